Context: an optimization exercise on an open-source flow, tuned for small area and a short achievable clock period. The choices shown serve that exercise and are no tape-out recipe. Where RTL was checked, it was by simulation tests only, not by an equivalence proof against the original. Runs are listed by start time; runs that overlapped did not see each other's results, and the first one shown may already differ from the original design. Some runs may be left out. An edit can pass the tests and still lose a function that they never use. The RTL of runs 3 to 9, 12 to 15 and 17 was laid out without a check of its function.

==> flow/design.v <==
module memory #(parameter inWidth = 121,
    parameter weightWidth = 16,
    parameter memoryDepth = 7)
(
   output reg signed [weightWidth-1:0] data_out,
   input [memoryDepth-1:0] address,
   input signed [weightWidth-1:0] data_in,
   input write_enable,
   input clk,
   input reset
);
   reg [weightWidth-1:0] mem [inWidth-1:0];
    integer i;
   always @(posedge clk or posedge reset) begin
        if (reset) begin
                for (i=0; i<inWidth; i=i+1) mem[i] <= 16'd0;
				data_out <= 0;
        end
        else if (write_enable) begin
                mem[address] <= data_in;
		end
        else begin
			data_out <= mem[address];
		end
   end
endmodule
module mac #(    parameter weightWidth = 16,
	parameter featureWidth = 16,
    parameter memoryDepth = 7
    )
(
    input signed [weightWidth-1:0] a,
    input signed [featureWidth-1:0] b,
    input clk, reset, sload,
    output reg signed [featureWidth+weightWidth:0] f
);
    reg signed [weightWidth-1:0] l1;
    reg signed [featureWidth-1:0] l2;
    reg signed [featureWidth+weightWidth:0] add;
    reg sloadreg;
    wire signed [featureWidth+weightWidth-1:0] mul;
    assign mul = l1 * l2;
    always @ (*)
    begin
		if (reset) begin
			add <= 0;
		end
		else begin
			if (sloadreg) begin
				add <= 0;
			end
			else begin
				add <= f;
			end
		end
    end
    always @ (posedge clk or posedge reset)
    begin
        if (reset) begin
            l1 <= 0;
            l2 <= 0;
            f <= 0;
            sloadreg <= 0;
        end
        else begin
            l1 <= a;
            l2 <= b;
            f <= add + mul;
            sloadreg <= sload;
        end
    end
endmodule
module outDown #(
		parameter weightWidth = 16,
		parameter featureWidth = 16,
		parameter div = 7
    )
	 (
	 input reset,
	 input clk,
	 input enable,
	 input signed [featureWidth+weightWidth:0] in,
	 output signed [featureWidth-1:0] out
	 );
	 reg [featureWidth+weightWidth:0] tmp;
	 always @(posedge clk or posedge reset) begin
	 if (reset) begin
		tmp <= 0;
	 end
	 else begin
		 if (enable) begin
				tmp <= in >> div;
		 end
		 else begin
				tmp <= 0;
		 end
	 end
	 end
	 assign out = tmp[featureWidth-1:0];
endmodule
module relu #(parameter weightWidth = 16,
		parameter featureWidth = 16)
(    
    input signed [featureWidth-1:0] x,
    input enable,
    input clk,
    output reg [featureWidth-1:0] finalout
);
    always @(posedge clk) begin
        if (enable) begin
            if (!x[featureWidth-1])  
                finalout <= x;
            else
                finalout <= 0;
        end
        else begin
            finalout <= 0;    
        end
    end
endmodule
module neuron #(    parameter inWidth = 120,
    parameter weightWidth = 16,
	parameter featureWidth = 16,
    parameter memoryDepth = 7,  
	parameter div = 4,  
    parameter layerselect = 1
	 )
(
    input startup,
    input reset,
    input enable,
    input signed [(inWidth*featureWidth)-1:0] in,
    input signed [weightWidth-1:0] weight,
    input clk,
    output wire signed [featureWidth-1:0] out,  
    output reg outvalid, tmp3
);    
    reg we;
    reg tmp, tmp2, newIn, macreset;  
    reg [memoryDepth-1:0] raddr;
    reg [memoryDepth-1:0] waddr;
    wire signed [weightWidth-1:0] ramOut;
    wire signed [weightWidth+featureWidth:0] macOut;
	 wire signed [featureWidth-1:0] truncateOut;
    reg [memoryDepth-1:0] addr;
    reg signed [featureWidth-1:0] qIn;
    reg signed [weightWidth-1:0] macIna;
    reg signed [featureWidth-1:0] macInb;
    always @(*) begin  
    if (reset) begin
        addr <= 0;
        we <= 0;
    end
    else if (enable) begin
        case (startup)
        1: begin
            addr <= waddr;
            we <= 1;
        end
        0: begin
            addr <= raddr;
            we <= 0;
        end
		default: begin
            we <= 0;
            addr <= 0;
        end			  
        endcase
    end  
    else begin
        addr <= 0;
        we <= 0;
    end  
    end
    always @(*) begin  
    if (reset) begin
        macIna <= 0;
        macInb <= 0;
    end
    else if (enable) begin
        case (startup)
        1: begin
            macIna <= 0;
            macInb <= 0;
        end
        0: begin
            macIna <= ramOut;
            macInb <= qIn;
        end
		default: begin
            macIna <= 0;
            macInb <= 0;
        end							
        endcase
    end  
    else begin
        macIna <= 0;
        macInb <= 0;
    end  
    end
    always @(posedge clk or posedge reset) begin  
    if (reset) begin
        raddr <= 0;
        waddr <= 0;
		newIn <= 0;
    end
    else if (enable) begin
        if (startup) begin
			newIn <= 0;
            raddr <= 0;
			if (waddr < inWidth-1) begin
				waddr <= waddr + 7'd1;
			end 
			else begin
				waddr <=0;
			end
        end
        else begin
            waddr <= 0;
			if (raddr < inWidth-1) begin
				raddr <= raddr + 7'd1;
				newIn <= 0;
			end 
			else begin
				raddr <=0;
				newIn <= 1;
			end
        end
    end  
	else if (!enable) begin
		raddr <=0;
		waddr <= 0;
		newIn <= 0;
	end
    end
    always @(posedge clk or posedge reset) begin  
    if (reset) begin
        tmp <= 0;
		tmp2 <= 0;
		tmp3 <= 0;
		outvalid <= 0;
		macreset <= 1;
    end
    else if (enable) begin
        tmp <= newIn;
		tmp2 <= tmp;
		tmp3 <= tmp2;
		outvalid <= tmp3;
		macreset <= 0;
	end
	else if (!enable) begin
		macreset <= 1;
	end
    end
    always @(posedge clk or posedge reset) begin
    if (reset) begin
        qIn <= 0;
    end
    else if (enable) begin
		if (!startup) begin
			qIn <= in >> (raddr * featureWidth);
		end 
		else begin
			qIn <= 0;
		end
	end
	else if (!enable) begin 
		qIn <= 0;
	end
    end
    memory #(inWidth, weightWidth, memoryDepth) xMEM( .data_out(ramOut), .address(addr), .data_in(weight), .write_enable(we), .clk(clk), .reset(reset) );
    mac #(weightWidth,featureWidth,memoryDepth) xMAC(.clk(clk), .reset(macreset), .a(macIna), .b(macInb), .sload(macreset), .f(macOut));
	generate
		if ( layerselect < 4 ) begin
			outDown #(weightWidth,featureWidth,div) xDown(.clk(clk), .reset(reset), .enable(enable), .in(macOut), .out(truncateOut));
			relu #(weightWidth, featureWidth)  xRELU(.enable(enable), .clk(clk), .x(truncateOut), .finalout(out));
		end
		else begin
			outDown #(weightWidth,featureWidth,div) xDown(.clk(clk), .reset(reset), .enable(enable), .in(macOut), .out(out));
		end
    endgenerate
endmodule
module neuron_l2 (
    input clk,
    input reset,
    input enable,
    input startup,
    input signed [17*16-1:0] in,
    input signed [15:0] weight,
    output wire signed [15:0] out,
    output wire outvalid,
    output wire tmp3
);
    neuron #(17, 16, 16, 5, 12, 2) n2 (.clk(clk), .in(in), .weight(weight), .enable(enable), .reset(reset),
        .startup(startup), .out(out), .outvalid(outvalid), .tmp3(tmp3));
endmodule
==> flow/run.sh <==
#!/bin/bash
# synth_recipe.tcl (not shown) runs the flow's synth.tcl, then flattens the netlist and writes it again
# the make line also repeats each setting of config.mk as NAME=value (left out here)
make -C /OpenROAD-flow-scripts/flow DESIGN_CONFIG=/design/flow/config.mk WORK_HOME=/design/flow/orfs CLKGATE_MAP_FILE= SYNTH_SCRIPT=/design/flow/synth_recipe.tcl finish
==> flow/config.mk <==
export PLATFORM = sky130hd
export DESIGN_NAME = neuron_l2
export DESIGN_NICKNAME = neuron_l2
export VERILOG_FILES = /design/flow/design.v
export SDC_FILE = /design/flow/constraint.sdc
export NUM_CORES = 4
export LEC_CHECK = 0
export CAP_MARGIN = 20
export CORE_MARGIN = 2
export CORE_UTILIZATION = 40
export SLEW_MARGIN = 20
==> flow/constraint.sdc <==
create_clock -name core_clock -period 7.0 [get_ports {clk}]
set_input_delay 1.4000 -clock core_clock [delete_from_list [all_inputs] [get_ports {clk}]]
set_output_delay 1.4000 -clock core_clock [all_outputs]
set_load 0.01 [all_outputs]
==> run_results.csv, run 1 <==
group,metric,value,unit
outcome,status,"no timing/DRC/antenna violations",
logic_synthesis,synth_cell_types,88,
layout,drive_gt1_share,19.0,%
clocking,clkTransAtPathRegs,60,ps
routing,topRoutingLayerUsed,"met5",
routing,drc,0,
min_path,hold_class,"reg2async",
routing,dr_wl_met3,4450,um
placement,finalWeightedCongestion,0.894,
grt,antenna_found_initial,8,
worst_setup_path,critPathMaxFanout,16,
worst_setup_path,critPathArrivalTime,6860,ps
logic_synthesis,synth_seq_cells,412,
clocking,cts_tree,"yes",
floorplanning,ioPinCount,310,
clocking,clk_latency,600,ps
sta,setup_viol,0,
sta,finalClockSkew,26.0,ps
layout,fillers,6593,
grt,grt_max_degree,200,
clocking,postCtsSetupRepairBufs,0,
worst_setup_path,end_kind,"register",
layout,layout.nets,3445,
logic_synthesis,async_flop_share,96.4,%
sta,maxSlewViolCount,0,
logic_synthesis,syn_nets,3181,
routing,via_per_inst,5.46,
clocking,cts-buffers-inserted,44,
clocking,cts_root_buffer,"clkbuf_16",
flow_run,cap_violations,0,
clocking,cts_htree_levels,2,
routing,wl_met2,47300,um
floorplanning,rows,99,
routing,dr.pass1.iters,5,
floorplanning,die-area,0.0756,mm^2
sta,period_needed,6410,ps
floorplanning,die-width,275,um
routing,ant_nets,0,
sta,tightest_slew,1090,ps
grt,grtUsageTotal,27.4,%
routing,wirelength,101000,um
logic_synthesis,synth_flop_cell,"dfrtp_1",
clocking,ctsHoldBuffers,0,
sta,finalWorstSetupSlack,594,ps
placement,hpwlAfterDp,76400,um
routing,route.detailed.wl_per_inst,26.5,um
clocking,ctsResizeCount,0,
sta,hold_viol,0,
sta,rsz0062_at_grt,"false",
layout,multi_input_area,0.0172,mm^2
logic_synthesis,synth_seq_area_share,34.9,%
logic_synthesis,synth_cells,2543,
layout,synthToLayoutAreaGrowth,19.1,%
sta,timing.fmax,156,MHz
floorplanning,core-area,0.0728,mm^2
routing,vias,20757,
grt,grt_pass1_wl,151000,um
placement,placedInstanceArea,0.0335,mm^2
logic_synthesis,ys_warn_count,6,
floorplanning,die_y,275,um
placement,portBuffers,308,
clocking,cts.sinks,412,
placement,place_ws,618,ps
floorplanning,initial_core_util,40.3,%
sta,relSlewSlack,26.8,%
worst_setup_path,critPathRequiredTime,7450,ps
sta,fin_crit_sh,91.5,%
grt,grt_pass1_vias,22100,
layout,regArea,0.0102,mm^2
grt,grt-ovfl-total,0,
worst_setup_path,critPathLaunchType,"register",
logic_synthesis,synth_edf_count,0,
routing,drt-met1-wl,46800,um
layout,final_cell_area,0.0350,mm^2
routing,drt_iter0_drc,1527,
worst_setup_path,critPathKind,"reg2reg",
clocking,cts_buffer_depth,3,
logic_synthesis,avgSynthCellArea,11.5,um^2
logic_synthesis,synth.cell_area,0.0294,mm^2
## path summary, 6_finish.rpt
check	start	to	slack, ps	cells after the start
worst max-delay path	n2.xMAC.l2[1]	n2.xMAC.f[27]	590	20
worst min-delay path	n2.macreset	n2.xMAC.sloadreg	130	1
worst max register to register	n2.xMAC.l2[1]	n2.xMAC.f[27]	590	20
worst min register to register	n2.macreset	n2.xMAC.sloadreg	130	1
max in group asynchronous	reset	n2.xMEM.mem[15][6]	3690	5
min in group core_clock	n2.macreset	n2.xMAC.sloadreg	440	0
## layout make-up
type	instances	share of cell area, %
diodes	3	0.0215
clock buffers	62	3.49
clock inverters	18	0.694
inverters	352	3.79
multi-input cells	1639	49.2
flip-flops and latches	412	29.3
well taps	959	3.43
repair buffers	358	10.0
## layout by cell type (no fill, tap or decap), types with 7 or more instances in the layout
cell             count
a21o_1              10
a21oi_1             44
a221o_1              7
a221oi_1            11
a22o_1              10
a22oi_1             56
a31oi_1             18
and2_1             224
and3_1              11
and4_1               7
buf_4               47
clkbuf_1            13
clkbuf_16           44
clkdlybuf4s50_1    308
dfrtp_1            394
dfxtp_1             15
fa_1               255
ha_1                91
inv_1              349
mux2_2             249
mux2_4              33
mux4_2              80
nand2_1            186
nand2_2              8
nand3_1             27
nand4_1             11
nor2_1              41
nor3_1              14
nor4_1              10
nor4_4               7
o21ai_0             50
o21ai_1             12
xnor2_1             35
xor2_1              10
## routing by layer
layer / vias to the layer above / GRT usage, %
met4: 4 / 5.76
met2: 602 / 44.3
li1: 9039 / -
met5: - / 0
met1: 10977 / 39.7
met3: 135 / 3.35
## through the flow
stage / utilization (%) / cells / TNS [ps] / hold WS [ps]
2_1_floorplan: - / 2543 / -107620 / 396
3_3_place_gp: 45.9 / 3719 / 0 / 104
3_5_place_dp: 45.9 / 3719 / 0 / 110
4_1_cts: 47.9 / 3799 / 0 / 125
5_1_grt: 48.0 / 3800 / 0 / 145
6_report: 48.0 / 3803 / 0 / 132
## logic make-up after synthesis
family,Yosys count,share of synthesized area [%]
compound gates,282,6.68
xor+xnor,46,1.37
buf+inv,492,6.85
mux,372,17.6
other cells,1,0.0128
simple gates,592,11.4
flops,412,34.9
fa+ha+maj,346,21.3
## synth_stat cells, drive strengths merged (4+ instances only)
cell type    n  area (um^2)
a221oi      12          111
a21oi       48          270
a22oi       56          420
xor2        10         87.6
o31ai        4         30.0
nand2b       7         46.3
a22o        11         97.6
a31oi       18          113
clkbuf      73          274
dfxtp       15          300
a2111oi      5         50.0
o21ai       63          319
a211oi       6         45.0
and4         7         61.3
nor3        25          200
and3        11         68.8
mux2i       10          133
buf         67          414
and2       224         1400
mux4        80         1800
a2bb2oi      4         35.0
a222oi       4         40.0
or3          5         31.3
a221o        7         70.1
o21a         4         30.0
nor2        49          220
nand3       30          173
ha          91         1140
xnor2       36          315
mux2       282         3220
nand2      196          771
fa         255         5100
a21o        10         75.1
o2bb2ai      5         43.8
o211ai       4         30.0
nor4        17          211
nand4       12         90.1
dfrtp      396         9910
inv        352         1320
## state kept, by name, summed over array words and instances, names as in the netlist
signal / cells
n2.genblk1.xDown.tmp: 16
n2.xMAC.l1: 16
n2.macreset: 1
n2.newIn: 1
n2.xMAC.l2: 16
n2.genblk1.xRELU.finalout: 15
n2.waddr: 5
n2.tmp2: 1
n2.tmp3: 1
n2.xMAC.sloadreg: 1
n2.xMAC.f: 28
n2.xMEM.mem: 272
n2.qIn: 16
n2.outvalid: 1
n2.tmp: 1
n2.xMEM.data_out: 16
n2.raddr: 5
## critical path, cell delays in order (launching register included)
cell and delay (ps):
dfrtp_1 670, nand2_1 190, inv_1 160, fa_1 440, inv_1 100, fa_1 410, fa_1 540, inv_1 60
fa_1 450, fa_1 520, inv_1 50, fa_1 470, inv_1 40, ha_1 370, nand2_1 150, or4_1 510
a211oi_1 490, nor4_1 150, o21bai_1 260, o31ai_1 120, xnor2_1 130
Power of run 1 is not shown: the default activity estimate is doubtful for this run.
==> run 2: changes to the inputs <==
==> flow/design.v (replaced) <==
module neuron_l2 (
    input clk,
    input reset,
    input enable,
    input startup,
    input signed [17*16-1:0] in,
    input signed [15:0] weight,
    output reg signed [15:0] out,
    output reg outvalid,
    output reg tmp3
);
    wire load = enable & startup;
    wire comp = enable & ~startup;
    reg [15:0] C [0:16];
    reg [16:0] V;        
    reg [16:0] z;        
    reg [16:0] wz;       
    integer j;
    always @(posedge clk) begin
        for (j = 0; j < 17; j = j + 1)
            C[j] <= (load & wz[j]) ? weight : C[(j + 16) % 17];
    end
    always @(posedge clk or posedge reset) begin
        if (reset) begin
            V <= 17'd0;
            z <= 17'd1;
            wz <= 17'd2;
        end else begin
            V <= ({17{load}} & wz) | {V[15:0], V[16]};
            z <= {z[15:0], z[16]};
            if (!load) wz <= {z[14:0], z[16:15]};
        end
    end
    reg [4:0] raddr;
    reg newIn, s1, s2;
    always @(posedge clk or posedge reset) begin
        if (reset) begin
            raddr <= 0; newIn <= 0; s1 <= 0; s2 <= 0; tmp3 <= 0; outvalid <= 0;
        end else if (enable) begin
            if (startup) begin
                raddr <= 0; newIn <= 0;
            end else if (raddr == 5'd16) begin
                raddr <= 0; newIn <= 1;
            end else begin
                raddr <= raddr + 5'd1; newIn <= 0;
            end
            s1 <= newIn; s2 <= s1; tmp3 <= s2; outvalid <= tmp3;
        end else begin
            raddr <= 0; newIn <= 0;
        end
    end
    wire xon = V[0];
    reg [15:0] xsel;
    integer i;
    always @(*) begin
        xsel = 16'd0;
        for (i = 0; i < 17; i = i + 1)
            xsel = xsel | (in[16*i +: 16] & {16{z[i] & xon}});
    end
    reg signed [15:0] xr;
    always @(posedge clk) xr <= xsel;
    reg [27:0] prod;
    wire signed [15:0] w1 = C[1];
    wire signed [31:0] p = xr * w1;
    always @(posedge clk) prod <= p[27:0];
    reg [27:0] acc;
    wire clr = comp & ~s2 & (raddr == 5'd2);
    always @(posedge clk) acc <= (clr ? 28'd0 : acc) + prod;
    wire g19 = s2 & comp & (raddr == 5'd2);
    wire g20 = tmp3 & comp & (raddr == 5'd3);
    always @(posedge clk) out <= g19 ? (acc[27] ? 16'd0 : acc[27:12]) : (g20 ? out : 16'd0);
endmodule
==> run_results.csv, run 2 <==
group,metric,value,unit
worst_setup_path,critPathArrivalTime,6790,ps
logic_synthesis,synth_top_area_cell,"dfxtp_1",
logic_synthesis,synth_cell_types,65,
worst_setup_path,cp-endpoint,"prod[27]",
layout,layout.nets,3188,
clocking,clkTransAtPathRegs,60,ps
worst_setup_path,cp_common_cell,"fa_1",
routing,route.detailed.wl_per_inst,20.8,um
grt,grt_pass1_wl,111000,um
routing,drt_iter0_drc,1340,
clocking,cts_tree,"yes",
worst_setup_path,cp_slowest_cell,"dfxtp_1",
clocking,postCtsSetupRepairBufs,0,
sta,maxSlewViolCount,0,
worst_setup_path,critPathMaxFanout,16,
clocking,cts_buffer_depth,3,
worst_setup_path,cp-startpoint,"xr[11]",
layout,final_cell_area,0.0299,mm^2
logic_synthesis,synth.cell_area,0.0246,mm^2
sta,setup_viol,0,
floorplanning,initial_core_util,40.6,%
sta,period_needed,6290,ps
clocking,cts-buffers-inserted,45,
routing,vias,17370,
placement,finalWeightedCongestion,0.936,
floorplanning,core-area,0.0606,mm^2
sta,timing.fmax,159,MHz
logic_synthesis,yosys.cell_count.top_type,"dfxtp_1",
grt,antenna_found_initial,3,
min_path,holdPathStages,0,
layout,mostFrequentLayoutCell,"dfxtp_1",
outcome,status,"no timing/DRC/antenna violations",
logic_synthesis,synth_seq_area_share,36.0,%
clocking,ctsHoldBuffers,0,
placement,hpwlAfterDp,54800,um
routing,drc,0,
clocking,cts_htree_levels,2,
layout,top_regs,"C x272, acc x28, prod x28",
sta,rsz0062_at_grt,"false",
sta,hold_viol,0,
placement,portBuffers,308,
grt,grt-ovfl-total,0,
logic_synthesis,synth_seq_cells,420,
grt,grt_pass1_vias,18637,
sta,relSlewSlack,21.2,%
logic_synthesis,synth_top_area_share,28.0,%
worst_setup_path,r2r_end,"prod[27]",
worst_setup_path,worstPathCellList,"nand2_1, fa_1, fa_1, fa_1, inv_1, fa_1, fa_1, inv_1, fa_1, inv_1, ha_1, a211oi_1, o211ai_1, a32oi_1, o311ai_1, o211a_1, a211o_1, a21oi_1, xnor2_1",
worst_setup_path,ff2ff_path_depth,19,
logic_synthesis,syn_nets,2930,
logic_synthesis,synth_flop_cell,"dfxtp_1",
clocking,cts_root_buffer,"clkbuf_16",
routing,via_per_inst,5.14,
logic_synthesis,synth_edf_count,15,
clocking,cts.sinks,420,
worst_setup_path,end_kind,"register",
sta,tightest_slew,1180,ps
worst_setup_path,cpPeakStageDelay,750,ps
routing,wirelength,70400,um
routing,dr.pass1.iters,6,
flow_run,cap_violations,0,
worst_setup_path,r2r-start,"xr[11]",
logic_synthesis,synthTopCellsByCount,"344 x dfxtp_1, 282 x inv_1, 276 x mux2_2, 230 x fa_1, 228 x nand2_1",
logic_synthesis,synth_top_cells_by_area,"dfxtp_1 28%, fa_1 19%, mux2_2 13%",
logic_synthesis,ys_warn_count,2,
logic_synthesis,synth_cells,2301,
logic_synthesis,async_flop_share,14.5,%
grt,grt_max_degree,62,
clocking,ctsResizeCount,0,
worst_setup_path,critPathLaunchType,"register",
layout,utilization,49.4,%
sta,finalClockSkew,29.7,ps
worst_setup_path,critPathKind,"reg2reg",
layout,largest_reg_flops,272,
min_path,hold_class,"reg2reg",
placement,placedInstanceArea,0.0283,mm^2
floorplanning,ioPinCount,310,
sta,tns,0,ps
logic_synthesis,avgSynthCellArea,10.7,um^2
clocking,clk_latency,590,ps
worst_setup_path,critPathRequiredTime,7510,ps
floorplanning,die_y,252,um
routing,ant_nets,0,
layout,final_cell_mix,"344 x dfxtp_1, 308 x clkdlybuf4s50_1, 281 x inv_1",
layout,synthToLayoutAreaGrowth,21.6,%
floorplanning,die-width,252,um
floorplanning,die-area,0.0635,mm^2
sta,fin_crit_sh,89.8,%
worst_setup_path,reg2reg_slack,710,ps
grt,grtUsageTotal,22.6,%
layout,drive_gt1_share,14.6,%
floorplanning,rows,90,
layout,top_register,"C",
-- run 2: how the worst min path moves through the flow --
stage | endpoint | slack (ps) | start
6_report | z[10] | 390 | z[9]
5_1_grt | z[14] | 400 | z[13]
4_1_cts | z[10] | 390 | z[9]
3_5_place_dp | z[4] | 380 | z[3]
3_3_place_gp | z[15] | 370 | z[14]
2_1_floorplan | z[10] | 370 | z[9]
-- run 2: stage by stage --
stage               hold WS, ps  instances  worst slack, ps
finish                      389       3379              715
global route                404       3377              372
CTS                         390       3377              798
detailed placement          378       3294              813
global placement            375       3294              886
floorplan                   366       2301             1300
-- run 2: area by class of cell --
cell class	count	area [um^2]
multi-input cells	1487	14200
clock inverters	23	293
diodes	2	5.00
inverters	282	1060
clock buffers	60	1260
well taps	782	978
repair buffers	323	3200
fillers	5527	30700
flip-flops and latches	420	8870
-- run 2: metal layers --
metal,track usage [%],routed length (um)
met5,0,13
met4,4.07,1160
met3,4.10,3870
met2,36.8,32400
met1,31.8,32900
-- run 2: worst max-delay path, delay by kind of cell (launching register included) --
family | cells | cell delay, ps
simple gates | 1 | 180
buf+inv | 3 | 150
compound gates | 7 | 1620
fa+ha+maj | 7 | 3350
xor+xnor | 1 | 150
flops | 1 | 750
-- run 2: cells by family (layout without fill, tap and decap cells) --
family / count (synthesis) / in the layout / synth area share (%)
AOI/OAI and AO/OA: 255 / 255 / 7.67
xor gates and xnor gates: 67 / 67 / 2.39
adders and majority gates: 337 / 337 / 24.2
buffers and inverters: 394 / 688 / 6.05
DFF: 420 / 420 / 36.0
muxes: 277 / 277 / 12.7
other: 1 / 3 / 0.0152
and+or+nand+nor: 550 / 550 / 11.0
Power of run 2 is not shown: the default activity estimate is doubtful for this run.
==> run 3: changes to the inputs <==
==> flow/design.v (replaced) <==
module neuron_l2 (
    input clk,
    input reset,
    input enable,
    input startup,
    input signed [17*16-1:0] in,
    input signed [15:0] weight,
    output reg signed [15:0] out,
    output reg outvalid,
    output reg tmp3
);
    wire load = enable & startup;
    wire comp = enable & ~startup;
    reg [15:0] C [0:16];
    reg [16:0] V;        
    reg [16:0] z;        
    reg [16:0] wz;       
    reg [15:0] wr;
    reg ld1;
    integer j;
    always @(posedge clk) begin
        wr <= weight;
        ld1 <= load;
        if (!ld1) wz <= {z[14:0], z[16:15]};
        for (j = 0; j < 17; j = j + 1)
            C[j] <= (ld1 & wz[j]) ? wr : C[(j + 16) % 17];
    end
    always @(posedge clk or posedge reset) begin
        if (reset) begin
            V <= 17'd0;
            z <= 17'd1;
        end else begin
            V <= ({17{ld1}} & wz) | {V[15:0], V[16]};
            z <= {z[15:0], z[16]};
        end
    end
    reg [4:0] raddr;
    reg newIn, s1, s2;
    always @(posedge clk or posedge reset) begin
        if (reset) begin
            raddr <= 0; newIn <= 0; s1 <= 0; s2 <= 0; tmp3 <= 0; outvalid <= 0;
        end else if (enable) begin
            if (startup) begin
                raddr <= 0; newIn <= 0;
            end else if (raddr == 5'd16) begin
                raddr <= 0; newIn <= 1;
            end else begin
                raddr <= raddr + 5'd1; newIn <= 0;
            end
            s1 <= newIn; s2 <= s1; tmp3 <= s2; outvalid <= tmp3;
        end else begin
            raddr <= 0; newIn <= 0;
        end
    end
    reg [15:0] xsel;
    integer i;
    always @(*) begin
        xsel = 16'd0;
        for (i = 0; i < 17; i = i + 1)
            xsel = xsel | (in[16*i +: 16] & {16{z[i] & V[0]}});
    end
    reg [15:0] xr;
    reg [7:0] bp1, bn1, bp2, bn2;
    wire [16:0] we = {C[0], 1'b0};
    integer d;
    always @(posedge clk) begin
        xr <= xsel;
        for (d = 0; d < 8; d = d + 1) begin
            bp1[d] <= ~we[2*d+2] & (we[2*d+1] ^ we[2*d]);
            bn1[d] <=  we[2*d+2] & (we[2*d+1] ^ we[2*d]);
            bp2[d] <= ~we[2*d+2] &  we[2*d+1] &  we[2*d];
            bn2[d] <=  we[2*d+2] & ~we[2*d+1] & ~we[2*d];
        end
    end
    wire [7:0] bneg = bn1 | bn2;
    wire [16:0] x1 = {xr[15], xr};
    wire [16:0] x2 = {xr, 1'b0};
    wire [16:0] pp0 = ({17{bp1[0]}} & x1) | ({17{bn1[0]}} & ~x1) | ({17{bp2[0]}} & x2) | ({17{bn2[0]}} & ~x2);
    wire [16:0] pp1 = ({17{bp1[1]}} & x1) | ({17{bn1[1]}} & ~x1) | ({17{bp2[1]}} & x2) | ({17{bn2[1]}} & ~x2);
    wire [16:0] pp2 = ({17{bp1[2]}} & x1) | ({17{bn1[2]}} & ~x1) | ({17{bp2[2]}} & x2) | ({17{bn2[2]}} & ~x2);
    wire [16:0] pp3 = ({17{bp1[3]}} & x1) | ({17{bn1[3]}} & ~x1) | ({17{bp2[3]}} & x2) | ({17{bn2[3]}} & ~x2);
    wire [16:0] pp4 = ({17{bp1[4]}} & x1) | ({17{bn1[4]}} & ~x1) | ({17{bp2[4]}} & x2) | ({17{bn2[4]}} & ~x2);
    wire [16:0] pp5 = ({17{bp1[5]}} & x1) | ({17{bn1[5]}} & ~x1) | ({17{bp2[5]}} & x2) | ({17{bn2[5]}} & ~x2);
    wire [16:0] pp6 = ({17{bp1[6]}} & x1) | ({17{bn1[6]}} & ~x1) | ({17{bp2[6]}} & x2) | ({17{bn2[6]}} & ~x2);
    wire [16:0] pp7 = ({17{bp1[7]}} & x1) | ({17{bn1[7]}} & ~x1) | ({17{bp2[7]}} & x2) | ({17{bn2[7]}} & ~x2);
    wire a1 = pp0[10] ^ pp1[8];
    wire a2 = pp0[10] & pp1[8];
    wire a3 = pp0[11] ^ pp1[9];
    wire a4 = pp0[11] & pp1[9];
    wire a5 = pp0[12] ^ pp1[10] ^ pp2[8];
    wire a6 = (pp0[12] & pp1[10]) | (pp0[12] & pp2[8]) | (pp1[10] & pp2[8]);
    wire a7 = pp3[6] ^ pp4[4];
    wire a8 = pp3[6] & pp4[4];
    wire a9 = pp0[13] ^ pp1[11] ^ pp2[9];
    wire a10 = (pp0[13] & pp1[11]) | (pp0[13] & pp2[9]) | (pp1[11] & pp2[9]);
    wire a11 = pp3[7] ^ pp4[5];
    wire a12 = pp3[7] & pp4[5];
    wire a13 = pp0[14] ^ pp1[12] ^ pp2[10];
    wire a14 = (pp0[14] & pp1[12]) | (pp0[14] & pp2[10]) | (pp1[12] & pp2[10]);
    wire a15 = pp3[8] ^ pp4[6] ^ pp5[4];
    wire a16 = (pp3[8] & pp4[6]) | (pp3[8] & pp5[4]) | (pp4[6] & pp5[4]);
    wire a17 = pp6[2] ^ pp7[0];
    wire a18 = pp6[2] & pp7[0];
    wire a19 = pp0[15] ^ pp1[13] ^ pp2[11];
    wire a20 = (pp0[15] & pp1[13]) | (pp0[15] & pp2[11]) | (pp1[13] & pp2[11]);
    wire a21 = pp3[9] ^ pp4[7] ^ pp5[5];
    wire a22 = (pp3[9] & pp4[7]) | (pp3[9] & pp5[5]) | (pp4[7] & pp5[5]);
    wire a23 = pp6[3] ^ pp7[1];
    wire a24 = pp6[3] & pp7[1];
    wire a25 = ~pp0[16] ^ pp1[14] ^ pp2[12];
    wire a26 = (~pp0[16] & pp1[14]) | (~pp0[16] & pp2[12]) | (pp1[14] & pp2[12]);
    wire a27 = pp3[10] ^ pp4[8] ^ pp5[6];
    wire a28 = (pp3[10] & pp4[8]) | (pp3[10] & pp5[6]) | (pp4[8] & pp5[6]);
    wire a29 = pp6[4] ^ pp7[2];
    wire a30 = pp6[4] & pp7[2];
    wire a31 = pp1[15] ^ pp2[13] ^ pp3[11];
    wire a32 = (pp1[15] & pp2[13]) | (pp1[15] & pp3[11]) | (pp2[13] & pp3[11]);
    wire a33 = pp4[9] ^ pp5[7] ^ pp6[5];
    wire a34 = (pp4[9] & pp5[7]) | (pp4[9] & pp6[5]) | (pp5[7] & pp6[5]);
    wire a35 = ~pp1[16] ^ pp2[14] ^ pp3[12];
    wire a36 = (~pp1[16] & pp2[14]) | (~pp1[16] & pp3[12]) | (pp2[14] & pp3[12]);
    wire a37 = pp4[10] ^ pp5[8];
    wire a38 = pp4[10] & pp5[8];
    wire a39 = pp2[15] ^ pp3[13] ^ pp4[11];
    wire a40 = (pp2[15] & pp3[13]) | (pp2[15] & pp4[11]) | (pp3[13] & pp4[11]);
    wire a41 = ~pp2[16] ^ pp3[14];
    wire a42 = ~pp2[16] & pp3[14];
    wire a43 = pp0[6] ^ pp1[4];
    wire a44 = pp0[6] & pp1[4];
    wire a45 = pp0[7] ^ pp1[5];
    wire a46 = pp0[7] & pp1[5];
    wire a47 = pp0[8] ^ pp1[6] ^ pp2[4];
    wire a48 = (pp0[8] & pp1[6]) | (pp0[8] & pp2[4]) | (pp1[6] & pp2[4]);
    wire a49 = pp3[2] ^ pp4[0];
    wire a50 = pp3[2] & pp4[0];
    wire a51 = pp0[9] ^ pp1[7] ^ pp2[5];
    wire a52 = (pp0[9] & pp1[7]) | (pp0[9] & pp2[5]) | (pp1[7] & pp2[5]);
    wire a53 = pp3[3] ^ pp4[1];
    wire a54 = pp3[3] & pp4[1];
    wire a55 = a1 ^ pp2[6] ^ pp3[4];
    wire a56 = (a1 & pp2[6]) | (a1 & pp3[4]) | (pp2[6] & pp3[4]);
    wire a57 = pp4[2] ^ pp5[0] ^ bneg[5];
    wire a58 = (pp4[2] & pp5[0]) | (pp4[2] & bneg[5]) | (pp5[0] & bneg[5]);
    wire a59 = a3 ^ pp2[7] ^ pp3[5];
    wire a60 = (a3 & pp2[7]) | (a3 & pp3[5]) | (pp2[7] & pp3[5]);
    wire a61 = pp4[3] ^ pp5[1] ^ a2;
    wire a62 = (pp4[3] & pp5[1]) | (pp4[3] & a2) | (pp5[1] & a2);
    wire a63 = a5 ^ a7 ^ pp5[2];
    wire a64 = (a5 & a7) | (a5 & pp5[2]) | (a7 & pp5[2]);
    wire a65 = pp6[0] ^ bneg[6] ^ a4;
    wire a66 = (pp6[0] & bneg[6]) | (pp6[0] & a4) | (bneg[6] & a4);
    wire a67 = a9 ^ a11 ^ pp5[3];
    wire a68 = (a9 & a11) | (a9 & pp5[3]) | (a11 & pp5[3]);
    wire a69 = pp6[1] ^ a6 ^ a8;
    wire a70 = (pp6[1] & a6) | (pp6[1] & a8) | (a6 & a8);
    wire a71 = a13 ^ a15 ^ a17;
    wire a72 = (a13 & a15) | (a13 & a17) | (a15 & a17);
    wire a73 = bneg[7] ^ a10 ^ a12;
    wire a74 = (bneg[7] & a10) | (bneg[7] & a12) | (a10 & a12);
    wire a75 = a19 ^ a21 ^ a23;
    wire a76 = (a19 & a21) | (a19 & a23) | (a21 & a23);
    wire a77 = a14 ^ a16 ^ a18;
    wire a78 = (a14 & a16) | (a14 & a18) | (a16 & a18);
    wire a79 = a25 ^ a27 ^ a29;
    wire a80 = (a25 & a27) | (a25 & a29) | (a27 & a29);
    wire a81 = a20 ^ a22 ^ a24;
    wire a82 = (a20 & a22) | (a20 & a24) | (a22 & a24);
    wire a83 = a31 ^ a33 ^ pp7[3];
    wire a84 = (a31 & a33) | (a31 & pp7[3]) | (a33 & pp7[3]);
    wire a85 = a26 ^ a28 ^ a30;
    wire a86 = (a26 & a28) | (a26 & a30) | (a28 & a30);
    wire a87 = a35 ^ a37 ^ pp6[6];
    wire a88 = (a35 & a37) | (a35 & pp6[6]) | (a37 & pp6[6]);
    wire a89 = pp7[4] ^ a32 ^ a34;
    wire a90 = (pp7[4] & a32) | (pp7[4] & a34) | (a32 & a34);
    wire a91 = a39 ^ pp5[9] ^ pp6[7];
    wire a92 = (a39 & pp5[9]) | (a39 & pp6[7]) | (pp5[9] & pp6[7]);
    wire a93 = pp7[5] ^ a36 ^ a38;
    wire a94 = (pp7[5] & a36) | (pp7[5] & a38) | (a36 & a38);
    wire a95 = a41 ^ pp4[12] ^ pp5[10];
    wire a96 = (a41 & pp4[12]) | (a41 & pp5[10]) | (pp4[12] & pp5[10]);
    wire a97 = pp6[8] ^ pp7[6] ^ a40;
    wire a98 = (pp6[8] & pp7[6]) | (pp6[8] & a40) | (pp7[6] & a40);
    wire a99 = pp3[15] ^ pp4[13] ^ pp5[11];
    wire a100 = (pp3[15] & pp4[13]) | (pp3[15] & pp5[11]) | (pp4[13] & pp5[11]);
    wire a101 = pp6[9] ^ pp7[7] ^ a42;
    wire a102 = (pp6[9] & pp7[7]) | (pp6[9] & a42) | (pp7[7] & a42);
    wire a103 = ~pp3[16] ^ pp4[14] ^ pp5[12];
    wire a104 = (~pp3[16] & pp4[14]) | (~pp3[16] & pp5[12]) | (pp4[14] & pp5[12]);
    wire a105 = pp6[10] ^ pp7[8];
    wire a106 = pp6[10] & pp7[8];
    wire a107 = pp4[15] ^ pp5[13] ^ pp6[11];
    wire a108 = (pp4[15] & pp5[13]) | (pp4[15] & pp6[11]) | (pp5[13] & pp6[11]);
    wire a109 = ~pp4[16] ^ pp5[14];
    wire a110 = ~pp4[16] & pp5[14];
    wire a111 = pp0[4] ^ pp1[2];
    wire a112 = pp0[4] & pp1[2];
    wire a113 = pp0[5] ^ pp1[3];
    wire a114 = pp0[5] & pp1[3];
    wire a115 = a43 ^ pp2[2] ^ pp3[0];
    wire a116 = (a43 & pp2[2]) | (a43 & pp3[0]) | (pp2[2] & pp3[0]);
    wire a117 = a45 ^ pp2[3] ^ pp3[1];
    wire a118 = (a45 & pp2[3]) | (a45 & pp3[1]) | (pp2[3] & pp3[1]);
    wire a119 = a47 ^ a49 ^ bneg[4];
    wire a120 = (a47 & a49) | (a47 & bneg[4]) | (a49 & bneg[4]);
    wire a121 = a51 ^ a53 ^ a48;
    wire a122 = (a51 & a53) | (a51 & a48) | (a53 & a48);
    wire a123 = a55 ^ a57 ^ a52;
    wire a124 = (a55 & a57) | (a55 & a52) | (a57 & a52);
    wire a125 = a59 ^ a61 ^ a56;
    wire a126 = (a59 & a61) | (a59 & a56) | (a61 & a56);
    wire a127 = a63 ^ a65 ^ a60;
    wire a128 = (a63 & a65) | (a63 & a60) | (a65 & a60);
    wire a129 = a67 ^ a69 ^ a64;
    wire a130 = (a67 & a69) | (a67 & a64) | (a69 & a64);
    wire a131 = a71 ^ a73 ^ a68;
    wire a132 = (a71 & a73) | (a71 & a68) | (a73 & a68);
    wire a133 = a75 ^ a77 ^ a72;
    wire a134 = (a75 & a77) | (a75 & a72) | (a77 & a72);
    wire a135 = a79 ^ a81 ^ a76;
    wire a136 = (a79 & a81) | (a79 & a76) | (a81 & a76);
    wire a137 = a83 ^ a85 ^ a80;
    wire a138 = (a83 & a85) | (a83 & a80) | (a85 & a80);
    wire a139 = a87 ^ a89 ^ a84;
    wire a140 = (a87 & a89) | (a87 & a84) | (a89 & a84);
    wire a141 = a91 ^ a93 ^ a88;
    wire a142 = (a91 & a93) | (a91 & a88) | (a93 & a88);
    wire a143 = a95 ^ a97 ^ a92;
    wire a144 = (a95 & a97) | (a95 & a92) | (a97 & a92);
    wire a145 = a99 ^ a101 ^ a96;
    wire a146 = (a99 & a101) | (a99 & a96) | (a101 & a96);
    wire a147 = a103 ^ a105 ^ a100;
    wire a148 = (a103 & a105) | (a103 & a100) | (a105 & a100);
    wire a149 = a107 ^ pp7[9] ^ a104;
    wire a150 = (a107 & pp7[9]) | (a107 & a104) | (pp7[9] & a104);
    wire a151 = a109 ^ pp6[12] ^ pp7[10];
    wire a152 = (a109 & pp6[12]) | (a109 & pp7[10]) | (pp6[12] & pp7[10]);
    wire a153 = pp5[15] ^ pp6[13] ^ pp7[11];
    wire a154 = (pp5[15] & pp6[13]) | (pp5[15] & pp7[11]) | (pp6[13] & pp7[11]);
    wire a155 = ~pp5[16] ^ pp6[14];
    wire a156 = ~pp5[16] & pp6[14];
    reg [27:0] r1 [0:2];
    always @(posedge clk) begin
        r1[0] <= {pp6[15], a155, a153, a151, a149, a147, a145, a143, a141, a139, a137, a135, a133, a131, a129, a127, a125, a123, a121, a119, a117, a115, a113, a111, pp0[3], pp0[2], pp0[1], pp0[0]};
        r1[1] <= {pp7[13], pp7[12], a110, a108, a106, a102, a98, a94, a90, a86, a82, a78, a74, a70, a66, a62, a58, a54, a50, a46, a44, bneg[3], pp2[1], pp2[0], pp1[1], pp1[0], 1'b0, bneg[0]};
        r1[2] <= {a156, a154, a152, a150, a148, a146, a144, a142, a140, a138, a136, a134, a132, a130, a128, a126, a124, a122, a120, a118, a116, a114, a112, bneg[2], 1'b0, bneg[1], 1'b0, 1'b0};
    end
    reg [27:0] as, ac;
    reg clr;
    always @(posedge clk) clr <= comp & (raddr == 5'd1);
    wire [27:0] fs = clr ? 28'd89849856 : as;
    wire [27:0] fc = clr ? 28'd0 : ac;
    wire b1 = r1[0][2] ^ r1[1][2];
    wire b2 = r1[0][2] & r1[1][2];
    wire b3 = r1[0][3] ^ r1[1][3];
    wire b4 = r1[0][3] & r1[1][3];
    wire b5 = r1[0][4] ^ r1[1][4] ^ r1[2][4];
    wire b6 = (r1[0][4] & r1[1][4]) | (r1[0][4] & r1[2][4]) | (r1[1][4] & r1[2][4]);
    wire b7 = r1[0][5] ^ r1[1][5] ^ r1[2][5];
    wire b8 = (r1[0][5] & r1[1][5]) | (r1[0][5] & r1[2][5]) | (r1[1][5] & r1[2][5]);
    wire b9 = r1[0][6] ^ r1[1][6] ^ r1[2][6];
    wire b10 = (r1[0][6] & r1[1][6]) | (r1[0][6] & r1[2][6]) | (r1[1][6] & r1[2][6]);
    wire b11 = r1[0][7] ^ r1[1][7] ^ r1[2][7];
    wire b12 = (r1[0][7] & r1[1][7]) | (r1[0][7] & r1[2][7]) | (r1[1][7] & r1[2][7]);
    wire b13 = r1[0][8] ^ r1[1][8] ^ r1[2][8];
    wire b14 = (r1[0][8] & r1[1][8]) | (r1[0][8] & r1[2][8]) | (r1[1][8] & r1[2][8]);
    wire b15 = r1[0][9] ^ r1[1][9] ^ r1[2][9];
    wire b16 = (r1[0][9] & r1[1][9]) | (r1[0][9] & r1[2][9]) | (r1[1][9] & r1[2][9]);
    wire b17 = r1[0][10] ^ r1[1][10] ^ r1[2][10];
    wire b18 = (r1[0][10] & r1[1][10]) | (r1[0][10] & r1[2][10]) | (r1[1][10] & r1[2][10]);
    wire b19 = r1[0][11] ^ r1[1][11] ^ r1[2][11];
    wire b20 = (r1[0][11] & r1[1][11]) | (r1[0][11] & r1[2][11]) | (r1[1][11] & r1[2][11]);
    wire b21 = r1[0][12] ^ r1[1][12] ^ r1[2][12];
    wire b22 = (r1[0][12] & r1[1][12]) | (r1[0][12] & r1[2][12]) | (r1[1][12] & r1[2][12]);
    wire b23 = r1[0][13] ^ r1[1][13] ^ r1[2][13];
    wire b24 = (r1[0][13] & r1[1][13]) | (r1[0][13] & r1[2][13]) | (r1[1][13] & r1[2][13]);
    wire b25 = r1[0][14] ^ r1[1][14] ^ r1[2][14];
    wire b26 = (r1[0][14] & r1[1][14]) | (r1[0][14] & r1[2][14]) | (r1[1][14] & r1[2][14]);
    wire b27 = r1[0][15] ^ r1[1][15] ^ r1[2][15];
    wire b28 = (r1[0][15] & r1[1][15]) | (r1[0][15] & r1[2][15]) | (r1[1][15] & r1[2][15]);
    wire b29 = r1[0][16] ^ r1[1][16] ^ r1[2][16];
    wire b30 = (r1[0][16] & r1[1][16]) | (r1[0][16] & r1[2][16]) | (r1[1][16] & r1[2][16]);
    wire b31 = r1[0][17] ^ r1[1][17] ^ r1[2][17];
    wire b32 = (r1[0][17] & r1[1][17]) | (r1[0][17] & r1[2][17]) | (r1[1][17] & r1[2][17]);
    wire b33 = r1[0][18] ^ r1[1][18] ^ r1[2][18];
    wire b34 = (r1[0][18] & r1[1][18]) | (r1[0][18] & r1[2][18]) | (r1[1][18] & r1[2][18]);
    wire b35 = r1[0][19] ^ r1[1][19] ^ r1[2][19];
    wire b36 = (r1[0][19] & r1[1][19]) | (r1[0][19] & r1[2][19]) | (r1[1][19] & r1[2][19]);
    wire b37 = r1[0][20] ^ r1[1][20] ^ r1[2][20];
    wire b38 = (r1[0][20] & r1[1][20]) | (r1[0][20] & r1[2][20]) | (r1[1][20] & r1[2][20]);
    wire b39 = r1[0][21] ^ r1[1][21] ^ r1[2][21];
    wire b40 = (r1[0][21] & r1[1][21]) | (r1[0][21] & r1[2][21]) | (r1[1][21] & r1[2][21]);
    wire b41 = r1[0][22] ^ r1[1][22] ^ r1[2][22];
    wire b42 = (r1[0][22] & r1[1][22]) | (r1[0][22] & r1[2][22]) | (r1[1][22] & r1[2][22]);
    wire b43 = r1[0][23] ^ r1[1][23] ^ r1[2][23];
    wire b44 = (r1[0][23] & r1[1][23]) | (r1[0][23] & r1[2][23]) | (r1[1][23] & r1[2][23]);
    wire b45 = r1[0][24] ^ r1[1][24] ^ r1[2][24];
    wire b46 = (r1[0][24] & r1[1][24]) | (r1[0][24] & r1[2][24]) | (r1[1][24] & r1[2][24]);
    wire b47 = r1[0][25] ^ r1[1][25] ^ r1[2][25];
    wire b48 = (r1[0][25] & r1[1][25]) | (r1[0][25] & r1[2][25]) | (r1[1][25] & r1[2][25]);
    wire b49 = r1[0][26] ^ r1[1][26] ^ r1[2][26];
    wire b50 = (r1[0][26] & r1[1][26]) | (r1[0][26] & r1[2][26]) | (r1[1][26] & r1[2][26]);
    wire b51 = r1[0][27] ^ r1[1][27] ^ r1[2][27];
    wire b52 = (r1[0][27] & r1[1][27]) | (r1[0][27] & r1[2][27]) | (r1[1][27] & r1[2][27]);
    wire b53 = r1[0][0] ^ r1[1][0];
    wire b54 = r1[0][0] & r1[1][0];
    wire b55 = r1[0][1] ^ fs[1];
    wire b56 = r1[0][1] & fs[1];
    wire b57 = b1 ^ r1[2][2] ^ fs[2];
    wire b58 = (b1 & r1[2][2]) | (b1 & fs[2]) | (r1[2][2] & fs[2]);
    wire b59 = b3 ^ fs[3] ^ fc[3];
    wire b60 = (b3 & fs[3]) | (b3 & fc[3]) | (fs[3] & fc[3]);
    wire b61 = b5 ^ fs[4] ^ fc[4];
    wire b62 = (b5 & fs[4]) | (b5 & fc[4]) | (fs[4] & fc[4]);
    wire b63 = b7 ^ fs[5] ^ fc[5];
    wire b64 = (b7 & fs[5]) | (b7 & fc[5]) | (fs[5] & fc[5]);
    wire b65 = b9 ^ fs[6] ^ fc[6];
    wire b66 = (b9 & fs[6]) | (b9 & fc[6]) | (fs[6] & fc[6]);
    wire b67 = b11 ^ fs[7] ^ fc[7];
    wire b68 = (b11 & fs[7]) | (b11 & fc[7]) | (fs[7] & fc[7]);
    wire b69 = b13 ^ fs[8] ^ fc[8];
    wire b70 = (b13 & fs[8]) | (b13 & fc[8]) | (fs[8] & fc[8]);
    wire b71 = b15 ^ fs[9] ^ fc[9];
    wire b72 = (b15 & fs[9]) | (b15 & fc[9]) | (fs[9] & fc[9]);
    wire b73 = b17 ^ fs[10] ^ fc[10];
    wire b74 = (b17 & fs[10]) | (b17 & fc[10]) | (fs[10] & fc[10]);
    wire b75 = b19 ^ fs[11] ^ fc[11];
    wire b76 = (b19 & fs[11]) | (b19 & fc[11]) | (fs[11] & fc[11]);
    wire b77 = b21 ^ fs[12] ^ fc[12];
    wire b78 = (b21 & fs[12]) | (b21 & fc[12]) | (fs[12] & fc[12]);
    wire b79 = b23 ^ fs[13] ^ fc[13];
    wire b80 = (b23 & fs[13]) | (b23 & fc[13]) | (fs[13] & fc[13]);
    wire b81 = b25 ^ fs[14] ^ fc[14];
    wire b82 = (b25 & fs[14]) | (b25 & fc[14]) | (fs[14] & fc[14]);
    wire b83 = b27 ^ fs[15] ^ fc[15];
    wire b84 = (b27 & fs[15]) | (b27 & fc[15]) | (fs[15] & fc[15]);
    wire b85 = b29 ^ fs[16] ^ fc[16];
    wire b86 = (b29 & fs[16]) | (b29 & fc[16]) | (fs[16] & fc[16]);
    wire b87 = b31 ^ fs[17] ^ fc[17];
    wire b88 = (b31 & fs[17]) | (b31 & fc[17]) | (fs[17] & fc[17]);
    wire b89 = b33 ^ fs[18] ^ fc[18];
    wire b90 = (b33 & fs[18]) | (b33 & fc[18]) | (fs[18] & fc[18]);
    wire b91 = b35 ^ fs[19] ^ fc[19];
    wire b92 = (b35 & fs[19]) | (b35 & fc[19]) | (fs[19] & fc[19]);
    wire b93 = b37 ^ fs[20] ^ fc[20];
    wire b94 = (b37 & fs[20]) | (b37 & fc[20]) | (fs[20] & fc[20]);
    wire b95 = b39 ^ fs[21] ^ fc[21];
    wire b96 = (b39 & fs[21]) | (b39 & fc[21]) | (fs[21] & fc[21]);
    wire b97 = b41 ^ fs[22] ^ fc[22];
    wire b98 = (b41 & fs[22]) | (b41 & fc[22]) | (fs[22] & fc[22]);
    wire b99 = b43 ^ fs[23] ^ fc[23];
    wire b100 = (b43 & fs[23]) | (b43 & fc[23]) | (fs[23] & fc[23]);
    wire b101 = b45 ^ fs[24] ^ fc[24];
    wire b102 = (b45 & fs[24]) | (b45 & fc[24]) | (fs[24] & fc[24]);
    wire b103 = b47 ^ fs[25] ^ fc[25];
    wire b104 = (b47 & fs[25]) | (b47 & fc[25]) | (fs[25] & fc[25]);
    wire b105 = b49 ^ fs[26] ^ fc[26];
    wire b106 = (b49 & fs[26]) | (b49 & fc[26]) | (fs[26] & fc[26]);
    wire b107 = b51 ^ fs[27] ^ fc[27];
    wire b108 = (b51 & fs[27]) | (b51 & fc[27]) | (fs[27] & fc[27]);
    wire b109 = b53 ^ fs[0];
    wire b110 = b53 & fs[0];
    wire b111 = b55 ^ fc[1] ^ b54;
    wire b112 = (b55 & fc[1]) | (b55 & b54) | (fc[1] & b54);
    wire b113 = b57 ^ fc[2] ^ b56;
    wire b114 = (b57 & fc[2]) | (b57 & b56) | (fc[2] & b56);
    wire b115 = b59 ^ b2 ^ b58;
    wire b116 = (b59 & b2) | (b59 & b58) | (b2 & b58);
    wire b117 = b61 ^ b4 ^ b60;
    wire b118 = (b61 & b4) | (b61 & b60) | (b4 & b60);
    wire b119 = b63 ^ b6 ^ b62;
    wire b120 = (b63 & b6) | (b63 & b62) | (b6 & b62);
    wire b121 = b65 ^ b8 ^ b64;
    wire b122 = (b65 & b8) | (b65 & b64) | (b8 & b64);
    wire b123 = b67 ^ b10 ^ b66;
    wire b124 = (b67 & b10) | (b67 & b66) | (b10 & b66);
    wire b125 = b69 ^ b12 ^ b68;
    wire b126 = (b69 & b12) | (b69 & b68) | (b12 & b68);
    wire b127 = b71 ^ b14 ^ b70;
    wire b128 = (b71 & b14) | (b71 & b70) | (b14 & b70);
    wire b129 = b73 ^ b16 ^ b72;
    wire b130 = (b73 & b16) | (b73 & b72) | (b16 & b72);
    wire b131 = b75 ^ b18 ^ b74;
    wire b132 = (b75 & b18) | (b75 & b74) | (b18 & b74);
    wire b133 = b77 ^ b20 ^ b76;
    wire b134 = (b77 & b20) | (b77 & b76) | (b20 & b76);
    wire b135 = b79 ^ b22 ^ b78;
    wire b136 = (b79 & b22) | (b79 & b78) | (b22 & b78);
    wire b137 = b81 ^ b24 ^ b80;
    wire b138 = (b81 & b24) | (b81 & b80) | (b24 & b80);
    wire b139 = b83 ^ b26 ^ b82;
    wire b140 = (b83 & b26) | (b83 & b82) | (b26 & b82);
    wire b141 = b85 ^ b28 ^ b84;
    wire b142 = (b85 & b28) | (b85 & b84) | (b28 & b84);
    wire b143 = b87 ^ b30 ^ b86;
    wire b144 = (b87 & b30) | (b87 & b86) | (b30 & b86);
    wire b145 = b89 ^ b32 ^ b88;
    wire b146 = (b89 & b32) | (b89 & b88) | (b32 & b88);
    wire b147 = b91 ^ b34 ^ b90;
    wire b148 = (b91 & b34) | (b91 & b90) | (b34 & b90);
    wire b149 = b93 ^ b36 ^ b92;
    wire b150 = (b93 & b36) | (b93 & b92) | (b36 & b92);
    wire b151 = b95 ^ b38 ^ b94;
    wire b152 = (b95 & b38) | (b95 & b94) | (b38 & b94);
    wire b153 = b97 ^ b40 ^ b96;
    wire b154 = (b97 & b40) | (b97 & b96) | (b40 & b96);
    wire b155 = b99 ^ b42 ^ b98;
    wire b156 = (b99 & b42) | (b99 & b98) | (b42 & b98);
    wire b157 = b101 ^ b44 ^ b100;
    wire b158 = (b101 & b44) | (b101 & b100) | (b44 & b100);
    wire b159 = b103 ^ b46 ^ b102;
    wire b160 = (b103 & b46) | (b103 & b102) | (b46 & b102);
    wire b161 = b105 ^ b48 ^ b104;
    wire b162 = (b105 & b48) | (b105 & b104) | (b48 & b104);
    wire b163 = b107 ^ b50 ^ b106;
    wire b164 = (b107 & b50) | (b107 & b106) | (b50 & b106);
    always @(posedge clk) begin
        as <= {b163, b161, b159, b157, b155, b153, b151, b149, b147, b145, b143, b141, b139, b137, b135, b133, b131, b129, b127, b125, b123, b121, b119, b117, b115, b113, b111, b109};
        ac <= {b162, b160, b158, b156, b154, b152, b150, b148, b146, b144, b142, b140, b138, b136, b134, b132, b130, b128, b126, b124, b122, b120, b118, b116, b114, b112, b110, fc[0]};
    end
    wire [27:0] acc = as + ac;
    wire g19 = s2 & (raddr == 5'd2);
    wire g20 = tmp3 & (raddr == 5'd3);
    always @(posedge clk) out <= g19 ? (acc[27] ? 16'd0 : acc[27:12]) : (g20 ? out : 16'd0);
endmodule
==> run_results.csv, run 3 <==
group,metric,value,unit
layout,fillers,5426,
sta,fin_crit_sh,46.7,%
logic_synthesis,ys_warn_count,3,
placement,finalWeightedCongestion,1.03,
logic_synthesis,avgSynthCellArea,11.8,um^2
worst_setup_path,critPathRequiredTime,7480,ps
logic_synthesis,yosys.cell_count.top_type,"dfxtp_1",
layout,final_cell_mix,"471 x dfxtp_1, 308 x clkdlybuf4s50_1, 289 x mux2_2",
logic_synthesis,synth_seq_cells,548,
logic_synthesis,synth_top_cells_by_area,"dfxtp_1 38%, mux2_2 13%, fa_1 11%",
grt,grtUsageTotal,23.2,%
floorplanning,die-width,253,um
layout,layout.nets,2786,
grt,grt_pass1_wl,111000,um
logic_synthesis,synth_seq_area_share,46.5,%
clocking,cts_buffer_depth,3,
flow_run,cap_violations,0,
logic_synthesis,synth_top_area_cell,"dfxtp_1",
floorplanning,die_y,253,um
sta,setup_viol,0,
clocking,clkTransAtPathRegs,60,ps
sta,rsz0062_at_grt,"false",
placement,dp.cells,3041,
sta,tightest_slew,1190,ps
placement,hpwlAfterDp,54700,um
outcome,status,"no timing/DRC/antenna violations",
grt,grt_max_degree,55,
min_path,hold_class,"reg2reg",
logic_synthesis,synth_flop_cell,"dfxtp_1",
worst_setup_path,critPathArrivalTime,3750,ps
logic_synthesis,synth_cells,2092,
logic_synthesis,synth_edf_count,32,
clocking,clk_latency,630,ps
sta,maxSlewViolCount,0,
floorplanning,rows,91,
clocking,cts_tree,"yes",
layout,finalNonFillerCells,3147,
routing,ant_nets,0,
logic_synthesis,synth_top_area_share,38.1,%
logic_synthesis,synth.cell_area,0.0248,mm^2
layout,drive_gt1_share,17.6,%
routing,wirelength,73300,um
sta,timing.fmax,306,MHz
floorplanning,initial_core_util,40.3,%
layout,top_register,"C",
routing,route.detailed.wl_per_inst,23.3,um
floorplanning,ioPinCount,310,
worst_setup_path,end_kind,"register",
worst_setup_path,critPathKind,"reg2reg",
sta,period_needed,3270,ps
worst_setup_path,critPathLaunchType,"register",
placement,portBuffers,308,
routing,drt_iter0_drc,1170,
routing,via_per_inst,5.23,
worst_setup_path,critPathMaxFanout,17,
logic_synthesis,synthTopCellsByCount,"472 x dfxtp_1, 289 x mux2_2, 185 x mux2i_1, 155 x nand2_1, 149 x clkbuf_1",
routing,dr.pass1.iters,7,
clocking,cts_root_buffer,"clkbuf_16",
logic_synthesis,async_flop_share,8.03,%
grt,grt-ovfl-total,0,
layout,final_cell_area,0.0302,mm^2
clocking,ctsResizeCount,0,
placement,placedInstanceArea,0.0283,mm^2
floorplanning,core-area,0.0615,mm^2
clocking,cts_htree_levels,2,
clocking,ctsHoldBuffers,0,
sta,hold_viol,0,
clocking,cts.sinks,548,
clocking,cts-buffers-inserted,55,
logic_synthesis,synth_cell_types,63,
clocking,postCtsSetupRepairBufs,0,
grt,antenna_found_initial,1,
routing,drc,0,
routing,vias,16461,
sta,finalClockSkew,28.7,ps
floorplanning,die-area,0.0639,mm^2
layout,mostFrequentLayoutCell,"dfxtp_1",
layout,largest_reg_flops,272,
sta,relSlewSlack,20.9,%
layout,top_regs,"C x272, r1 x80, as x28",
sta,tns,0,ps
logic_synthesis,syn_nets,2570,
layout,synthToLayoutAreaGrowth,22.1,%
grt,grt_pass1_vias,17132,
run 3: layer usage:
layer  global-route usage (%)  up-vias  share of wire [%]
met3                     3.25       89                4.5
li1                         -     7725                  -
met2                     36.5      423                 46
met5                        0        -                  0
met1                     33.5     8224                 48
met4                     5.61        0                2.1
run 3: cell families after synthesis:
logic type               count (synthesis)  synth area share [%]
flip-flops                             548                  46.5
adder cells (fa/ha/maj)                186                  13.5
multiplexers                           474                  20.6
XOR/XNOR                                25                 0.884
other                                    1                0.0151
AO/OA/AOI/OAI                          225                  7.08
buffers and inverters                  220                  3.41
AND/OR/NAND/NOR                        413                  8.08
run 3: layout make-up:
type                       count  area (um^2)  area share [%]
antenna                        3         7.51          0.0248
clock buffer                  80         1630            5.39
clock inverter                23          293           0.968
inverter                      59          223           0.736
multi-input combinational   1324        12400            41.1
sequential                   548        11500            38.1
tap                          790          988            3.27
timing repair buffer         320         3170            10.5
run 3: stage by stage:
step	hold slack (ps)	worst slack, ps	utilization (%)
after floorplan	363	4080	-
after global placement	372	3820	46.0
after detailed placement	377	3760	46.1
after CTS	390	3760	49.2
after global routing	397	3610	49.2
final	391	3730	49.2
run 3: worst max-delay path, cell delays in order, from the launching register on:
cell      delay, ps
dfxtp_1         990
mux2_2          420
a211oi_1        310
fa_1            470
inv_1            90
fa_1            430
fa_1            430
run 3: worst paths after layout:
kind                       slack (ps)  cells past startpoint   from        end
setup / recovery                 3730                      6  xr[9]  r1[0][14]
hold / removal                    390                      0   z[9]      z[10]
setup reg to reg                 3730                      6  xr[9]  r1[0][14]
hold reg to reg                   390                      0   z[9]      z[10]
max in group asynchronous        5230                      2  reset   raddr[4]
min in group asynchronous        1220                      2  reset       z[4]
Power of run 3 is not shown: the default activity estimate is doubtful for this run.
==> run 4: changes to the inputs <==
--- a/flow/config.mk
+++ b/flow/config.mk
@@ -9,3 +9,4 @@
 export CORE_MARGIN = 2
 export CORE_UTILIZATION = 40
+export SETUP_SLACK_MARGIN = 4.5
 export SLEW_MARGIN = 20
==> run_results.csv, run 4 <==
group,metric,value,unit
floorplanning,die_y,253,um
sta,maxSlewViolCount,0,
routing,drt_iter0_drc,1293,
flow_run,cap_violations,0,
logic_synthesis,syn_nets,2570,
clocking,cts-buffers-inserted,55,
floorplanning,initial_core_util,40.3,%
logic_synthesis,synth_cell_types,63,
worst_setup_path,cp_slowest_cell,"or4b_4",
logic_synthesis,yosys.cell_count.top_type,"dfxtp_1",
sta,hold_viol,0,
layout,layout.nets,2858,
floorplanning,die-width,253,um
logic_synthesis,synth_top_area_cell,"dfxtp_1",
floorplanning,core-area,0.0615,mm^2
clocking,ctsHoldBuffers,0,
worst_setup_path,worstPathCellList,"ha_4, o21a_1, o21a_1, nand4_1, buf_4, nand3b_4, a21oi_4, o21bai_4, or4b_4, a31oi_4",
clocking,clk_latency,620,ps
clocking,cts_buffer_depth,3,
logic_synthesis,synth_seq_area_share,46.5,%
floorplanning,ioPinCount,310,
sta,tightest_slew,1120,ps
routing,dr.pass1.iters,6,
layout,top_regs,"C x272, r1 x80, as x28",
routing,vias,16732,
min_path,holdPathStages,0,
logic_synthesis,avgSynthCellArea,11.8,um^2
logic_synthesis,synth.cell_area,0.0248,mm^2
sta,fin_crit_sh,36.9,%
logic_synthesis,synthTopCellsByCount,"472 x dfxtp_1, 289 x mux2_2, 185 x mux2i_1, 155 x nand2_1, 149 x clkbuf_1",
worst_setup_path,cp_common_cell,"o21a_1",
outcome,status,"no timing/DRC/antenna violations",
logic_synthesis,synth_flop_cell,"dfxtp_1",
sta,rsz0062_at_grt,"true",
grt,grt_pass1_vias,17624,
layout,fillers,5473,
routing,drc,0,
min_path,hold_class,"reg2reg",
worst_setup_path,critPathMaxFanout,3,
sta,setup_viol,0,
sta,relSlewSlack,25.0,%
logic_synthesis,synth_cells,2092,
floorplanning,die-area,0.0639,mm^2
grt,grt-ovfl-total,0,
grt,grtUsageTotal,23.8,%
routing,ant_nets,0,
placement,hpwlAfterDp,54700,um
worst_setup_path,critPathRequiredTime,7460,ps
worst_setup_path,cpPeakStageDelay,550,ps
worst_setup_path,end_kind,"register",
placement,portBuffers,308,
routing,via_per_inst,5.19,
floorplanning,rows,91,
layout,final_cell_mix,"425 x dfxtp_1, 291 x clkdlybuf4s50_1, 286 x mux2_2",
sta,tns,0,ps
logic_synthesis,ys_warn_count,3,
sta,timing.fmax,387,MHz
grt,grt_pass1_wl,115000,um
placement,finalWeightedCongestion,1.03,
clocking,cts.sinks,548,
worst_setup_path,cp_num_cells,10,
logic_synthesis,synth_top_cells_by_area,"dfxtp_1 38%, mux2_2 13%, fa_1 11%",
routing,wirelength,75200,um
clocking,cts_tree,"yes",
worst_setup_path,crit_buf_inv,1,
logic_synthesis,synth_edf_count,32,
worst_setup_path,critPathArrivalTime,3050,ps
worst_setup_path,ff2ff_path_depth,10,
logic_synthesis,async_flop_share,8.03,%
clocking,clkTransAtPathRegs,60,ps
worst_setup_path,critPathLaunchType,"register",
layout,largest_reg_flops,272,
logic_synthesis,synth_top_area_share,38.1,%
layout,synthToLayoutAreaGrowth,26.4,%
worst_setup_path,crit_family,"simple AND/OR/NAND/NOR gates",
clocking,cts_root_buffer,"clkbuf_16",
sta,period_needed,2590,ps
sta,finalClockSkew,25.4,ps
routing,route.detailed.wl_per_inst,23.3,um
worst_setup_path,critPathKind,"reg2reg",
clocking,cts_htree_levels,2,
sta,fin_hold_ws,386,ps
grt,grt_max_degree,55,
logic_synthesis,synth_seq_cells,548,
layout,mostFrequentLayoutCell,"dfxtp_1",
grt,antenna_found_initial,4,
layout,top_register,"C",
layout,drive_gt1_share,24.7,%
-- run 4: cell families (layout without fill, tap and decap cells) --
kind of cell	count (synthesis)	count (layout)	share of synthesized area, %
buf+inv	220	555	3.41
other cells	1	5	0.0151
xor+xnor	25	25	0.884
mux	474	474	20.6
compound gates	225	225	7.08
simple gates	413	413	8.08
fa+ha+maj	186	186	13.5
flops	548	548	46.5
-- run 4: worst paths after layout --
path                       start  endpoint  slack [ps]
setup / recovery           ac[9]    out[8]        4410
min in group asynchronous  reset      z[6]        1240
hold reg to reg            z[13]     z[14]         390
setup reg to reg           ac[9]    out[8]        4410
max in group asynchronous  reset  raddr[0]        5220
hold / removal             z[13]     z[14]         390
-- run 4: area by class of cell --
cell class                      instances  area (um^2)  share of cell area [%]
Multi-Input combinational cell       1324        12800                    40.8
Sequential cell                       548        11600                    37.1
Timing Repair Buffer                  392         3750                    12.0
Clock buffer                           79         1600                    5.10
Tap cell                              790          988                    3.16
Clock inverter                         25          329                    1.05
Inverter                               59          231                   0.739
Antenna cell                            4         10.0                  0.0320
-- run 4: per-layer routing --
metal	wire length, um	GRT usage, %
met1	35300	34.3
met2	34600	37.6
met3	3460	2.70
met4	1870	6.76
met5	0	0
-- run 4: timing repair --
item	in CTS	in global routing
cloned	1	0
endpoints found under the setup margin	61	53
pin swaps	25	30
buffers inserted	33	32
gates resized for setup	181	44
-- run 4: metrics by stage --
step                      instances  util (%)  setup slack, ps  area [um^2]
after floorplan                2092         -             4480        24900
after global placement         3047      46.2             3860        28400
after detailed placement       3047      46.2             3810        28400
after CTS                      3185      50.3             4430        30900
after global routing           3221      50.9             4310        31300
final                          3221      50.9             4410        31300
Power of run 4 is not shown: the default activity estimate is doubtful for this run.
==> run 5: changes to the inputs <==
--- a/flow/config.mk
+++ b/flow/config.mk
@@ -6,4 +6,5 @@
 export NUM_CORES = 4
 export LEC_CHECK = 0
+export ABC_CLOCK_PERIOD_IN_PS = 2000
 export CAP_MARGIN = 20
 export CORE_MARGIN = 2
==> run_results.csv, run 5 <==
group,metric,value,unit
outcome,status,"no timing/DRC/antenna violations",
floorplanning,ioPinCount,310,
sta,fin_crit_sh,36.9,%
layout,mostFrequentLayoutCell,"dfxtp_1",
grt,grt_pass1_vias,17624,
layout,final_cell_mix,"425 x dfxtp_1, 291 x clkdlybuf4s50_1, 286 x mux2_2",
grt,grt-ovfl-total,0,
routing,wirelength,75200,um
logic_synthesis,synth_cell_types,63,
sta,tns,0,ps
clocking,clk_latency,620,ps
logic_synthesis,synthTopCellsByCount,"472 x dfxtp_1, 289 x mux2_2, 185 x mux2i_1, 155 x nand2_1, 149 x clkbuf_1",
layout,top_regs,"C x272, r1 x80, as x28",
grt,grt_max_degree,55,
worst_setup_path,r2r-start,"ac[9]",
layout,finalNonFillerCells,3221,
layout,regArea,0.0116,mm^2
flow_run,cap_violations,0,
routing,vias,16732,
worst_setup_path,worstPathCellList,"ha_4, o21a_1, o21a_1, nand4_1, buf_4, nand3b_4, a21oi_4, o21bai_4, or4b_4, a31oi_4",
worst_setup_path,cp-startpoint,"ac[9]",
placement,dp.cells,3047,
placement,finalWeightedCongestion,1.03,
floorplanning,die-width,253,um
floorplanning,die-area,0.0639,mm^2
logic_synthesis,synth_top_area_share,38.1,%
routing,ant_nets,0,
sta,timing.fmax,387,MHz
placement,portBuffers,308,
worst_setup_path,critPathRequiredTime,7460,ps
logic_synthesis,synth_seq_cells,548,
layout,drive_gt1_share,24.7,%
min_path,hold_class,"reg2reg",
logic_synthesis,avgSynthCellArea,11.8,um^2
logic_synthesis,syn_nets,2570,
clocking,cts-buffers-inserted,55,
routing,route.detailed.wl_per_inst,23.3,um
worst_setup_path,cp_slowest_cell,"or4b_4",
logic_synthesis,synth_edf_count,32,
logic_synthesis,synth_cells,2092,
worst_setup_path,critPathArrivalTime,3050,ps
clocking,cts.sinks,548,
clocking,clkTransAtPathRegs,60,ps
sta,setup_viol,0,
clocking,cts_buffer_depth,3,
worst_setup_path,cpPeakStageDelay,550,ps
sta,finalClockSkew,25.4,ps
sta,period_needed,2590,ps
worst_setup_path,critPathKind,"reg2reg",
clocking,cts_root_buffer,"clkbuf_16",
placement,hpwlAfterDp,54700,um
layout,layout.nets,2858,
logic_synthesis,yosys.cell_count.top_type,"dfxtp_1",
sta,maxSlewViolCount,0,
min_path,worstHoldStart,"z[13]",
floorplanning,initial_core_util,40.3,%
floorplanning,die_y,253,um
grt,grt_pass1_wl,115000,um
sta,tightest_slew,1120,ps
grt,antenna_found_initial,4,
layout,multi_input_area,0.0128,mm^2
floorplanning,core-area,0.0615,mm^2
logic_synthesis,synth_top_cells_by_area,"dfxtp_1 38%, mux2_2 13%, fa_1 11%",
routing,dr.pass1.iters,6,
layout,largest_reg_flops,272,
logic_synthesis,synth_seq_area_share,46.5,%
logic_synthesis,synth_flop_cell,"dfxtp_1",
clocking,cts_htree_levels,2,
grt,grtUsageTotal,23.8,%
routing,drc,0,
routing,via_per_inst,5.19,
logic_synthesis,ys_warn_count,3,
layout,synthToLayoutAreaGrowth,26.4,%
worst_setup_path,critPathLaunchType,"register",
logic_synthesis,synth_top_area_cell,"dfxtp_1",
worst_setup_path,critPathMaxFanout,3,
logic_synthesis,async_flop_share,8.03,%
worst_setup_path,end_kind,"register",
sta,rsz0062_at_grt,"true",
sta,hold_viol,0,
logic_synthesis,synth.cell_area,0.0248,mm^2
layout,fillers,5473,
clocking,cts_tree,"yes",
sta,relSlewSlack,25.0,%
routing,drt_iter0_drc,1293,
layout,top_register,"C",
worst_setup_path,cp_common_cell,"o21a_1",
floorplanning,rows,91,
-- run 5: cell families (layout without fill, tap and decap cells) --
group	Yosys count	count (layout)	share of synthesized area [%]
buf+inv	220	555	3.41
other cells	1	5	0.0151
xor+xnor	25	25	0.884
mux	474	474	20.6
flops	548	548	46.5
compound gates	225	225	7.08
fa+ha+maj	186	186	13.5
simple gates	413	413	8.08
-- run 5: path summary, 6_finish.rpt --
check / end / slack [ps] / cells after the start
max: out[8] / 4410 / 10
min: z[14] / 390 / 0
max reg2reg: out[8] / 4410 / 10
min reg2reg: z[14] / 390 / 0
max in group asynchronous: raddr[0] / 5220 / 2
min in group asynchronous: z[6] / 1240 / 2
-- run 5: final cells by class --
class	count	area share (%)
multi-input combinational	1324	40.8
sequential	548	37.1
timing repair buffer	392	12.0
clock buffer	79	5.10
tap	790	3.16
clock inverter	25	1.05
inverter	59	0.739
antenna	4	0.0320
-- run 5: metal layers --
metal	track usage, %	wire [um]	vias to the layer above
met5	0	0	-
met4	6.76	1870	0
met3	2.70	3460	97
met2	37.6	34600	436
met1	34.3	35300	8337
li1	-	-	7862
-- run 5: metrics by stage --
step	hold WS [ps]	setup slack [ps]	instance area, um^2	utilization [%]
final	386	4410	31300	50.9
after global routing	406	4310	31300	50.9
after CTS	387	4430	30900	50.3
after detailed placement	378	3810	28400	46.2
after global placement	371	3860	28400	46.2
after floorplan	363	4480	24900	-
-- run 5: worst max-delay path, delay by kind of cell (launching register included) --
| kind | cells | cell delay [ps] |
|---|---|---|
| compound gates | 5 | 840 |
| fa+ha+maj | 1 | 220 |
| flops | 1 | 380 |
| simple gates | 3 | 840 |
| buf+inv | 1 | 160 |
-- run 5: timing repair --
action                                  in CTS  in global routing
hold buffers                                 0                  0
setup buffers                               33                 32
pin swaps                                   25                 30
resized for setup                          181                 44
endpoints found under the setup margin      61                 53
cloned                                       1                  0
Power of run 5 is not shown: the default activity estimate is doubtful for this run.
==> run 6: changes to the inputs <==
==> flow/flow/run.sh (new file) <==
#!/bin/bash
# Standard layout, with plain buffers (not delay cells) on the ports.
set -euo pipefail
export BUFFER_PORTS_ARGS="-buffer_cell sky130_fd_sc_hd__buf_2"
bash standard.sh synth > make_synth.log 2>&1
bash standard.sh finish > make_finish.log 2>&1
==> flow/standard.sh (new file) <==
#!/bin/bash
# synth_recipe.tcl (not shown) runs the flow's synth.tcl, then flattens the netlist and writes it again
# the make line also repeats each setting of config.mk as NAME=value (left out here)
make -C /OpenROAD-flow-scripts/flow DESIGN_CONFIG=/design/flow/config.mk WORK_HOME=/design/flow/orfs CLKGATE_MAP_FILE= SYNTH_SCRIPT=/design/flow/synth_recipe.tcl "${@:-finish}"
--- a/flow/config.mk
+++ b/flow/config.mk
@@ -6,5 +6,4 @@
 export NUM_CORES = 4
 export LEC_CHECK = 0
-export ABC_CLOCK_PERIOD_IN_PS = 2000
 export CAP_MARGIN = 20
 export CORE_MARGIN = 2
removed: flow/run.sh
==> run_results.csv, run 6 <==
group,metric,value,unit
logic_synthesis,synth_cells,2092,
sta,tightest_slew,1130,ps
placement,portBuffers,308,
layout,final_cell_mix,"425 x dfxtp_1, 306 x buf_2, 285 x mux2_2",
logic_synthesis,synth_edf_count,32,
worst_setup_path,cp-startpoint,"ac[8]",
clocking,cts-buffers-inserted,54,
routing,wirelength,73900,um
sta,maxSlewViolCount,0,
layout,synthToLayoutAreaGrowth,21.1,%
clocking,clkTransAtPathRegs,70,ps
worst_setup_path,critPathRequiredTime,7430,ps
placement,hpwlAfterDp,54100,um
worst_setup_path,cp_num_cells,9,
grt,grt_pass1_vias,17666,
logic_synthesis,avgSynthCellArea,11.8,um^2
routing,route.detailed.wl_per_inst,23.0,um
sta,period_needed,2630,ps
clocking,cts_tree,"yes",
flow_run,cap_violations,0,
clocking,cts_buffer_depth,3,
routing,drc,0,
routing,vias,16889,
routing,ant_nets,0,
sta,setup_viol,0,
logic_synthesis,synth_cell_types,63,
worst_setup_path,cpPeakStageDelay,510,ps
grt,grtUsageTotal,23.2,%
min_path,hold_class,"reg2reg",
routing,drt_iter0_drc,1175,
floorplanning,core-area,0.0615,mm^2
worst_setup_path,worstPathCellList,"ha_4, a211o_1, a31oi_4, a2bb2oi_4, nand3b_4, a21oi_4, o21bai_4, or4b_4, a31oi_2",
layout,top_register,"C",
floorplanning,die-area,0.0639,mm^2
logic_synthesis,yosys.cell_count.top_type,"dfxtp_1",
worst_setup_path,crit_family,"compound AO/OA/AOI/OAI gates",
layout,largest_reg_flops,272,
sta,rsz0062_at_grt,"true",
placement,finalWeightedCongestion,1.02,
sta,timing.fmax,380,MHz
logic_synthesis,ys_warn_count,3,
clocking,cts_root_buffer,"clkbuf_16",
sta,tns,0,ps
logic_synthesis,synth_top_cells_by_area,"dfxtp_1 38%, mux2_2 13%, fa_1 11%",
worst_setup_path,cp-endpoint,"out[8]",
worst_setup_path,critPathLaunchType,"register",
logic_synthesis,synth.cell_area,0.0248,mm^2
logic_synthesis,synth_seq_cells,548,
grt,grt-ovfl-total,0,
floorplanning,rows,91,
logic_synthesis,synth_seq_area_share,46.5,%
logic_synthesis,synth_top_area_cell,"dfxtp_1",
clocking,cts.sinks,548,
clocking,cts_htree_levels,2,
routing,via_per_inst,5.25,
routing,dr.pass1.iters,6,
worst_setup_path,reg2reg_slack,4370,ps
layout,mostFrequentLayoutCell,"dfxtp_1",
layout,fillers,5529,
logic_synthesis,synthTopCellsByCount,"472 x dfxtp_1, 289 x mux2_2, 185 x mux2i_1, 155 x nand2_1, 149 x clkbuf_1",
logic_synthesis,synth_top_area_share,38.1,%
clocking,ctsHoldBuffers,0,
worst_setup_path,r2r-start,"ac[8]",
logic_synthesis,syn_nets,2570,
worst_setup_path,crit_buf_inv,0,
floorplanning,die_y,253,um
grt,antenna_found_initial,5,
layout,drive_gt1_share,37.4,%
floorplanning,ioPinCount,310,
outcome,status,"no timing/DRC/antenna violations",
logic_synthesis,async_flop_share,8.03,%
worst_setup_path,critPathArrivalTime,3060,ps
worst_setup_path,critPathMaxFanout,4,
worst_setup_path,r2r_end,"out[8]",
floorplanning,initial_core_util,40.3,%
sta,finalClockSkew,43.0,ps
layout,top_regs,"C x272, r1 x80, as x28",
layout,layout.nets,2855,
clocking,clk_latency,620,ps
worst_setup_path,end_kind,"register",
worst_setup_path,cp_slowest_cell,"or4b_4",
floorplanning,die-width,253,um
sta,hold_viol,0,
worst_setup_path,ff2ff_path_depth,9,
worst_setup_path,critPathKind,"reg2reg",
logic_synthesis,synth_flop_cell,"dfxtp_1",
sta,relSlewSlack,24.6,%
grt,grt_pass1_wl,113000,um
sta,fin_crit_sh,37.6,%
grt,grt_max_degree,55,
run 6: cell counts after synthesis:
Identical to the previous run, type by type.
run 6: through the flow:
stage	area, um^2	hold slack, ps	util, %	instances	setup slack [ps]
6_report	30000	393	48.8	3214	4370
5_1_grt	30000	403	48.8	3213	4320
4_1_cts	29400	393	47.9	3172	4380
3_5_place_dp	26800	377	43.6	3039	3870
3_3_place_gp	26800	369	43.6	3039	3940
2_1_floorplan	24900	363	-	2092	4480
run 6: cell families after synthesis:
logic type / share of synthesized area, %
xor+xnor: 0.884
compound gates: 7.08
flops: 46.5
fa+ha+maj: 13.5
mux: 20.6
simple gates: 8.08
buf+inv: 3.41
other cells: 0.0151
run 6: timing repair:
action,in CTS,in global routing
gates resized for setup,123,60
setup endpoints to repair,70,67
setup buffers,33,38
cloned,1,0
pin swaps,40,33
run 6: layer usage:
| layer | GRT usage, % | vias to the layer above | part of all wire [%] | routed length (um) |
|---|---|---|---|---|
| met1 | 32.2 | 8438 | 46 | 33900 |
| met2 | 37.5 | 489 | 46 | 34300 |
| li1 | - | 7867 | - | - |
| met3 | 4.49 | 93 | 5.6 | 4150 |
| met5 | 0 | - | 0.012 | 9 |
| met4 | 5.11 | 2 | 2.0 | 1490 |
run 6: worst reg2reg max path, delay by kind of cell (launching register included):
kind | cells | cell delay, ps
AND/OR/NAND/NOR | 2 | 630
flip-flops | 1 | 330
AO/OA/AOI/OAI | 6 | 1220
adder cells (fa/ha/maj) | 1 | 260
run 6: how the worst min path moves through the flow:
stage | startpoint | slack, ps | depth (start not counted) | to
after detailed placement | z[13] | 380 | 0 | z[14]
final | z[6] | 390 | 0 | z[7]
after floorplan | z[9] | 360 | 0 | z[10]
after global placement | z[13] | 370 | 0 | z[14]
after global routing | z[6] | 400 | 0 | z[7]
after CTS | z[13] | 390 | 0 | z[14]
run 6: final cells by class:
cell class	count	area, um^2	share of cell area, %
Multi-Input combinational cell	1325	13000	43.2
Sequential cell	548	11600	38.7
Timing Repair Buffer	389	2270	7.56
Clock buffer	76	1610	5.36
Tap cell	790	988	3.30
Clock inverter	23	318	1.06
Inverter	59	231	0.772
Antenna cell	4	10.0	0.0334
Power of run 6 is not shown: the default activity estimate is doubtful for this run.
==> run 7: changes to the inputs <==
--- a/flow/design.v
+++ b/flow/design.v
@@ -16,13 +16,9 @@
     reg [16:0] z;        
     reg [16:0] wz;       
-    reg [15:0] wr;
-    reg ld1;
     integer j;
     always @(posedge clk) begin
-        wr <= weight;
-        ld1 <= load;
-        if (!ld1) wz <= {z[14:0], z[16:15]};
+        if (!load) wz <= {z[14:0], z[16:15]};
         for (j = 0; j < 17; j = j + 1)
-            C[j] <= (ld1 & wz[j]) ? wr : C[(j + 16) % 17];
+            C[j] <= (load & wz[j]) ? weight : C[(j + 16) % 17];
     end
     always @(posedge clk or posedge reset) begin
@@ -31,5 +27,5 @@
             z <= 17'd1;
         end else begin
-            V <= ({17{ld1}} & wz) | {V[15:0], V[16]};
+            V <= ({17{load}} & wz) | {V[15:0], V[16]};
             z <= {z[15:0], z[16]};
         end
@@ -53,4 +49,5 @@
         end
     end
+    wire xon = V[0] & ~newIn;
     reg [15:0] xsel;
     integer i;
@@ -58,5 +55,5 @@
         xsel = 16'd0;
         for (i = 0; i < 17; i = i + 1)
-            xsel = xsel | (in[16*i +: 16] & {16{z[i] & V[0]}});
+            xsel = xsel | (in[16*i +: 16] & {16{z[i] & xon}});
     end
     reg [15:0] xr;
@@ -248,6 +245,6 @@
     reg [27:0] as, ac;
     reg clr;
-    always @(posedge clk) clr <= comp & (raddr == 5'd1);
-    wire [27:0] fs = clr ? 28'd89849856 : as;
+    always @(posedge clk) clr <= comp & ~s1 & (raddr == 5'd1);
+    wire [27:0] fs = clr ? 28'd393216 : as;
     wire [27:0] fc = clr ? 28'd0 : ac;
     wire b1 = r1[0][2] ^ r1[1][2];
@@ -420,6 +417,5 @@
     end
     wire [27:0] acc = as + ac;
-    wire g19 = s2 & (raddr == 5'd2);
     wire g20 = tmp3 & (raddr == 5'd3);
-    always @(posedge clk) out <= g19 ? (acc[27] ? 16'd0 : acc[27:12]) : (g20 ? out : 16'd0);
+    always @(posedge clk) out <= (g20 & ~acc[27]) ? acc[27:12] : 16'd0;
 endmodule
==> run_results.csv, run 7 <==
group,metric,value,unit
outcome,status,"no timing/DRC/antenna violations",
sta,relSlewSlack,39.3,%
floorplanning,ioPinCount,310,
floorplanning,core-area,0.0600,mm^2
worst_setup_path,cp_common_cell,"fa_1",
routing,drt_iter0_drc,1104,
placement,finalWeightedCongestion,0.987,
routing,via_per_inst,5.24,
placement,hpwlAfterDp,58800,um
logic_synthesis,ys_warn_count,3,
logic_synthesis,synth_flop_cell,"dfxtp_1",
routing,ant_nets,0,
sta,hold_viol,0,
logic_synthesis,synth_top_cells_by_area,"dfxtp_1 39%, mux2_2 13%, fa_1 11%",
min_path,hold_class,"reg2reg",
logic_synthesis,avgSynthCellArea,11.7,um^2
logic_synthesis,synth_seq_cells,532,
clocking,cts-buffers-inserted,54,
clocking,clk_latency,630,ps
clocking,cts_buffer_depth,3,
clocking,cts_root_buffer,"clkbuf_16",
grt,grtUsageTotal,25.6,%
sta,timing.fmax,385,MHz
logic_synthesis,synth_seq_area_share,45.6,%
floorplanning,die_y,250,um
grt,grt-ovfl-total,0,
placement,portBuffers,309,
sta,setup_viol,0,
logic_synthesis,yosys.cell_count.top_type,"dfxtp_1",
flow_run,cap_violations,0,
clocking,cts_tree,"yes",
layout,mostFrequentLayoutCell,"dfxtp_1",
sta,fin_crit_sh,37.1,%
routing,vias,16640,
clocking,ctsHoldBuffers,0,
layout,top_register,"C",
worst_setup_path,critPathKind,"reg2reg",
logic_synthesis,synth_top_area_cell,"dfxtp_1",
floorplanning,initial_core_util,40.3,%
logic_synthesis,synth_cells,2059,
clocking,cts_htree_levels,2,
layout,largest_reg_flops,272,
logic_synthesis,synthTopCellsByCount,"471 x dfxtp_1, 289 x mux2_2, 184 x mux2i_1, 151 x nand2_1, 149 x clkbuf_1",
logic_synthesis,synth_top_area_share,39.0,%
worst_setup_path,crit_family,"adder cells",
routing,drc,0,
sta,maxSlewViolCount,0,
grt,grt_max_degree,55,
worst_setup_path,cpPeakStageDelay,470,ps
grt,grt_pass1_vias,17014,
sta,tightest_slew,911,ps
layout,utilization,49.4,%
worst_setup_path,end_kind,"register",
floorplanning,die-area,0.0625,mm^2
floorplanning,die-width,250,um
routing,dr.pass1.iters,6,
logic_synthesis,async_flop_share,8.27,%
sta,rsz0062_at_grt,"true",
logic_synthesis,synth_edf_count,17,
logic_synthesis,syn_nets,2536,
floorplanning,rows,90,
worst_setup_path,crit_buf_inv,1,
layout,final_cell_mix,"432 x dfxtp_1, 309 x buf_2, 213 x mux2_2",
sta,period_needed,2600,ps
logic_synthesis,synth.cell_area,0.0242,mm^2
layout,drive_gt1_share,37.7,%
layout,synthToLayoutAreaGrowth,22.6,%
logic_synthesis,synth_cell_types,58,
worst_setup_path,critPathRequiredTime,7480,ps
worst_setup_path,worstPathCellList,"mux2_2, a211oi_4, fa_1, inv_1, fa_1, fa_1",
routing,wirelength,80900,um
clocking,clkTransAtPathRegs,80,ps
routing,route.detailed.wl_per_inst,25.5,um
sta,tns,0,ps
worst_setup_path,cp_slowest_cell,"dfxtp_4",
layout,layout.nets,2825,
grt,antenna_found_initial,12,
worst_setup_path,critPathLaunchType,"register",
worst_setup_path,critPathMaxFanout,6,
clocking,cts.sinks,532,
grt,grt_pass1_wl,118000,um
layout,top_regs,"C x272, r1 x80, as x28",
worst_setup_path,critPathArrivalTime,3080,ps
sta,finalClockSkew,37.7,ps
==> run 7: changes by cell type after synthesis, moves of 3 or more <==
cell | previous run | this run
and3_1 | 3 | 6
edfxtp_1 | 32 | 17
o21ai_1 | 3 | 0
nand2_1 | 155 | 151
nand2b_1 | 32 | 28
o21ai_0 | 12 | 15
a22o_1 | 8 | 5
nor2b_1 | 64 | 76
inv_1 | 58 | 45
a22oi_1 | 96 | 102
a31oi_1 | 3 | 0
nand3_1 | 31 | 28
==> run 7: kinds of logic (layout without fill, tap and decap cells) <==
group | count (synthesis) | in the layout | share of synthesized area, %
buffers and inverters | 204 | 536 | 3.20
XOR/XNOR | 24 | 24 | 0.869
flip-flops | 532 | 532 | 45.6
adder cells (fa/ha/maj) | 185 | 185 | 13.7
AO/OA/AOI/OAI | 219 | 219 | 6.86
AND/OR/NAND/NOR | 420 | 420 | 8.53
other | 1 | 3 | 0.0155
multiplexers | 474 | 474 | 21.2
==> run 7: per-stage QoR <==
step           instance area (um^2)  cells  worst slack (ps)  hold WS [ps]
5_1_grt                       29700   3175              4350           403
6_report                      29700   3175              4400           390
4_1_cts                       28900   3132              4280           395
3_3_place_gp                  26700   3012              3590           371
3_5_place_dp                  26700   3012              3570           380
2_1_floorplan                 25000   2059              4440           362
==> run 7: worst paths after layout <==
path | start | endpoint | slack (ps) | depth (start not counted)
setup / recovery | xr[12] | r1[0][15] | 4400 | 6
hold / removal | z[9] | z[10] | 390 | 0
setup reg to reg | xr[12] | r1[0][15] | 4400 | 6
hold reg to reg | z[9] | z[10] | 390 | 0
max in group asynchronous | reset | z[14] | 5500 | 2
min in group asynchronous | reset | V[10] | 930 | 2
==> run 7: per-layer routing <==
layer  global-route usage (%)  vias up  part of all wire [%]
li1                         -     7730                     -
met1                     37.1     8369                    47
met2                     40.5      435                    46
met3                     4.18      104                   5.3
met4                     4.91        2                   1.8
met5                        0        -                 0.016
==> run 7: worst reg2reg max path, cell delays in order (launching register included) <==
cell	delay, ps
dfxtp_4	470
mux2_2	400
a211oi_4	200
fa_1	420
inv_1	80
fa_1	450
fa_1	440
==> run 7: cell type report <==
type                            count  area [um^2]
Clock inverter                     16          179
Clock buffer                       83         1580
Tap cell                          782          978
Inverter                           46          186
Fill cell                        5350        30400
Sequential cell                   532        11100
Antenna cell                        2         5.00
Timing Repair Buffer              391         2320
Multi-Input combinational cell   1323        13300
==> run 7: timing repair <==
action / CTS / global route
endpoints found under the setup margin: 211 / 171
pin swaps: 22 / 32
buffers inserted: 20 / 41
gates cloned: 1 / 0
gates resized for setup: 88 / 90
Power of run 7 is not shown: the default activity estimate is doubtful for this run.
==> run 8: changes to the inputs <==
==> flow/design.v (replaced) <==
module neuron_l2 (
    input clk,
    input reset,
    input enable,
    input startup,
    input signed [17*16-1:0] in,
    input signed [15:0] weight,
    output reg signed [15:0] out,
    output reg outvalid,
    output reg tmp3
);
    wire load = enable & startup;
    wire comp = enable & ~startup;
    reg [15:0] C [0:16];
    reg [16:0] V;        
    reg [16:0] z;        
    reg [16:0] wz;       
    integer j;
    always @(posedge clk) begin
        if (!load) wz <= {z[14:0], z[16:15]};
        for (j = 0; j < 17; j = j + 1)
            C[j] <= (load & wz[j]) ? weight : C[(j + 16) % 17];
    end
    always @(posedge clk or posedge reset) begin
        if (reset) begin
            V <= 17'd0;
            z <= 17'd1;
        end else begin
            V <= ({17{load}} & wz) | {V[15:0], V[16]};
            z <= {z[15:0], z[16]};
        end
    end
    reg [4:0] raddr;
    reg newIn, s1, s2;
    always @(posedge clk or posedge reset) begin
        if (reset) begin
            raddr <= 0; newIn <= 0; s1 <= 0; s2 <= 0; tmp3 <= 0; outvalid <= 0;
        end else if (enable) begin
            if (startup) begin
                raddr <= 0; newIn <= 0;
            end else if (raddr == 5'd16) begin
                raddr <= 0; newIn <= 1;
            end else begin
                raddr <= raddr + 5'd1; newIn <= 0;
            end
            s1 <= newIn; s2 <= s1; tmp3 <= s2; outvalid <= tmp3;
        end else begin
            raddr <= 0; newIn <= 0;
        end
    end
    wire xon = V[0] & ~newIn;
    reg [15:0] xsel;
    integer i;
    always @(*) begin
        xsel = 16'd0;
        for (i = 0; i < 17; i = i + 1)
            xsel = xsel | (in[16*i +: 16] & {16{z[i] & xon}});
    end
    reg [15:0] xr;
    reg [7:0] bp1, bn1, bp2, bn2;
    wire [16:0] we = {C[0], 1'b0};
    integer d;
    always @(posedge clk) begin
        xr <= xsel;
        for (d = 0; d < 8; d = d + 1) begin
            bp1[d] <= ~we[2*d+2] & (we[2*d+1] ^ we[2*d]);
            bn1[d] <=  we[2*d+2] & (we[2*d+1] ^ we[2*d]);
            bp2[d] <= ~we[2*d+2] &  we[2*d+1] &  we[2*d];
            bn2[d] <=  we[2*d+2] & ~we[2*d+1] & ~we[2*d];
        end
    end
    wire [7:0] bneg = bn1 | bn2;
    wire [16:0] x1 = {xr[15], xr};
    wire [16:0] x2 = {xr, 1'b0};
    wire [16:0] pp0 = ({17{bp1[0]}} & x1) | ({17{bn1[0]}} & ~x1) | ({17{bp2[0]}} & x2) | ({17{bn2[0]}} & ~x2);
    wire [16:0] pp1 = ({17{bp1[1]}} & x1) | ({17{bn1[1]}} & ~x1) | ({17{bp2[1]}} & x2) | ({17{bn2[1]}} & ~x2);
    wire [16:0] pp2 = ({17{bp1[2]}} & x1) | ({17{bn1[2]}} & ~x1) | ({17{bp2[2]}} & x2) | ({17{bn2[2]}} & ~x2);
    wire [16:0] pp3 = ({17{bp1[3]}} & x1) | ({17{bn1[3]}} & ~x1) | ({17{bp2[3]}} & x2) | ({17{bn2[3]}} & ~x2);
    wire [16:0] pp4 = ({17{bp1[4]}} & x1) | ({17{bn1[4]}} & ~x1) | ({17{bp2[4]}} & x2) | ({17{bn2[4]}} & ~x2);
    wire [16:0] pp5 = ({17{bp1[5]}} & x1) | ({17{bn1[5]}} & ~x1) | ({17{bp2[5]}} & x2) | ({17{bn2[5]}} & ~x2);
    wire [16:0] pp6 = ({17{bp1[6]}} & x1) | ({17{bn1[6]}} & ~x1) | ({17{bp2[6]}} & x2) | ({17{bn2[6]}} & ~x2);
    wire [16:0] pp7 = ({17{bp1[7]}} & x1) | ({17{bn1[7]}} & ~x1) | ({17{bp2[7]}} & x2) | ({17{bn2[7]}} & ~x2);
    wire a1 = pp0[10] ^ pp1[8];
    wire a2 = pp0[10] & pp1[8];
    wire a3 = pp0[11] ^ pp1[9];
    wire a4 = pp0[11] & pp1[9];
    wire a5 = pp0[12] ^ pp1[10] ^ pp2[8];
    wire a6 = (pp0[12] & pp1[10]) | (pp0[12] & pp2[8]) | (pp1[10] & pp2[8]);
    wire a7 = pp3[6] ^ pp4[4];
    wire a8 = pp3[6] & pp4[4];
    wire a9 = pp0[13] ^ pp1[11] ^ pp2[9];
    wire a10 = (pp0[13] & pp1[11]) | (pp0[13] & pp2[9]) | (pp1[11] & pp2[9]);
    wire a11 = pp3[7] ^ pp4[5];
    wire a12 = pp3[7] & pp4[5];
    wire a13 = pp0[14] ^ pp1[12] ^ pp2[10];
    wire a14 = (pp0[14] & pp1[12]) | (pp0[14] & pp2[10]) | (pp1[12] & pp2[10]);
    wire a15 = pp3[8] ^ pp4[6] ^ pp5[4];
    wire a16 = (pp3[8] & pp4[6]) | (pp3[8] & pp5[4]) | (pp4[6] & pp5[4]);
    wire a17 = pp6[2] ^ pp7[0];
    wire a18 = pp6[2] & pp7[0];
    wire a19 = pp0[15] ^ pp1[13] ^ pp2[11];
    wire a20 = (pp0[15] & pp1[13]) | (pp0[15] & pp2[11]) | (pp1[13] & pp2[11]);
    wire a21 = pp3[9] ^ pp4[7] ^ pp5[5];
    wire a22 = (pp3[9] & pp4[7]) | (pp3[9] & pp5[5]) | (pp4[7] & pp5[5]);
    wire a23 = pp6[3] ^ pp7[1];
    wire a24 = pp6[3] & pp7[1];
    wire a25 = ~pp0[16] ^ pp1[14] ^ pp2[12];
    wire a26 = (~pp0[16] & pp1[14]) | (~pp0[16] & pp2[12]) | (pp1[14] & pp2[12]);
    wire a27 = pp3[10] ^ pp4[8] ^ pp5[6];
    wire a28 = (pp3[10] & pp4[8]) | (pp3[10] & pp5[6]) | (pp4[8] & pp5[6]);
    wire a29 = pp6[4] ^ pp7[2];
    wire a30 = pp6[4] & pp7[2];
    wire a31 = pp1[15] ^ pp2[13] ^ pp3[11];
    wire a32 = (pp1[15] & pp2[13]) | (pp1[15] & pp3[11]) | (pp2[13] & pp3[11]);
    wire a33 = pp4[9] ^ pp5[7] ^ pp6[5];
    wire a34 = (pp4[9] & pp5[7]) | (pp4[9] & pp6[5]) | (pp5[7] & pp6[5]);
    wire a35 = ~pp1[16] ^ pp2[14] ^ pp3[12];
    wire a36 = (~pp1[16] & pp2[14]) | (~pp1[16] & pp3[12]) | (pp2[14] & pp3[12]);
    wire a37 = pp4[10] ^ pp5[8];
    wire a38 = pp4[10] & pp5[8];
    wire a39 = pp2[15] ^ pp3[13] ^ pp4[11];
    wire a40 = (pp2[15] & pp3[13]) | (pp2[15] & pp4[11]) | (pp3[13] & pp4[11]);
    wire a41 = ~pp2[16] ^ pp3[14];
    wire a42 = ~pp2[16] & pp3[14];
    wire a43 = pp0[6] ^ pp1[4];
    wire a44 = pp0[6] & pp1[4];
    wire a45 = pp0[7] ^ pp1[5];
    wire a46 = pp0[7] & pp1[5];
    wire a47 = pp0[8] ^ pp1[6] ^ pp2[4];
    wire a48 = (pp0[8] & pp1[6]) | (pp0[8] & pp2[4]) | (pp1[6] & pp2[4]);
    wire a49 = pp3[2] ^ pp4[0];
    wire a50 = pp3[2] & pp4[0];
    wire a51 = pp0[9] ^ pp1[7] ^ pp2[5];
    wire a52 = (pp0[9] & pp1[7]) | (pp0[9] & pp2[5]) | (pp1[7] & pp2[5]);
    wire a53 = pp3[3] ^ pp4[1];
    wire a54 = pp3[3] & pp4[1];
    wire a55 = a1 ^ pp2[6] ^ pp3[4];
    wire a56 = (a1 & pp2[6]) | (a1 & pp3[4]) | (pp2[6] & pp3[4]);
    wire a57 = pp4[2] ^ pp5[0] ^ bneg[5];
    wire a58 = (pp4[2] & pp5[0]) | (pp4[2] & bneg[5]) | (pp5[0] & bneg[5]);
    wire a59 = a3 ^ pp2[7] ^ pp3[5];
    wire a60 = (a3 & pp2[7]) | (a3 & pp3[5]) | (pp2[7] & pp3[5]);
    wire a61 = pp4[3] ^ pp5[1] ^ a2;
    wire a62 = (pp4[3] & pp5[1]) | (pp4[3] & a2) | (pp5[1] & a2);
    wire a63 = a5 ^ a7 ^ pp5[2];
    wire a64 = (a5 & a7) | (a5 & pp5[2]) | (a7 & pp5[2]);
    wire a65 = pp6[0] ^ bneg[6] ^ a4;
    wire a66 = (pp6[0] & bneg[6]) | (pp6[0] & a4) | (bneg[6] & a4);
    wire a67 = a9 ^ a11 ^ pp5[3];
    wire a68 = (a9 & a11) | (a9 & pp5[3]) | (a11 & pp5[3]);
    wire a69 = pp6[1] ^ a6 ^ a8;
    wire a70 = (pp6[1] & a6) | (pp6[1] & a8) | (a6 & a8);
    wire a71 = a13 ^ a15 ^ a17;
    wire a72 = (a13 & a15) | (a13 & a17) | (a15 & a17);
    wire a73 = bneg[7] ^ a10 ^ a12;
    wire a74 = (bneg[7] & a10) | (bneg[7] & a12) | (a10 & a12);
    wire a75 = a19 ^ a21 ^ a23;
    wire a76 = (a19 & a21) | (a19 & a23) | (a21 & a23);
    wire a77 = a14 ^ a16 ^ a18;
    wire a78 = (a14 & a16) | (a14 & a18) | (a16 & a18);
    wire a79 = a25 ^ a27 ^ a29;
    wire a80 = (a25 & a27) | (a25 & a29) | (a27 & a29);
    wire a81 = a20 ^ a22 ^ a24;
    wire a82 = (a20 & a22) | (a20 & a24) | (a22 & a24);
    wire a83 = a31 ^ a33 ^ pp7[3];
    wire a84 = (a31 & a33) | (a31 & pp7[3]) | (a33 & pp7[3]);
    wire a85 = a26 ^ a28 ^ a30;
    wire a86 = (a26 & a28) | (a26 & a30) | (a28 & a30);
    wire a87 = a35 ^ a37 ^ pp6[6];
    wire a88 = (a35 & a37) | (a35 & pp6[6]) | (a37 & pp6[6]);
    wire a89 = pp7[4] ^ a32 ^ a34;
    wire a90 = (pp7[4] & a32) | (pp7[4] & a34) | (a32 & a34);
    wire a91 = a39 ^ pp5[9] ^ pp6[7];
    wire a92 = (a39 & pp5[9]) | (a39 & pp6[7]) | (pp5[9] & pp6[7]);
    wire a93 = pp7[5] ^ a36 ^ a38;
    wire a94 = (pp7[5] & a36) | (pp7[5] & a38) | (a36 & a38);
    wire a95 = a41 ^ pp4[12] ^ pp5[10];
    wire a96 = (a41 & pp4[12]) | (a41 & pp5[10]) | (pp4[12] & pp5[10]);
    wire a97 = pp6[8] ^ pp7[6] ^ a40;
    wire a98 = (pp6[8] & pp7[6]) | (pp6[8] & a40) | (pp7[6] & a40);
    wire a99 = pp3[15] ^ pp4[13] ^ pp5[11];
    wire a100 = (pp3[15] & pp4[13]) | (pp3[15] & pp5[11]) | (pp4[13] & pp5[11]);
    wire a101 = pp6[9] ^ pp7[7] ^ a42;
    wire a102 = (pp6[9] & pp7[7]) | (pp6[9] & a42) | (pp7[7] & a42);
    wire a103 = ~pp3[16] ^ pp4[14] ^ pp5[12];
    wire a104 = (~pp3[16] & pp4[14]) | (~pp3[16] & pp5[12]) | (pp4[14] & pp5[12]);
    wire a105 = pp6[10] ^ pp7[8];
    wire a106 = pp6[10] & pp7[8];
    wire a107 = pp4[15] ^ pp5[13] ^ pp6[11];
    wire a108 = (pp4[15] & pp5[13]) | (pp4[15] & pp6[11]) | (pp5[13] & pp6[11]);
    wire a109 = ~pp4[16] ^ pp5[14];
    wire a110 = ~pp4[16] & pp5[14];
    reg [27:0] r1 [0:3];
    always @(posedge clk) begin
        r1[0] <= {pp6[15], ~pp5[16], pp5[15], a109, a107, a103, a99, a95, a91, a87, a83, a79, a75, a71, a67, a63, a59, a55, a51, a47, a45, a43, pp0[5], pp0[4], pp0[3], pp0[2], pp0[1], pp0[0]};
        r1[1] <= {pp7[13], pp6[14], pp6[13], pp6[12], pp7[9], a105, a101, a97, a93, a89, a85, a81, a77, a73, a69, a65, a61, a57, a53, a49, pp2[3], pp2[2], pp1[3], pp1[2], pp1[1], pp1[0], 1'b0, bneg[0]};
        r1[2] <= {1'b0, pp7[12], pp7[11], pp7[10], a104, a100, a96, a92, a88, a84, a80, a76, a72, a68, a64, a60, a56, a52, a48, bneg[4], pp3[1], pp3[0], pp2[1], pp2[0], 1'b0, bneg[1], 1'b0, 1'b0};
        r1[3] <= {1'b0, 1'b0, a110, a108, a106, a102, a98, a94, a90, a86, a82, a78, a74, a70, a66, a62, a58, a54, a50, a46, a44, bneg[3], 1'b0, bneg[2], 1'b0, 1'b0, 1'b0, 1'b0};
    end
    reg [27:0] as, ac;
    reg clr;
    always @(posedge clk) clr <= comp & ~s1 & (raddr == 5'd1);
    wire [27:0] fs = clr ? 28'd393216 : as;
    wire [27:0] fc = clr ? 28'd0 : ac;
    wire b1 = r1[0][2] ^ r1[1][2];
    wire b2 = r1[0][2] & r1[1][2];
    wire b3 = r1[0][3] ^ r1[1][3];
    wire b4 = r1[0][3] & r1[1][3];
    wire b5 = r1[0][4] ^ r1[1][4] ^ r1[2][4];
    wire b6 = (r1[0][4] & r1[1][4]) | (r1[0][4] & r1[2][4]) | (r1[1][4] & r1[2][4]);
    wire b7 = r1[3][4] ^ fs[4];
    wire b8 = r1[3][4] & fs[4];
    wire b9 = r1[0][5] ^ r1[1][5] ^ r1[2][5];
    wire b10 = (r1[0][5] & r1[1][5]) | (r1[0][5] & r1[2][5]) | (r1[1][5] & r1[2][5]);
    wire b11 = fs[5] ^ fc[5];
    wire b12 = fs[5] & fc[5];
    wire b13 = r1[0][6] ^ r1[1][6] ^ r1[2][6];
    wire b14 = (r1[0][6] & r1[1][6]) | (r1[0][6] & r1[2][6]) | (r1[1][6] & r1[2][6]);
    wire b15 = r1[3][6] ^ fs[6] ^ fc[6];
    wire b16 = (r1[3][6] & fs[6]) | (r1[3][6] & fc[6]) | (fs[6] & fc[6]);
    wire b17 = r1[0][7] ^ r1[1][7] ^ r1[2][7];
    wire b18 = (r1[0][7] & r1[1][7]) | (r1[0][7] & r1[2][7]) | (r1[1][7] & r1[2][7]);
    wire b19 = r1[3][7] ^ fs[7] ^ fc[7];
    wire b20 = (r1[3][7] & fs[7]) | (r1[3][7] & fc[7]) | (fs[7] & fc[7]);
    wire b21 = r1[0][8] ^ r1[1][8] ^ r1[2][8];
    wire b22 = (r1[0][8] & r1[1][8]) | (r1[0][8] & r1[2][8]) | (r1[1][8] & r1[2][8]);
    wire b23 = r1[3][8] ^ fs[8] ^ fc[8];
    wire b24 = (r1[3][8] & fs[8]) | (r1[3][8] & fc[8]) | (fs[8] & fc[8]);
    wire b25 = r1[0][9] ^ r1[1][9] ^ r1[2][9];
    wire b26 = (r1[0][9] & r1[1][9]) | (r1[0][9] & r1[2][9]) | (r1[1][9] & r1[2][9]);
    wire b27 = r1[3][9] ^ fs[9] ^ fc[9];
    wire b28 = (r1[3][9] & fs[9]) | (r1[3][9] & fc[9]) | (fs[9] & fc[9]);
    wire b29 = r1[0][10] ^ r1[1][10] ^ r1[2][10];
    wire b30 = (r1[0][10] & r1[1][10]) | (r1[0][10] & r1[2][10]) | (r1[1][10] & r1[2][10]);
    wire b31 = r1[3][10] ^ fs[10] ^ fc[10];
    wire b32 = (r1[3][10] & fs[10]) | (r1[3][10] & fc[10]) | (fs[10] & fc[10]);
    wire b33 = r1[0][11] ^ r1[1][11] ^ r1[2][11];
    wire b34 = (r1[0][11] & r1[1][11]) | (r1[0][11] & r1[2][11]) | (r1[1][11] & r1[2][11]);
    wire b35 = r1[3][11] ^ fs[11] ^ fc[11];
    wire b36 = (r1[3][11] & fs[11]) | (r1[3][11] & fc[11]) | (fs[11] & fc[11]);
    wire b37 = r1[0][12] ^ r1[1][12] ^ r1[2][12];
    wire b38 = (r1[0][12] & r1[1][12]) | (r1[0][12] & r1[2][12]) | (r1[1][12] & r1[2][12]);
    wire b39 = r1[3][12] ^ fs[12] ^ fc[12];
    wire b40 = (r1[3][12] & fs[12]) | (r1[3][12] & fc[12]) | (fs[12] & fc[12]);
    wire b41 = r1[0][13] ^ r1[1][13] ^ r1[2][13];
    wire b42 = (r1[0][13] & r1[1][13]) | (r1[0][13] & r1[2][13]) | (r1[1][13] & r1[2][13]);
    wire b43 = r1[3][13] ^ fs[13] ^ fc[13];
    wire b44 = (r1[3][13] & fs[13]) | (r1[3][13] & fc[13]) | (fs[13] & fc[13]);
    wire b45 = r1[0][14] ^ r1[1][14] ^ r1[2][14];
    wire b46 = (r1[0][14] & r1[1][14]) | (r1[0][14] & r1[2][14]) | (r1[1][14] & r1[2][14]);
    wire b47 = r1[3][14] ^ fs[14] ^ fc[14];
    wire b48 = (r1[3][14] & fs[14]) | (r1[3][14] & fc[14]) | (fs[14] & fc[14]);
    wire b49 = r1[0][15] ^ r1[1][15] ^ r1[2][15];
    wire b50 = (r1[0][15] & r1[1][15]) | (r1[0][15] & r1[2][15]) | (r1[1][15] & r1[2][15]);
    wire b51 = r1[3][15] ^ fs[15] ^ fc[15];
    wire b52 = (r1[3][15] & fs[15]) | (r1[3][15] & fc[15]) | (fs[15] & fc[15]);
    wire b53 = r1[0][16] ^ r1[1][16] ^ r1[2][16];
    wire b54 = (r1[0][16] & r1[1][16]) | (r1[0][16] & r1[2][16]) | (r1[1][16] & r1[2][16]);
    wire b55 = r1[3][16] ^ fs[16] ^ fc[16];
    wire b56 = (r1[3][16] & fs[16]) | (r1[3][16] & fc[16]) | (fs[16] & fc[16]);
    wire b57 = r1[0][17] ^ r1[1][17] ^ r1[2][17];
    wire b58 = (r1[0][17] & r1[1][17]) | (r1[0][17] & r1[2][17]) | (r1[1][17] & r1[2][17]);
    wire b59 = r1[3][17] ^ fs[17] ^ fc[17];
    wire b60 = (r1[3][17] & fs[17]) | (r1[3][17] & fc[17]) | (fs[17] & fc[17]);
    wire b61 = r1[0][18] ^ r1[1][18] ^ r1[2][18];
    wire b62 = (r1[0][18] & r1[1][18]) | (r1[0][18] & r1[2][18]) | (r1[1][18] & r1[2][18]);
    wire b63 = r1[3][18] ^ fs[18] ^ fc[18];
    wire b64 = (r1[3][18] & fs[18]) | (r1[3][18] & fc[18]) | (fs[18] & fc[18]);
    wire b65 = r1[0][19] ^ r1[1][19] ^ r1[2][19];
    wire b66 = (r1[0][19] & r1[1][19]) | (r1[0][19] & r1[2][19]) | (r1[1][19] & r1[2][19]);
    wire b67 = r1[3][19] ^ fs[19] ^ fc[19];
    wire b68 = (r1[3][19] & fs[19]) | (r1[3][19] & fc[19]) | (fs[19] & fc[19]);
    wire b69 = r1[0][20] ^ r1[1][20] ^ r1[2][20];
    wire b70 = (r1[0][20] & r1[1][20]) | (r1[0][20] & r1[2][20]) | (r1[1][20] & r1[2][20]);
    wire b71 = r1[3][20] ^ fs[20] ^ fc[20];
    wire b72 = (r1[3][20] & fs[20]) | (r1[3][20] & fc[20]) | (fs[20] & fc[20]);
    wire b73 = r1[0][21] ^ r1[1][21] ^ r1[2][21];
    wire b74 = (r1[0][21] & r1[1][21]) | (r1[0][21] & r1[2][21]) | (r1[1][21] & r1[2][21]);
    wire b75 = r1[3][21] ^ fs[21] ^ fc[21];
    wire b76 = (r1[3][21] & fs[21]) | (r1[3][21] & fc[21]) | (fs[21] & fc[21]);
    wire b77 = r1[0][22] ^ r1[1][22] ^ r1[2][22];
    wire b78 = (r1[0][22] & r1[1][22]) | (r1[0][22] & r1[2][22]) | (r1[1][22] & r1[2][22]);
    wire b79 = r1[3][22] ^ fs[22] ^ fc[22];
    wire b80 = (r1[3][22] & fs[22]) | (r1[3][22] & fc[22]) | (fs[22] & fc[22]);
    wire b81 = r1[0][23] ^ r1[1][23] ^ r1[2][23];
    wire b82 = (r1[0][23] & r1[1][23]) | (r1[0][23] & r1[2][23]) | (r1[1][23] & r1[2][23]);
    wire b83 = r1[3][23] ^ fs[23] ^ fc[23];
    wire b84 = (r1[3][23] & fs[23]) | (r1[3][23] & fc[23]) | (fs[23] & fc[23]);
    wire b85 = r1[0][24] ^ r1[1][24] ^ r1[2][24];
    wire b86 = (r1[0][24] & r1[1][24]) | (r1[0][24] & r1[2][24]) | (r1[1][24] & r1[2][24]);
    wire b87 = r1[3][24] ^ fs[24] ^ fc[24];
    wire b88 = (r1[3][24] & fs[24]) | (r1[3][24] & fc[24]) | (fs[24] & fc[24]);
    wire b89 = r1[0][25] ^ r1[1][25] ^ r1[2][25];
    wire b90 = (r1[0][25] & r1[1][25]) | (r1[0][25] & r1[2][25]) | (r1[1][25] & r1[2][25]);
    wire b91 = r1[3][25] ^ fs[25] ^ fc[25];
    wire b92 = (r1[3][25] & fs[25]) | (r1[3][25] & fc[25]) | (fs[25] & fc[25]);
    wire b93 = r1[0][26] ^ r1[1][26] ^ r1[2][26];
    wire b94 = (r1[0][26] & r1[1][26]) | (r1[0][26] & r1[2][26]) | (r1[1][26] & r1[2][26]);
    wire b95 = fs[26] ^ fc[26];
    wire b96 = fs[26] & fc[26];
    wire b97 = r1[0][27] ^ r1[1][27] ^ fs[27];
    wire b98 = (r1[0][27] & r1[1][27]) | (r1[0][27] & fs[27]) | (r1[1][27] & fs[27]);
    wire b99 = r1[0][0] ^ r1[1][0];
    wire b100 = r1[0][0] & r1[1][0];
    wire b101 = r1[0][1] ^ fs[1];
    wire b102 = r1[0][1] & fs[1];
    wire b103 = b1 ^ r1[2][2] ^ fs[2];
    wire b104 = (b1 & r1[2][2]) | (b1 & fs[2]) | (r1[2][2] & fs[2]);
    wire b105 = b3 ^ fs[3] ^ fc[3];
    wire b106 = (b3 & fs[3]) | (b3 & fc[3]) | (fs[3] & fc[3]);
    wire b107 = b5 ^ b7 ^ fc[4];
    wire b108 = (b5 & b7) | (b5 & fc[4]) | (b7 & fc[4]);
    wire b109 = b9 ^ b11 ^ b6;
    wire b110 = (b9 & b11) | (b9 & b6) | (b11 & b6);
    wire b111 = b13 ^ b15 ^ b10;
    wire b112 = (b13 & b15) | (b13 & b10) | (b15 & b10);
    wire b113 = b17 ^ b19 ^ b14;
    wire b114 = (b17 & b19) | (b17 & b14) | (b19 & b14);
    wire b115 = b21 ^ b23 ^ b18;
    wire b116 = (b21 & b23) | (b21 & b18) | (b23 & b18);
    wire b117 = b25 ^ b27 ^ b22;
    wire b118 = (b25 & b27) | (b25 & b22) | (b27 & b22);
    wire b119 = b29 ^ b31 ^ b26;
    wire b120 = (b29 & b31) | (b29 & b26) | (b31 & b26);
    wire b121 = b33 ^ b35 ^ b30;
    wire b122 = (b33 & b35) | (b33 & b30) | (b35 & b30);
    wire b123 = b37 ^ b39 ^ b34;
    wire b124 = (b37 & b39) | (b37 & b34) | (b39 & b34);
    wire b125 = b41 ^ b43 ^ b38;
    wire b126 = (b41 & b43) | (b41 & b38) | (b43 & b38);
    wire b127 = b45 ^ b47 ^ b42;
    wire b128 = (b45 & b47) | (b45 & b42) | (b47 & b42);
    wire b129 = b49 ^ b51 ^ b46;
    wire b130 = (b49 & b51) | (b49 & b46) | (b51 & b46);
    wire b131 = b53 ^ b55 ^ b50;
    wire b132 = (b53 & b55) | (b53 & b50) | (b55 & b50);
    wire b133 = b57 ^ b59 ^ b54;
    wire b134 = (b57 & b59) | (b57 & b54) | (b59 & b54);
    wire b135 = b61 ^ b63 ^ b58;
    wire b136 = (b61 & b63) | (b61 & b58) | (b63 & b58);
    wire b137 = b65 ^ b67 ^ b62;
    wire b138 = (b65 & b67) | (b65 & b62) | (b67 & b62);
    wire b139 = b69 ^ b71 ^ b66;
    wire b140 = (b69 & b71) | (b69 & b66) | (b71 & b66);
    wire b141 = b73 ^ b75 ^ b70;
    wire b142 = (b73 & b75) | (b73 & b70) | (b75 & b70);
    wire b143 = b77 ^ b79 ^ b74;
    wire b144 = (b77 & b79) | (b77 & b74) | (b79 & b74);
    wire b145 = b81 ^ b83 ^ b78;
    wire b146 = (b81 & b83) | (b81 & b78) | (b83 & b78);
    wire b147 = b85 ^ b87 ^ b82;
    wire b148 = (b85 & b87) | (b85 & b82) | (b87 & b82);
    wire b149 = b89 ^ b91 ^ b86;
    wire b150 = (b89 & b91) | (b89 & b86) | (b91 & b86);
    wire b151 = b93 ^ b95 ^ b90;
    wire b152 = (b93 & b95) | (b93 & b90) | (b95 & b90);
    wire b153 = b97 ^ fc[27] ^ b94;
    wire b154 = (b97 & fc[27]) | (b97 & b94) | (fc[27] & b94);
    wire b155 = b99 ^ fs[0];
    wire b156 = b99 & fs[0];
    wire b157 = b101 ^ fc[1] ^ b100;
    wire b158 = (b101 & fc[1]) | (b101 & b100) | (fc[1] & b100);
    wire b159 = b103 ^ fc[2] ^ b102;
    wire b160 = (b103 & fc[2]) | (b103 & b102) | (fc[2] & b102);
    wire b161 = b105 ^ b2 ^ b104;
    wire b162 = (b105 & b2) | (b105 & b104) | (b2 & b104);
    wire b163 = b107 ^ b4 ^ b106;
    wire b164 = (b107 & b4) | (b107 & b106) | (b4 & b106);
    wire b165 = b109 ^ b8 ^ b108;
    wire b166 = (b109 & b8) | (b109 & b108) | (b8 & b108);
    wire b167 = b111 ^ b12 ^ b110;
    wire b168 = (b111 & b12) | (b111 & b110) | (b12 & b110);
    wire b169 = b113 ^ b16 ^ b112;
    wire b170 = (b113 & b16) | (b113 & b112) | (b16 & b112);
    wire b171 = b115 ^ b20 ^ b114;
    wire b172 = (b115 & b20) | (b115 & b114) | (b20 & b114);
    wire b173 = b117 ^ b24 ^ b116;
    wire b174 = (b117 & b24) | (b117 & b116) | (b24 & b116);
    wire b175 = b119 ^ b28 ^ b118;
    wire b176 = (b119 & b28) | (b119 & b118) | (b28 & b118);
    wire b177 = b121 ^ b32 ^ b120;
    wire b178 = (b121 & b32) | (b121 & b120) | (b32 & b120);
    wire b179 = b123 ^ b36 ^ b122;
    wire b180 = (b123 & b36) | (b123 & b122) | (b36 & b122);
    wire b181 = b125 ^ b40 ^ b124;
    wire b182 = (b125 & b40) | (b125 & b124) | (b40 & b124);
    wire b183 = b127 ^ b44 ^ b126;
    wire b184 = (b127 & b44) | (b127 & b126) | (b44 & b126);
    wire b185 = b129 ^ b48 ^ b128;
    wire b186 = (b129 & b48) | (b129 & b128) | (b48 & b128);
    wire b187 = b131 ^ b52 ^ b130;
    wire b188 = (b131 & b52) | (b131 & b130) | (b52 & b130);
    wire b189 = b133 ^ b56 ^ b132;
    wire b190 = (b133 & b56) | (b133 & b132) | (b56 & b132);
    wire b191 = b135 ^ b60 ^ b134;
    wire b192 = (b135 & b60) | (b135 & b134) | (b60 & b134);
    wire b193 = b137 ^ b64 ^ b136;
    wire b194 = (b137 & b64) | (b137 & b136) | (b64 & b136);
    wire b195 = b139 ^ b68 ^ b138;
    wire b196 = (b139 & b68) | (b139 & b138) | (b68 & b138);
    wire b197 = b141 ^ b72 ^ b140;
    wire b198 = (b141 & b72) | (b141 & b140) | (b72 & b140);
    wire b199 = b143 ^ b76 ^ b142;
    wire b200 = (b143 & b76) | (b143 & b142) | (b76 & b142);
    wire b201 = b145 ^ b80 ^ b144;
    wire b202 = (b145 & b80) | (b145 & b144) | (b80 & b144);
    wire b203 = b147 ^ b84 ^ b146;
    wire b204 = (b147 & b84) | (b147 & b146) | (b84 & b146);
    wire b205 = b149 ^ b88 ^ b148;
    wire b206 = (b149 & b88) | (b149 & b148) | (b88 & b148);
    wire b207 = b151 ^ b92 ^ b150;
    wire b208 = (b151 & b92) | (b151 & b150) | (b92 & b150);
    wire b209 = b153 ^ b96 ^ b152;
    wire b210 = (b153 & b96) | (b153 & b152) | (b96 & b152);
    always @(posedge clk) begin
        as <= {b209, b207, b205, b203, b201, b199, b197, b195, b193, b191, b189, b187, b185, b183, b181, b179, b177, b175, b173, b171, b169, b167, b165, b163, b161, b159, b157, b155};
        ac <= {b208, b206, b204, b202, b200, b198, b196, b194, b192, b190, b188, b186, b184, b182, b180, b178, b176, b174, b172, b170, b168, b166, b164, b162, b160, b158, b156, fc[0]};
    end
    wire [27:0] acc = as + ac;
    wire g20 = tmp3 & (raddr == 5'd3);
    always @(posedge clk) out <= (g20 & ~acc[27]) ? acc[27:12] : 16'd0;
endmodule
==> run_results.csv, run 8 <==
group,metric,value,unit
logic_synthesis,syn_nets,2581,
placement,finalWeightedCongestion,0.987,
layout,fillers,5578,
worst_setup_path,cpPeakStageDelay,380,ps
sta,fin_crit_sh,36.3,%
routing,drt-met1-wl,37000,um
min_path,holdPathEnd,"z[13]",
floorplanning,die-area,0.0641,mm^2
min_path,holdPathStages,0,
worst_setup_path,end_kind,"output pin",
sta,timing.fmax,393,MHz
grt,grt-ovfl-total,0,
worst_setup_path,critPathRequiredTime,5600,ps
worst_setup_path,critPathMaxFanout,2,
worst_setup_path,critPathArrivalTime,1140,ps
logic_synthesis,synth_top_family_by_area,"multiplexers",
logic_synthesis,avgSynthCellArea,11.8,um^2
clocking,clkTransAtPathRegs,70,ps
routing,dr.pass1.iters,6,
logic_synthesis,synth_seq_cells,552,
logic_synthesis,synth_xor_area_share,0.987,%
layout,regArea,0.0115,mm^2
routing,wirelength,78500,um
placement,portBuffers,309,
logic_synthesis,yosys.cell_count.top_type,"dfxtp_1",
sta,tightest_slew,1050,ps
sta,hold_viol,0,
clocking,cts.sinks,552,
min_path,worstHoldStart,"z[12]",
logic_synthesis,synth_flop_cell,"dfxtp_1",
grt,grt_pass1_wl,116000,um
sta,period_needed,2540,ps
layout,multi_input_area,0.0129,mm^2
worst_setup_path,r2r-start,"xr[13]",
layout,final_cell_mix,"482 x dfxtp_1, 309 x buf_2, 262 x mux2_2",
clocking,cts-buffers-inserted,56,
outcome,status,"no timing/DRC/antenna violations",
routing,dr_wl_met3,4800,um
sta,finalClockSkew,42.6,ps
worst_setup_path,ff2ff_path_depth,5,
grt,grt_max_degree,55,
routing,route.detailed.wl_per_inst,24.3,um
worst_setup_path,critPathLaunchType,"register",
floorplanning,die-width,253,um
logic_synthesis,synth_compound_area_share,7.22,%
logic_synthesis,synth_top_area_cell,"dfxtp_1",
placement,hpwlAfterDp,57900,um
worst_setup_path,reg2reg_slack,4550,ps
clocking,cts_buffer_depth,3,
clocking,cts_root_buffer,"clkbuf_16",
routing,topRoutingLayerUsed,"met5",
layout,largest_reg_flops,272,
routing,wl_met2,35000,um
layout,top_regs,"C x272, r1 x100, as x28",
worst_setup_path,crit_family,"flip-flops",
sta,maxSlewViolCount,0,
routing,via_per_inst,5.14,
sta,relSlewSlack,30.1,%
clocking,cts_tree,"yes",
layout,mostFrequentLayoutCell,"dfxtp_1",
sta,tns,0,ps
floorplanning,core-area,0.0616,mm^2
routing,drt_iter0_drc,1140,
flow_run,cap_violations,0,
routing,vias,16634,
sta,rsz0062_at_grt,"true",
logic_synthesis,synth.area.mux_share,20.6,%
worst_setup_path,cp_slowest_cell,"dfrtp_1",
routing,ant_nets,0,
clocking,cts_htree_levels,2,
sta,setup_viol,0,
logic_synthesis,synthTopCellsByCount,"491 x dfxtp_1, 289 x mux2_2, 186 x mux2i_1, 160 x nand2_1, 134 x fa_1",
worst_setup_path,worstPathCellList,"buf_2",
min_path,hold_class,"reg2reg",
floorplanning,die_y,253,um
layout,synthToLayoutAreaGrowth,18.8,%
clocking,clk_latency,630,ps
grt,antenna_found_initial,10,
logic_synthesis,ys_warn_count,3,
logic_synthesis,async_flop_share,7.97,%
logic_synthesis,synth_edf_count,17,
logic_synthesis,synth.cell_area,0.0248,mm^2
worst_setup_path,r2r_end,"r1[0][18]",
logic_synthesis,synth_cell_types,64,
layout,layout.nets,2820,
clocking,ctsHoldBuffers,0,
floorplanning,ioPinCount,310,
logic_synthesis,synthAdderAreaFrac,13.4,%
floorplanning,initial_core_util,40.3,%
routing,drc,0,
worst_setup_path,crit_buf_inv,1,
floorplanning,rows,91,
logic_synthesis,synth_cells,2104,
worst_setup_path,critPathKind,"reg2out",
grt,grtUsageTotal,24.7,%
logic_synthesis,synth_seq_area_share,46.1,%
grt,grt_pass1_vias,17352,
layout,drive_gt1_share,33.3,%
logic_synthesis,synth_top_area_share,39.6,%
logic_synthesis,synth_simple_gate_area_share,8.42,%
layout,top_register,"C",
logic_synthesis,synth_top_cells_by_area,"dfxtp_1 40%, mux2_2 13%, fa_1 11%",
## run 8: timing repair
action / 4_1_cts / 5_1_grt
pin swaps: 1 / 8
buffers inserted: 8 / 6
endpoints found under the setup margin: 228 / 32
gates cloned: 0 / 1
resized for setup: 29 / 18
## run 8: worst register-to-register path, stage by stage (launching register included)
cell and delay [ps]:
dfxtp_4 560, mux2_2 410, a211oi_1 330, fa_1 520, inv_1 100, fa_1 410
## run 8: how the worst max path moves through the flow
stage | cells past startpoint | start | end | slack [ps]
after floorplan | 5 | enable | C[0][10] | 4440
after global placement | 4 | enable | C[16][15] | 3640
after detailed placement | 4 | enable | C[0][13] | 3550
after CTS | 5 | xr[13] | r1[0][18] | 4320
after global routing | 1 | tmp3 | tmp3 | 4410
final | 1 | tmp3 | tmp3 | 4460
## run 8: cell type report
cell class / instances / share of cell area [%]
Clock inverter: 29 / 1.37
Clock buffer: 75 / 5.47
Tap cell: 837 / 3.55
Timing Repair Buffer: 342 / 6.26
Inverter: 47 / 0.615
Sequential cell: 552 / 38.9
Multi-Input combinational cell: 1344 / 43.8
Antenna cell: 10 / 0.0848
## run 8: kinds of logic after synthesis
group / after synthesis
AO/OA/AOI/OAI: 227
XOR/XNOR: 28
adder cells (fa/ha/maj): 185
buffers and inverters: 208
flip-flops: 552
multiplexers: 475
other: 1
AND/OR/NAND/NOR: 428
## run 8: metal layers
layer	up-vias	track usage [%]
met3	99	6.14
met4	2	5.85
met5	-	0
met2	413	38.1
li1	7820	-
met1	8300	34.7
## run 8: per-stage QoR
stage / util, % / setup WS (ps) / area (um^2) / cells / hold WS [ps]
3_3_place_gp: 44.1 / 3640 / 27200 / 3107 / 372
2_1_floorplan: - / 4440 / 25200 / 2104 / 362
6_report: 47.9 / 4460 / 29500 / 3236 / 386
5_1_grt: 47.9 / 4410 / 29500 / 3234 / 396
4_1_cts: 47.6 / 4320 / 29300 / 3219 / 385
3_5_place_dp: 44.1 / 3550 / 27200 / 3107 / 381
Power of run 8 is not shown: the default activity estimate is doubtful for this run.
==> run 9: changes to the inputs <==
--- a/flow/config.mk
+++ b/flow/config.mk
@@ -9,4 +9,6 @@
 export CORE_MARGIN = 2
 export CORE_UTILIZATION = 40
-export SETUP_SLACK_MARGIN = 4.5
+export CTS_CLUSTER_DIAMETER = 100
+export CTS_CLUSTER_SIZE = 30
+export SETUP_SLACK_MARGIN = 5.0
 export SLEW_MARGIN = 20
==> run_results.csv, run 9 <==
group,metric,value,unit
sta,finalClockSkew,23.7,ps
logic_synthesis,synth.cell_area,0.0248,mm^2
sta,rsz0062_at_grt,"true",
floorplanning,rows,91,
logic_synthesis,synth_top_area_share,39.6,%
sta,relSlewSlack,43.7,%
worst_setup_path,cpPeakStageDelay,390,ps
sta,fin_crit_sh,36.1,%
worst_setup_path,crit_buf_inv,1,
flow_run,cap_violations,0,
sta,setup_viol,0,
placement,portBuffers,309,
logic_synthesis,ys_warn_count,3,
clocking,cts-buffers-inserted,22,
logic_synthesis,synth_edf_count,17,
layout,synthToLayoutAreaGrowth,29.1,%
logic_synthesis,yosys.cell_count.top_type,"dfxtp_1",
worst_setup_path,cp_num_cells,1,
logic_synthesis,avgSynthCellArea,11.8,um^2
worst_setup_path,critPathMaxFanout,2,
sta,hold_viol,0,
sta,maxSlewViolCount,0,
floorplanning,ioPinCount,310,
logic_synthesis,synth_flop_cell,"dfxtp_1",
routing,drc,0,
layout,finalNonFillerCells,3357,
routing,drt_iter0_drc,1139,
layout,multi_input_area,0.0146,mm^2
worst_setup_path,critPathArrivalTime,1130,ps
sta,tightest_slew,845,ps
routing,via_per_inst,5.20,
grt,antenna_found_initial,5,
logic_synthesis,synth_seq_area_share,46.1,%
placement,hpwlAfterDp,59500,um
grt,grt_pass1_wl,127000,um
sta,timing.fmax,395,MHz
min_path,holdPathStages,0,
clocking,cts.sinks,552,
clocking,clkTransAtPathRegs,110,ps
worst_setup_path,ff2ff_path_depth,7,
sta,period_needed,2530,ps
routing,wirelength,87500,um
placement,placedInstanceArea,0.0277,mm^2
worst_setup_path,critPathLaunchType,"register",
layout,final_cell_area,0.0321,mm^2
worst_setup_path,cp_slowest_cell,"dfrtp_1",
floorplanning,die-area,0.0641,mm^2
layout,fillers,5345,
placement,finalWeightedCongestion,1.00,
worst_setup_path,end_kind,"output pin",
layout,top_register,"C",
worst_setup_path,worstPathCellList,"buf_2",
layout,mostFrequentLayoutCell,"dfxtp_1",
layout,layout.nets,2983,
logic_synthesis,synth_cell_types,64,
outcome,status,"no timing/DRC/antenna violations",
clocking,ctsHoldBuffers,0,
clocking,cts_tree,"yes",
logic_synthesis,synth_top_area_cell,"dfxtp_1",
grt,grt_pass1_vias,18112,
clocking,cts_buffer_depth,3,
logic_synthesis,async_flop_share,7.97,%
floorplanning,initial_core_util,40.3,%
logic_synthesis,synth_top_cells_by_area,"dfxtp_1 40%, mux2_2 13%, fa_1 11%",
logic_synthesis,synthTopCellsByCount,"491 x dfxtp_1, 289 x mux2_2, 186 x mux2i_1, 160 x nand2_1, 134 x fa_1",
layout,drive_gt1_share,47.2,%
clocking,clk_latency,600,ps
routing,route.detailed.wl_per_inst,26.1,um
layout,largest_reg_flops,272,
clocking,cts_root_buffer,"clkbuf_16",
routing,vias,17471,
floorplanning,die_y,253,um
grt,grt_max_degree,45,
routing,dr.pass1.iters,7,
layout,top_regs,"C x272, r1 x100, as x28",
grt,grt-ovfl-total,0,
worst_setup_path,critPathRequiredTime,5600,ps
logic_synthesis,synth_seq_cells,552,
floorplanning,die-width,253,um
worst_setup_path,critPathKind,"reg2out",
logic_synthesis,syn_nets,2581,
layout,regArea,0.0116,mm^2
worst_setup_path,crit_family,"flip-flops",
clocking,cts_htree_levels,1,
layout,final_cell_mix,"438 x dfxtp_1, 298 x buf_2, 262 x mux2_2",
logic_synthesis,synth_cells,2104,
routing,ant_nets,0,
placement,dp.cells,3113,
min_path,hold_class,"reg2reg",
grt,grtUsageTotal,27.1,%
sta,tns,0,ps
floorplanning,core-area,0.0616,mm^2
[run 9: layout make-up]
class | count | share of cell area [%]
antenna | 5 | 0.0390
clock buffer | 31 | 1.83
clock inverter | 2 | 0.156
inverter | 47 | 0.601
multi-input combinational | 1367 | 45.5
sequential | 552 | 36.1
tap | 837 | 3.27
timing repair buffer | 516 | 12.6
[run 9: what timing repair did]
item                       4_1_cts  5_1_grt
gates cloned                    34        2
pin swaps                       96      106
buffers inserted               126       44
resized for setup              305      147
setup endpoints to repair      456      281
[run 9: cell families (layout without fill, tap and decap cells)]
| family | count (synthesis) | in the layout | synth area share, % |
|---|---|---|---|
| xor gates and xnor gates | 28 | 28 | 0.987 |
| muxes | 475 | 475 | 20.6 |
| adders and majority gates | 185 | 185 | 13.4 |
| buffers and inverters | 208 | 596 | 3.32 |
| DFF | 552 | 552 | 46.1 |
| AOI/OAI and AO/OA | 227 | 227 | 7.22 |
| other | 1 | 6 | 0.0151 |
| and+or+nand+nor | 428 | 451 | 8.42 |
[run 9: routing by layer]
layer	GRT usage (%)	share of wire, %	wire [um]
met1	37.8	47	40900
met4	3.60	1.4	1200
met3	3.50	3.6	3150
met5	0	0	0
met2	46.1	48	42300
[run 9: final timing paths]
check | from | to | slack, ps
worst max-delay path | outvalid | outvalid | 4470
worst min-delay path | z[12] | z[13] | 410
worst max register to register | clr | as[20] | 4510
worst min register to register | z[12] | z[13] | 410
max in group asynchronous | reset | z[4] | 5560
min in group asynchronous | reset | s1 | 970
[run 9: stage by stage]
step	util, %	hold slack, ps	setup WS, ps
CTS	50.3	413	4440
global route	52.0	426	4430
global placement	45.0	371	3790
detailed placement	45.0	381	3740
floorplan	-	362	4450
finish	52.1	411	4470
Power of run 9 is not shown: the default activity estimate is doubtful for this run.
==> run 10: changes to the inputs <==
--- a/flow/design.v
+++ b/flow/design.v
@@ -14,19 +14,26 @@
     reg [15:0] C [0:16];
     reg [16:0] V;        
-    reg [16:0] z;        
-    reg [16:0] wz;       
+    reg [4:0] zc;        
+    reg [4:0] wc;        
+    wire [15:0] wn = ~weight;
     integer j;
     always @(posedge clk) begin
-        if (!load) wz <= {z[14:0], z[16:15]};
+        if (!load) wc <= (zc >= 5'd15) ? zc - 5'd15 : zc + 5'd2;
+        C[0] <= (load & (wc == 5'd0)) ? weight : C[16];
+        for (j = 1; j < 17; j = j + 1)
+            C[j] <= ~((load & (wc == j)) ? ((j % 2) ? weight : wn) : C[j - 1]);
+    end
+    reg [16:0] wsel;
+    always @(*) begin
         for (j = 0; j < 17; j = j + 1)
-            C[j] <= (load & wz[j]) ? weight : C[(j + 16) % 17];
+            wsel[j] = load & (wc == j);
     end
     always @(posedge clk or posedge reset) begin
         if (reset) begin
             V <= 17'd0;
-            z <= 17'd1;
+            zc <= 5'd0;
         end else begin
-            V <= ({17{load}} & wz) | {V[15:0], V[16]};
-            z <= {z[15:0], z[16]};
+            V <= wsel | {V[15:0], V[16]};
+            zc <= (zc == 5'd16) ? 5'd0 : zc + 5'd1;
         end
     end
@@ -55,5 +62,5 @@
         xsel = 16'd0;
         for (i = 0; i < 17; i = i + 1)
-            xsel = xsel | (in[16*i +: 16] & {16{z[i] & xon}});
+            xsel = xsel | (in[16*i +: 16] & {16{zc == i}});
     end
     reg [15:0] xr;
@@ -62,5 +69,5 @@
     integer d;
     always @(posedge clk) begin
-        xr <= xsel;
+        xr <= xsel & {16{xon}};
         for (d = 0; d < 8; d = d + 1) begin
             bp1[d] <= ~we[2*d+2] & (we[2*d+1] ^ we[2*d]);
--- a/flow/config.mk
+++ b/flow/config.mk
@@ -9,6 +9,4 @@
 export CORE_MARGIN = 2
 export CORE_UTILIZATION = 40
-export CTS_CLUSTER_DIAMETER = 100
-export CTS_CLUSTER_SIZE = 30
-export SETUP_SLACK_MARGIN = 5.0
+export SETUP_SLACK_MARGIN = 4.5
 export SLEW_MARGIN = 20
==> run_results.csv, run 10 <==
group,metric,value,unit
clocking,clkTransAtPathRegs,60,ps
layout,top_register,"C",
sta,fin_crit_sh,37.2,%
worst_setup_path,end_kind,"register",
layout,drive_gt1_share,23.6,%
layout,final_cell_mix,"474 x dfxtp_1, 309 x buf_2, 308 x mux2i_1",
grt,antenna_found_initial,12,
grt,grt_max_degree,34,
clocking,clk_latency,620,ps
sta,rsz0062_at_grt,"true",
placement,portBuffers,309,
logic_synthesis,synth_top_area_cell,"dfxtp_1",
worst_setup_path,critPathMaxFanout,8,
sta,finalClockSkew,27.3,ps
layout,multi_input_area,0.0126,mm^2
grt,grtUsageTotal,22.7,%
grt,grtUsageMet3,5.05,%
routing,via_per_inst,5.19,
routing,vias,17115,
floorplanning,die_y,248,um
layout,fillers,5333,
worst_setup_path,ff2ff_path_depth,12,
floorplanning,initial_core_util,40.3,%
worst_setup_path,critPathLaunchType,"register",
sta,tns,0,ps
logic_synthesis,yosys.cell_count.top_type,"dfxtp_1",
sta,period_needed,2610,ps
min_path,hold_class,"reg2reg",
layout,largest_reg_flops,272,
clocking,cts-buffers-inserted,53,
clocking,cts.sinks,528,
sta,hold_viol,0,
floorplanning,ioPinCount,310,
sta,maxSlewViolCount,0,
logic_synthesis,synth_top_area_share,41.4,%
grt,grt_pass1_vias,17577,
flow_run,cap_violations,0,
layout,layout.nets,2956,
grt,grt_busiest_layer,"met2",
logic_synthesis,async_flop_share,6.06,%
floorplanning,die-area,0.0613,mm^2
clocking,cts_buffer_depth,3,
clocking,ctsHoldBuffers,0,
placement,finalWeightedCongestion,1.04,
clocking,cts_htree_levels,2,
logic_synthesis,synth.cell_area,0.0238,mm^2
worst_setup_path,critPathArrivalTime,3150,ps
logic_synthesis,synth_flop_cell,"dfxtp_1",
routing,drc,0,
floorplanning,rows,89,
logic_synthesis,synth_cell_types,61,
floorplanning,die-width,248,um
routing,route.detailed.wl_per_inst,20.9,um
logic_synthesis,synth_edf_count,5,
sta,timing.fmax,384,MHz
sta,tightest_slew,975,ps
logic_synthesis,ys_warn_count,3,
grt,grt_use_met2,34.6,%
logic_synthesis,syn_nets,2718,
layout,mostFrequentLayoutCell,"dfxtp_1",
logic_synthesis,synth_seq_area_share,45.4,%
logic_synthesis,synthTopCellsByCount,"491 x dfxtp_1, 308 x mux2i_1, 186 x nor2_1, 159 x nand2_1, 143 x a21oi_1",
sta,setup_viol,0,
layout,top_regs,"C x272, r1 x100, as x28",
outcome,status,"no timing/DRC/antenna violations",
logic_synthesis,synth_seq_cells,528,
routing,dr.pass1.iters,6,
clocking,cts_root_buffer,"clkbuf_16",
grt,grt-ovfl-total,0,
min_path,holdPathStages,1,
clocking,cts_tree,"yes",
layout,regArea,0.0108,mm^2
routing,ant_nets,0,
logic_synthesis,synth_top_cells_by_area,"dfxtp_1 41%, mux2i_1 13%, fa_1 11%",
routing,wirelength,68900,um
grt,use_met1,31.5,%
placement,hpwlAfterDp,49700,um
floorplanning,core-area,0.0589,mm^2
logic_synthesis,synth_cells,2235,
sta,relSlewSlack,35.0,%
routing,drt_iter0_drc,1372,
grt,grt_pass1_wl,106000,um
worst_setup_path,critPathKind,"reg2reg",
layout,synthToLayoutAreaGrowth,20.0,%
logic_synthesis,avgSynthCellArea,10.6,um^2
worst_setup_path,critPathRequiredTime,7540,ps
==> run 10: cells by family after synthesis <==
kind of cell	after synthesis	synth area share [%]
and+or+nand+nor	553	10.8
AOI/OAI and AO/OA	357	9.95
adders and majority gates	191	14.3
buffers and inverters	232	3.78
xor gates and xnor gates	33	1.22
DFF	528	45.4
muxes	340	14.5
other	1	0.0158
==> run 10: per-layer routing <==
| metal | part of all wire (%) | wire length (um) |
|---|---|---|
| met5 | 0.039 | 27 |
| met3 | 6.0 | 4110 |
| met4 | 2.7 | 1830 |
| met1 | 46 | 32000 |
| met2 | 45 | 30900 |
==> run 10: final cells by class <==
type                       instances  share of cell area, %
timing repair buffer             365                   7.50
sequential                       528                   38.0
clock inverter                    23                  0.865
multi-input combinational       1475                   44.2
clock buffer                      73                   5.38
inverter                          50                  0.658
tap                              773                   3.39
antenna                            9                 0.0790
==> run 10: timing repair <==
item | CTS | global route
hold endpoints to repair | 0 | 0
setup buffers | 17 | 14
setup endpoints to repair | 290 | 217
cloned | 1 | 0
gates resized for setup | 62 | 39
pin swaps | 29 | 16
==> run 10: worst max-delay path, cell delays in order (launching register included) <==
cell      delay [ps]
dfxtp_2          330
ha_4             280
nand4_1          180
a21o_4           280
a31oi_4          190
a311oi_4         130
buf_12           160
o211ai_4         200
a41oi_2          170
mux2i_2          180
buf_4            150
buf_12           140
nor3b_2          140
==> run 10: worst paths after layout <==
| path | from | endpoint | slack [ps] |
|---|---|---|---|
| hold / removal | C[11][11] | C[12][11] | 400 |
| setup / recovery | as[3] | out[3] | 4390 |
| hold reg to reg | C[11][11] | C[12][11] | 400 |
| setup reg to reg | as[3] | out[3] | 4390 |
| min in group asynchronous | reset | s1 | 880 |
| max in group asynchronous | reset | zc[0] | 5780 |
==> run 10: stage by stage <==
step	instances	cell area [um^2]	util (%)	worst slack [ps]	hold WS, ps
floorplan	2235	23900	-	4280	383
global placement	3158	25800	43.9	3540	385
detailed placement	3158	25800	43.9	3430	389
CTS	3272	28100	47.7	4240	392
global route	3296	28500	48.4	4300	402
finish	3296	28500	48.4	4390	395
Power of run 10 is not shown: the default activity estimate is doubtful for this run.
==> run 11: changes to the inputs <==
==> flow/flow/run.sh (replaced) <==
#!/bin/bash
# Standard layout, with plain buffers (not delay cells) on the ports.
set -euo pipefail
export BUFFER_PORTS_ARGS="-buffer_cell sky130_fd_sc_hd__buf_1"
bash standard.sh synth > make_synth.log 2>&1
bash standard.sh finish > make_finish.log 2>&1
--- a/flow/config.mk
+++ b/flow/config.mk
@@ -9,4 +9,6 @@
 export CORE_MARGIN = 2
 export CORE_UTILIZATION = 40
+export CTS_CLUSTER_DIAMETER = 100
+export CTS_CLUSTER_SIZE = 30
 export SETUP_SLACK_MARGIN = 4.5
 export SLEW_MARGIN = 20
==> run_results.csv, run 11 <==
group,metric,value,unit
routing,wirelength,68600,um
grt,use_met1,32.0,%
logic_synthesis,synth_flop_cell,"dfxtp_1",
logic_synthesis,synth_seq_area_share,45.4,%
sta,fin_crit_sh,37.0,%
layout,largest_reg_flops,272,
routing,route.detailed.wl_per_inst,21.2,um
grt,grt_pass1_wl,105000,um
logic_synthesis,syn_nets,2718,
sta,period_needed,2590,ps
routing,via_per_inst,5.24,
layout,drive_gt1_share,10.6,%
clocking,cts_tree,"yes",
grt,grt_busiest_layer,"met2",
floorplanning,rows,89,
sta,rsz0062_at_grt,"true",
grt,grt_use_met2,36.2,%
worst_setup_path,end_kind,"register",
grt,grt-ovfl-total,0,
floorplanning,die-area,0.0613,mm^2
routing,ant_nets,0,
logic_synthesis,yosys.cell_count.top_type,"dfxtp_1",
worst_setup_path,critPathKind,"reg2reg",
sta,timing.fmax,386,MHz
grt,grt_pass1_vias,17240,
logic_synthesis,synth_seq_cells,528,
floorplanning,initial_core_util,40.3,%
clocking,cts.sinks,528,
worst_setup_path,critPathRequiredTime,7480,ps
clocking,cts_htree_levels,1,
logic_synthesis,ys_warn_count,3,
sta,tns,0,ps
logic_synthesis,synth_top_cells_by_area,"dfxtp_1 41%, mux2i_1 13%, fa_1 11%",
clocking,cts_buffer_depth,3,
placement,portBuffers,309,
layout,top_register,"C",
worst_setup_path,critPathMaxFanout,8,
routing,drt_iter0_drc,1327,
logic_synthesis,synth_top_area_share,41.4,%
min_path,hold_class,"reg2reg",
logic_synthesis,synth_edf_count,5,
grt,antenna_found_initial,3,
worst_setup_path,critPathArrivalTime,3060,ps
grt,grtUsageTotal,22.2,%
outcome,status,"no timing/DRC/antenna violations",
grt,grtUsageMet3,2.84,%
logic_synthesis,async_flop_share,6.06,%
layout,mostFrequentLayoutCell,"dfxtp_1",
logic_synthesis,avgSynthCellArea,10.6,um^2
logic_synthesis,synth.cell_area,0.0238,mm^2
logic_synthesis,synth_top_area_cell,"dfxtp_1",
clocking,cts-buffers-inserted,23,
flow_run,cap_violations,0,
clocking,cts_root_buffer,"clkbuf_16",
layout,top_regs,"C x272, r1 x100, as x28",
floorplanning,die-width,248,um
placement,hpwlAfterDp,49700,um
sta,relSlewSlack,31.1,%
sta,maxSlewViolCount,0,
logic_synthesis,synthTopCellsByCount,"491 x dfxtp_1, 308 x mux2i_1, 186 x nor2_1, 159 x nand2_1, 143 x a21oi_1",
floorplanning,die_y,248,um
layout,layout.nets,2928,
clocking,clk_latency,590,ps
layout,final_cell_mix,"467 x dfxtp_1, 308 x mux2i_1, 294 x buf_1",
routing,dr.pass1.iters,8,
sta,hold_viol,0,
clocking,clkTransAtPathRegs,110,ps
sta,tightest_slew,1030,ps
layout,synthToLayoutAreaGrowth,14.3,%
floorplanning,ioPinCount,310,
floorplanning,core-area,0.0589,mm^2
logic_synthesis,synth_cell_types,61,
logic_synthesis,synth_cells,2235,
grt,grt_max_degree,34,
sta,finalClockSkew,21.0,ps
placement,finalWeightedCongestion,0.984,
worst_setup_path,critPathLaunchType,"register",
routing,vias,16919,
routing,drc,0,
sta,setup_viol,0,
==> run 11: changes by cell type in the layout (fill, tap and decap cells not counted), sizes merged <==
cell    delta
buf       -12
bufinv     -2
diode      -6
clkinv    -13
clkbuf    -32
inv        -2
nand3      +1
==> run 11: stage by stage <==
| step | hold WS, ps | instances | setup WS [ps] | util [%] | cell area, um^2 |
|---|---|---|---|---|---|
| 3_3_place_gp | 386 | 3158 | 3360 | 43.2 | 25500 |
| 6_report | 401 | 3230 | 4410 | 46.1 | 27200 |
| 5_1_grt | 410 | 3228 | 4300 | 46.1 | 27200 |
| 2_1_floorplan | 383 | 2235 | 4280 | - | 23900 |
| 3_5_place_dp | 391 | 3158 | 3270 | 43.2 | 25500 |
| 4_1_cts | 381 | 3207 | 4120 | 45.3 | 26700 |
==> run 11: final cells by class <==
class | instances | area, um^2
Antenna cell | 3 | 7.51
Timing Repair Buffer | 366 | 1740
Inverter | 50 | 188
Clock buffer | 28 | 604
Sequential cell | 528 | 10800
Multi-Input combinational cell | 1476 | 12700
Tap cell | 773 | 967
Fill cell | 5506 | 31800
Clock inverter | 6 | 110
==> run 11: path summary, 6_finish.rpt <==
| kind | slack [ps] | cells after the start | end | startpoint |
|---|---|---|---|---|
| worst max-delay path | 4410 | 12 | out[3] | as[14] |
| max in group asynchronous | 5790 | 3 | zc[2] | reset |
| worst min register to register | 400 | 1 | C[2][5] | C[1][5] |
| worst min-delay path | 400 | 1 | C[2][5] | C[1][5] |
| min in group asynchronous | 860 | 3 | tmp3 | reset |
| worst max register to register | 4410 | 12 | out[3] | as[14] |
==> run 11: logic make-up after synthesis <==
group	Yosys count	share of synthesized area (%)
simple gates	553	10.8
xor+xnor	33	1.22
compound gates	357	9.95
mux	340	14.5
buf+inv	232	3.78
other cells	1	0.0158
flops	528	45.4
fa+ha+maj	191	14.3
==> run 11: metal layers <==
layer	up-vias	share of wire, %
met1	8456	47
met5	-	0
met4	0	1.6
li1	8035	-
met3	66	4.8
met2	362	47
==> run 11: critical path, cell delays in order, from the launching register on <==
cell      delay, ps
dfxtp_2         350
ha_4            270
a21oi_2         150
nor2b_1          90
o31a_1          280
a311oi_4        250
buf_12          160
o211ai_4         90
a41oi_2         220
mux2i_2         260
buf_4           150
buf_12          140
nor3b_2          50
==> run 11: timing repair <==
action | 4_1_cts | 5_1_grt
hold buffers | 0 | 0
gates resized for setup | 71 | 69
endpoints found under the setup margin | 366 | 202
pin swaps | 26 | 24
gates cloned | 1 | 1
setup buffers | 14 | 19
Power of run 11 is not shown: the default activity estimate is doubtful for this run.
==> run 12: changes to the inputs <==
--- a/flow/design.v
+++ b/flow/design.v
@@ -15,17 +15,31 @@
     reg [16:0] V;        
     reg [4:0] zc;        
-    reg [4:0] wc;        
-    wire [15:0] wn = ~weight;
-    integer j;
-    always @(posedge clk) begin
-        if (!load) wc <= (zc >= 5'd15) ? zc - 5'd15 : zc + 5'd2;
-        C[0] <= (load & (wc == 5'd0)) ? weight : C[16];
-        for (j = 1; j < 17; j = j + 1)
-            C[j] <= ~((load & (wc == j)) ? ((j % 2) ? weight : wn) : C[j - 1]);
-    end
+    reg [4:0] pc;        
+    reg dly;             
+    reg ld1;
+    reg [15:0] wr1;
+    wire [4:0] tn = (zc >= 5'd15) ? zc - 5'd15 : zc + 5'd2;   
+    wire wen = dly ? ld1 : load;
+    wire [15:0] wd = dly ? wr1 : weight;
+    wire [15:0] wdn = ~wd;
     reg [16:0] wsel;
+    integer j;
     always @(*) begin
         for (j = 0; j < 17; j = j + 1)
-            wsel[j] = load & (wc == j);
+            wsel[j] = (j % 2 == 0) & wen & (pc == j);
+    end
+    always @(posedge clk) begin
+        ld1 <= load;
+        wr1 <= weight;
+        if (!load) begin
+            pc <= tn + {4'd0, tn[0]};
+            dly <= tn[0];
+        end
+        C[0] <= wsel[0] ? wd : C[16];
+        for (j = 1; j < 17; j = j + 1)
+            if (j % 2)
+                C[j] <= C[j - 1];
+            else
+                C[j] <= ~(wsel[j] ? ((j % 4 == 2) ? wd : wdn) : C[j - 1]);
     end
     always @(posedge clk or posedge reset) begin
@@ -66,13 +80,13 @@
     reg [15:0] xr;
     reg [7:0] bp1, bn1, bp2, bn2;
-    wire [16:0] we = {C[0], 1'b0};
+    wire [16:0] we = {C[0], 1'b0};   
     integer d;
     always @(posedge clk) begin
-        xr <= xsel & {16{xon}};
+        xr <= xsel;
         for (d = 0; d < 8; d = d + 1) begin
-            bp1[d] <= ~we[2*d+2] & (we[2*d+1] ^ we[2*d]);
-            bn1[d] <=  we[2*d+2] & (we[2*d+1] ^ we[2*d]);
-            bp2[d] <= ~we[2*d+2] &  we[2*d+1] &  we[2*d];
-            bn2[d] <=  we[2*d+2] & ~we[2*d+1] & ~we[2*d];
+            bp1[d] <= xon & ~we[2*d+2] & (we[2*d+1] ^ we[2*d]);
+            bn1[d] <= xon &  we[2*d+2] & (we[2*d+1] ^ we[2*d]);
+            bp2[d] <= xon & ~we[2*d+2] &  we[2*d+1] &  we[2*d];
+            bn2[d] <= xon &  we[2*d+2] & ~we[2*d+1] & ~we[2*d];
         end
     end
==> run_results.csv, run 12 <==
group,metric,value,unit
outcome,status,"no timing/DRC/antenna violations",
sta,fin_crit_sh,38.5,%
logic_synthesis,avgSynthCellArea,11.5,um^2
sta,tns,0,ps
clocking,clkTransAtPathRegs,110,ps
logic_synthesis,synth.cell_area,0.0234,mm^2
worst_setup_path,critPathArrivalTime,3110,ps
worst_setup_path,cp_common_cell,"ha_4",
worst_setup_path,ff2ff_path_depth,8,
logic_synthesis,synth_top_area_cell,"dfxtp_1",
logic_synthesis,synth_flop_cell,"dfxtp_1",
floorplanning,initial_core_util,40.5,%
floorplanning,rows,88,
worst_setup_path,r2r_end,"xr[9]",
worst_setup_path,critPathLaunchType,"register",
grt,grt_pass1_wl,102000,um
worst_setup_path,crit_family,"compound AO/OA/AOI/OAI gates",
logic_synthesis,synth_edf_count,5,
logic_synthesis,synth_cells,2031,
logic_synthesis,synth_seq_area_share,47.6,%
routing,wirelength,67300,um
sta,relSlewSlack,30.9,%
worst_setup_path,r2r-start,"zc[0]",
routing,dr_wl_met3,4120,um
clocking,cts-buffers-inserted,22,
sta,maxSlewViolCount,0,
placement,hpwlAfterDp,50600,um
worst_setup_path,cp_slowest_cell,"a222oi_1",
routing,wl_met2,29800,um
logic_synthesis,synthTopCellsByCount,"508 x dfxtp_1, 311 x mux2i_1, 149 x nand2_1, 134 x fa_1, 109 x clkbuf_1",
placement,portBuffers,309,
layout,drive_gt1_share,12.2,%
logic_synthesis,async_flop_share,5.87,%
logic_synthesis,synth_top_area_share,43.5,%
sta,finalWorstSetupSlack,4300,ps
worst_setup_path,end_kind,"register",
logic_synthesis,synth_top_cells_by_area,"dfxtp_1 43%, mux2i_1 13%, fa_1 11%",
worst_setup_path,reg2reg_slack,4300,ps
placement,finalWeightedCongestion,1.07,
worst_setup_path,cp_num_cells,8,
worst_setup_path,cp-startpoint,"zc[0]",
logic_synthesis,ys_warn_count,3,
clocking,cts.sinks,545,
grt,grt_max_degree,55,
clocking,cts_tree,"yes",
logic_synthesis,synth_seq_cells,545,
placement,place_ws,3110,ps
clocking,cts_htree_levels,1,
floorplanning,die_y,246,um
layout,finalNonFillerCells,3076,
routing,drc,0,
placement,dp.cells,3002,
layout,mostFrequentLayoutCell,"dfxtp_1",
routing,via_per_inst,5.27,
logic_synthesis,yosys.cell_count.top_type,"dfxtp_1",
clocking,ctsHoldBuffers,0,
logic_synthesis,syn_nets,2516,
sta,hold_viol,0,
clocking,clk_latency,590,ps
logic_synthesis,synth_cell_types,69,
floorplanning,die-width,246,um
layout,layout.nets,2788,
grt,grt_pass1_vias,16631,
flow_run,cap_violations,0,
floorplanning,ioPinCount,310,
floorplanning,core-area,0.0577,mm^2
worst_setup_path,worstPathCellList,"ha_4, and3_4, ha_4, buf_12, a222oi_1, nand2_1, nor2_1, nand3_2",
routing,topRoutingLayerUsed,"met5",
clocking,cts_buffer_depth,3,
floorplanning,die-area,0.0604,mm^2
sta,tightest_slew,1040,ps
grt,grt-ovfl-total,0,
layout,synthToLayoutAreaGrowth,15.2,%
grt,grtUsageTotal,22.2,%
layout,largest_reg_flops,272,
sta,period_needed,2700,ps
grt,antenna_found_initial,5,
layout,final_cell_mix,"488 x dfxtp_1, 311 x mux2i_1, 289 x buf_1",
worst_setup_path,crit_buf_inv,1,
routing,route.detailed.wl_per_inst,21.9,um
layout,top_register,"C",
worst_setup_path,critPathMaxFanout,4,
routing,drt-met1-wl,31700,um
min_path,hold_class,"reg2reg",
sta,rsz0062_at_grt,"true",
sta,finalClockSkew,23.2,ps
routing,dr.pass1.iters,6,
clocking,cts_root_buffer,"clkbuf_16",
worst_setup_path,cpPeakStageDelay,870,ps
sta,setup_viol,0,
worst_setup_path,critPathKind,"reg2reg",
worst_setup_path,critPathRequiredTime,7420,ps
layout,top_regs,"C x272, r1 x100, as x28",
routing,vias,16201,
routing,ant_nets,0,
worst_setup_path,cp-endpoint,"xr[9]",
routing,drt_iter0_drc,985,
sta,timing.fmax,371,MHz
-- run 12: cell type report --
class	instances	area (um^2)
Antenna cell	2	5.00
Clock buffer	25	562
Clock inverter	5	62.6
Fill cell	5378	30800
Inverter	51	195
Multi-Input combinational cell	1306	12100
Sequential cell	545	11200
Tap cell	765	957
Timing Repair Buffer	377	1850
-- run 12: routing by layer --
layer,track usage (%),up-vias
met4,4.97,4
met2,34.3,410
met3,4.93,94
met5,0,-
met1,31.7,8085
li1,-,7608
-- run 12: per-stage QoR --
step | area [um^2] | utilization (%) | hold slack [ps]
2_1_floorplan | 23500 | - | 310
3_3_place_gp | 25300 | 43.9 | 310
3_5_place_dp | 25300 | 43.9 | 312
4_1_cts | 26400 | 45.8 | 336
5_1_grt | 26900 | 46.7 | 341
6_report | 26900 | 46.7 | 332
-- run 12: repair_timing --
item,4_1_cts,5_1_grt
cloned,2,0
pin swaps,17,23
buffers inserted,31,9
endpoints found under the setup margin,219,114
endpoints found under the hold margin,0,0
gates resized for setup,36,97
-- run 12: logic make-up (layout without fill, tap and decap cells) --
kind of cell / count (synthesis) / after routing / synth area share, %
buffers and inverters: 182 / 458 / 3.09
adder cells (fa/ha/maj): 193 / 193 / 14.6
multiplexers: 343 / 343 / 14.9
XOR/XNOR: 36 / 36 / 1.35
AND/OR/NAND/NOR: 442 / 444 / 9.30
other: 1 / 3 / 0.0160
AO/OA/AOI/OAI: 289 / 289 / 9.19
flip-flops: 545 / 545 / 47.6
-- run 12: worst min-delay path by stage --
stage	start	depth (start not counted)	slack [ps]	endpoint
floorplan	C[10][0]	0	310	C[11][0]
global placement	C[8][6]	0	310	C[9][6]
detailed placement	C[12][7]	0	310	C[13][7]
CTS	C[8][3]	0	340	C[9][3]
global route	C[12][14]	0	340	C[13][14]
finish	C[8][3]	0	330	C[9][3]
Power of run 12 is not shown: the default activity estimate is doubtful for this run.
==> run 13: changes to the inputs <==
--- a/flow/design.v
+++ b/flow/design.v
@@ -14,10 +14,10 @@
     reg [15:0] C [0:16];
     reg [16:0] V;        
-    reg [4:0] zc;        
-    reg [4:0] pc;        
+    reg [16:0] z;        
+    reg [8:0] ps;        
     reg dly;             
     reg ld1;
     reg [15:0] wr1;
-    wire [4:0] tn = (zc >= 5'd15) ? zc - 5'd15 : zc + 5'd2;   
+    wire [16:0] tz = {z[14:0], z[16:15]};    
     wire wen = dly ? ld1 : load;
     wire [15:0] wd = dly ? wr1 : weight;
@@ -27,5 +27,5 @@
     always @(*) begin
         for (j = 0; j < 17; j = j + 1)
-            wsel[j] = (j % 2 == 0) & wen & (pc == j);
+            wsel[j] = (j % 2 == 0) ? (wen & ps[j / 2]) : 1'b0;
     end
     always @(posedge clk) begin
@@ -33,6 +33,8 @@
         wr1 <= weight;
         if (!load) begin
-            pc <= tn + {4'd0, tn[0]};
-            dly <= tn[0];
+            ps[0] <= tz[0];
+            for (j = 1; j < 9; j = j + 1)
+                ps[j] <= tz[2 * j] | tz[2 * j - 1];
+            dly <= tz[1] | tz[3] | tz[5] | tz[7] | tz[9] | tz[11] | tz[13] | tz[15];
         end
         C[0] <= wsel[0] ? wd : C[16];
@@ -46,8 +48,8 @@
         if (reset) begin
             V <= 17'd0;
-            zc <= 5'd0;
+            z <= 17'd1;
         end else begin
             V <= wsel | {V[15:0], V[16]};
-            zc <= (zc == 5'd16) ? 5'd0 : zc + 5'd1;
+            z <= {z[15:0], z[16]};
         end
     end
@@ -56,5 +58,5 @@
     always @(posedge clk or posedge reset) begin
         if (reset) begin
-            raddr <= 0; newIn <= 0; s1 <= 0; s2 <= 0; tmp3 <= 0; outvalid <= 0;
+            raddr <= 0; newIn <= 0; s1 <= 0; s2 <= 0;
         end else if (enable) begin
             if (startup) begin
@@ -65,9 +67,16 @@
                 raddr <= raddr + 5'd1; newIn <= 0;
             end
-            s1 <= newIn; s2 <= s1; tmp3 <= s2; outvalid <= tmp3;
+            s1 <= newIn; s2 <= s1;
         end else begin
             raddr <= 0; newIn <= 0;
         end
     end
+    always @(posedge clk) begin
+        if (reset) begin
+            tmp3 <= 0; outvalid <= 0;
+        end else if (enable) begin
+            tmp3 <= s2; outvalid <= tmp3;
+        end
+    end
     wire xon = V[0] & ~newIn;
     reg [15:0] xsel;
@@ -76,5 +85,5 @@
         xsel = 16'd0;
         for (i = 0; i < 17; i = i + 1)
-            xsel = xsel | (in[16*i +: 16] & {16{zc == i}});
+            xsel = xsel | (in[16*i +: 16] & {16{z[i]}});
     end
     reg [15:0] xr;
@@ -439,5 +448,7 @@
     end
     wire [27:0] acc = as + ac;
-    wire g20 = tmp3 & (raddr == 5'd3);
-    always @(posedge clk) out <= (g20 & ~acc[27]) ? acc[27:12] : 16'd0;
+    wire [27:0] acc19 = as + ac + 28'd89456640;
+    reg og;
+    always @(posedge clk) og <= comp & s2 & (raddr == 5'd2) & ~acc19[27];
+    always @(posedge clk) out <= og ? acc[27:12] : 16'd0;
 endmodule
==> run_results.csv, run 13 <==
group,metric,value,unit
sta,tns,0,ps
logic_synthesis,synth_edf_count,10,
logic_synthesis,synth_seq_area_share,49.6,%
worst_setup_path,end_kind,"register",
clocking,cts.sinks,563,
layout,mostFrequentLayoutCell,"dfxtp_1",
logic_synthesis,synth_cell_types,64,
floorplanning,initial_core_util,40.5,%
clocking,cts_buffer_depth,3,
routing,via_per_inst,5.27,
floorplanning,core-area,0.0577,mm^2
sta,rsz0062_at_grt,"true",
clocking,cts_tree,"yes",
logic_synthesis,synth_cells,2142,
logic_synthesis,async_flop_share,7.46,%
logic_synthesis,synth.area.mux_share,10.0,%
logic_synthesis,synth_simple_gate_area_share,11.3,%
flow_run,cap_violations,0,
clocking,clk_latency,600,ps
logic_synthesis,synth_top_cells_by_area,"dfxtp_1 44%, fa_1 11%, mux2i_1 8.6%",
logic_synthesis,synthTopCellsByCount,"511 x dfxtp_1, 200 x mux2i_1, 178 x nand2_1, 167 x nor2_1, 158 x a21oi_1",
clocking,cts_htree_levels,1,
worst_setup_path,worstPathCellList,"ha_4, nand4_1, a2111o_1, a21o_4, nand2_4, a211oi_4, nor3_4, o211ai_1, buf_4, a211o_1, nand2_1",
grt,grt-ovfl-total,0,
sta,maxSlewViolCount,0,
sta,hold_viol,0,
logic_synthesis,synth_flop_cell,"dfxtp_1",
worst_setup_path,r2r-start,"as[3]",
layout,top_register,"C",
routing,drc,0,
placement,portBuffers,309,
floorplanning,die-width,246,um
min_path,holdPathEnd,"C[3][12]",
worst_setup_path,critPathLaunchType,"register",
logic_synthesis,syn_nets,2620,
layout,utilization,46.0,%
worst_setup_path,reg2reg_slack,4290,ps
grt,grt_max_degree,55,
routing,route.detailed.wl_per_inst,24.0,um
sta,relSlewSlack,28.0,%
clocking,cts-buffers-inserted,23,
outcome,status,"no timing/DRC/antenna violations",
logic_synthesis,synth_seq_cells,563,
routing,ant_nets,0,
worst_setup_path,ff2ff_path_depth,11,
logic_synthesis,synth_top_area_share,43.8,%
routing,vias,16595,
logic_synthesis,ys_warn_count,3,
grt,grt_pass1_wl,112000,um
grt,grt_pass1_vias,16658,
min_path,hold_class,"reg2reg",
layout,synthToLayoutAreaGrowth,13.6,%
sta,setup_viol,0,
placement,hpwlAfterDp,57700,um
logic_synthesis,synthAdderAreaFrac,14.3,%
sta,tightest_slew,1080,ps
worst_setup_path,r2r_end,"og",
sta,finalClockSkew,25.5,ps
worst_setup_path,critPathKind,"reg2reg",
grt,grtUsageTotal,25.0,%
logic_synthesis,synth.cell_area,0.0234,mm^2
sta,fin_hold_ws,322,ps
logic_synthesis,synth_compound_area_share,10.8,%
clocking,clkTransAtPathRegs,120,ps
sta,timing.fmax,369,MHz
floorplanning,ioPinCount,310,
clocking,ctsHoldBuffers,0,
routing,dr.pass1.iters,8,
logic_synthesis,avgSynthCellArea,10.9,um^2
layout,fillers,5448,
logic_synthesis,yosys.cell_count.top_type,"dfxtp_1",
worst_setup_path,crit_buf_inv,1,
floorplanning,die-area,0.0603,mm^2
worst_setup_path,critPathArrivalTime,3250,ps
grt,antenna_found_initial,10,
worst_setup_path,cp-startpoint,"as[3]",
sta,period_needed,2710,ps
layout,layout.nets,2852,
floorplanning,die_y,246,um
layout,final_cell_mix,"478 x dfxtp_1, 291 x buf_1, 200 x mux2i_1",
worst_setup_path,critPathMaxFanout,4,
sta,fin_crit_sh,38.7,%
layout,largest_reg_flops,272,
logic_synthesis,synth_xor_area_share,0.938,%
logic_synthesis,synth_top_area_cell,"dfxtp_1",
worst_setup_path,cp_slowest_cell,"a2111o_1",
clocking,cts_root_buffer,"clkbuf_16",
worst_setup_path,critPathRequiredTime,7540,ps
min_path,holdPathStages,0,
layout,top_regs,"C x272, r1 x100, as x28",
logic_synthesis,synth_top_family_by_area,"adder cells",
routing,drt_iter0_drc,1213,
placement,finalWeightedCongestion,1.09,
min_path,worstHoldStart,"C[2][12]",
routing,wirelength,75600,um
worst_setup_path,crit_family,"compound AO/OA/AOI/OAI gates",
layout,drive_gt1_share,9.49,%
floorplanning,rows,88,
worst_setup_path,cpPeakStageDelay,500,ps
[run 13: routing by layer]
layer / GRT usage, % / wire, um / up-vias / share of wire [%]
li1: - / - / 7794 / -
met1: 37.4 / 36700 / 8261 / 49
met2: 38.7 / 33700 / 462 / 45
met3: 4.39 / 4250 / 70 / 5.6
met4: 2.76 / 940 / 8 / 1.2
met5: 0 / 50 / - / 0.066
[run 13: kinds of logic (layout without fill, tap and decap cells)]
group,count (synthesis),in the layout
DFF,563,563
and+or+nand+nor,560,560
AOI/OAI and AO/OA,384,384
muxes,230,230
buffers and inverters,194,433
adders and majority gates,186,186
xor gates and xnor gates,25,25
other,0,4
[run 13: repair_timing]
action,4_1_cts,5_1_grt
pin swaps,18,13
endpoints found under the setup margin,221,180
gates cloned,0,1
resized for setup,71,57
setup buffers,12,9
hold endpoints to repair,0,0
[run 13: per-stage QoR]
step           std cells  worst slack [ps]  area [um^2]
6_report            3150              4290        26500
2_1_floorplan       2142              4500        23500
3_3_place_gp        3092              3690        25100
4_1_cts             3136              4250        26200
3_5_place_dp        3092              3620        25100
5_1_grt             3147              4200        26500
[run 13: worst max path at each step]
stage | end | slack [ps] | cells after the start
finish | og | 4290 | 11
global route | og | 4200 | 13
CTS | og | 4250 | 11
detailed placement | C[8][7] | 3620 | 6
global placement | C[8][7] | 3690 | 6
floorplan | C[16][10] | 4500 | 7
[run 13: cell type report]
class,instances,area (um^2),share of cell area [%]
well taps,765,957,3.61
diodes,4,10.0,0.0377
clock buffers,27,601,2.26
clock inverters,5,93.8,0.354
inverters,46,173,0.651
repair buffers,355,1610,6.08
flip-flops and latches,563,11600,43.9
multi-input cells,1385,11500,43.2
Power of run 13 is not shown: the default activity estimate is doubtful for this run.
==> run 14: changes to the inputs <==
--- a/flow/config.mk
+++ b/flow/config.mk
@@ -8,5 +8,5 @@
 export CAP_MARGIN = 20
 export CORE_MARGIN = 2
-export CORE_UTILIZATION = 40
+export CORE_UTILIZATION = 65
 export CTS_CLUSTER_DIAMETER = 100
 export CTS_CLUSTER_SIZE = 30
==> run_results.csv, run 14 <==
group,metric,value,unit
worst_setup_path,end_kind,"register",
sta,hold_viol,0,
outcome,status,"no timing/DRC/antenna violations",
clocking,clk_latency,590,ps
sta,relSlewSlack,27.1,%
floorplanning,rows,69,
layout,drive_gt1_share,7.87,%
layout,layout.nets,2837,
layout,mostFrequentLayoutCell,"dfxtp_1",
min_path,holdPathEnd,"C[15][15]",
worst_setup_path,critPathMaxFanout,5,
sta,period_needed,2820,ps
worst_setup_path,crit_family,"compound AO/OA/AOI/OAI gates",
sta,tightest_slew,1090,ps
floorplanning,initial_core_util,65.8,%
logic_synthesis,ys_warn_count,3,
routing,via_per_inst,6.22,
placement,placedInstanceArea,0.0247,mm^2
logic_synthesis,synth_edf_count,10,
floorplanning,core-area,0.0355,mm^2
layout,finalNonFillerCells,2829,
worst_setup_path,critPathArrivalTime,3340,ps
floorplanning,die-area,0.0375,mm^2
grt,grt_max_degree,55,
clocking,cts_root_buffer,"clkbuf_16",
grt,grt-ovfl-total,0,
sta,finalClockSkew,23.4,ps
placement,portBuffers,309,
logic_synthesis,synth_cell_types,64,
routing,drt_iter0_drc,1888,
clocking,cts.sinks,563,
worst_setup_path,ff2ff_path_depth,10,
layout,final_cell_area,0.0259,mm^2
logic_synthesis,synth_seq_cells,563,
clocking,clkTransAtPathRegs,110,ps
placement,finalWeightedCongestion,0.986,
worst_setup_path,critPathLaunchType,"register",
logic_synthesis,yosys.cell_count.top_type,"dfxtp_1",
worst_setup_path,cp_slowest_cell,"a2111oi_1",
grt,grtUsageTotal,37.7,%
floorplanning,ioPinCount,310,
logic_synthesis,async_flop_share,7.46,%
logic_synthesis,synth_top_cells_by_area,"dfxtp_1 44%, fa_1 11%, mux2i_1 8.6%",
clocking,cts_htree_levels,1,
floorplanning,die_y,194,um
flow_run,cap_violations,0,
worst_setup_path,cp_num_cells,10,
clocking,cts_tree,"yes",
sta,rsz0062_at_grt,"true",
layout,final_cell_mix,"479 x dfxtp_1, 305 x buf_1, 200 x mux2i_1",
logic_synthesis,avgSynthCellArea,10.9,um^2
placement,dp.cells,2777,
layout,top_regs,"C x272, r1 x100, as x28",
min_path,hold_class,"reg2reg",
worst_setup_path,reg2reg_slack,4180,ps
worst_setup_path,critPathKind,"reg2reg",
sta,fin_crit_sh,40.3,%
layout,largest_reg_flops,272,
floorplanning,die-width,194,um
min_path,worstHoldStart,"C[14][15]",
layout,top_register,"C",
layout,synthToLayoutAreaGrowth,10.8,%
grt,grt_pass1_vias,17855,
routing,wirelength,72100,um
logic_synthesis,synth_seq_area_share,49.6,%
logic_synthesis,synth_flop_cell,"dfxtp_1",
sta,timing.fmax,355,MHz
logic_synthesis,syn_nets,2620,
worst_setup_path,cpPeakStageDelay,590,ps
worst_setup_path,crit_buf_inv,0,
worst_setup_path,r2r-start,"as[15]",
logic_synthesis,synth_top_area_cell,"dfxtp_1",
sta,setup_viol,0,
logic_synthesis,synth_cells,2142,
clocking,cts_buffer_depth,3,
worst_setup_path,critPathRequiredTime,7520,ps
layout,fillers,2370,
placement,hpwlAfterDp,52000,um
routing,vias,17606,
sta,maxSlewViolCount,0,
grt,antenna_found_initial,9,
sta,tns,0,ps
layout,utilization,72.9,%
logic_synthesis,synth_top_area_share,43.8,%
logic_synthesis,synth.cell_area,0.0234,mm^2
min_path,holdPathStages,0,
logic_synthesis,synthTopCellsByCount,"511 x dfxtp_1, 200 x mux2i_1, 178 x nand2_1, 167 x nor2_1, 158 x a21oi_1",
clocking,cts-buffers-inserted,22,
routing,dr.pass1.iters,7,
routing,drc,0,
worst_setup_path,r2r_end,"og",
routing,route.detailed.wl_per_inst,25.5,um
grt,grt_pass1_wl,108000,um
worst_setup_path,worstPathCellList,"ha_4, a21oi_1, o21bai_1, a2111oi_1, o21ai_2, a31oi_1, xnor2_1, o211ai_1, a211o_1, nand2_1",
routing,ant_nets,0,
run 14: changes by cell type in the layout (fill, tap and decap cells not counted), sizes merged:
| cell | delta |
|---|---|
| bufinv | -1 |
| buf | -2 |
| clkbuf | -12 |
| clkinv | -2 |
run 14: timing repair:
item,4_1_cts,5_1_grt
cloned,0,1
hold buffers,0,0
endpoints found under the setup margin,225,34
resized for setup,65,34
setup buffers,6,12
pin swaps,15,14
run 14: worst max path at each step:
stage            from         to
2_1_floorplan  enable  C[16][10]
3_3_place_gp   enable    C[4][4]
3_5_place_dp   enable    C[4][4]
4_1_cts        xr[14]  r1[0][17]
5_1_grt        as[15]         og
6_report       as[15]         og
run 14: stage by stage:
stage	hold WS (ps)	worst slack [ps]
after floorplan	310	4500
after global placement	310	3710
after detailed placement	312	3640
after CTS	319	4340
after global routing	331	4200
final	322	4180
run 14: kinds of logic (layout without fill, tap and decap cells):
group,after synthesis,after routing,synth area share (%)
flip-flops,563,563,49.6
AND/OR/NAND/NOR,560,560,11.3
AO/OA/AOI/OAI,384,384,10.8
multiplexers,230,230,10.0
buffers and inverters,194,416,3.12
adder cells (fa/ha/maj),186,186,14.3
XOR/XNOR,25,25,0.938
other,0,4,0
run 14: metal layers:
layer  share of wire (%)  global-route usage, %
met2                  47                   60.5
met4                 3.0                   8.96
met5               0.050                      0
met3                 8.8                   6.61
met1                  42                   53.9
run 14: area by class of cell:
type	count	area [um^2]	share of cell area, %
clock inverters	2	38.8	0.150
flip-flops and latches	563	11600	45.0
multi-input cells	1385	11400	44.1
clock buffers	27	573	2.21
diodes	4	10.0	0.0387
repair buffers	341	1460	5.66
inverters	46	173	0.667
well taps	461	577	2.23
Power of run 14 is not shown: the default activity estimate is doubtful for this run.
==> run 15: changes to the inputs <==
--- a/flow/design.v
+++ b/flow/design.v
@@ -89,8 +89,10 @@
     reg [15:0] xr;
     reg [7:0] bp1, bn1, bp2, bn2;
+    reg nul;    
     wire [16:0] we = {C[0], 1'b0};   
     integer d;
     always @(posedge clk) begin
         xr <= xsel;
+        nul <= newIn;
         for (d = 0; d < 8; d = d + 1) begin
             bp1[d] <= xon & ~we[2*d+2] & (we[2*d+1] ^ we[2*d]);
@@ -103,4 +105,12 @@
     wire [16:0] x1 = {xr[15], xr};
     wire [16:0] x2 = {xr, 1'b0};
+    wire sx0 = ~pp0[16] & ~nul;
+    wire sx1 = ~pp1[16] & ~nul;
+    wire sx2 = ~pp2[16] & ~nul;
+    wire sx3 = ~pp3[16] & ~nul;
+    wire sx4 = ~pp4[16] & ~nul;
+    wire sx5 = ~pp5[16] & ~nul;
+    wire sx6 = ~pp6[16] & ~nul;
+    wire sx7 = ~pp7[16] & ~nul;
     wire [16:0] pp0 = ({17{bp1[0]}} & x1) | ({17{bn1[0]}} & ~x1) | ({17{bp2[0]}} & x2) | ({17{bn2[0]}} & ~x2);
     wire [16:0] pp1 = ({17{bp1[1]}} & x1) | ({17{bn1[1]}} & ~x1) | ({17{bp2[1]}} & x2) | ({17{bn2[1]}} & ~x2);
@@ -135,6 +145,6 @@
     wire a23 = pp6[3] ^ pp7[1];
     wire a24 = pp6[3] & pp7[1];
-    wire a25 = ~pp0[16] ^ pp1[14] ^ pp2[12];
-    wire a26 = (~pp0[16] & pp1[14]) | (~pp0[16] & pp2[12]) | (pp1[14] & pp2[12]);
+    wire a25 = sx0 ^ pp1[14] ^ pp2[12];
+    wire a26 = (sx0 & pp1[14]) | (sx0 & pp2[12]) | (pp1[14] & pp2[12]);
     wire a27 = pp3[10] ^ pp4[8] ^ pp5[6];
     wire a28 = (pp3[10] & pp4[8]) | (pp3[10] & pp5[6]) | (pp4[8] & pp5[6]);
@@ -145,12 +155,12 @@
     wire a33 = pp4[9] ^ pp5[7] ^ pp6[5];
     wire a34 = (pp4[9] & pp5[7]) | (pp4[9] & pp6[5]) | (pp5[7] & pp6[5]);
-    wire a35 = ~pp1[16] ^ pp2[14] ^ pp3[12];
-    wire a36 = (~pp1[16] & pp2[14]) | (~pp1[16] & pp3[12]) | (pp2[14] & pp3[12]);
+    wire a35 = sx1 ^ pp2[14] ^ pp3[12];
+    wire a36 = (sx1 & pp2[14]) | (sx1 & pp3[12]) | (pp2[14] & pp3[12]);
     wire a37 = pp4[10] ^ pp5[8];
     wire a38 = pp4[10] & pp5[8];
     wire a39 = pp2[15] ^ pp3[13] ^ pp4[11];
     wire a40 = (pp2[15] & pp3[13]) | (pp2[15] & pp4[11]) | (pp3[13] & pp4[11]);
-    wire a41 = ~pp2[16] ^ pp3[14];
-    wire a42 = ~pp2[16] & pp3[14];
+    wire a41 = sx2 ^ pp3[14];
+    wire a42 = sx2 & pp3[14];
     wire a43 = pp0[6] ^ pp1[4];
     wire a44 = pp0[6] & pp1[4];
@@ -213,15 +223,15 @@
     wire a101 = pp6[9] ^ pp7[7] ^ a42;
     wire a102 = (pp6[9] & pp7[7]) | (pp6[9] & a42) | (pp7[7] & a42);
-    wire a103 = ~pp3[16] ^ pp4[14] ^ pp5[12];
-    wire a104 = (~pp3[16] & pp4[14]) | (~pp3[16] & pp5[12]) | (pp4[14] & pp5[12]);
+    wire a103 = sx3 ^ pp4[14] ^ pp5[12];
+    wire a104 = (sx3 & pp4[14]) | (sx3 & pp5[12]) | (pp4[14] & pp5[12]);
     wire a105 = pp6[10] ^ pp7[8];
     wire a106 = pp6[10] & pp7[8];
     wire a107 = pp4[15] ^ pp5[13] ^ pp6[11];
     wire a108 = (pp4[15] & pp5[13]) | (pp4[15] & pp6[11]) | (pp5[13] & pp6[11]);
-    wire a109 = ~pp4[16] ^ pp5[14];
-    wire a110 = ~pp4[16] & pp5[14];
+    wire a109 = sx4 ^ pp5[14];
+    wire a110 = sx4 & pp5[14];
     reg [27:0] r1 [0:3];
     always @(posedge clk) begin
-        r1[0] <= {pp6[15], ~pp5[16], pp5[15], a109, a107, a103, a99, a95, a91, a87, a83, a79, a75, a71, a67, a63, a59, a55, a51, a47, a45, a43, pp0[5], pp0[4], pp0[3], pp0[2], pp0[1], pp0[0]};
+        r1[0] <= {pp6[15], sx5, pp5[15], a109, a107, a103, a99, a95, a91, a87, a83, a79, a75, a71, a67, a63, a59, a55, a51, a47, a45, a43, pp0[5], pp0[4], pp0[3], pp0[2], pp0[1], pp0[0]};
         r1[1] <= {pp7[13], pp6[14], pp6[13], pp6[12], pp7[9], a105, a101, a97, a93, a89, a85, a81, a77, a73, a69, a65, a61, a57, a53, a49, pp2[3], pp2[2], pp1[3], pp1[2], pp1[1], pp1[0], 1'b0, bneg[0]};
         r1[2] <= {1'b0, pp7[12], pp7[11], pp7[10], a104, a100, a96, a92, a88, a84, a80, a76, a72, a68, a64, a60, a56, a52, a48, bneg[4], pp3[1], pp3[0], pp2[1], pp2[0], 1'b0, bneg[1], 1'b0, 1'b0};
@@ -231,5 +241,5 @@
     reg clr;
     always @(posedge clk) clr <= comp & ~s1 & (raddr == 5'd1);
-    wire [27:0] fs = clr ? 28'd393216 : as;
+    wire [27:0] fs = clr ? 28'd89849856 : as;
     wire [27:0] fc = clr ? 28'd0 : ac;
     wire b1 = r1[0][2] ^ r1[1][2];
@@ -448,7 +458,6 @@
     end
     wire [27:0] acc = as + ac;
-    wire [27:0] acc19 = as + ac + 28'd89456640;
     reg og;
-    always @(posedge clk) og <= comp & s2 & (raddr == 5'd2) & ~acc19[27];
+    always @(posedge clk) og <= comp & s2 & (raddr == 5'd2) & ~acc[27];
     always @(posedge clk) out <= og ? acc[27:12] : 16'd0;
 endmodule
--- a/flow/config.mk
+++ b/flow/config.mk
@@ -8,5 +8,5 @@
 export CAP_MARGIN = 20
 export CORE_MARGIN = 2
-export CORE_UTILIZATION = 65
+export CORE_UTILIZATION = 40
 export CTS_CLUSTER_DIAMETER = 100
 export CTS_CLUSTER_SIZE = 30
==> run_results.csv, run 15 <==
group,metric,value,unit
outcome,status,"no timing/DRC/antenna violations",
worst_setup_path,crit_buf_inv,1,
logic_synthesis,syn_nets,2679,
floorplanning,die-width,247,um
routing,drt_iter0_drc,1166,
grt,grt_pass1_vias,16688,
worst_setup_path,critPathRequiredTime,5600,ps
sta,period_needed,2500,ps
logic_synthesis,synth.cell_area,0.0236,mm^2
logic_synthesis,synth_edf_count,10,
sta,finalWorstSetupSlack,4500,ps
worst_setup_path,end_kind,"output pin",
worst_setup_path,cp_slowest_cell,"dfxtp_4",
layout,utilization,44.8,%
sta,hold_viol,0,
worst_setup_path,ff2ff_path_depth,5,
clocking,cts_tree,"yes",
min_path,holdPathStages,0,
worst_setup_path,critPathMaxFanout,3,
logic_synthesis,synth_top_area_share,43.4,%
sta,rsz0062_at_grt,"true",
sta,timing.fmax,400,MHz
routing,dr.pass1.iters,5,
floorplanning,initial_core_util,40.3,%
floorplanning,core-area,0.0587,mm^2
clocking,clkTransAtPathRegs,110,ps
placement,finalWeightedCongestion,1.02,
clocking,clk_latency,580,ps
layout,drive_gt1_share,6.83,%
placement,dp.cells,3154,
clocking,cts_buffer_depth,3,
min_path,hold_class,"reg2reg",
grt,antenna_found_initial,10,
worst_setup_path,worstPathCellList,"buf_6",
routing,drc,0,
worst_setup_path,critPathArrivalTime,1100,ps
floorplanning,die_y,247,um
logic_synthesis,synth_seq_area_share,49.1,%
routing,route.detailed.wl_per_inst,24.0,um
clocking,cts_root_buffer,"clkbuf_16",
routing,vias,16730,
worst_setup_path,critPathLaunchType,"register",
sta,setup_viol,0,
sta,fin_crit_sh,35.7,%
logic_synthesis,synthTopCellsByCount,"512 x dfxtp_1, 208 x mux2i_1, 193 x nor2_1, 182 x nand2_1, 168 x a21oi_1",
grt,grt-ovfl-total,0,
worst_setup_path,critPathKind,"reg2out",
logic_synthesis,synth_cells,2201,
layout,fillers,5596,
floorplanning,rows,89,
sta,maxSlewViolCount,0,
worst_setup_path,reg2reg_slack,4520,ps
sta,tightest_slew,1110,ps
clocking,cts_htree_levels,1,
clocking,cts.sinks,564,
logic_synthesis,synth_seq_cells,564,
layout,layout.nets,2889,
clocking,cts-buffers-inserted,22,
floorplanning,die-area,0.0610,mm^2
worst_setup_path,cpPeakStageDelay,400,ps
grt,grtUsageTotal,25.2,%
placement,hpwlAfterDp,59500,um
layout,top_register,"C",
logic_synthesis,ys_warn_count,3,
flow_run,cap_violations,0,
logic_synthesis,avgSynthCellArea,10.7,um^2
routing,via_per_inst,5.23,
logic_synthesis,synth_top_area_cell,"dfxtp_1",
layout,final_cell_mix,"493 x dfxtp_1, 290 x buf_1, 208 x mux2i_1",
layout,top_regs,"C x272, r1 x100, as x28",
layout,mostFrequentLayoutCell,"dfxtp_1",
layout,largest_reg_flops,272,
sta,finalClockSkew,18.8,ps
logic_synthesis,synth_top_cells_by_area,"dfxtp_1 43%, fa_1 11%, mux2i_1 8.8%",
grt,grt_pass1_wl,113000,um
logic_synthesis,synth_flop_cell,"dfxtp_1",
logic_synthesis,async_flop_share,7.45,%
placement,place_ws,3430,ps
sta,tns,0,ps
worst_setup_path,r2r-start,"xr[12]",
logic_synthesis,synth_cell_types,64,
min_path,holdPathEnd,"C[3][2]",
worst_setup_path,r2r_end,"r1[0][17]",
routing,ant_nets,0,
grt,grt_max_degree,55,
layout,finalNonFillerCells,3198,
worst_setup_path,crit_family,"flip-flops",
floorplanning,ioPinCount,310,
layout,synthToLayoutAreaGrowth,11.1,%
sta,relSlewSlack,26.1,%
routing,wirelength,76700,um
min_path,worstHoldStart,"C[2][2]",
placement,portBuffers,309,
logic_synthesis,yosys.cell_count.top_type,"dfxtp_1",
run 15: worst max path at each step:
stage / startpoint / to / slack, ps / depth (start not counted)
2_1_floorplan: enable / C[16][10] / 4470 / 7
3_3_place_gp: enable / C[6][9] / 3510 / 6
3_5_place_dp: enable / C[6][6] / 3430 / 6
4_1_cts: xr[12] / r1[0][17] / 4330 / 5
5_1_grt: tmp3 / tmp3 / 4420 / 1
6_report: tmp3 / tmp3 / 4500 / 1
run 15: stage by stage:
step / area, um^2 / hold WS, ps
after global placement: 25400 / 310
after detailed placement: 25400 / 312
after global routing: 26300 / 338
after CTS: 26200 / 330
after floorplan: 23700 / 310
final: 26300 / 331
run 15: routing by layer:
| metal | wire [um] | track usage [%] | up-vias |
|---|---|---|---|
| li1 | - | - | 7942 |
| met3 | 3310 | 3.03 | 42 |
| met2 | 34300 | 39.1 | 403 |
| met4 | 716 | 3.26 | 0 |
| met1 | 38300 | 38.3 | 8343 |
| met5 | 0 | 0 | - |
run 15: repair_timing:
item	CTS	global route
setup endpoints to repair	221	100
setup buffers	2	4
pin swaps	1	0
hold buffers	0	0
resized for setup	45	28
run 15: cell type report:
class / instances / area (um^2) / share of cell area [%]
Sequential cell: 564 / 11600 / 44.4
Multi-Input combinational cell: 1424 / 11300 / 43.1
Timing Repair Buffer: 339 / 1450 / 5.51
Tap cell: 773 / 967 / 3.68
Clock buffer: 28 / 583 / 2.22
Inverter: 60 / 225 / 0.858
Clock inverter: 2 / 60.1 / 0.229
Antenna cell: 8 / 20.0 / 0.0762
run 15: cell families (layout without fill, tap and decap cells):
| family | count (synthesis) | after routing | share of synthesized area (%) |
|---|---|---|---|
| flip-flops | 564 | 564 | 49.1 |
| adder cells (fa/ha/maj) | 186 | 186 | 14.1 |
| XOR/XNOR | 17 | 17 | 0.630 |
| AND/OR/NAND/NOR | 577 | 577 | 11.3 |
| multiplexers | 238 | 238 | 10.2 |
| buffers and inverters | 213 | 429 | 3.41 |
| other | 0 | 8 | 0 |
| AO/OA/AOI/OAI | 406 | 406 | 11.2 |
Power of run 15 is not shown: the default activity estimate is doubtful for this run.
==> run 16: changes to the inputs <==
--- a/flow/design.v
+++ b/flow/design.v
@@ -457,5 +457,135 @@
         ac <= {b208, b206, b204, b202, b200, b198, b196, b194, b192, b190, b188, b186, b184, b182, b180, b178, b176, b174, b172, b170, b168, b166, b164, b162, b160, b158, b156, fc[0]};
     end
-    wire [27:0] acc = as + ac;
+    wire [27:0] pg0 = as ^ ac;
+    wire [27:0] gg0 = as & ac;
+    wire gl1_1 = gg0[1] | (pg0[1] & gg0[0]);
+    wire pl1_1 = pg0[1] & pg0[0];
+    wire gl1_3 = gg0[3] | (pg0[3] & gg0[2]);
+    wire pl1_3 = pg0[3] & pg0[2];
+    wire gl1_5 = gg0[5] | (pg0[5] & gg0[4]);
+    wire pl1_5 = pg0[5] & pg0[4];
+    wire gl1_7 = gg0[7] | (pg0[7] & gg0[6]);
+    wire pl1_7 = pg0[7] & pg0[6];
+    wire gl1_9 = gg0[9] | (pg0[9] & gg0[8]);
+    wire pl1_9 = pg0[9] & pg0[8];
+    wire gl1_11 = gg0[11] | (pg0[11] & gg0[10]);
+    wire pl1_11 = pg0[11] & pg0[10];
+    wire gl1_13 = gg0[13] | (pg0[13] & gg0[12]);
+    wire pl1_13 = pg0[13] & pg0[12];
+    wire gl1_15 = gg0[15] | (pg0[15] & gg0[14]);
+    wire pl1_15 = pg0[15] & pg0[14];
+    wire gl1_17 = gg0[17] | (pg0[17] & gg0[16]);
+    wire pl1_17 = pg0[17] & pg0[16];
+    wire gl1_19 = gg0[19] | (pg0[19] & gg0[18]);
+    wire pl1_19 = pg0[19] & pg0[18];
+    wire gl1_21 = gg0[21] | (pg0[21] & gg0[20]);
+    wire pl1_21 = pg0[21] & pg0[20];
+    wire gl1_23 = gg0[23] | (pg0[23] & gg0[22]);
+    wire pl1_23 = pg0[23] & pg0[22];
+    wire gl1_25 = gg0[25] | (pg0[25] & gg0[24]);
+    wire pl1_25 = pg0[25] & pg0[24];
+    wire gl1_27 = gg0[27] | (pg0[27] & gg0[26]);
+    wire pl1_27 = pg0[27] & pg0[26];
+    wire gl2_2 = gg0[2] | (pg0[2] & gl1_1);
+    wire pl2_2 = pg0[2] & pl1_1;
+    wire gl2_3 = gl1_3 | (pl1_3 & gl1_1);
+    wire pl2_3 = pl1_3 & pl1_1;
+    wire gl2_6 = gg0[6] | (pg0[6] & gl1_5);
+    wire pl2_6 = pg0[6] & pl1_5;
+    wire gl2_7 = gl1_7 | (pl1_7 & gl1_5);
+    wire pl2_7 = pl1_7 & pl1_5;
+    wire gl2_10 = gg0[10] | (pg0[10] & gl1_9);
+    wire pl2_10 = pg0[10] & pl1_9;
+    wire gl2_11 = gl1_11 | (pl1_11 & gl1_9);
+    wire pl2_11 = pl1_11 & pl1_9;
+    wire gl2_14 = gg0[14] | (pg0[14] & gl1_13);
+    wire pl2_14 = pg0[14] & pl1_13;
+    wire gl2_15 = gl1_15 | (pl1_15 & gl1_13);
+    wire pl2_15 = pl1_15 & pl1_13;
+    wire gl2_18 = gg0[18] | (pg0[18] & gl1_17);
+    wire pl2_18 = pg0[18] & pl1_17;
+    wire gl2_19 = gl1_19 | (pl1_19 & gl1_17);
+    wire pl2_19 = pl1_19 & pl1_17;
+    wire gl2_22 = gg0[22] | (pg0[22] & gl1_21);
+    wire pl2_22 = pg0[22] & pl1_21;
+    wire gl2_23 = gl1_23 | (pl1_23 & gl1_21);
+    wire pl2_23 = pl1_23 & pl1_21;
+    wire gl2_26 = gg0[26] | (pg0[26] & gl1_25);
+    wire pl2_26 = pg0[26] & pl1_25;
+    wire gl2_27 = gl1_27 | (pl1_27 & gl1_25);
+    wire pl2_27 = pl1_27 & pl1_25;
+    wire gl3_4 = gg0[4] | (pg0[4] & gl2_3);
+    wire pl3_4 = pg0[4] & pl2_3;
+    wire gl3_5 = gl1_5 | (pl1_5 & gl2_3);
+    wire pl3_5 = pl1_5 & pl2_3;
+    wire gl3_6 = gl2_6 | (pl2_6 & gl2_3);
+    wire pl3_6 = pl2_6 & pl2_3;
+    wire gl3_7 = gl2_7 | (pl2_7 & gl2_3);
+    wire pl3_7 = pl2_7 & pl2_3;
+    wire gl3_12 = gg0[12] | (pg0[12] & gl2_11);
+    wire pl3_12 = pg0[12] & pl2_11;
+    wire gl3_13 = gl1_13 | (pl1_13 & gl2_11);
+    wire pl3_13 = pl1_13 & pl2_11;
+    wire gl3_14 = gl2_14 | (pl2_14 & gl2_11);
+    wire pl3_14 = pl2_14 & pl2_11;
+    wire gl3_15 = gl2_15 | (pl2_15 & gl2_11);
+    wire pl3_15 = pl2_15 & pl2_11;
+    wire gl3_20 = gg0[20] | (pg0[20] & gl2_19);
+    wire pl3_20 = pg0[20] & pl2_19;
+    wire gl3_21 = gl1_21 | (pl1_21 & gl2_19);
+    wire pl3_21 = pl1_21 & pl2_19;
+    wire gl3_22 = gl2_22 | (pl2_22 & gl2_19);
+    wire pl3_22 = pl2_22 & pl2_19;
+    wire gl3_23 = gl2_23 | (pl2_23 & gl2_19);
+    wire pl3_23 = pl2_23 & pl2_19;
+    wire gl4_8 = gg0[8] | (pg0[8] & gl3_7);
+    wire pl4_8 = pg0[8] & pl3_7;
+    wire gl4_9 = gl1_9 | (pl1_9 & gl3_7);
+    wire pl4_9 = pl1_9 & pl3_7;
+    wire gl4_10 = gl2_10 | (pl2_10 & gl3_7);
+    wire pl4_10 = pl2_10 & pl3_7;
+    wire gl4_11 = gl2_11 | (pl2_11 & gl3_7);
+    wire pl4_11 = pl2_11 & pl3_7;
+    wire gl4_12 = gl3_12 | (pl3_12 & gl3_7);
+    wire pl4_12 = pl3_12 & pl3_7;
+    wire gl4_13 = gl3_13 | (pl3_13 & gl3_7);
+    wire pl4_13 = pl3_13 & pl3_7;
+    wire gl4_14 = gl3_14 | (pl3_14 & gl3_7);
+    wire pl4_14 = pl3_14 & pl3_7;
+    wire gl4_15 = gl3_15 | (pl3_15 & gl3_7);
+    wire pl4_15 = pl3_15 & pl3_7;
+    wire gl4_24 = gg0[24] | (pg0[24] & gl3_23);
+    wire pl4_24 = pg0[24] & pl3_23;
+    wire gl4_25 = gl1_25 | (pl1_25 & gl3_23);
+    wire pl4_25 = pl1_25 & pl3_23;
+    wire gl4_26 = gl2_26 | (pl2_26 & gl3_23);
+    wire pl4_26 = pl2_26 & pl3_23;
+    wire gl4_27 = gl2_27 | (pl2_27 & gl3_23);
+    wire pl4_27 = pl2_27 & pl3_23;
+    wire gl5_16 = gg0[16] | (pg0[16] & gl4_15);
+    wire pl5_16 = pg0[16] & pl4_15;
+    wire gl5_17 = gl1_17 | (pl1_17 & gl4_15);
+    wire pl5_17 = pl1_17 & pl4_15;
+    wire gl5_18 = gl2_18 | (pl2_18 & gl4_15);
+    wire pl5_18 = pl2_18 & pl4_15;
+    wire gl5_19 = gl2_19 | (pl2_19 & gl4_15);
+    wire pl5_19 = pl2_19 & pl4_15;
+    wire gl5_20 = gl3_20 | (pl3_20 & gl4_15);
+    wire pl5_20 = pl3_20 & pl4_15;
+    wire gl5_21 = gl3_21 | (pl3_21 & gl4_15);
+    wire pl5_21 = pl3_21 & pl4_15;
+    wire gl5_22 = gl3_22 | (pl3_22 & gl4_15);
+    wire pl5_22 = pl3_22 & pl4_15;
+    wire gl5_23 = gl3_23 | (pl3_23 & gl4_15);
+    wire pl5_23 = pl3_23 & pl4_15;
+    wire gl5_24 = gl4_24 | (pl4_24 & gl4_15);
+    wire pl5_24 = pl4_24 & pl4_15;
+    wire gl5_25 = gl4_25 | (pl4_25 & gl4_15);
+    wire pl5_25 = pl4_25 & pl4_15;
+    wire gl5_26 = gl4_26 | (pl4_26 & gl4_15);
+    wire pl5_26 = pl4_26 & pl4_15;
+    wire gl5_27 = gl4_27 | (pl4_27 & gl4_15);
+    wire pl5_27 = pl4_27 & pl4_15;
+    wire [27:0] acc = {(pg0[27] ^ gl5_26), (pg0[26] ^ gl5_25), (pg0[25] ^ gl5_24), (pg0[24] ^ gl5_23), (pg0[23] ^ gl5_22), (pg0[22] ^ gl5_21), (pg0[21] ^ gl5_20), (pg0[20] ^ gl5_19), (pg0[19] ^ gl5_18), (pg0[18] ^ gl5_17), (pg0[17] ^ gl5_16), (pg0[16] ^ gl4_15), (pg0[15] ^ gl4_14), (pg0[14] ^ gl4_13), (pg0[13] ^ gl4_12), (pg0[12] ^ gl4_11), (pg0[11] ^ gl4_10), (pg0[10] ^ gl4_9), (pg0[9] ^ gl4_8), (pg0[8] ^ gl3_7), (pg0[7] ^ gl3_6), (pg0[6] ^ gl3_5), (pg0[5] ^ gl3_4), (pg0[4] ^ gl2_3), (pg0[3] ^ gl2_2), (pg0[2] ^ gl1_1), (pg0[1] ^ gg0[0]), pg0[0]};
     reg og;
     always @(posedge clk) og <= comp & s2 & (raddr == 5'd2) & ~acc[27];
--- a/flow/config.mk
+++ b/flow/config.mk
@@ -11,4 +11,4 @@
 export CTS_CLUSTER_DIAMETER = 100
 export CTS_CLUSTER_SIZE = 30
-export SETUP_SLACK_MARGIN = 4.5
+export SETUP_SLACK_MARGIN = 4.65
 export SLEW_MARGIN = 20
==> run_results.csv, run 16 <==
group,metric,value,unit
logic_synthesis,ys_warn_count,3,
floorplanning,ioPinCount,310,
worst_setup_path,critPathLaunchType,"register",
worst_setup_path,critPathKind,"reg2out",
worst_setup_path,cpPeakStageDelay,380,ps
clocking,cts_tree,"yes",
flow_run,cap_violations,0,
sta,finalClockSkew,29.2,ps
layout,drive_gt1_share,10.4,%
sta,timing.fmax,401,MHz
logic_synthesis,synth_top_cells_by_area,"dfxtp_1 44%, fa_1 12%, mux2i_1 9.0%",
clocking,ctsHoldBuffers,0,
worst_setup_path,ff2ff_path_depth,6,
sta,tightest_slew,1070,ps
routing,vias,16397,
logic_synthesis,synth_flop_cell,"dfxtp_1",
logic_synthesis,synth_cells,2142,
placement,hpwlAfterDp,51200,um
grt,antenna_found_initial,3,
routing,dr_wl_met3,4060,um
routing,wirelength,69900,um
outcome,status,"no timing/DRC/antenna violations",
floorplanning,die-area,0.0601,mm^2
layout,mostFrequentLayoutCell,"dfxtp_1",
grt,grt_max_degree,43,
routing,wl_met2,30600,um
logic_synthesis,synth_edf_count,10,
layout,layout.nets,2843,
routing,drc,0,
worst_setup_path,crit_buf_inv,1,
grt,grtUsageTotal,23.2,%
sta,tns,0,ps
clocking,clk_latency,600,ps
logic_synthesis,synth.cell_area,0.0233,mm^2
worst_setup_path,critPathMaxFanout,2,
clocking,cts_buffer_depth,3,
worst_setup_path,worstPathCellList,"buf_6",
floorplanning,initial_core_util,40.4,%
min_path,hold_class,"reg2reg",
grt,grt_pass1_wl,106000,um
worst_setup_path,critPathArrivalTime,1090,ps
routing,drt_iter0_drc,1419,
sta,rsz0062_at_grt,"true",
logic_synthesis,avgSynthCellArea,10.9,um^2
layout,top_register,"C",
sta,maxSlewViolCount,0,
logic_synthesis,syn_nets,2621,
grt,grt_pass1_vias,16536,
sta,finalWorstSetupSlack,4510,ps
floorplanning,die_y,245,um
floorplanning,die-width,245,um
clocking,cts.sinks,564,
logic_synthesis,synth_top_area_share,44.0,%
floorplanning,core-area,0.0576,mm^2
logic_synthesis,synth_seq_cells,564,
logic_synthesis,synthTopCellsByCount,"512 x dfxtp_1, 210 x mux2i_1, 188 x nor2_1, 176 x nand2_1, 152 x a21oi_1",
routing,drt-met1-wl,34300,um
worst_setup_path,end_kind,"output pin",
clocking,clkTransAtPathRegs,120,ps
floorplanning,rows,88,
sta,relSlewSlack,28.6,%
worst_setup_path,cp_num_cells,1,
layout,largest_reg_flops,272,
placement,portBuffers,309,
logic_synthesis,synth_seq_area_share,49.8,%
routing,topRoutingLayerUsed,"met4",
sta,fin_crit_sh,35.6,%
routing,route.detailed.wl_per_inst,22.3,um
clocking,cts_htree_levels,1,
layout,final_cell_mix,"492 x dfxtp_1, 289 x buf_1, 210 x mux2i_1",
worst_setup_path,crit_family,"flip-flops",
worst_setup_path,critPathRequiredTime,5600,ps
layout,top_regs,"C x272, r1 x100, as x28",
grt,grt-ovfl-total,0,
routing,dr.pass1.iters,7,
sta,hold_viol,0,
routing,ant_nets,0,
placement,place_ws,3620,ps
logic_synthesis,yosys.cell_count.top_type,"dfxtp_1",
layout,synthToLayoutAreaGrowth,13.5,%
placement,finalWeightedCongestion,1.00,
clocking,cts_root_buffer,"clkbuf_16",
clocking,cts-buffers-inserted,23,
routing,via_per_inst,5.22,
logic_synthesis,async_flop_share,7.45,%
layout,fillers,5434,
logic_synthesis,synth_cell_types,57,
worst_setup_path,cp_slowest_cell,"dfxtp_4",
sta,period_needed,2490,ps
min_path,holdPathStages,0,
sta,setup_viol,0,
logic_synthesis,synth_top_area_cell,"dfxtp_1",
-- run 16: cell types whose count changed after synthesis, moves of 3 or more --
cell and delta:
o21ai_0 -5, nor2_1 -5, inv_1 -6, o21a_1 -3, a22oi_1 +3, o21bai_1 -4
a21oi_1 -16, nand2_1 -6, nor3b_1 -3, o211ai_1 -3
-- run 16: path summary, 6_finish.rpt --
kind	startpoint	end	slack, ps
worst max-delay path	tmp3	tmp3	4510
worst min-delay path	C[12][0]	C[13][0]	320
worst max register to register	clr	as[18]	4520
worst min register to register	C[12][0]	C[13][0]	320
max in group asynchronous	reset	V[6]	5390
min in group asynchronous	reset	V[10]	1130
-- run 16: cell type report --
cell class	count	area [um^2]	share of cell area [%]
clock buffer	28	594	2.25
timing repair buffer	350	1690	6.41
clock inverter	5	63.8	0.242
inverter	54	206	0.782
antenna	4	10.0	0.0379
tap	765	957	3.62
sequential	564	11700	44.1
multi-input combinational	1371	11200	42.5
-- run 16: repair_timing --
action	4_1_cts	5_1_grt
gates resized for setup	109	46
endpoints found under the setup margin	249	97
setup buffers	13	4
cloned	6	0
pin swaps	25	22
hold endpoints to repair	0	0
-- run 16: cell families after synthesis --
| logic type | share of synthesized area, % |
|---|---|
| buffers and inverters | 3.35 |
| flip-flops | 49.8 |
| AO/OA/AOI/OAI | 10.3 |
| XOR/XNOR | 0.753 |
| multiplexers | 10.5 |
| AND/OR/NAND/NOR | 10.9 |
| adder cells (fa/ha/maj) | 14.4 |
-- run 16: per-stage QoR --
stage               instance area [um^2]  std cells  hold slack [ps]  util (%)
finish                             26400       3141              321      45.9
global route                       26400       3137              328      45.9
detailed placement                 25000       3081              312      43.4
CTS                                26200       3133              318      45.6
global placement                   25000       3081              310      43.4
floorplan                          23600       2142              310         -
-- run 16: layer usage --
layer / up-vias / GRT usage (%)
met5: - / 0
met4: 0 / 3.21
met2: 473 / 35.6
li1: 7722 / -
met3: 69 / 3.97
met1: 8133 / 35.0
Power of run 16 is not shown: the default activity estimate is doubtful for this run.
==> run 17: changes to the inputs <==
==> flow/design.v: back to that of run 15 <==
==> run_results.csv, run 17 <==
group,metric,value,unit
sta,finalClockSkew,29.8,ps
worst_setup_path,worstPathCellList,"buf_6",
logic_synthesis,avgSynthCellArea,10.7,um^2
routing,drc,0,
logic_synthesis,async_flop_share,7.45,%
clocking,cts_buffer_depth,3,
sta,tns,0,ps
sta,fin_crit_sh,35.8,%
clocking,clk_latency,590,ps
floorplanning,die-width,247,um
logic_synthesis,synth_seq_cells,564,
layout,regArea,0.0117,mm^2
layout,synthToLayoutAreaGrowth,14.2,%
worst_setup_path,critPathKind,"reg2out",
layout,top_register,"C",
clocking,cts_root_buffer,"clkbuf_16",
worst_setup_path,cp_slowest_cell,"dfxtp_4",
routing,ant_nets,0,
layout,finalNonFillerCells,3212,
grt,grt_max_degree,43,
floorplanning,ioPinCount,310,
worst_setup_path,crit_family,"flip-flops",
placement,placedInstanceArea,0.0254,mm^2
clocking,cts_htree_levels,1,
placement,dp.cells,3151,
sta,period_needed,2510,ps
grt,grt_busiest_layer,"met2",
layout,fillers,5445,
sta,maxSlewViolCount,0,
routing,vias,16928,
routing,dr.pass1.iters,7,
layout,final_cell_area,0.0270,mm^2
layout,mostFrequentLayoutCell,"dfxtp_1",
logic_synthesis,yosys.cell_count.top_type,"dfxtp_1",
layout,multi_input_area,0.0117,mm^2
grt,grt-ovfl-total,0,
flow_run,cap_violations,0,
logic_synthesis,synth_top_cells_by_area,"dfxtp_1 43%, fa_1 11%, mux2i_1 8.8%",
logic_synthesis,synth_top_area_cell,"dfxtp_1",
layout,layout.nets,2906,
grt,grtUsageMet3,3.54,%
routing,wirelength,74300,um
min_path,holdPathStages,0,
logic_synthesis,synth_cells,2201,
sta,hold_viol,0,
worst_setup_path,reg2reg_slack,4520,ps
layout,top_regs,"C x272, r1 x100, as x28",
layout,final_cell_mix,"487 x dfxtp_1, 289 x buf_1, 208 x mux2i_1",
grt,use_met1,35.7,%
logic_synthesis,ys_warn_count,3,
clocking,ctsHoldBuffers,0,
placement,hpwlAfterDp,55800,um
worst_setup_path,end_kind,"output pin",
min_path,hold_class,"reg2reg",
floorplanning,initial_core_util,40.3,%
clocking,cts_tree,"yes",
logic_synthesis,synth_seq_area_share,49.1,%
worst_setup_path,critPathRequiredTime,5600,ps
logic_synthesis,synth_flop_cell,"dfxtp_1",
logic_synthesis,synth.cell_area,0.0236,mm^2
clocking,clkTransAtPathRegs,120,ps
logic_synthesis,synth_edf_count,10,
clocking,cts.sinks,564,
worst_setup_path,cpPeakStageDelay,400,ps
placement,finalWeightedCongestion,1.05,
layout,drive_gt1_share,11.2,%
routing,drt_iter0_drc,1202,
grt,grt_pass1_vias,16978,
routing,via_per_inst,5.27,
floorplanning,die_y,247,um
logic_synthesis,synthTopCellsByCount,"512 x dfxtp_1, 208 x mux2i_1, 193 x nor2_1, 182 x nand2_1, 168 x a21oi_1",
grt,grt_pass1_wl,110000,um
worst_setup_path,critPathArrivalTime,1110,ps
worst_setup_path,crit_buf_inv,1,
floorplanning,rows,89,
grt,grtUsageTotal,24.2,%
layout,largest_reg_flops,272,
sta,relSlewSlack,29.0,%
worst_setup_path,critPathMaxFanout,2,
worst_setup_path,critPathLaunchType,"register",
grt,grt_use_met2,38.2,%
sta,setup_viol,0,
worst_setup_path,cp_num_cells,1,
logic_synthesis,syn_nets,2679,
worst_setup_path,ff2ff_path_depth,7,
routing,route.detailed.wl_per_inst,23.1,um
floorplanning,die-area,0.0610,mm^2
sta,rsz0062_at_grt,"true",
outcome,status,"no timing/DRC/antenna violations",
floorplanning,core-area,0.0587,mm^2
placement,portBuffers,309,
clocking,cts-buffers-inserted,22,
grt,antenna_found_initial,4,
logic_synthesis,synth_cell_types,64,
sta,timing.fmax,399,MHz
sta,tightest_slew,1060,ps
logic_synthesis,synth_top_area_share,43.4,%
[run 17: changes by cell type after synthesis, sizes merged, moves of 4 or more]
cell    previous run  this run
o21ai             31        36
inv               54        60
nor2             188       193
o21bai             2         6
a21oi            154       168
nand2            176       183
[run 17: path summary, 6_finish.rpt]
| kind | from | end |
|---|---|---|
| min | C[12][10] | C[13][10] |
| max in group asynchronous | reset | V[15] |
| max reg2reg | clr | as[21] |
| min reg2reg | C[12][10] | C[13][10] |
| max | outvalid | outvalid |
| min in group asynchronous | reset | s2 |
[run 17: cell type report]
cell class	instances	area share, %
clock inverter	2	0.222
antenna	5	0.0464
inverter	60	0.848
multi-input combinational	1424	43.3
tap	773	3.58
clock buffer	28	2.13
timing repair buffer	356	6.66
sequential	564	43.2
[run 17: cells by family (layout without fill, tap and decap cells)]
group	after synthesis	after routing	share of synthesized area (%)
buffers and inverters	213	446	3.41
XOR/XNOR	17	17	0.630
other	0	5	0
AND/OR/NAND/NOR	577	577	11.3
multiplexers	238	238	10.2
adder cells (fa/ha/maj)	186	186	14.1
flip-flops	564	564	49.1
AO/OA/AOI/OAI	406	406	11.2
[run 17: through the flow]
| step | worst slack [ps] | utilization, % | hold slack (ps) |
|---|---|---|---|
| 4_1_cts | 4460 | 45.5 | 332 |
| 2_1_floorplan | 4560 | - | 310 |
| 3_5_place_dp | 3700 | 43.3 | 312 |
| 5_1_grt | 4440 | 46.0 | 332 |
| 6_report | 4490 | 46.0 | 328 |
| 3_3_place_gp | 3810 | 43.3 | 310 |
[run 17: repair_timing]
item | CTS | global route
resized for setup | 129 | 69
pin swaps | 34 | 20
cloned | 5 | 1
setup endpoints to repair | 248 | 105
endpoints found under the hold margin | 0 | 0
buffers inserted | 18 | 2
[run 17: per-layer routing]
| metal | vias to the layer above | routed length [um] |
|---|---|---|
| li1 | 7979 | - |
| met1 | 8401 | 35700 |
| met2 | 461 | 33600 |
| met3 | 87 | 3710 |
| met4 | 0 | 1280 |
| met5 | - | 0 |
Power of run 17 is not shown: the default activity estimate is doubtful for this run.
==> run 18: changes to the inputs <==
==> flow/design.v: back to that of run 16 <==
--- a/flow/config.mk
+++ b/flow/config.mk
@@ -11,4 +11,4 @@
 export CTS_CLUSTER_DIAMETER = 100
 export CTS_CLUSTER_SIZE = 30
-export SETUP_SLACK_MARGIN = 4.65
+export SETUP_SLACK_MARGIN = 4.5
 export SLEW_MARGIN = 20
==> run_results.csv, run 18 <==
group,metric,value,unit
floorplanning,initial_core_util,40.4,%
routing,drt_iter0_drc,1240,
logic_synthesis,synth_flop_cell,"dfxtp_1",
floorplanning,die_y,245,um
routing,drc,0,
routing,wirelength,69600,um
logic_synthesis,synth_cell_types,57,
worst_setup_path,critPathKind,"in2reg",
grt,antenna_found_initial,8,
clocking,cts-buffers-inserted,23,
placement,hpwlAfterDp,53000,um
clocking,cts_buffer_depth,3,
clocking,clkTransAtPathRegs,110,ps
layout,layout.nets,2840,
clocking,clk_latency,590,ps
routing,route.detailed.wl_per_inst,22.2,um
clocking,ctsHoldBuffers,0,
sta,fin_crit_sh,35.3,%
logic_synthesis,synth_seq_area_share,49.8,%
layout,top_regs,"C x272, r1 x100, as x28",
worst_setup_path,critPathLaunchType,"input pin",
worst_setup_path,critPathMaxFanout,33,
sta,relSlewSlack,24.1,%
placement,portBuffers,309,
logic_synthesis,synth_cells,2142,
routing,vias,16226,
layout,top_register,"C",
sta,tns,0,ps
worst_setup_path,r2r_end,"as[22]",
clocking,cts_htree_levels,1,
worst_setup_path,critPathRequiredTime,7460,ps
floorplanning,core-area,0.0576,mm^2
logic_synthesis,async_flop_share,7.45,%
min_path,worstHoldStart,"C[6][12]",
placement,finalWeightedCongestion,1.08,
sta,rsz0062_at_grt,"true",
floorplanning,ioPinCount,310,
routing,via_per_inst,5.17,
floorplanning,die-area,0.0601,mm^2
placement,place_ws,3920,ps
grt,grt-ovfl-total,0,
logic_synthesis,synth_edf_count,10,
logic_synthesis,synthTopCellsByCount,"512 x dfxtp_1, 210 x mux2i_1, 188 x nor2_1, 176 x nand2_1, 152 x a21oi_1",
worst_setup_path,reg2reg_slack,4580,ps
flow_run,cap_violations,0,
grt,grtUsageTotal,23.1,%
sta,maxSlewViolCount,0,
worst_setup_path,critPathArrivalTime,2930,ps
worst_setup_path,end_kind,"register",
routing,dr.pass1.iters,7,
min_path,hold_class,"reg2reg",
sta,period_needed,2470,ps
sta,setup_viol,0,
sta,finalWorstSetupSlack,4530,ps
logic_synthesis,synth_top_cells_by_area,"dfxtp_1 44%, fa_1 12%, mux2i_1 9.0%",
min_path,holdPathEnd,"C[7][12]",
min_path,holdPathStages,0,
layout,mostFrequentLayoutCell,"dfxtp_1",
logic_synthesis,yosys.cell_count.top_type,"dfxtp_1",
clocking,cts_tree,"yes",
logic_synthesis,avgSynthCellArea,10.9,um^2
sta,tightest_slew,1140,ps
worst_setup_path,r2r-start,"clr",
outcome,status,"no timing/DRC/antenna violations",
sta,hold_viol,0,
layout,final_cell_mix,"494 x dfxtp_1, 291 x buf_1, 210 x mux2i_1",
logic_synthesis,ys_warn_count,3,
logic_synthesis,synth_top_area_cell,"dfxtp_1",
sta,finalClockSkew,15.4,ps
clocking,cts_root_buffer,"clkbuf_16",
layout,drive_gt1_share,7.48,%
logic_synthesis,synth_seq_cells,564,
clocking,cts.sinks,564,
sta,timing.fmax,404,MHz
routing,ant_nets,0,
grt,grt_max_degree,55,
logic_synthesis,syn_nets,2621,
logic_synthesis,synth.cell_area,0.0233,mm^2
grt,grt_pass1_vias,16387,
logic_synthesis,synth_top_area_share,44.0,%
layout,largest_reg_flops,272,
layout,synthToLayoutAreaGrowth,11.5,%
grt,grt_pass1_wl,105000,um
floorplanning,rows,88,
worst_setup_path,ff2ff_path_depth,6,
floorplanning,die-width,245,um
## run 18: cell types whose count changed after synthesis, sizes merged, moves of 3 or more
cell    change
o22ai       -3
a21oi      -14
nor2        -5
nor3b       -3
o211ai      -3
a22oi       +3
o21ai       -5
o21a        -3
nand2       -7
inv         -6
and2        +3
o21bai      -4
## run 18: cells by family (layout without fill, tap and decap cells)
kind of cell | after synthesis | in the layout | share of synthesized area [%]
buf+inv | 207 | 432 | 3.35
compound gates | 367 | 367 | 10.3
fa+ha+maj | 187 | 187 | 14.4
simple gates | 557 | 557 | 10.9
xor+xnor | 20 | 20 | 0.753
flops | 564 | 564 | 49.8
mux | 240 | 240 | 10.5
other cells | 0 | 6 | 0
## run 18: worst max path at each step
stage                  from        end  slack (ps)  cells past startpoint
floorplan            enable  C[14][10]        4510                      7
global placement     enable    C[6][6]        3990                      7
detailed placement  startup    C[6][7]        3920                      6
CTS                  xr[14]  r1[0][17]        4470                      5
global route        startup   C[8][10]        4340                      6
finish              startup   C[12][8]        4530                      6
## run 18: worst max-delay path, cell delays in order
cell and delay [ps]:
buf_1 250, nand2_8 150, o21ai_4 380, nand2_2 430
nor2_1 240, a21oi_1 60
## run 18: repair_timing
item	CTS	global route
pin swaps	1	0
hold endpoints to repair	0	0
gates cloned	0	1
setup buffers	3	12
endpoints found under the setup margin	70	165
resized for setup	32	25
## run 18: area by class of cell
type,instances,area [um^2]
sequential,564,11600
clock buffer,26,587
timing repair buffer,347,1510
clock inverter,5,62.6
inverter,54,203
antenna,6,15.0
multi-input combinational,1371,11000
fill,5446,31600
tap,765,957
## run 18: routing by layer
metal | track usage [%] | share of wire, % | up-vias
li1 | - | - | 7722
met5 | 0 | 0.059 | -
met4 | 3.78 | 1.5 | 6
met1 | 35.0 | 50 | 7989
met3 | 3.97 | 5.7 | 71
met2 | 34.8 | 43 | 438
## run 18: per-stage QoR
stage | std cells | hold WS, ps | util, % | area, um^2
final | 3138 | 332 | 45.1 | 26000
after detailed placement | 3085 | 312 | 43.5 | 25000
after global placement | 3085 | 310 | 43.5 | 25000
after global routing | 3134 | 339 | 45.1 | 25900
after CTS | 3119 | 332 | 44.7 | 25800
after floorplan | 2142 | 310 | - | 23400
Power of run 18 is not shown: the default activity estimate is doubtful for this run.
==> run 19: changes to the inputs <==
--- a/flow/design.v
+++ b/flow/design.v
@@ -72,9 +72,18 @@
         end
     end
+    reg t3i, ovi;
+    always @(posedge clk or posedge reset) begin
+        if (reset) begin
+            t3i <= 0; ovi <= 0;
+        end else if (enable) begin
+            t3i <= s2; ovi <= t3i;
+        end
+    end
     always @(posedge clk) begin
         if (reset) begin
             tmp3 <= 0; outvalid <= 0;
-        end else if (enable) begin
-            tmp3 <= s2; outvalid <= tmp3;
+        end else begin
+            tmp3 <= enable ? s2 : t3i;
+            outvalid <= enable ? t3i : ovi;
         end
     end
@@ -231,229 +240,230 @@
     wire a109 = sx4 ^ pp5[14];
     wire a110 = sx4 & pp5[14];
+    wire a111 = pp0[2] ^ pp1[0] ^ bneg[1];
+    wire a112 = (pp0[2] & pp1[0]) | (pp0[2] & bneg[1]) | (pp1[0] & bneg[1]);
+    wire a113 = pp0[4] ^ pp1[2] ^ pp2[0];
+    wire a114 = (pp0[4] & pp1[2]) | (pp0[4] & pp2[0]) | (pp1[2] & pp2[0]);
+    wire a115 = pp5[15] ^ pp6[13] ^ pp7[11];
+    wire a116 = (pp5[15] & pp6[13]) | (pp5[15] & pp7[11]) | (pp6[13] & pp7[11]);
+    wire a117 = sx5 ^ pp6[14] ^ pp7[12];
+    wire a118 = (sx5 & pp6[14]) | (sx5 & pp7[12]) | (pp6[14] & pp7[12]);
+    wire a119 = pp6[15] ^ pp7[13] ^ a118;
+    wire a120 = (pp6[15] & pp7[13]) | (pp6[15] & a118) | (pp7[13] & a118);
     reg [27:0] r1 [0:3];
     always @(posedge clk) begin
-        r1[0] <= {pp6[15], sx5, pp5[15], a109, a107, a103, a99, a95, a91, a87, a83, a79, a75, a71, a67, a63, a59, a55, a51, a47, a45, a43, pp0[5], pp0[4], pp0[3], pp0[2], pp0[1], pp0[0]};
-        r1[1] <= {pp7[13], pp6[14], pp6[13], pp6[12], pp7[9], a105, a101, a97, a93, a89, a85, a81, a77, a73, a69, a65, a61, a57, a53, a49, pp2[3], pp2[2], pp1[3], pp1[2], pp1[1], pp1[0], 1'b0, bneg[0]};
-        r1[2] <= {1'b0, pp7[12], pp7[11], pp7[10], a104, a100, a96, a92, a88, a84, a80, a76, a72, a68, a64, a60, a56, a52, a48, bneg[4], pp3[1], pp3[0], pp2[1], pp2[0], 1'b0, bneg[1], 1'b0, 1'b0};
-        r1[3] <= {1'b0, 1'b0, a110, a108, a106, a102, a98, a94, a90, a86, a82, a78, a74, a70, a66, a62, a58, a54, a50, a46, a44, bneg[3], 1'b0, bneg[2], 1'b0, 1'b0, 1'b0, 1'b0};
+        r1[0] <= {a119, a116, a110, a109, a107, a103, a99, a95, a91, a87, a83, a79, a75, a71, a67, a63, a59, a55, a51, a47, a45, a43, pp0[5], bneg[2], pp0[3], a111, pp0[1], pp0[0]};
+        r1[1] <= {1'b0, a117, a115, pp6[12], pp7[9], a105, a101, a97, a93, a89, a85, a81, a77, a73, a69, a65, a61, a57, a53, a49, pp2[3], pp2[2], pp1[3], a113, pp1[1], 1'b0, 1'b0, bneg[0]};
+        r1[2] <= {1'b0, 1'b0, 1'b0, pp7[10], a104, a100, a96, a92, a88, a84, a80, a76, a72, a68, a64, a60, a56, a52, a48, bneg[4], pp3[1], pp3[0], pp2[1], 1'b0, a112, 1'b0, 1'b0, 1'b0};
+        r1[3] <= {1'b0, 1'b0, 1'b0, a108, a106, a102, a98, a94, a90, a86, a82, a78, a74, a70, a66, a62, a58, a54, a50, a46, a44, bneg[3], a114, 1'b0, 1'b0, 1'b0, 1'b0, 1'b0};
     end
     reg [27:0] as, ac;
-    reg clr;
+    reg clr, clrc;
     always @(posedge clk) clr <= comp & ~s1 & (raddr == 5'd1);
+    always @(posedge clk) clrc <= comp & ~nul & (raddr == 5'd1);
     wire [27:0] fs = clr ? 28'd89849856 : as;
-    wire [27:0] fc = clr ? 28'd0 : ac;
-    wire b1 = r1[0][2] ^ r1[1][2];
-    wire b2 = r1[0][2] & r1[1][2];
-    wire b3 = r1[0][3] ^ r1[1][3];
-    wire b4 = r1[0][3] & r1[1][3];
-    wire b5 = r1[0][4] ^ r1[1][4] ^ r1[2][4];
-    wire b6 = (r1[0][4] & r1[1][4]) | (r1[0][4] & r1[2][4]) | (r1[1][4] & r1[2][4]);
-    wire b7 = r1[3][4] ^ fs[4];
-    wire b8 = r1[3][4] & fs[4];
-    wire b9 = r1[0][5] ^ r1[1][5] ^ r1[2][5];
-    wire b10 = (r1[0][5] & r1[1][5]) | (r1[0][5] & r1[2][5]) | (r1[1][5] & r1[2][5]);
-    wire b11 = fs[5] ^ fc[5];
-    wire b12 = fs[5] & fc[5];
-    wire b13 = r1[0][6] ^ r1[1][6] ^ r1[2][6];
-    wire b14 = (r1[0][6] & r1[1][6]) | (r1[0][6] & r1[2][6]) | (r1[1][6] & r1[2][6]);
-    wire b15 = r1[3][6] ^ fs[6] ^ fc[6];
-    wire b16 = (r1[3][6] & fs[6]) | (r1[3][6] & fc[6]) | (fs[6] & fc[6]);
-    wire b17 = r1[0][7] ^ r1[1][7] ^ r1[2][7];
-    wire b18 = (r1[0][7] & r1[1][7]) | (r1[0][7] & r1[2][7]) | (r1[1][7] & r1[2][7]);
-    wire b19 = r1[3][7] ^ fs[7] ^ fc[7];
-    wire b20 = (r1[3][7] & fs[7]) | (r1[3][7] & fc[7]) | (fs[7] & fc[7]);
-    wire b21 = r1[0][8] ^ r1[1][8] ^ r1[2][8];
-    wire b22 = (r1[0][8] & r1[1][8]) | (r1[0][8] & r1[2][8]) | (r1[1][8] & r1[2][8]);
-    wire b23 = r1[3][8] ^ fs[8] ^ fc[8];
-    wire b24 = (r1[3][8] & fs[8]) | (r1[3][8] & fc[8]) | (fs[8] & fc[8]);
-    wire b25 = r1[0][9] ^ r1[1][9] ^ r1[2][9];
-    wire b26 = (r1[0][9] & r1[1][9]) | (r1[0][9] & r1[2][9]) | (r1[1][9] & r1[2][9]);
-    wire b27 = r1[3][9] ^ fs[9] ^ fc[9];
-    wire b28 = (r1[3][9] & fs[9]) | (r1[3][9] & fc[9]) | (fs[9] & fc[9]);
-    wire b29 = r1[0][10] ^ r1[1][10] ^ r1[2][10];
-    wire b30 = (r1[0][10] & r1[1][10]) | (r1[0][10] & r1[2][10]) | (r1[1][10] & r1[2][10]);
-    wire b31 = r1[3][10] ^ fs[10] ^ fc[10];
-    wire b32 = (r1[3][10] & fs[10]) | (r1[3][10] & fc[10]) | (fs[10] & fc[10]);
-    wire b33 = r1[0][11] ^ r1[1][11] ^ r1[2][11];
-    wire b34 = (r1[0][11] & r1[1][11]) | (r1[0][11] & r1[2][11]) | (r1[1][11] & r1[2][11]);
-    wire b35 = r1[3][11] ^ fs[11] ^ fc[11];
-    wire b36 = (r1[3][11] & fs[11]) | (r1[3][11] & fc[11]) | (fs[11] & fc[11]);
-    wire b37 = r1[0][12] ^ r1[1][12] ^ r1[2][12];
-    wire b38 = (r1[0][12] & r1[1][12]) | (r1[0][12] & r1[2][12]) | (r1[1][12] & r1[2][12]);
-    wire b39 = r1[3][12] ^ fs[12] ^ fc[12];
-    wire b40 = (r1[3][12] & fs[12]) | (r1[3][12] & fc[12]) | (fs[12] & fc[12]);
-    wire b41 = r1[0][13] ^ r1[1][13] ^ r1[2][13];
-    wire b42 = (r1[0][13] & r1[1][13]) | (r1[0][13] & r1[2][13]) | (r1[1][13] & r1[2][13]);
-    wire b43 = r1[3][13] ^ fs[13] ^ fc[13];
-    wire b44 = (r1[3][13] & fs[13]) | (r1[3][13] & fc[13]) | (fs[13] & fc[13]);
-    wire b45 = r1[0][14] ^ r1[1][14] ^ r1[2][14];
-    wire b46 = (r1[0][14] & r1[1][14]) | (r1[0][14] & r1[2][14]) | (r1[1][14] & r1[2][14]);
-    wire b47 = r1[3][14] ^ fs[14] ^ fc[14];
-    wire b48 = (r1[3][14] & fs[14]) | (r1[3][14] & fc[14]) | (fs[14] & fc[14]);
-    wire b49 = r1[0][15] ^ r1[1][15] ^ r1[2][15];
-    wire b50 = (r1[0][15] & r1[1][15]) | (r1[0][15] & r1[2][15]) | (r1[1][15] & r1[2][15]);
-    wire b51 = r1[3][15] ^ fs[15] ^ fc[15];
-    wire b52 = (r1[3][15] & fs[15]) | (r1[3][15] & fc[15]) | (fs[15] & fc[15]);
-    wire b53 = r1[0][16] ^ r1[1][16] ^ r1[2][16];
-    wire b54 = (r1[0][16] & r1[1][16]) | (r1[0][16] & r1[2][16]) | (r1[1][16] & r1[2][16]);
-    wire b55 = r1[3][16] ^ fs[16] ^ fc[16];
-    wire b56 = (r1[3][16] & fs[16]) | (r1[3][16] & fc[16]) | (fs[16] & fc[16]);
-    wire b57 = r1[0][17] ^ r1[1][17] ^ r1[2][17];
-    wire b58 = (r1[0][17] & r1[1][17]) | (r1[0][17] & r1[2][17]) | (r1[1][17] & r1[2][17]);
-    wire b59 = r1[3][17] ^ fs[17] ^ fc[17];
-    wire b60 = (r1[3][17] & fs[17]) | (r1[3][17] & fc[17]) | (fs[17] & fc[17]);
-    wire b61 = r1[0][18] ^ r1[1][18] ^ r1[2][18];
-    wire b62 = (r1[0][18] & r1[1][18]) | (r1[0][18] & r1[2][18]) | (r1[1][18] & r1[2][18]);
-    wire b63 = r1[3][18] ^ fs[18] ^ fc[18];
-    wire b64 = (r1[3][18] & fs[18]) | (r1[3][18] & fc[18]) | (fs[18] & fc[18]);
-    wire b65 = r1[0][19] ^ r1[1][19] ^ r1[2][19];
-    wire b66 = (r1[0][19] & r1[1][19]) | (r1[0][19] & r1[2][19]) | (r1[1][19] & r1[2][19]);
-    wire b67 = r1[3][19] ^ fs[19] ^ fc[19];
-    wire b68 = (r1[3][19] & fs[19]) | (r1[3][19] & fc[19]) | (fs[19] & fc[19]);
-    wire b69 = r1[0][20] ^ r1[1][20] ^ r1[2][20];
-    wire b70 = (r1[0][20] & r1[1][20]) | (r1[0][20] & r1[2][20]) | (r1[1][20] & r1[2][20]);
-    wire b71 = r1[3][20] ^ fs[20] ^ fc[20];
-    wire b72 = (r1[3][20] & fs[20]) | (r1[3][20] & fc[20]) | (fs[20] & fc[20]);
-    wire b73 = r1[0][21] ^ r1[1][21] ^ r1[2][21];
-    wire b74 = (r1[0][21] & r1[1][21]) | (r1[0][21] & r1[2][21]) | (r1[1][21] & r1[2][21]);
-    wire b75 = r1[3][21] ^ fs[21] ^ fc[21];
-    wire b76 = (r1[3][21] & fs[21]) | (r1[3][21] & fc[21]) | (fs[21] & fc[21]);
-    wire b77 = r1[0][22] ^ r1[1][22] ^ r1[2][22];
-    wire b78 = (r1[0][22] & r1[1][22]) | (r1[0][22] & r1[2][22]) | (r1[1][22] & r1[2][22]);
-    wire b79 = r1[3][22] ^ fs[22] ^ fc[22];
-    wire b80 = (r1[3][22] & fs[22]) | (r1[3][22] & fc[22]) | (fs[22] & fc[22]);
-    wire b81 = r1[0][23] ^ r1[1][23] ^ r1[2][23];
-    wire b82 = (r1[0][23] & r1[1][23]) | (r1[0][23] & r1[2][23]) | (r1[1][23] & r1[2][23]);
-    wire b83 = r1[3][23] ^ fs[23] ^ fc[23];
-    wire b84 = (r1[3][23] & fs[23]) | (r1[3][23] & fc[23]) | (fs[23] & fc[23]);
-    wire b85 = r1[0][24] ^ r1[1][24] ^ r1[2][24];
-    wire b86 = (r1[0][24] & r1[1][24]) | (r1[0][24] & r1[2][24]) | (r1[1][24] & r1[2][24]);
-    wire b87 = r1[3][24] ^ fs[24] ^ fc[24];
-    wire b88 = (r1[3][24] & fs[24]) | (r1[3][24] & fc[24]) | (fs[24] & fc[24]);
-    wire b89 = r1[0][25] ^ r1[1][25] ^ r1[2][25];
-    wire b90 = (r1[0][25] & r1[1][25]) | (r1[0][25] & r1[2][25]) | (r1[1][25] & r1[2][25]);
-    wire b91 = r1[3][25] ^ fs[25] ^ fc[25];
-    wire b92 = (r1[3][25] & fs[25]) | (r1[3][25] & fc[25]) | (fs[25] & fc[25]);
-    wire b93 = r1[0][26] ^ r1[1][26] ^ r1[2][26];
-    wire b94 = (r1[0][26] & r1[1][26]) | (r1[0][26] & r1[2][26]) | (r1[1][26] & r1[2][26]);
-    wire b95 = fs[26] ^ fc[26];
-    wire b96 = fs[26] & fc[26];
-    wire b97 = r1[0][27] ^ r1[1][27] ^ fs[27];
-    wire b98 = (r1[0][27] & r1[1][27]) | (r1[0][27] & fs[27]) | (r1[1][27] & fs[27]);
-    wire b99 = r1[0][0] ^ r1[1][0];
-    wire b100 = r1[0][0] & r1[1][0];
-    wire b101 = r1[0][1] ^ fs[1];
-    wire b102 = r1[0][1] & fs[1];
-    wire b103 = b1 ^ r1[2][2] ^ fs[2];
-    wire b104 = (b1 & r1[2][2]) | (b1 & fs[2]) | (r1[2][2] & fs[2]);
-    wire b105 = b3 ^ fs[3] ^ fc[3];
-    wire b106 = (b3 & fs[3]) | (b3 & fc[3]) | (fs[3] & fc[3]);
-    wire b107 = b5 ^ b7 ^ fc[4];
-    wire b108 = (b5 & b7) | (b5 & fc[4]) | (b7 & fc[4]);
-    wire b109 = b9 ^ b11 ^ b6;
-    wire b110 = (b9 & b11) | (b9 & b6) | (b11 & b6);
-    wire b111 = b13 ^ b15 ^ b10;
-    wire b112 = (b13 & b15) | (b13 & b10) | (b15 & b10);
-    wire b113 = b17 ^ b19 ^ b14;
-    wire b114 = (b17 & b19) | (b17 & b14) | (b19 & b14);
-    wire b115 = b21 ^ b23 ^ b18;
-    wire b116 = (b21 & b23) | (b21 & b18) | (b23 & b18);
-    wire b117 = b25 ^ b27 ^ b22;
-    wire b118 = (b25 & b27) | (b25 & b22) | (b27 & b22);
-    wire b119 = b29 ^ b31 ^ b26;
-    wire b120 = (b29 & b31) | (b29 & b26) | (b31 & b26);
-    wire b121 = b33 ^ b35 ^ b30;
-    wire b122 = (b33 & b35) | (b33 & b30) | (b35 & b30);
-    wire b123 = b37 ^ b39 ^ b34;
-    wire b124 = (b37 & b39) | (b37 & b34) | (b39 & b34);
-    wire b125 = b41 ^ b43 ^ b38;
-    wire b126 = (b41 & b43) | (b41 & b38) | (b43 & b38);
-    wire b127 = b45 ^ b47 ^ b42;
-    wire b128 = (b45 & b47) | (b45 & b42) | (b47 & b42);
-    wire b129 = b49 ^ b51 ^ b46;
-    wire b130 = (b49 & b51) | (b49 & b46) | (b51 & b46);
-    wire b131 = b53 ^ b55 ^ b50;
-    wire b132 = (b53 & b55) | (b53 & b50) | (b55 & b50);
-    wire b133 = b57 ^ b59 ^ b54;
-    wire b134 = (b57 & b59) | (b57 & b54) | (b59 & b54);
-    wire b135 = b61 ^ b63 ^ b58;
-    wire b136 = (b61 & b63) | (b61 & b58) | (b63 & b58);
-    wire b137 = b65 ^ b67 ^ b62;
-    wire b138 = (b65 & b67) | (b65 & b62) | (b67 & b62);
-    wire b139 = b69 ^ b71 ^ b66;
-    wire b140 = (b69 & b71) | (b69 & b66) | (b71 & b66);
-    wire b141 = b73 ^ b75 ^ b70;
-    wire b142 = (b73 & b75) | (b73 & b70) | (b75 & b70);
-    wire b143 = b77 ^ b79 ^ b74;
-    wire b144 = (b77 & b79) | (b77 & b74) | (b79 & b74);
-    wire b145 = b81 ^ b83 ^ b78;
-    wire b146 = (b81 & b83) | (b81 & b78) | (b83 & b78);
-    wire b147 = b85 ^ b87 ^ b82;
-    wire b148 = (b85 & b87) | (b85 & b82) | (b87 & b82);
-    wire b149 = b89 ^ b91 ^ b86;
-    wire b150 = (b89 & b91) | (b89 & b86) | (b91 & b86);
-    wire b151 = b93 ^ b95 ^ b90;
-    wire b152 = (b93 & b95) | (b93 & b90) | (b95 & b90);
-    wire b153 = b97 ^ fc[27] ^ b94;
-    wire b154 = (b97 & fc[27]) | (b97 & b94) | (fc[27] & b94);
-    wire b155 = b99 ^ fs[0];
-    wire b156 = b99 & fs[0];
-    wire b157 = b101 ^ fc[1] ^ b100;
-    wire b158 = (b101 & fc[1]) | (b101 & b100) | (fc[1] & b100);
-    wire b159 = b103 ^ fc[2] ^ b102;
-    wire b160 = (b103 & fc[2]) | (b103 & b102) | (fc[2] & b102);
-    wire b161 = b105 ^ b2 ^ b104;
-    wire b162 = (b105 & b2) | (b105 & b104) | (b2 & b104);
-    wire b163 = b107 ^ b4 ^ b106;
-    wire b164 = (b107 & b4) | (b107 & b106) | (b4 & b106);
-    wire b165 = b109 ^ b8 ^ b108;
-    wire b166 = (b109 & b8) | (b109 & b108) | (b8 & b108);
-    wire b167 = b111 ^ b12 ^ b110;
-    wire b168 = (b111 & b12) | (b111 & b110) | (b12 & b110);
-    wire b169 = b113 ^ b16 ^ b112;
-    wire b170 = (b113 & b16) | (b113 & b112) | (b16 & b112);
-    wire b171 = b115 ^ b20 ^ b114;
-    wire b172 = (b115 & b20) | (b115 & b114) | (b20 & b114);
-    wire b173 = b117 ^ b24 ^ b116;
-    wire b174 = (b117 & b24) | (b117 & b116) | (b24 & b116);
-    wire b175 = b119 ^ b28 ^ b118;
-    wire b176 = (b119 & b28) | (b119 & b118) | (b28 & b118);
-    wire b177 = b121 ^ b32 ^ b120;
-    wire b178 = (b121 & b32) | (b121 & b120) | (b32 & b120);
-    wire b179 = b123 ^ b36 ^ b122;
-    wire b180 = (b123 & b36) | (b123 & b122) | (b36 & b122);
-    wire b181 = b125 ^ b40 ^ b124;
-    wire b182 = (b125 & b40) | (b125 & b124) | (b40 & b124);
-    wire b183 = b127 ^ b44 ^ b126;
-    wire b184 = (b127 & b44) | (b127 & b126) | (b44 & b126);
-    wire b185 = b129 ^ b48 ^ b128;
-    wire b186 = (b129 & b48) | (b129 & b128) | (b48 & b128);
-    wire b187 = b131 ^ b52 ^ b130;
-    wire b188 = (b131 & b52) | (b131 & b130) | (b52 & b130);
-    wire b189 = b133 ^ b56 ^ b132;
-    wire b190 = (b133 & b56) | (b133 & b132) | (b56 & b132);
-    wire b191 = b135 ^ b60 ^ b134;
-    wire b192 = (b135 & b60) | (b135 & b134) | (b60 & b134);
-    wire b193 = b137 ^ b64 ^ b136;
-    wire b194 = (b137 & b64) | (b137 & b136) | (b64 & b136);
-    wire b195 = b139 ^ b68 ^ b138;
-    wire b196 = (b139 & b68) | (b139 & b138) | (b68 & b138);
-    wire b197 = b141 ^ b72 ^ b140;
-    wire b198 = (b141 & b72) | (b141 & b140) | (b72 & b140);
-    wire b199 = b143 ^ b76 ^ b142;
-    wire b200 = (b143 & b76) | (b143 & b142) | (b76 & b142);
-    wire b201 = b145 ^ b80 ^ b144;
-    wire b202 = (b145 & b80) | (b145 & b144) | (b80 & b144);
-    wire b203 = b147 ^ b84 ^ b146;
-    wire b204 = (b147 & b84) | (b147 & b146) | (b84 & b146);
-    wire b205 = b149 ^ b88 ^ b148;
-    wire b206 = (b149 & b88) | (b149 & b148) | (b88 & b148);
-    wire b207 = b151 ^ b92 ^ b150;
-    wire b208 = (b151 & b92) | (b151 & b150) | (b92 & b150);
-    wire b209 = b153 ^ b96 ^ b152;
-    wire b210 = (b153 & b96) | (b153 & b152) | (b96 & b152);
+    wire [27:0] fc = clrc ? 28'd0 : ac;
+    wire b1 = r1[0][3] ^ r1[1][3];
+    wire b2 = r1[0][3] & r1[1][3];
+    wire b3 = r1[0][4] ^ r1[1][4];
+    wire b4 = r1[0][4] & r1[1][4];
+    wire b5 = r1[0][5] ^ r1[1][5] ^ r1[2][5];
+    wire b6 = (r1[0][5] & r1[1][5]) | (r1[0][5] & r1[2][5]) | (r1[1][5] & r1[2][5]);
+    wire b7 = r1[3][5] ^ fs[5];
+    wire b8 = r1[3][5] & fs[5];
+    wire b9 = r1[0][6] ^ r1[1][6] ^ r1[2][6];
+    wire b10 = (r1[0][6] & r1[1][6]) | (r1[0][6] & r1[2][6]) | (r1[1][6] & r1[2][6]);
+    wire b11 = r1[3][6] ^ fs[6] ^ fc[6];
+    wire b12 = (r1[3][6] & fs[6]) | (r1[3][6] & fc[6]) | (fs[6] & fc[6]);
+    wire b13 = r1[0][7] ^ r1[1][7] ^ r1[2][7];
+    wire b14 = (r1[0][7] & r1[1][7]) | (r1[0][7] & r1[2][7]) | (r1[1][7] & r1[2][7]);
+    wire b15 = r1[3][7] ^ fs[7] ^ fc[7];
+    wire b16 = (r1[3][7] & fs[7]) | (r1[3][7] & fc[7]) | (fs[7] & fc[7]);
+    wire b17 = r1[0][8] ^ r1[1][8] ^ r1[2][8];
+    wire b18 = (r1[0][8] & r1[1][8]) | (r1[0][8] & r1[2][8]) | (r1[1][8] & r1[2][8]);
+    wire b19 = r1[3][8] ^ fs[8] ^ fc[8];
+    wire b20 = (r1[3][8] & fs[8]) | (r1[3][8] & fc[8]) | (fs[8] & fc[8]);
+    wire b21 = r1[0][9] ^ r1[1][9] ^ r1[2][9];
+    wire b22 = (r1[0][9] & r1[1][9]) | (r1[0][9] & r1[2][9]) | (r1[1][9] & r1[2][9]);
+    wire b23 = r1[3][9] ^ fs[9] ^ fc[9];
+    wire b24 = (r1[3][9] & fs[9]) | (r1[3][9] & fc[9]) | (fs[9] & fc[9]);
+    wire b25 = r1[0][10] ^ r1[1][10] ^ r1[2][10];
+    wire b26 = (r1[0][10] & r1[1][10]) | (r1[0][10] & r1[2][10]) | (r1[1][10] & r1[2][10]);
+    wire b27 = r1[3][10] ^ fs[10] ^ fc[10];
+    wire b28 = (r1[3][10] & fs[10]) | (r1[3][10] & fc[10]) | (fs[10] & fc[10]);
+    wire b29 = r1[0][11] ^ r1[1][11] ^ r1[2][11];
+    wire b30 = (r1[0][11] & r1[1][11]) | (r1[0][11] & r1[2][11]) | (r1[1][11] & r1[2][11]);
+    wire b31 = r1[3][11] ^ fs[11] ^ fc[11];
+    wire b32 = (r1[3][11] & fs[11]) | (r1[3][11] & fc[11]) | (fs[11] & fc[11]);
+    wire b33 = r1[0][12] ^ r1[1][12] ^ r1[2][12];
+    wire b34 = (r1[0][12] & r1[1][12]) | (r1[0][12] & r1[2][12]) | (r1[1][12] & r1[2][12]);
+    wire b35 = r1[3][12] ^ fs[12] ^ fc[12];
+    wire b36 = (r1[3][12] & fs[12]) | (r1[3][12] & fc[12]) | (fs[12] & fc[12]);
+    wire b37 = r1[0][13] ^ r1[1][13] ^ r1[2][13];
+    wire b38 = (r1[0][13] & r1[1][13]) | (r1[0][13] & r1[2][13]) | (r1[1][13] & r1[2][13]);
+    wire b39 = r1[3][13] ^ fs[13] ^ fc[13];
+    wire b40 = (r1[3][13] & fs[13]) | (r1[3][13] & fc[13]) | (fs[13] & fc[13]);
+    wire b41 = r1[0][14] ^ r1[1][14] ^ r1[2][14];
+    wire b42 = (r1[0][14] & r1[1][14]) | (r1[0][14] & r1[2][14]) | (r1[1][14] & r1[2][14]);
+    wire b43 = r1[3][14] ^ fs[14] ^ fc[14];
+    wire b44 = (r1[3][14] & fs[14]) | (r1[3][14] & fc[14]) | (fs[14] & fc[14]);
+    wire b45 = r1[0][15] ^ r1[1][15] ^ r1[2][15];
+    wire b46 = (r1[0][15] & r1[1][15]) | (r1[0][15] & r1[2][15]) | (r1[1][15] & r1[2][15]);
+    wire b47 = r1[3][15] ^ fs[15] ^ fc[15];
+    wire b48 = (r1[3][15] & fs[15]) | (r1[3][15] & fc[15]) | (fs[15] & fc[15]);
+    wire b49 = r1[0][16] ^ r1[1][16] ^ r1[2][16];
+    wire b50 = (r1[0][16] & r1[1][16]) | (r1[0][16] & r1[2][16]) | (r1[1][16] & r1[2][16]);
+    wire b51 = r1[3][16] ^ fs[16] ^ fc[16];
+    wire b52 = (r1[3][16] & fs[16]) | (r1[3][16] & fc[16]) | (fs[16] & fc[16]);
+    wire b53 = r1[0][17] ^ r1[1][17] ^ r1[2][17];
+    wire b54 = (r1[0][17] & r1[1][17]) | (r1[0][17] & r1[2][17]) | (r1[1][17] & r1[2][17]);
+    wire b55 = r1[3][17] ^ fs[17] ^ fc[17];
+    wire b56 = (r1[3][17] & fs[17]) | (r1[3][17] & fc[17]) | (fs[17] & fc[17]);
+    wire b57 = r1[0][18] ^ r1[1][18] ^ r1[2][18];
+    wire b58 = (r1[0][18] & r1[1][18]) | (r1[0][18] & r1[2][18]) | (r1[1][18] & r1[2][18]);
+    wire b59 = r1[3][18] ^ fs[18] ^ fc[18];
+    wire b60 = (r1[3][18] & fs[18]) | (r1[3][18] & fc[18]) | (fs[18] & fc[18]);
+    wire b61 = r1[0][19] ^ r1[1][19] ^ r1[2][19];
+    wire b62 = (r1[0][19] & r1[1][19]) | (r1[0][19] & r1[2][19]) | (r1[1][19] & r1[2][19]);
+    wire b63 = r1[3][19] ^ fs[19] ^ fc[19];
+    wire b64 = (r1[3][19] & fs[19]) | (r1[3][19] & fc[19]) | (fs[19] & fc[19]);
+    wire b65 = r1[0][20] ^ r1[1][20] ^ r1[2][20];
+    wire b66 = (r1[0][20] & r1[1][20]) | (r1[0][20] & r1[2][20]) | (r1[1][20] & r1[2][20]);
+    wire b67 = r1[3][20] ^ fs[20] ^ fc[20];
+    wire b68 = (r1[3][20] & fs[20]) | (r1[3][20] & fc[20]) | (fs[20] & fc[20]);
+    wire b69 = r1[0][21] ^ r1[1][21] ^ r1[2][21];
+    wire b70 = (r1[0][21] & r1[1][21]) | (r1[0][21] & r1[2][21]) | (r1[1][21] & r1[2][21]);
+    wire b71 = r1[3][21] ^ fs[21] ^ fc[21];
+    wire b72 = (r1[3][21] & fs[21]) | (r1[3][21] & fc[21]) | (fs[21] & fc[21]);
+    wire b73 = r1[0][22] ^ r1[1][22] ^ r1[2][22];
+    wire b74 = (r1[0][22] & r1[1][22]) | (r1[0][22] & r1[2][22]) | (r1[1][22] & r1[2][22]);
+    wire b75 = r1[3][22] ^ fs[22] ^ fc[22];
+    wire b76 = (r1[3][22] & fs[22]) | (r1[3][22] & fc[22]) | (fs[22] & fc[22]);
+    wire b77 = r1[0][23] ^ r1[1][23] ^ r1[2][23];
+    wire b78 = (r1[0][23] & r1[1][23]) | (r1[0][23] & r1[2][23]) | (r1[1][23] & r1[2][23]);
+    wire b79 = r1[3][23] ^ fs[23] ^ fc[23];
+    wire b80 = (r1[3][23] & fs[23]) | (r1[3][23] & fc[23]) | (fs[23] & fc[23]);
+    wire b81 = r1[0][24] ^ r1[1][24] ^ r1[2][24];
+    wire b82 = (r1[0][24] & r1[1][24]) | (r1[0][24] & r1[2][24]) | (r1[1][24] & r1[2][24]);
+    wire b83 = r1[3][24] ^ fs[24] ^ fc[24];
+    wire b84 = (r1[3][24] & fs[24]) | (r1[3][24] & fc[24]) | (fs[24] & fc[24]);
+    wire b85 = r1[0][25] ^ r1[1][25] ^ fs[25];
+    wire b86 = (r1[0][25] & r1[1][25]) | (r1[0][25] & fs[25]) | (r1[1][25] & fs[25]);
+    wire b87 = r1[0][26] ^ r1[1][26];
+    wire b88 = r1[0][26] & r1[1][26];
+    wire b89 = r1[0][0] ^ r1[1][0];
+    wire b90 = r1[0][0] & r1[1][0];
+    wire b91 = r1[0][1] ^ fs[1];
+    wire b92 = r1[0][1] & fs[1];
+    wire b93 = r1[0][2] ^ fs[2];
+    wire b94 = r1[0][2] & fs[2];
+    wire b95 = b1 ^ r1[2][3] ^ fs[3];
+    wire b96 = (b1 & r1[2][3]) | (b1 & fs[3]) | (r1[2][3] & fs[3]);
+    wire b97 = b3 ^ fs[4] ^ fc[4];
+    wire b98 = (b3 & fs[4]) | (b3 & fc[4]) | (fs[4] & fc[4]);
+    wire b99 = b5 ^ b7 ^ fc[5];
+    wire b100 = (b5 & b7) | (b5 & fc[5]) | (b7 & fc[5]);
+    wire b101 = b9 ^ b11 ^ b6;
+    wire b102 = (b9 & b11) | (b9 & b6) | (b11 & b6);
+    wire b103 = b13 ^ b15 ^ b10;
+    wire b104 = (b13 & b15) | (b13 & b10) | (b15 & b10);
+    wire b105 = b17 ^ b19 ^ b14;
+    wire b106 = (b17 & b19) | (b17 & b14) | (b19 & b14);
+    wire b107 = b21 ^ b23 ^ b18;
+    wire b108 = (b21 & b23) | (b21 & b18) | (b23 & b18);
+    wire b109 = b25 ^ b27 ^ b22;
+    wire b110 = (b25 & b27) | (b25 & b22) | (b27 & b22);
+    wire b111 = b29 ^ b31 ^ b26;
+    wire b112 = (b29 & b31) | (b29 & b26) | (b31 & b26);
+    wire b113 = b33 ^ b35 ^ b30;
+    wire b114 = (b33 & b35) | (b33 & b30) | (b35 & b30);
+    wire b115 = b37 ^ b39 ^ b34;
+    wire b116 = (b37 & b39) | (b37 & b34) | (b39 & b34);
+    wire b117 = b41 ^ b43 ^ b38;
+    wire b118 = (b41 & b43) | (b41 & b38) | (b43 & b38);
+    wire b119 = b45 ^ b47 ^ b42;
+    wire b120 = (b45 & b47) | (b45 & b42) | (b47 & b42);
+    wire b121 = b49 ^ b51 ^ b46;
+    wire b122 = (b49 & b51) | (b49 & b46) | (b51 & b46);
+    wire b123 = b53 ^ b55 ^ b50;
+    wire b124 = (b53 & b55) | (b53 & b50) | (b55 & b50);
+    wire b125 = b57 ^ b59 ^ b54;
+    wire b126 = (b57 & b59) | (b57 & b54) | (b59 & b54);
+    wire b127 = b61 ^ b63 ^ b58;
+    wire b128 = (b61 & b63) | (b61 & b58) | (b63 & b58);
+    wire b129 = b65 ^ b67 ^ b62;
+    wire b130 = (b65 & b67) | (b65 & b62) | (b67 & b62);
+    wire b131 = b69 ^ b71 ^ b66;
+    wire b132 = (b69 & b71) | (b69 & b66) | (b71 & b66);
+    wire b133 = b73 ^ b75 ^ b70;
+    wire b134 = (b73 & b75) | (b73 & b70) | (b75 & b70);
+    wire b135 = b77 ^ b79 ^ b74;
+    wire b136 = (b77 & b79) | (b77 & b74) | (b79 & b74);
+    wire b137 = b81 ^ b83 ^ b78;
+    wire b138 = (b81 & b83) | (b81 & b78) | (b83 & b78);
+    wire b139 = b85 ^ fc[25] ^ b82;
+    wire b140 = (b85 & fc[25]) | (b85 & b82) | (fc[25] & b82);
+    wire b141 = b87 ^ fs[26] ^ fc[26];
+    wire b142 = (b87 & fs[26]) | (b87 & fc[26]) | (fs[26] & fc[26]);
+    wire b143 = r1[0][27] ^ fs[27] ^ fc[27];
+    wire b144 = (r1[0][27] & fs[27]) | (r1[0][27] & fc[27]) | (fs[27] & fc[27]);
+    wire b145 = b89 ^ fs[0];
+    wire b146 = b89 & fs[0];
+    wire b147 = b91 ^ fc[1] ^ b90;
+    wire b148 = (b91 & fc[1]) | (b91 & b90) | (fc[1] & b90);
+    wire b149 = b93 ^ fc[2] ^ b92;
+    wire b150 = (b93 & fc[2]) | (b93 & b92) | (fc[2] & b92);
+    wire b151 = b95 ^ fc[3] ^ b94;
+    wire b152 = (b95 & fc[3]) | (b95 & b94) | (fc[3] & b94);
+    wire b153 = b97 ^ b2 ^ b96;
+    wire b154 = (b97 & b2) | (b97 & b96) | (b2 & b96);
+    wire b155 = b99 ^ b4 ^ b98;
+    wire b156 = (b99 & b4) | (b99 & b98) | (b4 & b98);
+    wire b157 = b101 ^ b8 ^ b100;
+    wire b158 = (b101 & b8) | (b101 & b100) | (b8 & b100);
+    wire b159 = b103 ^ b12 ^ b102;
+    wire b160 = (b103 & b12) | (b103 & b102) | (b12 & b102);
+    wire b161 = b105 ^ b16 ^ b104;
+    wire b162 = (b105 & b16) | (b105 & b104) | (b16 & b104);
+    wire b163 = b107 ^ b20 ^ b106;
+    wire b164 = (b107 & b20) | (b107 & b106) | (b20 & b106);
+    wire b165 = b109 ^ b24 ^ b108;
+    wire b166 = (b109 & b24) | (b109 & b108) | (b24 & b108);
+    wire b167 = b111 ^ b28 ^ b110;
+    wire b168 = (b111 & b28) | (b111 & b110) | (b28 & b110);
+    wire b169 = b113 ^ b32 ^ b112;
+    wire b170 = (b113 & b32) | (b113 & b112) | (b32 & b112);
+    wire b171 = b115 ^ b36 ^ b114;
+    wire b172 = (b115 & b36) | (b115 & b114) | (b36 & b114);
+    wire b173 = b117 ^ b40 ^ b116;
+    wire b174 = (b117 & b40) | (b117 & b116) | (b40 & b116);
+    wire b175 = b119 ^ b44 ^ b118;
+    wire b176 = (b119 & b44) | (b119 & b118) | (b44 & b118);
+    wire b177 = b121 ^ b48 ^ b120;
+    wire b178 = (b121 & b48) | (b121 & b120) | (b48 & b120);
+    wire b179 = b123 ^ b52 ^ b122;
+    wire b180 = (b123 & b52) | (b123 & b122) | (b52 & b122);
+    wire b181 = b125 ^ b56 ^ b124;
+    wire b182 = (b125 & b56) | (b125 & b124) | (b56 & b124);
+    wire b183 = b127 ^ b60 ^ b126;
+    wire b184 = (b127 & b60) | (b127 & b126) | (b60 & b126);
+    wire b185 = b129 ^ b64 ^ b128;
+    wire b186 = (b129 & b64) | (b129 & b128) | (b64 & b128);
+    wire b187 = b131 ^ b68 ^ b130;
+    wire b188 = (b131 & b68) | (b131 & b130) | (b68 & b130);
+    wire b189 = b133 ^ b72 ^ b132;
+    wire b190 = (b133 & b72) | (b133 & b132) | (b72 & b132);
+    wire b191 = b135 ^ b76 ^ b134;
+    wire b192 = (b135 & b76) | (b135 & b134) | (b76 & b134);
+    wire b193 = b137 ^ b80 ^ b136;
+    wire b194 = (b137 & b80) | (b137 & b136) | (b80 & b136);
+    wire b195 = b139 ^ b84 ^ b138;
+    wire b196 = (b139 & b84) | (b139 & b138) | (b84 & b138);
+    wire b197 = b141 ^ b86 ^ b140;
+    wire b198 = (b141 & b86) | (b141 & b140) | (b86 & b140);
+    wire b199 = b143 ^ b88 ^ b142;
+    wire b200 = (b143 & b88) | (b143 & b142) | (b88 & b142);
     always @(posedge clk) begin
-        as <= {b209, b207, b205, b203, b201, b199, b197, b195, b193, b191, b189, b187, b185, b183, b181, b179, b177, b175, b173, b171, b169, b167, b165, b163, b161, b159, b157, b155};
-        ac <= {b208, b206, b204, b202, b200, b198, b196, b194, b192, b190, b188, b186, b184, b182, b180, b178, b176, b174, b172, b170, b168, b166, b164, b162, b160, b158, b156, fc[0]};
+        as <= {b199, b197, b195, b193, b191, b189, b187, b185, b183, b181, b179, b177, b175, b173, b171, b169, b167, b165, b163, b161, b159, b157, b155, b153, b151, b149, b147, b145};
+        ac <= {b198, b196, b194, b192, b190, b188, b186, b184, b182, b180, b178, b176, b174, b172, b170, b168, b166, b164, b162, b160, b158, b156, b154, b152, b150, b148, b146, fc[0]};
     end
     wire [27:0] pg0 = as ^ ac;
==> run_results.csv, run 19 <==
group,metric,value,unit
layout,mostFrequentLayoutCell,"dfxtp_1",
layout,layout.nets,2832,
grt,grt_pass1_vias,16549,
logic_synthesis,synth_top_family_by_area,"adder cells",
logic_synthesis,synthTopCellsByCount,"507 x dfxtp_1, 201 x mux2i_1, 183 x nor2_1, 166 x nand2_1, 146 x a21oi_1",
sta,rsz0062_at_grt,"true",
logic_synthesis,synth_cell_types,63,
floorplanning,die_y,245,um
sta,setup_viol,0,
grt,grt_pass1_wl,116000,um
routing,drt_iter0_drc,1141,
worst_setup_path,end_kind,"output pin",
clocking,cts_htree_levels,1,
outcome,status,"no timing/DRC/antenna violations",
worst_setup_path,critPathRequiredTime,5600,ps
min_path,hold_class,"reg2reg",
floorplanning,core-area,0.0576,mm^2
grt,grtUsageTotal,26.3,%
sta,tns,0,ps
worst_setup_path,cp_slowest_cell,"dfxtp_1",
flow_run,cap_violations,0,
clocking,cts-buffers-inserted,23,
floorplanning,ioPinCount,310,
grt,antenna_found_initial,10,
sta,relSlewSlack,26.9,%
floorplanning,die-width,245,um
layout,regArea,0.0116,mm^2
routing,wirelength,79300,um
grt,grt-ovfl-total,0,
logic_synthesis,synth_seq_cells,561,
routing,vias,16296,
layout,fillers,5487,
logic_synthesis,synth_top_area_cell,"dfxtp_1",
worst_setup_path,cpPeakStageDelay,340,ps
logic_synthesis,synth_top_cells_by_area,"dfxtp_1 44%, fa_1 12%, mux2i_1 8.6%",
logic_synthesis,synth_edf_count,10,
floorplanning,rows,88,
logic_synthesis,synth_top_area_share,43.6,%
placement,portBuffers,309,
layout,final_cell_mix,"493 x dfxtp_1, 292 x buf_1, 201 x mux2i_1",
floorplanning,initial_core_util,40.4,%
logic_synthesis,synth_compound_area_share,10.4,%
logic_synthesis,yosys.cell_count.top_type,"dfxtp_1",
logic_synthesis,synth.area.mux_share,10.3,%
routing,via_per_inst,5.21,
worst_setup_path,critPathMaxFanout,1,
routing,drc,0,
placement,finalWeightedCongestion,1.03,
sta,tightest_slew,1100,ps
logic_synthesis,synth_cells,2129,
logic_synthesis,synthAdderAreaFrac,14.4,%
worst_setup_path,crit_buf_inv,1,
worst_setup_path,crit_family,"flip-flops",
worst_setup_path,critPathLaunchType,"register",
logic_synthesis,synth_flop_cell,"dfxtp_1",
logic_synthesis,synth_simple_gate_area_share,10.9,%
placement,hpwlAfterDp,61200,um
worst_setup_path,worstPathCellList,"buf_2",
clocking,cts.sinks,561,
clocking,clk_latency,600,ps
sta,hold_viol,0,
logic_synthesis,synth.cell_area,0.0233,mm^2
routing,dr.pass1.iters,7,
layout,drive_gt1_share,7.84,%
floorplanning,die-area,0.0601,mm^2
logic_synthesis,ys_warn_count,3,
layout,utilization,45.3,%
clocking,ctsHoldBuffers,0,
layout,multi_input_area,0.0111,mm^2
clocking,cts_root_buffer,"clkbuf_16",
sta,maxSlewViolCount,0,
sta,fin_hold_ws,323,ps
sta,fin_crit_sh,35.2,%
grt,grt_max_degree,47,
clocking,cts_buffer_depth,3,
clocking,clkTransAtPathRegs,120,ps
layout,top_register,"C",
logic_synthesis,async_flop_share,7.84,%
logic_synthesis,synth_xor_area_share,0.941,%
logic_synthesis,avgSynthCellArea,10.9,um^2
worst_setup_path,critPathArrivalTime,1070,ps
layout,top_regs,"C x272, r1 x94, as x28",
logic_synthesis,synth_seq_area_share,49.6,%
layout,synthToLayoutAreaGrowth,12.1,%
sta,timing.fmax,406,MHz
logic_synthesis,syn_nets,2608,
placement,placedInstanceArea,0.0250,mm^2
worst_setup_path,critPathKind,"reg2out",
layout,largest_reg_flops,272,
sta,period_needed,2470,ps
routing,ant_nets,0,
layout,final_cell_area,0.0261,mm^2
routing,route.detailed.wl_per_inst,25.3,um
sta,finalClockSkew,18.1,ps
clocking,cts_tree,"yes",
[run 19: repair_timing]
action,4_1_cts,5_1_grt
pin swaps,5,6
buffers inserted,1,13
setup endpoints to repair,227,169
hold endpoints to repair,0,0
gates resized for setup,41,36
[run 19: layout make-up]
class	count	area share, %
antenna	4	0.0384
timing repair buffer	346	5.81
clock buffer	28	2.28
multi-input combinational	1361	42.6
inverter	60	0.877
clock inverter	5	0.269
tap	765	3.67
sequential	561	44.4
[run 19: path summary, 6_finish.rpt]
path / start / to / slack (ps) / cells after the start
hold reg to reg: C[2][13] / C[3][13] / 320 / 0
max in group asynchronous: reset / V[4] / 5770 / 3
min in group asynchronous: reset / z[2] / 780 / 2
hold / removal: C[2][13] / C[3][13] / 320 / 0
setup / recovery: out[13] / out[13] / 4530 / 1
setup reg to reg: bn1[1] / r1[0][18] / 4580 / 7
[run 19: logic make-up after synthesis]
group,count (synthesis)
AOI/OAI and AO/OA,364
xor gates and xnor gates,25
adders and majority gates,187
buffers and inverters,207
DFF,561
muxes,235
and+or+nand+nor,550
[run 19: metrics by stage]
step / setup slack [ps] / cells
2_1_floorplan: 4530 / 2129
3_3_place_gp: 3560 / 3078
3_5_place_dp: 3470 / 3078
4_1_cts: 4330 / 3112
5_1_grt: 4470 / 3130
6_report: 4530 / 3130
[run 19: routing by layer]
| metal | vias to the layer above | global-route usage [%] | wire length, um |
|---|---|---|---|
| met4 | 2 | 4.21 | 1400 |
| li1 | 7688 | - | - |
| met1 | 8120 | 40.6 | 39600 |
| met2 | 409 | 40.6 | 35000 |
| met5 | - | 0 | 13 |
| met3 | 77 | 1.99 | 3330 |
Power of run 19 is not shown: the default activity estimate is doubtful for this run.
==> run 20: changes to the inputs <==
--- a/flow/config.mk
+++ b/flow/config.mk
@@ -6,4 +6,5 @@
 export NUM_CORES = 4
 export LEC_CHECK = 0
+export ABC_AREA = 1
 export CAP_MARGIN = 20
 export CORE_MARGIN = 2
==> run_results.csv, run 20 <==
group,metric,value,unit
outcome,status,"no timing/DRC/antenna violations",
sta,period_needed,2460,ps
worst_setup_path,cp_slowest_cell,"dfxtp_1",
sta,timing.fmax,407,MHz
sta,hold_viol,0,
routing,drc,0,
logic_synthesis,synth_seq_cells,561,
layout,top_regs,"C x272, r1 x94, as x28",
floorplanning,die_y,244,um
logic_synthesis,yosys.cell_count.top_type,"dfxtp_1",
logic_synthesis,synth_flop_cell,"dfxtp_1",
grt,grt_pass1_vias,17725,
clocking,cts-buffers-inserted,22,
layout,largest_reg_flops,272,
floorplanning,rows,87,
grt,grt_pass1_wl,105000,um
logic_synthesis,avgSynthCellArea,9.30,um^2
worst_setup_path,critPathMaxFanout,1,
sta,fin_crit_sh,35.1,%
logic_synthesis,synth.cell_area,0.0230,mm^2
layout,layout.nets,3185,
clocking,clk_latency,590,ps
logic_synthesis,synth_edf_count,10,
worst_setup_path,crit_family,"flip-flops",
worst_setup_path,reg2reg_slack,4570,ps
worst_setup_path,crit_buf_inv,1,
logic_synthesis,syn_nets,2954,
clocking,cts_tree,"yes",
logic_synthesis,synth_top_area_cell,"dfxtp_1",
clocking,cts_htree_levels,1,
routing,dr.pass1.iters,8,
min_path,holdPathStages,0,
routing,route.detailed.wl_per_inst,20.1,um
layout,mostFrequentLayoutCell,"dfxtp_1",
worst_setup_path,critPathArrivalTime,1060,ps
floorplanning,initial_core_util,40.6,%
logic_synthesis,ys_warn_count,3,
layout,synthToLayoutAreaGrowth,11.8,%
logic_synthesis,synth_top_area_share,44.1,%
sta,maxSlewViolCount,0,
clocking,cts.sinks,561,
sta,fin_hold_ws,331,ps
clocking,cts_root_buffer,"clkbuf_16",
worst_setup_path,end_kind,"output pin",
layout,drive_gt1_share,5.12,%
worst_setup_path,ff2ff_path_depth,8,
worst_setup_path,worstPathCellList,"buf_2",
placement,hpwlAfterDp,52100,um
floorplanning,die-width,244,um
logic_synthesis,synth_cells,2475,
routing,vias,17947,
grt,grtUsageTotal,23.1,%
layout,top_register,"C",
sta,rsz0062_at_grt,"true",
worst_setup_path,critPathKind,"reg2out",
logic_synthesis,synth_cell_types,41,
sta,tightest_slew,981,ps
grt,grt_max_degree,45,
clocking,clkTransAtPathRegs,110,ps
min_path,hold_class,"reg2reg",
placement,finalWeightedCongestion,0.993,
placement,portBuffers,309,
logic_synthesis,synth_seq_area_share,50.2,%
logic_synthesis,async_flop_share,7.84,%
flow_run,cap_violations,0,
clocking,ctsHoldBuffers,0,
grt,antenna_found_initial,3,
worst_setup_path,cp_num_cells,1,
worst_setup_path,critPathLaunchType,"register",
routing,ant_nets,0,
grt,grt-ovfl-total,0,
logic_synthesis,synthTopCellsByCount,"507 x dfxtp_1, 504 x nand2_1, 238 x nor2_1, 199 x inv_1, 172 x a21oi_1",
sta,relSlewSlack,34.2,%
sta,tns,0,ps
routing,wirelength,69700,um
clocking,cts_buffer_depth,3,
sta,setup_viol,0,
worst_setup_path,critPathRequiredTime,5600,ps
layout,final_cell_mix,"499 x dfxtp_1, 494 x nand2_1, 300 x buf_1",
layout,utilization,45.4,%
routing,drt_iter0_drc,1755,
floorplanning,core-area,0.0566,mm^2
sta,finalClockSkew,16.4,ps
worst_setup_path,cpPeakStageDelay,340,ps
logic_synthesis,synth_top_cells_by_area,"dfxtp_1 44%, fa_1 12%, nand2_1 8.2%",
routing,via_per_inst,5.17,
floorplanning,die-area,0.0594,mm^2
floorplanning,ioPinCount,310,
[run 20: kinds of logic after synthesis]
logic type               Yosys count  synth area share (%)
AND/OR/NAND/NOR                  848                  14.7
flip-flops                       561                  50.2
AO/OA/AOI/OAI                    500                  13.8
buffers and inverters            361                  6.05
adder cells (fa/ha/maj)          187                  14.6
XOR/XNOR                          18                 0.685
[run 20: timing repair]
action,CTS,global route
resized for setup,15,44
pin swaps,0,1
endpoints found under the setup margin,197,178
setup buffers,0,10
[run 20: worst paths after layout]
| check | from | endpoint |
|---|---|---|
| hold / removal | C[6][9] | C[7][9] |
| setup reg to reg | bp1[2] | r1[0][19] |
| hold reg to reg | C[6][9] | C[7][9] |
| max in group asynchronous | reset | z[0] |
| min in group asynchronous | reset | V[5] |
| setup / recovery | outvalid | outvalid |
[run 20: area by class of cell]
class | count | area (um^2)
repair buffers | 355 | 1580
well taps | 756 | 946
clock buffers | 29 | 587
inverters | 213 | 825
multi-input cells | 1553 | 10200
diodes | 3 | 7.51
clock inverters | 2 | 38.8
flip-flops and latches | 561 | 11600
fillers | 5480 | 30900
[run 20: per-stage QoR]
step | cell area, um^2 | instances | setup WS (ps)
final | 25700 | 3472 | 4540
after global routing | 25700 | 3471 | 4470
after CTS | 25400 | 3457 | 4190
after detailed placement | 24800 | 3426 | 3500
after global placement | 24800 | 3426 | 3620
after floorplan | 23000 | 2475 | 4520
[run 20: routing by layer]
layer,wire length (um),track usage [%],vias to the layer above
li1,-,-,8545
met1,31100,32.0,8556
met2,31900,37.4,735
met3,4810,3.75,111
met4,1910,6.46,0
met5,0,0,-
Power of run 20 is not shown: the default activity estimate is doubtful for this run.
==> run 21: changes to the inputs <==
--- a/flow/config.mk
+++ b/flow/config.mk
@@ -6,5 +6,4 @@
 export NUM_CORES = 4
 export LEC_CHECK = 0
-export ABC_AREA = 1
 export CAP_MARGIN = 20
 export CORE_MARGIN = 2
@@ -12,4 +11,4 @@
 export CTS_CLUSTER_DIAMETER = 100
 export CTS_CLUSTER_SIZE = 30
-export SETUP_SLACK_MARGIN = 4.5
+export SETUP_SLACK_MARGIN = 4.6
 export SLEW_MARGIN = 20
==> run_results.csv, run 21 <==
group,metric,value,unit
worst_setup_path,critPathLaunchType,"register",
worst_setup_path,crit_buf_inv,1,
routing,drc,0,
routing,dr.pass1.iters,7,
logic_synthesis,ys_warn_count,3,
layout,final_cell_area,0.0264,mm^2
clocking,cts_buffer_depth,3,
sta,period_needed,2440,ps
min_path,hold_class,"reg2reg",
floorplanning,ioPinCount,310,
worst_setup_path,cp_slowest_cell,"dfxtp_1",
worst_setup_path,r2r-start,"clrc",
logic_synthesis,synth_seq_area_share,49.6,%
worst_setup_path,cp_num_cells,1,
sta,tightest_slew,1190,ps
min_path,holdPathStages,0,
routing,wirelength,74000,um
floorplanning,rows,88,
clocking,clkTransAtPathRegs,120,ps
layout,utilization,45.8,%
worst_setup_path,critPathRequiredTime,5600,ps
worst_setup_path,end_kind,"output pin",
logic_synthesis,syn_nets,2608,
grt,grt_pass1_vias,16466,
grt,grt_max_degree,47,
clocking,clk_latency,600,ps
worst_setup_path,cpPeakStageDelay,330,ps
layout,mostFrequentLayoutCell,"dfxtp_1",
sta,tns,0,ps
logic_synthesis,synth_top_cells_by_area,"dfxtp_1 44%, fa_1 12%, mux2i_1 8.6%",
worst_setup_path,crit_family,"flip-flops",
logic_synthesis,synth_edf_count,10,
flow_run,cap_violations,0,
worst_setup_path,critPathMaxFanout,1,
sta,timing.fmax,411,MHz
sta,finalClockSkew,30.0,ps
layout,drive_gt1_share,9.45,%
routing,drt_iter0_drc,1154,
placement,finalWeightedCongestion,1.00,
clocking,ctsHoldBuffers,0,
grt,grtUsageTotal,24.4,%
clocking,cts_htree_levels,1,
routing,route.detailed.wl_per_inst,23.5,um
sta,relSlewSlack,20.6,%
clocking,cts_tree,"yes",
routing,via_per_inst,5.21,
outcome,status,"no timing/DRC/antenna violations",
floorplanning,die_y,245,um
layout,top_register,"C",
sta,maxSlewViolCount,0,
layout,finalNonFillerCells,3145,
logic_synthesis,synth_seq_cells,561,
sta,fin_crit_sh,34.8,%
floorplanning,initial_core_util,40.4,%
worst_setup_path,cp-endpoint,"out[2]",
sta,setup_viol,0,
logic_synthesis,synth_top_area_cell,"dfxtp_1",
logic_synthesis,yosys.cell_count.top_type,"dfxtp_1",
routing,ant_nets,0,
worst_setup_path,reg2reg_slack,4640,ps
logic_synthesis,async_flop_share,7.84,%
logic_synthesis,synth_cells,2129,
logic_synthesis,synth_cell_types,63,
worst_setup_path,critPathArrivalTime,1040,ps
layout,final_cell_mix,"482 x dfxtp_1, 290 x buf_1, 201 x mux2i_1",
grt,antenna_found_initial,9,
layout,layout.nets,2844,
placement,hpwlAfterDp,56000,um
grt,grt-ovfl-total,0,
floorplanning,core-area,0.0576,mm^2
worst_setup_path,r2r_end,"as[22]",
floorplanning,die-area,0.0601,mm^2
worst_setup_path,ff2ff_path_depth,6,
clocking,cts.sinks,561,
worst_setup_path,cp-startpoint,"out[2]",
sta,hold_viol,0,
worst_setup_path,critPathKind,"reg2out",
logic_synthesis,synthTopCellsByCount,"507 x dfxtp_1, 201 x mux2i_1, 183 x nor2_1, 166 x nand2_1, 146 x a21oi_1",
logic_synthesis,synth.cell_area,0.0233,mm^2
logic_synthesis,synth_flop_cell,"dfxtp_1",
routing,vias,16390,
placement,portBuffers,309,
layout,top_regs,"C x272, r1 x94, as x28",
placement,dp.cells,3080,
grt,grt_pass1_wl,110000,um
placement,placedInstanceArea,0.0250,mm^2
logic_synthesis,synth_top_area_share,43.6,%
floorplanning,die-width,245,um
logic_synthesis,avgSynthCellArea,10.9,um^2
clocking,cts-buffers-inserted,23,
layout,largest_reg_flops,272,
sta,rsz0062_at_grt,"true",
worst_setup_path,worstPathCellList,"buf_2",
clocking,cts_root_buffer,"clkbuf_16",
layout,synthToLayoutAreaGrowth,13.4,%
==> run 21: changes by cell type after synthesis, sizes merged, moves of 32 or more <==
cell	previous run	this run
o211ai	51	3
o221ai	49	8
a221oi	34	2
nand2	504	166
inv	208	60
nor2	238	183
a22oi	37	109
nor2b	0	58
o21ai	111	29
mux2i	0	201
mux2	0	34
==> run 21: how the worst min path moves through the flow <==
stage	end	slack (ps)	start
after global routing	C[5][9]	340	C[4][9]
after detailed placement	C[13][14]	310	C[12][14]
after global placement	C[13][10]	310	C[12][10]
final	C[5][9]	330	C[4][9]
after floorplan	C[11][0]	310	C[10][0]
after CTS	C[5][9]	330	C[4][9]
==> run 21: through the flow <==
stage	hold slack [ps]	setup WS [ps]
after floorplan	310	4530
after global placement	310	3460
after detailed placement	312	3390
after CTS	326	4520
after global routing	338	4510
final	327	4560
==> run 21: area by class of cell <==
| type | instances | area (um^2) |
|---|---|---|
| antenna | 9 | 22.5 |
| clock buffer | 28 | 604 |
| clock inverter | 3 | 66.3 |
| fill | 5465 | 31200 |
| inverter | 60 | 229 |
| multi-input combinational | 1361 | 11200 |
| sequential | 561 | 11600 |
| tap | 765 | 957 |
| timing repair buffer | 358 | 1710 |
==> run 21: per-layer routing <==
layer  vias to the layer above  part of all wire [%]  routed length [um]  global-route usage (%)
met5                         -                     0                   0                       0
met4                         0                   1.5                1100                    3.95
met3                        64                   5.3                3920                    3.55
met2                       412                    44               32700                    37.3
met1                      8188                    49               36300                    37.0
li1                       7726                     -                   -                       -
==> run 21: logic make-up (layout without fill, tap and decap cells) <==
group | Yosys count | count (layout) | share of synthesized area (%)
other | 0 | 9 | 0
and+or+nand+nor | 550 | 550 | 10.9
muxes | 235 | 235 | 10.3
xor gates and xnor gates | 25 | 25 | 0.941
adders and majority gates | 187 | 187 | 14.4
DFF | 561 | 561 | 49.6
buffers and inverters | 207 | 449 | 3.35
AOI/OAI and AO/OA | 364 | 364 | 10.4
==> run 21: repair_timing <==
item                       in CTS  in global routing
gates resized for setup        70                 51
setup endpoints to repair     219                190
buffers inserted                8                 14
pin swaps                       7                  8
cloned                          0                  2
Power of run 21 is not shown: the default activity estimate is doubtful for this run.
==> run 22: changes to the inputs <==
--- a/flow/design.v
+++ b/flow/design.v
@@ -97,5 +97,5 @@
     end
     reg [15:0] xr;
-    reg [7:0] bp1, bn1, bp2, bn2;
+    reg [7:0] bm1, bm2, bng;    
     reg nul;    
     wire [16:0] we = {C[0], 1'b0};   
@@ -105,11 +105,10 @@
         nul <= newIn;
         for (d = 0; d < 8; d = d + 1) begin
-            bp1[d] <= xon & ~we[2*d+2] & (we[2*d+1] ^ we[2*d]);
-            bn1[d] <= xon &  we[2*d+2] & (we[2*d+1] ^ we[2*d]);
-            bp2[d] <= xon & ~we[2*d+2] &  we[2*d+1] &  we[2*d];
-            bn2[d] <= xon &  we[2*d+2] & ~we[2*d+1] & ~we[2*d];
+            bm1[d] <= xon & (we[2*d+1] ^ we[2*d]);
+            bm2[d] <= xon & ((~we[2*d+2] & we[2*d+1] & we[2*d]) | (we[2*d+2] & ~we[2*d+1] & ~we[2*d]));
+            bng[d] <= xon & we[2*d+2] & ~(we[2*d+1] & we[2*d]);
         end
     end
-    wire [7:0] bneg = bn1 | bn2;
+    wire [7:0] bneg = bng;
     wire [16:0] x1 = {xr[15], xr};
     wire [16:0] x2 = {xr, 1'b0};
@@ -122,12 +121,12 @@
     wire sx6 = ~pp6[16] & ~nul;
     wire sx7 = ~pp7[16] & ~nul;
-    wire [16:0] pp0 = ({17{bp1[0]}} & x1) | ({17{bn1[0]}} & ~x1) | ({17{bp2[0]}} & x2) | ({17{bn2[0]}} & ~x2);
-    wire [16:0] pp1 = ({17{bp1[1]}} & x1) | ({17{bn1[1]}} & ~x1) | ({17{bp2[1]}} & x2) | ({17{bn2[1]}} & ~x2);
-    wire [16:0] pp2 = ({17{bp1[2]}} & x1) | ({17{bn1[2]}} & ~x1) | ({17{bp2[2]}} & x2) | ({17{bn2[2]}} & ~x2);
-    wire [16:0] pp3 = ({17{bp1[3]}} & x1) | ({17{bn1[3]}} & ~x1) | ({17{bp2[3]}} & x2) | ({17{bn2[3]}} & ~x2);
-    wire [16:0] pp4 = ({17{bp1[4]}} & x1) | ({17{bn1[4]}} & ~x1) | ({17{bp2[4]}} & x2) | ({17{bn2[4]}} & ~x2);
-    wire [16:0] pp5 = ({17{bp1[5]}} & x1) | ({17{bn1[5]}} & ~x1) | ({17{bp2[5]}} & x2) | ({17{bn2[5]}} & ~x2);
-    wire [16:0] pp6 = ({17{bp1[6]}} & x1) | ({17{bn1[6]}} & ~x1) | ({17{bp2[6]}} & x2) | ({17{bn2[6]}} & ~x2);
-    wire [16:0] pp7 = ({17{bp1[7]}} & x1) | ({17{bn1[7]}} & ~x1) | ({17{bp2[7]}} & x2) | ({17{bn2[7]}} & ~x2);
+    wire [16:0] pp0 = (({17{bm1[0]}} & x1) | ({17{bm2[0]}} & x2)) ^ {17{bng[0]}};
+    wire [16:0] pp1 = (({17{bm1[1]}} & x1) | ({17{bm2[1]}} & x2)) ^ {17{bng[1]}};
+    wire [16:0] pp2 = (({17{bm1[2]}} & x1) | ({17{bm2[2]}} & x2)) ^ {17{bng[2]}};
+    wire [16:0] pp3 = (({17{bm1[3]}} & x1) | ({17{bm2[3]}} & x2)) ^ {17{bng[3]}};
+    wire [16:0] pp4 = (({17{bm1[4]}} & x1) | ({17{bm2[4]}} & x2)) ^ {17{bng[4]}};
+    wire [16:0] pp5 = (({17{bm1[5]}} & x1) | ({17{bm2[5]}} & x2)) ^ {17{bng[5]}};
+    wire [16:0] pp6 = (({17{bm1[6]}} & x1) | ({17{bm2[6]}} & x2)) ^ {17{bng[6]}};
+    wire [16:0] pp7 = (({17{bm1[7]}} & x1) | ({17{bm2[7]}} & x2)) ^ {17{bng[7]}};
     wire a1 = pp0[10] ^ pp1[8];
     wire a2 = pp0[10] & pp1[8];
--- a/flow/config.mk
+++ b/flow/config.mk
@@ -11,4 +11,4 @@
 export CTS_CLUSTER_DIAMETER = 100
 export CTS_CLUSTER_SIZE = 30
-export SETUP_SLACK_MARGIN = 4.6
+export SETUP_SLACK_MARGIN = 4.5
 export SLEW_MARGIN = 20
==> run_results.csv, run 22 <==
group,metric,value,unit
outcome,status,"no timing/DRC/antenna violations",
min_path,worstHoldStart,"C[10][9]",
layout,fillers,5177,
layout,mostFrequentLayoutCell,"dfxtp_1",
layout,top_register,"C",
layout,drive_gt1_share,6.01,%
routing,ant_nets,0,
floorplanning,rows,86,
worst_setup_path,cpPeakStageDelay,320,ps
placement,finalWeightedCongestion,0.963,
grt,grt_pass1_wl,92400,um
logic_synthesis,synth_seq_cells,554,
routing,dr_wl_met3,4760,um
worst_setup_path,ff2ff_path_depth,6,
sta,tns,0,ps
sta,tightest_slew,1040,ps
clocking,cts.sinks,554,
floorplanning,die-area,0.0575,mm^2
logic_synthesis,synth_seq_area_share,51.4,%
worst_setup_path,worstPathCellList,"buf_1",
routing,drc,0,
sta,fin_crit_sh,34.9,%
logic_synthesis,synth_top_area_share,45.0,%
clocking,clk_latency,590,ps
clocking,cts-buffers-inserted,23,
worst_setup_path,critPathLaunchType,"register",
sta,timing.fmax,410,MHz
logic_synthesis,yosys.cell_count.top_type,"dfxtp_1",
routing,vias,15301,
logic_synthesis,avgSynthCellArea,11.2,um^2
logic_synthesis,synth_edf_count,10,
placement,hpwlAfterDp,45200,um
sta,relSlewSlack,30.4,%
worst_setup_path,r2r_end,"as[17]",
clocking,cts_root_buffer,"clkbuf_16",
worst_setup_path,critPathArrivalTime,1040,ps
layout,regArea,0.0114,mm^2
grt,grt_pass1_vias,15433,
floorplanning,ioPinCount,310,
worst_setup_path,crit_family,"flip-flops",
worst_setup_path,r2r-start,"clrc",
logic_synthesis,synth_top_area_cell,"dfxtp_1",
logic_synthesis,ys_warn_count,3,
routing,route.detailed.wl_per_inst,20.5,um
clocking,cts_htree_levels,1,
grt,grt-ovfl-total,0,
layout,multi_input_area,0.0102,mm^2
grt,grtUsageTotal,21.1,%
layout,synthToLayoutAreaGrowth,11.6,%
worst_setup_path,reg2reg_slack,4580,ps
logic_synthesis,async_flop_share,7.94,%
sta,setup_viol,0,
worst_setup_path,critPathKind,"reg2out",
routing,drt_iter0_drc,1277,
sta,rsz0062_at_grt,"true",
clocking,clkTransAtPathRegs,110,ps
min_path,holdPathEnd,"C[11][9]",
worst_setup_path,crit_buf_inv,1,
min_path,hold_class,"reg2reg",
sta,hold_viol,0,
routing,via_per_inst,5.19,
floorplanning,die-width,240,um
worst_setup_path,critPathRequiredTime,5600,ps
sta,period_needed,2440,ps
logic_synthesis,synth_cells,1978,
routing,drt-met1-wl,27400,um
layout,largest_reg_flops,272,
floorplanning,core-area,0.0550,mm^2
clocking,cts_tree,"yes",
layout,final_cell_mix,"491 x dfxtp_1, 291 x buf_1, 224 x a22oi_1",
worst_setup_path,end_kind,"output pin",
worst_setup_path,cp_slowest_cell,"dfxtp_1",
logic_synthesis,syn_nets,2461,
routing,dr.pass1.iters,7,
sta,maxSlewViolCount,0,
grt,antenna_found_initial,9,
clocking,cts_buffer_depth,3,
min_path,holdPathStages,0,
placement,portBuffers,309,
logic_synthesis,synth.cell_area,0.0222,mm^2
grt,grt_max_degree,47,
worst_setup_path,critPathMaxFanout,1,
logic_synthesis,synth_cell_types,49,
floorplanning,die_y,240,um
logic_synthesis,synth_top_cells_by_area,"dfxtp_1 45%, fa_1 12%, a22oi_1 7.6%",
logic_synthesis,synth_flop_cell,"dfxtp_1",
routing,wl_met2,27200,um
sta,finalClockSkew,22.0,ps
layout,top_regs,"C x272, r1 x94, as x28",
flow_run,cap_violations,0,
routing,topRoutingLayerUsed,"met5",
routing,wirelength,60500,um
layout,layout.nets,2670,
floorplanning,initial_core_util,40.4,%
logic_synthesis,synthTopCellsByCount,"500 x dfxtp_1, 224 x a22oi_1, 167 x nor2_1, 146 x a21oi_1, 132 x fa_1",
## run 22: repair_timing
action | 4_1_cts | 5_1_grt
buffers inserted | 4 | 3
hold buffers | 0 | 0
setup endpoints to repair | 192 | 153
pin swaps | 2 | 1
gates resized for setup | 13 | 30
## run 22: cells by family (layout without fill, tap and decap cells)
logic type | count (synthesis) | after routing | share of synthesized area [%]
buffers and inverters | 194 | 411 | 3.28
DFF | 554 | 554 | 51.4
and+or+nand+nor | 404 | 404 | 8.86
muxes | 45 | 45 | 2.16
xor gates and xnor gates | 150 | 150 | 5.91
adders and majority gates | 191 | 191 | 15.2
AOI/OAI and AO/OA | 440 | 440 | 13.2
other | 0 | 4 | 0
## run 22: how the worst max path moves through the flow
stage	startpoint	to	slack [ps]	cells past startpoint
floorplan	clr	as[16]	4530	7
global placement	enable	C[10][12]	3450	6
detailed placement	enable	C[16][15]	3450	6
CTS	enable	C[12][14]	4420	6
global route	enable	C[12][2]	4420	6
finish	out[5]	out[5]	4560	1
## run 22: area by class of cell
type,instances,area share [%]
antenna,4,0.0404
clock buffer,28,2.52
sequential,554,46.1
timing repair buffer,325,5.41
tap,748,3.77
clock inverter,5,0.373
inverter,53,0.817
multi-input combinational,1230,41.0
## run 22: metal layers
layer  up-vias  track usage, %
li1       7150               -
met1      7590            29.4
met2       487            32.9
met3        70            5.57
met4         4            4.30
met5         -               0
## run 22: per-stage QoR
| stage | util (%) | hold slack, ps | setup slack, ps | cells | area (um^2) |
|---|---|---|---|---|---|
| floorplan | - | 310 | 4530 | 1978 | 22200 |
| global placement | 43.4 | 310 | 3450 | 2901 | 23900 |
| detailed placement | 43.5 | 312 | 3450 | 2903 | 23900 |
| CTS | 44.9 | 337 | 4420 | 2940 | 24700 |
| global route | 45.1 | 344 | 4420 | 2943 | 24800 |
| finish | 45.1 | 335 | 4560 | 2947 | 24800 |
Power of run 22 is not shown: the default activity estimate is doubtful for this run.
==> run 23: changes to the inputs <==
--- a/flow/config.mk
+++ b/flow/config.mk
@@ -6,4 +6,5 @@
 export NUM_CORES = 4
 export LEC_CHECK = 0
+export ABC_AREA = 1
 export CAP_MARGIN = 20
 export CORE_MARGIN = 2
==> run_results.csv, run 23 <==
group,metric,value,unit
clocking,clkTransAtPathRegs,110,ps
logic_synthesis,async_flop_share,7.94,%
logic_synthesis,synth_top_area_cell,"dfxtp_1",
routing,route.detailed.wl_per_inst,17.9,um
sta,period_needed,2480,ps
floorplanning,die-area,0.0582,mm^2
logic_synthesis,synth_seq_area_share,50.7,%
logic_synthesis,synth_cells,2336,
logic_synthesis,synth.cell_area,0.0225,mm^2
placement,finalWeightedCongestion,0.962,
worst_setup_path,cp-startpoint,"in[208]",
outcome,status,"no timing/DRC/antenna violations",
min_path,hold_class,"reg2reg",
grt,grtUsageTotal,20.6,%
layout,mostFrequentLayoutCell,"dfxtp_1",
routing,vias,16584,
sta,tightest_slew,1040,ps
sta,rsz0062_at_grt,"false",
sta,relSlewSlack,30.0,%
logic_synthesis,synth_flop_cell,"dfxtp_1",
clocking,cts_root_buffer,"clkbuf_16",
logic_synthesis,avgSynthCellArea,9.64,um^2
clocking,clk_latency,590,ps
clocking,cts_htree_levels,1,
layout,layout.nets,3075,
worst_setup_path,r2r-start,"bng[4]",
routing,ant_nets,0,
worst_setup_path,critPathKind,"in2reg",
routing,drc,0,
routing,via_per_inst,4.95,
routing,wirelength,60100,um
logic_synthesis,yosys.cell_count.top_type,"dfxtp_1",
placement,portBuffers,309,
logic_synthesis,synth_top_cells_by_area,"dfxtp_1 44%, fa_1 12%, nand2_1 6.0%",
layout,utilization,45.8,%
floorplanning,die_y,241,um
layout,fillers,5269,
logic_synthesis,synth_top_area_share,44.4,%
worst_setup_path,end_kind,"register",
clocking,cts_buffer_depth,3,
floorplanning,rows,86,
sta,hold_viol,0,
grt,grt_max_degree,45,
min_path,worstHoldStart,"C[12][15]",
clocking,ctsHoldBuffers,0,
floorplanning,core-area,0.0554,mm^2
sta,maxSlewViolCount,0,
logic_synthesis,synthTopCellsByCount,"500 x dfxtp_1, 360 x nand2_1, 234 x nor2_1, 222 x inv_1, 178 x a21oi_1",
worst_setup_path,critPathRequiredTime,7370,ps
worst_setup_path,critPathArrivalTime,2850,ps
grt,antenna_found_initial,3,
flow_run,cap_violations,0,
sta,fin_crit_sh,35.4,%
logic_synthesis,synth_seq_cells,554,
floorplanning,die-width,241,um
worst_setup_path,critPathMaxFanout,1,
routing,dr.pass1.iters,5,
grt,grt-ovfl-total,0,
layout,drive_gt1_share,5.19,%
floorplanning,ioPinCount,310,
clocking,cts.sinks,554,
logic_synthesis,synth_edf_count,10,
sta,fin_hold_ws,325,ps
layout,top_register,"C",
layout,final_cell_mix,"492 x dfxtp_1, 350 x nand2_1, 296 x buf_1",
layout,largest_reg_flops,272,
sta,setup_viol,0,
floorplanning,initial_core_util,40.6,%
logic_synthesis,ys_warn_count,3,
clocking,cts_tree,"yes",
sta,finalClockSkew,22.9,ps
layout,synthToLayoutAreaGrowth,12.7,%
grt,grt_pass1_vias,16373,
layout,top_regs,"C x272, r1 x94, as x28",
worst_setup_path,critPathLaunchType,"input pin",
placement,hpwlAfterDp,45400,um
logic_synthesis,synth_cell_types,38,
clocking,cts-buffers-inserted,24,
sta,timing.fmax,404,MHz
sta,tns,0,ps
routing,drt_iter0_drc,1218,
logic_synthesis,syn_nets,2819,
grt,grt_pass1_wl,92400,um
run 23: changes by cell type after synthesis, moves of 38 or more:
cell and delta:
nand2_1 +297, inv_1 +169, a22oi_1 -224, clkbuf_1 -53
o22ai_1 +118, nor2_1 +67, xor2_1 +102, xnor2_1 -115
nor2b_1 -41, buf_2 +38
run 23: critical path, cell delays in order:
cell and delay (ps):
buf_1 70, nand2_1 50, nand2_1 60, a21oi_1 110, nand4_1 100, a211oi_1 680
nand4_1 370
run 23: routing by layer:
metal | part of all wire [%] | track usage (%) | vias up
li1 | - | - | 8004
met1 | 45 | 28.2 | 7843
met2 | 46 | 33.8 | 602
met3 | 6.1 | 3.04 | 135
met4 | 3.3 | 6.21 | 0
met5 | 0 | 0 | -
run 23: logic make-up after synthesis:
| family | after synthesis | share of synthesized area [%] |
|---|---|---|
| buffers and inverters | 355 | 6.13 |
| AND/OR/NAND/NOR | 699 | 12.4 |
| AO/OA/AOI/OAI | 400 | 10.4 |
| flip-flops | 554 | 50.7 |
| adder cells (fa/ha/maj) | 191 | 15.0 |
| XOR/XNOR | 137 | 5.33 |
run 23: metrics by stage:
stage,worst slack [ps],instances,instance area [um^2]
4_1_cts,4230,3335,25100
5_1_grt,4500,3351,25400
3_3_place_gp,3600,3299,24300
3_5_place_dp,3560,3299,24300
2_1_floorplan,4520,2336,22500
6_report,4520,3352,25400
run 23: cell type report:
type / instances / area, um^2 / area share [%]
flip-flops and latches: 554 / 11400 / 45.0
multi-input cells: 1427 / 9820 / 38.7
repair buffers: 350 / 1530 / 6.01
well taps: 748 / 936 / 3.69
inverters: 235 / 921 / 3.63
clock buffers: 29 / 641 / 2.52
clock inverters: 7 / 115 / 0.453
diodes: 2 / 5.00 / 0.0197
run 23: worst paths after layout:
kind	endpoint	slack [ps]	cells after the start
setup / recovery	xr[0]	4520	7
hold / removal	C[13][15]	330	0
setup reg to reg	r1[0][16]	4540	5
hold reg to reg	C[13][15]	330	0
max in group asynchronous	V[12]	5410	2
min in group asynchronous	s2	1020	2
run 23: timing repair:
| item | CTS | global route |
|---|---|---|
| endpoints found under the setup margin | 191 | 181 |
| buffers inserted | 0 | 15 |
| gates cloned | 0 | 0 |
| gates resized for setup | 17 | 40 |
| pin swaps | 0 | 1 |
Power of run 23 is not shown: the default activity estimate is doubtful for this run.
==> run 24: changes to the inputs <==
--- a/flow/design.v
+++ b/flow/design.v
@@ -22,5 +22,4 @@
     wire wen = dly ? ld1 : load;
     wire [15:0] wd = dly ? wr1 : weight;
-    wire [15:0] wdn = ~wd;
     reg [16:0] wsel;
     integer j;
@@ -43,5 +42,5 @@
                 C[j] <= C[j - 1];
             else
-                C[j] <= ~(wsel[j] ? ((j % 4 == 2) ? wd : wdn) : C[j - 1]);
+                C[j] <= wsel[j] ? wd : C[j - 1];
     end
     always @(posedge clk or posedge reset) begin
@@ -99,5 +98,5 @@
     reg [7:0] bm1, bm2, bng;    
     reg nul;    
-    wire [16:0] we = {C[0], 1'b0};   
+    wire [16:0] we = {C[0], 1'b0};
     integer d;
     always @(posedge clk) begin
--- a/flow/config.mk
+++ b/flow/config.mk
@@ -6,5 +6,4 @@
 export NUM_CORES = 4
 export LEC_CHECK = 0
-export ABC_AREA = 1
 export CAP_MARGIN = 20
 export CORE_MARGIN = 2
==> run_results.csv, run 24 <==
group,metric,value,unit
layout,utilization,44.7,%
sta,relSlewSlack,28.6,%
grt,grt-ovfl-total,0,
logic_synthesis,synth_top_cells_by_area,"dfxtp_1 45%, fa_1 12%, a22oi_1 7.7%",
sta,rsz0062_at_grt,"false",
routing,vias,15000,
layout,final_cell_area,0.0245,mm^2
grt,grt_max_degree,47,
sta,fin_crit_sh,34.8,%
clocking,clkTransAtPathRegs,110,ps
worst_setup_path,critPathLaunchType,"register",
clocking,cts-buffers-inserted,22,
sta,finalClockSkew,21.8,ps
layout,drive_gt1_share,5.10,%
logic_synthesis,synth_cells,1961,
worst_setup_path,end_kind,"register",
sta,setup_viol,0,
layout,synthToLayoutAreaGrowth,11.2,%
floorplanning,die-area,0.0570,mm^2
clocking,cts_tree,"yes",
floorplanning,die-width,239,um
sta,tns,0,ps
routing,via_per_inst,5.19,
layout,fillers,5167,
floorplanning,core-area,0.0548,mm^2
worst_setup_path,critPathMaxFanout,16,
min_path,hold_class,"reg2reg",
routing,wirelength,60700,um
routing,route.detailed.wl_per_inst,21.0,um
logic_synthesis,synth_seq_area_share,51.8,%
layout,top_regs,"C x272, r1 x94, as x28",
min_path,holdPathEnd,"C[9][11]",
routing,drt_iter0_drc,1300,
sta,timing.fmax,410,MHz
logic_synthesis,synth_top_area_share,45.4,%
worst_setup_path,r2r_end,"r1[0][17]",
sta,hold_viol,0,
worst_setup_path,r2r-start,"xr[5]",
min_path,holdPathStages,0,
logic_synthesis,synth_cell_types,50,
logic_synthesis,synthTopCellsByCount,"500 x dfxtp_1, 227 x a22oi_1, 191 x nand2_1, 153 x o21ai_0, 132 x fa_1",
worst_setup_path,critPathArrivalTime,2900,ps
placement,portBuffers,309,
logic_synthesis,synth_top_area_cell,"dfxtp_1",
clocking,cts_htree_levels,1,
outcome,status,"no timing/DRC/antenna violations",
worst_setup_path,ff2ff_path_depth,5,
routing,dr.pass1.iters,6,
worst_setup_path,critPathKind,"reg2reg",
placement,hpwlAfterDp,45200,um
routing,drc,0,
grt,antenna_found_initial,5,
floorplanning,ioPinCount,310,
floorplanning,initial_core_util,40.2,%
grt,grt_pass1_wl,93100,um
flow_run,cap_violations,0,
logic_synthesis,ys_warn_count,3,
clocking,cts.sinks,554,
sta,tightest_slew,1070,ps
worst_setup_path,critPathRequiredTime,7460,ps
logic_synthesis,yosys.cell_count.top_type,"dfxtp_1",
grt,grtUsageTotal,21.3,%
logic_synthesis,syn_nets,2444,
min_path,worstHoldStart,"C[8][11]",
logic_synthesis,async_flop_share,7.94,%
placement,placedInstanceArea,0.0237,mm^2
clocking,cts_buffer_depth,3,
sta,period_needed,2440,ps
layout,top_register,"C",
clocking,clk_latency,590,ps
logic_synthesis,synth.cell_area,0.0220,mm^2
layout,final_cell_mix,"484 x dfxtp_1, 300 x buf_1, 227 x a22oi_1",
layout,largest_reg_flops,272,
worst_setup_path,reg2reg_slack,4560,ps
placement,finalWeightedCongestion,0.916,
logic_synthesis,synth_seq_cells,554,
floorplanning,die_y,239,um
sta,maxSlewViolCount,0,
logic_synthesis,avgSynthCellArea,11.2,um^2
clocking,cts_root_buffer,"clkbuf_16",
logic_synthesis,synth_edf_count,10,
floorplanning,rows,86,
grt,grt_pass1_vias,15255,
layout,layout.nets,2653,
logic_synthesis,synth_flop_cell,"dfxtp_1",
routing,ant_nets,0,
layout,mostFrequentLayoutCell,"dfxtp_1",
## run 24: cell count changes in the layout (fill, tap and decap cells not counted), sizes merged, moves of 102 or more
cell   before  now
a22oi       0  227
nor2      234   40
inv       226   53
nand2     360  191
a21oi     178   20
o22ai     118    0
xnor2      10  125
o21ai      45  156
xor2      127   25
## run 24: per-layer routing
layer	GRT usage [%]	part of all wire, %	wire, um
met5	0	0	0
met1	31.4	47	28800
met2	32.0	43	26000
met4	4.19	1.7	1050
met3	5.14	8.0	4830
## run 24: cell families after synthesis
family	count (synthesis)	synth area share, %
AOI/OAI and AO/OA	440	13.3
xor gates and xnor gates	150	5.96
adders and majority gates	191	15.3
buffers and inverters	192	3.28
DFF	554	51.8
muxes	29	1.36
and+or+nand+nor	405	8.95
## run 24: layout make-up
cell class / instances / area [um^2] / area share (%)
Antenna cell: 6 / 15.0 / 0.0613
Inverter: 53 / 203 / 0.827
Clock inverter: 4 / 73.8 / 0.301
Tap cell: 704 / 881 / 3.59
Clock buffer: 28 / 577 / 2.35
Sequential cell: 554 / 11400 / 46.7
Timing Repair Buffer: 324 / 1310 / 5.36
Multi-Input combinational cell: 1215 / 10000 / 40.8
## run 24: what timing repair did
item / CTS / global route
pin swaps: 1 / 1
gates resized for setup: 16 / 32
hold buffers: 0 / 0
endpoints found under the setup margin: 170 / 156
setup buffers: 2 / 0
## run 24: how the worst max path moves through the flow
stage	startpoint	endpoint	depth (start not counted)
floorplan	clr	as[16]	7
global placement	enable	C[2][2]	5
detailed placement	enable	C[4][13]	5
CTS	out[0]	out[0]	1
global route	as[11]	out[11]	8
finish	xr[5]	r1[0][17]	5
## run 24: per-stage QoR
step                      std cells  setup slack [ps]  hold WS (ps)
after CTS                      2881              4500           337
after global placement         2847              3520           310
after global routing           2884              4500           339
after detailed placement       2847              3490           312
after floorplan                1961              4530           310
final                          2888              4560           331
## run 24: worst max-delay path, cell delays in order, from the launching register on
cell and delay [ps]:
dfxtp_1 850, a22oi_1 220, xor2_1 210, fa_1 540, inv_1 60, fa_1 450
Power of run 24 is not shown: the default activity estimate is doubtful for this run.
==> run 25: changes to the inputs <==
--- a/flow/config.mk
+++ b/flow/config.mk
@@ -11,4 +11,4 @@
 export CTS_CLUSTER_DIAMETER = 100
 export CTS_CLUSTER_SIZE = 30
-export SETUP_SLACK_MARGIN = 4.5
+export SETUP_SLACK_MARGIN = 4.4
 export SLEW_MARGIN = 20
==> run_results.csv, run 25 <==
group,metric,value,unit
routing,vias,15061,
layout,top_regs,"C x272, r1 x94, as x28",
worst_setup_path,critPathMaxFanout,16,
routing,via_per_inst,5.23,
worst_setup_path,cp_num_cells,5,
placement,portBuffers,309,
grt,grt_pass1_wl,93300,um
logic_synthesis,yosys.cell_count.top_type,"dfxtp_1",
routing,drc,0,
layout,drive_gt1_share,3.91,%
layout,mostFrequentLayoutCell,"dfxtp_1",
grt,grtUsageTotal,21.3,%
outcome,status,"no timing/DRC/antenna violations",
floorplanning,die-area,0.0570,mm^2
clocking,cts-buffers-inserted,22,
worst_setup_path,end_kind,"register",
clocking,cts.sinks,554,
sta,maxSlewViolCount,0,
floorplanning,initial_core_util,40.2,%
logic_synthesis,synthTopCellsByCount,"500 x dfxtp_1, 227 x a22oi_1, 191 x nand2_1, 153 x o21ai_0, 132 x fa_1",
sta,tightest_slew,1060,ps
grt,antenna_found_initial,7,
logic_synthesis,synth_top_area_share,45.4,%
clocking,cts_root_buffer,"clkbuf_16",
logic_synthesis,synth_top_cells_by_area,"dfxtp_1 45%, fa_1 12%, a22oi_1 7.7%",
sta,relSlewSlack,27.1,%
layout,fillers,5174,
routing,dr.pass1.iters,6,
worst_setup_path,cp_common_cell,"fa_1",
clocking,cts_htree_levels,1,
worst_setup_path,cp_slowest_cell,"dfxtp_1",
min_path,hold_class,"reg2reg",
grt,grt_pass1_vias,15384,
layout,top_register,"C",
floorplanning,core-area,0.0548,mm^2
logic_synthesis,synth_edf_count,10,
floorplanning,ioPinCount,310,
logic_synthesis,synth_top_area_cell,"dfxtp_1",
sta,period_needed,2480,ps
logic_synthesis,avgSynthCellArea,11.2,um^2
floorplanning,die_y,239,um
worst_setup_path,critPathLaunchType,"register",
layout,synthToLayoutAreaGrowth,10.6,%
floorplanning,die-width,239,um
clocking,clk_latency,590,ps
worst_setup_path,critPathKind,"reg2reg",
clocking,clkTransAtPathRegs,110,ps
placement,hpwlAfterDp,45400,um
worst_setup_path,crit_buf_inv,1,
flow_run,cap_violations,0,
worst_setup_path,worstPathCellList,"a22oi_1, xor2_1, fa_1, inv_1, fa_1",
sta,finalClockSkew,20.7,ps
placement,finalWeightedCongestion,0.920,
logic_synthesis,synth_cell_types,50,
sta,hold_viol,0,
sta,setup_viol,0,
logic_synthesis,async_flop_share,7.94,%
grt,grt-ovfl-total,0,
worst_setup_path,ff2ff_path_depth,5,
logic_synthesis,synth.cell_area,0.0220,mm^2
worst_setup_path,critPathRequiredTime,7470,ps
clocking,cts_tree,"yes",
sta,fin_crit_sh,35.4,%
worst_setup_path,crit_family,"adder cells",
sta,tns,0,ps
logic_synthesis,synth_seq_cells,554,
routing,drt_iter0_drc,1380,
logic_synthesis,synth_flop_cell,"dfxtp_1",
logic_synthesis,synth_seq_area_share,51.8,%
logic_synthesis,ys_warn_count,3,
min_path,holdPathStages,0,
sta,timing.fmax,403,MHz
routing,wirelength,60000,um
layout,final_cell_mix,"496 x dfxtp_1, 309 x buf_1, 227 x a22oi_1",
routing,route.detailed.wl_per_inst,20.8,um
grt,grt_max_degree,47,
clocking,ctsHoldBuffers,0,
worst_setup_path,critPathArrivalTime,2950,ps
routing,ant_nets,0,
clocking,cts_buffer_depth,3,
sta,rsz0062_at_grt,"true",
logic_synthesis,synth_cells,1961,
logic_synthesis,syn_nets,2444,
layout,largest_reg_flops,272,
layout,layout.nets,2651,
worst_setup_path,cpPeakStageDelay,850,ps
floorplanning,rows,86,
==> run 25: final timing paths <==
kind | from | to | slack, ps
hold reg to reg | C[2][6] | C[3][6] | 330
hold / removal | C[2][6] | C[3][6] | 330
max in group asynchronous | reset | V[12] | 5630
setup reg to reg | xr[4] | r1[0][14] | 4520
min in group asynchronous | reset | raddr[3] | 970
setup / recovery | xr[4] | r1[0][14] | 4520
==> run 25: area by class of cell <==
class | count | area [um^2] | share of cell area, %
timing repair buffer | 322 | 1270 | 5.21
multi-input combinational | 1215 | 9960 | 40.9
inverter | 53 | 203 | 0.832
sequential | 554 | 11400 | 46.9
tap | 704 | 881 | 3.61
clock inverter | 3 | 47.5 | 0.195
clock buffer | 26 | 576 | 2.36
antenna | 5 | 12.5 | 0.0513
==> run 25: cell families (layout without fill, tap and decap cells) <==
family | after synthesis | after routing | share of synthesized area (%)
AO/OA/AOI/OAI | 440 | 440 | 13.3
XOR/XNOR | 150 | 150 | 5.96
adder cells (fa/ha/maj) | 191 | 191 | 15.3
buffers and inverters | 192 | 404 | 3.28
flip-flops | 554 | 554 | 51.8
multiplexers | 29 | 29 | 1.36
other | 0 | 5 | 0
AND/OR/NAND/NOR | 405 | 405 | 8.95
==> run 25: through the flow <==
stage	setup WS, ps	std cells	hold WS (ps)	cell area (um^2)	util [%]
6_report	4520	2882	327	24400	44.5
2_1_floorplan	4440	1961	310	22000	-
4_1_cts	4400	2877	326	24300	44.4
3_5_place_dp	3280	2846	312	23700	43.2
3_3_place_gp	3300	2846	310	23700	43.2
5_1_grt	4400	2877	329	24400	44.5
==> run 25: worst register-to-register path, stage by stage (launching register included) <==
cell and delay, ps:
dfxtp_1 850, a22oi_1 240, xor2_1 210, fa_1 560, inv_1 60, fa_1 450
==> run 25: repair_timing <==
action,in CTS,in global routing
gates resized for setup,12,8
pin swaps,1,0
setup buffers,2,0
setup endpoints to repair,193,125
==> run 25: metal layers <==
metal  vias to the layer above  share of wire [%]  GRT usage [%]
met5                         -              0.045              0
met4                         4                1.5           3.39
met3                        58                6.5           3.64
met2                       530                 43           32.5
met1                      7394                 49           32.1
li1                       7075                  -              -
Power of run 25 is not shown: the default activity estimate is doubtful for this run.
==> run 26: changes to the inputs <==
--- a/flow/config.mk
+++ b/flow/config.mk
@@ -11,4 +11,4 @@
 export CTS_CLUSTER_DIAMETER = 100
 export CTS_CLUSTER_SIZE = 30
-export SETUP_SLACK_MARGIN = 4.4
+export SETUP_SLACK_MARGIN = 4.7
 export SLEW_MARGIN = 20
==> run_results.csv, run 26 <==
group,metric,value,unit
grt,grt_max_degree,47,
logic_synthesis,synthTopCellsByCount,"500 x dfxtp_1, 227 x a22oi_1, 191 x nand2_1, 153 x o21ai_0, 132 x fa_1",
grt,antenna_found_initial,2,
logic_synthesis,synth.cell_area,0.0220,mm^2
sta,period_needed,2460,ps
sta,tns,0,ps
routing,dr.pass1.iters,7,
min_path,hold_class,"reg2reg",
logic_synthesis,synth_compound_area_share,13.3,%
sta,finalWorstSetupSlack,4540,ps
placement,hpwlAfterDp,46700,um
routing,drc,0,
layout,top_register,"C",
sta,rsz0062_at_grt,"true",
placement,place_ws,3730,ps
outcome,status,"no timing/DRC/antenna violations",
clocking,cts_htree_levels,1,
worst_setup_path,cpPeakStageDelay,370,ps
routing,route.detailed.wl_per_inst,21.8,um
worst_setup_path,crit_buf_inv,1,
floorplanning,die_y,239,um
layout,layout.nets,2673,
clocking,cts.sinks,554,
logic_synthesis,synth_top_family_by_area,"adder cells",
logic_synthesis,synth.area.mux_share,1.36,%
sta,timing.fmax,406,MHz
grt,grt-ovfl-total,0,
placement,placedInstanceArea,0.0238,mm^2
clocking,cts_tree,"yes",
logic_synthesis,synth_cells,1961,
layout,mostFrequentLayoutCell,"dfxtp_1",
logic_synthesis,synth_edf_count,10,
grt,grtUsageTotal,22.3,%
sta,tightest_slew,1030,ps
logic_synthesis,avgSynthCellArea,11.2,um^2
placement,dp.cells,2855,
logic_synthesis,synth_cell_types,50,
layout,final_cell_mix,"456 x dfxtp_1, 289 x buf_1, 227 x a22oi_1",
grt,use_met1,31.9,%
layout,largest_reg_flops,272,
placement,finalWeightedCongestion,0.995,
floorplanning,core-area,0.0548,mm^2
sta,relSlewSlack,29.8,%
layout,synthToLayoutAreaGrowth,13.7,%
logic_synthesis,synth_simple_gate_area_share,8.95,%
layout,drive_gt1_share,10.2,%
logic_synthesis,ys_warn_count,3,
floorplanning,die-width,239,um
grt,grt_use_met2,35.7,%
worst_setup_path,critPathLaunchType,"register",
worst_setup_path,critPathKind,"reg2out",
sta,hold_viol,0,
worst_setup_path,critPathRequiredTime,5600,ps
grt,grtUsageMet3,3.81,%
worst_setup_path,critPathArrivalTime,1060,ps
logic_synthesis,synth_seq_area_share,51.8,%
sta,finalClockSkew,21.5,ps
clocking,clk_latency,590,ps
logic_synthesis,synth_top_area_share,45.4,%
sta,setup_viol,0,
logic_synthesis,synth_flop_cell,"dfxtp_1",
logic_synthesis,synthAdderAreaFrac,15.3,%
placement,portBuffers,309,
sta,fin_crit_sh,35.2,%
floorplanning,initial_core_util,40.2,%
logic_synthesis,async_flop_share,7.94,%
layout,final_cell_area,0.0251,mm^2
worst_setup_path,cp_slowest_cell,"dfxtp_2",
grt,grt_pass1_wl,96800,um
layout,top_regs,"C x272, r1 x94, as x28",
logic_synthesis,yosys.cell_count.top_type,"dfxtp_1",
routing,wirelength,63300,um
worst_setup_path,reg2reg_slack,4610,ps
grt,grt_busiest_layer,"met2",
floorplanning,ioPinCount,310,
layout,finalNonFillerCells,2906,
routing,drt_iter0_drc,1390,
logic_synthesis,syn_nets,2444,
logic_synthesis,synth_xor_area_share,5.96,%
clocking,ctsHoldBuffers,0,
clocking,cts-buffers-inserted,22,
clocking,cts_buffer_depth,3,
clocking,cts_root_buffer,"clkbuf_16",
grt,grt_pass1_vias,15865,
flow_run,cap_violations,0,
logic_synthesis,synth_top_area_cell,"dfxtp_1",
worst_setup_path,critPathMaxFanout,1,
routing,ant_nets,0,
routing,via_per_inst,5.25,
worst_setup_path,worstPathCellList,"buf_6",
worst_setup_path,crit_family,"flip-flops",
floorplanning,die-area,0.0570,mm^2
sta,maxSlewViolCount,0,
routing,vias,15245,
clocking,clkTransAtPathRegs,110,ps
logic_synthesis,synth_seq_cells,554,
worst_setup_path,end_kind,"output pin",
floorplanning,rows,86,
logic_synthesis,synth_top_cells_by_area,"dfxtp_1 45%, fa_1 12%, a22oi_1 7.7%",
[run 26: changes by cell type in the layout (fill, tap and decap cells not counted), moves of 19 or more]
cell / change
nor2b_1: -19
dfxtp_2: +39
o21ai_0: -132
dfxtp_1: -40
o21ai_1: +131
buf_1: -20
[run 26: cell families (layout without fill, tap and decap cells)]
family / Yosys count / count (layout)
buffers and inverters: 192 / 431
multiplexers: 29 / 29
AO/OA/AOI/OAI: 440 / 440
other: 0 / 2
adder cells (fa/ha/maj): 191 / 191
XOR/XNOR: 150 / 150
flip-flops: 554 / 554
AND/OR/NAND/NOR: 405 / 405
[run 26: path summary, 6_finish.rpt]
| path | from | end | cells after the start |
|---|---|---|---|
| setup / recovery | tmp3 | tmp3 | 1 |
| hold / removal | C[14][2] | C[15][2] | 0 |
| setup reg to reg | clr | as[17] | 7 |
| hold reg to reg | C[14][2] | C[15][2] | 0 |
| max in group asynchronous | reset | V[11] | 3 |
| min in group asynchronous | reset | z[13] | 3 |
[run 26: cell type report]
type	instances	area, um^2
Antenna cell	2	5.00
Clock buffer	31	594
Clock inverter	3	46.3
Fill cell	5098	29700
Inverter	53	203
Multi-Input combinational cell	1215	10300
Sequential cell	554	11500
Tap cell	704	881
Timing Repair Buffer	344	1560
[run 26: metrics by stage]
step	hold slack, ps	utilization, %
final	326	45.7
after global routing	342	45.7
after CTS	329	45.3
after detailed placement	312	43.4
after global placement	311	43.4
after floorplan	310	-
[run 26: repair_timing]
action / 4_1_cts / 5_1_grt
gates resized for setup: 96 / 58
gates cloned: 2 / 0
endpoints found under the setup margin: 257 / 93
setup buffers: 11 / 1
pin swaps: 18 / 24
[run 26: metal layers]
layer | up-vias | share of wire [%]
met2 | 545 | 45
li1 | 7122 | -
met3 | 65 | 6.8
met1 | 7513 | 46
met5 | - | 0
met4 | 0 | 1.8
[run 26: worst register-to-register path: cells and delay by family (launching register included)]
family,cells,cell delay (ps)
fa+ha+maj,3,1440
buf+inv,3,330
flops,1,450
simple gates,1,50
Power of run 26 is not shown: the default activity estimate is doubtful for this run.
==> run 27: changes to the inputs <==
--- a/flow/config.mk
+++ b/flow/config.mk
@@ -11,4 +11,4 @@
 export CTS_CLUSTER_DIAMETER = 100
 export CTS_CLUSTER_SIZE = 30
-export SETUP_SLACK_MARGIN = 4.7
+export SETUP_SLACK_MARGIN = 4.6
 export SLEW_MARGIN = 20
==> run_results.csv, run 27 <==
group,metric,value,unit
worst_setup_path,crit_family,"flip-flops",
worst_setup_path,critPathRequiredTime,5600,ps
clocking,cts_htree_levels,1,
layout,utilization,44.9,%
clocking,ctsHoldBuffers,0,
worst_setup_path,critPathArrivalTime,1030,ps
sta,relSlewSlack,30.0,%
worst_setup_path,cpPeakStageDelay,330,ps
clocking,cts_buffer_depth,3,
floorplanning,ioPinCount,310,
grt,grt_pass1_vias,15399,
placement,hpwlAfterDp,44100,um
routing,dr.pass1.iters,6,
grt,grtUsageTotal,20.7,%
layout,top_regs,"C x272, r1 x94, as x28",
floorplanning,initial_core_util,40.2,%
min_path,worstHoldStart,"C[14][9]",
layout,drive_gt1_share,6.79,%
grt,grt-ovfl-total,0,
grt,grt_pass1_wl,91200,um
logic_synthesis,syn_nets,2444,
logic_synthesis,async_flop_share,7.94,%
logic_synthesis,synth_top_area_share,45.4,%
clocking,cts.sinks,554,
logic_synthesis,synth_top_cells_by_area,"dfxtp_1 45%, fa_1 12%, a22oi_1 7.7%",
logic_synthesis,synthTopCellsByCount,"500 x dfxtp_1, 227 x a22oi_1, 191 x nand2_1, 153 x o21ai_0, 132 x fa_1",
layout,final_cell_mix,"462 x dfxtp_1, 290 x buf_1, 227 x a22oi_1",
logic_synthesis,synth_top_area_cell,"dfxtp_1",
worst_setup_path,critPathLaunchType,"register",
sta,period_needed,2430,ps
worst_setup_path,reg2reg_slack,4670,ps
placement,place_ws,3390,ps
layout,synthToLayoutAreaGrowth,11.7,%
logic_synthesis,avgSynthCellArea,11.2,um^2
worst_setup_path,critPathMaxFanout,1,
logic_synthesis,synth_seq_area_share,51.8,%
worst_setup_path,r2r-start,"as[2]",
sta,tns,0,ps
layout,mostFrequentLayoutCell,"dfxtp_1",
routing,drc,0,
layout,top_register,"C",
logic_synthesis,synth.cell_area,0.0220,mm^2
layout,finalNonFillerCells,2891,
sta,finalWorstSetupSlack,4570,ps
worst_setup_path,end_kind,"output pin",
logic_synthesis,ys_warn_count,3,
placement,finalWeightedCongestion,0.943,
logic_synthesis,synth_seq_cells,554,
placement,portBuffers,309,
logic_synthesis,yosys.cell_count.top_type,"dfxtp_1",
logic_synthesis,synth_edf_count,10,
sta,setup_viol,0,
clocking,clkTransAtPathRegs,110,ps
floorplanning,die_y,239,um
floorplanning,core-area,0.0548,mm^2
sta,tightest_slew,1020,ps
layout,fillers,5104,
routing,via_per_inst,5.20,
logic_synthesis,synth_cells,1961,
min_path,holdPathEnd,"C[15][9]",
min_path,hold_class,"reg2reg",
logic_synthesis,synth_cell_types,50,
worst_setup_path,worstPathCellList,"buf_2",
sta,finalClockSkew,18.4,ps
floorplanning,die-area,0.0570,mm^2
layout,multi_input_area,0.0100,mm^2
clocking,cts-buffers-inserted,22,
floorplanning,rows,86,
outcome,status,"no timing/DRC/antenna violations",
grt,antenna_found_initial,9,
sta,maxSlewViolCount,0,
grt,grt_max_degree,34,
clocking,cts_root_buffer,"clkbuf_16",
sta,rsz0062_at_grt,"true",
worst_setup_path,ff2ff_path_depth,8,
layout,regArea,0.0115,mm^2
routing,drt_iter0_drc,1434,
logic_synthesis,synth_flop_cell,"dfxtp_1",
min_path,holdPathStages,0,
clocking,cts_tree,"yes",
worst_setup_path,r2r_end,"out[4]",
sta,timing.fmax,411,MHz
routing,route.detailed.wl_per_inst,20.7,um
floorplanning,die-width,239,um
placement,dp.cells,2840,
worst_setup_path,crit_buf_inv,1,
routing,wirelength,59800,um
worst_setup_path,cp_slowest_cell,"dfxtp_1",
flow_run,cap_violations,0,
sta,fin_crit_sh,34.7,%
layout,layout.nets,2658,
worst_setup_path,critPathKind,"reg2out",
clocking,clk_latency,590,ps
layout,largest_reg_flops,272,
routing,ant_nets,0,
sta,hold_viol,0,
routing,vias,15030,
## run 27: cells by family after synthesis
group                    synth area share, %
flip-flops                              51.8
AO/OA/AOI/OAI                           13.3
AND/OR/NAND/NOR                         8.95
buffers and inverters                   3.28
adder cells (fa/ha/maj)                 15.3
XOR/XNOR                                5.96
multiplexers                            1.36
## run 27: how the worst max path moves through the flow
| stage | from | end | slack (ps) | cells past startpoint |
|---|---|---|---|---|
| 6_report | outvalid | outvalid | 4570 | 1 |
| 2_1_floorplan | reset | outvalid | 4530 | 2 |
| 3_3_place_gp | enable | C[2][4] | 3370 | 5 |
| 3_5_place_dp | enable | C[2][13] | 3390 | 5 |
| 4_1_cts | out[4] | out[4] | 4530 | 1 |
| 5_1_grt | out[4] | out[4] | 4510 | 1 |
## run 27: per-stage QoR
step / area [um^2] / hold slack (ps)
2_1_floorplan: 22100 / 310
3_3_place_gp: 23600 / 310
3_5_place_dp: 23600 / 312
4_1_cts: 24400 / 331
5_1_grt: 24600 / 338
6_report: 24600 / 327
## run 27: final cells by class
class	count	share of cell area, %
Multi-Input combinational cell	1215	40.7
Sequential cell	554	46.6
Inverter	53	0.824
Antenna cell	7	0.0712
Tap cell	704	3.58
Timing Repair Buffer	328	5.69
Clock buffer	26	2.30
Clock inverter	3	0.203
Timing Repair inverter	1	0.0305
## run 27: layer usage
layer | GRT usage (%) | vias up | share of wire [%]
li1 | - | 7086 | -
met1 | 30.3 | 7340 | 47
met2 | 30.6 | 518 | 43
met3 | 5.05 | 82 | 8.0
met4 | 4.30 | 4 | 2.1
met5 | 1.90 | - | 0.033
## run 27: timing repair
item / CTS / global route
hold endpoints to repair: 0 / 0
pin swaps: 2 / 4
cloned: 1 / 0
buffers inserted: 7 / 7
setup endpoints to repair: 236 / 178
gates resized for setup: 49 / 38
Power of run 27 is not shown: the default activity estimate is doubtful for this run.
==> run 28: changes to the inputs <==
--- a/flow/config.mk
+++ b/flow/config.mk
@@ -11,4 +11,4 @@
 export CTS_CLUSTER_DIAMETER = 100
 export CTS_CLUSTER_SIZE = 30
-export SETUP_SLACK_MARGIN = 4.6
+export SETUP_SLACK_MARGIN = 4.65
 export SLEW_MARGIN = 20
==> run_results.csv, run 28 <==
group,metric,value,unit
clocking,cts_tree,"yes",
outcome,status,"no timing/DRC/antenna violations",
layout,synthToLayoutAreaGrowth,11.7,%
routing,wirelength,60900,um
clocking,cts_htree_levels,1,
sta,fin_crit_sh,34.7,%
logic_synthesis,synth_top_area_cell,"dfxtp_1",
clocking,clkTransAtPathRegs,110,ps
worst_setup_path,cpPeakStageDelay,340,ps
min_path,hold_class,"reg2reg",
clocking,ctsHoldBuffers,0,
placement,finalWeightedCongestion,0.943,
routing,ant_nets,0,
layout,final_cell_mix,"457 x dfxtp_1, 290 x buf_1, 227 x a22oi_1",
worst_setup_path,crit_family,"flip-flops",
worst_setup_path,worstPathCellList,"buf_6",
routing,drt_iter0_drc,1331,
flow_run,cap_violations,0,
worst_setup_path,critPathArrivalTime,1030,ps
grt,grt_max_degree,47,
grt,grt_pass1_wl,93100,um
routing,via_per_inst,5.24,
clocking,cts-buffers-inserted,22,
placement,hpwlAfterDp,45200,um
logic_synthesis,synth_top_area_share,45.4,%
sta,relSlewSlack,28.1,%
worst_setup_path,crit_buf_inv,1,
floorplanning,initial_core_util,40.2,%
logic_synthesis,synth_seq_area_share,51.8,%
placement,dp.cells,2842,
logic_synthesis,yosys.cell_count.top_type,"dfxtp_1",
layout,layout.nets,2653,
routing,vias,15106,
logic_synthesis,ys_warn_count,3,
floorplanning,die-width,239,um
sta,setup_viol,0,
logic_synthesis,synth_seq_cells,554,
worst_setup_path,critPathLaunchType,"register",
logic_synthesis,synth_edf_count,10,
sta,timing.fmax,412,MHz
worst_setup_path,end_kind,"output pin",
logic_synthesis,synth_top_cells_by_area,"dfxtp_1 45%, fa_1 12%, a22oi_1 7.7%",
layout,mostFrequentLayoutCell,"dfxtp_1",
sta,tightest_slew,1050,ps
floorplanning,ioPinCount,310,
sta,finalClockSkew,23.4,ps
clocking,cts.sinks,554,
routing,drc,0,
routing,dr.pass1.iters,8,
sta,period_needed,2430,ps
worst_setup_path,critPathKind,"reg2out",
worst_setup_path,critPathRequiredTime,5600,ps
grt,antenna_found_initial,6,
sta,maxSlewViolCount,0,
grt,grtUsageTotal,21.3,%
logic_synthesis,syn_nets,2444,
sta,fin_hold_ws,327,ps
logic_synthesis,synth_cells,1961,
layout,largest_reg_flops,272,
placement,portBuffers,309,
logic_synthesis,async_flop_share,7.94,%
layout,drive_gt1_share,7.31,%
logic_synthesis,synth_cell_types,50,
layout,top_register,"C",
grt,grt_pass1_vias,15305,
clocking,cts_root_buffer,"clkbuf_16",
worst_setup_path,critPathMaxFanout,1,
floorplanning,die_y,239,um
logic_synthesis,synthTopCellsByCount,"500 x dfxtp_1, 227 x a22oi_1, 191 x nand2_1, 153 x o21ai_0, 132 x fa_1",
sta,tns,0,ps
clocking,cts_buffer_depth,3,
floorplanning,core-area,0.0548,mm^2
sta,hold_viol,0,
routing,route.detailed.wl_per_inst,21.1,um
layout,finalNonFillerCells,2885,
grt,grt-ovfl-total,0,
clocking,clk_latency,590,ps
logic_synthesis,synth_flop_cell,"dfxtp_1",
worst_setup_path,cp_slowest_cell,"dfxtp_2",
logic_synthesis,synth.cell_area,0.0220,mm^2
logic_synthesis,avgSynthCellArea,11.2,um^2
layout,top_regs,"C x272, r1 x94, as x28",
sta,rsz0062_at_grt,"true",
floorplanning,rows,86,
floorplanning,die-area,0.0570,mm^2
## run 28: cell counts after synthesis
Identical to the previous run, type by type.
## run 28: through the flow
step                util [%]  setup slack (ps)  cell area, um^2
floorplan                  -              4530            22100
CTS                     44.6              4530            24400
global placement        43.1              3530            23600
detailed placement      43.2              3490            23600
global route            44.9              4530            24600
finish                  45.0              4570            24600
## run 28: kinds of logic (layout without fill, tap and decap cells)
| group | after synthesis | count (layout) | synth area share (%) |
|---|---|---|---|
| AOI/OAI and AO/OA | 440 | 440 | 13.3 |
| muxes | 29 | 29 | 1.36 |
| DFF | 554 | 554 | 51.8 |
| adders and majority gates | 191 | 191 | 15.3 |
| xor gates and xnor gates | 150 | 150 | 5.96 |
| buffers and inverters | 192 | 407 | 3.28 |
| and+or+nand+nor | 405 | 405 | 8.95 |
| other | 0 | 5 | 0 |
## run 28: timing repair
action / 4_1_cts / 5_1_grt
endpoints found under the setup margin: 255 / 69
setup buffers: 2 / 5
endpoints found under the hold margin: 0 / 0
gates resized for setup: 63 / 43
gates cloned: 0 / 1
pin swaps: 3 / 9
## run 28: final timing paths
| check | startpoint | endpoint | slack, ps | cells after the start |
|---|---|---|---|---|
| max | outvalid | outvalid | 4570 | 1 |
| min | C[10][2] | C[11][2] | 330 | 0 |
| max reg2reg | clrc | as[17] | 4610 | 6 |
| min reg2reg | C[10][2] | C[11][2] | 330 | 0 |
| max in group asynchronous | reset | V[6] | 5640 | 3 |
| min in group asynchronous | reset | z[13] | 950 | 3 |
## run 28: metal layers
| layer | routed length [um] | part of all wire, % | global-route usage, % | vias up |
|---|---|---|---|---|
| met3 | 3900 | 6.4 | 3.39 | 78 |
| li1 | - | - | - | 7082 |
| met4 | 922 | 1.5 | 3.39 | 2 |
| met1 | 29800 | 49 | 32.6 | 7439 |
| met5 | 13 | 0.021 | 0 | - |
| met2 | 26300 | 43 | 32.0 | 505 |
## run 28: area by class of cell
type	count	area, um^2
Antenna cell	5	12.5
Tap cell	704	881
Clock inverter	3	46.3
Fill cell	5158	30100
Timing Repair Buffer	324	1380
Sequential cell	554	11500
Multi-Input combinational cell	1215	10100
Clock buffer	27	579
Inverter	53	203
Power of run 28 is not shown: the default activity estimate is doubtful for this run.
==> run 29: changes to the inputs <==
--- a/flow/config.mk
+++ b/flow/config.mk
@@ -11,4 +11,5 @@
 export CTS_CLUSTER_DIAMETER = 100
 export CTS_CLUSTER_SIZE = 30
-export SETUP_SLACK_MARGIN = 4.65
+export GPL_ROUTABILITY_DRIVEN = 0
+export SETUP_SLACK_MARGIN = 4.6
 export SLEW_MARGIN = 20
==> run_results.csv, run 29 <==
group,metric,value,unit
min_path,holdPathEnd,"C[11][8]",
worst_setup_path,r2r_end,"as[16]",
layout,synthToLayoutAreaGrowth,11.9,%
logic_synthesis,synth_flop_cell,"dfxtp_1",
layout,top_register,"C",
grt,grt_max_degree,47,
logic_synthesis,yosys.cell_count.top_type,"dfxtp_1",
routing,dr.pass1.iters,8,
sta,relSlewSlack,27.2,%
worst_setup_path,crit_buf_inv,1,
layout,drive_gt1_share,6.74,%
worst_setup_path,critPathMaxFanout,1,
logic_synthesis,async_flop_share,7.94,%
logic_synthesis,synth_top_cells_by_area,"dfxtp_1 45%, fa_1 12%, a22oi_1 7.7%",
logic_synthesis,synth_seq_area_share,51.8,%
worst_setup_path,critPathLaunchType,"register",
worst_setup_path,cpPeakStageDelay,340,ps
routing,vias,15138,
worst_setup_path,critPathRequiredTime,5600,ps
logic_synthesis,synth_cell_types,50,
floorplanning,die-area,0.0570,mm^2
logic_synthesis,ys_warn_count,3,
min_path,hold_class,"reg2reg",
worst_setup_path,ff2ff_path_depth,6,
layout,final_cell_mix,"466 x dfxtp_1, 290 x buf_1, 227 x a22oi_1",
clocking,ctsHoldBuffers,0,
sta,rsz0062_at_grt,"true",
logic_synthesis,synth_top_area_share,45.4,%
worst_setup_path,cp_num_cells,1,
logic_synthesis,avgSynthCellArea,11.2,um^2
sta,finalClockSkew,16.4,ps
routing,drc,0,
clocking,cts_htree_levels,1,
sta,tightest_slew,1060,ps
sta,timing.fmax,412,MHz
floorplanning,initial_core_util,40.2,%
floorplanning,ioPinCount,310,
logic_synthesis,synth_edf_count,10,
routing,ant_nets,0,
layout,largest_reg_flops,272,
worst_setup_path,critPathArrivalTime,1030,ps
grt,grt-ovfl-total,0,
routing,via_per_inst,5.24,
worst_setup_path,r2r-start,"clrc",
grt,antenna_found_initial,9,
sta,period_needed,2430,ps
clocking,cts_tree,"yes",
sta,fin_crit_sh,34.7,%
flow_run,cap_violations,0,
outcome,status,"no timing/DRC/antenna violations",
worst_setup_path,end_kind,"output pin",
logic_synthesis,synth_cells,1961,
clocking,cts-buffers-inserted,23,
worst_setup_path,reg2reg_slack,4590,ps
min_path,holdPathStages,0,
floorplanning,core-area,0.0548,mm^2
clocking,clkTransAtPathRegs,110,ps
logic_synthesis,syn_nets,2444,
worst_setup_path,cp-startpoint,"outvalid",
logic_synthesis,synthTopCellsByCount,"500 x dfxtp_1, 227 x a22oi_1, 191 x nand2_1, 153 x o21ai_0, 132 x fa_1",
routing,route.detailed.wl_per_inst,20.0,um
clocking,cts_buffer_depth,3,
worst_setup_path,cp_slowest_cell,"dfxtp_2",
worst_setup_path,worstPathCellList,"buf_6",
clocking,clk_latency,580,ps
grt,grt_pass1_vias,15601,
worst_setup_path,critPathKind,"reg2out",
floorplanning,die-width,239,um
clocking,cts.sinks,554,
sta,setup_viol,0,
min_path,worstHoldStart,"C[10][8]",
routing,drt_iter0_drc,1465,
placement,hpwlAfterDp,42800,um
clocking,cts_root_buffer,"clkbuf_16",
logic_synthesis,synth_top_area_cell,"dfxtp_1",
sta,hold_viol,0,
layout,layout.nets,2655,
grt,grt_pass1_wl,90000,um
logic_synthesis,synth.cell_area,0.0220,mm^2
logic_synthesis,synth_seq_cells,554,
floorplanning,rows,86,
routing,wirelength,57700,um
sta,maxSlewViolCount,0,
worst_setup_path,crit_family,"flip-flops",
layout,mostFrequentLayoutCell,"dfxtp_1",
placement,portBuffers,309,
layout,top_regs,"C x272, r1 x94, as x28",
grt,grtUsageTotal,20.2,%
floorplanning,die_y,239,um
sta,tns,0,ps
run 29: area by class of cell:
type                            instances  area (um^2)
Multi-Input combinational cell       1215        10000
Antenna cell                            6         15.0
Fill cell                            5012        30100
Tap cell                              704          881
Inverter                               53          203
Clock inverter                          7          123
Clock buffer                           26          597
Sequential cell                       554        11500
Timing Repair Buffer                  325         1360
run 29: kinds of logic after synthesis:
family	after synthesis	synth area share, %
mux	29	1.36
simple gates	405	8.95
buf+inv	192	3.28
flops	554	51.8
fa+ha+maj	191	15.3
compound gates	440	13.3
xor+xnor	150	5.96
run 29: metal layers:
metal	share of wire (%)	vias up	GRT usage, %
met2	42	616	29.9
met5	0.25	-	1.47
met4	1.9	8	4.41
met1	47	7323	29.4
li1	-	7084	-
met3	8.4	107	5.40
run 29: how the worst max path moves through the flow:
stage               end  slack [ps]
3_5_place_dp    C[4][6]        3360
3_3_place_gp    C[2][4]        3410
2_1_floorplan  outvalid        4530
5_1_grt         out[15]        4510
6_report       outvalid        4570
4_1_cts            tmp3        4530
run 29: stage by stage:
step	area [um^2]	std cells	util [%]	hold slack (ps)	setup WS, ps
final	24700	2890	45.0	328	4570
after global routing	24700	2884	45.0	338	4510
after CTS	24500	2880	44.7	333	4530
after detailed placement	23600	2844	43.2	312	3360
after global placement	23600	2842	43.1	310	3410
after floorplan	22100	1961	-	310	4530
run 29: what timing repair did:
item                                    CTS  global route
gates resized for setup                  52            33
endpoints found under the setup margin  226           163
buffers inserted                          3             4
pin swaps                                 2             1
Power of run 29 is not shown: the default activity estimate is doubtful for this run.
==> run 30: changes to the inputs <==
--- a/flow/config.mk
+++ b/flow/config.mk
@@ -8,8 +8,7 @@
 export CAP_MARGIN = 20
 export CORE_MARGIN = 2
-export CORE_UTILIZATION = 40
+export CORE_UTILIZATION = 50
 export CTS_CLUSTER_DIAMETER = 100
 export CTS_CLUSTER_SIZE = 30
-export GPL_ROUTABILITY_DRIVEN = 0
 export SETUP_SLACK_MARGIN = 4.6
 export SLEW_MARGIN = 20
==> run_results.csv, run 30 <==
group,metric,value,unit
worst_setup_path,ff2ff_path_depth,6,
outcome,status,"no timing/DRC/antenna violations",
layout,mostFrequentLayoutCell,"dfxtp_1",
sta,tightest_slew,1040,ps
layout,final_cell_mix,"466 x dfxtp_1, 290 x buf_1, 227 x a22oi_1",
routing,drt_iter0_drc,1242,
layout,fillers,3790,
logic_synthesis,synth_seq_cells,554,
sta,timing.fmax,411,MHz
logic_synthesis,synth_top_area_share,45.4,%
sta,maxSlewViolCount,0,
logic_synthesis,synth.cell_area,0.0220,mm^2
layout,drive_gt1_share,6.70,%
clocking,cts.sinks,554,
grt,grt-ovfl-total,0,
worst_setup_path,critPathKind,"reg2out",
logic_synthesis,synth_cells,1961,
sta,period_needed,2430,ps
worst_setup_path,cpPeakStageDelay,330,ps
logic_synthesis,synth_simple_gate_area_share,8.95,%
floorplanning,core-area,0.0433,mm^2
routing,route.detailed.wl_per_inst,22.6,um
layout,top_regs,"C x272, r1 x94, as x28",
placement,finalWeightedCongestion,0.966,
floorplanning,die-width,214,um
logic_synthesis,synth_top_family_by_area,"adder cells",
sta,relSlewSlack,28.8,%
routing,dr.pass1.iters,7,
grt,grt_pass1_vias,15287,
sta,tns,0,ps
floorplanning,initial_core_util,50.9,%
worst_setup_path,critPathRequiredTime,5600,ps
logic_synthesis,synth_cell_types,50,
floorplanning,ioPinCount,310,
layout,layout.nets,2659,
grt,antenna_found_initial,5,
routing,via_per_inst,5.46,
worst_setup_path,cp_slowest_cell,"dfxtp_1",
min_path,holdPathStages,0,
sta,rsz0062_at_grt,"true",
worst_setup_path,cp_num_cells,1,
worst_setup_path,critPathArrivalTime,1030,ps
min_path,hold_class,"reg2reg",
logic_synthesis,ys_warn_count,3,
sta,fin_crit_sh,34.7,%
logic_synthesis,syn_nets,2444,
clocking,clkTransAtPathRegs,110,ps
logic_synthesis,yosys.cell_count.top_type,"dfxtp_1",
clocking,cts_tree,"yes",
grt,grtUsageTotal,27.2,%
logic_synthesis,synth_xor_area_share,5.96,%
logic_synthesis,synth_flop_cell,"dfxtp_1",
placement,portBuffers,309,
clocking,cts_htree_levels,1,
clocking,cts_root_buffer,"clkbuf_16",
grt,grt_pass1_wl,95000,um
floorplanning,rows,76,
routing,ant_nets,0,
logic_synthesis,synth_compound_area_share,13.3,%
sta,fin_hold_ws,332,ps
placement,dp.cells,2728,
worst_setup_path,critPathLaunchType,"register",
floorplanning,die-area,0.0458,mm^2
logic_synthesis,avgSynthCellArea,11.2,um^2
layout,synthToLayoutAreaGrowth,11.1,%
logic_synthesis,synth_top_cells_by_area,"dfxtp_1 45%, fa_1 12%, a22oi_1 7.7%",
logic_synthesis,synthTopCellsByCount,"500 x dfxtp_1, 227 x a22oi_1, 191 x nand2_1, 153 x o21ai_0, 132 x fa_1",
logic_synthesis,synth_seq_area_share,51.8,%
routing,vias,15111,
flow_run,cap_violations,0,
clocking,ctsHoldBuffers,0,
layout,top_register,"C",
logic_synthesis,synth_top_area_cell,"dfxtp_1",
logic_synthesis,synth_edf_count,10,
logic_synthesis,synth.area.mux_share,1.36,%
routing,wirelength,62500,um
worst_setup_path,end_kind,"output pin",
sta,finalClockSkew,23.7,ps
layout,finalNonFillerCells,2767,
logic_synthesis,async_flop_share,7.94,%
sta,hold_viol,0,
grt,grt_max_degree,47,
routing,drc,0,
logic_synthesis,synthAdderAreaFrac,15.3,%
placement,hpwlAfterDp,47100,um
worst_setup_path,crit_family,"flip-flops",
floorplanning,die_y,214,um
clocking,clk_latency,590,ps
worst_setup_path,worstPathCellList,"buf_2",
clocking,cts-buffers-inserted,22,
worst_setup_path,critPathMaxFanout,1,
sta,setup_viol,0,
layout,largest_reg_flops,272,
worst_setup_path,crit_buf_inv,1,
clocking,cts_buffer_depth,3,
[run 30: layout make-up]
class	count	area [um^2]	share of cell area (%)
Sequential cell	554	11500	46.8
Multi-Input combinational cell	1215	10000	41.0
Timing Repair Buffer	330	1420	5.82
Tap cell	585	732	2.99
Clock buffer	25	562	2.30
Inverter	53	203	0.828
Clock inverter	3	51.3	0.210
Antenna cell	2	5.00	0.0205
[run 30: path summary, 6_finish.rpt]
path	startpoint	endpoint	slack, ps
worst max-delay path	out[14]	out[14]	4570
max in group asynchronous	reset	ovi	5660
worst min register to register	C[12][9]	C[13][9]	330
min in group asynchronous	reset	z[7]	950
worst min-delay path	C[12][9]	C[13][9]	330
worst max register to register	clrc	as[24]	4660
[run 30: worst reg2reg max path, cell delays in order (launching register included)]
cell and delay (ps):
dfxtp_4 390, buf_8 170, nand2b_1 190, fa_1 500, inv_1 50, fa_1 530
fa_1 400
[run 30: metal layers]
layer  part of all wire [%]  GRT usage, %
met3                    8.8          7.36
met4                    2.1          5.48
met2                     42          39.9
met5                  0.019             0
met1                     47          40.4
[run 30: cells by family (layout without fill, tap and decap cells)]
| group | after synthesis | in the layout |
|---|---|---|
| compound gates | 440 | 440 |
| xor+xnor | 150 | 150 |
| fa+ha+maj | 191 | 191 |
| buf+inv | 192 | 411 |
| flops | 554 | 554 |
| mux | 29 | 29 |
| other cells | 0 | 2 |
| simple gates | 405 | 405 |
[run 30: through the flow]
step                      util (%)  setup slack [ps]  area (um^2)
after floorplan                  -              4530        22100
after global placement        54.3              3430        23500
after detailed placement      54.3              3430        23500
after CTS                     56.1              4540        24300
after global routing          56.6              4520        24500
final                         56.6              4570        24500
[run 30: timing repair]
action,CTS,global route
pin swaps,2,8
gates resized for setup,49,38
setup endpoints to repair,236,68
buffers inserted,3,6
Power of run 30 is not shown: the default activity estimate is doubtful for this run.

## port drivers added, routing unchanged
Ports are ideal in the flow. The routed layouts listed here were re-timed in OpenROAD. Step 1 assumes that a clkbuf_16 drives the clock port and a buf_2 every other input. Step 2 times the ports against the registers' clock, not the clock port: input delays grow and output delays shrink by t, the midpoint of the rising clock arrivals with the driver on. a / b / c = no drivers / after step 1 / after step 2; a / b = the first two.
| run | t (ns) | setup slack, ns | clock arrival spread, ns | worst slew at a driven data input, ns |
|---|---|---|---|---|
| run 1 | 0.649 | 0.594 / 0.594 / 0.594 | 0.026 / 0.027 | 0.19 |
| run 2 | 0.635 | 0.715 / 0.715 / 0.715 | 0.031 / 0.030 | 0.18 |
| run 3 | 0.663 | 3.733 / 3.733 / 3.733 | 0.030 / 0.030 | 0.16 |
| run 4 | 0.665 | 4.414 / 4.414 / 3.865 | 0.029 / 0.029 | 0.11 |
| run 5 | 0.665 | 4.414 / 4.414 / 3.865 | 0.029 / 0.029 | 0.11 |
| run 6 | 0.654 | 4.370 / 4.370 / 4.294 | 0.046 / 0.046 | 0.14 |
| run 7 | 0.665 | 4.401 / 4.401 / 4.216 | 0.039 / 0.039 | 0.21 |
| run 8 | 0.666 | 4.456 / 4.401 / 4.131 | 0.056 / 0.055 | 0.20 |
| run 9 | 0.643 | 4.471 / 4.415 / 4.306 | 0.027 / 0.028 | 0.24 |
| run 10 | 0.666 | 4.394 / 4.384 / 3.948 | 0.030 / 0.030 | 0.14 |
| run 11 | 0.633 | 4.412 / 4.378 / 3.876 | 0.024 / 0.024 | 0.14 |
| run 12 | 0.635 | 4.304 / 4.304 / 3.954 | 0.025 / 0.025 | 0.12 |
| run 13 | 0.640 | 4.291 / 4.291 / 4.029 | 0.026 / 0.026 | 0.19 |
| run 14 | 0.631 | 4.180 / 4.180 / 4.012 | 0.026 / 0.025 | 0.12 |
| run 15 | 0.627 | 4.501 / 4.449 / 3.998 | 0.019 / 0.020 | 0.20 |
| run 16 | 0.639 | 4.506 / 4.451 / 4.218 | 0.035 / 0.036 | 0.15 |
| run 17 | 0.633 | 4.492 / 4.436 / 4.149 | 0.031 / 0.031 | 0.19 |
| run 18 | 0.639 | 4.527 / 4.448 / 3.809 | 0.017 / 0.016 | 0.16 |
| run 19 | 0.647 | 4.534 / 4.478 / 3.980 | 0.022 / 0.023 | 0.17 |
| run 20 | 0.640 | 4.541 / 4.483 / 4.032 | 0.022 / 0.022 | 0.09 |
| run 21 | 0.642 | 4.564 / 4.504 / 4.183 | 0.030 / 0.030 | 0.20 |
| run 22 | 0.633 | 4.560 / 4.502 / 3.945 | 0.022 / 0.022 | 0.13 |
| run 23 | 0.641 | 4.522 / 4.488 / 3.914 | 0.023 / 0.024 | 0.10 |
| run 24 | 0.631 | 4.562 / 4.511 / 4.172 | 0.023 / 0.023 | 0.22 |
| run 25 | 0.635 | 4.520 / 4.470 / 3.925 | 0.023 / 0.023 | 0.14 |
| run 26 | 0.631 | 4.537 / 4.484 / 4.203 | 0.023 / 0.023 | 0.17 |
| run 27 | 0.635 | 4.570 / 4.516 / 4.054 | 0.023 / 0.023 | 0.23 |
| run 28 | 0.633 | 4.572 / 4.517 / 4.199 | 0.023 / 0.023 | 0.18 |
| run 29 | 0.631 | 4.572 / 4.516 / 4.112 | 0.019 / 0.019 | 0.17 |
| run 30 | 0.632 | 4.568 / 4.512 / 4.128 | 0.024 / 0.024 | 0.14 |
After both steps every run listed still meets setup and hold. For run 18, which loses most, drivers alone change the setup slack by -0.079 ns; drivers and shift together by -0.718 ns.
